Context: an optimization exercise on an open-source flow, tuned for small area and a short achievable clock period. The choices shown serve that exercise and are no tape-out recipe. At most, simulation tests tie the RTL to the original design; equivalence was not proved. The runs stand in the order in which they began. Some may have run side by side, so a run need not build on the results above it, and the first need not be the original design. Some runs may be left out. An edit can pass the tests and still lose a function that they never use. Only the layout flow was run in runs 2 to 17, 25, 41, 45 and 46; the RTL was not checked for function there. In runs 28 to 48, 50 and 51 the design's own scripts or RTL, not TritonCTS, make the clock network. The clock port is modelled as an ideal driver, which makes a skipped or thinned clock tree look cheaper than it is; a real chip needs a root buffer or a tree. Power is estimated from default activity; no workload was simulated.

==> flow/design.v <==
module fir_filter (
    data_in, data_out, clk, rst
);
    output[17:0] data_out;
    input[7:0] data_in;
    input clk, rst;
    parameter b0 = 8'b01010101;
    parameter b1 = 8'b01001111;
    parameter b2 = 8'b00000000;
    parameter b3 = 8'b01001111;
    parameter b4 = 8'b11111111;
    parameter b5 = 8'b01001111;
    parameter b6 = 8'b00000000;
    parameter b7 = 8'b01001111;
    parameter b8 = 8'b01010101;
    reg[17:0] ff_data[1:8];
    assign data_out = b0*data_in+b1*ff_data[1]+b2*ff_data[2]+b3*ff_data[3]+b4*ff_data[4]+b5*ff_data[5]+b6*ff_data[6]+b7*ff_data[7]+b8*ff_data[8];
    integer k;
    always @ (posedge clk)
        if (rst==1)
        begin
            for (k=1;k<=8;k=k+1)
            begin
                ff_data[k]<=0;
            end
        end
        else
        begin
          	ff_data[1]<=data_in;
            for (k=2;k<=8;k=k+1)
            begin
                ff_data[k]<=ff_data[k-1];
            end
        end
endmodule
==> flow/run.sh <==
#!/bin/bash
# synth_recipe.tcl (not shown) runs the flow's synth.tcl, then flattens the netlist and writes it again
# the make line also repeats each setting of config.mk as NAME=value (left out here)
make -C /OpenROAD-flow-scripts/flow DESIGN_CONFIG=/design/flow/config.mk WORK_HOME=/design/flow/orfs CLKGATE_MAP_FILE= SYNTH_SCRIPT=/design/flow/synth_recipe.tcl finish
==> flow/config.mk <==
export PLATFORM = sky130hd
export DESIGN_NAME = fir_filter
export DESIGN_NICKNAME = fir_filter
export VERILOG_FILES = /design/flow/design.v
export SDC_FILE = /design/flow/constraint.sdc
export NUM_CORES = 4
export LEC_CHECK = 0
export CAP_MARGIN = 20
export CORE_MARGIN = 2
export CORE_UTILIZATION = 40
export SLEW_MARGIN = 20
==> flow/constraint.sdc <==
create_clock -name core_clock -period 11.0 [get_ports {clk}]
set_input_delay 2.2000 -clock core_clock [delete_from_list [all_inputs] [get_ports {clk}]]
set_output_delay 2.2000 -clock core_clock [all_outputs]
set_load 0.01 [all_outputs]
==> results of run 1 <==
==> logic make-up after synthesis <==
family	count (synthesis)
AOI/OAI and AO/OA	43
xor gates and xnor gates	12
and+or+nand+nor	87
buffers and inverters	366
DFF	64
adders and majority gates	422
==> critical path: stages <==
cell and delay [ps]:
clkdlybuf4s50_1 450, buf_4 180, ha_1 270, ha_1 280, ha_1 280, fa_1 490, inv_1 60, fa_1 540
inv_1 60, fa_1 480, fa_1 570, fa_1 430, fa_1 500, ha_2 310, a211o_1 270, a31o_1 250
a31oi_4 180, nand2_1 80, xor2_1 130, clkdlybuf4s50_1 540
==> stage by stage <==
step	setup WS (ps)	hold WS (ps)
finish	261.9	434.9
global route	11.65	454.3
CTS	17.01	436.8
detailed placement	-145.4	421.8
global placement	-108.4	415.8
floorplan	1169	413.8
==> worst paths after layout <==
check | start | end | slack (ps) | depth (start not counted)
max reg2reg | ff_data[4][5] | ff_data[5][5] | 10100 | 2
min | ff_data[2][5] | ff_data[3][5] | 430 | 1
max | data_in[4] | data_out[12] | 260 | 20
min reg2reg | ff_data[2][5] | ff_data[3][5] | 430 | 1
==> routing by layer <==
layer	global-route usage (%)	vias to the layer above	share of wire, %
li1	-	2960	-
met1	24.12	3174	46
met2	28.79	82	50
met3	2.056	14	2.9
met4	3.100	0	1.2
met5	0	-	0
==> Yosys cell counts (all sizes together), types with 2 or more instances <==
master / instances / area share [%]
inv: 359 / 13
o211ai: 3 / 0.21
clkbuf: 6 / 0.21
ha: 171 / 20
a21oi: 12 / 0.60
nand2: 8 / 0.31
xnor2: 7 / 0.57
a21o: 4 / 0.29
a31oi: 4 / 0.29
nor2b: 40 / 2.3
dfxtp: 64 / 12
o21a: 3 / 0.22
a211oi: 2 / 0.19
fa: 251 / 47
o21ai: 6 / 0.28
nor2: 32 / 1.1
a21boi: 2 / 0.14
nand3: 3 / 0.14
xor2: 5 / 0.41
==> area by class of cell <==
class | instances | share of cell area [%]
Clock buffer | 10 | 2.028
Inverter | 359 | 11.44
Sequential cell | 64 | 10.87
Timing Repair Buffer | 39 | 3.122
Clock inverter | 6 | 0.6371
Multi-Input combinational cell | 564 | 68.35
Tap cell | 335 | 3.557
==> what timing repair did <==
action                                  4_1_cts  5_1_grt
gates resized for setup                       3       15
hold buffers                                  0        0
endpoints found under the setup margin        4        6
buffers inserted                              0        1
pin swaps                                     0        3
==> results.txt, run 1 <==
Post-Route WL 21.79 mm; synth warn 2; layout cells sized above 1 4.223%; Max-slew headroom 47.56%; number of flip-flops in the largest register 64; Std-Cell Rows 59; Die Span Y 167.3 um; Final Max Slew Viols 0; outcome finished clean; Vias/cell 4.524; largest net degree at the start of global routing 65; commonest non-fill, non-tap cell in the layout inv_1; first-pass GRT wire length 36.34 mm; RSZ-0062 raised after global routing false; DR pass1 iterations 17; finished layout cell area 11780 sq um; Post-Syn Area 10670 sq um; GRT Total Usage 17.09%; Worst Skew 7.929 ps; Hold Path Class flip-flop to flip-flop; period utilization 97.62%; Worst Setup Path Type input port to output port; WL per Instance 15.82 um; die area 27990 sq um; CTS tree yes; fraction of the mapped netlist area in simple logic gates 4.175%; crit path launch type input port; final setup fails 0; Post-DP Area 11410 sq um; remaining antenna violation count after routing 0; Register Area 1281 sq um; Required @ worst endpoint 8800 ps; xor/xnor share of the synthesized area 0.9852%; DPL Wire Length 19.57 mm; dpl cells 1360; Synth Area per Inst 10.73 sq um; Clock transition at path regs 60 ps; area occupied by multi-input gates 8054 sq um; sequential-to-total area share from yosys stat 12.01%; area added between synthesis and finish 10.46%; H-tree Lvls 3; Worst Path Arrival 8540 ps; Initial DRC Count 250; gp weighted congestion 0.8160; Post-Synthesis Cells 994; top_reg_cell synth dfxtp_1; clk latency of the worst-skew pair 340 ps; Post-Synth Adder-Cell Area 67.16%; initial antenna violation count 0; Antenna Cells 0; starting density of the core 40.82%; Max Root-Sink Buffers 2; EDFF count, synth 0; fin cells 1377; fin crit period 10740 ps; number of I/O port buffers 27; CORE AREA 26130 sq um; largest family of logic cells by synthesized area adder cells; vias in the first global route 6786; Max Cap Violations 0; crit path max fanout 6; Top Registers ff_data x64; Most flops, register ff_data; # fillers 2475; Root Buffer clkbuf_16; Slew @ Worst Pin 786.5 ps; post-layout util 45.09%; cts bufs inserted 9; setup TNS 0 ps; compound-cell area share of the yosys netlist 2.791%; Netlist cell types 39; DRC 0; CP endpoint kind output port; clk sinks 64; Final nets 1469; highest clock rate 0.09313 GHz; via count 6230; multiplexer area fraction after synthesis 0%; final hold vios 0; most frequent cells in the layout inv_1 (359), fa_1 (251), ha_1 (170); Seq cells post-synth 64; grt ovf 0; # IOs 28; Post-synth ARST share 0%; width of the die 167.3 um
Power of run 1 is not shown: the default activity estimate is doubtful for this run.
## Run 2: large edit since run 1, in outline
flow/design.v: 35 -> 282 lines; modules unchanged: 0
  fir_filter: edited, 35 -> 274 lines, shown in part
  fa: new, 4 lines
  ha: new, 4 lines
==> module fir_filter, changes in run 2, first 31 of 304 lines <==
@@ -2,34 +2,273 @@
     data_in, data_out, clk, rst
 );
-    output[17:0] data_out;
-    input[7:0] data_in;
-    input clk, rst;
-    parameter b0 = 8'b01010101;
-    parameter b1 = 8'b01001111;
-    parameter b2 = 8'b00000000;
-    parameter b3 = 8'b01001111;
-    parameter b4 = 8'b11111111;
-    parameter b5 = 8'b01001111;
-    parameter b6 = 8'b00000000;
-    parameter b7 = 8'b01001111;
-    parameter b8 = 8'b01010101;
-    reg[17:0] ff_data[1:8];
-    assign data_out = b0*data_in+b1*ff_data[1]+b2*ff_data[2]+b3*ff_data[3]+b4*ff_data[4]+b5*ff_data[5]+b6*ff_data[6]+b7*ff_data[7]+b8*ff_data[8];
-    integer k;
-    always @ (posedge clk)
-        if (rst==1)
-        begin
-            for (k=1;k<=8;k=k+1)
-            begin
-                ff_data[k]<=0;
-            end
-        end
-        else
-        begin
-          	ff_data[1]<=data_in;
-            for (k=2;k<=8;k=k+1)
-            begin
==> module fa as of run 2 <==
module fa (input a, input b, input c, output s, output co);
    assign s = a ^ b ^ c;
    assign co = (a & b) | (a & c) | (b & c);
endmodule
==> module ha as of run 2 <==
module ha (input a, input b, output s, output co);
    assign s = a ^ b;
    assign co = a & b;
endmodule
--- a/flow/config.mk
+++ b/flow/config.mk
@@ -10,2 +10,3 @@
 export CORE_UTILIZATION = 40
 export SLEW_MARGIN = 20
+export SYNTH_HIERARCHICAL = 1
==> run 2 against run 1 <==
Compared with the run above:
- still clean on timing, DRC and antenna
- synthesized cell count fell by 61%
- final cell count fell by 55%
- maximum frequency barely moved
- wire length fell by 57%
- worst setup slack got worse by 8.6 ps
- critical path depth rose by 6
- die area fell by 51%
- global-route usage fell by 1.9 points
- flip-flop and latch count rose by 10
- clock skew barely moved
- largest cell class unchanged
==> results.txt, run 2 <==
outcome finished clean; period utilization 97.70% (about the same); maximum VDD drop 0.0001858 V; highest clock rate 0.09305 GHz (about the same); r2r worst-path depth 25 (+23); GRT Total Usage 15.17% (-1.9 points); flop-to-flop setup slack 2100 ps (-8000 ps); crit path max fanout 2 (-4); remaining antenna violation count after routing 0 (unchanged); Initial DRC Count 105 (-58%); clk latency of the worst-skew pair 340 ps (about the same); Worst Skew 7.503 ps (-0.4259 ps); PwrDens 288.8 nW/um^2; area added between synthesis and finish 17.86%; CTS tree yes; first-pass GRT wire length 16.04 mm (-56%); Max-slew headroom 53.44% (+5.9 points); postcts setup bufs 0 (unchanged); reg2reg end s[17]; Buf/Inv on CP 2 (-3); Post-Syn Area 5142 sq um (-52%); starting density of the core 40.92% (+0.094 points); Synth Area per Inst 13.36 sq um (+24%); Post-synth ARST share 0% (unchanged); largest net degree at the start of global routing 75 (+15%); CORE AREA 12570 sq um (-52%); Post-Synthesis Cells 385 (-61%); CP max stage cell fa_1; Vias/cell 4.636 (+2.5%); number of flip-flops in the largest register 18 (-72%); Max Cap Violations 0 (unchanged); RSZ-0062 raised after global routing false; final setup fails 0 (unchanged); final hold vios 0 (unchanged); Crit. path cell count 26 (+30%); Root Buffer clkbuf_16; via count 2842 (-54%); synth top area cells fa_1 (45%), dfxtp_1 (29%), nor2b_1 (7.9%), ha_1 (4.4%), xnor2_1 (1.9%); Post-Route M1 WL 4.203 mm (-58%); Pleak 2.497 nW; Slowest Stage Delay on Critical Path 550 ps (-20 ps); Met3 Wirelength 320 um (-49%); Final nets 580 (-61%); grt ovf 0 (unchanged); Post-Route WL 9.323 mm (-57%); die area 13780 sq um (-51%); Die Span Y 117.4 um (-30%); origin of the critical flop-to-flop path x2[1]; worst hold slack 428.9 ps (-6.025 ps); clk sinks 74 (+16%); Clock transition at path regs 60 ps (about the same); commonest non-fill, non-tap cell in the layout fa_1; EDFF count, synth 0 (unchanged); Seq cells post-synth 74 (+16%); WL per Instance 15.21 um (-3.9%); fin crit period 10750 ps (+8.580 ps); DR pass1 iterations 4 (-13); metal2 WL 4.713 mm (-57%); Crit path top cell by count fa_1; pre-CTS WS -752.2 ps (-606.8 ps); DRC 0 (unchanged); width of the die 117.4 um (-30%); # fillers 1151 (-53%); Top Family by Delay on Critical Path adder cells; Synth area leader fa_1; Antenna Cells 0 (unchanged); layout cells sized above 1 12.02% (+7.8 points); DPL Wire Length 7.861 mm (-60%); Std-Cell Rows 41 (-31%); Worst Path Arrival 10950 ps (+2410 ps); vias in the first global route 3266 (-52%); number of I/O port buffers 27 (unchanged); Slew @ Worst Pin 698.5 ps (-88.07 ps); cts bufs inserted 9 (unchanged); Required @ worst endpoint 11200 ps (+2400 ps); sequential-to-total area share from yosys stat 28.81% (+17 points); Netlist cell types 44 (+13%); Top Metal Used met4; Most flops, register s; synth warn 7 (+5); most frequent cell after synthesis fa_1; # IOs 28 (unchanged); CP Capture Point s[17]; Hold Path Class flip-flop to flip-flop; Worst Setup Path Type input port to flip-flop; Final Max Slew Viols 0 (unchanged); post-layout util 48.22% (+3.1 points); Max Root-Sink Buffers 2 (unchanged); crit path from data_in[1]; area share of the largest cell type after synthesis 45.16% (-1.9 points); CP endpoint kind flip-flop; initial antenna violation count 0 (unchanged); most frequent cells in the layout fa_1 (105), dfxtp_1 (74), nor2b_1 (65); gp weighted congestion 0.8554 (+4.8%); CTS Hold Bufs 0 (unchanged); top_reg_cell synth dfxtp_1; Final WS setup 253.3 ps (-8.580 ps); top cells by count, synth fa_1 (116), dfxtp_1 (74), nor2b_1 (65); H-tree Lvls 3 (unchanged); crit path launch type input port
==> run 2: cell types whose count changed in the layout (fill, tap and decap cells not counted), moves of 5 or more <==
cell / change
a21oi_1: -6
clkdlybuf4s50_1: +5
conb_1: +10
dfxtp_1: +10
dlymetal6s2s_1: -6
fa_1: -146
fa_2: +11
ha_1: -153
inv_1: -336
nor2_1: -20
nor2b_1: +25
==> run 2: cell type report <==
class / count / area, sq um / area share (%)
tap: 172 / 215.2 / 3.551
clock inverter: 6 / 90.09 / 1.486
clock buffer: 10 / 229.0 / 3.778
timing repair buffer: 41 / 366.6 / 6.049
sequential: 74 / 1481 / 24.44
inverter: 23 / 86.33 / 1.424
multi-input combinational: 287 / 3592 / 59.27
==> run 2: cells by family after synthesis <==
logic type,count (synthesis),share of synthesized area (%)
fa+ha+maj,134,49.54
simple gates,107,12.36
flops,74,28.81
buf+inv,33,2.579
compound gates,23,4.428
xor+xnor,13,2.214
other cells,1,0.07292
==> run 2: how the worst min path moves through the flow <==
stage / cells past startpoint / end / start
floorplan: 1 / x2[0] / x1[0]
global placement: 1 / x2[5] / x1[5]
detailed placement: 1 / x2[0] / x1[0]
CTS: 1 / x6[5] / x5[5]
global route: 1 / x2[7] / x1[7]
finish: 1 / x6[5] / x5[5]
==> run 2: Yosys stat by module (local to each module, per instance) <==
module	area (sq um)	cells inside	times used
fir_filter	2715	260	1
ha	12.51	1	10
fa	20.02	1	115
==> run 2: repair_timing <==
item	in CTS	in global routing
setup endpoints to repair	2	1
gates resized for setup	8	7
pin swaps	0	1
==> run 2: layer usage <==
layer | global-route usage (%) | up-vias
met2 | 25.29 | 39
met5 | 0 | -
met4 | 3.464 | 0
met1 | 19.66 | 1482
li1 | - | 1313
met3 | 4.475 | 8
==> run 2: power by group <==
group / switching (mW) / internal (mW)
clock network: 0.113 / 0.199
logic: 0.528 / 0.587
registers: 0.0204 / 0.302
total: 0.662 / 1.09
==> run 2: through the flow <==
stage	cells	instance area [sq um]	power, mW	setup TNS, ps
3_5_place_dp	597	5715	1.458	-1331
3_3_place_gp	597	5715	1.430	-1010
6_report	613	6061	1.750	0
4_1_cts	613	6043	1.779	0
5_1_grt	613	6061	1.914	0
2_1_floorplan	394	5176	1.079	0
## Run 3: large edit since run 2, in outline
flow/design.v: 282 -> 267 lines; modules unchanged: 2
  fir_filter: edited, 274 -> 259 lines, not shown
==> run 3 against run 2 <==
Compared with the run above:
- still clean
- synthesized area grew 8.0%
- first-iteration DRC count grew 20%
- synthesized cell count increased by 22%
- design area increased by 4.0%
- critical path depth decreased by 14
- final cell count rose by 12%
==> results.txt, run 3 <==
clk latency of the worst-skew pair 330 ps (about the same); synth top area cells fa_1 (39%), dfxtp_1 (27%), ha_1 (7.7%), nor2b_1 (5.2%), xnor2_1 (2.8%); most frequent cells in the layout fa_1 (109), dfxtp_1 (74), nor2b_1 (46); CTS Hold Bufs 0 (unchanged); Initial DRC Count 126 (+20%); die area 14840 sq um (+7.7%); Post-synth ARST share 0% (unchanged); synth warn 7 (unchanged); Slew @ Worst Pin 681.3 ps (-17.14 ps); flop-to-flop setup slack 4170 ps (+2070 ps); GRT Total Usage 15.79% (+0.62 points); top cells by count, synth fa_1 (109), dfxtp_1 (74), nor2b_1 (46); cts bufs inserted 9 (unchanged); period utilization 79.21% (-18 points); Post-Synthesis Cells 471 (+22%); area added between synthesis and finish 13.54%; setup TNS 0 ps (unchanged); largest net degree at the start of global routing 68 (-9.3%); gp weighted congestion 0.8442 (-1.3%); Worst Setup Path Type input port to output port; Worst Skew 7.558 ps (+0.05515 ps); width of the die 121.8 um (+3.8%); reg2reg end r[17]; final hold vios 0 (unchanged); number of I/O port buffers 27 (unchanged); H-tree Lvls 3 (unchanged); # fillers 1251 (+8.7%); crit path from data_in[5]; remaining antenna violation count after routing 0 (unchanged); layout cells sized above 1 4.536% (-7.5 points); hold depth 1 (unchanged); Root Buffer clkbuf_16; first-pass GRT wire length 17.95 mm (+12%); Clock transition at path regs 60 ps (about the same); clk sinks 74 (unchanged); grt ovf 0 (unchanged); area share of the largest cell type after synthesis 39.30% (-5.9 points); Vias/cell 4.793 (+3.4%); dpl cells 671 (+12%); Die Span Y 121.8 um (+3.8%); fin cells 687 (+12%); final setup fails 0 (unchanged); post-layout util 45.96% (-2.3 points); starting density of the core 40.47% (-0.44 points); postcts setup bufs 0 (unchanged); sequential-to-total area share from yosys stat 26.68% (-2.1 points); DRC 0 (unchanged); Max Root-Sink Buffers 2 (unchanged); number of flip-flops in the largest register 18 (unchanged); Final nets 655 (+13%); commonest non-fill, non-tap cell in the layout fa_1; crit path launch type input port; Std-Cell Rows 43 (+4.9%); Final Max Slew Viols 0 (unchanged); CORE AREA 13720 sq um (+9.2%); Post-Syn Area 5553 sq um (+8.0%); RSZ-0062 raised after global routing false; Post-Route WL 10.40 mm (+11%); EDFF count, synth 0 (unchanged); DPL Wire Length 8.622 mm (+9.7%); Synth Area per Inst 11.79 sq um (-12%); Seq cells post-synth 74 (unchanged); Netlist cell types 45 (+2.3%); DR pass1 iterations 4 (unchanged); r2r worst-path depth 20 (-20%); Hold Path Class flip-flop to flip-flop; Synth area leader fa_1; CP Capture Point data_out[16]; post_cts resized 0 (-8); top_reg_cell synth dfxtp_1; highest clock rate 0.1148 GHz (+23%); crit path max fanout 5 (+3); Antenna Cells 0 (unchanged); # IOs 28 (unchanged); via count 3293 (+16%); vias in the first global route 3667 (+12%); Required @ worst endpoint 8800 ps (-2400 ps); initial antenna violation count 0 (unchanged); Max-slew headroom 54.58% (+1.1 points); most frequent cell after synthesis fa_1; Max Cap Violations 0 (unchanged); outcome finished clean; fin crit period 8713 ps (-2034 ps); origin of the critical flop-to-flop path x2[2]; CTS tree yes; Worst Path Arrival 6510 ps (-4440 ps); CP endpoint kind output port; WL per Instance 15.13 um (-0.51%); Most flops, register r
==> run 3: cell types whose count changed in the layout (fill, tap and decap cells not counted), sizes merged, moves of 5 or more <==
cell | before | now
a21oi | 3 | 12
buf | 15 | 2
conb | 10 | 0
fa | 116 | 109
ha | 18 | 34
inv | 24 | 39
nand3 | 2 | 7
nor2 | 11 | 33
nor2b | 65 | 46
o21ai | 2 | 20
or3 | 0 | 5
xnor2 | 11 | 18
xor2 | 2 | 10
==> run 3: how the worst min path moves through the flow <==
stage               startpoint  endpoint  slack [ps]
floorplan                x5[0]     x6[0]         410
global placement         x5[2]     x6[2]         420
detailed placement       x5[2]     x6[2]         420
CTS                      x5[2]     x6[2]         440
global route             x5[7]     x6[7]         450
finish                   x5[2]     x6[2]         430
==> run 3: logic make-up after synthesis <==
logic type,count (synthesis),synth area share [%]
compound gates,63,7.346
flops,74,26.68
simple gates,115,11.29
buf+inv,48,3.312
fa+ha+maj,143,46.96
xor+xnor,28,4.416
==> run 3: cell type report <==
| cell class | count | area (sq um) | share of cell area (%) |
|---|---|---|---|
| tap | 180 | 225.2 | 3.572 |
| sequential | 74 | 1481 | 23.50 |
| multi-input combinational | 349 | 3887 | 61.66 |
| clock buffer | 11 | 232.7 | 3.691 |
| inverter | 40 | 150.1 | 2.381 |
| clock inverter | 5 | 55.05 | 0.8732 |
| timing repair buffer | 28 | 272.8 | 4.326 |
==> run 3: worst max-delay path, stage by stage <==
cell and delay (ps):
clkdlybuf4s50_1 660, fa_1 490, fa_1 400, fa_1 410, fa_1 390, fa_1 380
ha_1 250, a31oi_1 330, inv_1 90, a41oi_1 210, xnor2_1 150, clkdlybuf4s50_1 550
==> run 3: per-module statistics from Yosys, one instance, submodules excluded <==
| module | cells inside | cell area [sq um] | flip-flops and latches | times used |
|---|---|---|---|---|
| fir_filter | 363 | 3391 | 74 | 1 |
| fa | 1 | 20.02 | 0 | 108 |
==> run 3: metal layers <==
| metal | share of wire [%] | GRT usage, % | wire length, um | up-vias |
|---|---|---|---|---|
| met5 | 0 | 0 | 0 | - |
| met3 | 3.5 | 2.762 | 363 | 13 |
| met4 | 1.6 | 5.029 | 170 | 0 |
| met1 | 46 | 20.77 | 4831 | 1638 |
| met2 | 48 | 26.64 | 5029 | 51 |
| li1 | - | - | - | 1591 |
==> run 3: metrics by stage <==
step | area [sq um] | setup WS, ps | hold slack, ps
floorplan | 5553 | 3439 | 413.8
global placement | 6017 | 2310 | 417.8
detailed placement | 6017 | 2271 | 420.4
CTS | 6305 | 2252 | 435.3
global route | 6305 | 2029 | 446.6
finish | 6305 | 2287 | 432.2
Power of run 3 is not shown: the default activity estimate is doubtful for this run.
==> run 4: changes to the inputs <==
--- a/flow/config.mk
+++ b/flow/config.mk
@@ -8,5 +8,6 @@
 export CAP_MARGIN = 20
 export CORE_MARGIN = 2
-export CORE_UTILIZATION = 40
+export CORE_UTILIZATION = 65
+export CTS_BUF_LIST = sky130_fd_sc_hd__clkbuf_4 sky130_fd_sc_hd__clkbuf_8
 export SLEW_MARGIN = 20
 export SYNTH_HIERARCHICAL = 1
==> run 4 against run 3 <==
Compared with the run above:
- worst setup slack gained 5.9 ps
- count of clock-buffer cells in the layout shrank 1
- die area shrank 37%
- critical path depth is the same
- first-iteration DRC count grew 13%
- critical path type unchanged
- highest routed layer unchanged
- critical endpoint unchanged
- maximum frequency is essentially flat
- synthesized area is the same
==> results.txt, run 4 <==
layout cells sized above 1 4.931% (+0.39 points); Register Area 1481 sq um (unchanged); setup TNS 0 ps (unchanged); Root Buffer clkbuf_8; DPL Wire Length 8.100 mm (-6.1%); Final nets 655 (unchanged); r2r worst-path depth 20 (unchanged); gp weighted congestion 0.8776 (+4.0%); clk latency of the worst-skew pair 360 ps (+30 ps); top cells by count, synth fa_1 (109), dfxtp_1 (74), nor2b_1 (46); CTS tree yes; Seq cells post-synth 74 (unchanged); die area 9298 sq um (-37%); Final Max Slew Viols 0 (unchanged); RSZ-0062 raised after global routing false; cts bufs inserted 9 (unchanged); H-tree Lvls 3 (unchanged); vias in the first global route 3593 (-2.0%); reg2reg end r[17]; commonest non-fill, non-tap cell in the layout fa_1; most frequent cells in the layout fa_1 (109), dfxtp_1 (74), nor2b_1 (46); outcome finished clean; area added between synthesis and finish 11.11%; initial antenna violation count 0 (unchanged); # fillers 576 (-54%); Max Cap Violations 0 (unchanged); Hold Path Class flip-flop to flip-flop; EDFF count, synth 0 (unchanged); Worst Path Arrival 6510 ps (about the same); postcts setup bufs 0 (unchanged); Max Root-Sink Buffers 2 (unchanged); clk sinks 74 (unchanged); Post-Route WL 9.897 mm (-4.8%); Slowest Stage Delay on Critical Path 650 ps (about the same); Vias/cell 5.477 (+14%); Std-Cell Rows 33 (-23%); number of I/O port buffers 27 (unchanged); crit path max fanout 5 (unchanged); Post-Syn Area 5553 sq um (unchanged); largest net degree at the start of global routing 68 (unchanged); Max-slew headroom 55.68% (+1.1 points); CORE AREA 8258 sq um (-40%); highest clock rate 0.1149 GHz (about the same); final setup fails 0 (unchanged); CP max stage cell clkdlybuf4s50_1; synth top area cells fa_1 (39%), dfxtp_1 (27%), ha_1 (7.7%), nor2b_1 (5.2%), xnor2_1 (2.8%); Synth Area per Inst 11.79 sq um (unchanged); width of the die 96.43 um (-21%); Required @ worst endpoint 8800 ps (about the same); post_cts resized 0 (unchanged); top_reg_cell synth dfxtp_1; Worst Skew 11.11 ps (+3.553 ps); chain of cells forming the critical path clkdlybuf4s50_1, fa_1, fa_1, fa_1, fa_1, fa_1, ha_1, a31oi_1, inv_1, a41oi_1, xnor2_1, clkdlybuf4s50_1; Hold Path Origin x5[1]; # IOs 28 (unchanged); Post-synth ARST share 0% (unchanged); final hold vios 0 (unchanged); first-pass GRT wire length 16.67 mm (-7.1%); DRC 0 (unchanged); most frequent cell after synthesis fa_1; Post-Synthesis Cells 471 (unchanged); crit path launch type input port; area share of the largest cell type after synthesis 39.30% (unchanged); CP endpoint kind output port; GRT Total Usage 24.51% (+8.7 points); synth warn 7 (unchanged); starting density of the core 67.24% (+27 points); WL per Instance 16.17 um (+6.9%); Antenna Cells 0 (unchanged); Crit path top cell by count fa_1; Worst Setup Path Type input port to output port; remaining antenna violation count after routing 0 (unchanged); Netlist cell types 45 (unchanged); CTS Hold Bufs 0 (unchanged); Slew @ Worst Pin 664.9 ps (-16.46 ps); via count 3352 (+1.8%); Clock transition at path regs 80 ps (+20 ps); origin of the critical flop-to-flop path x2[2]; DR pass1 iterations 4 (unchanged); Most flops, register r; fin crit period 8707 ps (-5.940 ps); area occupied by multi-input gates 3887 sq um (unchanged); hold depth 1 (unchanged); flop-to-flop setup slack 4180 ps (about the same); post-layout util 74.71% (+29 points); sequential-to-total area share from yosys stat 26.68% (unchanged); grt ovf 0 (unchanged); Worst Hold Path EP x6[1]; Initial DRC Count 142 (+13%); period utilization 79.15% (about the same); Synth area leader fa_1; Die Span Y 96.43 um (-21%); number of flip-flops in the largest register 18 (unchanged)
## run 4: cell counts after synthesis
No cell type changed its count.
## run 4: kinds of logic after synthesis
group	synth area share, %
adders and majority gates	46.96
xor gates and xnor gates	4.416
and+or+nand+nor	11.29
AOI/OAI and AO/OA	7.346
buffers and inverters	3.312
DFF	26.68
## run 4: worst max path at each step
| stage | startpoint | to | depth (start not counted) |
|---|---|---|---|
| 2_1_floorplan | data_in[7] | data_out[17] | 9 |
| 3_3_place_gp | data_in[5] | data_out[17] | 11 |
| 3_5_place_dp | data_in[5] | data_out[16] | 12 |
| 4_1_cts | data_in[5] | data_out[17] | 11 |
| 5_1_grt | data_in[5] | data_out[17] | 11 |
| 6_report | data_in[5] | data_out[16] | 12 |
## run 4: worst max-delay path: cells and delay by family
kind	cells	cell delay (ps)
adders and majority gates	6	2320
buffers and inverters	3	1300
AOI/OAI and AO/OA	2	540
xor gates and xnor gates	1	150
## run 4: metal layers
layer	track usage, %	wire length (um)
met3	4.965	331
met4	9.155	260
met1	30.21	4290
met5	0	0
met2	42.88	5014
## run 4: per-stage QoR
stage	setup slack (ps)	hold WS (ps)	std cells	cell area, sq um
global placement	2349	418.1	596	5923
global route	2069	473.1	612	6170
floorplan	3439	413.8	471	5553
finish	2293	445.3	612	6170
detailed placement	2279	425.6	596	5923
CTS	2279	444.4	612	6170
## run 4: layout make-up
class | instances | area share (%)
clock buffer | 10 | 2.129
clock inverter | 6 | 1.866
inverter | 40 | 2.434
multi-input combinational | 349 | 63.01
sequential | 74 | 24.01
tap | 105 | 2.129
timing repair buffer | 28 | 4.421
## run 4: Yosys stat by module (local to each module, per instance)
module | copies in the design | cells | area, sq um
fa | 108 | 1 | 20.02
fir_filter | 1 | 363 | 3391
Power of run 4 is not shown: the default activity estimate is doubtful for this run.
==> run 5: changes to the inputs <==
--- a/flow/config.mk
+++ b/flow/config.mk
@@ -10,4 +10,5 @@
 export CORE_UTILIZATION = 65
 export CTS_BUF_LIST = sky130_fd_sc_hd__clkbuf_4 sky130_fd_sc_hd__clkbuf_8
+export SETUP_SLACK_MARGIN = 3.5
 export SLEW_MARGIN = 20
 export SYNTH_HIERARCHICAL = 1
==> run 5 against run 4 <==
Compared with the run above:
- die area did not move
- register-to-register slack got worse by 60 ps
- flip-flop and latch count did not move
- largest cell class unchanged
- highest routed layer unchanged
- worst setup slack improved by 1200 ps
- synthesized cell count did not move
- utilization rose by 1.2 points
- via count rose by 0.15%
- final cell count rose by 0.65%
- critical path depth fell by 1
- count of clock-buffer cells in the layout did not move
- still clean
- maximum frequency rose by 16%
==> results.txt, run 5 <==
grt met1 use 30.85% (+0.64 points); Most flops, register r; Most Crowded Layer GR met2; Netlist cell types 45 (unchanged); synth warn 7 (unchanged); fraction of the mapped netlist area in simple logic gates 11.29% (unchanged); Worst Setup Path Type input port to output port; Post-Syn Area 5553 sq um (unchanged); most frequent cells in the layout fa_1 (96), dfxtp_1 (74), nor2b_1 (46); area share of the largest cell type after synthesis 39.30% (unchanged); Std-Cell Rows 33 (unchanged); Final Max Slew Viols 0 (unchanged); vias in the first global route 3636 (+1.2%); CP max stage cell fa_1; largest family of logic cells by synthesized area adder cells; remaining antenna violation count after routing 0 (unchanged); highest clock rate 0.1331 GHz (+16%); multiplexer area fraction after synthesis 0% (unchanged); clk sinks 74 (unchanged); Top Family by Delay on Critical Path adder cells; crit path launch type input port; die area 9298 sq um (unchanged); commonest non-fill, non-tap cell in the layout fa_1; RSZ-0062 raised after global routing true; Worst Skew 10.12 ps (-0.9948 ps); Max Root-Sink Buffers 2 (unchanged); CORE AREA 8258 sq um (unchanged); reg2reg end r[17]; Antenna Cells 0 (unchanged); Final nets 659 (+0.61%); outcome finished clean; Worst Path Arrival 5310 ps (-1200 ps); Synth area leader fa_1; Vias/cell 5.450 (-0.50%); DR pass1 iterations 4 (unchanged); Synth Area per Inst 11.79 sq um (unchanged); grt ovf 0 (unchanged); EDFF count, synth 0 (unchanged); starting density of the core 67.24% (unchanged); sequential-to-total area share from yosys stat 26.68% (unchanged); number of I/O port buffers 27 (unchanged); largest net degree at the start of global routing 68 (unchanged); layout cells sized above 1 12.72% (+7.8 points); # fillers 564 (-2.1%); xor/xnor share of the synthesized area 4.416% (unchanged); period utilization 68.31% (-11 points); Hold Path Origin x5[2]; Worst Hold Path EP x6[2]; CP endpoint kind output port; WL per Instance 16.96 um (+4.9%); fin crit period 7515 ps (-1192 ps); origin of the critical flop-to-flop path x2[2]; Crit path top cell by count fa_1; initial antenna violation count 0 (unchanged); flop-to-flop setup slack 4120 ps (-60 ps); first-pass GRT wire length 17.07 mm (+2.4%); CTS tree yes; crit path max fanout 5 (unchanged); Max Cap Violations 0 (unchanged); width of the die 96.43 um (unchanged); Buf/Inv on CP 2 (-1); Post-Route WL 10.45 mm (+5.5%); chain of cells forming the critical path buf_4, fa_1, fa_1, fa_2, fa_1, ha_1, and3b_2, a21o_1, a41oi_2, xnor2_1, clkdlybuf4s15_2; Slew @ Worst Pin 649.5 ps (-15.38 ps); top cells by count, synth fa_1 (109), dfxtp_1 (74), nor2b_1 (46); H-tree Lvls 3 (unchanged); Slowest Stage Delay on Critical Path 490 ps (-160 ps); met2 Usage GRT 45.54% (+2.7 points); GR Util met3 3.724% (-1.2 points); Post-Synth Adder-Cell Area 46.96% (unchanged); Seq cells post-synth 74 (unchanged); clk latency of the worst-skew pair 360 ps (about the same); via count 3357 (+0.15%); cts bufs inserted 9 (unchanged); Required @ worst endpoint 8800 ps (about the same); Die Span Y 96.43 um (unchanged); setup TNS 0 ps (unchanged); hold depth 1 (unchanged); most frequent cell after synthesis fa_1; Hold Path Class flip-flop to flip-flop; GRT Total Usage 25.20% (+0.69 points); area added between synthesis and finish 12.91%; DPL Wire Length 8.396 mm (+3.7%); top_reg_cell synth dfxtp_1; final hold vios 0 (unchanged); Post-synth ARST share 0% (unchanged); # IOs 28 (unchanged); DRC 0 (unchanged); gp weighted congestion 0.9008 (+2.6%); Clock transition at path regs 80 ps (about the same); final setup fails 0 (unchanged); Max-slew headroom 56.70% (+1.0 points); Post-Synthesis Cells 471 (unchanged); r2r worst-path depth 20 (unchanged); synth top area cells fa_1 (39%), dfxtp_1 (27%), ha_1 (7.7%), nor2b_1 (5.2%), xnor2_1 (2.8%); Initial DRC Count 124 (-13%); number of flip-flops in the largest register 18 (unchanged); compound-cell area share of the yosys netlist 7.346% (unchanged); Root Buffer clkbuf_8
## run 5: cell counts after synthesis
Identical to the previous run, type by type.
## run 5: layout make-up
cell class                      instances  area (sq um)  area share, %
Clock inverter                          6         113.9          1.816
Tap cell                              105         131.4          2.095
Inverter                               40         150.1          2.395
Clock buffer                           10         131.4          2.095
Timing Repair Buffer                   32         272.8          4.350
Sequential cell                        74          1481          23.63
Multi-Input combinational cell        349          3989          63.62
## run 5: logic make-up after synthesis
| group | after synthesis |
|---|---|
| flip-flops | 74 |
| buffers and inverters | 48 |
| adder cells (fa/ha/maj) | 143 |
| AND/OR/NAND/NOR | 115 |
| XOR/XNOR | 28 |
| AO/OA/AOI/OAI | 63 |
## run 5: timing repair
action,CTS,global route
hold endpoints to repair,0,0
resized for setup,81,12
setup buffers,1,3
pin swaps,9,3
setup endpoints to repair,12,10
hold buffers,0,0
## run 5: worst max-delay path by stage
stage               startpoint           end  slack [ps]  cells after the start
floorplan           data_in[7]  data_out[17]        3570                      9
global placement    data_in[5]  data_out[16]        2390                     12
detailed placement  data_in[3]  data_out[16]        2290                     12
CTS                 data_in[5]  data_out[16]        3490                     11
global route        data_in[7]  data_out[14]        3370                     11
finish              data_in[7]  data_out[16]        3490                     11
## run 5: per-layer routing
layer  vias up  wire, um
met5         -         0
met4         0       254
met3        18       261
met2        44      5530
met1      1697      4398
li1       1598         -
## run 5: worst reg2reg max path, cell delays in order (launching register included)
cell and delay (ps):
dfxtp_1 360, fa_1 520, ha_1 320, a21o_1 200, a21oi_1 280, o21ai_0 120, a21oi_1 290, xor2_1 330
fa_1 500, fa_1 450, fa_1 430, fa_1 410, fa_1 400, fa_1 390, fa_1 380, ha_1 350
nand3_2 110, nor3_4 260, a211oi_1 140, or4_1 480, nand3_1 100
## run 5: through the flow
step | cell area (sq um) | hold WS [ps] | worst slack [ps] | instances | utilization (%)
after floorplan | 5553 | 413.8 | 3568 | 471 | -
after global placement | 5923 | 417.6 | 2393 | 596 | 71.73
after detailed placement | 5923 | 429.8 | 2292 | 596 | 71.73
after CTS | 6233 | 452.0 | 3492 | 613 | 75.48
after global routing | 6270 | 467.9 | 3372 | 616 | 75.92
final | 6270 | 447.7 | 3485 | 616 | 75.92
## run 5: Yosys stat by module, one instance, submodules excluded
| module | area, sq um | copies in the design | flip-flops and latches | cells inside |
|---|---|---|---|---|
| fa | 20.02 | 108 | 0 | 1 |
| fir_filter | 3391 | 1 | 74 | 363 |
Power of run 5 is not shown: the default activity estimate is doubtful for this run.
## Run 6: large edit since run 5, in outline
flow/design.v: 267 -> 267 lines; modules unchanged: 2
  fir_filter: edited, 259 -> 259 lines, not shown
--- a/flow/config.mk
+++ b/flow/config.mk
@@ -10,5 +10,5 @@
 export CORE_UTILIZATION = 65
 export CTS_BUF_LIST = sky130_fd_sc_hd__clkbuf_4 sky130_fd_sc_hd__clkbuf_8
-export SETUP_SLACK_MARGIN = 3.5
+export SETUP_SLACK_MARGIN = 4.0
 export SLEW_MARGIN = 20
 export SYNTH_HIERARCHICAL = 1
==> run 6 against run 5 <==
Compared with the run above:
- sequential share of layout area down 1.0 points
- register-to-register slack better by 180 ps
- synthesized area up 2.9%
- non-clock buffer count grew 6
==> results.txt, run 6 <==
outcome finished clean; GRT Total Usage 26.79% (+1.6 points); maximum VDD drop 0.0002344 V; Synth area leader fa_1; area added between synthesis and finish 14.72%; final hold vios 0 (unchanged); Most flops, register s; Max Root-Sink Buffers 2 (unchanged); flop-to-flop setup slack 4300 ps (+180 ps); Worst Skew 7.724 ps (-2.392 ps); cts bufs inserted 9 (unchanged); crit path launch type input port; DPL Wire Length 8.667 mm (+3.2%); highest clock rate 0.1335 GHz (+0.29%); sequential-to-total area share from yosys stat 25.93% (-0.75 points); crit path max fanout 7 (+2); H-tree Lvls 3 (unchanged); Post-Synthesis Cells 494 (+4.9%); setup TNS 0 ps (unchanged); Post-Syn Area 5713 sq um (+2.9%); width of the die 97.75 um (+1.4%); vias in the first global route 4129 (+14%); commonest non-fill, non-tap cell in the layout fa_1; first-pass GRT wire length 20.10 mm (+18%); DR pass1 iterations 5 (+1); Slew @ Worst Pin 750.5 ps (+101.0 ps); gp weighted congestion 0.8292 (-7.9%); Final Max Slew Viols 0 (unchanged); hold depth 1 (unchanged); area share of the largest cell type after synthesis 39.25% (-0.050 points); synth warn 7 (unchanged); CORE AREA 8636 sq um (+4.6%); Antenna Cells 0 (unchanged); via count 3706 (+10%); initial antenna violation count 0 (unchanged); most frequent cell after synthesis fa_1; period utilization 68.12% (-0.20 points); dpl cells 622 (+4.4%); grt ovf 0 (unchanged); Post-synth ARST share 0% (unchanged); Clock transition at path regs 90 ps (about the same); fin crit period 7493 ps (-21.66 ps); # IOs 28 (unchanged); number of I/O port buffers 27 (unchanged); die area 9555 sq um (+2.8%); EDFF count, synth 0 (unchanged); Netlist cell types 44 (-2.2%); clk latency of the worst-skew pair 350 ps (about the same); synth top area cells fa_1 (39%), dfxtp_1 (26%), ha_1 (6.8%), nor2b_1 (5.3%), inv_1 (3.4%); Initial DRC Count 144 (+16%); starting density of the core 66.15% (-1.1 points); origin of the critical flop-to-flop path x2[1]; Worst Path Arrival 5290 ps (-20 ps); clk sinks 74 (unchanged); Post-Route WL 11.24 mm (+7.6%); Hold Path Class flip-flop to flip-flop; layout cells sized above 1 15.74% (+3.0 points); Worst Setup Path Type input port to output port; RSZ-0062 raised after global routing true; CTS tree yes; most frequent cells in the layout fa_1 (104), dfxtp_1 (74), inv_1 (52); Final nets 688 (+4.4%); WL per Instance 17.34 um (+2.3%); Std-Cell Rows 34 (+3.0%); top_reg_cell synth dfxtp_1; Root Buffer clkbuf_8; fin cells 648 (+5.2%); r2r worst-path depth 19 (-5.0%); Required @ worst endpoint 8800 ps (about the same); Max-slew headroom 49.97% (-6.7 points); Synth Area per Inst 11.56 sq um (-1.9%); DRC 0 (unchanged); power consumption 1.784 mW; Seq cells post-synth 74 (unchanged); Worst Hold Path EP x2[5]; PwrDens 272.2 nW/um^2; remaining antenna violation count after routing 0 (unchanged); Pleak 2.819 nW; CP endpoint kind output port; reg2reg end s[16]; Max Cap Violations 0 (unchanged); worst hold slack 441.2 ps (-6.501 ps); CTS Hold Bufs 0 (unchanged); largest net degree at the start of global routing 81 (+19%); final setup fails 0 (unchanged); top cells by count, synth fa_1 (112), dfxtp_1 (74), inv_1 (52); number of flip-flops in the largest register 18 (unchanged); Hold Path Origin x1[5]; Die Span Y 97.75 um (+1.4%); Vias/cell 5.719 (+4.9%)
run 6: metal layers:
metal | track usage (%) | routed length, um | vias up
met5 | 0 | 0 | -
met4 | 5.556 | 131 | 0
met3 | 4.939 | 433 | 13
met2 | 44.14 | 5702 | 69
met1 | 38.10 | 4968 | 1930
li1 | - | - | 1694
run 6: cell families (layout without fill, tap and decap cells):
group / Yosys count / in the layout / share of synthesized area [%]
AO/OA/AOI/OAI: 59 / 59 / 7.162
XOR/XNOR: 26 / 26 / 3.986
adder cells (fa/ha/maj): 143 / 143 / 46.04
buffers and inverters: 60 / 106 / 3.942
flip-flops: 74 / 74 / 25.93
multiplexers: 3 / 3 / 0.5913
AND/OR/NAND/NOR: 129 / 129 / 12.35
run 6: through the flow:
stage | worst slack, ps | cell area [sq um] | util (%)
2_1_floorplan | 3764 | 5788 | -
3_3_place_gp | 2366 | 6166 | 71.40
3_5_place_dp | 2261 | 6166 | 71.40
4_1_cts | 3471 | 6449 | 74.67
5_1_grt | 3385 | 6554 | 75.89
6_report | 3507 | 6554 | 75.89
run 6: how the worst max path moves through the flow:
stage / startpoint / end / slack [ps] / cells past startpoint
6_report: data_in[4] / data_out[15] / 3510 / 12
5_1_grt: data_in[6] / data_out[15] / 3390 / 12
4_1_cts: data_in[6] / data_out[15] / 3470 / 12
3_5_place_dp: data_in[6] / data_out[15] / 2260 / 12
3_3_place_gp: data_in[4] / data_out[15] / 2370 / 12
2_1_floorplan: data_in[6] / data_out[15] / 3760 / 10
run 6: timing repair:
action,4_1_cts,5_1_grt
resized for setup,104,19
setup endpoints to repair,16,14
setup buffers,6,4
pin swaps,15,16
run 6: power breakdown:
group | total (mW) | internal, mW | switching [mW]
registers | 0.317 | 0.299 | 0.0176
clock network | 0.200 | 0.0858 | 0.114
logic | 1.27 | 0.604 | 0.663
total | 1.78 | 0.989 | 0.795
run 6: layout make-up:
| class | instances | area, sq um |
|---|---|---|
| clock inverters | 7 | 58.81 |
| multi-input cells | 360 | 4232 |
| repair buffers | 38 | 327.8 |
| flip-flops and latches | 74 | 1481 |
| inverters | 52 | 195.2 |
| clock buffers | 9 | 123.9 |
| fillers | 608 | 2082 |
| well taps | 108 | 135.1 |
run 6: critical path: stages:
cell	delay, ps
buf_12	120
fa_2	330
fa_1	460
fa_2	350
fa_2	350
fa_2	380
ha_4	310
nand3_4	90
nor3_4	240
a31oi_1	120
xnor2_1	170
buf_2	150
run 6: Yosys stat by module, one instance, submodules excluded:
module | cells inside | times used | flops+latches | area, sq um
fir_filter | 385 | 1 | 74 | 3531
fa | 1 | 109 | 0 | 20.02
==> run 7: changes to the inputs <==
==> flow/design.v (replaced) <==
module fir_filter (
    data_in, data_out, clk, rst
);
    output [17:0] data_out;
    input  [7:0]  data_in;
    input         clk, rst;
    wire [7:0] d = data_in;
    reg  [7:0]  x1, x2, x3, x4, x5, x6, x7;
    reg  [17:0] s;
    wire p1, p2;
    fa u_p1 (.a(x2[0]), .b(x4[0]), .c(x6[0]), .s(p1), .co(p2));
    wire p3, p4;
    fa u_p3 (.a(x2[1]), .b(x4[1]), .c(x6[1]), .s(p3), .co(p4));
    wire p5, p6;
    fa u_p5 (.a(x7[1]), .b(p2), .c(p3), .s(p5), .co(p6));
    wire p7, p8;
    fa u_p7 (.a(x2[2]), .b(x4[2]), .c(x6[2]), .s(p7), .co(p8));
    wire p9, p10;
    fa u_p9 (.a(x7[2]), .b(p4), .c(p7), .s(p9), .co(p10));
    wire p11, p12;
    fa u_p11 (.a(x2[3]), .b(x4[3]), .c(x6[3]), .s(p11), .co(p12));
    wire p13, p14;
    fa u_p13 (.a(x7[3]), .b(p8), .c(p11), .s(p13), .co(p14));
    wire p15, p16;
    fa u_p15 (.a(x2[4]), .b(x4[4]), .c(x6[4]), .s(p15), .co(p16));
    wire p17, p18;
    fa u_p17 (.a(x7[4]), .b(p12), .c(p15), .s(p17), .co(p18));
    wire p19, p20;
    fa u_p19 (.a(x2[5]), .b(x4[5]), .c(x6[5]), .s(p19), .co(p20));
    wire p21, p22;
    fa u_p21 (.a(x7[5]), .b(p16), .c(p19), .s(p21), .co(p22));
    wire p23, p24;
    fa u_p23 (.a(x2[6]), .b(x4[6]), .c(x6[6]), .s(p23), .co(p24));
    wire p25, p26;
    fa u_p25 (.a(x7[6]), .b(p20), .c(p23), .s(p25), .co(p26));
    wire p27, p28;
    fa u_p27 (.a(x2[7]), .b(x4[7]), .c(x6[7]), .s(p27), .co(p28));
    wire p29, p30;
    fa u_p29 (.a(x7[7]), .b(p24), .c(p27), .s(p29), .co(p30));
    wire [10:0] P = {1'b0, 1'b0, p28, p26, p22, p18, p14, p10, p6, p5, x7[0]} + {1'b0, 1'b0, p30, p29, p25, p21, p17, p13, p9, 1'b0, p1};
    wire t1 = ~(~x3[0] ^ ~P[0]);
    wire t2 = ~x3[0] | ~P[0];
    wire t3 = ~(x7[0] ^ ~x3[1]);
    wire t4 = x7[0] | ~x3[1];
    wire t5, t6;
    fa u_t5 (.a(t3), .b(~P[1]), .c(t2), .s(t5), .co(t6));
    wire t7, t8;
    fa u_t7 (.a(x7[1]), .b(x7[0]), .c(~x3[2]), .s(t7), .co(t8));
    wire t9, t10;
    fa u_t9 (.a(t4), .b(t7), .c(~P[2]), .s(t9), .co(t10));
    wire t11, t12;
    fa u_t11 (.a(~d[2]), .b(t9), .c(t6), .s(t11), .co(t12));
    wire t13, t14;
    fa u_t13 (.a(x7[2]), .b(x7[1]), .c(~x3[3]), .s(t13), .co(t14));
    wire t15, t16;
    fa u_t15 (.a(t8), .b(t13), .c(~P[3]), .s(t15), .co(t16));
    wire t17, t18;
    fa u_t17 (.a(~d[3]), .b(t10), .c(t15), .s(t17), .co(t18));
    wire t19, t20;
    fa u_t19 (.a(x7[3]), .b(x7[2]), .c(~x3[4]), .s(t19), .co(t20));
    wire t21, t22;
    fa u_t21 (.a(t14), .b(t19), .c(P[0]), .s(t21), .co(t22));
    wire t23, t24;
    fa u_t23 (.a(~P[4]), .b(d[0]), .c(t21), .s(t23), .co(t24));
    wire t25, t26;
    fa u_t25 (.a(~d[4]), .b(t16), .c(t23), .s(t25), .co(t26));
    wire t27, t28;
    fa u_t27 (.a(x7[4]), .b(x7[3]), .c(~x3[5]), .s(t27), .co(t28));
    wire t29, t30;
    fa u_t29 (.a(t20), .b(t27), .c(P[1]), .s(t29), .co(t30));
    wire t31, t32;
    fa u_t31 (.a(~P[5]), .b(d[1]), .c(t22), .s(t31), .co(t32));
    wire t33, t34;
    fa u_t33 (.a(t29), .b(~d[5]), .c(t24), .s(t33), .co(t34));
    wire t35, t36;
    fa u_t35 (.a(t31), .b(t26), .c(t33), .s(t35), .co(t36));
    wire t37, t38;
    fa u_t37 (.a(x7[5]), .b(x7[4]), .c(~x3[6]), .s(t37), .co(t38));
    wire t39, t40;
    fa u_t39 (.a(t28), .b(t37), .c(P[0]), .s(t39), .co(t40));
    wire t41, t42;
    fa u_t41 (.a(P[2]), .b(~P[6]), .c(d[0]), .s(t41), .co(t42));
    wire t43, t44;
    fa u_t43 (.a(d[2]), .b(t30), .c(t39), .s(t43), .co(t44));
    wire t45, t46;
    fa u_t45 (.a(~d[6]), .b(t32), .c(t41), .s(t45), .co(t46));
    wire t47, t48;
    fa u_t47 (.a(t43), .b(t34), .c(t45), .s(t47), .co(t48));
    wire t49, t50;
    fa u_t49 (.a(x7[6]), .b(x7[5]), .c(~x3[7]), .s(t49), .co(t50));
    wire t51, t52;
    fa u_t51 (.a(t38), .b(t49), .c(P[1]), .s(t51), .co(t52));
    wire t53, t54;
    fa u_t53 (.a(P[3]), .b(~P[7]), .c(d[1]), .s(t53), .co(t54));
    wire t55, t56;
    fa u_t55 (.a(d[3]), .b(t40), .c(t51), .s(t55), .co(t56));
    wire t57, t58;
    fa u_t57 (.a(~d[7]), .b(t42), .c(t44), .s(t57), .co(t58));
    wire t59, t60;
    fa u_t59 (.a(t53), .b(t55), .c(t46), .s(t59), .co(t60));
    wire t61, t62;
    fa u_t61 (.a(t57), .b(t48), .c(t59), .s(t61), .co(t62));
    wire t63, t64;
    fa u_t63 (.a(x3[0]), .b(x7[7]), .c(x7[6]), .s(t63), .co(t64));
    wire t65, t66;
    fa u_t65 (.a(t63), .b(t50), .c(P[2]), .s(t65), .co(t66));
    wire t67, t68;
    fa u_t67 (.a(P[4]), .b(~P[8]), .c(d[2]), .s(t67), .co(t68));
    wire t69, t70;
    fa u_t69 (.a(d[4]), .b(t52), .c(t65), .s(t69), .co(t70));
    wire t71, t72;
    fa u_t71 (.a(t54), .b(t56), .c(t67), .s(t71), .co(t72));
    wire t73, t74;
    fa u_t73 (.a(t69), .b(t58), .c(t71), .s(t73), .co(t74));
    wire t75, t76;
    fa u_t75 (.a(t60), .b(t73), .c(t62), .s(t75), .co(t76));
    wire t77 = ~(x3[1] ^ x7[7]);
    wire t78 = x3[1] | x7[7];
    wire t79, t80;
    fa u_t79 (.a(t77), .b(t64), .c(P[3]), .s(t79), .co(t80));
    wire t81, t82;
    fa u_t81 (.a(P[5]), .b(~P[9]), .c(d[3]), .s(t81), .co(t82));
    wire t83, t84;
    fa u_t83 (.a(d[5]), .b(t66), .c(t79), .s(t83), .co(t84));
    wire t85, t86;
    fa u_t85 (.a(t68), .b(t70), .c(t81), .s(t85), .co(t86));
    wire t87, t88;
    fa u_t87 (.a(t83), .b(t72), .c(t85), .s(t87), .co(t88));
    wire t89, t90;
    fa u_t89 (.a(t74), .b(t87), .c(t76), .s(t89), .co(t90));
    wire t91 = ~(x3[2] ^ t78);
    wire t92 = x3[2] | t78;
    wire t93, t94;
    fa u_t93 (.a(t91), .b(P[4]), .c(P[6]), .s(t93), .co(t94));
    wire t95, t96;
    fa u_t95 (.a(~P[10]), .b(d[4]), .c(d[6]), .s(t95), .co(t96));
    wire t97, t98;
    fa u_t97 (.a(t80), .b(t93), .c(t82), .s(t97), .co(t98));
    wire t99, t100;
    fa u_t99 (.a(t84), .b(t95), .c(t86), .s(t99), .co(t100));
    wire t101, t102;
    fa u_t101 (.a(t97), .b(t88), .c(t99), .s(t101), .co(t102));
    wire t103, t104;
    fa u_t103 (.a(x3[3]), .b(t92), .c(P[5]), .s(t103), .co(t104));
    wire t105, t106;
    fa u_t105 (.a(P[7]), .b(d[5]), .c(d[7]), .s(t105), .co(t106));
    wire t107, t108;
    fa u_t107 (.a(t94), .b(t103), .c(t96), .s(t107), .co(t108));
    wire t109, t110;
    fa u_t109 (.a(t105), .b(t98), .c(t107), .s(t109), .co(t110));
    wire t111, t112;
    fa u_t111 (.a(t100), .b(t109), .c(t102), .s(t111), .co(t112));
    wire t113 = ~(x3[4] ^ P[6]);
    wire t114 = x3[4] | P[6];
    wire t115, t116;
    fa u_t115 (.a(P[8]), .b(t113), .c(d[6]), .s(t115), .co(t116));
    wire t117, t118;
    fa u_t117 (.a(t104), .b(t106), .c(t115), .s(t117), .co(t118));
    wire t119, t120;
    fa u_t119 (.a(t108), .b(t117), .c(t110), .s(t119), .co(t120));
    wire t121 = ~(x3[5] ^ P[7]);
    wire t122 = x3[5] | P[7];
    wire t123, t124;
    fa u_t123 (.a(P[9]), .b(t114), .c(t121), .s(t123), .co(t124));
    wire t125, t126;
    fa u_t125 (.a(d[7]), .b(t123), .c(t116), .s(t125), .co(t126));
    wire t127, t128;
    fa u_t127 (.a(t118), .b(t125), .c(t120), .s(t127), .co(t128));
    wire t129 = ~(x3[6] ^ P[8]);
    wire t130 = x3[6] | P[8];
    wire t131, t132;
    fa u_t131 (.a(P[10]), .b(t122), .c(t129), .s(t131), .co(t132));
    wire t133, t134;
    fa u_t133 (.a(t124), .b(t131), .c(t126), .s(t133), .co(t134));
    wire t135 = ~(x3[7] ^ P[9]);
    wire t136 = x3[7] | P[9];
    wire t137, t138;
    fa u_t137 (.a(t130), .b(t135), .c(t132), .s(t137), .co(t138));
    wire t139 = ~(P[10] ^ t136);
    wire t140 = P[10] | t136;
    wire [17:0] s_next = {1'b1, t139, t137, t133, t127, t119, t111, t101, t89, t75, t61, t36, t35, t18, t17, t11, ~d[1], t1} + {t140, t138, t134, t128, 1'b0, t112, 1'b0, t90, 1'b0, 1'b0, 1'b0, t47, 1'b0, t25, t12, 1'b0, t5, ~d[0]};
    wire o1, o2;
    fa u_o1 (.a(s[2]), .b(d[2]), .c(d[0]), .s(o1), .co(o2));
    wire o3, o4;
    fa u_o3 (.a(s[3]), .b(d[3]), .c(d[1]), .s(o3), .co(o4));
    wire o5, o6;
    fa u_o5 (.a(s[4]), .b(d[4]), .c(d[2]), .s(o5), .co(o6));
    wire o7, o8;
    fa u_o7 (.a(d[0]), .b(o4), .c(o5), .s(o7), .co(o8));
    wire o9, o10;
    fa u_o9 (.a(s[5]), .b(d[5]), .c(d[3]), .s(o9), .co(o10));
    wire o11, o12;
    fa u_o11 (.a(d[1]), .b(o6), .c(o9), .s(o11), .co(o12));
    wire o13, o14;
    fa u_o13 (.a(s[6]), .b(d[6]), .c(d[4]), .s(o13), .co(o14));
    wire o15, o16;
    fa u_o15 (.a(d[2]), .b(d[0]), .c(o10), .s(o15), .co(o16));
    wire o17, o18;
    fa u_o17 (.a(o13), .b(o12), .c(o15), .s(o17), .co(o18));
    wire o19, o20;
    fa u_o19 (.a(s[7]), .b(d[7]), .c(d[5]), .s(o19), .co(o20));
    wire o21, o22;
    fa u_o21 (.a(d[3]), .b(d[1]), .c(o14), .s(o21), .co(o22));
    wire o23, o24;
    fa u_o23 (.a(o19), .b(o16), .c(o21), .s(o23), .co(o24));
    wire o25, o26;
    fa u_o25 (.a(s[8]), .b(d[6]), .c(d[4]), .s(o25), .co(o26));
    wire o27, o28;
    fa u_o27 (.a(d[2]), .b(o20), .c(o25), .s(o27), .co(o28));
    wire o29, o30;
    fa u_o29 (.a(o22), .b(o27), .c(o24), .s(o29), .co(o30));
    wire o31, o32;
    fa u_o31 (.a(s[9]), .b(d[7]), .c(d[5]), .s(o31), .co(o32));
    wire o33, o34;
    fa u_o33 (.a(d[3]), .b(o26), .c(o31), .s(o33), .co(o34));
    wire o35, o36;
    fa u_o35 (.a(o28), .b(o33), .c(o30), .s(o35), .co(o36));
    wire o37, o38;
    fa u_o37 (.a(s[10]), .b(d[6]), .c(d[4]), .s(o37), .co(o38));
    wire o39, o40;
    fa u_o39 (.a(o32), .b(o37), .c(o34), .s(o39), .co(o40));
    wire o41, o42;
    fa u_o41 (.a(s[11]), .b(d[7]), .c(d[5]), .s(o41), .co(o42));
    wire o43, o44;
    fa u_o43 (.a(o38), .b(o41), .c(o40), .s(o43), .co(o44));
    wire o45, o46;
    fa u_o45 (.a(s[12]), .b(d[6]), .c(o42), .s(o45), .co(o46));
    wire o47, o48;
    fa u_o47 (.a(s[13]), .b(d[7]), .c(o46), .s(o47), .co(o48));
    assign data_out = {s[17], s[16], s[15], s[14], o47, o45, o43, o39, o35, o29, o18, o17, o8, o7, o2, o1, s[1], s[0]} + {1'b0, 1'b0, 1'b0, o48, 1'b0, o44, 1'b0, o36, 1'b0, 1'b0, o23, 1'b0, o11, 1'b0, o3, 1'b0, d[1], d[0]};
    always @(posedge clk)
        if (rst) begin
            x1 <= 8'd0; x2 <= 8'd0; x3 <= 8'd0; x4 <= 8'd0;
            x5 <= 8'd0; x6 <= 8'd0; x7 <= 8'd0;
            s <= 18'd0;
        end else begin
            x1 <= d; x2 <= x1; x3 <= x2; x4 <= x3;
            x5 <= x4; x6 <= x5; x7 <= x6;
            s <= s_next;
        end
endmodule
module fa (input a, input b, input c, output s, output co);
    assign s = a ^ b ^ c;
    assign co = (a & b) | (a & c) | (b & c);
endmodule
module ha (input a, input b, output s, output co);
    assign s = a ^ b;
    assign co = a & b;
endmodule
==> run 7 against run 6 <==
Compared with the run above:
- still clean on timing, DRC and antenna
- hold slack got worse by 7.7 ps
- via count fell by 0.40%
- utilization rose by 3.2 points
- synthesized cell count rose by 0.40%
- largest cell class unchanged
- highest routed layer unchanged
==> results.txt, run 7 <==
Max Cap Violations 0 (unchanged); Clock transition at path regs 80 ps (about the same); final hold vios 0 (unchanged); DRC 0 (unchanged); first-pass GRT wire length 18.65 mm (-7.2%); clk sinks 74 (unchanged); commonest non-fill, non-tap cell in the layout fa_1; gp weighted congestion 0.8123 (-2.0%); Std-Cell Rows 33 (-2.9%); Final Max Slew Viols 0 (unchanged); Post-Synthesis Cells 496 (+0.40%); Pleak 2.771 nW (-1.7%); pre-CTS WS 2191 ps (-70.09 ps); Crit path top cell by count fa_2; area added between synthesis and finish 16.42%; die area 9437 sq um (-1.2%); outcome finished clean; Slew @ Worst Pin 722.7 ps (-27.77 ps); highest clock rate 0.1318 GHz (-1.2%); largest net degree at the start of global routing 79 (-2.5%); CTS Hold Bufs 0 (unchanged); CTS tree yes; top cells by count, synth fa_1 (102), dfxtp_1 (74), inv_1 (48); Netlist cell types 54 (+23%); Seq cells post-synth 74 (unchanged); Worst Skew 7.950 ps (+0.2263 ps); WL per Instance 17.09 um (-1.4%); Antenna Cells 0 (unchanged); Required @ worst endpoint 8800 ps (about the same); area share of the largest cell type after synthesis 36.21% (-3.0 points); Max-slew headroom 51.82% (+1.9 points); vias in the first global route 3909 (-5.3%); Die Span Y 97.15 um (-0.62%); Post-Syn Area 5639 sq um (-1.3%); # IOs 28 (unchanged); Final nets 696 (+1.2%); Vias/cell 5.609 (-1.9%); grt ovf 0 (unchanged); period utilization 68.95% (+0.84 points); Synth Area per Inst 11.37 sq um (-1.7%); number of flip-flops in the largest register 18 (unchanged); DR pass1 iterations 4 (-1); fin crit period 7585 ps (+92.11 ps); Hold Path Origin x5[5]; Worst Path Arrival 5390 ps (+100 ps); initial antenna violation count 0 (unchanged); GRT Total Usage 25.27% (-1.5 points); remaining antenna violation count after routing 0 (unchanged); width of the die 97.15 um (-0.62%); Hold Path Class flip-flop to flip-flop; crit path max fanout 4 (-3); origin of the critical flop-to-flop path x2[2]; RSZ-0062 raised after global routing true; layout cells sized above 1 17.72% (+2.0 points); Post-Synth Adder-Cell Area 43.98% (-2.1 points); # fillers 531 (-13%); via count 3691 (-0.40%); largest family of logic cells by synthesized area adder cells; H-tree Lvls 3 (unchanged); Synth area leader fa_1; power consumption 1.821 mW (+2.1%); compound-cell area share of the yosys netlist 7.366% (+0.20 points); crit path launch type input port; cts bufs inserted 9 (unchanged); most frequent cell after synthesis fa_1; multiplexer area fraction after synthesis 0.6434% (+0.052 points); crit path from data_in[6]; number of I/O port buffers 27 (unchanged); xor/xnor share of the synthesized area 5.125% (+1.1 points); top_reg_cell synth dfxtp_1; Final WS setup 3415 ps (-92.11 ps); Post-synth ARST share 0% (unchanged); Most flops, register s; fraction of the mapped netlist area in simple logic gates 12.67% (+0.32 points); CP max stage cell fa_1; EDFF count, synth 0 (unchanged); Slowest Stage Delay on Critical Path 460 ps (about the same); setup TNS 0 ps (unchanged); DPL Wire Length 8.451 mm (-2.5%); Root Buffer clkbuf_8; Max Root-Sink Buffers 2 (unchanged); most frequent cells in the layout fa_1 (93), dfxtp_1 (74), inv_1 (48); Post-Route WL 11.25 mm (about the same); CORE AREA 8299 sq um (-3.9%); synth top area cells fa_1 (36%), dfxtp_1 (26%), ha_1 (7.8%), nor2b_1 (5.0%), xnor2_1 (3.3%); chain of cells forming the critical path buf_12, fa_2, fa_1, fa_2, fa_2, fa_2, ha_4, a31o_1, a31oi_4, nor3_1, a311oi_2, o211ai_1, buf_2; synth warn 7 (unchanged); CP endpoint kind output port; maximum VDD drop 0.0002573 V (+9.8%); PwrDens 277.3 nW/um^2 (+1.9%); sequential-to-total area share from yosys stat 26.27% (+0.34 points); starting density of the core 67.95% (+1.8 points); Initial DRC Count 113 (-22%); clk latency of the worst-skew pair 350 ps (about the same); final setup fails 0 (unchanged); Worst Setup Path Type input port to output port
run 7: cell types whose count changed in the layout (fill, tap and decap cells not counted), sizes merged, moves of 4 or more:
cell	delta
fa	-10
buf	+12
a21o	-5
inv	-8
nor2	+6
a21boi	+4
ha	+4
nand2	+7
xnor2	+4
run 7: worst paths after layout:
check                 end  slack [ps]  depth (start not counted)
max          data_out[17]        3410                         13
min                 x6[5]         430                          1
max reg2reg         s[16]        4270                         20
min reg2reg         x6[5]         430                          1
run 7: cells by family after synthesis:
kind of cell    count (synthesis)
fa+ha+maj                     137
simple gates                  135
flops                          74
buf+inv                        57
compound gates                 55
xor+xnor                       33
mux                             3
other cells                     2
run 7: per-layer routing:
metal / share of wire (%) / global-route usage (%)
met5: 0 / 0
met3: 3.0 / 4.820
met1: 45 / 34.48
met4: 1.3 / 6.609
met2: 51 / 42.09
run 7: report_power, final:
part           total (mW)  switching (mW)  internal (mW)
sequential          0.317          0.0192          0.298
clock               0.183          0.0976         0.0858
combinational        1.32           0.674          0.647
total                1.82           0.790           1.03
run 7: stage by stage:
step | instances | cell area (sq um) | util, % | hold slack [ps]
CTS | 655 | 6457 | 77.81 | 440.1
global route | 658 | 6565 | 79.10 | 456.3
detailed placement | 620 | 6058 | 73.00 | 426.8
global placement | 620 | 6058 | 73.00 | 417.2
finish | 658 | 6565 | 79.10 | 433.5
floorplan | 496 | 5689 | - | 413.8
run 7: what timing repair did:
action                     in CTS  in global routing
hold endpoints to repair        0                  0
pin swaps                      15                  7
buffers inserted               20                  3
gates resized for setup       107                 17
setup endpoints to repair      14                 16
gates cloned                    0                  0
run 7: cell type report:
cell class | count | area [sq um] | area share [%]
well taps | 105 | 131.4 | 2.001
clock inverters | 5 | 31.28 | 0.4765
multi-input cells | 365 | 4153 | 63.26
repair buffers | 51 | 450.4 | 6.861
inverters | 48 | 180.2 | 2.744
flip-flops and latches | 74 | 1481 | 22.57
clock buffers | 10 | 137.6 | 2.096
run 7: critical path: cells and delay by family:
family / cells / cell delay [ps]
adder cells (fa/ha/maj): 6 / 2090
AO/OA/AOI/OAI: 4 / 750
AND/OR/NAND/NOR: 1 / 100
buffers and inverters: 2 / 250
run 7: per-module statistics from Yosys (local to each module, per instance):
| module | cell area (sq um) | times used | flip-flops and latches | cells inside |
|---|---|---|---|---|
| fir_filter | 3637 | 1 | 74 | 396 |
| fa | 20.02 | 100 | 0 | 1 |
## Run 8: large edit since run 7, in outline
flow/design.v: 249 -> 499 lines; modules unchanged: 2
  fir_filter: edited, 241 -> 485 lines, not shown
  nand2v: new, 3 lines
  nor2v: new, 3 lines
==> module nand2v as of run 8 <==
module nand2v (input [7:0] a, input [7:0] b, output [7:0] y);
    assign y = ~(a & b);
endmodule
==> module nor2v as of run 8 <==
module nor2v (input [7:0] a, input [7:0] b, output [7:0] y);
    assign y = ~(a | b);
endmodule
==> run 8 against run 7 <==
Compared with the run above:
- still clean on timing, DRC and antenna
- sequential share of layout area rose by 1.2 points
- clock skew down 2.0 ps
- utilization up 1.0 points
- maximum frequency up 3.9%
- synthesized cell count fell by 9.5%
- combinational power is 6% lower
- critical path type unchanged
- largest power group unchanged
- highest routed layer unchanged
==> results.txt, run 8 <==
setup TNS 0 ps (unchanged); power consumption 1.811 mW (-0.53%); width of the die 93.55 um (-3.7%); fin crit period 7299 ps (-286.3 ps); largest family of logic cells by synthesized area adder cells; largest net degree at the start of global routing 44 (-44%); final setup fails 0 (unchanged); Slew @ Worst Pin 939.9 ps (+217.2 ps); most frequent cells in the layout fa_1 (79), dfxtp_1 (74), ha_1 (52); Slowest Stage Delay on Critical Path 600 ps (+140 ps); combinational share of power 68.3% (-4.2 points); die area 8752 sq um (-7.3%); DRC 0 (unchanged); layout cells sized above 1 21.54% (+3.8 points); Max Root-Sink Buffers 2 (unchanged); Vias/cell 5.288 (-5.7%); Final Max Slew Viols 0 (unchanged); period utilization 66.35% (-2.6 points); Most flops, register s; Synth area leader fa_1; Register Area 1481 sq um (unchanged); grt ovf 0 (unchanged); number of flip-flops in the largest register 18 (unchanged); Pleak 2.895 nW (+4.5%); Max Cap Violations 0 (unchanged); crit path max fanout 3 (-1); Hold Path Class flip-flop to flip-flop; number of I/O port buffers 27 (unchanged); Antenna Cells 0 (unchanged); internal power 1.103 mW (+7.0%); Worst Setup Path Type input port to output port; final hold vios 0 (unchanged); cts bufs inserted 9 (unchanged); area added between synthesis and finish 19.42%; post-layout util 80.14% (+1.0 points); Final WS setup 3701 ps (+286.3 ps); Clock transition at path regs 80 ps (about the same); sequential-to-total area share from yosys stat 28.42% (+2.2 points); # IOs 28 (unchanged); area share of the largest cell type after synthesis 32.65% (-3.6 points); Psw 0.7087 mW (-10%); H-tree Lvls 3 (unchanged); r2r worst-path depth 24 (+20%); Netlist cell types 34 (-37%); Post-DP Area 5579 sq um (-7.9%); compound-cell area share of the yosys netlist 4.393% (-3.0 points); Post-Synth Adder-Cell Area 48.73% (+4.8 points); maximum VDD drop 0.0002648 V (+2.9%); CTS tree yes; outcome finished clean; met2 Usage GRT 42.15% (+0.052 points); DR pass1 iterations 4 (unchanged); clock share of power 14.3% (+4.2 points); grt met1 use 33.42% (-1.1 points); fin cells 594 (-9.7%); highest clock rate 0.1370 GHz (+3.9%); hold depth 1 (unchanged); area occupied by multi-input gates 3806 sq um (-8.3%); dpl cells 560 (-9.7%); Initial DRC Count 91 (-19%); top cells by count, synth fa_1 (85), dfxtp_1 (74), ha_1 (67); Post-synth ARST share 0% (unchanged); Required @ worst endpoint 8800 ps (about the same); vias in the first global route 3397 (-13%); gp weighted congestion 0.8809 (+8.4%); Max-slew headroom 37.27% (-15 points); Synth Area per Inst 11.61 sq um (+2.1%); CP max stage cell fa_1; finished layout cell area 6225 sq um (-5.2%); multiplexer area fraction after synthesis 0% (-0.64 points); Std-Cell Rows 32 (-3.0%); synth warn 7 (unchanged); starting density of the core 67.11% (-0.84 points); CP endpoint kind output port; switching share of power 39.13% (-4.3 points); Post-Syn Area 5212 sq um (-7.6%); clk latency of the worst-skew pair 350 ps (about the same); fraction of the mapped netlist area in simple logic gates 9.554% (-3.1 points); GRT Total Usage 24.86% (-0.41 points); PwrDens 291.0 nW/um^2 (+4.9%); Seq cells post-synth 74 (unchanged); commonest non-fill, non-tap cell in the layout fa_1; Most Crowded Layer GR met2; EDFF count, synth 0 (unchanged); Post-Synthesis Cells 449 (-9.5%); Final nets 649 (-6.8%); top_reg_cell synth dfxtp_1; Worst Skew 5.969 ps (-1.982 ps); GR Util met3 4.190% (-0.63 points); worst hold slack 377.4 ps (-56.06 ps); initial antenna violation count 0 (unchanged); pre-CTS WS 2456 ps (+264.7 ps); RSZ-0062 raised after global routing true; xor/xnor share of the synthesized area 3.361% (-1.8 points); synth top area cells fa_1 (33%), dfxtp_1 (28%), ha_1 (16%), nor2_1 (3.6%), inv_1 (2.7%); via count 3141 (-15%); DPL Wire Length 7.250 mm (-14%); Crit path top cell by count fa_1; Worst Path Arrival 5100 ps (-290 ps); Root Buffer clkbuf_8; crit path launch type input port; first-pass GRT wire length 16.31 mm (-13%); WL per Instance 16.38 um (-4.2%); clk sinks 74 (unchanged); remaining antenna violation count after routing 0 (unchanged); Post-Route WL 9.728 mm (-14%); # fillers 479 (-9.8%); most frequent cell after synthesis fa_1; CORE AREA 7767 sq um (-6.4%); sequential power share 17.5% (about the same); Die Span Y 93.55 um (-3.7%); chain of cells forming the critical path buf_12, buf_6, fa_1, fa_1, ha_4, a21oi_4, o21ai_4, nor3_4, a211oi_4, a211oi_2, nor2b_1, ha_2, xor2_1, buf_2
==> run 8: changes by cell type in the layout (fill, tap and decap cells not counted), sizes merged, moves of 6 or more <==
cell   previous run  this run
a21o              2         8
a31oi             8         1
buf              40        32
fa              102        85
ha               35        67
inv              48        38
nand2            17        36
nor2             38        50
nor2b            45        14
nor3              7         1
xnor2            21        13
==> run 8: timing repair <==
item,4_1_cts,5_1_grt
buffers inserted,10,8
hold buffers,0,0
pin swaps,34,21
setup endpoints to repair,22,16
resized for setup,98,42
==> run 8: power groups by stage <==
stage,clock network (mW),registers [mW],logic (mW)
2_1_floorplan,0,0.318,0.846
3_3_place_gp,0,0.321,1.01
3_5_place_dp,0,0.322,1.04
4_1_cts,0.262,0.316,1.06
5_1_grt,0.274,0.320,1.37
6_report,0.258,0.316,1.24
==> run 8: final timing paths <==
| check | startpoint | end | slack, ps |
|---|---|---|---|
| hold reg to reg | x1n[4] | x2[4] | 380 |
| hold / removal | x1n[4] | x2[4] | 380 |
| setup / recovery | data_in[7] | data_out[17] | 3700 |
| setup reg to reg | x2[2] | s[17] | 4960 |
==> run 8: logic make-up after synthesis <==
| family | Yosys count |
|---|---|
| AO/OA/AOI/OAI | 31 |
| XOR/XNOR | 20 |
| adder cells (fa/ha/maj) | 152 |
| buffers and inverters | 57 |
| flip-flops | 74 |
| other | 2 |
| AND/OR/NAND/NOR | 113 |
==> run 8: per-layer routing <==
metal	up-vias	routed length, um
li1	1483	-
met1	1605	4292
met2	41	5058
met3	12	246
met4	0	129
met5	-	0
==> run 8: modules after synthesis (local to each module, per instance) <==
module	copies in the design	cells	flops+latches	area [sq um]
fir_filter	1	267	74	2788
nand2v	4	8	0	30.03
nor2v	3	8	0	30.03
fa	85	1	0	20.02
ha	41	1	0	12.51
==> run 8: worst max-delay path, delay by kind of cell <==
kind | cells | cell delay, ps
AO/OA/AOI/OAI | 4 | 620
buffers and inverters | 3 | 360
adder cells (fa/ha/maj) | 4 | 1500
XOR/XNOR | 1 | 140
AND/OR/NAND/NOR | 2 | 250
==> run 8: cell type report <==
cell class | count | share of cell area, %
Clock buffer | 10 | 2.111
Clock inverter | 6 | 1.829
Inverter | 37 | 2.231
Multi-Input combinational cell | 319 | 61.15
Sequential cell | 74 | 23.80
Tap cell | 102 | 2.050
Timing Repair Buffer | 46 | 6.834
==> run 9: changes to the inputs <==
--- a/flow/design.v
+++ b/flow/design.v
@@ -388,72 +388,119 @@
     ha u_yc_h14 (.a(s[14]), .b(o48), .s(yc_p14), .co(yc_g14));
     wire yc_G1 = yc_g1 | (yc_p1 & yc_g0);
-    wire yc_G2 = yc_g3 | (yc_p3 & yc_g2);
-    wire yc_P2 = yc_p3 & yc_p2;
-    wire yc_G3 = yc_g5 | (yc_p5 & yc_g4);
-    wire yc_P3 = yc_p5 & yc_p4;
-    wire yc_G4 = yc_g7 | (yc_p7 & yc_g6);
-    wire yc_P4 = yc_p7 & yc_p6;
-    wire yc_G5 = yc_g9 | (yc_p9 & yc_g8);
-    wire yc_P5 = yc_p9 & yc_p8;
-    wire yc_G6 = yc_g11 | (yc_p11 & yc_g10);
-    wire yc_P6 = yc_p11 & yc_p10;
-    wire yc_G7 = yc_g13 | (yc_p13 & yc_g12);
-    wire yc_P7 = yc_p13 & yc_p12;
-    wire yc_G8 = s[15] & yc_g14;
-    wire yc_P8 = s[15] & yc_p14;
-    wire yc_P9 = s[17] & s[16];
-    wire yc_G10 = yc_g2 | (yc_p2 & yc_G1);
-    wire yc_G11 = yc_G2 | (yc_P2 & yc_G1);
-    wire yc_G12 = yc_g6 | (yc_p6 & yc_G3);
-    wire yc_P12 = yc_p6 & yc_P3;
-    wire yc_G13 = yc_G4 | (yc_P4 & yc_G3);
-    wire yc_P13 = yc_P4 & yc_P3;
-    wire yc_G14 = yc_g10 | (yc_p10 & yc_G5);
-    wire yc_P14 = yc_p10 & yc_P5;
-    wire yc_G15 = yc_G6 | (yc_P6 & yc_G5);
-    wire yc_P15 = yc_P6 & yc_P5;
-    wire yc_G16 = yc_g14 | (yc_p14 & yc_G7);
-    wire yc_P16 = yc_p14 & yc_P7;
-    wire yc_G17 = yc_G8 | (yc_P8 & yc_G7);
-    wire yc_P17 = yc_P8 & yc_P7;
-    wire yc_G18 = yc_g4 | (yc_p4 & yc_G11);
-    wire yc_G19 = yc_G3 | (yc_P3 & yc_G11);
-    wire yc_G20 = yc_G12 | (yc_P12 & yc_G11);
-    wire yc_G21 = yc_G13 | (yc_P13 & yc_G11);
-    wire yc_G22 = yc_g12 | (yc_p12 & yc_G15);
-    wire yc_P22 = yc_p12 & yc_P15;
-    wire yc_G23 = yc_G7 | (yc_P7 & yc_G15);
-    wire yc_P23 = yc_P7 & yc_P15;
-    wire yc_G24 = yc_G16 | (yc_P16 & yc_G15);
-    wire yc_P24 = yc_P16 & yc_P15;
-    wire yc_G25 = yc_G17 | (yc_P17 & yc_G15);
-    wire yc_P25 = yc_P17 & yc_P15;
-    wire yc_G26 = yc_g8 | (yc_p8 & yc_G21);
-    wire yc_G27 = yc_G5 | (yc_P5 & yc_G21);
-    wire yc_G28 = yc_G14 | (yc_P14 & yc_G21);
-    wire yc_G29 = yc_G15 | (yc_P15 & yc_G21);
-    wire yc_G30 = yc_G22 | (yc_P22 & yc_G21);
-    wire yc_G31 = yc_G23 | (yc_P23 & yc_G21);
-    wire yc_G32 = yc_G24 | (yc_P24 & yc_G21);
-    wire yc_G33 = yc_G25 | (yc_P25 & yc_G21);
-    wire yc_G34 = s[16] & yc_G33;
-    wire yc_G35 = yc_P9 & yc_G33;
+    wire yc_G2 = yc_g2 | (yc_p2 & yc_g1);
+    wire yc_P2 = yc_p2 & yc_p1;
+    wire yc_G3 = yc_g3 | (yc_p3 & yc_g2);
+    wire yc_P3 = yc_p3 & yc_p2;
+    wire yc_G4 = yc_g4 | (yc_p4 & yc_g3);
+    wire yc_P4 = yc_p4 & yc_p3;
+    wire yc_G5 = yc_g5 | (yc_p5 & yc_g4);
+    wire yc_P5 = yc_p5 & yc_p4;
+    wire yc_G6 = yc_g6 | (yc_p6 & yc_g5);
+    wire yc_P6 = yc_p6 & yc_p5;
+    wire yc_G7 = yc_g7 | (yc_p7 & yc_g6);
+    wire yc_P7 = yc_p7 & yc_p6;
+    wire yc_G8 = yc_g8 | (yc_p8 & yc_g7);
+    wire yc_P8 = yc_p8 & yc_p7;
+    wire yc_G9 = yc_g9 | (yc_p9 & yc_g8);
+    wire yc_P9 = yc_p9 & yc_p8;
+    wire yc_G10 = yc_g10 | (yc_p10 & yc_g9);
+    wire yc_P10 = yc_p10 & yc_p9;
+    wire yc_G11 = yc_g11 | (yc_p11 & yc_g10);
+    wire yc_P11 = yc_p11 & yc_p10;
+    wire yc_G12 = yc_g12 | (yc_p12 & yc_g11);
+    wire yc_P12 = yc_p12 & yc_p11;
+    wire yc_G13 = yc_g13 | (yc_p13 & yc_g12);
+    wire yc_P13 = yc_p13 & yc_p12;
+    wire yc_G14 = yc_g14 | (yc_p14 & yc_g13);
+    wire yc_P14 = yc_p14 & yc_p13;
+    wire yc_G15 = s[15] & yc_g14;
+    wire yc_P15 = s[15] & yc_p14;
+    wire yc_P16 = s[16] & s[15];
+    wire yc_P17 = s[17] & s[16];
+    wire yc_G18 = yc_G2 | (yc_P2 & yc_g0);
+    wire yc_G19 = yc_G3 | (yc_P3 & yc_G1);
+    wire yc_G20 = yc_G4 | (yc_P4 & yc_G2);
+    wire yc_P20 = yc_P4 & yc_P2;
+    wire yc_G21 = yc_G5 | (yc_P5 & yc_G3);
+    wire yc_P21 = yc_P5 & yc_P3;
+    wire yc_G22 = yc_G6 | (yc_P6 & yc_G4);
+    wire yc_P22 = yc_P6 & yc_P4;
+    wire yc_G23 = yc_G7 | (yc_P7 & yc_G5);
+    wire yc_P23 = yc_P7 & yc_P5;
+    wire yc_G24 = yc_G8 | (yc_P8 & yc_G6);
+    wire yc_P24 = yc_P8 & yc_P6;
+    wire yc_G25 = yc_G9 | (yc_P9 & yc_G7);
+    wire yc_P25 = yc_P9 & yc_P7;
+    wire yc_G26 = yc_G10 | (yc_P10 & yc_G8);
+    wire yc_P26 = yc_P10 & yc_P8;
+    wire yc_G27 = yc_G11 | (yc_P11 & yc_G9);
+    wire yc_P27 = yc_P11 & yc_P9;
+    wire yc_G28 = yc_G12 | (yc_P12 & yc_G10);
+    wire yc_P28 = yc_P12 & yc_P10;
+    wire yc_G29 = yc_G13 | (yc_P13 & yc_G11);
+    wire yc_P29 = yc_P13 & yc_P11;
+    wire yc_G30 = yc_G14 | (yc_P14 & yc_G12);
+    wire yc_P30 = yc_P14 & yc_P12;
+    wire yc_G31 = yc_G15 | (yc_P15 & yc_G13);
+    wire yc_P31 = yc_P15 & yc_P13;
+    wire yc_G32 = yc_P16 & yc_G14;
+    wire yc_P32 = yc_P16 & yc_P14;
+    wire yc_G33 = yc_P17 & yc_G15;
+    wire yc_P33 = yc_P17 & yc_P15;
+    wire yc_G34 = yc_G20 | (yc_P20 & yc_g0);
+    wire yc_G35 = yc_G21 | (yc_P21 & yc_G1);
+    wire yc_G36 = yc_G22 | (yc_P22 & yc_G18);
+    wire yc_G37 = yc_G23 | (yc_P23 & yc_G19);
+    wire yc_G38 = yc_G24 | (yc_P24 & yc_G20);
+    wire yc_P38 = yc_P24 & yc_P20;
+    wire yc_G39 = yc_G25 | (yc_P25 & yc_G21);
+    wire yc_P39 = yc_P25 & yc_P21;
+    wire yc_G40 = yc_G26 | (yc_P26 & yc_G22);
+    wire yc_P40 = yc_P26 & yc_P22;
+    wire yc_G41 = yc_G27 | (yc_P27 & yc_G23);
+    wire yc_P41 = yc_P27 & yc_P23;
+    wire yc_G42 = yc_G28 | (yc_P28 & yc_G24);
+    wire yc_P42 = yc_P28 & yc_P24;
+    wire yc_G43 = yc_G29 | (yc_P29 & yc_G25);
+    wire yc_P43 = yc_P29 & yc_P25;
+    wire yc_G44 = yc_G30 | (yc_P30 & yc_G26);
+    wire yc_P44 = yc_P30 & yc_P26;
+    wire yc_G45 = yc_G31 | (yc_P31 & yc_G27);
+    wire yc_P45 = yc_P31 & yc_P27;
+    wire yc_G46 = yc_G32 | (yc_P32 & yc_G28);
+    wire yc_P46 = yc_P32 & yc_P28;
+    wire yc_G47 = yc_G33 | (yc_P33 & yc_G29);
+    wire yc_P47 = yc_P33 & yc_P29;
+    wire yc_G48 = yc_G38 | (yc_P38 & yc_g0);
+    wire yc_G49 = yc_G39 | (yc_P39 & yc_G1);
+    wire yc_G50 = yc_G40 | (yc_P40 & yc_G18);
+    wire yc_G51 = yc_G41 | (yc_P41 & yc_G19);
+    wire yc_G52 = yc_G42 | (yc_P42 & yc_G34);
+    wire yc_G53 = yc_G43 | (yc_P43 & yc_G35);
+    wire yc_G54 = yc_G44 | (yc_P44 & yc_G36);
+    wire yc_G55 = yc_G45 | (yc_P45 & yc_G37);
+    wire yc_G56 = yc_G46 | (yc_P46 & yc_G38);
+    wire yc_P56 = yc_P46 & yc_P38;
+    wire yc_G57 = yc_G47 | (yc_P47 & yc_G39);
+    wire yc_P57 = yc_P47 & yc_P39;
+    wire yc_G58 = yc_G56 | (yc_P56 & yc_g0);
+    wire yc_G59 = yc_G57 | (yc_P57 & yc_G1);
     wire yc_s1 = yc_p1 ^ yc_g0;
     wire yc_s2 = yc_p2 ^ yc_G1;
-    wire yc_s3 = yc_p3 ^ yc_G10;
-    wire yc_s4 = yc_p4 ^ yc_G11;
-    wire yc_s5 = yc_p5 ^ yc_G18;
-    wire yc_s6 = yc_p6 ^ yc_G19;
-    wire yc_s7 = yc_p7 ^ yc_G20;
-    wire yc_s8 = yc_p8 ^ yc_G21;
-    wire yc_s9 = yc_p9 ^ yc_G26;
-    wire yc_s10 = yc_p10 ^ yc_G27;
-    wire yc_s11 = yc_p11 ^ yc_G28;
-    wire yc_s12 = yc_p12 ^ yc_G29;
-    wire yc_s13 = yc_p13 ^ yc_G30;
-    wire yc_s14 = yc_p14 ^ yc_G31;
-    wire yc_s15 = s[15] ^ yc_G32;
-    wire yc_s16 = s[16] ^ yc_G33;
-    wire yc_s17 = s[17] ^ yc_G34;
+    wire yc_s3 = yc_p3 ^ yc_G18;
+    wire yc_s4 = yc_p4 ^ yc_G19;
+    wire yc_s5 = yc_p5 ^ yc_G34;
+    wire yc_s6 = yc_p6 ^ yc_G35;
+    wire yc_s7 = yc_p7 ^ yc_G36;
+    wire yc_s8 = yc_p8 ^ yc_G37;
+    wire yc_s9 = yc_p9 ^ yc_G48;
+    wire yc_s10 = yc_p10 ^ yc_G49;
+    wire yc_s11 = yc_p11 ^ yc_G50;
+    wire yc_s12 = yc_p12 ^ yc_G51;
+    wire yc_s13 = yc_p13 ^ yc_G52;
+    wire yc_s14 = yc_p14 ^ yc_G53;
+    wire yc_s15 = s[15] ^ yc_G54;
+    wire yc_s16 = s[16] ^ yc_G55;
+    wire yc_s17 = s[17] ^ yc_G58;
     wire [17:0] y = {yc_s17, yc_s16, yc_s15, yc_s14, yc_s13, yc_s12, yc_s11, yc_s10, yc_s9, yc_s8, yc_s7, yc_s6, yc_s5, yc_s4, yc_s3, yc_s2, yc_s1, yc_p0};
     assign data_out = y;
==> run 9 against run 8 <==
Compared with the run above:
- still clean
- maximum frequency is 0.57% higher
- count of clock-buffer cells in the layout is 1 lower
- wire length is 4.2% higher
- critical endpoint unchanged
- largest power group unchanged
==> results.txt, run 9 <==
final hold vios 0 (unchanged); hold depth 1 (unchanged); period utilization 65.98% (-0.38 points); Synth area leader fa_1; vias in the first global route 3500 (+3.0%); grt ovf 0 (unchanged); crit path max fanout 4 (+1); CP endpoint kind output port; width of the die 95.18 um (+1.7%); maximum VDD drop 0.0002562 V (-3.2%); Post-synth ARST share 0% (unchanged); most frequent cell after synthesis fa_1; gp weighted congestion 0.8836 (+0.31%); CORE AREA 8134 sq um (+4.7%); largest net degree at the start of global routing 44 (unchanged); area added between synthesis and finish 16.30%; Max Cap Violations 0 (unchanged); number of flip-flops in the largest register 18 (unchanged); die area 9059 sq um (+3.5%); clk latency of the worst-skew pair 350 ps (about the same); first-pass GRT wire length 16.80 mm (+3.0%); CTS tree yes; final setup fails 0 (unchanged); r2r worst-path depth 23 (-4.2%); Post-Route WL 10.14 mm (+4.2%); Worst Path Arrival 5060 ps (-40 ps); cts bufs inserted 9 (unchanged); Worst Skew 12.59 ps (+6.626 ps); area occupied by multi-input gates 3913 sq um (+2.8%); clk sinks 74 (unchanged); Final nets 676 (+4.2%); dpl cells 596 (+6.4%); Most flops, register s; via count 3418 (+8.8%); initial antenna violation count 0 (unchanged); Std-Cell Rows 33 (+3.1%); area share of the largest cell type after synthesis 31.49% (-1.2 points); Worst Setup Path Type input port to output port; setup TNS 0 ps (unchanged); starting density of the core 66.44% (-0.67 points); Max-slew headroom 37.69% (+0.42 points); fin cells 627 (+5.6%); crit path launch type input port; top_reg_cell synth dfxtp_1; Initial DRC Count 98 (+7.7%); WL per Instance 16.16 um (-1.3%); PwrDens 294.1 nW/um^2 (+1.1%); EDFF count, synth 0 (unchanged); DRC 0 (unchanged); remaining antenna violation count after routing 0 (unchanged); Pleak 2.889 nW (-0.21%); synth top area cells fa_1 (31%), dfxtp_1 (27%), ha_1 (15%), nor2_1 (3.1%), inv_1 (2.8%); top cells by count, synth fa_1 (85), dfxtp_1 (74), ha_1 (63); most frequent cells in the layout fa_1 (82), dfxtp_1 (74), ha_1 (48); Final Max Slew Viols 0 (unchanged); Synth Area per Inst 11.19 sq um (-3.6%); H-tree Lvls 3 (unchanged); Hold Path Class flip-flop to flip-flop; fin crit period 7257 ps (-41.26 ps); Die Span Y 95.18 um (+1.7%); Root Buffer clkbuf_8; outcome finished clean; Register Area 1481 sq um (unchanged); GRT Total Usage 25.00% (+0.13 points); Max Root-Sink Buffers 2 (unchanged); number of I/O port buffers 27 (unchanged); DR pass1 iterations 4 (unchanged); DPL Wire Length 7.508 mm (+3.6%); Slew @ Worst Pin 933.7 ps (-6.220 ps); # fillers 537 (+12%); Antenna Cells 0 (unchanged); # IOs 28 (unchanged); Required @ worst endpoint 8800 ps (about the same); commonest non-fill, non-tap cell in the layout fa_1; layout cells sized above 1 18.77% (-2.8 points); Seq cells post-synth 74 (unchanged); Post-Syn Area 5404 sq um (+3.7%); Clock transition at path regs 80 ps (about the same); RSZ-0062 raised after global routing true; sequential-to-total area share from yosys stat 27.41% (-1.0 points); power consumption 1.849 mW (+2.1%); Vias/cell 5.451 (+3.1%); highest clock rate 0.1378 GHz (+0.57%); synth warn 7 (unchanged); Post-Synthesis Cells 483 (+7.6%); Netlist cell types 45 (+32%)
run 9: layer usage:
metal  global-route usage (%)  up-vias  wire, um
met4                    8.575        0       241
li1                         -     1629         -
met3                    4.269       20       362
met5                        0        -         0
met2                    41.43       50      5101
met1                    33.53     1719      4430
run 9: cells by family (layout without fill, tap and decap cells):
logic type                 count (synthesis)  count (layout)  synth area share [%]
other                                      2               3                0.1390
AOI/OAI and AO/OA                         62              62                 7.803
xor gates and xnor gates                  23              23                 3.728
DFF                                       74              74                 27.41
adders and majority gates                148             148                 46.08
and+or+nand+nor                          112             112                 9.285
buffers and inverters                     62             100                 5.557
run 9: where the power goes:
group,total (mW),switching [mW],internal (mW)
registers,0.317,0.0164,0.300
logic,1.28,0.622,0.656
clock network,0.254,0.104,0.151
run 9: what timing repair did:
action,in CTS,in global routing
resized for setup,103,29
pin swaps,25,38
hold buffers,0,0
setup endpoints to repair,22,15
buffers inserted,10,6
run 9: path summary, 6_finish.rpt:
check              from            to  slack, ps
max          data_in[6]  data_out[17]       3740
min              x5n[4]         x6[4]        380
max reg2reg       x2[1]         s[15]       5290
min reg2reg      x5n[4]         x6[4]        380
run 9: Yosys stat by module (local to each module, per instance):
| module | flops+latches | cells inside |
|---|---|---|
| ha | 0 | 1 |
| nand2v | 0 | 8 |
| fir_filter | 74 | 301 |
| fa | 0 | 1 |
| nor2v | 0 | 8 |
run 9: cell type report:
type	instances	share of cell area (%)
multi-input combinational	348	62.25
sequential	74	23.57
timing repair buffer	44	5.873
inverter	41	2.449
tap	105	2.090
clock buffer	9	1.971
clock inverter	6	1.792
run 9: through the flow:
step / instance area (sq um) / utilization, % / hold slack, ps / worst slack (ps)
2_1_floorplan: 5468 / - / 362.7 / 3987
3_3_place_gp: 5731 / 70.45 / 364.0 / 2574
3_5_place_dp: 5731 / 70.45 / 366.5 / 2508
4_1_cts: 6135 / 75.42 / 378.0 / 3723
5_1_grt: 6285 / 77.27 / 392.0 / 3628
6_report: 6285 / 77.27 / 381.7 / 3743
run 9: worst max-delay path, cell delays in order:
cell	delay (ps)
buf_12	120
ha_4	230
fa_1	490
fa_1	450
ha_4	300
o21a_1	130
o211ai_1	120
a221oi_2	290
o211ai_1	140
buf_4	170
a21oi_4	110
xor2_1	140
buf_2	140
==> run 10: changes to the inputs <==
==> flow/design.v: back to that of run 8 <==
--- a/flow/config.mk
+++ b/flow/config.mk
@@ -10,5 +10,5 @@
 export CORE_UTILIZATION = 65
 export CTS_BUF_LIST = sky130_fd_sc_hd__clkbuf_4 sky130_fd_sc_hd__clkbuf_8
-export SETUP_SLACK_MARGIN = 4.0
+export SETUP_SLACK_MARGIN = 3.0
 export SLEW_MARGIN = 20
 export SYNTH_HIERARCHICAL = 1
==> run 10 against run 9 <==
Compared with the run above:
- still clean on timing, DRC and antenna
- synthesized cell count is 7.0% lower
- power is 15% lower
- utilization is 3.6 points lower
- final cell count is 7.7% lower
- design area is 8.9% lower
- combinational power is about 20% lower
- sequential share of layout area is 2.3 points higher
==> results.txt, run 10 <==
Final Max Slew Viols 0 (unchanged); Post-DP Area 5479 sq um (-4.4%); clk sinks 74 (unchanged); Die Span Y 93.55 um (-1.7%); Register Area 1481 sq um (unchanged); H-tree Lvls 3 (unchanged); Max Cap Violations 0 (unchanged); crit path launch type input port; CTS Hold Bufs 0 (unchanged); Worst Path Arrival 5650 ps (+590 ps); largest net degree at the start of global routing 44 (unchanged); CTS tree yes; period utilization 71.33% (+5.4 points); # IOs 28 (unchanged); Slowest Stage Delay on Critical Path 550 ps (+60 ps); Initial DRC Count 71 (-28%); Max-slew headroom 37.76% (+0.068 points); sequential-to-total area share from yosys stat 28.42% (+1.0 points); Netlist cell types 34 (-24%); Hold Path Class flip-flop to flip-flop; number of I/O port buffers 27 (unchanged); Std-Cell Rows 32 (-3.0%); WL per Instance 15.49 um (-4.2%); Buf/Inv on CP 3 (unchanged); worst hold slack 378.8 ps (-2.847 ps); highest clock rate 0.1274 GHz (-7.5%); power consumption 1.564 mW (-15%); synth warn 7 (unchanged); die area 8752 sq um (-3.4%); Clock transition at path regs 80 ps (about the same); outcome finished clean; fin crit period 7847 ps (+589.1 ps); commonest non-fill, non-tap cell in the layout fa_1; CP endpoint kind output port; Post-Synthesis Cells 449 (-7.0%); number of flip-flops in the largest register 18 (unchanged); EDFF count, synth 0 (unchanged); PwrDens 273.2 nW/um^2 (-7.1%); GRT Total Usage 23.55% (-1.4 points); Worst Setup Path Type input port to output port; Post-Syn Area 5212 sq um (-3.5%); finished layout cell area 5724 sq um (-8.9%); chain of cells forming the critical path buf_4, ha_1, fa_1, fa_1, ha_1, nand2_1, nor2_2, o21ai_2, a211oi_4, a211oi_2, buf_4, xnor2_1, clkdlybuf4s50_1; clk latency of the worst-skew pair 350 ps (about the same); Required @ worst endpoint 8800 ps (about the same); gp weighted congestion 0.8585 (-2.8%); top_reg_cell synth dfxtp_1; Most flops, register s; DRC 0 (unchanged); grt ovf 0 (unchanged); starting density of the core 67.11% (+0.67 points); remaining antenna violation count after routing 0 (unchanged); RSZ-0062 raised after global routing false; cts bufs inserted 9 (unchanged); vias in the first global route 3232 (-7.7%); Post-Route WL 8.969 mm (-12%); final setup fails 0 (unchanged); top cells by count, synth fa_1 (85), dfxtp_1 (74), ha_1 (67); initial antenna violation count 0 (unchanged); Max Root-Sink Buffers 2 (unchanged); DPL Wire Length 7.258 mm (-3.3%); area share of the largest cell type after synthesis 32.65% (+1.2 points); # fillers 579 (+7.8%); CORE AREA 7767 sq um (-4.5%); area occupied by multi-input gates 3486 sq um (-11%); Antenna Cells 0 (unchanged); Vias/cell 5.204 (-4.5%); most frequent cell after synthesis fa_1; Synth Area per Inst 11.61 sq um (+3.8%); layout cells sized above 1 9.015% (-9.8 points); Root Buffer clkbuf_8; Synth area leader fa_1; Final nets 634 (-6.2%); Post-synth ARST share 0% (unchanged); first-pass GRT wire length 15.30 mm (-8.9%); area added between synthesis and finish 9.818%; Worst Skew 13.08 ps (+0.4867 ps); Top Family by Delay on Critical Path adder cells; final hold vios 0 (unchanged); post-layout util 73.70% (-3.6 points); crit path max fanout 6 (+2); Pleak 2.738 nW (-5.2%); DR pass1 iterations 4 (unchanged); Seq cells post-synth 74 (unchanged); Slew @ Worst Pin 932.6 ps (-1.020 ps); synth top area cells fa_1 (33%), dfxtp_1 (28%), ha_1 (16%), nor2_1 (3.6%), inv_1 (2.7%); CP max stage cell clkdlybuf4s50_1; most frequent cells in the layout fa_1 (85), dfxtp_1 (74), ha_1 (66); maximum VDD drop 0.0002394 V (-6.5%); width of the die 93.55 um (-1.7%); setup TNS 0 ps (unchanged); via count 3013 (-12%)
-- run 10: repair_timing --
action | CTS | global route
gates resized for setup | 34 | 7
endpoints found under the setup margin | 14 | 3
pin swaps | 3 | 4
setup buffers | 1 | 2
hold endpoints to repair | 0 | 0
-- run 10: final timing paths --
path	from	to	slack, ps	depth (start not counted)
min reg2reg	x5n[5]	x6[5]	380	1
max	data_in[6]	data_out[15]	3150	13
max reg2reg	x2[2]	s[17]	4520	24
min	x5n[5]	x6[5]	380	1
-- run 10: area by class of cell --
cell class	count	share of cell area, %
repair buffers	31	4.896
inverters	37	2.426
flip-flops and latches	74	25.88
well taps	102	2.230
multi-input cells	319	60.90
clock buffers	10	2.404
clock inverters	6	1.268
-- run 10: kinds of logic after synthesis --
logic type	after synthesis	share of synthesized area, %
and+or+nand+nor	113	9.553
adders and majority gates	152	48.73
AOI/OAI and AO/OA	31	4.393
other	2	0.1441
xor gates and xnor gates	20	3.361
buffers and inverters	57	5.401
DFF	74	28.42
-- run 10: layer usage --
| layer | vias to the layer above | global-route usage, % | part of all wire, % | wire (um) |
|---|---|---|---|---|
| li1 | 1452 | - | - | - |
| met3 | 14 | 5.641 | 2.8 | 252 |
| met2 | 35 | 39.51 | 50 | 4527 |
| met5 | - | 0 | 0 | 0 |
| met1 | 1512 | 30.76 | 45 | 4000 |
| met4 | 0 | 6.763 | 2.1 | 189 |
-- run 10: power by group --
part	total, mW	switching, mW	leakage, nW	internal [mW]
clock	0.223	0.109	0.103	0.113
combinational	1.03	0.483	2.03	0.545
sequential	0.313	0.0130	0.607	0.300
-- run 10: modules after synthesis (local to each module, per instance) --
module      copies in the design  flip-flops and latches  cell area [sq um]
fir_filter                     1                      74               2788
nand2v                         4                       0              30.03
nor2v                          3                       0              30.03
fa                            85                       0              20.02
ha                            41                       0              12.51
-- run 10: worst register-to-register path, stage by stage (launching register included) --
cell and delay [ps]:
dfxtp_1 350, fa_1 580, fa_1 430, ha_1 310, a21o_1 160, a21o_1 190, a21o_1 190, a21o_1 200
a21o_1 170, a21o_1 170, ha_1 160, or2_2 340, inv_1 90, fa_1 430, fa_1 390, fa_1 400
fa_1 380, ha_1 320, a41oi_1 200, o21ai_1 100, a221o_1 300, ha_1 180, nor2_1 130, xor2_1 150
nor2_1 50
-- run 10: per-stage QoR --
stage	setup slack, ps	std cells
after floorplan	3468	450
after global placement	2441	560
after detailed placement	2302	560
after CTS	3035	577
after global routing	2985	579
final	3153	579
==> run 11: changes to the inputs <==
--- a/flow/config.mk
+++ b/flow/config.mk
@@ -9,6 +9,8 @@
 export CORE_MARGIN = 2
 export CORE_UTILIZATION = 65
-export CTS_BUF_LIST = sky130_fd_sc_hd__clkbuf_4 sky130_fd_sc_hd__clkbuf_8
-export SETUP_SLACK_MARGIN = 3.0
+export CTS_BUF_LIST = sky130_fd_sc_hd__clkbuf_8
+export CTS_CLUSTER_DIAMETER = 200
+export CTS_CLUSTER_SIZE = 50
+export SETUP_SLACK_MARGIN = 3.5
 export SLEW_MARGIN = 20
 export SYNTH_HIERARCHICAL = 1
==> run 11 against run 10 <==
Compared with the run above:
- critical path depth grew 1
- die area stayed put
- critical endpoint is now data_out[14]
- count of clock-buffer cells in the layout is 1 lower
- register-to-register slack improved by 280 ps
- critical path type unchanged
- still clean on timing, DRC and antenna
==> results.txt, run 11 <==
outcome finished clean; CP Capture Point data_out[14]; sequential-to-total area share from yosys stat 28.42% (unchanged); first-pass GRT wire length 15.33 mm (+0.18%); WL per Instance 15.48 um (about the same); final hold vios 0 (unchanged); period utilization 67.38% (-3.9 points); Root Buffer clkbuf_8; largest net degree at the start of global routing 44 (unchanged); Std-Cell Rows 32 (unchanged); metal2 WL 4.640 mm (+2.5%); DR pass1 iterations 4 (unchanged); setup TNS 0 ps (unchanged); final setup fails 0 (unchanged); synth top area cells fa_1 (33%), dfxtp_1 (28%), ha_1 (16%), nor2_1 (3.6%), inv_1 (2.7%); crit path max fanout 6 (unchanged); commonest non-fill, non-tap cell in the layout fa_1; synth warn 7 (unchanged); CP endpoint kind output port; H-tree Lvls 3 (unchanged); CTS Hold Bufs 0 (unchanged); Slew @ Worst Pin 913.1 ps (-19.52 ps); power consumption 1.631 mW (+4.3%); Post-Syn Area 5212 sq um (unchanged); CTS tree yes; top cells by count, synth fa_1 (85), dfxtp_1 (74), ha_1 (67); Required @ worst endpoint 8800 ps (about the same); Vias/cell 5.212 (+0.15%); DRC 0 (unchanged); vias in the first global route 3286 (+1.7%); Die Span Y 93.55 um (unchanged); width of the die 93.55 um (unchanged); finished layout cell area 5843 sq um (+2.1%); Max Cap Violations 0 (unchanged); gp weighted congestion 0.8779 (+2.3%); top_reg_cell synth dfxtp_1; Antenna Cells 0 (unchanged); Most flops, register s; Netlist cell types 34 (unchanged); maximum VDD drop 0.0002100 V (-12%); Post-DP Area 5492 sq um (+0.23%); Worst Path Arrival 5210 ps (-440 ps); area added between synthesis and finish 12.10%; post-layout util 75.23% (+1.5 points); Worst Setup Path Type input port to output port; Post-synth ARST share 0% (unchanged); Pleak 2.753 nW (+0.53%); reg2reg end s[17]; starting density of the core 67.11% (unchanged); CORE AREA 7767 sq um (unchanged); number of flip-flops in the largest register 18 (unchanged); fin crit period 7412 ps (-434.3 ps); Top Metal Used met4; Hold Path Class flip-flop to flip-flop; area share of the largest cell type after synthesis 32.65% (unchanged); Met3 Wirelength 201 um (-20%); RSZ-0062 raised after global routing true; Post-Synthesis Cells 449 (unchanged); clk sinks 74 (unchanged); number of I/O port buffers 27 (unchanged); via count 3028 (+0.50%); origin of the critical flop-to-flop path x2[2]; flop-to-flop setup slack 4800 ps (+280 ps); clk latency of the worst-skew pair 340 ps (about the same); Clock transition at path regs 70 ps (about the same); highest clock rate 0.1349 GHz (+5.9%); initial antenna violation count 0 (unchanged); Final Max Slew Viols 0 (unchanged); remaining antenna violation count after routing 0 (unchanged); # IOs 28 (unchanged); Seq cells post-synth 74 (unchanged); GRT Total Usage 23.37% (-0.17 points); die area 8752 sq um (unchanged); crit path launch type input port; Final nets 637 (+0.47%); most frequent cell after synthesis fa_1; Max Root-Sink Buffers 2 (unchanged); cts bufs inserted 9 (unchanged); Post-Route WL 8.991 mm (+0.25%); # fillers 535 (-7.6%); most frequent cells in the layout fa_1 (82), dfxtp_1 (74), ha_1 (61); Post-Route M1 WL 4.009 mm (+0.22%); Synth area leader fa_1; grt ovf 0 (unchanged); Initial DRC Count 55 (-23%); Max-slew headroom 39.06% (+1.3 points); crit path from data_in[7]; PwrDens 279.2 nW/um^2 (+2.2%); Worst Skew 11.20 ps (-1.877 ps); layout cells sized above 1 13.99% (+5.0 points); DPL Wire Length 7.138 mm (-1.6%); Synth Area per Inst 11.61 sq um (unchanged); r2r worst-path depth 24 (unchanged); EDFF count, synth 0 (unchanged)
[run 11: worst min path at each step]
stage,to,depth (start not counted),from
finish,x2[4],1,x1n[4]
global route,x2[4],1,x1n[4]
CTS,x2[4],1,x1n[4]
detailed placement,x2[4],1,x1n[4]
global placement,x6[2],1,x5n[2]
floorplan,x2[0],1,x1n[0]
[run 11: repair_timing]
| item | in CTS | in global routing |
|---|---|---|
| setup buffers | 4 | 2 |
| pin swaps | 8 | 20 |
| setup endpoints to repair | 18 | 11 |
| resized for setup | 68 | 22 |
| gates cloned | 0 | 0 |
[run 11: layout make-up]
cell class | count | area [sq um] | share of cell area (%)
tap | 102 | 127.6 | 2.184
inverter | 37 | 138.9 | 2.377
clock buffer | 9 | 123.9 | 2.120
sequential | 74 | 1481 | 25.35
multi-input combinational | 319 | 3611 | 61.80
clock inverter | 6 | 68.82 | 1.178
timing repair buffer | 34 | 291.5 | 4.989
[run 11: logic make-up after synthesis]
logic type | after synthesis | share of synthesized area [%]
flip-flops | 74 | 28.42
buffers and inverters | 57 | 5.401
XOR/XNOR | 20 | 3.361
AO/OA/AOI/OAI | 31 | 4.393
adder cells (fa/ha/maj) | 152 | 48.73
other | 2 | 0.1441
AND/OR/NAND/NOR | 113 | 9.553
[run 11: power breakdown]
part,internal [mW],switching (mW)
registers,0.300,0.0147
logic,0.582,0.531
clock network,0.104,0.100
[run 11: stage by stage]
stage	std cells	hold WS (ps)	worst slack [ps]
6_report	581	375.0	3588
5_1_grt	581	383.8	3456
4_1_cts	579	375.8	3379
3_5_place_dp	560	365.4	2315
3_3_place_gp	560	365.8	2449
2_1_floorplan	450	362.7	3510
[run 11: metal layers]
metal,track usage [%],up-vias
met5,0,-
met4,6.884,0
met3,3.948,9
met2,40.05,33
met1,30.82,1528
li1,-,1458
[run 11: worst max-delay path, stage by stage]
cell and delay, ps:
buf_4 160, ha_4 270, fa_1 410, fa_1 490, ha_4 340, nand2_4 70, o21ai_4 190, nor3_4 70
a211oi_4 280, buf_4 170, buf_6 90, o21ai_2 50, a221oi_2 240, buf_2 170
[run 11: Yosys stat by module, one instance, submodules excluded]
module / cells / area [sq um] / times used
fa: 1 / 20.02 / 85
ha: 1 / 12.51 / 41
fir_filter: 267 / 2788 / 1
nand2v: 8 / 30.03 / 4
nor2v: 8 / 30.03 / 3
==> run 12: changes to the inputs <==
==> flow/flow/run.sh (new file) <==
#!/bin/bash
# Layout flow: the standard ORFS flow (standard.sh, unchanged synthesis),
# with two layout settings changed:
#  - ports are buffered with the smallest buffer (repair_timing upsizes the
#    ones on critical paths) instead of the delay cell buffer_ports picks;
#  - clock tree synthesis without dummy loads.
# Each tool's output is in this folder's orfs/logs; the make output is in
# flow.log.
set -euo pipefail
export BUFFER_PORTS_ARGS="-buffer_cell sky130_fd_sc_hd__buf_1"
export CTS_ARGS="-sink_clustering_enable -repair_clock_nets -dont_use_dummy_load -buf_list {sky130_fd_sc_hd__clkbuf_8}"
bash standard.sh finish > flow.log 2>&1
==> flow/standard.sh (new file) <==
#!/bin/bash
# synth_recipe.tcl (not shown) runs the flow's synth.tcl, then flattens the netlist and writes it again
# the make line also repeats each setting of config.mk as NAME=value (left out here)
make -C /OpenROAD-flow-scripts/flow DESIGN_CONFIG=/design/flow/config.mk WORK_HOME=/design/flow/orfs CLKGATE_MAP_FILE= SYNTH_SCRIPT=/design/flow/synth_recipe.tcl "${@:-finish}"
removed: flow/run.sh
==> run 12 against run 11 <==
Compared with the run above:
- wire length is 3.7% higher
- critical path depth stayed put
- synthesized area unchanged
- die area did not move
- first-iteration DRC count grew 67%
- critical endpoint is now data_out[17]
- largest cell class unchanged
- clock skew grew 14 ps
- combinational power is 9% lower
- still clean
- flip-flop and latch count stayed put
- clock power down 23%
- highest routed layer unchanged
- global-route usage grew 0.63 points
- largest power group unchanged
- power down 9.1%
- design area down 3.4%
==> results.txt, run 12 <==
Max Root-Sink Buffers 2 (unchanged); period utilization 67.35% (about the same); largest net degree at the start of global routing 44 (unchanged); remaining antenna violation count after routing 0 (unchanged); Post-Synthesis Cells 449 (unchanged); finished layout cell area 5645 sq um (-3.4%); PwrDens 262.8 nW/um^2 (-5.9%); DR pass1 iterations 4 (unchanged); DRC 0 (unchanged); Root Buffer clkbuf_8; GR Util met3 3.948% (unchanged); DPL Wire Length 7.571 mm (+6.1%); GRT Total Usage 24.00% (+0.63 points); Most flops, register s; clk sinks 74 (unchanged); first-pass GRT wire length 15.75 mm (+2.7%); worst hold slack 361.9 ps (-13.18 ps); area added between synthesis and finish 8.305%; via count 3042 (+0.46%); final setup fails 0 (unchanged); # IOs 28 (unchanged); synth warn 7 (unchanged); setup TNS 0 ps (unchanged); top cells by count, synth fa_1 (85), dfxtp_1 (74), ha_1 (67); Worst Setup Path Type input port to output port; crit path launch type input port; Max Cap Violations 0 (unchanged); crit path max fanout 6 (unchanged); flop-to-flop setup slack 4800 ps (about the same); grt ovf 0 (unchanged); synth top area cells fa_1 (33%), dfxtp_1 (28%), ha_1 (16%), nor2_1 (3.6%), inv_1 (2.7%); Worst Path Arrival 5210 ps (about the same); fraction of the mapped netlist area in simple logic gates 9.554% (unchanged); gp weighted congestion 0.8181 (-6.8%); CP max stage cell fa_1; width of the die 93.55 um (unchanged); clk latency of the worst-skew pair 350 ps (about the same); Register Area 1481 sq um (unchanged); Post-Route WL 9.320 mm (+3.7%); Vias/cell 5.327 (+2.2%); Netlist cell types 34 (unchanged); Initial DRC Count 92 (+67%); chain of cells forming the critical path buf_4, ha_1, fa_1, fa_1, ha_4, a21oi_4, o21ai_4, nor3_4, a211oi_4, a211oi_2, nor2b_1, ha_2, xor2_1, buf_2; Hold Path Class flip-flop to flip-flop; EDFF count, synth 0 (unchanged); vias in the first global route 3283 (-0.091%); Clock transition at path regs 80 ps (about the same); Post-synth ARST share 0% (unchanged); Crit path top cell by count fa_1; Final nets 633 (-0.63%); Post-Syn Area 5212 sq um (unchanged); Slowest Stage Delay on Critical Path 520 ps (+30 ps); Pleak 2.648 nW (-3.8%); most frequent cell after synthesis fa_1; # fillers 563 (+5.2%); Std-Cell Rows 32 (unchanged); CTS tree yes; area occupied by multi-input gates 3625 sq um (+0.38%); most frequent cells in the layout fa_1 (81), dfxtp_1 (74), ha_1 (59); outcome finished clean; Slew @ Worst Pin 984.0 ps (+70.91 ps); xor/xnor share of the synthesized area 3.361% (unchanged); CP endpoint kind output port; Synth Area per Inst 11.61 sq um (unchanged); Post-DP Area 5316 sq um (-3.2%); H-tree Lvls 3 (unchanged); highest clock rate 0.1350 GHz (about the same); met2 Usage GRT 41.61% (+1.6 points); cts bufs inserted 9 (unchanged); Post-Synth Adder-Cell Area 48.73% (unchanged); Synth area leader fa_1; Required @ worst endpoint 8800 ps (about the same); number of flip-flops in the largest register 18 (unchanged); compound-cell area share of the yosys netlist 4.393% (unchanged); Most Crowded Layer GR met2; starting density of the core 67.11% (unchanged); largest family of logic cells by synthesized area adder cells; maximum VDD drop 0.0002078 V (-1.1%); power consumption 1.483 mW (-9.1%); Antenna Cells 0 (unchanged); CTS Hold Bufs 0 (unchanged); die area 8752 sq um (unchanged); final hold vios 0 (unchanged); number of I/O port buffers 27 (unchanged); Final Max Slew Viols 0 (unchanged); multiplexer area fraction after synthesis 0% (unchanged); Seq cells post-synth 74 (unchanged); fin crit period 7408 ps (-4.270 ps); CORE AREA 7767 sq um (unchanged); Die Span Y 93.55 um (unchanged); Worst Skew 25.24 ps (+14.04 ps); WL per Instance 16.32 um (+5.5%); RSZ-0062 raised after global routing true; top_reg_cell synth dfxtp_1; Max-slew headroom 34.33% (-4.7 points); grt met1 use 32.00% (+1.2 points); layout cells sized above 1 10.87% (-3.1 points); area share of the largest cell type after synthesis 32.65% (unchanged); initial antenna violation count 0 (unchanged); sequential-to-total area share from yosys stat 28.42% (unchanged); commonest non-fill, non-tap cell in the layout fa_1
## run 12: path summary, 6_finish.rpt
path / from / endpoint / depth (start not counted)
max: data_in[6] / data_out[17] / 14
min: x5n[3] / x6[3] / 1
max reg2reg: x2[1] / s[17] / 24
min reg2reg: x5n[3] / x6[3] / 1
## run 12: per-module statistics from Yosys, one instance, submodules excluded
| module | area (sq um) | flops+latches | copies in the design | cells |
|---|---|---|---|---|
| fir_filter | 2788 | 74 | 1 | 267 |
| ha | 12.51 | 0 | 41 | 1 |
| nand2v | 30.03 | 0 | 4 | 8 |
| fa | 20.02 | 0 | 85 | 1 |
| nor2v | 30.03 | 0 | 3 | 8 |
## run 12: stage by stage
stage	util, %	setup slack (ps)	instances
6_report	72.68	3592	571
3_3_place_gp	68.44	2904	559
4_1_cts	71.21	3493	569
5_1_grt	72.68	3476	571
2_1_floorplan	-	3510	450
3_5_place_dp	68.44	2789	559
## run 12: layer usage
metal	share of wire, %	vias up
met5	0	-
met3	2.0	7
met1	44	1555
met4	0.85	0
li1	-	1447
met2	53	33
## run 12: cell families after synthesis
family / after synthesis
xor gates and xnor gates: 20
buffers and inverters: 57
DFF: 74
AOI/OAI and AO/OA: 31
and+or+nand+nor: 113
other: 2
adders and majority gates: 152
## run 12: critical path: cells and delay by family
family / cells / cell delay, ps
and+or+nand+nor: 2 / 200
AOI/OAI and AO/OA: 4 / 660
adders and majority gates: 5 / 1720
buffers and inverters: 2 / 300
xor gates and xnor gates: 1 / 120
## run 12: power breakdown
group	internal (mW)	total, mW	switching [mW]
registers	0.301	0.316	0.0152
clock network	0.0730	0.158	0.0848
logic	0.484	1.01	0.526
total	0.857	1.48	0.626
## run 12: repair_timing
| item | 4_1_cts | 5_1_grt |
|---|---|---|
| setup endpoints to repair | 10 | 6 |
| pin swaps | 6 | 11 |
| cloned | 0 | 0 |
| buffers inserted | 1 | 2 |
| resized for setup | 22 | 16 |
## run 12: layout make-up
cell class	instances	area share [%]
Multi-Input combinational cell	319	64.21
Sequential cell	74	26.24
Timing Repair Buffer	30	2.637
Inverter	37	2.460
Tap cell	102	2.261
Clock buffer	9	2.194
==> run 13: too many edits to list; what changed since run 12 <==
flow/design.v: 499 -> 478 lines; modules unchanged: 4
  fir_filter: edited, 485 -> 464 lines, not shown
--- a/flow/config.mk
+++ b/flow/config.mk
@@ -9,7 +9,4 @@
 export CORE_MARGIN = 2
 export CORE_UTILIZATION = 65
-export CTS_BUF_LIST = sky130_fd_sc_hd__clkbuf_8
-export CTS_CLUSTER_DIAMETER = 200
-export CTS_CLUSTER_SIZE = 50
 export SETUP_SLACK_MARGIN = 3.5
 export SLEW_MARGIN = 20
==> run 13 against run 12 <==
Compared with the run above:
- critical path depth rose by 12
- utilization is 2.0 points higher
- synthesized area decreased by 2.7%
- flip-flop and latch count stayed put
- global-route usage shrank 0.78 points
- combinational power about the same
- register-to-register slack lost 700 ps
- hold slack improved by 6.2 ps
- synthesized cell count decreased by 1.6%
- largest power group unchanged
==> results.txt, run 13 <==
internal power 0.8495 mW (-0.91%); Antenna Cells 0 (unchanged); final hold vios 0 (unchanged); via count 2989 (-1.7%); final setup fails 0 (unchanged); origin of the critical flop-to-flop path x2[3]; clk sinks 74 (unchanged); starting density of the core 66.31% (-0.79 points); Max-slew headroom 33.40% (-0.93 points); width of the die 92.33 um (-1.3%); clock share of power 10.8% (+0.2 points); CP endpoint kind flip-flop; area share of the largest cell type after synthesis 31.58% (-1.1 points); first-pass GRT wire length 15.06 mm (-4.4%); sequential-to-total area share from yosys stat 29.21% (+0.79 points); maximum VDD drop 0.0002013 V (-3.1%); sequential power share 21.6% (+0.3 points); Worst Skew 17.32 ps (-7.918 ps); Most flops, register s; Post-Synthesis Cells 442 (-1.6%); remaining antenna violation count after routing 0 (unchanged); most frequent cell after synthesis fa_1; combinational share of power 67.6% (-0.5 points); PwrDens 256.1 nW/um^2 (-2.5%); crit path from data_in[0]; Slew @ Worst Pin 997.9 ps (+13.93 ps); number of flip-flops in the largest register 18 (unchanged); period utilization 69.18% (+1.8 points); Final Max Slew Viols 0 (unchanged); synth warn 7 (unchanged); Post-synth ARST share 0% (unchanged); layout cells sized above 1 17.89% (+7.0 points); CTS Hold Bufs 0 (unchanged); RSZ-0062 raised after global routing true; setup TNS 0 ps (unchanged); Hold Path Class flip-flop to flip-flop; Clock transition at path regs 80 ps (about the same); synth top area cells fa_1 (32%), dfxtp_1 (29%), ha_1 (16%), nor2_1 (3.6%), inv_1 (3.0%); grt ovf 0 (unchanged); top_reg_cell synth dfxtp_1; Pleak 2.651 nW (+0.11%); Root Buffer clkbuf_8; area added between synthesis and finish 12.61%; Synth area leader fa_1; clk latency of the worst-skew pair 340 ps (about the same); Hold Path Origin x1n[2]; Register Area 1481 sq um (unchanged); post-layout util 74.67% (+2.0 points); Final nets 630 (-0.47%); power consumption 1.462 mW (-1.4%); CTS tree yes; vias in the first global route 3217 (-2.0%); CORE AREA 7647 sq um (-1.5%); worst hold slack 368.1 ps (+6.200 ps); most frequent cells in the layout dfxtp_1 (74), fa_1 (70), ha_1 (51); top cells by count, synth fa_1 (80), dfxtp_1 (74), ha_1 (63); crit path max fanout 2 (-4); Seq cells post-synth 74 (unchanged); Initial DRC Count 60 (-35%); cts bufs inserted 9 (unchanged); number of I/O port buffers 27 (unchanged); Worst Setup Path Type input port to flip-flop; outcome finished clean; Die Span Y 92.33 um (-1.3%); highest clock rate 0.1314 GHz (-2.7%); WL per Instance 15.40 um (-5.6%); DPL Wire Length 6.870 mm (-9.3%); commonest non-fill, non-tap cell in the layout dfxtp_1; Post-Syn Area 5071 sq um (-2.7%); EDFF count, synth 0 (unchanged); initial antenna violation count 0 (unchanged); GRT Total Usage 23.22% (-0.78 points); area occupied by multi-input gates 3542 sq um (-2.3%); Required @ worst endpoint 11190 ps (+2390 ps); Vias/cell 5.180 (-2.8%); DR pass1 iterations 4 (unchanged); largest net degree at the start of global routing 44 (unchanged); Netlist cell types 33 (-2.9%); H-tree Lvls 3 (unchanged); # fillers 552 (-2.0%); Synth Area per Inst 11.47 sq um (-1.2%); Psw 0.6128 mW (-2.1%); switching share of power 41.90% (-0.30 points); Post-Route WL 8.886 mm (-4.7%); DRC 0 (unchanged); # IOs 28 (unchanged); Max Root-Sink Buffers 2 (unchanged); Worst Path Arrival 7800 ps (+2590 ps); die area 8524 sq um (-2.6%); crit path launch type input port; Std-Cell Rows 32 (unchanged); Max Cap Violations 0 (unchanged); gp weighted congestion 0.8764 (+7.1%); fin crit period 7610 ps (+202.1 ps)
==> run 13: worst paths after layout <==
path                              end  slack (ps)  cells after the start
worst min register to register  x2[2]         370                      1
worst min-delay path            x2[2]         370                      1
worst max-delay path            s[17]        3390                     26
worst max register to register  s[17]        4100                     26
==> run 13: timing repair <==
action,CTS,global route
endpoints found under the setup margin,8,9
setup buffers,11,6
pin swaps,33,32
gates resized for setup,26,21
==> run 13: worst max-delay path: stages <==
cell	delay, ps
buf_12	100
fa_2	330
fa_2	360
ha_4	180
ha_4	140
or2_4	240
a21oi_2	110
o21bai_1	90
a21o_1	180
a21o_1	230
ha_4	180
xor2_2	170
inv_2	80
fa_2	340
fa_2	350
fa_2	380
fa_2	400
fa_2	370
fa_2	360
ha_4	220
and4_1	150
a21o_1	180
ha_4	160
nor2_2	90
xor2_1	160
nor2_1	60
==> run 13: cell type report <==
type / instances / area share [%]
Multi-Input combinational cell: 307 / 62.03
Sequential cell: 74 / 25.94
Timing Repair Buffer: 44 / 4.930
Inverter: 41 / 2.695
Tap cell: 102 / 2.235
Clock buffer: 9 / 2.169
==> run 13: power groups by stage <==
stage	Sequential (mW)	Clock (mW)	Combinational (mW)
detailed placement	0.320	0	0.871
floorplan	0.316	0	0.817
global placement	0.320	0	0.848
finish	0.316	0.158	0.988
CTS	0.316	0.163	0.925
global route	0.319	0.172	1.11
==> run 13: kinds of logic after synthesis <==
logic type	Yosys count	share of synthesized area [%]
AOI/OAI and AO/OA	27	4.145
buffers and inverters	61	5.848
other	1	0.07395
adders and majority gates	143	47.13
xor gates and xnor gates	22	3.800
DFF	74	29.21
and+or+nand+nor	114	9.795
==> run 13: per-layer routing <==
layer	vias up	track usage (%)	share of wire (%)
li1	1443	-	-
met1	1503	30.19	43
met2	33	40.09	53
met3	10	3.906	2.3
met4	0	7.090	1.7
met5	-	0	0
==> run 13: Yosys stat by module, one instance, submodules excluded <==
module / times used / area [sq um] / cells / flops+latches
fir_filter: 1 / 2796 / 269 / 74
nand2v: 4 / 30.03 / 8 / 0
nor2v: 3 / 30.03 / 8 / 0
fa: 80 / 20.02 / 1 / 0
ha: 37 / 12.51 / 1 / 0
==> run 13: metrics by stage <==
stage          cells  worst slack [ps]  area [sq um]
2_1_floorplan    442              3282          5159
3_3_place_gp     551              2795          5246
3_5_place_dp     551              2636          5246
4_1_cts          571              3371          5563
5_1_grt          577              3228          5710
6_report         577              3390          5710
==> run 14: changes to the inputs <==
--- a/flow/flow/run.sh
+++ b/flow/flow/run.sh
@@ -9,4 +9,4 @@
 set -euo pipefail
 export BUFFER_PORTS_ARGS="-buffer_cell sky130_fd_sc_hd__buf_1"
-export CTS_ARGS="-sink_clustering_enable -repair_clock_nets -dont_use_dummy_load -buf_list {sky130_fd_sc_hd__clkbuf_8}"
+export CTS_ARGS="-sink_clustering_enable -repair_clock_nets -dont_use_dummy_load -sink_clustering_size 80 -sink_clustering_max_diameter 400 -buf_list {sky130_fd_sc_hd__clkbuf_16}"
 bash standard.sh finish > flow.log 2>&1
==> run 14 against run 13 <==
Compared with the run above:
- die area is the same
- still clean on timing, DRC and antenna
- flip-flop and latch count is the same
- utilization grew 1.2 points
- design area grew 1.6%
- critical endpoint unchanged
- worst setup slack gained 33 ps
- count of clock-buffer cells in the layout is the same
- wire length grew 2.3%
- final cell count shrank 0.17%
==> results.txt, run 14 <==
Worst Skew 11.37 ps (-5.949 ps); Post-Synth Adder-Cell Area 47.13% (unchanged); Post-Syn Area 5071 sq um (unchanged); Synth area leader fa_1; PwrDens 266.0 nW/um^2 (+3.9%); hold depth 1 (unchanged); outcome finished clean; top_reg_cell synth dfxtp_1; Synth Area per Inst 11.47 sq um (unchanged); Max Cap Violations 0 (unchanged); r2r worst-path depth 26 (unchanged); crit path max fanout 2 (unchanged); Slew @ Worst Pin 1013 ps (+15.28 ps); Most flops, register s; Root Buffer clkbuf_16; most frequent cell after synthesis fa_1; Netlist cell types 33 (unchanged); CTS Hold Bufs 0 (unchanged); Clock transition at path regs 60 ps (-20 ps); Max Root-Sink Buffers 2 (unchanged); commonest non-fill, non-tap cell in the layout dfxtp_1; Post-synth ARST share 0% (unchanged); Vias/cell 5.227 (+0.91%); Slowest Stage Delay on Critical Path 400 ps (about the same); multiplexer area fraction after synthesis 0% (unchanged); top cells by count, synth fa_1 (80), dfxtp_1 (74), ha_1 (63); Pleak 2.692 nW (+1.6%); Required @ worst endpoint 11170 ps (-20 ps); setup TNS 0 ps (unchanged); number of flip-flops in the largest register 18 (unchanged); die area 8524 sq um (unchanged); Antenna Cells 0 (unchanged); DPL Wire Length 6.870 mm (unchanged); CTS tree yes; maximum VDD drop 0.0002013 V (about the same); starting density of the core 66.31% (unchanged); remaining antenna violation count after routing 0 (unchanged); Top Family by Delay on Critical Path adder cells; largest net degree at the start of global routing 44 (unchanged); first-pass GRT wire length 15.34 mm (+1.9%); Post-Synthesis Cells 442 (unchanged); RSZ-0062 raised after global routing true; clk latency of the worst-skew pair 330 ps (about the same); synth top area cells fa_1 (32%), dfxtp_1 (29%), ha_1 (16%), nor2_1 (3.6%), inv_1 (3.0%); Crit. path cell count 26 (unchanged); CP max stage cell fa_2; highest clock rate 0.1320 GHz (+0.44%); largest family of logic cells by synthesized area adder cells; crit path launch type input port; cts bufs inserted 9 (unchanged); Hold Path Class flip-flop to flip-flop; compound-cell area share of the yosys netlist 4.145% (unchanged); EDFF count, synth 0 (unchanged); DR pass1 iterations 6 (+2); layout cells sized above 1 17.93% (+0.038 points); DRC 0 (unchanged); synth warn 7 (unchanged); final hold vios 0 (unchanged); Crit path top cell by count fa_2; gp weighted congestion 0.8764 (unchanged); # fillers 529 (-4.2%); worst hold slack 369.3 ps (+1.236 ps); fraction of the mapped netlist area in simple logic gates 9.795% (unchanged); xor/xnor share of the synthesized area 3.800% (unchanged); Seq cells post-synth 74 (unchanged); fin crit period 7577 ps (-33.30 ps); Initial DRC Count 64 (+6.7%); via count 3011 (+0.74%); Worst Setup Path Type input port to flip-flop; number of I/O port buffers 27 (unchanged); Die Span Y 92.33 um (unchanged); final setup fails 0 (unchanged); vias in the first global route 3216 (-0.031%); area share of the largest cell type after synthesis 31.58% (unchanged); Post-Route WL 9.092 mm (+2.3%); width of the die 92.33 um (unchanged); WL per Instance 15.78 um (+2.5%); Final Max Slew Viols 0 (unchanged); Std-Cell Rows 32 (unchanged); Worst Path Arrival 7750 ps (-50 ps); most frequent cells in the layout dfxtp_1 (74), fa_1 (70), ha_1 (51); initial antenna violation count 0 (unchanged); Buf/Inv on CP 2 (unchanged); sequential-to-total area share from yosys stat 29.21% (unchanged); H-tree Lvls 3 (unchanged); # IOs 28 (unchanged); Max-slew headroom 32.38% (-1.0 points); clk sinks 74 (unchanged); Final nets 629 (-0.16%); period utilization 68.88% (-0.30 points); grt ovf 0 (unchanged); GRT Total Usage 23.49% (+0.28 points); area added between synthesis and finish 14.46%; CORE AREA 7647 sq um (unchanged); CP endpoint kind flip-flop
run 14: repair_timing:
| item | 4_1_cts | 5_1_grt |
|---|---|---|
| setup buffers | 11 | 5 |
| endpoints found under the setup margin | 8 | 9 |
| pin swaps | 33 | 32 |
| resized for setup | 26 | 23 |
run 14: per-module statistics from Yosys, one instance, submodules excluded:
module / cells / flops+latches / cell area, sq um / copies in the design
fir_filter: 269 / 74 / 2796 / 1
nand2v: 8 / 0 / 30.03 / 4
nor2v: 8 / 0 / 30.03 / 3
fa: 1 / 0 / 20.02 / 80
ha: 1 / 0 / 12.51 / 37
run 14: logic make-up (layout without fill, tap and decap cells):
| group | Yosys count | count (layout) |
|---|---|---|
| flip-flops | 74 | 74 |
| AND/OR/NAND/NOR | 114 | 114 |
| buffers and inverters | 61 | 93 |
| AO/OA/AOI/OAI | 27 | 27 |
| adder cells (fa/ha/maj) | 143 | 143 |
| other | 1 | 1 |
| XOR/XNOR | 22 | 22 |
run 14: metrics by stage:
step / worst slack, ps / cell area (sq um) / std cells / total power [mW] / utilization [%]
final: 3423 / 5804 / 576 / 1.544 / 75.90
after global routing: 3250 / 5804 / 576 / 1.679 / 75.90
after CTS: 3342 / 5664 / 571 / 1.486 / 74.07
after detailed placement: 2636 / 5246 / 551 / 1.191 / 68.60
after global placement: 2795 / 5246 / 551 / 1.168 / 68.60
after floorplan: 3282 / 5159 / 442 / 1.133 / -
run 14: path summary, 6_finish.rpt:
path / startpoint / endpoint / slack [ps]
worst max register to register: x2[2] / s[17] / 4080
worst min-delay path: x5n[2] / x6[2] / 370
worst min register to register: x5n[2] / x6[2] / 370
worst max-delay path: data_in[0] / s[17] / 3420
run 14: power breakdown:
part	switching [mW]	internal [mW]	total, mW
sequential	0.0158	0.301	0.317
clock	0.0938	0.143	0.237
combinational	0.514	0.476	0.990
run 14: routing by layer:
layer	vias to the layer above	global-route usage, %	part of all wire [%]
li1	1445	-	-
met1	1529	30.27	43
met2	28	41.48	53
met3	9	3.987	1.9
met4	0	5.846	1.6
met5	-	0	0
run 14: cell type report:
cell class / count / area [sq um] / share of cell area (%)
well taps: 102 / 127.6 / 2.199
clock buffers: 9 / 225.2 / 3.880
multi-input cells: 307 / 3542 / 61.03
repair buffers: 43 / 274.0 / 4.721
flip-flops and latches: 74 / 1481 / 25.52
inverters: 41 / 153.9 / 2.651
--- run 15: outline of the changes from run 14 ---
flow/design.v: 478 -> 418 lines; modules unchanged: 4
  fir_filter: edited, 464 -> 404 lines, not shown
--- a/flow/flow/run.sh
+++ b/flow/flow/run.sh
@@ -9,4 +9,4 @@
 set -euo pipefail
 export BUFFER_PORTS_ARGS="-buffer_cell sky130_fd_sc_hd__buf_1"
-export CTS_ARGS="-sink_clustering_enable -repair_clock_nets -dont_use_dummy_load -sink_clustering_size 80 -sink_clustering_max_diameter 400 -buf_list {sky130_fd_sc_hd__clkbuf_16}"
+export CTS_ARGS="-sink_clustering_enable -repair_clock_nets -dont_use_dummy_load -buf_list {sky130_fd_sc_hd__clkbuf_8}"
 bash standard.sh finish > flow.log 2>&1
==> run 15 against run 14 <==
Compared with the run above:
- worst setup slack worse by 410 ps
- utilization is 2.4 points lower
- wire length down 7.1%
- design area shrank 3.6%
- non-clock buffer count grew 1
- die area is 0.44% lower
- still clean
- final cell count down 7.1%
- first-iteration DRC count up 44%
- power fell by 5.3%
- clock power is 32% lower
- hold slack better by 4.2 ps
==> results.txt, run 15 <==
Synth Area per Inst 12.59 sq um (+9.7%); met2 Usage GRT 39.58% (-1.9 points); most frequent cells in the layout fa_1 (84), dfxtp_1 (76), ha_1 (39); final hold vios 0 (unchanged); # IOs 28 (unchanged); DRC 0 (unchanged); Hold Path Origin x1n[2]; r2r worst-path depth 18 (-31%); layout cells sized above 1 18.24% (+0.31 points); fin crit period 7983 ps (+406.6 ps); largest net degree at the start of global routing 54 (+23%); Post-Route WL 8.449 mm (-7.1%); final setup fails 0 (unchanged); area added between synthesis and finish 10.81%; # fillers 546 (+3.2%); starting density of the core 66.35% (about the same); area occupied by multi-input gates 3396 sq um (-4.1%); crit path max fanout 2 (unchanged); H-tree Lvls 3 (unchanged); Synth area leader fa_1; Max-slew headroom 32.67% (+0.29 points); synth warn 7 (unchanged); Post-Syn Area 5047 sq um (-0.47%); Die Span Y 92.12 um (-0.22%); PwrDens 261.4 nW/um^2 (-1.7%); origin of the critical flop-to-flop path x2[1]; Most flops, register s; Worst Path Arrival 8160 ps (+410 ps); hold depth 1 (unchanged); GR Util met3 4.026% (+0.039 points); reg2reg end s[17]; first-pass GRT wire length 14.39 mm (-6.2%); CTS tree yes; Post-synth ARST share 0% (unchanged); initial antenna violation count 0 (unchanged); CP endpoint kind flip-flop; commonest non-fill, non-tap cell in the layout fa_1; setup TNS 0 ps (unchanged); DR pass1 iterations 4 (-2); Worst Skew 19.37 ps (+7.996 ps); flop-to-flop setup slack 3570 ps (-510 ps); gp weighted congestion 0.9033 (+3.1%); maximum VDD drop 0.0002435 V (+21%); Root Buffer clkbuf_8; Antenna Cells 0 (unchanged); Netlist cell types 27 (-18%); fin cells 535 (-7.1%); top cells by count, synth fa_1 (100), dfxtp_1 (76), ha_1 (45); EDFF count, synth 0 (unchanged); width of the die 92.12 um (-0.22%); sequential-to-total area share from yosys stat 30.14% (+0.93 points); grt met1 use 29.87% (-0.40 points); Hold Path Class flip-flop to flip-flop; GRT Total Usage 22.88% (-0.62 points); highest clock rate 0.1253 GHz (-5.1%); via count 2699 (-10%); top_reg_cell synth dfxtp_1; number of I/O port buffers 27 (unchanged); RSZ-0062 raised after global routing true; grt ovf 0 (unchanged); clk sinks 76 (+2.7%); Clock transition at path regs 60 ps (about the same); DPL Wire Length 6.571 mm (-4.3%); vias in the first global route 3036 (-5.6%); Pleak 2.502 nW (-7.1%); die area 8486 sq um (-0.44%); most frequent cell after synthesis fa_1; post-layout util 73.52% (-2.4 points); Seq cells post-synth 76 (+2.7%); Worst Setup Path Type input port to flip-flop; Slew @ Worst Pin 1010 ps (-3.279 ps); number of flip-flops in the largest register 18 (unchanged); Required @ worst endpoint 11180 ps (about the same); WL per Instance 15.79 um (about the same); Std-Cell Rows 32 (unchanged); Initial DRC Count 92 (+44%); Most Crowded Layer GR met2; Register Area 1521 sq um (+2.7%); CORE AREA 7607 sq um (-0.52%); synth top area cells fa_1 (40%), dfxtp_1 (30%), ha_1 (11%), nor2b_1 (3.8%), buf_4 (2.7%); Final Max Slew Viols 0 (unchanged); area share of the largest cell type after synthesis 39.66% (+8.1 points); Vias/cell 5.045 (-3.5%); cts bufs inserted 9 (unchanged); clk latency of the worst-skew pair 350 ps (+20 ps); Max Cap Violations 0 (unchanged); Max Root-Sink Buffers 2 (unchanged); dpl cells 509 (-7.6%); Worst Hold Path EP x2[2]; crit path launch type input port; Final nets 590 (-6.2%); Post-Synthesis Cells 401 (-9.3%); outcome finished clean; remaining antenna violation count after routing 0 (unchanged); period utilization 72.58% (+3.7 points); power consumption 1.462 mW (-5.3%)
## run 15: critical path, stage by stage
cell and delay (ps):
buf_12 100, fa_1 470, fa_2 380, fa_2 340
fa_2 340, fa_2 340, fa_2 560, fa_1 450
fa_2 370, fa_1 500, ha_4 190, fa_2 330
fa_2 350, fa_2 340, fa_2 340, fa_1 420
nor2b_1 130
## run 15: Yosys stat by module, one instance, submodules excluded
module      cells  cell area, sq um  flops+latches  copies in the design
fa              1             20.02              0                   100
nand2v          8             30.03              0                     3
nor2v           8             30.03              0                     3
fir_filter    218              2427             76                     1
ha              1             12.51              0                    35
## run 15: worst max path at each step
stage,slack (ps),start,endpoint,cells after the start
2_1_floorplan,3020,data_in[1],s[16],15
3_3_place_gp,2140,data_in[1],s[17],17
3_5_place_dp,2040,data_in[1],s[17],17
4_1_cts,3020,data_in[1],s[17],17
5_1_grt,2920,data_in[1],s[17],17
6_report,3020,data_in[1],s[17],17
## run 15: cells by family after synthesis
logic type | after synthesis | share of synthesized area [%]
buffers and inverters | 53 | 5.280
and+or+nand+nor | 99 | 9.271
DFF | 76 | 30.14
adders and majority gates | 145 | 50.82
other | 1 | 0.07430
AOI/OAI and AO/OA | 17 | 2.677
xor gates and xnor gates | 10 | 1.735
## run 15: where the power goes
part	total, mW	switching, mW	internal (mW)
combinational	0.974	0.483	0.490
sequential	0.328	0.0176	0.310
clock	0.160	0.0873	0.0731
## run 15: stage by stage
| step | setup WS [ps] | cell area [sq um] | hold slack [ps] |
|---|---|---|---|
| detailed placement | 2037 | 5186 | 366.4 |
| CTS | 3020 | 5459 | 370.5 |
| floorplan | 3018 | 5102 | 362.7 |
| global route | 2922 | 5593 | 373.0 |
| finish | 3017 | 5593 | 373.5 |
| global placement | 2143 | 5186 | 363.0 |
## run 15: area by class of cell
| class | count | area share, % |
|---|---|---|
| clock buffer | 9 | 2.215 |
| inverter | 32 | 2.148 |
| multi-input combinational | 272 | 60.72 |
| sequential | 76 | 27.20 |
| tap | 102 | 2.282 |
| timing repair buffer | 44 | 5.436 |
## run 15: timing repair
item	in CTS	in global routing
pin swaps	26	13
buffers inserted	8	9
setup endpoints to repair	14	11
resized for setup	28	15
hold buffers	0	0
## run 15: metal layers
| layer | share of wire, % | vias to the layer above |
|---|---|---|
| met5 | 0 | - |
| met3 | 2.3 | 10 |
| met1 | 43 | 1377 |
| li1 | - | 1286 |
| met4 | 1.3 | 0 |
| met2 | 54 | 26 |
==> run 16: too many edits to list; what changed since run 15 <==
flow/design.v: 418 -> 410 lines; modules unchanged: 4
  fir_filter: edited, 404 -> 396 lines, not shown
==> run 16 against run 15 <==
Compared with the run above:
- count of clock-buffer cells in the layout is the same
- sequential power is essentially flat
- maximum frequency shrank 9.1%
- design area is 0.40% lower
- worst setup slack worse by 800 ps
- sequential share of layout area grew 0.11 points
- synthesized cell count fell by 3.2%
- non-clock buffer count is 1 higher
- critical path depth rose by 5
- hold slack lost 20 ps
- die area shrank 1.7%
- still clean on timing, DRC and antenna
==> results.txt, run 16 <==
EDFF count, synth 0 (unchanged); Std-Cell Rows 31 (-3.1%); Post-Synthesis Cells 388 (-3.2%); Pleak 2.440 nW (-2.5%); CTS tree yes; Die Span Y 91.32 um (-0.87%); crit path launch type input port; Final Max Slew Viols 0 (unchanged); CTS Hold Bufs 0 (unchanged); PwrDens 271.1 nW/um^2 (+3.7%); fin crit period 8781 ps (+797.3 ps); Post-synth ARST share 0% (unchanged); period utilization 79.83% (+7.2 points); power consumption 1.510 mW (+3.3%); Most flops, register s; Final WS setup 2219 ps (-797.4 ps); Synth Area per Inst 12.77 sq um (+1.5%); area occupied by multi-input gates 3398 sq um (about the same); commonest non-fill, non-tap cell in the layout fa_1; Register Area 1521 sq um (unchanged); Worst Hold Path EP x2[7]; most frequent cells in the layout fa_1 (81), dfxtp_1 (76), ha_1 (35); WL per Instance 15.76 um (-0.20%); number of I/O port buffers 27 (unchanged); area added between synthesis and finish 12.40%; DR pass1 iterations 4 (unchanged); outcome finished clean; Worst Skew 35.58 ps (+16.21 ps); top cells by count, synth fa_1 (99), dfxtp_1 (76), ha_1 (42); Antenna Cells 0 (unchanged); Post-DP Area 5096 sq um (-1.7%); via count 2701 (+0.074%); CORE AREA 7331 sq um (-3.6%); Max Cap Violations 0 (unchanged); Slew @ Worst Pin 984.0 ps (-25.92 ps); area share of the largest cell type after synthesis 39.99% (+0.33 points); Seq cells post-synth 76 (unchanged); final hold vios 0 (unchanged); Vias/cell 5.194 (+3.0%); number of flip-flops in the largest register 18 (unchanged); highest clock rate 0.1139 GHz (-9.1%); initial antenna violation count 0 (unchanged); sequential-to-total area share from yosys stat 30.70% (+0.56 points); Final nets 574 (-2.7%); Crit path top cell by count fa_2; die area 8339 sq um (-1.7%); width of the die 91.32 um (-0.87%); synth top area cells fa_1 (40%), dfxtp_1 (31%), ha_1 (11%), nor2b_1 (3.9%), buf_4 (2.7%); post-layout util 75.99% (+2.5 points); most frequent cell after synthesis fa_1; crit path max fanout 2 (unchanged); reg2reg end s[17]; origin of the critical flop-to-flop path x2[1]; Worst Setup Path Type input port to flip-flop; Initial DRC Count 57 (-38%); # fillers 480 (-12%); grt ovf 0 (unchanged); maximum VDD drop 0.0001474 V (-39%); chain of cells forming the critical path buf_12, fa_1, fa_2, fa_2, fa_2, fa_2, fa_2, fa_2, fa_2, fa_2, ha_4, inv_4, fa_1, fa_2, fa_2, ha_4, fa_2, fa_2, fa_2, fa_2, fa_1, nor2b_1; Post-Syn Area 4956 sq um (-1.8%); Hold Path Class flip-flop to flip-flop; first-pass GRT wire length 14.71 mm (+2.3%); # IOs 28 (unchanged); Post-Route WL 8.196 mm (-3.0%); top_reg_cell synth dfxtp_1; RSZ-0062 raised after global routing true; Root Buffer clkbuf_8; Synth area leader fa_1; setup TNS 0 ps (unchanged); GRT Total Usage 23.50% (+0.62 points); Netlist cell types 27 (unchanged); CP max stage cell fa_1; final setup fails 0 (unchanged); flop-to-flop setup slack 2800 ps (-770 ps); remaining antenna violation count after routing 0 (unchanged); synth warn 7 (unchanged); Top Family by Delay on Critical Path adder cells; CP endpoint kind flip-flop; finished layout cell area 5570 sq um (-0.40%); DRC 0 (unchanged); Worst Path Arrival 8970 ps (+810 ps); Hold Path Origin x1n[7]; gp weighted congestion 0.8218 (-9.0%); layout cells sized above 1 19.71% (+1.5 points); vias in the first global route 3134 (+3.2%); cts bufs inserted 9 (unchanged); hold depth 1 (unchanged); Required @ worst endpoint 11190 ps (about the same); clk sinks 76 (unchanged); pre-CTS WS 1452 ps (-585.2 ps); Max-slew headroom 34.40% (+1.7 points); Max Root-Sink Buffers 2 (unchanged); r2r worst-path depth 23 (+5); clk latency of the worst-skew pair 350 ps (about the same); starting density of the core 67.61% (+1.3 points); Slowest Stage Delay on Critical Path 450 ps (-110 ps); largest net degree at the start of global routing 54 (unchanged); DPL Wire Length 6.245 mm (-5.0%); H-tree Lvls 3 (unchanged); Clock transition at path regs 90 ps (+30 ps); Buf/Inv on CP 2 (+1)
[run 16: cell count changes after synthesis]
cell   previous run  this run
inv_1            32        23
ha_1             45        42
fa_1            100        99
[run 16: metrics by stage]
stage	hold WS, ps	cells
global route	379.2	520
CTS	356.2	513
global placement	364.0	493
floorplan	362.7	388
detailed placement	365.4	493
finish	353.7	520
[run 16: report_power, final]
part | leakage (nW) | internal [mW] | total, mW | switching [mW]
registers | 0.623 | 0.311 | 0.328 | 0.0169
clock network | 0.0647 | 0.0730 | 0.158 | 0.0849
logic | 1.75 | 0.514 | 1.02 | 0.511
[run 16: how the worst max path moves through the flow]
stage / startpoint / to / cells past startpoint
2_1_floorplan: data_in[1] / s[17] / 21
3_3_place_gp: data_in[1] / s[17] / 22
3_5_place_dp: data_in[1] / s[17] / 22
4_1_cts: data_in[1] / s[17] / 22
5_1_grt: data_in[1] / s[17] / 22
6_report: data_in[1] / s[17] / 22
[run 16: cells by family (layout without fill, tap and decap cells)]
group,after synthesis,after routing,share of synthesized area (%)
flops,76,76,30.70
xor+xnor,10,10,1.767
other cells,1,1,0.07567
fa+ha+maj,141,141,50.59
simple gates,99,99,9.442
compound gates,17,17,2.726
buf+inv,44,77,4.696
[run 16: worst register-to-register path, cell delays in order (launching register included)]
cell and delay, ps:
dfxtp_1 340, fa_1 570, fa_1 440, fa_1 490
fa_2 350, fa_2 340, fa_2 340, fa_2 340
fa_2 340, fa_2 340, fa_2 340, fa_2 360
ha_4 180, inv_4 50, fa_1 430, fa_2 360
fa_2 360, ha_4 170, fa_2 330, fa_2 350
fa_2 350, fa_2 340, fa_1 410, nor2b_1 130
[run 16: repair_timing]
item	CTS	global route
gates resized for setup	30	21
buffers inserted	11	7
endpoints found under the setup margin	17	17
pin swaps	24	23
[run 16: Yosys stat by module (local to each module, per instance)]
module / flops+latches / cells / cell area [sq um]
fa: 0 / 1 / 20.02
fir_filter: 76 / 207 / 2369
nor2v: 0 / 8 / 30.03
nand2v: 0 / 8 / 30.03
ha: 0 / 1 / 12.51
[run 16: final cells by class]
class / instances / area share (%)
sequential: 76 / 27.31
inverter: 23 / 1.595
tap: 99 / 2.224
timing repair buffer: 45 / 5.638
clock buffer: 9 / 2.224
multi-input combinational: 268 / 61.01
[run 16: per-layer routing]
metal / track usage [%] / vias to the layer above / wire length, um
li1: - / 1255 / -
met3: 4.564 / 9 / 231
met2: 42.96 / 30 / 4430
met1: 29.25 / 1407 / 3454
met4: 4.545 / 0 / 80
met5: 0 / - / 0
--- run 17: outline of the changes from run 16 ---
flow/design.v: 410 -> 424 lines; modules unchanged: 4
  fir_filter: edited, 396 -> 410 lines, not shown
==> run 17 against run 16 <==
Compared with the run above:
- maximum frequency is 18% higher
- register-to-register slack better by 1400 ps
- highest routed layer unchanged
- wire length grew 3.0%
- critical path type is now input port to output port
- largest power group unchanged
- sequential share of layout area rose by 0.30 points
- largest cell class unchanged
- synthesized cell count is 5.7% higher
- synthesized area up 3.1%
- utilization shrank 4.3 points
==> results.txt, run 17 <==
Post-DP Area 5205 sq um (+2.1%); DPL Wire Length 6.826 mm (+9.3%); clk sinks 76 (unchanged); Initial DRC Count 63 (+11%); top_reg_cell synth dfxtp_1; starting density of the core 66.49% (-1.1 points); # IOs 28 (unchanged); Max-slew headroom 43.12% (+8.7 points); GRT Total Usage 22.47% (-1.0 points); Final nets 593 (+3.3%); Max Cap Violations 0 (unchanged); Seq cells post-synth 76 (unchanged); remaining antenna violation count after routing 0 (unchanged); cts bufs inserted 9 (unchanged); commonest non-fill, non-tap cell in the layout fa_1; initial antenna violation count 0 (unchanged); period utilization 67.50% (-12 points); dpl cells 518 (+5.1%); Std-Cell Rows 32 (+3.2%); Synth area leader fa_1; RSZ-0062 raised after global routing true; clk latency of the worst-skew pair 330 ps (-20 ps); Clock transition at path regs 80 ps (about the same); Worst Path Arrival 5220 ps (-3750 ps); Synth Area per Inst 12.47 sq um (-2.4%); Antenna Cells 0 (unchanged); Slew @ Worst Pin 852.2 ps (-131.8 ps); most frequent cells in the layout fa_1 (94), dfxtp_1 (76), ha_1 (44); Hold Path Class flip-flop to flip-flop; chain of cells forming the critical path buf_8, ha_4, fa_1, fa_1, ha_4, nand4_1, a211oi_2, nor2_2, o31a_1, o21bai_1, ha_2, xor2_1, buf_2; vias in the first global route 3041 (-3.0%); post-layout util 71.66% (-4.3 points); finished layout cell area 5509 sq um (-1.1%); outcome finished clean; Worst Setup Path Type input port to output port; fin crit period 7425 ps (-1356 ps); CP endpoint kind output port; number of I/O port buffers 27 (unchanged); CTS tree yes; most frequent cell after synthesis fa_1; top cells by count, synth fa_1 (99), dfxtp_1 (76), ha_1 (49); sequential-to-total area share from yosys stat 29.77% (-0.93 points); Max Root-Sink Buffers 2 (unchanged); CORE AREA 7687 sq um (+4.9%); Slowest Stage Delay on Critical Path 550 ps (+100 ps); Most flops, register s; gp weighted congestion 0.8509 (+3.5%); Post-Syn Area 5111 sq um (+3.1%); final hold vios 0 (unchanged); Die Span Y 92.68 um (+1.5%); EDFF count, synth 0 (unchanged); grt ovf 0 (unchanged); layout cells sized above 1 11.09% (-8.6 points); via count 2825 (+4.6%); crit path launch type input port; Post-Synthesis Cells 410 (+5.7%); Post-Route WL 8.440 mm (+3.0%); flop-to-flop setup slack 4230 ps (+1430 ps); H-tree Lvls 3 (unchanged); fin cells 535 (+2.9%); CP max stage cell fa_1; Required @ worst endpoint 8800 ps (-2390 ps); area share of the largest cell type after synthesis 38.78% (-1.2 points); largest net degree at the start of global routing 54 (unchanged); setup TNS 0 ps (unchanged); final setup fails 0 (unchanged); Root Buffer clkbuf_8; first-pass GRT wire length 14.59 mm (-0.84%); Worst Skew 27.16 ps (-8.421 ps); WL per Instance 15.78 um (about the same); crit path max fanout 6 (+4); maximum VDD drop 0.0002435 V (+65%); Top Family by Delay on Critical Path adder cells; Netlist cell types 31 (+15%); Vias/cell 5.280 (+1.7%); Buf/Inv on CP 2 (unchanged); Final Max Slew Viols 0 (unchanged); highest clock rate 0.1347 GHz (+18%); Pleak 2.500 nW (+2.5%); width of the die 92.68 um (+1.5%); PwrDens 253.9 nW/um^2 (-6.4%); number of flip-flops in the largest register 18 (unchanged); synth warn 7 (unchanged); Post-synth ARST share 0% (unchanged); die area 8589 sq um (+3.0%); DR pass1 iterations 4 (unchanged); area added between synthesis and finish 7.785%; power consumption 1.399 mW (-7.4%); synth top area cells fa_1 (39%), dfxtp_1 (30%), ha_1 (12%), nor2b_1 (3.5%), buf_4 (2.6%); DRC 0 (unchanged); CTS Hold Bufs 0 (unchanged)
run 17: cell families after synthesis:
group	Yosys count	share of synthesized area, %
fa+ha+maj	148	50.77
compound gates	23	3.182
other cells	1	0.07337
xor+xnor	12	2.056
simple gates	94	8.715
flops	76	29.77
buf+inv	56	5.435
run 17: path summary, 6_finish.rpt:
kind	startpoint	to	cells after the start
setup / recovery	data_in[6]	data_out[17]	13
hold reg to reg	x1n[4]	x2[4]	1
setup reg to reg	x2[1]	s[13]	16
hold / removal	x1n[4]	x2[4]	1
run 17: Yosys stat by module (local to each module, per instance):
module / flops+latches / cells inside / times used
fir_filter: 76 / 225 / 1
nand2v: 0 / 8 / 3
nor2v: 0 / 8 / 3
fa: 0 / 1 / 99
ha: 0 / 1 / 38
run 17: final cells by class:
cell class	count	area [sq um]
clock buffers	9	123.9
well taps	102	127.6
repair buffers	35	214.0
inverters	35	131.4
fillers	572	2178
multi-input cells	278	3391
flip-flops and latches	76	1521
run 17: routing by layer:
| metal | track usage (%) | wire, um | vias to the layer above |
|---|---|---|---|
| li1 | - | - | 1319 |
| met2 | 38.08 | 4468 | 38 |
| met4 | 5.025 | 69 | 0 |
| met5 | 0 | 0 | - |
| met1 | 31.00 | 3685 | 1462 |
| met3 | 3.824 | 217 | 6 |
run 17: repair_timing:
action                     CTS  global route
setup endpoints to repair   13             7
buffers inserted             2             5
pin swaps                    3            11
gates resized for setup     17            13
run 17: power breakdown:
part           switching, mW  internal, mW
Clock                 0.0831        0.0731
Sequential            0.0146         0.309
Combinational          0.480         0.439
run 17: per-stage QoR:
stage	hold WS, ps	worst slack [ps]
after floorplan	362.7	3522
after global placement	364.7	2999
after detailed placement	366.4	2913
after CTS	341.0	3491
after global routing	370.6	3439
final	341.0	3575
## Run 18: large edit since run 17, in outline
flow/design.v: 424 -> 436 lines; modules unchanged: 4
  fir_filter: edited, 410 -> 422 lines, not shown
==> run 18 against run 17 <==
Compared with the run above:
- still clean
- flip-flop and latch count up 1
- critical path depth unchanged
- wire length up 0.81%
- synthesized area up 2.2%
- maximum frequency up 0.85%
- register-to-register slack better by 60 ps
- hold slack better by 18 ps
- sequential power about the same
- largest cell class unchanged
==> results.txt, run 18 <==
Final WS setup 3638 ps (+62.67 ps); CORE AREA 7767 sq um (+1.0%); synth warn 7 (unchanged); # IOs 28 (unchanged); Netlist cell types 31 (unchanged); Hold Path Class flip-flop to flip-flop; Std-Cell Rows 32 (unchanged); Final Max Slew Viols 0 (unchanged); number of I/O port buffers 27 (unchanged); remaining antenna violation count after routing 0 (unchanged); CP endpoint kind output port; Post-Route WL 8.508 mm (+0.81%); fin crit period 7362 ps (-62.67 ps); Max Cap Violations 0 (unchanged); highest clock rate 0.1358 GHz (+0.85%); clk sinks 77 (+1.3%); grt ovf 0 (unchanged); switching share of power 41.54% (+0.23 points); Seq cells post-synth 77 (+1.3%); final setup fails 0 (unchanged); final hold vios 0 (unchanged); Initial DRC Count 74 (+17%); Pleak 2.522 nW (+0.86%); vias in the first global route 3056 (+0.49%); Worst Setup Path Type input port to output port; PwrDens 253.0 nW/um^2 (-0.34%); WL per Instance 15.78 um (about the same); clk latency of the worst-skew pair 340 ps (about the same); DRC 0 (unchanged); Synth area leader fa_1; most frequent cell after synthesis fa_1; Worst Skew 17.73 ps (-9.427 ps); outcome finished clean; DR pass1 iterations 4 (unchanged); via count 2857 (+1.1%); sequential power share 23.3% (about the same); GRT Total Usage 22.27% (-0.20 points); Max-slew headroom 32.19% (-11 points); H-tree Lvls 3 (unchanged); Post-synth ARST share 0% (unchanged); Synth Area per Inst 12.40 sq um (-0.51%); commonest non-fill, non-tap cell in the layout fa_1; CTS tree yes; Antenna Cells 0 (unchanged); RSZ-0062 raised after global routing true; area added between synthesis and finish 6.278%; area share of the largest cell type after synthesis 38.73% (-0.051 points); sequential-to-total area share from yosys stat 29.52% (-0.24 points); top_reg_cell synth dfxtp_1; Required @ worst endpoint 8800 ps (about the same); crit path launch type input port; DPL Wire Length 7.052 mm (+3.3%); Most flops, register s; combinational share of power 65.1% (-0.6 points); starting density of the core 67.22% (+0.73 points); pre-CTS WS 3006 ps (+93.30 ps); top cells by count, synth fa_1 (101), dfxtp_1 (77), ha_1 (51); Psw 0.5832 mW (+0.95%); cts bufs inserted 9 (unchanged); setup TNS 0 ps (unchanged); Die Span Y 93.63 um (+1.0%); most frequent cells in the layout fa_1 (100), dfxtp_1 (77), ha_1 (46); Final nets 601 (+1.3%); Post-Syn Area 5221 sq um (+2.2%); number of flip-flops in the largest register 18 (unchanged); Root Buffer clkbuf_8; # fillers 588 (+2.8%); crit path max fanout 6 (unchanged); width of the die 93.63 um (+1.0%); Clock transition at path regs 80 ps (about the same); internal power 0.8209 mW (about the same); EDFF count, synth 0 (unchanged); Worst Path Arrival 5160 ps (-60 ps); die area 8766 sq um (+2.1%); period utilization 66.93% (-0.57 points); Slew @ Worst Pin 1017 ps (+165.0 ps); initial antenna violation count 0 (unchanged); clock share of power 11.6% (+0.4 points); Post-Synthesis Cells 421 (+2.7%); Vias/cell 5.301 (+0.38%); layout cells sized above 1 8.009% (-3.1 points); gp weighted congestion 0.8983 (+5.6%); Max Root-Sink Buffers 2 (unchanged); maximum VDD drop 0.0001980 V (-19%); largest net degree at the start of global routing 55 (+1.9%); synth top area cells fa_1 (39%), dfxtp_1 (30%), ha_1 (12%), nor2b_1 (3.6%), inv_1 (2.9%); first-pass GRT wire length 14.50 mm (-0.62%)
run 18: cell types whose count changed after synthesis, sizes merged:
cell and change:
fa +2, ha +2, nor2b +1, inv +5, dfxtp +1
run 18: timing repair:
action                                  CTS  global route
endpoints found under the setup margin   11             9
hold endpoints to repair                  0             0
gates resized for setup                  10            21
pin swaps                                 0            11
buffers inserted                          1             0
hold buffers                              0             0
run 18: power by group through the flow:
stage,clock network [mW],logic (mW),registers (mW)
floorplan,0,0.813,0.329
global placement,0,0.841,0.333
detailed placement,0,0.863,0.333
CTS,0.168,0.883,0.327
global route,0.178,1.05,0.330
finish,0.162,0.915,0.327
run 18: final timing paths:
check,start,end,slack [ps],cells after the start
hold reg to reg,x5n[2],x6[2],360,1
setup / recovery,data_in[6],data_out[17],3640,13
hold / removal,x5n[2],x6[2],360,1
setup reg to reg,x2[1],s[9],4290,16
run 18: Yosys stat by module (local to each module, per instance):
module	flip-flops and latches	cells
fir_filter	77	233
nor2v	0	8
fa	0	1
nand2v	0	8
ha	0	1
run 18: logic make-up (layout without fill, tap and decap cells):
kind of cell,after synthesis,count (layout),synth area share (%)
adders and majority gates,152,152,50.95
and+or+nand+nor,95,95,8.651
DFF,77,77,29.52
buffers and inverters,61,77,5.679
AOI/OAI and AO/OA,23,23,3.115
other,1,1,0.07182
xor gates and xnor gates,12,12,2.013
run 18: layout make-up:
type / count / area (sq um) / share of cell area (%)
Multi-Input combinational cell: 283 / 3467 / 62.48
Clock buffer: 9 / 123.9 / 2.232
Inverter: 40 / 150.1 / 2.706
Timing Repair Buffer: 28 / 138.9 / 2.503
Tap cell: 102 / 127.6 / 2.300
Sequential cell: 77 / 1541 / 27.78
run 18: through the flow:
stage,util [%],total power [mW],cells,hold WS (ps),cell area (sq um)
after CTS,70.22,1.378,539,364.0,5454
after global routing,71.44,1.557,539,382.2,5549
after floorplan,-,1.143,421,362.7,5221
after global placement,68.30,1.173,529,363.8,5305
final,71.44,1.404,539,358.6,5549
after detailed placement,68.30,1.196,529,365.7,5305
run 18: routing by layer:
metal	part of all wire (%)	track usage [%]	up-vias
met5	0	0	-
met4	1.5	6.159	0
met3	2.6	4.110	13
met2	53	38.01	35
met1	43	29.57	1476
li1	-	-	1333
run 18: worst max-delay path, cell delays in order:
cell and delay [ps]:
buf_8 120, ha_4 210, fa_1 520, fa_1 450, ha_4 310, nand4_1 110, a211oi_2 260, nor2_4 80
o31a_1 260, o21bai_1 170, ha_2 190, xor2_1 140, buf_2 140
==> run 19: changes to the inputs <==
--- a/flow/config.mk
+++ b/flow/config.mk
@@ -6,4 +6,5 @@
 export NUM_CORES = 4
 export LEC_CHECK = 0
+export ABC_AREA = 1
 export CAP_MARGIN = 20
 export CORE_MARGIN = 2
==> run 19 against run 18 <==
Compared with the run above:
- still clean on timing, DRC and antenna
- design area grew 1.0%
- maximum frequency up 0.71%
- die area rose by 2.8%
- global-route usage rose by 0.79 points
- sequential share of layout area fell by 0.28 points
- largest cell class unchanged
==> results.txt, run 19 <==
outcome finished clean; H-tree Lvls 3 (unchanged); flop-to-flop setup slack 4390 ps (+100 ps); Final Max Slew Viols 0 (unchanged); reg2reg end s[9]; vias in the first global route 3380 (+11%); metal2 WL 4.352 mm (-2.6%); Seq cells post-synth 77 (unchanged); most frequent cell after synthesis fa_1; Psw 0.6143 mW (+5.3%); post-layout util 68.91% (-2.5 points); Worst Setup Path Type input port to output port; clock share of power 11.9% (+0.3 points); DPL Wire Length 7.034 mm (-0.26%); highest clock rate 0.1368 GHz (+0.71%); Antenna Cells 0 (unchanged); width of the die 94.95 um (+1.4%); hold depth 1 (unchanged); Initial DRC Count 60 (-19%); CP max stage cell fa_1; DR pass1 iterations 5 (+1); Post-Syn Area 5376 sq um (+3.0%); CTS Hold Bufs 0 (unchanged); largest net degree at the start of global routing 55 (unchanged); number of flip-flops in the largest register 18 (unchanged); sequential power share 24.0% (+0.7 points); postcts setup bufs 0 (-1); clk sinks 77 (unchanged); area added between synthesis and finish 4.259%; Post-Synthesis Cells 505 (+20%); clk latency of the worst-skew pair 360 ps (+20 ps); Clock transition at path regs 90 ps (about the same); Synth area leader fa_1; CORE AREA 8134 sq um (+4.7%); Std-Cell Rows 33 (+3.1%); grt ovf 0 (unchanged); synth warn 7 (unchanged); final setup fails 0 (unchanged); commonest non-fill, non-tap cell in the layout fa_1; Slew @ Worst Pin 949.2 ps (-67.90 ps); Worst Skew 33.50 ps (+15.77 ps); layout cells sized above 1 5.192% (-2.8 points); first-pass GRT wire length 15.26 mm (+5.3%); top_reg_cell synth dfxtp_1; grt met1 use 29.36% (-0.21 points); Hold Path Origin x5n[2]; CP endpoint kind output port; WL per Instance 13.73 um (-13%); most frequent cells in the layout fa_1 (100), inv_1 (90), dfxtp_1 (77); Root Buffer clkbuf_8; gp weighted congestion 0.8584 (-4.4%); DRC 0 (unchanged); period utilization 66.46% (-0.47 points); GRT Total Usage 23.06% (+0.79 points); Hold Path Class flip-flop to flip-flop; fin crit period 7310 ps (-51.62 ps); synth top area cells fa_1 (38%), dfxtp_1 (29%), ha_1 (12%), inv_1 (6.3%), nand2_1 (5.0%); Most Crowded Layer GR met2; Crit. path cell count 16 (+3); initial antenna violation count 0 (unchanged); Slowest Stage Delay on Critical Path 510 ps (about the same); Worst Hold Path EP x6[2]; CTS tree yes; PwrDens 242.9 nW/um^2 (-4.0%); Max Cap Violations 0 (unchanged); r2r worst-path depth 17 (+1); top cells by count, synth fa_1 (101), inv_1 (90), dfxtp_1 (77); crit path launch type input port; Netlist cell types 17 (-45%); area share of the largest cell type after synthesis 37.61% (-1.1 points); maximum VDD drop 0.0001210 V (-39%); sequential-to-total area share from yosys stat 28.67% (-0.85 points); number of I/O port buffers 27 (unchanged); Final nets 684 (+14%); Synth Area per Inst 10.65 sq um (-14%); Post-Route WL 8.581 mm (+0.86%); via count 3117 (+9.1%); Top Metal Used met4; Vias/cell 4.987 (-5.9%); Most flops, register s; crit path max fanout 6 (unchanged); Met3 Wirelength 280 um (+29%); cts bufs inserted 9 (unchanged); starting density of the core 66.10% (-1.1 points); Max Root-Sink Buffers 2 (unchanged); switching share of power 45.12% (+3.6 points); # IOs 28 (unchanged); chain of cells forming the critical path clkbuf_4, ha_1, fa_1, fa_1, ha_1, nand2_1, nand2_1, nand2_1, nand2_1, inv_1, nand2_2, nand2_1, nand2_1, ha_1, xor2_1, clkbuf_2; GR Util met3 4.948% (+0.84 points); Worst Path Arrival 5110 ps (-50 ps); Post-Route M1 WL 3.870 mm (+4.9%); final hold vios 0 (unchanged); combinational share of power 64.1% (-1.0 points); met2 Usage GRT 40.78% (+2.8 points); Pleak 2.797 nW (+11%); Max-slew headroom 36.72% (+4.5 points); Die Span Y 94.95 um (+1.4%); remaining antenna violation count after routing 0 (unchanged); Post-synth ARST share 0% (unchanged); Top Family by Delay on Critical Path adder cells; origin of the critical flop-to-flop path x2[1]; Buf/Inv on CP 3 (+1); # fillers 656 (+12%); EDFF count, synth 0 (unchanged); die area 9015 sq um (+2.8%); Crit path top cell by count nand2_1; Required @ worst endpoint 8800 ps (about the same); post_cts resized 3 (-7); setup TNS 0 ps (unchanged); internal power 0.7473 mW (-9.0%); RSZ-0062 raised after global routing true
==> run 19: cell count changes in the layout (fill, tap and decap cells not counted), moves of 5 or more <==
cell     delta
inv_1      +50
nand2_1    +43
nor2_1     +36
nor2b_1    -30
nand2_2     +6
nand3_1     +6
ha_1        +5
==> run 19: stage by stage <==
stage / total power, mW / setup WS [ps] / hold WS, ps / instance area, sq um / cells
after floorplan: 1.155 / 3766 / 362.7 / 5376 / 505
after detailed placement: 1.217 / 3068 / 368.2 / 5464 / 616
after global routing: 1.558 / 3495 / 373.8 / 5605 / 625
after global placement: 1.192 / 3159 / 363.8 / 5464 / 616
after CTS: 1.384 / 3565 / 358.1 / 5592 / 625
final: 1.362 / 3690 / 347.7 / 5605 / 625
==> run 19: worst register-to-register path: stages, from the launching register on <==
cell and delay [ps]:
dfxtp_1 340, fa_1 570, fa_1 460, fa_1 490, fa_1 410, fa_1 390, fa_2 600, inv_1 70
fa_1 440, ha_1 220, fa_1 370, fa_1 380, fa_1 380, fa_1 380, fa_1 390, fa_1 430
inv_1 60, nor2_1 30
==> run 19: power groups by stage <==
stage	combinational (mW)	clock, mW	sequential [mW]
6_report	0.873	0.162	0.326
5_1_grt	1.05	0.176	0.330
4_1_cts	0.889	0.168	0.327
3_5_place_dp	0.883	0	0.333
3_3_place_gp	0.860	0	0.333
2_1_floorplan	0.826	0	0.329
==> run 19: area by class of cell <==
class / instances / area (sq um) / area share, %
multi-input combinational: 316 / 3349 / 59.75
sequential: 77 / 1541 / 27.50
inverter: 91 / 341.6 / 6.094
timing repair buffer: 27 / 117.6 / 2.098
tap: 105 / 131.4 / 2.344
clock buffer: 9 / 123.9 / 2.210
==> run 19: worst max path at each step <==
stage	startpoint	endpoint	slack (ps)
after global placement	data_in[1]	s[9]	3160
after floorplan	data_in[1]	s[9]	3770
after CTS	data_in[3]	data_out[17]	3560
after global routing	data_in[7]	data_out[17]	3500
after detailed placement	data_in[1]	s[9]	3070
final	data_in[7]	data_out[17]	3690
==> run 19: cells by family (layout without fill, tap and decap cells) <==
family	after synthesis	after routing	synth area share (%)
buffers and inverters	112	127	9.076
AO/OA/AOI/OAI	9	9	0.9077
adder cells (fa/ha/maj)	152	152	49.48
flip-flops	77	77	28.67
other	1	1	0.06975
AND/OR/NAND/NOR	149	149	10.98
XOR/XNOR	5	5	0.8147
==> run 19: Yosys stat by module, one instance, submodules excluded <==
module	flops+latches	times used	cells
nand2v	0	3	8
ha	0	39	1
nor2v	0	3	8
fa	0	101	1
fir_filter	77	1	317
==> run 20: changes to the inputs <==
--- a/flow/config.mk
+++ b/flow/config.mk
@@ -10,5 +10,5 @@
 export CORE_MARGIN = 2
 export CORE_UTILIZATION = 65
-export SETUP_SLACK_MARGIN = 3.5
+export SETUP_SLACK_MARGIN = 4.0
 export SLEW_MARGIN = 20
 export SYNTH_HIERARCHICAL = 1
==> run 20 against run 19 <==
Compared with the run above:
- via count rose by 2.3%
- first-iteration DRC count rose by 37%
- hold slack improved by 19 ps
- wire length grew 7.0%
- worst setup slack better by 340 ps
- clock skew rose by 6.0 ps
- sequential power about the same
- final cell count grew 2.2%
- design area grew 5.8%
- register-to-register slack improved by 310 ps
- synthesized area is the same
- flip-flop and latch count unchanged
- critical path type unchanged
- largest cell class unchanged
==> results.txt, run 20 <==
clk sinks 77 (unchanged); crit path launch type input port; Hold Path Class flip-flop to flip-flop; top cells by count, synth fa_1 (101), inv_1 (90), dfxtp_1 (77); Crit path top cell by count nand2_2; Max Cap Violations 0 (unchanged); Antenna Cells 0 (unchanged); RSZ-0062 raised after global routing true; crit path from data_in[7]; Clock transition at path regs 90 ps (about the same); number of I/O port buffers 27 (unchanged); Die Span Y 94.95 um (unchanged); dpl cells 616 (unchanged); Post-synth ARST share 0% (unchanged); most frequent cells in the layout inv_1 (87), fa_1 (87), dfxtp_1 (77); CTS Hold Bufs 0 (unchanged); Synth area leader fa_1; CP endpoint kind output port; synth top area cells fa_1 (38%), dfxtp_1 (29%), ha_1 (12%), inv_1 (6.3%), nand2_1 (5.0%); Required @ worst endpoint 8800 ps (about the same); die area 9015 sq um (unchanged); pre-CTS WS 3200 ps (+132.1 ps); width of the die 94.95 um (unchanged); Post-Route WL 9.181 mm (+7.0%); Final Max Slew Viols 0 (unchanged); CP max stage cell fa_1; maximum VDD drop 0.0001823 V (+51%); area share of the largest cell type after synthesis 37.61% (unchanged); DR pass1 iterations 5 (unchanged); period utilization 63.35% (-3.1 points); Hold Path Origin x1n[3]; vias in the first global route 3501 (+3.6%); Max-slew headroom 35.73% (-0.98 points); most frequent cell after synthesis fa_1; sequential-to-total area share from yosys stat 28.67% (unchanged); gp weighted congestion 0.8470 (-1.3%); Vias/cell 4.989 (about the same); area added between synthesis and finish 10.33%; crit path max fanout 4 (-2); Final nets 698 (+2.0%); flop-to-flop setup slack 4700 ps (+310 ps); Most flops, register s; final setup fails 0 (unchanged); largest net degree at the start of global routing 55 (unchanged); starting density of the core 66.10% (unchanged); Max Root-Sink Buffers 2 (unchanged); outcome finished clean; Seq cells post-synth 77 (unchanged); Worst Skew 39.52 ps (+6.016 ps); CTS tree yes; synth warn 7 (unchanged); CORE AREA 8134 sq um (unchanged); GRT Total Usage 24.56% (+1.5 points); Slowest Stage Delay on Critical Path 520 ps (about the same); EDFF count, synth 0 (unchanged); highest clock rate 0.1435 GHz (+4.9%); Slew @ Worst Pin 964.0 ps (+14.75 ps); Synth Area per Inst 10.65 sq um (unchanged); Worst Path Arrival 4770 ps (-340 ps); final hold vios 0 (unchanged); clk latency of the worst-skew pair 350 ps (about the same); chain of cells forming the critical path buf_12, ha_4, fa_1, fa_1, ha_4, nand2_2, inv_2, nand2_2, inv_1, nand2_2, nand2_2, nand2_1, nand2_1, ha_2, xor2_1, buf_2; initial antenna violation count 0 (unchanged); PwrDens 262.5 nW/um^2 (+8.0%); fin crit period 6968 ps (-342.1 ps); cts bufs inserted 9 (unchanged); top_reg_cell synth dfxtp_1; origin of the critical flop-to-flop path x2[1]; DRC 0 (unchanged); setup TNS 0 ps (unchanged); Netlist cell types 17 (unchanged); first-pass GRT wire length 16.20 mm (+6.2%); Final WS setup 4032 ps (+342.1 ps); # IOs 28 (unchanged); Post-Synthesis Cells 505 (unchanged); Root Buffer clkbuf_8; via count 3188 (+2.3%); layout cells sized above 1 15.17% (+10 points); Post-Syn Area 5376 sq um (unchanged); remaining antenna violation count after routing 0 (unchanged); grt ovf 0 (unchanged); Pleak 2.886 nW (+3.2%); H-tree Lvls 3 (unchanged); fin cells 639 (+2.2%); WL per Instance 14.37 um (+4.6%); Initial DRC Count 82 (+37%); number of flip-flops in the largest register 18 (unchanged); Worst Setup Path Type input port to output port; DPL Wire Length 7.208 mm (+2.5%); Std-Cell Rows 33 (unchanged)
## run 20: routing by layer
layer  vias to the layer above  part of all wire [%]  GRT usage, %
met3                        14                   4.1         5.108
met1                      1589                    43         31.17
met5                         -                     0             0
li1                       1531                     -             -
met4                         0                   1.5         7.729
met2                        54                    51         42.49
## run 20: per-module statistics from Yosys (local to each module, per instance)
| module | area (sq um) | flops+latches |
|---|---|---|
| fa | 20.02 | 0 |
| fir_filter | 2686 | 77 |
| ha | 12.51 | 0 |
| nand2v | 30.03 | 0 |
| nor2v | 30.03 | 0 |
## run 20: final timing paths
check | cells past startpoint | to
worst max-delay path | 16 | data_out[17]
worst min-delay path | 1 | x2[3]
worst max register to register | 17 | s[9]
worst min register to register | 1 | x2[3]
## run 20: through the flow
stage / total power, mW / hold WS [ps] / instance area (sq um) / utilization, %
after floorplan: 1.161 / 362.7 / 5391 / -
after global placement: 1.198 / 363.7 / 5479 / 67.36
after detailed placement: 1.225 / 365.4 / 5479 / 67.36
after CTS: 1.480 / 364.8 / 5801 / 71.31
after global routing: 1.758 / 393.4 / 5932 / 72.93
final: 1.557 / 366.8 / 5932 / 72.93
## run 20: cell families (layout without fill, tap and decap cells)
logic type,count (synthesis),count (layout),share of synthesized area [%]
adders and majority gates,152,152,49.48
AOI/OAI and AO/OA,9,9,0.9077
DFF,77,77,28.67
other,1,1,0.06975
buffers and inverters,112,141,9.076
xor gates and xnor gates,5,5,0.8147
and+or+nand+nor,149,149,10.98
## run 20: timing repair
action / CTS / global route
resized for setup: 36 / 26
pin swaps: 19 / 20
setup buffers: 9 / 5
setup endpoints to repair: 17 / 10
## run 20: area by class of cell
class / count / area [sq um]
timing repair buffer: 41 / 276.5
multi-input combinational: 316 / 3517
inverter: 91 / 341.6
sequential: 77 / 1541
clock buffer: 9 / 123.9
tap: 105 / 131.4
fill: 586 / 2202
## run 20: power breakdown
group          switching (mW)  internal (mW)
Sequential             0.0157          0.313
Combinational           0.577          0.489
Clock                  0.0886         0.0730
Total                   0.682          0.875
## run 20: critical path: cells and delay by family
family	cells	cell delay, ps
AND/OR/NAND/NOR	6	350
buffers and inverters	4	370
adder cells (fa/ha/maj)	5	1710
XOR/XNOR	1	120
==> run 21: changes to the inputs <==
--- a/flow/flow/run.sh
+++ b/flow/flow/run.sh
@@ -9,4 +9,4 @@
 set -euo pipefail
 export BUFFER_PORTS_ARGS="-buffer_cell sky130_fd_sc_hd__buf_1"
-export CTS_ARGS="-sink_clustering_enable -repair_clock_nets -dont_use_dummy_load -buf_list {sky130_fd_sc_hd__clkbuf_8}"
+export CTS_ARGS="-repair_clock_nets -dont_use_dummy_load -buf_list {sky130_fd_sc_hd__clkbuf_8}"
 bash standard.sh finish > flow.log 2>&1
--- a/flow/config.mk
+++ b/flow/config.mk
@@ -6,9 +6,8 @@
 export NUM_CORES = 4
 export LEC_CHECK = 0
-export ABC_AREA = 1
 export CAP_MARGIN = 20
 export CORE_MARGIN = 2
 export CORE_UTILIZATION = 65
-export SETUP_SLACK_MARGIN = 4.0
+export SETUP_SLACK_MARGIN = 3.5
 export SLEW_MARGIN = 20
 export SYNTH_HIERARCHICAL = 1
==> run 21 against run 20 <==
Compared with the run above:
- worst setup slack got worse by 390 ps
- largest cell class unchanged
- hold slack got worse by 8.2 ps
- non-clock buffer count fell by 13
- synthesized area fell by 2.9%
- critical path type unchanged
- still clean on timing, DRC and antenna
==> results.txt, run 21 <==
outcome finished clean; Clock transition at path regs 80 ps (about the same); Vias/cell 5.301 (+6.2%); r2r worst-path depth 16 (-1); synth warn 7 (unchanged); gp weighted congestion 0.8983 (+6.1%); grt ovf 0 (unchanged); cts bufs inserted 9 (unchanged); reg2reg end s[9]; vias in the first global route 3056 (-13%); combinational share of power 65.1% (-3.4 points); CTS tree yes; area share of the largest cell type after synthesis 38.73% (+1.1 points); remaining antenna violation count after routing 0 (unchanged); Max Root-Sink Buffers 2 (unchanged); Std-Cell Rows 32 (-3.0%); starting density of the core 67.22% (+1.1 points); DR pass1 iterations 4 (-1); most frequent cells in the layout fa_1 (100), dfxtp_1 (77), ha_1 (46); clk sinks 77 (unchanged); Antenna Cells 0 (unchanged); via count 2857 (-10%); internal power 0.8209 mW (-6.2%); highest clock rate 0.1358 GHz (-5.3%); Post-Synthesis Cells 421 (-17%); Seq cells post-synth 77 (unchanged); sequential power share 23.3% (+2.2 points); Psw 0.5832 mW (-14%); number of flip-flops in the largest register 18 (unchanged); hold depth 1 (unchanged); origin of the critical flop-to-flop path x2[1]; Max-slew headroom 32.19% (-3.5 points); Die Span Y 93.63 um (-1.4%); top_reg_cell synth dfxtp_1; H-tree Lvls 3 (unchanged); WL per Instance 15.78 um (+9.9%); final setup fails 0 (unchanged); width of the die 93.63 um (-1.4%); Register Area 1541 sq um (unchanged); Final Max Slew Viols 0 (unchanged); crit path launch type input port; clock share of power 11.6% (+1.2 points); # fillers 588 (+0.34%); Hold Path Class flip-flop to flip-flop; RSZ-0062 raised after global routing true; DPL Wire Length 7.052 mm (-2.2%); DRC 0 (unchanged); GRT Total Usage 22.27% (-2.3 points); CP max stage cell fa_1; Post-synth ARST share 0% (unchanged); Most flops, register s; layout cells sized above 1 8.009% (-7.2 points); setup TNS 0 ps (unchanged); CORE AREA 7767 sq um (-4.5%); Worst Skew 17.73 ps (-21.79 ps); most frequent cell after synthesis fa_1; Initial DRC Count 74 (-9.8%); final hold vios 0 (unchanged); switching share of power 41.54% (-2.3 points); area occupied by multi-input gates 3467 sq um (-1.4%); synth top area cells fa_1 (39%), dfxtp_1 (30%), ha_1 (12%), nor2b_1 (3.6%), inv_1 (2.9%); Synth Area per Inst 12.40 sq um (+16%); Netlist cell types 31 (+14); area added between synthesis and finish 6.278%; period utilization 66.93% (+3.6 points); top cells by count, synth fa_1 (101), dfxtp_1 (77), ha_1 (51); Final nets 601 (-14%); Worst Hold Path EP x6[2]; Hold Path Origin x5n[2]; Slowest Stage Delay on Critical Path 520 ps (about the same); first-pass GRT wire length 14.50 mm (-11%); Post-Syn Area 5221 sq um (-2.9%); Post-Route WL 8.508 mm (-7.3%); fin crit period 7362 ps (+393.7 ps); PwrDens 253.0 nW/um^2 (-3.6%); Worst Setup Path Type input port to output port; Max Cap Violations 0 (unchanged); CTS Hold Bufs 0 (unchanged); Synth area leader fa_1; EDFF count, synth 0 (unchanged); crit path max fanout 6 (+2); flop-to-flop setup slack 4290 ps (-410 ps); number of I/O port buffers 27 (unchanged); post-layout util 71.44% (-1.5 points); die area 8766 sq um (-2.8%); clk latency of the worst-skew pair 340 ps (about the same); Root Buffer clkbuf_8; # IOs 28 (unchanged); initial antenna violation count 0 (unchanged); Slew @ Worst Pin 1017 ps (+53.15 ps); largest net degree at the start of global routing 55 (unchanged); Pleak 2.522 nW (-13%); maximum VDD drop 0.0001980 V (+8.6%); Required @ worst endpoint 8800 ps (about the same); sequential-to-total area share from yosys stat 29.52% (+0.85 points); commonest non-fill, non-tap cell in the layout fa_1; CP endpoint kind output port; chain of cells forming the critical path buf_8, ha_4, fa_1, fa_1, ha_4, nand4_1, a211oi_2, nor2_4, o31a_1, o21bai_1, ha_2, xor2_1, buf_2; Worst Path Arrival 5160 ps (+390 ps)
run 21: cell count changes in the layout (fill, tap and decap cells not counted), sizes merged, moves of 4 or more:
cell and change:
nor2b +30, xnor2 +4, nand3 -6, nor2 -35, buf -15, nand2 -50
inv -50
run 21: worst max-delay path by stage:
stage                from           end  slack (ps)
6_report       data_in[6]  data_out[17]        3640
5_1_grt        data_in[6]  data_out[17]        3450
4_1_cts        data_in[4]  data_out[17]        3400
3_5_place_dp   data_in[7]  data_out[17]        3010
3_3_place_gp   data_in[6]  data_out[17]        3160
2_1_floorplan  data_in[7]  data_out[17]        3700
run 21: logic make-up (layout without fill, tap and decap cells):
group | Yosys count | in the layout | synth area share [%]
xor gates and xnor gates | 12 | 12 | 2.013
adders and majority gates | 152 | 152 | 50.95
DFF | 77 | 77 | 29.52
other | 1 | 1 | 0.07182
and+or+nand+nor | 95 | 95 | 8.651
AOI/OAI and AO/OA | 23 | 23 | 3.115
buffers and inverters | 61 | 77 | 5.679
run 21: repair_timing:
item	4_1_cts	5_1_grt
pin swaps	0	11
endpoints found under the setup margin	11	9
setup buffers	1	0
resized for setup	10	21
run 21: modules after synthesis, one instance, submodules excluded:
module	area, sq um	cells	flip-flops and latches
ha	12.51	1	0
nor2v	30.03	8	0
nand2v	30.03	8	0
fa	20.02	1	0
fir_filter	2531	233	77
run 21: stage by stage:
stage / instance area, sq um / std cells / power (mW) / worst slack (ps) / hold WS (ps)
finish: 5549 / 539 / 1.404 / 3638 / 358.6
global route: 5549 / 539 / 1.557 / 3448 / 382.2
CTS: 5454 / 539 / 1.378 / 3404 / 364.0
detailed placement: 5305 / 529 / 1.196 / 3006 / 365.7
global placement: 5305 / 529 / 1.173 / 3161 / 363.8
floorplan: 5221 / 421 / 1.143 / 3704 / 362.7
run 21: layout make-up:
cell class	instances	share of cell area (%)
clock buffer	9	2.232
inverter	40	2.706
multi-input combinational	283	62.48
sequential	77	27.78
tap	102	2.300
timing repair buffer	28	2.503
run 21: worst max-delay path: cells and delay by family:
family	cells	cell delay, ps
adders and majority gates	5	1680
AOI/OAI and AO/OA	3	690
buffers and inverters	2	260
and+or+nand+nor	2	190
xor gates and xnor gates	1	140
run 21: power groups by stage:
stage | Combinational, mW | Sequential [mW] | Clock, mW
global route | 1.05 | 0.330 | 0.178
floorplan | 0.813 | 0.329 | 0
detailed placement | 0.863 | 0.333 | 0
global placement | 0.841 | 0.333 | 0
CTS | 0.883 | 0.327 | 0.168
finish | 0.915 | 0.327 | 0.162
run 21: metal layers:
metal	track usage (%)	wire length (um)
met1	29.57	3689
met4	6.159	131
met2	38.01	4470
met5	0	0
met3	4.110	217
==> run 22: changes to the inputs <==
--- a/flow/flow/run.sh
+++ b/flow/flow/run.sh
@@ -9,4 +9,4 @@
 set -euo pipefail
 export BUFFER_PORTS_ARGS="-buffer_cell sky130_fd_sc_hd__buf_1"
-export CTS_ARGS="-repair_clock_nets -dont_use_dummy_load -buf_list {sky130_fd_sc_hd__clkbuf_8}"
+export CTS_ARGS="-sink_clustering_enable -repair_clock_nets -dont_use_dummy_load -sink_clustering_levels 1 -sink_clustering_size 40 -sink_clustering_max_diameter 300 -buf_list {sky130_fd_sc_hd__clkbuf_8}"
 bash standard.sh finish > flow.log 2>&1
==> run 22 against run 21 <==
Compared with the run above:
- still clean
- final cell count stayed put
- synthesized cell count stayed put
- design area stayed put
- critical path depth stayed put
- non-clock buffer count stayed put
- via count stayed put
- die area stayed put
- critical path type unchanged
- largest cell class unchanged
- largest power group unchanged
- highest routed layer unchanged
==> results.txt, run 22 <==
outcome finished clean; CTS tree yes; Post-synth ARST share 0% (unchanged); Worst Setup Path Type input port to output port; fin cells 539 (unchanged); highest clock rate 0.1358 GHz (unchanged); via count 2857 (unchanged); width of the die 93.63 um (unchanged); chain of cells forming the critical path buf_8, ha_4, fa_1, fa_1, ha_4, nand4_1, a211oi_2, nor2_4, o31a_1, o21bai_1, ha_2, xor2_1, buf_2; remaining antenna violation count after routing 0 (unchanged); DR pass1 iterations 4 (unchanged); H-tree Lvls 3 (unchanged); clk sinks 77 (unchanged); CP endpoint kind output port; Root Buffer clkbuf_8; most frequent cells in the layout fa_1 (100), dfxtp_1 (77), ha_1 (46); Synth Area per Inst 12.40 sq um (unchanged); starting density of the core 67.22% (unchanged); Seq cells post-synth 77 (unchanged); Psw 0.5832 mW (unchanged); top cells by count, synth fa_1 (101), dfxtp_1 (77), ha_1 (51); Slew @ Worst Pin 1017 ps (unchanged); largest net degree at the start of global routing 55 (unchanged); most frequent cell after synthesis fa_1; DRC 0 (unchanged); vias in the first global route 3056 (unchanged); worst hold slack 358.6 ps (unchanged); period utilization 66.93% (unchanged); Most flops, register s; Hold Path Origin x5n[2]; Worst Skew 17.73 ps (unchanged); Die Span Y 93.63 um (unchanged); cts bufs inserted 9 (unchanged); Synth area leader fa_1; internal power 0.8209 mW (unchanged); Max Cap Violations 0 (unchanged); initial antenna violation count 0 (unchanged); switching share of power 41.54% (unchanged); Netlist cell types 31 (unchanged); Final nets 601 (unchanged); reg2reg end s[9]; first-pass GRT wire length 14.50 mm (unchanged); Max Root-Sink Buffers 2 (unchanged); grt ovf 0 (unchanged); Antenna Cells 0 (unchanged); die area 8766 sq um (unchanged); RSZ-0062 raised after global routing true; synth warn 7 (unchanged); Required @ worst endpoint 8800 ps (about the same); CTS Hold Bufs 0 (unchanged); maximum VDD drop 0.0001980 V (unchanged); EDFF count, synth 0 (unchanged); hold depth 1 (unchanged); Pleak 2.522 nW (unchanged); sequential power share 23.3% (about the same); Worst Path Arrival 5160 ps (about the same); synth top area cells fa_1 (39%), dfxtp_1 (30%), ha_1 (12%), nor2b_1 (3.6%), inv_1 (2.9%); CORE AREA 7767 sq um (unchanged); crit path launch type input port; Post-Route WL 8.508 mm (unchanged); top_reg_cell synth dfxtp_1; # IOs 28 (unchanged); Hold Path Class flip-flop to flip-flop; Final Max Slew Viols 0 (unchanged); clock share of power 11.6% (about the same); setup TNS 0 ps (unchanged); WL per Instance 15.78 um (unchanged); origin of the critical flop-to-flop path x2[1]; Slowest Stage Delay on Critical Path 520 ps (about the same); combinational share of power 65.1% (about the same); Post-Synthesis Cells 421 (unchanged); sequential-to-total area share from yosys stat 29.52% (unchanged); r2r worst-path depth 16 (unchanged); fin crit period 7362 ps (unchanged); Post-Syn Area 5221 sq um (unchanged); area share of the largest cell type after synthesis 38.73% (unchanged); DPL Wire Length 7.052 mm (unchanged); layout cells sized above 1 8.009% (unchanged); number of flip-flops in the largest register 18 (unchanged); Max-slew headroom 32.19% (unchanged); crit path max fanout 6 (unchanged); flop-to-flop setup slack 4290 ps (about the same); area added between synthesis and finish 6.278% (unchanged); clk latency of the worst-skew pair 340 ps (about the same); GRT Total Usage 22.27% (unchanged); commonest non-fill, non-tap cell in the layout fa_1; power consumption 1.404 mW (unchanged); final hold vios 0 (unchanged); Vias/cell 5.301 (unchanged); number of I/O port buffers 27 (unchanged); Initial DRC Count 74 (unchanged); Std-Cell Rows 32 (unchanged); Clock transition at path regs 80 ps (about the same); CP max stage cell fa_1; final setup fails 0 (unchanged); Worst Hold Path EP x6[2]; dpl cells 529 (unchanged); gp weighted congestion 0.8983 (unchanged); PwrDens 253.0 nW/um^2 (unchanged)
==> run 22: worst max-delay path: cells and delay by family <==
family | cells | cell delay [ps]
compound gates | 3 | 690
buf+inv | 2 | 260
xor+xnor | 1 | 140
fa+ha+maj | 5 | 1680
simple gates | 2 | 190
==> run 22: per-layer routing <==
| layer | share of wire, % | vias up | track usage (%) | routed length, um |
|---|---|---|---|---|
| met1 | 43 | 1476 | 29.57 | 3689 |
| met4 | 1.5 | 0 | 6.159 | 131 |
| met5 | 0 | - | 0 | 0 |
| met3 | 2.6 | 13 | 4.110 | 217 |
| li1 | - | 1333 | - | - |
| met2 | 53 | 35 | 38.01 | 4470 |
==> run 22: Yosys stat by module, one instance, submodules excluded <==
module	flip-flops and latches	copies in the design	cells inside
ha	0	39	1
nor2v	0	3	8
nand2v	0	3	8
fa	0	101	1
fir_filter	77	1	233
==> run 22: timing repair <==
item                       CTS  global route
setup buffers                1             0
pin swaps                    0            11
setup endpoints to repair   11             9
resized for setup           10            21
==> run 22: cells by family after synthesis <==
| group | synth area share (%) |
|---|---|
| adders and majority gates | 50.95 |
| and+or+nand+nor | 8.651 |
| DFF | 29.52 |
| buffers and inverters | 5.679 |
| AOI/OAI and AO/OA | 3.115 |
| xor gates and xnor gates | 2.013 |
| other | 0.07182 |
==> run 22: worst max-delay path by stage <==
stage / start / to / cells after the start
floorplan: data_in[7] / data_out[17] / 12
global placement: data_in[6] / data_out[17] / 13
detailed placement: data_in[7] / data_out[17] / 13
CTS: data_in[4] / data_out[17] / 12
global route: data_in[6] / data_out[17] / 13
finish: data_in[6] / data_out[17] / 13
==> run 22: cell type report <==
cell class / instances / area, sq um
multi-input cells: 283 / 3467
fillers: 588 / 2218
flip-flops and latches: 77 / 1541
inverters: 40 / 150.1
repair buffers: 28 / 138.9
well taps: 102 / 127.6
clock buffers: 9 / 123.9
==> run 22: per-stage QoR <==
| step | util, % | setup slack, ps | instance area, sq um |
|---|---|---|---|
| 4_1_cts | 70.22 | 3404 | 5454 |
| 6_report | 71.44 | 3638 | 5549 |
| 3_5_place_dp | 68.30 | 3006 | 5305 |
| 3_3_place_gp | 68.30 | 3161 | 5305 |
| 5_1_grt | 71.44 | 3448 | 5549 |
| 2_1_floorplan | - | 3704 | 5221 |
==> run 22: power groups by stage <==
stage / registers [mW] / logic, mW / clock network (mW)
global placement: 0.333 / 0.841 / 0
CTS: 0.327 / 0.883 / 0.168
global route: 0.330 / 1.05 / 0.178
detailed placement: 0.333 / 0.863 / 0
finish: 0.327 / 0.915 / 0.162
floorplan: 0.329 / 0.813 / 0
==> run 23: changes to the inputs <==
--- a/flow/flow/run.sh
+++ b/flow/flow/run.sh
@@ -9,4 +9,4 @@
 set -euo pipefail
 export BUFFER_PORTS_ARGS="-buffer_cell sky130_fd_sc_hd__buf_1"
-export CTS_ARGS="-sink_clustering_enable -repair_clock_nets -dont_use_dummy_load -sink_clustering_levels 1 -sink_clustering_size 40 -sink_clustering_max_diameter 300 -buf_list {sky130_fd_sc_hd__clkbuf_8}"
+export CTS_ARGS="-sink_clustering_enable -repair_clock_nets -dont_use_dummy_load -buf_list {sky130_fd_sc_hd__clkbuf_8}"
 bash standard.sh finish > flow.log 2>&1
--- a/flow/config.mk
+++ b/flow/config.mk
@@ -8,5 +8,5 @@
 export CAP_MARGIN = 20
 export CORE_MARGIN = 2
-export CORE_UTILIZATION = 65
+export CORE_UTILIZATION = 50
 export SETUP_SLACK_MARGIN = 3.5
 export SLEW_MARGIN = 20
==> run 23 against run 22 <==
Compared with the run above:
- die area is 29% higher
- critical path depth stayed put
- global-route usage is 4.5 points lower
- design area is 1.6% higher
- wire length is 2.3% higher
- count of clock-buffer cells in the layout stayed put
- sequential power hardly changed
- still clean
- via count is 0.25% lower
==> results.txt, run 23 <==
hold depth 1 (unchanged); area share of the largest cell type after synthesis 38.73% (unchanged); first-pass GRT wire length 14.92 mm (+3.0%); r2r worst-path depth 16 (unchanged); PwrDens 255.8 nW/um^2 (+1.1%); crit path launch type input port; sequential-to-total area share from yosys stat 29.52% (unchanged); Post-Syn Area 5221 sq um (unchanged); CORE AREA 10230 sq um (+32%); Initial DRC Count 71 (-4.1%); CP max stage cell fa_1; number of flip-flops in the largest register 18 (unchanged); gp weighted congestion 0.8290 (-7.7%); Max Root-Sink Buffers 2 (unchanged); top cells by count, synth fa_1 (101), dfxtp_1 (77), ha_1 (51); number of I/O port buffers 27 (unchanged); synth top area cells fa_1 (39%), dfxtp_1 (30%), ha_1 (12%), nor2b_1 (3.6%), inv_1 (2.9%); Worst Skew 21.04 ps (+3.306 ps); final setup fails 0 (unchanged); setup TNS 0 ps (unchanged); post-layout util 55.11% (-16 points); fin crit period 7378 ps (+16.45 ps); Synth area leader fa_1; cts bufs inserted 9 (unchanged); Final nets 606 (+0.83%); starting density of the core 51.03% (-16 points); Pleak 2.541 nW (+0.76%); Seq cells post-synth 77 (unchanged); DPL Wire Length 6.984 mm (-0.97%); Slew @ Worst Pin 959.9 ps (-57.23 ps); clk latency of the worst-skew pair 360 ps (+20 ps); Worst Setup Path Type input port to output port; Synth Area per Inst 12.40 sq um (unchanged); Vias/cell 4.931 (-7.0%); DRC 0 (unchanged); final hold vios 0 (unchanged); area added between synthesis and finish 7.980%; outcome finished clean; Max Cap Violations 0 (unchanged); EDFF count, synth 0 (unchanged); layout cells sized above 1 9.276% (+1.3 points); commonest non-fill, non-tap cell in the layout fa_1; via count 2850 (-0.25%); period utilization 67.08% (+0.15 points); GRT Total Usage 17.81% (-4.5 points); Required @ worst endpoint 8800 ps (about the same); highest clock rate 0.1355 GHz (-0.22%); Root Buffer clkbuf_8; largest net degree at the start of global routing 55 (unchanged); die area 11280 sq um (+29%); Clock transition at path regs 80 ps (about the same); CP endpoint kind output port; Most flops, register s; remaining antenna violation count after routing 0 (unchanged); WL per Instance 15.06 um (-4.6%); initial antenna violation count 0 (unchanged); Hold Path Class flip-flop to flip-flop; width of the die 106.2 um (+13%); Slowest Stage Delay on Critical Path 600 ps (+80 ps); Netlist cell types 31 (unchanged); maximum VDD drop 0.0001936 V (-2.2%); crit path max fanout 6 (unchanged); Antenna Cells 0 (unchanged); # IOs 28 (unchanged); H-tree Lvls 3 (unchanged); chain of cells forming the critical path buf_4, ha_4, fa_1, fa_1, ha_4, a21oi_4, o21ai_4, a221oi_2, o31a_1, o21bai_1, ha_2, xor2_1, buf_2; pre-CTS WS 2984 ps (-21.85 ps); clk sinks 77 (unchanged); most frequent cells in the layout fa_1 (100), dfxtp_1 (77), ha_1 (45); Max-slew headroom 36.01% (+3.8 points); top_reg_cell synth dfxtp_1; vias in the first global route 3083 (+0.88%); synth warn 7 (unchanged); Final Max Slew Viols 0 (unchanged); CTS tree yes; Die Span Y 106.2 um (+13%); CTS Hold Bufs 0 (unchanged); Final WS setup 3622 ps (-16.45 ps); Std-Cell Rows 37 (+16%); RSZ-0062 raised after global routing true; grt ovf 0 (unchanged); Post-Route WL 8.702 mm (+2.3%); Post-Synthesis Cells 421 (unchanged); Post-synth ARST share 0% (unchanged); DR pass1 iterations 4 (unchanged); Worst Path Arrival 5180 ps (+20 ps); most frequent cell after synthesis fa_1
run 23: timing repair:
action	in CTS	in global routing
setup buffers	1	5
pin swaps	1	12
gates resized for setup	13	16
endpoints found under the hold margin	0	0
cloned	0	0
setup endpoints to repair	12	6
run 23: path summary, 6_finish.rpt:
path / slack [ps] / start / end
worst max-delay path: 3620 / data_in[7] / data_out[17]
worst max register to register: 4380 / x2[1] / s[9]
worst min register to register: 370 / x1n[4] / x2[4]
worst min-delay path: 370 / x1n[4] / x2[4]
run 23: modules after synthesis (local to each module, per instance):
module	copies in the design	cell area, sq um	flops+latches
fir_filter	1	2531	77
ha	39	12.51	0
nand2v	3	30.03	0
fa	101	20.02	0
nor2v	3	30.03	0
run 23: kinds of logic after synthesis:
kind of cell | after synthesis | share of synthesized area (%)
AND/OR/NAND/NOR | 95 | 8.651
other | 1 | 0.07182
XOR/XNOR | 12 | 2.013
AO/OA/AOI/OAI | 23 | 3.115
adder cells (fa/ha/maj) | 152 | 50.95
flip-flops | 77 | 29.52
buffers and inverters | 61 | 5.679
run 23: final cells by class:
cell class | instances | area, sq um
multi-input combinational | 283 | 3482
clock buffer | 9 | 123.9
inverter | 40 | 150.1
sequential | 77 | 1541
timing repair buffer | 33 | 170.2
fill | 895 | 4593
tap | 136 | 170.2
run 23: power by group:
group	total (mW)	leakage [nW]	switching (mW)	internal [mW]
logic	0.951	1.84	0.493	0.458
clock network	0.163	0.0647	0.0904	0.0730
registers	0.328	0.632	0.0150	0.313
run 23: routing by layer:
layer  up-vias  track usage (%)  share of wire, %
met3        13            3.985               3.1
met2        30            29.03                51
met1      1466            23.63                44
met4         0            6.203               1.6
li1       1341                -                 -
met5         -                0                 0
run 23: through the flow:
step	cells	hold WS (ps)	cell area, sq um	power, mW
3_5_place_dp	563	365.5	5348	1.189
3_3_place_gp	563	364.3	5348	1.179
2_1_floorplan	421	362.7	5221	1.143
5_1_grt	578	377.9	5638	1.603
6_report	578	369.1	5638	1.442
4_1_cts	573	369.8	5502	1.372
run 23: critical path, delay by kind of cell:
family	cells	cell delay (ps)
compound gates	5	780
xor+xnor	1	150
fa+ha+maj	5	1720
buf+inv	2	310
==> run 24: changes to the inputs <==
--- a/flow/config.mk
+++ b/flow/config.mk
@@ -8,5 +8,5 @@
 export CAP_MARGIN = 20
 export CORE_MARGIN = 2
-export CORE_UTILIZATION = 50
+export CORE_UTILIZATION = 80
 export SETUP_SLACK_MARGIN = 3.5
 export SLEW_MARGIN = 20
==> run 24 against run 23 <==
Compared with the run above:
- worst setup slack lost 200 ps
- utilization grew 34 points
- clock power is essentially flat
- hold slack is essentially flat
- die area shrank 36%
- sequential power grew 1%
- count of clock-buffer cells in the layout is the same
- via count grew 14%
- highest routed layer unchanged
- critical path type unchanged
- maximum frequency shrank 2.7%
- still clean
==> results.txt, run 24 <==
initial antenna violation count 0 (unchanged); H-tree Lvls 3 (unchanged); Worst Skew 21.72 ps (+0.6831 ps); Max Root-Sink Buffers 2 (unchanged); CP max stage cell fa_1; top_reg_cell synth dfxtp_1; Die Span Y 84.79 um (-20%); grt ovf 0 (unchanged); fin cells 525 (-9.2%); Netlist cell types 31 (unchanged); Clock transition at path regs 70 ps (about the same); Worst Path Arrival 5380 ps (+200 ps); synth top area cells fa_1 (39%), dfxtp_1 (30%), ha_1 (12%), nor2b_1 (3.6%), inv_1 (2.9%); layout cells sized above 1 12.05% (+2.8 points); # IOs 28 (unchanged); GRT Total Usage 32.12% (+14 points); top cells by count, synth fa_1 (101), dfxtp_1 (77), ha_1 (51); Synth Area per Inst 12.40 sq um (unchanged); Post-DP Area 5274 sq um (-1.4%); r2r worst-path depth 15 (-1); Post-synth ARST share 0% (unchanged); Antenna Cells 0 (unchanged); Post-Syn Area 5221 sq um (unchanged); crit path max fanout 6 (unchanged); Synth area leader fa_1; Worst Setup Path Type input port to output port; post-layout util 89.30% (+34 points); Required @ worst endpoint 8800 ps (about the same); most frequent cells in the layout fa_1 (98), dfxtp_1 (77), ha_1 (45); CORE AREA 6314 sq um (-38%); maximum VDD drop 0.0003976 V (+110%); final hold vios 0 (unchanged); first-pass GRT wire length 16.78 mm (+12%); crit path from data_in[7]; clk latency of the worst-skew pair 360 ps (about the same); CTS tree yes; Max-slew headroom 32.47% (-3.5 points); area share of the largest cell type after synthesis 38.73% (unchanged); vias in the first global route 3546 (+15%); Slowest Stage Delay on Critical Path 530 ps (-70 ps); starting density of the core 82.70% (+32 points); cts bufs inserted 9 (unchanged); via count 3235 (+14%); highest clock rate 0.1319 GHz (-2.7%); area occupied by multi-input gates 3493 sq um (+0.32%); width of the die 84.79 um (-20%); fin crit period 7582 ps (+203.5 ps); Final Max Slew Viols 0 (unchanged); most frequent cell after synthesis fa_1; WL per Instance 22.76 um (+51%); final setup fails 0 (unchanged); EDFF count, synth 0 (unchanged); Final nets 612 (+0.99%); area added between synthesis and finish 7.980% (unchanged); number of I/O port buffers 27 (unchanged); DR pass1 iterations 5 (+1); Most flops, register s; outcome finished clean; Pleak 2.589 nW (+1.9%); Initial DRC Count 265 (+270%); dpl cells 504 (-10%); gp weighted congestion 0.8944 (+7.9%); largest net degree at the start of global routing 55 (unchanged); CP Capture Point data_out[17]; DRC 0 (unchanged); PwrDens 283.3 nW/um^2 (+11%); origin of the critical flop-to-flop path x2[3]; die area 7189 sq um (-36%); commonest non-fill, non-tap cell in the layout fa_1; Hold Path Class flip-flop to flip-flop; period utilization 68.93% (+1.9 points); Slew @ Worst Pin 1013 ps (+52.99 ps); finished layout cell area 5638 sq um (unchanged); Post-Route WL 11.95 mm (+37%); CP endpoint kind output port; Post-Synthesis Cells 421 (unchanged); Seq cells post-synth 77 (unchanged); number of flip-flops in the largest register 18 (unchanged); RSZ-0062 raised after global routing true; Std-Cell Rows 29 (-22%); remaining antenna violation count after routing 0 (unchanged); chain of cells forming the critical path buf_4, ha_1, fa_1, fa_1, ha_2, a21oi_4, o21ai_2, a221oi_2, o31a_1, o21bai_1, ha_2, xor2_1, buf_2; crit path launch type input port; Register Area 1541 sq um (unchanged); # fillers 275 (-69%); flop-to-flop setup slack 4220 ps (-160 ps); CTS Hold Bufs 0 (unchanged); Root Buffer clkbuf_8; Max Cap Violations 0 (unchanged); DPL Wire Length 7.792 mm (+12%); setup TNS 0 ps (unchanged); clk sinks 77 (unchanged); hold depth 1 (unchanged); reg2reg end s[9]; sequential-to-total area share from yosys stat 29.52% (unchanged); synth warn 7 (unchanged); Vias/cell 6.162 (+25%)
[run 24: critical path, delay by kind of cell]
kind	cells	cell delay, ps
XOR/XNOR	1	140
buffers and inverters	2	290
AO/OA/AOI/OAI	5	880
adder cells (fa/ha/maj)	5	1860
[run 24: timing repair]
item                                    in CTS  in global routing
gates resized for setup                     21                 21
buffers inserted                             3                  9
endpoints found under the setup margin      12                  7
hold endpoints to repair                     0                  0
pin swaps                                    8                 13
[run 24: report_power, final]
part           total (mW)  switching [mW]  internal, mW
clock network       0.162          0.0892        0.0730
logic                1.10           0.608         0.495
registers           0.332          0.0189         0.313
[run 24: final cells by class]
cell class	count	share of cell area, %
clock buffer	9	2.197
inverter	40	2.663
sequential	77	27.34
tap	77	1.709
timing repair buffer	39	4.128
multi-input combinational	283	61.96
[run 24: logic make-up after synthesis]
| family | count (synthesis) | share of synthesized area [%] |
|---|---|---|
| XOR/XNOR | 12 | 2.013 |
| other | 1 | 0.07182 |
| flip-flops | 77 | 29.52 |
| AND/OR/NAND/NOR | 95 | 8.651 |
| buffers and inverters | 61 | 5.679 |
| AO/OA/AOI/OAI | 23 | 3.115 |
| adder cells (fa/ha/maj) | 152 | 50.95 |
[run 24: per-module statistics from Yosys (local to each module, per instance)]
module | cells inside | flops+latches
ha | 1 | 0
nor2v | 8 | 0
nand2v | 8 | 0
fa | 1 | 0
fir_filter | 233 | 77
[run 24: metal layers]
metal	vias up	track usage (%)	share of wire [%]
li1	1351	-	-
met1	1628	35.82	35
met2	179	57.27	52
met3	77	7.276	5.5
met4	0	16.88	7.2
met5	-	0	0
[run 24: how the worst min path moves through the flow]
stage	startpoint	endpoint	slack, ps
floorplan	x1n[0]	x2[0]	360
global placement	x5n[6]	x6[6]	360
detailed placement	x5n[7]	x6[7]	370
CTS	x5n[2]	x6[2]	360
global route	x5n[3]	x6[3]	380
finish	x5n[2]	x6[2]	370
[run 24: per-stage QoR]
stage | total power [mW] | hold WS [ps] | setup WS (ps)
after floorplan | 1.143 | 362.7 | 3704
after global placement | 1.161 | 364.0 | 3187
after detailed placement | 1.222 | 365.7 | 2974
after CTS | 1.442 | 359.3 | 3501
after global routing | 1.709 | 377.2 | 3293
final | 1.597 | 369.2 | 3418
## Run 25: large edit since run 24, in outline
flow/design.v: 436 -> 413 lines; modules unchanged: 4
  fir_filter: edited, 422 -> 399 lines, not shown
--- a/flow/config.mk
+++ b/flow/config.mk
@@ -8,5 +8,5 @@
 export CAP_MARGIN = 20
 export CORE_MARGIN = 2
-export CORE_UTILIZATION = 80
+export CORE_UTILIZATION = 65
 export SETUP_SLACK_MARGIN = 3.5
 export SLEW_MARGIN = 20
==> run 25 against run 24 <==
Compared with the run above:
- global-route usage fell by 8.1 points
- highest routed layer unchanged
- critical path type unchanged
- hold slack got worse by 6.9 ps
- register-to-register slack improved by 330 ps
- critical path depth rose by 1
==> results.txt, run 25 <==
via count 2738 (-15%); clk latency of the worst-skew pair 350 ps (about the same); Final Max Slew Viols 0 (unchanged); Die Span Y 91.89 um (+8.4%); CTS Hold Bufs 0 (unchanged); crit path max fanout 6 (unchanged); DRC 0 (unchanged); most frequent cells in the layout fa_1 (97), dfxtp_1 (77), ha_1 (38); Max Cap Violations 0 (unchanged); number of I/O port buffers 27 (unchanged); area share of the largest cell type after synthesis 39.07% (+0.35 points); GRT Total Usage 24.07% (-8.1 points); CP endpoint kind output port; first-pass GRT wire length 15.08 mm (-10%); final hold vios 0 (unchanged); Worst Skew 26.10 ps (+4.377 ps); CORE AREA 7607 sq um (+20%); top_reg_cell synth dfxtp_1; largest family of logic cells by synthesized area adder cells; WL per Instance 16.34 um (-28%); clock share of power 11.3% (+1.1 points); highest clock rate 0.1358 GHz (+2.9%); Synth area leader fa_1; Crit path top cell by count ha_4; Pleak 2.429 nW (-6.2%); fraction of the mapped netlist area in simple logic gates 9.295% (+0.64 points); fin cells 525 (unchanged); synth top area cells fa_1 (39%), dfxtp_1 (31%), ha_1 (11%), nor2b_1 (3.6%), nor2_1 (2.8%); DPL Wire Length 6.574 mm (-16%); xor/xnor share of the synthesized area 1.919% (-0.094 points); Psw 0.6002 mW (-16%); layout cells sized above 1 10.40% (-1.7 points); power consumption 1.446 mW (-9.5%); crit path launch type input port; outcome finished clean; Slew @ Worst Pin 934.0 ps (-78.92 ps); EDFF count, synth 0 (unchanged); Required @ worst endpoint 8800 ps (about the same); maximum VDD drop 0.0002291 V (-42%); Post-Syn Area 5021 sq um (-3.8%); H-tree Lvls 3 (unchanged); Root Buffer clkbuf_8; area added between synthesis and finish 7.376%; DR pass1 iterations 4 (-1); width of the die 91.89 um (+8.4%); RSZ-0062 raised after global routing true; gp weighted congestion 0.8877 (-0.75%); remaining antenna violation count after routing 0 (unchanged); Seq cells post-synth 77 (unchanged); Std-Cell Rows 32 (+10%); Post-synth ARST share 0% (unchanged); fin crit period 7365 ps (-217.1 ps); Worst Path Arrival 5160 ps (-220 ps); PwrDens 268.2 nW/um^2 (-5.3%); commonest non-fill, non-tap cell in the layout fa_1; setup TNS 0 ps (unchanged); Netlist cell types 26 (-16%); starting density of the core 66.00% (-17 points); final setup fails 0 (unchanged); switching share of power 41.51% (-3.3 points); sequential power share 23.0% (+2.2 points); Post-Synth Adder-Cell Area 49.79% (-1.2 points); die area 8444 sq um (+17%); Post-Synthesis Cells 403 (-4.3%); chain of cells forming the critical path buf_4, ha_4, fa_2, fa_1, ha_4, nand2_4, o21ai_4, nor3_4, a211oi_4, a211oi_2, nor2b_1, ha_2, xor2_1, buf_2; multiplexer area fraction after synthesis 0% (unchanged); Post-Route WL 8.576 mm (-28%); post-layout util 70.87% (-18 points); clk sinks 77 (unchanged); largest net degree at the start of global routing 55 (unchanged); most frequent cell after synthesis fa_1; compound-cell area share of the yosys netlist 2.691% (-0.42 points); Most flops, register s; initial antenna violation count 0 (unchanged); period utilization 66.95% (-2.0 points); Slowest Stage Delay on Critical Path 530 ps (about the same); Hold Path Class flip-flop to flip-flop; Max Root-Sink Buffers 2 (unchanged); top cells by count, synth fa_1 (98), dfxtp_1 (77), ha_1 (43); synth warn 7 (unchanged); Antenna Cells 0 (unchanged); Initial DRC Count 61 (-77%); vias in the first global route 3117 (-12%); internal power 0.8458 mW (-4.0%); Final nets 576 (-5.9%); Worst Setup Path Type input port to output port; number of flip-flops in the largest register 18 (unchanged); Max-slew headroom 37.73% (+5.3 points); CTS tree yes; cts bufs inserted 9 (unchanged); grt ovf 0 (unchanged); combinational share of power 65.8% (-3.3 points); # IOs 28 (unchanged); flop-to-flop setup slack 4550 ps (+330 ps); Clock transition at path regs 80 ps (about the same); Vias/cell 5.215 (-15%); CP max stage cell fa_2; Synth Area per Inst 12.46 sq um (+0.46%); dpl cells 511 (+1.4%); sequential-to-total area share from yosys stat 30.70% (+1.2 points)
==> run 25: cell count changes in the layout (fill, tap and decap cells not counted), moves of 3 or more <==
cell	previous run	this run
inv_1	40	36
nand4_1	3	0
buf_1	14	17
xnor2_1	6	9
buf_4	13	6
ha_1	45	38
xor2_1	5	2
o21bai_1	3	0
nor2_1	28	36
clkbuf_2	3	0
==> run 25: metal layers <==
layer  global-route usage [%]  share of wire (%)
met5                        0                  0
met1                    30.24                 42
met2                    42.89                 54
met3                    5.177                2.7
met4                    5.721                1.6
==> run 25: layout make-up <==
cell class              count  area [sq um]
well taps                 102         127.6
fillers                   562          2216
repair buffers             32         158.9
multi-input cells         269          3304
inverters                  36         135.1
flip-flops and latches     77          1541
clock buffers               9         123.9
==> run 25: power groups by stage <==
stage | combinational, mW | clock (mW) | sequential [mW]
after floorplan | 0.791 | 0 | 0.333
after global placement | 0.813 | 0 | 0.337
after detailed placement | 0.827 | 0 | 0.338
after CTS | 0.884 | 0.169 | 0.331
after global routing | 1.11 | 0.180 | 0.336
final | 0.951 | 0.163 | 0.332
==> run 25: per-stage QoR <==
stage	area [sq um]	worst slack (ps)	hold WS, ps
after floorplan	5021	3822	362.7
after global placement	5105	3179	363.4
after detailed placement	5105	3129	366.0
after CTS	5295	3505	365.3
after global routing	5391	3507	383.8
final	5391	3635	362.3
==> run 25: path summary, 6_finish.rpt <==
kind / startpoint / endpoint / cells after the start
worst max-delay path: data_in[6] / data_out[17] / 14
worst min-delay path: x5n[2] / x6[2] / 1
worst max register to register: x2[1] / s[12] / 16
worst min register to register: x5n[2] / x6[2] / 1
==> run 25: Yosys stat by module (local to each module, per instance) <==
module	times used	cell area, sq um	cells	flip-flops and latches
nor2v	3	30.03	8	0
ha	33	12.51	1	0
fa	98	20.02	1	0
fir_filter	1	2466	224	77
nand2v	3	30.03	8	0
==> run 25: logic make-up (layout without fill, tap and decap cells) <==
group | count (synthesis) | after routing
and+or+nand+nor | 100 | 100
adders and majority gates | 141 | 141
xor gates and xnor gates | 11 | 11
DFF | 77 | 77
buffers and inverters | 57 | 77
AOI/OAI and AO/OA | 17 | 17
==> run 25: worst max-delay path, delay by kind of cell <==
family | cells | cell delay (ps)
buf+inv | 2 | 300
xor+xnor | 1 | 120
fa+ha+maj | 5 | 1690
simple gates | 3 | 270
compound gates | 3 | 570
==> run 25: repair_timing <==
| item | in CTS | in global routing |
|---|---|---|
| cloned | 0 | 0 |
| pin swaps | 5 | 8 |
| setup endpoints to repair | 6 | 5 |
| buffers inserted | 4 | 1 |
| gates resized for setup | 14 | 15 |
==> run 26: changes to the inputs <==
--- a/flow/design.v
+++ b/flow/design.v
@@ -184,5 +184,5 @@
     fa u_Sr3 (.a(t60), .b(t61), .c(Src2), .s(Srs3), .co(Src3));
     wire Srs4, Src4;
-    ha u_Sr4 (.a(t63), .b(t62), .s(Srs4), .co(Src4));
+    fa u_Sr4 (.a(t63), .b(t62), .c(Src3), .s(Srs4), .co(Src4));
     wire Srs5, Src5;
     fa u_Sr5 (.a(t64), .b(t65), .c(Src4), .s(Srs5), .co(Src5));
@@ -214,6 +214,4 @@
     wire Src18 = t90 | Src17;
     wire [17:0] s_next = {Srs18, Srs17, Srs16, Srs15, Srs14, Srs13, Srs12, Srs11, Srs10, Srs9, Srs8, Srs7, Srs6, Srs5, Srs4, Srs3, Srs2, Srs1};
-    reg  sc3;    
-    wire sc3_next = Src3;
     reg  sc9;    
     wire sc9_next = Src9;
@@ -229,45 +227,43 @@
     fa u_o7 (.a(s[9]), .b(sc9), .c(d[7]), .s(o7), .co(o8));
     wire o9, o10;
-    ha u_o9 (.a(s[3]), .b(sc3), .s(o9), .co(o10));
+    ha u_o9 (.a(s[4]), .b(d[4]), .s(o9), .co(o10));
     wire o11, o12;
-    fa u_o11 (.a(s[4]), .b(d[4]), .c(d[2]), .s(o11), .co(o12));
+    fa u_o11 (.a(s[5]), .b(d[5]), .c(d[3]), .s(o11), .co(o12));
     wire o13, o14;
-    fa u_o13 (.a(s[5]), .b(d[5]), .c(d[3]), .s(o13), .co(o14));
+    fa u_o13 (.a(d[4]), .b(d[2]), .c(d[0]), .s(o13), .co(o14));
     wire o15, o16;
-    fa u_o15 (.a(d[4]), .b(d[2]), .c(d[0]), .s(o15), .co(o16));
+    fa u_o15 (.a(d[3]), .b(d[1]), .c(o2), .s(o15), .co(o16));
     wire o17, o18;
-    fa u_o17 (.a(d[3]), .b(d[1]), .c(o2), .s(o17), .co(o18));
+    fa u_o17 (.a(d[4]), .b(d[2]), .c(o5), .s(o17), .co(o18));
     wire o19, o20;
-    fa u_o19 (.a(d[4]), .b(d[2]), .c(o5), .s(o19), .co(o20));
+    fa u_o19 (.a(d[5]), .b(d[3]), .c(o6), .s(o19), .co(o20));
     wire o21, o22;
-    fa u_o21 (.a(d[5]), .b(d[3]), .c(o6), .s(o21), .co(o22));
+    fa u_o21 (.a(s[10]), .b(d[6]), .c(d[4]), .s(o21), .co(o22));
     wire o23, o24;
-    fa u_o23 (.a(s[10]), .b(d[6]), .c(d[4]), .s(o23), .co(o24));
+    ha u_o23 (.a(s[11]), .b(d[7]), .s(o23), .co(o24));
     wire o25, o26;
-    ha u_o25 (.a(s[11]), .b(d[7]), .s(o25), .co(o26));
+    ha u_o25 (.a(s[2]), .b(d[2]), .s(o25), .co(o26));
     wire o27, o28;
-    ha u_o27 (.a(s[2]), .b(d[2]), .s(o27), .co(o28));
+    fa u_o27 (.a(s[3]), .b(d[3]), .c(d[1]), .s(o27), .co(o28));
     wire o29, o30;
-    fa u_o29 (.a(o9), .b(d[3]), .c(d[1]), .s(o29), .co(o30));
+    fa u_o29 (.a(d[2]), .b(d[0]), .c(o9), .s(o29), .co(o30));
     wire o31, o32;
-    fa u_o31 (.a(o10), .b(d[0]), .c(o11), .s(o31), .co(o32));
+    fa u_o31 (.a(d[1]), .b(o10), .c(o11), .s(o31), .co(o32));
     wire o33, o34;
-    fa u_o33 (.a(d[1]), .b(o13), .c(o12), .s(o33), .co(o34));
+    fa u_o33 (.a(o1), .b(o13), .c(o12), .s(o33), .co(o34));
     wire o35, o36;
-    fa u_o35 (.a(o1), .b(o15), .c(o14), .s(o35), .co(o36));
+    fa u_o35 (.a(o3), .b(o14), .c(o15), .s(o35), .co(o36));
     wire o37, o38;
-    fa u_o37 (.a(o3), .b(o16), .c(o17), .s(o37), .co(o38));
+    fa u_o37 (.a(o4), .b(o17), .c(o16), .s(o37), .co(o38));
     wire o39, o40;
-    fa u_o39 (.a(o4), .b(o19), .c(o18), .s(o39), .co(o40));
+    fa u_o39 (.a(o7), .b(o19), .c(o18), .s(o39), .co(o40));
     wire o41, o42;
-    fa u_o41 (.a(o7), .b(o21), .c(o20), .s(o41), .co(o42));
+    fa u_o41 (.a(o8), .b(o21), .c(o20), .s(o41), .co(o42));
     wire o43, o44;
-    fa u_o43 (.a(o8), .b(o23), .c(o22), .s(o43), .co(o44));
+    fa u_o43 (.a(d[5]), .b(o23), .c(o22), .s(o43), .co(o44));
     wire o45, o46;
-    fa u_o45 (.a(d[5]), .b(o25), .c(o24), .s(o45), .co(o46));
+    fa u_o45 (.a(s[12]), .b(d[6]), .c(o24), .s(o45), .co(o46));
     wire o47, o48;
-    fa u_o47 (.a(s[12]), .b(d[6]), .c(o26), .s(o47), .co(o48));
-    wire o49, o50;
-    fa u_o49 (.a(s[13]), .b(sc13), .c(d[7]), .s(o49), .co(o50));
+    fa u_o47 (.a(s[13]), .b(sc13), .c(d[7]), .s(o47), .co(o48));
     wire yc_p0, yc_g0;
     ha u_yc_h0 (.a(s[0]), .b(d[0]), .s(yc_p0), .co(yc_g0));
@@ -275,29 +271,29 @@
     ha u_yc_h1 (.a(s[1]), .b(d[1]), .s(yc_p1), .co(yc_g1));
     wire yc_p2, yc_g2;
-    ha u_yc_h2 (.a(d[0]), .b(o27), .s(yc_p2), .co(yc_g2));
+    ha u_yc_h2 (.a(d[0]), .b(o25), .s(yc_p2), .co(yc_g2));
     wire yc_p3, yc_g3;
-    ha u_yc_h3 (.a(o28), .b(o29), .s(yc_p3), .co(yc_g3));
+    ha u_yc_h3 (.a(o26), .b(o27), .s(yc_p3), .co(yc_g3));
     wire yc_p4, yc_g4;
-    ha u_yc_h4 (.a(o30), .b(o31), .s(yc_p4), .co(yc_g4));
+    ha u_yc_h4 (.a(o28), .b(o29), .s(yc_p4), .co(yc_g4));
     wire yc_p5, yc_g5;
-    ha u_yc_h5 (.a(o33), .b(o32), .s(yc_p5), .co(yc_g5));
+    ha u_yc_h5 (.a(o30), .b(o31), .s(yc_p5), .co(yc_g5));
     wire yc_p6, yc_g6;
-    ha u_yc_h6 (.a(o35), .b(o34), .s(yc_p6), .co(yc_g6));
+    ha u_yc_h6 (.a(o33), .b(o32), .s(yc_p6), .co(yc_g6));
     wire yc_p7, yc_g7;
-    ha u_yc_h7 (.a(o36), .b(o37), .s(yc_p7), .co(yc_g7));
+    ha u_yc_h7 (.a(o34), .b(o35), .s(yc_p7), .co(yc_g7));
     wire yc_p8, yc_g8;
-    ha u_yc_h8 (.a(o39), .b(o38), .s(yc_p8), .co(yc_g8));
+    ha u_yc_h8 (.a(o37), .b(o36), .s(yc_p8), .co(yc_g8));
     wire yc_p9, yc_g9;
-    ha u_yc_h9 (.a(o41), .b(o40), .s(yc_p9), .co(yc_g9));
+    ha u_yc_h9 (.a(o39), .b(o38), .s(yc_p9), .co(yc_g9));
     wire yc_p10, yc_g10;
-    ha u_yc_h10 (.a(o43), .b(o42), .s(yc_p10), .co(yc_g10));
+    ha u_yc_h10 (.a(o41), .b(o40), .s(yc_p10), .co(yc_g10));
     wire yc_p11, yc_g11;
-    ha u_yc_h11 (.a(o45), .b(o44), .s(yc_p11), .co(yc_g11));
+    ha u_yc_h11 (.a(o43), .b(o42), .s(yc_p11), .co(yc_g11));
     wire yc_p12, yc_g12;
-    ha u_yc_h12 (.a(o47), .b(o46), .s(yc_p12), .co(yc_g12));
+    ha u_yc_h12 (.a(o45), .b(o44), .s(yc_p12), .co(yc_g12));
     wire yc_p13, yc_g13;
-    ha u_yc_h13 (.a(o49), .b(o48), .s(yc_p13), .co(yc_g13));
+    ha u_yc_h13 (.a(o47), .b(o46), .s(yc_p13), .co(yc_g13));
     wire yc_p14, yc_g14;
-    ha u_yc_h14 (.a(s[14]), .b(o50), .s(yc_p14), .co(yc_g14));
+    ha u_yc_h14 (.a(s[14]), .b(o48), .s(yc_p14), .co(yc_g14));
     wire yc_G1 = yc_g1 | (yc_p1 & yc_g0);
     wire yc_G2 = yc_g3 | (yc_p3 & yc_g2);
@@ -393,5 +389,4 @@
         x7 <= x7_d;
         s <= rst ? 18'd0 : s_next;
-        sc3 <= rst ? 1'b0 : sc3_next;
         sc9 <= rst ? 1'b0 : sc9_next;
         sc13 <= rst ? 1'b0 : sc13_next;
==> run 26 against run 25 <==
Compared with the run above:
- clock skew about the same
- synthesized area is 0.77% lower
- utilization grew 1.7 points
- power is 3.4% lower
- register-to-register slack worse by 130 ps
- worst setup slack better by 19 ps
- critical path depth unchanged
- hold slack worse by 5.8 ps
- sequential share of layout area about the same
- maximum frequency is 0.25% higher
==> results.txt, run 26 <==
outcome finished clean; Synth Area per Inst 12.46 sq um (about the same); Final nets 573 (-0.52%); Netlist cell types 26 (unchanged); EDFF count, synth 0 (unchanged); CP endpoint kind output port; crit path launch type input port; Worst Path Arrival 5150 ps (about the same); final hold vios 0 (unchanged); crit path max fanout 6 (unchanged); number of flip-flops in the largest register 18 (unchanged); width of the die 91.55 um (-0.37%); Hold Path Origin x1n[5]; Max-slew headroom 51.74% (+14 points); Antenna Cells 0 (unchanged); Final WS setup 3654 ps (+18.61 ps); RSZ-0062 raised after global routing false; highest clock rate 0.1361 GHz (+0.25%); initial antenna violation count 0 (unchanged); hold depth 1 (unchanged); Max Root-Sink Buffers 2 (unchanged); first-pass GRT wire length 14.78 mm (-2.0%); Post-Syn Area 4982 sq um (-0.77%); Pleak 2.404 nW (-0.99%); Synth area leader fa_1; # IOs 28 (unchanged); Seq cells post-synth 76 (-1.3%); Root Buffer clkbuf_8; Worst Skew 26.59 ps (+0.4941 ps); Initial DRC Count 53 (-13%); Post-Route WL 7.988 mm (-6.9%); Hold Path Class flip-flop to flip-flop; Post-synth ARST share 0% (unchanged); via count 2684 (-2.0%); CP Capture Point data_out[17]; final setup fails 0 (unchanged); area share of the largest cell type after synthesis 39.38% (+0.30 points); GRT Total Usage 23.29% (-0.78 points); synth warn 7 (unchanged); commonest non-fill, non-tap cell in the layout fa_1; Vias/cell 5.162 (-1.0%); largest net degree at the start of global routing 54 (-1.8%); fin crit period 7346 ps (-18.61 ps); Final Max Slew Viols 0 (unchanged); top_reg_cell synth dfxtp_1; CTS tree yes; reg2reg end s[8]; Worst Setup Path Type input port to output port; xor/xnor share of the synthesized area 1.934% (+0.015 points); pre-CTS WS 3102 ps (-26.61 ps); Std-Cell Rows 31 (-3.1%); compound-cell area share of the yosys netlist 2.712% (+0.021 points); PwrDens 262.5 nW/um^2 (-2.1%); DR pass1 iterations 4 (unchanged); DRC 0 (unchanged); most frequent cells in the layout fa_1 (97), dfxtp_1 (76), ha_1 (38); H-tree Lvls 3 (unchanged); Max Cap Violations 0 (unchanged); multiplexer area fraction after synthesis 0% (unchanged); top cells by count, synth fa_1 (98), dfxtp_1 (76), ha_1 (42); clk latency of the worst-skew pair 340 ps (about the same); crit path from data_in[6]; sequential-to-total area share from yosys stat 30.54% (-0.16 points); Clock transition at path regs 80 ps (about the same); origin of the critical flop-to-flop path x2[1]; Post-Synthesis Cells 400 (-0.74%); # fillers 506 (-10%); remaining antenna violation count after routing 0 (unchanged); synth top area cells fa_1 (39%), dfxtp_1 (31%), ha_1 (11%), nor2b_1 (3.5%), nor2_1 (2.8%); fraction of the mapped netlist area in simple logic gates 9.242% (-0.053 points); area added between synthesis and finish 6.806%; starting density of the core 67.96% (+2.0 points); number of I/O port buffers 27 (unchanged); Die Span Y 91.55 um (-0.37%); Most flops, register s; layout cells sized above 1 10.21% (-0.19 points); largest family of logic cells by synthesized area adder cells; cts bufs inserted 9 (unchanged); die area 8381 sq um (-0.74%); DPL Wire Length 6.502 mm (-1.1%); maximum VDD drop 0.0001526 V (-33%); gp weighted congestion 0.8601 (-3.1%); clk sinks 76 (-1.3%); most frequent cell after synthesis fa_1; Required @ worst endpoint 8800 ps (about the same); flop-to-flop setup slack 4420 ps (-130 ps); setup TNS 0 ps (unchanged); grt ovf 0 (unchanged); r2r worst-path depth 15 (-1); Slew @ Worst Pin 723.0 ps (-210.9 ps); period utilization 66.78% (-0.17 points); CORE AREA 7331 sq um (-3.6%); WL per Instance 15.36 um (-6.0%); Post-Synth Adder-Cell Area 49.92% (+0.14 points); vias in the first global route 3154 (+1.2%)
run 26: layout make-up:
cell class | instances | area, sq um | share of cell area (%)
clock buffers | 9 | 123.9 | 2.328
inverters | 36 | 135.1 | 2.539
multi-input cells | 267 | 3252 | 61.11
flip-flops and latches | 76 | 1521 | 28.59
well taps | 99 | 123.9 | 2.328
repair buffers | 33 | 165.2 | 3.104
run 26: kinds of logic (layout without fill, tap and decap cells):
logic type | after synthesis | in the layout
simple gates | 99 | 99
xor+xnor | 11 | 11
compound gates | 17 | 17
flops | 76 | 76
buf+inv | 57 | 78
fa+ha+maj | 140 | 140
run 26: metrics by stage:
stage          utilization (%)  cells  cell area [sq um]  hold WS, ps  total power [mW]
2_1_floorplan                -    400               4982        362.7             1.118
3_3_place_gp             69.16    506               5070        363.3             1.148
3_5_place_dp             69.16    506               5070        367.3             1.166
4_1_cts                  71.79    519               5263        360.1             1.378
5_1_grt                  72.59    520               5321        373.1             1.565
6_report                 72.59    520               5321        356.4             1.397
run 26: worst max-delay path: stages:
cell and delay, ps:
buf_6 120, ha_4 220, fa_1 540, fa_1 420, ha_1 320, nand2_2 80
o21ai_4 160, nor3_4 60, a211oi_4 270, a211oi_2 120, nor2b_1 130, ha_2 180
xor2_1 140, buf_2 150
run 26: how the worst min path moves through the flow:
stage | endpoint | slack [ps]
detailed placement | x6[7] | 370
CTS | x2[5] | 360
floorplan | x2[0] | 360
global placement | x2[4] | 360
finish | x2[5] | 360
global route | x2[5] | 370
run 26: modules after synthesis, one instance, submodules excluded:
module,cell area (sq um),flops+latches,times used,cells inside
nor2v,30.03,0,3,8
ha,12.51,0,32,1
fa,20.02,0,98,1
fir_filter,2440,76,1,222
nand2v,30.03,0,3,8
run 26: timing repair:
item	CTS	global route
endpoints found under the setup margin	7	5
gates resized for setup	12	11
gates cloned	0	0
buffers inserted	4	1
hold buffers	0	0
pin swaps	5	10
run 26: metal layers:
metal / track usage (%) / wire [um] / up-vias
met2: 40.26 / 4191 / 41
met5: 0 / 0 / -
li1: - / - / 1256
met4: 7.449 / 146 / 0
met3: 4.647 / 257 / 13
met1: 29.55 / 3392 / 1374
run 26: report_power, final:
| part | internal [mW] | switching (mW) |
|---|---|---|
| registers | 0.311 | 0.0162 |
| logic | 0.439 | 0.474 |
| clock network | 0.0730 | 0.0843 |
==> run 27: changes to the inputs <==
--- a/flow/config.mk
+++ b/flow/config.mk
@@ -9,5 +9,5 @@
 export CORE_MARGIN = 2
 export CORE_UTILIZATION = 65
-export SETUP_SLACK_MARGIN = 3.5
+export SETUP_SLACK_MARGIN = 3.7
 export SLEW_MARGIN = 20
 export SYNTH_HIERARCHICAL = 1
==> run 27 against run 26 <==
Compared with the run above:
- final cell count is 1.2% higher
- utilization up 1.8 points
- clock skew hardly changed
- combinational power up 8.0%
- synthesized cell count did not move
- register-to-register slack better by 100 ps
- power grew 5.3%
- worst setup slack gained 4.6 ps
- largest cell class unchanged
- largest power group unchanged
==> results.txt, run 27 <==
outcome finished clean; width of the die 91.55 um (unchanged); grt ovf 0 (unchanged); Max Root-Sink Buffers 2 (unchanged); largest net degree at the start of global routing 54 (unchanged); Max Cap Violations 0 (unchanged); Hold Path Class flip-flop to flip-flop; CTS Hold Bufs 0 (unchanged); Initial DRC Count 49 (-7.5%); number of flip-flops in the largest register 18 (unchanged); Root Buffer clkbuf_8; RSZ-0062 raised after global routing true; highest clock rate 0.1362 GHz (about the same); CP max stage cell fa_1; Post-synth ARST share 0% (unchanged); number of I/O port buffers 27 (unchanged); DRC 0 (unchanged); synth top area cells fa_1 (39%), dfxtp_1 (31%), ha_1 (11%), nor2b_1 (3.5%), nor2_1 (2.8%); H-tree Lvls 3 (unchanged); Post-Route WL 8.214 mm (+2.8%); gp weighted congestion 0.8601 (unchanged); via count 2727 (+1.6%); crit path launch type input port; Post-DP Area 5070 sq um (unchanged); clk sinks 76 (unchanged); Pleak 2.450 nW (+1.9%); Final Max Slew Viols 0 (unchanged); layout cells sized above 1 14.05% (+3.8 points); Synth Area per Inst 12.46 sq um (unchanged); Seq cells post-synth 76 (unchanged); clk latency of the worst-skew pair 340 ps (about the same); DR pass1 iterations 4 (unchanged); commonest non-fill, non-tap cell in the layout fa_1; Crit path top cell by count ha_4; top_reg_cell synth dfxtp_1; Slowest Stage Delay on Critical Path 510 ps (-30 ps); Post-Syn Area 4982 sq um (unchanged); EDFF count, synth 0 (unchanged); most frequent cell after synthesis fa_1; CP endpoint kind output port; Std-Cell Rows 31 (unchanged); Worst Skew 27.07 ps (+0.4731 ps); area added between synthesis and finish 9.493%; first-pass GRT wire length 14.97 mm (+1.3%); Die Span Y 91.55 um (unchanged); final hold vios 0 (unchanged); Most flops, register s; GRT Total Usage 23.61% (+0.33 points); synth warn 7 (unchanged); Required @ worst endpoint 8800 ps (about the same); die area 8381 sq um (unchanged); Netlist cell types 26 (unchanged); CTS tree yes; area share of the largest cell type after synthesis 39.38% (unchanged); PwrDens 269.6 nW/um^2 (+2.7%); WL per Instance 15.62 um (+1.7%); dpl cells 506 (unchanged); Worst Setup Path Type input port to output port; # IOs 28 (unchanged); top cells by count, synth fa_1 (98), dfxtp_1 (76), ha_1 (42); DPL Wire Length 6.502 mm (unchanged); starting density of the core 67.96% (unchanged); finished layout cell area 5455 sq um (+2.5%); chain of cells forming the critical path buf_12, ha_4, fa_2, fa_1, ha_4, nand2_4, o21ai_4, nor3_4, a211oi_4, a211oi_2, nor2b_1, ha_2, xor2_1, buf_2; maximum VDD drop 0.0001802 V (+18%); Max-slew headroom 51.59% (-0.16 points); cts bufs inserted 9 (unchanged); initial antenna violation count 0 (unchanged); Final nets 579 (+1.0%); sequential-to-total area share from yosys stat 30.54% (unchanged); CORE AREA 7331 sq um (unchanged); vias in the first global route 3187 (+1.0%); period utilization 66.74% (about the same); Post-Synthesis Cells 400 (unchanged); Antenna Cells 0 (unchanged); fin cells 526 (+1.2%); fin crit period 7342 ps (-4.570 ps); setup TNS 0 ps (unchanged); Worst Path Arrival 5140 ps (about the same); final setup fails 0 (unchanged); remaining antenna violation count after routing 0 (unchanged); crit path max fanout 6 (unchanged); most frequent cells in the layout fa_1 (93), dfxtp_1 (76), inv_1 (36); Clock transition at path regs 80 ps (about the same); Synth area leader fa_1; Vias/cell 5.184 (+0.44%); Slew @ Worst Pin 725.4 ps (+2.342 ps)
## run 27: cell types whose count changed in the layout (fill, tap and decap cells not counted), moves of 3 or more
| cell | previous run | this run |
|---|---|---|
| buf_4 | 6 | 12 |
| fa_1 | 97 | 93 |
| fa_2 | 1 | 5 |
| buf_1 | 17 | 14 |
| clkbuf_4 | 0 | 3 |
| ha_1 | 38 | 35 |
| ha_4 | 3 | 6 |
## run 27: final timing paths
kind | slack (ps) | depth (start not counted) | start | end
worst max-delay path | 3660 | 14 | data_in[6] | data_out[17]
worst min-delay path | 360 | 1 | x1n[5] | x2[5]
worst max register to register | 4520 | 15 | x2[1] | s[8]
worst min register to register | 360 | 1 | x1n[5] | x2[5]
## run 27: logic make-up after synthesis
group                      Yosys count  share of synthesized area [%]
AOI/OAI and AO/OA                   17                          2.712
DFF                                 76                          30.54
adders and majority gates          140                          49.92
and+or+nand+nor                     99                          9.242
xor gates and xnor gates            11                          1.934
buffers and inverters               57                          5.650
## run 27: where the power goes
group / switching (mW) / internal (mW)
logic: 0.498 / 0.488
clock network: 0.0841 / 0.0730
registers: 0.0170 / 0.311
## run 27: critical path, delay by kind of cell
kind / cells / cell delay [ps]
compound gates: 3 / 550
simple gates: 3 / 260
buf+inv: 2 / 270
xor+xnor: 1 / 140
fa+ha+maj: 5 / 1690
## run 27: through the flow
| stage | worst slack (ps) | total power [mW] | hold WS, ps | util (%) |
|---|---|---|---|---|
| floorplan | 3822 | 1.118 | 362.7 | - |
| global placement | 3170 | 1.148 | 363.3 | 69.16 |
| detailed placement | 3102 | 1.166 | 367.3 | 69.16 |
| CTS | 3643 | 1.425 | 360.1 | 73.10 |
| global route | 3513 | 1.645 | 373.1 | 74.42 |
| finish | 3658 | 1.471 | 355.5 | 74.42 |
## run 27: layout make-up
class / count / area, sq um
multi-input combinational: 267 / 3314
fill: 484 / 1876
sequential: 76 / 1521
timing repair buffer: 39 / 236.5
inverter: 36 / 135.1
clock buffer: 9 / 123.9
tap: 99 / 123.9
## run 27: metal layers
metal | global-route usage [%] | vias to the layer above | part of all wire (%)
met2 | 41.48 | 46 | 53
met3 | 5.062 | 11 | 3.5
li1 | - | 1268 | -
met5 | 0 | - | 0
met1 | 29.44 | 1402 | 42
met4 | 6.818 | 0 | 1.4
## run 27: timing repair
action                     in CTS  in global routing
buffers inserted                6                  5
setup endpoints to repair      11                 10
pin swaps                      12                 11
resized for setup              29                 15
==> run 28: changes to the inputs <==
==> flow/flow/run.sh (replaced) <==
#!/bin/bash
# Layout flow: the standard ORFS flow (standard.sh, unchanged synthesis),
# with these layout changes:
#  - ports are buffered with the smallest buffer (repair_timing upsizes the
#    ones on critical paths) instead of the delay cell buffer_ports picks;
#  - the clock tree is a root buffer and two leaf buffers (flow/cts_tree.tcl,
#    sourced before the CTS step) instead of TritonCTS's 9-buffer H-tree.
# Each tool's output is in this folder's orfs/logs; the make output is in
# flow.log.
set -euo pipefail
here=$(cd "$(dirname "$0")" && pwd)
export BUFFER_PORTS_ARGS="-buffer_cell sky130_fd_sc_hd__buf_1"
export PRE_CTS_TCL="$here/cts_tree.tcl"
export CTS_NLEAF=4
export CTS_ROOT_CELL=sky130_fd_sc_hd__clkbuf_8
export CTS_LEAF_CELL=sky130_fd_sc_hd__clkbuf_8
bash standard.sh finish > flow.log 2>&1
==> flow/flow/cts_tree.tcl (new file) <==
# Sourced before clock tree synthesis (PRE_CTS_TCL). Replaces TritonCTS with a
# small two-level clock tree: the clock port drives one root buffer, which
# drives NLEAF leaf buffers; the flip-flops are split by position into NLEAF
# equal groups, each driven by the leaf buffer placed at the group's centroid.
# All flip-flops sit at the same depth (root + one leaf), so the tree adds no
# deliberate skew.
proc clock_tree_synthesis { args } {
  set nleaf $::env(CTS_NLEAF)
  set db [ord::get_db]
  set block [ord::get_db_block]
  set clk_net [$block findNet clk]
  set leafm [$db findMaster $::env(CTS_LEAF_CELL)]
  set rootm [$db findMaster $::env(CTS_ROOT_CELL)]
  set sinks {}
  foreach it [$clk_net getITerms] {
    set loc [[$it getInst] getLocation]
    lappend sinks [list $it [lindex $loc 0] [lindex $loc 1]]
  }
  set n [llength $sinks]
  # split by x into nleaf groups of (nearly) equal size
  set sinks [lsort -integer -index 1 $sinks]
  set groups {}
  for {set g 0} {$g < $nleaf} {incr g} {
    set lo [expr {($g * $n) / $nleaf}]
    set hi [expr {(($g + 1) * $n) / $nleaf - 1}]
    lappend groups [lrange $sinks $lo $hi]
  }
  set sx 0; set sy 0
  foreach s $sinks { incr sx [lindex $s 1]; incr sy [lindex $s 2] }
  set root [odb::dbInst_create $block $rootm clkroot]
  $root setLocation [expr {$sx / $n}] [expr {$sy / $n}]
  $root setPlacementStatus PLACED
  set rootnet [odb::dbNet_create $block clknet_root]
  $rootnet setSigType CLOCK
  [$root findITerm A] connect $clk_net
  [$root findITerm X] connect $rootnet
  set g 0
  foreach grp $groups {
    set gx 0; set gy 0
    foreach s $grp { incr gx [lindex $s 1]; incr gy [lindex $s 2] }
    set m [llength $grp]
    set leaf [odb::dbInst_create $block $leafm clkleaf_$g]
    $leaf setLocation [expr {$gx / $m}] [expr {$gy / $m}]
    $leaf setPlacementStatus PLACED
    set net [odb::dbNet_create $block clknet_leaf_$g]
    $net setSigType CLOCK
    [$leaf findITerm A] connect $rootnet
    [$leaf findITerm X] connect $net
    foreach s $grp {
      set it [lindex $s 0]
      $it disconnect
      $it connect $net
    }
    incr g
  }
  $clk_net setSigType CLOCK
  puts "clock tree: root [$rootm getName], $nleaf leaves [$leafm getName], $n sinks"
  set_propagated_clock [all_clocks]
}
--- a/flow/config.mk
+++ b/flow/config.mk
@@ -9,5 +9,5 @@
 export CORE_MARGIN = 2
 export CORE_UTILIZATION = 65
-export SETUP_SLACK_MARGIN = 3.7
+export SETUP_SLACK_MARGIN = 3.5
 export SLEW_MARGIN = 20
 export SYNTH_HIERARCHICAL = 1
==> run 28 against run 27 <==
Compared with the run above:
- still clean on timing, DRC and antenna
- synthesized cell count unchanged
- maximum frequency about the same
- register-to-register slack got worse by 90 ps
- via count decreased by 1.2%
- design area decreased by 3.5%
- die area unchanged
- combinational power decreased by 7.4%
- hold slack improved by 27 ps
- largest power group unchanged
==> results.txt, run 28 <==
Final WS setup 3663 ps (+4.800 ps); CORE AREA 7331 sq um (unchanged); origin of the critical flop-to-flop path x2[1]; Most flops, register s; Antenna Cells 0 (unchanged); Post-Route WL 7.898 mm (-3.8%); post-layout util 71.80% (-2.6 points); maximum VDD drop 0.0001521 V (-16%); area added between synthesis and finish 5.650%; DPL Wire Length 6.502 mm (unchanged); Initial DRC Count 57 (+16%); Crit path top cell by count fa_1; flop-to-flop setup slack 4430 ps (-90 ps); setup TNS 0 ps (unchanged); compound-cell area share of the yosys netlist 2.712% (unchanged); most frequent cells in the layout fa_1 (98), dfxtp_1 (76), ha_1 (38); Max-slew headroom 52.31% (+0.73 points); layout cells sized above 1 9.113% (-4.9 points); CTS Hold Bufs 0 (unchanged); number of flip-flops in the largest register 18 (unchanged); Seq cells post-synth 76 (unchanged); Netlist cell types 26 (unchanged); starting density of the core 67.96% (unchanged); fin crit period 7337 ps (-4.800 ps); Post-Synthesis Cells 400 (unchanged); final hold vios 0 (unchanged); reg2reg end s[8]; commonest non-fill, non-tap cell in the layout fa_1; grt ovf 0 (unchanged); top cells by count, synth fa_1 (98), dfxtp_1 (76), ha_1 (42); Post-Syn Area 4982 sq um (unchanged); GRT Total Usage 22.00% (-1.6 points); Clock transition at path regs 110 ps (+30 ps); DRC 0 (unchanged); area share of the largest cell type after synthesis 39.38% (unchanged); Vias/cell 5.219 (+0.67%); highest clock rate 0.1363 GHz (about the same); Worst Path Arrival 5140 ps (about the same); CP max stage cell fa_1; # fillers 504 (+4.1%); period utilization 66.70% (about the same); Slowest Stage Delay on Critical Path 540 ps (+30 ps); Final Max Slew Viols 0 (unchanged); number of I/O port buffers 27 (unchanged); # IOs 28 (unchanged); Final nets 569 (-1.7%); Worst Hold Path EP x6[7]; top_reg_cell synth dfxtp_1; initial antenna violation count 0 (unchanged); r2r worst-path depth 15 (unchanged); multiplexer area fraction after synthesis 0% (unchanged); width of the die 91.55 um (unchanged); final setup fails 0 (unchanged); Post-Synth Adder-Cell Area 49.92% (unchanged); die area 8381 sq um (unchanged); first-pass GRT wire length 14.64 mm (-2.2%); sequential-to-total area share from yosys stat 30.54% (unchanged); Die Span Y 91.55 um (unchanged); Pleak 2.377 nW (-3.0%); crit path max fanout 6 (unchanged); Max Cap Violations 0 (unchanged); gp weighted congestion 0.8601 (unchanged); via count 2693 (-1.2%); RSZ-0062 raised after global routing false; most frequent cell after synthesis fa_1; hold depth 1 (unchanged); Worst Skew 10.64 ps (-16.43 ps); PwrDens 258.0 nW/um^2 (-4.3%); Std-Cell Rows 31 (unchanged); Worst Setup Path Type input port to output port; synth warn 7 (unchanged); vias in the first global route 3094 (-2.9%); chain of cells forming the critical path buf_6, ha_4, fa_1, fa_1, ha_1, nand2_2, o21ai_4, nor3_4, a211oi_4, a211oi_2, nor2b_1, ha_2, xor2_1, buf_2; largest net degree at the start of global routing 54 (unchanged); synth top area cells fa_1 (39%), dfxtp_1 (31%), ha_1 (11%), nor2b_1 (3.5%), nor2_1 (2.8%); CP endpoint kind output port; remaining antenna violation count after routing 0 (unchanged); pre-CTS WS 3102 ps (unchanged); Synth area leader fa_1; fraction of the mapped netlist area in simple logic gates 9.242% (unchanged); Required @ worst endpoint 8800 ps (about the same); Slew @ Worst Pin 714.5 ps (-10.88 ps); largest family of logic cells by synthesized area adder cells; Post-synth ARST share 0% (unchanged); Synth Area per Inst 12.46 sq um (unchanged); EDFF count, synth 0 (unchanged); clk latency of the worst-skew pair 330 ps (about the same); DR pass1 iterations 4 (unchanged); outcome finished clean; WL per Instance 15.31 um (-2.0%); xor/xnor share of the synthesized area 1.934% (unchanged); crit path launch type input port; Hold Path Origin x5n[7]; Hold Path Class flip-flop to flip-flop
==> run 28: cell counts after synthesis <==
No cell type changed its count.
==> run 28: logic make-up (layout without fill, tap and decap cells) <==
kind of cell    Yosys count  in the layout
compound gates           17             17
xor+xnor                 11             11
fa+ha+maj               140            140
buf+inv                  57             74
flops                    76             76
simple gates             99             99
==> run 28: per-module statistics from Yosys, one instance, submodules excluded <==
module,cells inside,flip-flops and latches
fa,1,0
fir_filter,222,76
ha,1,0
nand2v,8,0
nor2v,8,0
==> run 28: worst max path at each step <==
stage                     startpoint  slack (ps)            to  depth (start not counted)
after global placement    data_in[6]        3170  data_out[17]                         14
after detailed placement  data_in[6]        3100  data_out[17]                         14
after global routing      data_in[6]        3500  data_out[17]                         14
after CTS                 data_in[6]        3510  data_out[17]                         14
final                     data_in[6]        3660  data_out[17]                         14
after floorplan           data_in[6]        3820  data_out[17]                         13
==> run 28: through the flow <==
step	std cells	area (sq um)	total power, mW	hold WS, ps
floorplan	400	4982	1.118	362.7
global placement	506	5070	1.148	363.3
detailed placement	506	5070	1.166	367.3
CTS	515	5207	1.338	384.1
global route	516	5264	1.525	395.4
finish	516	5264	1.358	382.6
==> run 28: routing by layer <==
metal,global-route usage [%],vias up,wire length (um)
met5,0,-,0
met4,1.389,0,59
met3,2.241,7,279
met2,41.05,44,4274
met1,29.15,1394,3285
li1,-,1248,-
==> run 28: what timing repair did <==
item,CTS,global route
gates cloned,0,0
pin swaps,5,10
endpoints found under the setup margin,7,4
gates resized for setup,12,10
setup buffers,4,1
==> run 28: worst max-delay path: cells and delay by family <==
family                   cells  cell delay [ps]
buffers and inverters        2              270
AO/OA/AOI/OAI                3              550
adder cells (fa/ha/maj)      5             1670
AND/OR/NAND/NOR              3              270
XOR/XNOR                     1              140
==> run 28: cell type report <==
class / instances / area, sq um / share of cell area (%)
Buffer: 5 / 68.82 / 1.307
Inverter: 36 / 135.1 / 2.567
Multi-Input combinational cell: 267 / 3249 / 61.73
Sequential cell: 76 / 1521 / 28.90
Tap cell: 99 / 123.9 / 2.353
Timing Repair Buffer: 33 / 165.2 / 3.138
==> run 28: power breakdown <==
part | total, mW | switching (mW) | leakage (nW) | internal [mW]
Clock | 0.119 | 0.0775 | 0.0359 | 0.0417
Combinational | 0.912 | 0.473 | 1.72 | 0.438
Sequential | 0.327 | 0.0162 | 0.623 | 0.311
==> run 29: changes to the inputs <==
--- a/flow/flow/cts_tree.tcl
+++ b/flow/flow/cts_tree.tcl
@@ -1,6 +1,6 @@
 # Sourced before clock tree synthesis (PRE_CTS_TCL). Replaces TritonCTS with a
 # small two-level clock tree: the clock port drives one root buffer, which
-# drives NLEAF leaf buffers; the flip-flops are split by position into NLEAF
-# equal groups, each driven by the leaf buffer placed at the group's centroid.
+# drives NLEAF leaf buffers; the flip-flops are split by position (recursive
+# bisection) into NLEAF equal groups, each driven by the leaf buffer placed at the group's centroid.
 # All flip-flops sit at the same depth (root + one leaf), so the tree adds no
 # deliberate skew.
@@ -18,11 +18,17 @@
   }
   set n [llength $sinks]
-  # split by x into nleaf groups of (nearly) equal size
-  set sinks [lsort -integer -index 1 $sinks]
-  set groups {}
-  for {set g 0} {$g < $nleaf} {incr g} {
-    set lo [expr {($g * $n) / $nleaf}]
-    set hi [expr {(($g + 1) * $n) / $nleaf - 1}]
-    lappend groups [lrange $sinks $lo $hi]
+  # recursive bisection (alternately by x and y) into nleaf groups of
+  # (nearly) equal size; nleaf is a power of two
+  set groups [list $sinks]
+  set axis 1
+  while {[llength $groups] < $nleaf} {
+    set next {}
+    foreach grp $groups {
+      set grp [lsort -integer -index $axis $grp]
+      set h [expr {[llength $grp] / 2}]
+      lappend next [lrange $grp 0 [expr {$h - 1}]] [lrange $grp $h end]
+    }
+    set groups $next
+    set axis [expr {3 - $axis}]
   }
   set sx 0; set sy 0
==> run 29 against run 28 <==
Compared with the run above:
- register-to-register slack got worse by 20 ps
- sequential share of layout area unchanged
- worst setup slack got worse by 0.71 ps
- critical endpoint unchanged
- hold slack got worse by 1.9 ps
- via count decreased by 0.41%
- final cell count unchanged
- die area unchanged
- flip-flop and latch count unchanged
- synthesized area unchanged
- clock power about the same
- global-route usage decreased by 0.072 points
==> results.txt, run 29 <==
Antenna Cells 0 (unchanged); gp weighted congestion 0.8601 (unchanged); outcome finished clean; area added between synthesis and finish 5.650% (unchanged); layout cells sized above 1 9.113% (unchanged); pre-CTS WS 3102 ps (unchanged); synth top area cells fa_1 (39%), dfxtp_1 (31%), ha_1 (11%), nor2b_1 (3.5%), nor2_1 (2.8%); fin cells 516 (unchanged); Post-Route WL 7.907 mm (+0.11%); Final WS setup 3662 ps (-0.7100 ps); Synth area leader fa_1; WL per Instance 15.32 um (+0.11%); # fillers 507 (+0.60%); fin crit period 7338 ps (+0.7100 ps); Std-Cell Rows 31 (unchanged); via count 2682 (-0.41%); sequential-to-total area share from yosys stat 30.54% (unchanged); DR pass1 iterations 4 (unchanged); DPL Wire Length 6.502 mm (unchanged); post-layout util 71.80% (unchanged); crit path from data_in[6]; first-pass GRT wire length 14.59 mm (-0.38%); vias in the first global route 3092 (-0.065%); grt ovf 0 (unchanged); reg2reg end s[8]; Post-DP Area 5070 sq um (unchanged); width of the die 91.55 um (unchanged); Pleak 2.377 nW (unchanged); largest net degree at the start of global routing 54 (unchanged); final setup fails 0 (unchanged); flop-to-flop setup slack 4410 ps (-20 ps); # IOs 28 (unchanged); Hold Path Class flip-flop to flip-flop; Final nets 569 (unchanged); final hold vios 0 (unchanged); number of flip-flops in the largest register 18 (unchanged); die area 8381 sq um (unchanged); Worst Setup Path Type input port to output port; Post-Syn Area 4982 sq um (unchanged); CORE AREA 7331 sq um (unchanged); Initial DRC Count 33 (-42%); Max-slew headroom 51.10% (-1.2 points); remaining antenna violation count after routing 0 (unchanged); r2r worst-path depth 15 (unchanged); CP endpoint kind output port; most frequent cells in the layout fa_1 (98), dfxtp_1 (76), ha_1 (38); period utilization 66.70% (about the same); setup TNS 0 ps (unchanged); Required @ worst endpoint 8800 ps (about the same); top_reg_cell synth dfxtp_1; finished layout cell area 5264 sq um (unchanged); top cells by count, synth fa_1 (98), dfxtp_1 (76), ha_1 (42); starting density of the core 67.96% (unchanged); initial antenna violation count 0 (unchanged); Worst Path Arrival 5140 ps (about the same); RSZ-0062 raised after global routing false; Netlist cell types 26 (unchanged); Post-synth ARST share 0% (unchanged); Final Max Slew Viols 0 (unchanged); Max Cap Violations 0 (unchanged); highest clock rate 0.1363 GHz (about the same); commonest non-fill, non-tap cell in the layout fa_1; Die Span Y 91.55 um (unchanged); Vias/cell 5.198 (-0.41%); crit path launch type input port; most frequent cell after synthesis fa_1; PwrDens 258.0 nW/um^2 (about the same); Post-Synthesis Cells 400 (unchanged); number of I/O port buffers 27 (unchanged); area share of the largest cell type after synthesis 39.38% (unchanged); EDFF count, synth 0 (unchanged); synth warn 7 (unchanged); Most flops, register s; Register Area 1521 sq um (unchanged); Seq cells post-synth 76 (unchanged); Synth Area per Inst 12.46 sq um (unchanged); Worst Skew 11.94 ps (+1.295 ps); maximum VDD drop 0.0001822 V (+20%); origin of the critical flop-to-flop path x2[1]; DRC 0 (unchanged); crit path max fanout 6 (unchanged); dpl cells 506 (unchanged); GRT Total Usage 21.93% (-0.072 points); Clock transition at path regs 110 ps (about the same); CP Capture Point data_out[17]; clk latency of the worst-skew pair 340 ps (about the same); area occupied by multi-input gates 3249 sq um (unchanged); Slew @ Worst Pin 732.7 ps (+18.15 ps)
[run 29: metrics by stage]
step	total power, mW	hold WS (ps)
after floorplan	1.118	362.7
after global routing	1.524	395.1
final	1.358	380.7
after CTS	1.337	383.1
after detailed placement	1.166	367.3
after global placement	1.148	363.3
[run 29: how the worst min path moves through the flow]
stage                start     to  slack, ps  cells past startpoint
detailed placement  x5n[7]  x6[7]        370                      1
floorplan           x1n[0]  x2[0]        360                      1
CTS                 x5n[7]  x6[7]        380                      1
finish              x5n[7]  x6[7]        380                      1
global route        x1n[6]  x2[6]        400                      1
global placement    x1n[4]  x2[4]        360                      1
[run 29: metal layers]
layer | global-route usage [%] | part of all wire (%)
met4 | 2.020 | 1.2
met2 | 40.38 | 53
met5 | 0 | 0
met3 | 2.158 | 2.7
met1 | 29.32 | 43
[run 29: cells by family after synthesis]
logic type	after synthesis	synth area share, %
xor+xnor	11	1.934
fa+ha+maj	140	49.92
flops	76	30.54
simple gates	99	9.242
buf+inv	57	5.650
compound gates	17	2.712
[run 29: what timing repair did]
action | CTS | global route
buffers inserted | 4 | 1
hold buffers | 0 | 0
setup endpoints to repair | 7 | 4
resized for setup | 12 | 10
pin swaps | 5 | 10
[run 29: power by group]
group	switching [mW]	total [mW]	internal (mW)
Sequential	0.0162	0.327	0.311
Clock	0.0770	0.119	0.0417
Combinational	0.474	0.912	0.438
Total	0.567	1.36	0.791
[run 29: area by class of cell]
| type | instances | area share (%) |
|---|---|---|
| buffer | 5 | 1.307 |
| sequential | 76 | 28.90 |
| tap | 99 | 2.353 |
| inverter | 36 | 2.567 |
| multi-input combinational | 267 | 61.73 |
| timing repair buffer | 33 | 3.138 |
[run 29: critical path, stage by stage]
cell and delay (ps):
buf_6 120, ha_4 220, fa_1 540, fa_1 410, ha_1 320, nand2_2 80
o21ai_4 160, nor3_4 60, a211oi_4 270, a211oi_2 120, nor2b_1 130, ha_2 180
xor2_1 150, buf_2 160
[run 29: per-module statistics from Yosys, one instance, submodules excluded]
module,times used,flip-flops and latches,area (sq um)
fa,98,0,20.02
ha,32,0,12.51
fir_filter,1,76,2440
nor2v,3,0,30.03
nand2v,3,0,30.03
==> run 30: changes to the inputs <==
--- a/flow/flow/run.sh
+++ b/flow/flow/run.sh
@@ -4,5 +4,5 @@
 #  - ports are buffered with the smallest buffer (repair_timing upsizes the
 #    ones on critical paths) instead of the delay cell buffer_ports picks;
-#  - the clock tree is a root buffer and two leaf buffers (flow/cts_tree.tcl,
+#  - the clock tree is a root buffer and four leaf buffers (flow/cts_tree.tcl,
 #    sourced before the CTS step) instead of TritonCTS's 9-buffer H-tree.
 # Each tool's output is in this folder's orfs/logs; the make output is in
==> run 30 against run 29 <==
Compared with the run above:
- die area stayed put
- synthesized cell count unchanged
- sequential power is essentially flat
- wire length unchanged
- critical path type unchanged
==> results.txt, run 30 <==
area added between synthesis and finish 5.650% (unchanged); DPL Wire Length 6.502 mm (unchanged); number of flip-flops in the largest register 18 (unchanged); GRT Total Usage 21.93% (unchanged); number of I/O port buffers 27 (unchanged); Initial DRC Count 33 (unchanged); remaining antenna violation count after routing 0 (unchanged); top cells by count, synth fa_1 (98), dfxtp_1 (76), ha_1 (42); crit path max fanout 6 (unchanged); CORE AREA 7331 sq um (unchanged); final hold vios 0 (unchanged); Netlist cell types 26 (unchanged); synth top area cells fa_1 (39%), dfxtp_1 (31%), ha_1 (11%), nor2b_1 (3.5%), nor2_1 (2.8%); Final Max Slew Viols 0 (unchanged); PwrDens 258.0 nW/um^2 (unchanged); Max Cap Violations 0 (unchanged); worst hold slack 380.7 ps (unchanged); Pleak 2.377 nW (unchanged); starting density of the core 67.96% (unchanged); power consumption 1.358 mW (unchanged); RSZ-0062 raised after global routing false; clk latency of the worst-skew pair 340 ps (about the same); via count 2682 (unchanged); initial antenna violation count 0 (unchanged); Die Span Y 91.55 um (unchanged); EDFF count, synth 0 (unchanged); # fillers 507 (unchanged); Hold Path Class flip-flop to flip-flop; grt ovf 0 (unchanged); Synth Area per Inst 12.46 sq um (unchanged); maximum VDD drop 0.0001822 V (unchanged); Final nets 569 (unchanged); width of the die 91.55 um (unchanged); Worst Setup Path Type input port to output port; Post-synth ARST share 0% (unchanged); commonest non-fill, non-tap cell in the layout fa_1; DRC 0 (unchanged); Std-Cell Rows 31 (unchanged); highest clock rate 0.1363 GHz (unchanged); Vias/cell 5.198 (unchanged); layout cells sized above 1 9.113% (unchanged); Post-DP Area 5070 sq um (unchanged); Post-Syn Area 4982 sq um (unchanged); most frequent cell after synthesis fa_1; first-pass GRT wire length 14.59 mm (unchanged); Seq cells post-synth 76 (unchanged); WL per Instance 15.32 um (unchanged); Max-slew headroom 51.10% (unchanged); setup TNS 0 ps (unchanged); area share of the largest cell type after synthesis 39.38% (unchanged); Post-Synthesis Cells 400 (unchanged); Worst Path Arrival 5140 ps (about the same); finished layout cell area 5264 sq um (unchanged); Post-Route WL 7.907 mm (unchanged); # IOs 28 (unchanged); most frequent cells in the layout fa_1 (98), dfxtp_1 (76), ha_1 (38); crit path launch type input port; top_reg_cell synth dfxtp_1; vias in the first global route 3092 (unchanged); final setup fails 0 (unchanged); Clock transition at path regs 110 ps (about the same); synth warn 7 (unchanged); fin crit period 7338 ps (unchanged); sequential-to-total area share from yosys stat 30.54% (unchanged); Most flops, register s; die area 8381 sq um (unchanged); period utilization 66.70% (unchanged); DR pass1 iterations 4 (unchanged); Synth area leader fa_1; outcome finished clean; Required @ worst endpoint 8800 ps (about the same); CP endpoint kind output port; Worst Skew 11.94 ps (unchanged); largest net degree at the start of global routing 54 (unchanged); Antenna Cells 0 (unchanged); gp weighted congestion 0.8601 (unchanged); Slew @ Worst Pin 732.7 ps (unchanged)
run 30: worst max-delay path, cell delays in order:
cell and delay (ps):
buf_6 120, ha_4 220, fa_1 540, fa_1 410, ha_1 320, nand2_2 80, o21ai_4 160, nor3_4 60
a211oi_4 270, a211oi_2 120, nor2b_1 130, ha_2 180, xor2_1 150, buf_2 160
run 30: modules after synthesis (local to each module, per instance):
module / cells / flops+latches
fa: 1 / 0
fir_filter: 222 / 76
ha: 1 / 0
nand2v: 8 / 0
nor2v: 8 / 0
run 30: metrics by stage:
stage	util, %	setup slack, ps	instances
final	71.80	3662	516
after global placement	69.16	3170	506
after detailed placement	69.16	3102	506
after CTS	71.04	3506	515
after global routing	71.80	3498	516
after floorplan	-	3822	400
run 30: final timing paths:
kind	cells after the start	slack [ps]	startpoint	end
setup / recovery	14	3660	data_in[6]	data_out[17]
setup reg to reg	15	4410	x2[1]	s[8]
hold / removal	1	380	x5n[7]	x6[7]
hold reg to reg	1	380	x5n[7]	x6[7]
run 30: metal layers:
| layer | vias to the layer above | GRT usage, % | wire length [um] |
|---|---|---|---|
| met4 | 0 | 2.020 | 93 |
| li1 | 1249 | - | - |
| met5 | - | 0 | 0 |
| met2 | 31 | 40.38 | 4192 |
| met1 | 1394 | 29.32 | 3408 |
| met3 | 8 | 2.158 | 212 |
run 30: where the power goes:
group / switching [mW] / internal (mW)
sequential: 0.0162 / 0.311
combinational: 0.474 / 0.438
clock: 0.0770 / 0.0417
total: 0.567 / 0.791
run 30: cells by family after synthesis:
| family | share of synthesized area (%) |
|---|---|
| flops | 30.54 |
| simple gates | 9.242 |
| xor+xnor | 1.934 |
| compound gates | 2.712 |
| fa+ha+maj | 49.92 |
| buf+inv | 5.650 |
run 30: layout make-up:
type	count	area [sq um]	share of cell area, %
plain buffers	5	68.82	1.307
inverters	36	135.1	2.567
multi-input cells	267	3249	61.73
flip-flops and latches	76	1521	28.90
well taps	99	123.9	2.353
repair buffers	33	165.2	3.138
run 30: what timing repair did:
| item | in CTS | in global routing |
|---|---|---|
| pin swaps | 5 | 10 |
| buffers inserted | 4 | 1 |
| endpoints found under the setup margin | 7 | 4 |
| hold buffers | 0 | 0 |
| gates resized for setup | 12 | 10 |
--- run 31: outline of the changes from run 30 ---
flow/design.v: 408 -> 406 lines; modules unchanged: 4
  fir_filter: edited, 394 -> 392 lines, not shown
==> run 31 against run 30 <==
Compared with the run above:
- worst setup slack got worse by 22 ps
- sequential share of layout area grew 0.75 points
- die area is 1.0% lower
- hold slack improved by 1.0 ps
- final cell count down 3.3%
- first-iteration DRC count increased by 18%
- design area is 2.5% lower
- critical path depth fell by 1
- clock skew down 3.8 ps
- critical endpoint is now data_out[13]
==> results.txt, run 31 <==
clk latency of the worst-skew pair 340 ps (about the same); Most flops, register s; Max-slew headroom 50.72% (-0.38 points); Synth Area per Inst 12.71 sq um (+2.0%); Post-synth ARST share 0% (unchanged); # IOs 28 (unchanged); CORE AREA 7292 sq um (-0.53%); grt ovf 0 (unchanged); CTS Hold Bufs 0 (unchanged); combinational share of power 65.1% (-2.1 points); largest family of logic cells by synthesized area adder cells; WL per Instance 15.58 um (+1.7%); Psw 0.5320 mW (-6.2%); # fillers 571 (+13%); worst hold slack 381.7 ps (+1.003 ps); Worst Skew 8.104 ps (-3.832 ps); pre-CTS WS 3236 ps (+133.8 ps); Hold Path Class flip-flop to flip-flop; internal power 0.7484 mW (-5.4%); number of I/O port buffers 27 (unchanged); number of flip-flops in the largest register 18 (unchanged); sequential power share 25.5% (+1.4 points); top_reg_cell synth dfxtp_1; Seq cells post-synth 76 (unchanged); Antenna Cells 0 (unchanged); width of the die 91.09 um (-0.51%); fin crit period 7360 ps (+22.40 ps); crit path launch type input port; Worst Path Arrival 5160 ps (+20 ps); period utilization 66.91% (+0.20 points); Pleak 2.356 nW (-0.89%); fraction of the mapped netlist area in simple logic gates 8.731% (-0.51 points); Post-Syn Area 4930 sq um (-1.1%); multiplexer area fraction after synthesis 0% (unchanged); EDFF count, synth 0 (unchanged); PwrDens 249.6 nW/um^2 (-3.3%); Std-Cell Rows 31 (unchanged); outcome finished clean; highest clock rate 0.1359 GHz (-0.30%); first-pass GRT wire length 14.36 mm (-1.6%); postcts setup bufs 0 (-4); synth top area cells fa_1 (40%), dfxtp_1 (31%), ha_1 (10%), nor2b_1 (3.3%), buf_4 (2.7%); synth warn 7 (unchanged); area added between synthesis and finish 4.061%; Final Max Slew Viols 0 (unchanged); compound-cell area share of the yosys netlist 2.716% (+0.0035 points); setup TNS 0 ps (unchanged); vias in the first global route 2968 (-4.0%); maximum VDD drop 0.0001694 V (-7.0%); remaining antenna violation count after routing 0 (unchanged); die area 8296 sq um (-1.0%); Max Cap Violations 0 (unchanged); final hold vios 0 (unchanged); initial antenna violation count 0 (unchanged); xor/xnor share of the synthesized area 1.599% (-0.33 points); DRC 0 (unchanged); area share of the largest cell type after synthesis 40.20% (+0.83 points); dpl cells 494 (-2.4%); hold depth 1 (unchanged); sequential-to-total area share from yosys stat 30.86% (+0.33 points); fin cells 499 (-3.3%); Required @ worst endpoint 8800 ps (about the same); Slew @ Worst Pin 738.3 ps (+5.676 ps); Vias/cell 5.206 (+0.17%); Netlist cell types 23 (-12%); GRT Total Usage 21.85% (-0.084 points); DR pass1 iterations 4 (unchanged); via count 2598 (-3.1%); RSZ-0062 raised after global routing false; commonest non-fill, non-tap cell in the layout fa_1; Post-Route WL 7.774 mm (-1.7%); Post-Synthesis Cells 388 (-3.0%); top cells by count, synth fa_1 (99), dfxtp_1 (76), ha_1 (41); switching share of power 41.55% (-0.21 points); DPL Wire Length 6.499 mm (about the same); gp weighted congestion 0.8649 (+0.56%); Die Span Y 91.09 um (-0.51%); Worst Setup Path Type input port to output port; CP endpoint kind output port; r2r worst-path depth 20 (+5); Clock transition at path regs 110 ps (about the same); Final WS setup 3640 ps (-22.40 ps); Initial DRC Count 39 (+18%); clock share of power 9.4% (+0.7 points); post-layout util 70.35% (-1.5 points); Final nets 552 (-3.0%); largest net degree at the start of global routing 54 (unchanged); Synth area leader fa_1; Post-Synth Adder-Cell Area 50.61% (+0.68 points); crit path max fanout 6 (unchanged); final setup fails 0 (unchanged); most frequent cell after synthesis fa_1; most frequent cells in the layout fa_1 (99), dfxtp_1 (76), ha_1 (39); starting density of the core 67.60% (-0.36 points); layout cells sized above 1 6.750% (-2.4 points)
run 31: power groups by stage:
stage | logic [mW] | clock network [mW] | registers [mW]
floorplan | 0.772 | 0 | 0.330
global placement | 0.793 | 0 | 0.334
detailed placement | 0.823 | 0 | 0.334
CTS | 0.845 | 0.125 | 0.328
global route | 0.975 | 0.131 | 0.332
finish | 0.833 | 0.120 | 0.327
run 31: layer usage:
metal	global-route usage [%]	routed length, um	up-vias
li1	-	-	1205
met1	28.92	3260	1359
met2	40.99	4205	26
met3	1.577	194	8
met4	2.399	114	0
met5	0	0	-
run 31: cells by family (layout without fill, tap and decap cells):
| family | count (synthesis) | count (layout) |
|---|---|---|
| xor+xnor | 9 | 9 |
| fa+ha+maj | 140 | 140 |
| compound gates | 16 | 16 |
| simple gates | 93 | 93 |
| buf+inv | 54 | 66 |
| flops | 76 | 76 |
run 31: worst paths after layout:
path         startpoint            to  slack [ps]
max          data_in[6]  data_out[13]        3640
min              x1n[4]         x2[4]         380
max reg2reg       x2[4]         s[12]        4640
min reg2reg      x1n[4]         x2[4]         380
run 31: per-module statistics from Yosys, one instance, submodules excluded:
module | cell area, sq um | flip-flops and latches | cells inside
fa | 20.02 | 0 | 1
nor2v | 30.03 | 0 | 8
nand2v | 30.03 | 0 | 8
ha | 12.51 | 0 | 1
fir_filter | 2417 | 76 | 213
run 31: through the flow:
stage          power, mW  cell area, sq um
6_report           1.280              5130
3_3_place_gp       1.127              5017
2_1_floorplan      1.102              4930
3_5_place_dp       1.158              5017
4_1_cts            1.299              5112
5_1_grt            1.438              5130
run 31: repair_timing:
action,in CTS,in global routing
setup endpoints to repair,8,3
gates cloned,0,0
pin swaps,1,2
gates resized for setup,12,3
endpoints found under the hold margin,0,0
run 31: critical path, stage by stage:
cell,delay [ps]
buf_4,160
ha_1,200
fa_1,500
fa_1,420
ha_1,340
a21oi_1,200
o21ai_1,130
o41ai_4,320
inv_1,80
ha_1,190
nor2_1,130
xnor2_1,130
buf_2,150
run 31: final cells by class:
cell class / instances / area [sq um] / share of cell area [%]
Tap cell: 99 / 123.9 / 2.415
Multi-Input combinational cell: 258 / 3167 / 61.73
Sequential cell: 76 / 1521 / 29.66
Inverter: 33 / 123.9 / 2.415
Buffer: 5 / 68.82 / 1.341
Timing Repair Buffer: 28 / 125.1 / 2.439
==> run 32: changes to the inputs <==
--- a/flow/config.mk
+++ b/flow/config.mk
@@ -9,5 +9,5 @@
 export CORE_MARGIN = 2
 export CORE_UTILIZATION = 65
-export SETUP_SLACK_MARGIN = 3.5
+export SETUP_SLACK_MARGIN = 3.9
 export SLEW_MARGIN = 20
 export SYNTH_HIERARCHICAL = 1
==> run 32 against run 31 <==
Compared with the run above:
- sequential share of layout area down 1.0 points
- flip-flop and latch count unchanged
- critical endpoint is now data_out[15]
- register-to-register slack better by 140 ps
- sequential power about the same
- final cell count up 0.80%
- synthesized area unchanged
- critical path depth unchanged
- largest cell class unchanged
- worst setup slack better by 160 ps
- power up 10%
- die area unchanged
- design area up 3.5%
- global-route usage up 0.95 points
==> results.txt, run 32 <==
DPL Wire Length 6.499 mm (unchanged); GRT Total Usage 22.79% (+0.95 points); gp weighted congestion 0.8649 (unchanged); Met3 Wirelength 242 um (+25%); hold depth 1 (unchanged); Post-Syn Area 4930 sq um (unchanged); # IOs 28 (unchanged); EDFF count, synth 0 (unchanged); Die Span Y 91.09 um (unchanged); Hold Path Origin x1n[0]; pre-CTS WS 3236 ps (unchanged); outcome finished clean; sequential-to-total area share from yosys stat 30.86% (unchanged); vias in the first global route 3054 (+2.9%); CTS Hold Bufs 0 (unchanged); Post-Route M1 WL 3.373 mm (+3.5%); origin of the critical flop-to-flop path x2[4]; Pleak 2.405 nW (+2.1%); crit path max fanout 3 (-3); CP endpoint kind output port; worst hold slack 383.5 ps (+1.713 ps); Worst Skew 10.02 ps (+1.917 ps); CORE AREA 7292 sq um (unchanged); post-layout util 72.84% (+2.5 points); Worst Hold Path EP x2[0]; setup TNS 0 ps (unchanged); Final nets 556 (+0.72%); area share of the largest cell type after synthesis 40.20% (unchanged); largest net degree at the start of global routing 54 (unchanged); number of I/O port buffers 27 (unchanged); top_reg_cell synth dfxtp_1; most frequent cell after synthesis fa_1; reg2reg end s[12]; clk latency of the worst-skew pair 340 ps (about the same); Seq cells post-synth 76 (unchanged); starting density of the core 67.60% (unchanged); fin crit period 7201 ps (-159.4 ps); Required @ worst endpoint 8800 ps (about the same); commonest non-fill, non-tap cell in the layout fa_1; Clock transition at path regs 110 ps (about the same); remaining antenna violation count after routing 0 (unchanged); Hold Path Class flip-flop to flip-flop; most frequent cells in the layout fa_1 (95), dfxtp_1 (76), inv_1 (33), ha_1 (33), nor2_1 (31); grt ovf 0 (unchanged); Worst Path Arrival 5000 ps (-160 ps); Antenna Cells 0 (unchanged); # fillers 552 (-3.3%); flop-to-flop setup slack 4780 ps (+140 ps); period utilization 65.46% (-1.4 points); Top Metal Used met4; Max Cap Violations 0 (unchanged); Vias/cell 5.211 (about the same); first-pass GRT wire length 14.89 mm (+3.7%); maximum VDD drop 0.0002031 V (+20%); area occupied by multi-input gates 3276 sq um (+3.4%); top cells by count, synth fa_1 (99), dfxtp_1 (76), ha_1 (41); number of flip-flops in the largest register 18 (unchanged); layout cells sized above 1 13.12% (+6.4 points); dpl cells 494 (unchanged); Post-DP Area 5017 sq um (unchanged); final setup fails 0 (unchanged); Post-synth ARST share 0% (unchanged); die area 8296 sq um (unchanged); highest clock rate 0.1389 GHz (+2.2%); finished layout cell area 5311 sq um (+3.5%); DRC 0 (unchanged); Max-slew headroom 49.75% (-0.98 points); final hold vios 0 (unchanged); initial antenna violation count 0 (unchanged); via count 2621 (+0.89%); Worst Setup Path Type input port to output port; DR pass1 iterations 4 (unchanged); Std-Cell Rows 31 (unchanged); Register Area 1521 sq um (unchanged); r2r worst-path depth 20 (unchanged); fin cells 503 (+0.80%); Most flops, register s; Netlist cell types 23 (unchanged); Slew @ Worst Pin 753.0 ps (+14.63 ps); metal2 WL 4.499 mm (+7.0%); Synth area leader fa_1; crit path launch type input port; WL per Instance 16.39 um (+5.2%); Synth Area per Inst 12.71 sq um (unchanged); width of the die 91.09 um (unchanged); Initial DRC Count 61 (+56%); synth top area cells fa_1 (40%), dfxtp_1 (31%), ha_1 (10%), nor2b_1 (3.3%), buf_4 (2.7%); Post-Synthesis Cells 388 (unchanged); power consumption 1.414 mW (+10%); RSZ-0062 raised after global routing true; Post-Route WL 8.244 mm (+6.0%); synth warn 7 (unchanged); PwrDens 266.2 nW/um^2 (+6.7%); Final Max Slew Viols 0 (unchanged); Final WS setup 3799 ps (+159.4 ps); area added between synthesis and finish 7.741%
[run 32: cell counts after synthesis]
Identical to the previous run, type by type.
[run 32: per-module statistics from Yosys, one instance, submodules excluded]
module / cells / flip-flops and latches / times used / area [sq um]
fir_filter: 213 / 76 / 1 / 2417
nand2v: 8 / 0 / 3 / 30.03
nor2v: 8 / 0 / 3 / 30.03
fa: 1 / 0 / 99 / 20.02
ha: 1 / 0 / 28 / 12.51
[run 32: worst max-delay path by stage]
stage / startpoint / to / slack, ps
after global placement: data_in[6] / data_out[13] / 3350
final: data_in[6] / data_out[15] / 3800
after floorplan: data_in[6] / data_out[13] / 3950
after CTS: data_in[6] / data_out[13] / 3750
after detailed placement: data_in[6] / data_out[13] / 3240
after global routing: data_in[6] / data_out[15] / 3670
[run 32: timing repair]
item | 4_1_cts | 5_1_grt
setup endpoints to repair | 15 | 11
gates resized for setup | 43 | 8
setup buffers | 2 | 2
pin swaps | 17 | 3
[run 32: where the power goes]
part           internal (mW)  total [mW]  switching (mW)
clock                 0.0417       0.121          0.0796
combinational          0.485       0.964           0.479
sequential             0.311       0.328          0.0177
total                  0.838        1.41           0.576
[run 32: worst max-delay path, stage by stage]
cell	delay [ps]
buf_12	110
ha_4	260
fa_2	430
fa_1	550
ha_4	220
nand4_1	110
a21oi_2	60
o41ai_4	400
o21ai_2	130
ha_4	170
nor2_2	90
xnor2_1	110
buf_2	140
[run 32: layout make-up]
type,count,area share [%]
inverter,33,2.332
buffer,5,1.296
sequential,76,28.65
multi-input combinational,258,61.67
tap,99,2.332
timing repair buffer,32,3.722
[run 32: metal layers]
metal	vias up	global-route usage, %
met4	0	2.525
met2	32	43.21
met3	10	2.075
met5	-	0
li1	1211	-
met1	1368	29.44
[run 32: cell families after synthesis]
family	share of synthesized area, %
compound gates	2.716
fa+ha+maj	50.61
buf+inv	5.482
xor+xnor	1.599
flops	30.86
simple gates	8.731
==> run 33: changes to the inputs <==
--- a/flow/config.mk
+++ b/flow/config.mk
@@ -9,5 +9,5 @@
 export CORE_MARGIN = 2
 export CORE_UTILIZATION = 65
-export SETUP_SLACK_MARGIN = 3.9
+export SETUP_SLACK_MARGIN = 4.1
 export SLEW_MARGIN = 20
 export SYNTH_HIERARCHICAL = 1
==> run 33 against run 32 <==
Compared with the run above:
- still clean on timing, DRC and antenna
- combinational power increased by 8%
- flip-flop and latch count unchanged
- clock skew increased by 7.2 ps
- register-to-register slack improved by 90 ps
- design area increased by 1.8%
- wire length increased by 3.1%
- first-iteration DRC count increased by 28%
- hold slack got worse by 2.2 ps
- critical path type unchanged
- largest cell class unchanged
- largest power group unchanged
- highest routed layer unchanged
==> results.txt, run 33 <==
outcome finished clean; number of I/O port buffers 27 (unchanged); starting density of the core 67.60% (unchanged); origin of the critical flop-to-flop path x2[4]; switching share of power 40.05% (-0.69 points); Antenna Cells 0 (unchanged); gp weighted congestion 0.8384 (-3.1%); Required @ worst endpoint 8800 ps (about the same); WL per Instance 16.77 um (+2.3%); Psw 0.5986 mW (+3.9%); maximum VDD drop 0.0002288 V (+13%); Worst Skew 17.25 ps (+7.229 ps); CTS Hold Bufs 0 (unchanged); most frequent cells in the layout fa_1 (88), dfxtp_1 (76), inv_1 (32); layout cells sized above 1 17.65% (+4.5 points); fin crit period 7217 ps (+16.18 ps); top_reg_cell synth dfxtp_1; area added between synthesis and finish 9.645%; synth top area cells fa_1 (40%), dfxtp_1 (31%), ha_1 (10%), nor2b_1 (3.3%), buf_4 (2.7%); Worst Path Arrival 5020 ps (+20 ps); Initial DRC Count 78 (+28%); Post-Route WL 8.502 mm (+3.1%); flop-to-flop setup slack 4870 ps (+90 ps); first-pass GRT wire length 15.10 mm (+1.4%); reg2reg end s[12]; Synth area leader fa_1; RSZ-0062 raised after global routing true; Hold Path Class flip-flop to flip-flop; crit path launch type input port; top cells by count, synth fa_1 (99), dfxtp_1 (76), ha_1 (41); period utilization 65.61% (+0.15 points); CP endpoint kind output port; Crit. path cell count 14 (+1); Std-Cell Rows 31 (unchanged); commonest non-fill, non-tap cell in the layout fa_1; largest net degree at the start of global routing 54 (unchanged); CORE AREA 7292 sq um (unchanged); width of the die 91.09 um (unchanged); Top Family by Delay on Critical Path adder cells; Most flops, register s; final setup fails 0 (unchanged); crit path max fanout 4 (+1); Post-Syn Area 4930 sq um (unchanged); most frequent cell after synthesis fa_1; Seq cells post-synth 76 (unchanged); DRC 0 (unchanged); Final nets 560 (+0.72%); Pleak 2.423 nW (+0.73%); Post-synth ARST share 0% (unchanged); grt ovf 0 (unchanged); Max Cap Violations 0 (unchanged); Final WS setup 3783 ps (-16.18 ps); highest clock rate 0.1386 GHz (-0.22%); Vias/cell 5.241 (+0.57%); Worst Hold Path EP x2[4]; clock share of power 8.3% (-0.3 points); Slew @ Worst Pin 1048 ps (+295.4 ps); die area 8296 sq um (unchanged); Hold Path Origin x1n[4]; remaining antenna violation count after routing 0 (unchanged); vias in the first global route 3186 (+4.3%); Post-Synthesis Cells 388 (unchanged); Worst Setup Path Type input port to output port; GRT Total Usage 23.27% (+0.48 points); synth warn 7 (unchanged); sequential power share 22.0% (-1.2 points); # IOs 28 (unchanged); Clock transition at path regs 110 ps (about the same); DPL Wire Length 6.713 mm (+3.3%); Final Max Slew Viols 0 (unchanged); pre-CTS WS 3233 ps (-2.720 ps); Die Span Y 91.09 um (unchanged); initial antenna violation count 0 (unchanged); Netlist cell types 23 (unchanged); CP max stage cell fa_2; area share of the largest cell type after synthesis 40.20% (unchanged); Slowest Stage Delay on Critical Path 540 ps (about the same); chain of cells forming the critical path buf_12, ha_4, fa_2, fa_1, ha_4, a21oi_4, o21ai_2, o41ai_4, buf_4, o21ai_2, ha_4, nor2_2, xnor2_1, buf_2; Crit path top cell by count ha_4; r2r worst-path depth 20 (unchanged); number of flip-flops in the largest register 18 (unchanged); hold depth 1 (unchanged); clk latency of the worst-skew pair 340 ps (about the same); setup TNS 0 ps (unchanged); Buf/Inv on CP 3 (+1); PwrDens 276.5 nW/um^2 (+3.9%); via count 2657 (+1.4%); Max-slew headroom 30.11% (-20 points); EDFF count, synth 0 (unchanged); internal power 0.8960 mW (+6.9%); final hold vios 0 (unchanged); combinational share of power 69.7% (+1.5 points); DR pass1 iterations 4 (unchanged); sequential-to-total area share from yosys stat 30.86% (unchanged); Synth Area per Inst 12.71 sq um (unchanged)
## run 33: cell types whose count changed in the layout (fill, tap and decap cells not counted), sizes merged
| cell | delta |
|---|---|
| buf | +4 |
## run 33: through the flow
step | power [mW] | std cells | util (%) | hold slack [ps] | cell area, sq um
floorplan | 1.118 | 388 | - | 362.7 | 4970
CTS | 1.441 | 501 | 72.51 | 382.7 | 5288
global placement | 1.146 | 493 | 69.25 | 364.4 | 5050
detailed placement | 1.181 | 493 | 69.25 | 367.2 | 5050
finish | 1.495 | 507 | 74.12 | 381.2 | 5405
global route | 1.651 | 507 | 74.12 | 392.5 | 5405
## run 33: worst max path at each step
stage / from / end
floorplan: data_in[6] / data_out[13]
global placement: data_in[6] / data_out[13]
detailed placement: data_in[6] / data_out[13]
CTS: data_in[6] / data_out[15]
global route: data_in[6] / data_out[15]
finish: data_in[6] / data_out[15]
## run 33: what timing repair did
| action | 4_1_cts | 5_1_grt |
|---|---|---|
| resized for setup | 39 | 24 |
| gates cloned | 0 | 0 |
| setup buffers | 3 | 6 |
| pin swaps | 9 | 16 |
| endpoints found under the setup margin | 17 | 16 |
## run 33: kinds of logic after synthesis
group	Yosys count	synth area share [%]
simple gates	93	8.731
fa+ha+maj	140	50.61
flops	76	30.86
compound gates	16	2.716
xor+xnor	9	1.599
buf+inv	54	5.482
## run 33: layer usage
| layer | wire, um | GRT usage, % | vias to the layer above |
|---|---|---|---|
| met5 | 0 | 0 | - |
| met4 | 108 | 2.778 | 0 |
| met3 | 176 | 1.577 | 10 |
| met2 | 4676 | 45.37 | 28 |
| met1 | 3540 | 29.17 | 1398 |
| li1 | - | - | 1221 |
## run 33: power groups by stage
stage / Clock, mW / Combinational, mW / Sequential [mW]
floorplan: 0 / 0.788 / 0.331
global placement: 0 / 0.811 / 0.335
finish: 0.124 / 1.04 / 0.329
detailed placement: 0 / 0.845 / 0.335
CTS: 0.126 / 0.986 / 0.329
global route: 0.135 / 1.18 / 0.332
## run 33: layout make-up
| cell class | instances | area [sq um] |
|---|---|---|
| Fill cell | 521 | 1887 |
| Sequential cell | 76 | 1521 |
| Inverter | 33 | 123.9 |
| Buffer | 5 | 68.82 |
| Tap cell | 99 | 123.9 |
| Timing Repair Buffer | 36 | 244.0 |
| Multi-Input combinational cell | 258 | 3323 |
## run 33: Yosys stat by module, one instance, submodules excluded
module	times used	cell area, sq um	flip-flops and latches
fa	99	20.02	0
fir_filter	1	2417	76
ha	28	12.51	0
nand2v	3	30.03	0
nor2v	3	30.03	0
==> run 34: changes to the inputs <==
--- a/flow/config.mk
+++ b/flow/config.mk
@@ -9,5 +9,5 @@
 export CORE_MARGIN = 2
 export CORE_UTILIZATION = 65
-export SETUP_SLACK_MARGIN = 4.1
+export SETUP_SLACK_MARGIN = 3.7
 export SLEW_MARGIN = 20
 export SYNTH_HIERARCHICAL = 1
==> run 34 against run 33 <==
Compared with the run above:
- still clean
- design area fell by 3.5%
- sequential share of layout area rose by 1.0 points
- clock power fell by 3%
- wire length fell by 5.6%
- critical endpoint unchanged
- largest cell class unchanged
- largest power group unchanged
- highest routed layer unchanged
==> results.txt, run 34 <==
chain of cells forming the critical path buf_6, ha_4, fa_2, fa_1, ha_4, nand4_1, a21oi_2, o41ai_4, o21ai_2, ha_1, nor2_1, xnor2_1, buf_2; Worst Skew 9.818 ps (-7.432 ps); Most flops, register s; worst hold slack 381.8 ps (+0.5640 ps); highest clock rate 0.1387 GHz (about the same); gp weighted congestion 0.8649 (+3.2%); DRC 0 (unchanged); die area 8296 sq um (unchanged); Antenna Cells 0 (unchanged); Worst Hold Path EP x2[4]; post-layout util 71.53% (-2.6 points); fin cells 500 (-1.4%); Slowest Stage Delay on Critical Path 550 ps (about the same); power consumption 1.342 mW (-10%); Register Area 1521 sq um (unchanged); Post-Route WL 8.022 mm (-5.6%); Pleak 2.365 nW (-2.4%); number of flip-flops in the largest register 18 (unchanged); final hold vios 0 (unchanged); most frequent cell after synthesis fa_1; Post-synth ARST share 0% (unchanged); Post-Syn Area 4930 sq um (unchanged); final setup fails 0 (unchanged); Die Span Y 91.09 um (unchanged); Worst Setup Path Type input port to output port; largest net degree at the start of global routing 54 (unchanged); Seq cells post-synth 76 (unchanged); EDFF count, synth 0 (unchanged); DR pass1 iterations 4 (unchanged); Netlist cell types 23 (unchanged); commonest non-fill, non-tap cell in the layout fa_1; period utilization 65.54% (about the same); width of the die 91.09 um (unchanged); Slew @ Worst Pin 758.2 ps (-290.2 ps); origin of the critical flop-to-flop path x2[4]; r2r worst-path depth 20 (unchanged); Worst Path Arrival 5010 ps (about the same); Final nets 553 (-1.3%); outcome finished clean; top cells by count, synth fa_1 (99), dfxtp_1 (76), ha_1 (41); PwrDens 257.2 nW/um^2 (-7.0%); CORE AREA 7292 sq um (unchanged); CTS Hold Bufs 0 (unchanged); Hold Path Class flip-flop to flip-flop; Required @ worst endpoint 8800 ps (about the same); hold depth 1 (unchanged); vias in the first global route 3011 (-5.5%); pre-CTS WS 3236 ps (+2.720 ps); synth warn 7 (unchanged); crit path max fanout 6 (+2); Max-slew headroom 49.40% (+19 points); finished layout cell area 5216 sq um (-3.5%); sequential-to-total area share from yosys stat 30.86% (unchanged); Clock transition at path regs 110 ps (about the same); reg2reg end s[12]; setup TNS 0 ps (unchanged); starting density of the core 67.60% (unchanged); Final WS setup 3790 ps (+7.090 ps); first-pass GRT wire length 14.76 mm (-2.3%); flop-to-flop setup slack 4730 ps (-140 ps); layout cells sized above 1 9.975% (-7.7 points); Initial DRC Count 43 (-45%); Vias/cell 5.248 (+0.14%); Crit path top cell by count ha_4; clk latency of the worst-skew pair 340 ps (about the same); Synth Area per Inst 12.71 sq um (unchanged); Max Cap Violations 0 (unchanged); GRT Total Usage 22.54% (-0.74 points); top_reg_cell synth dfxtp_1; via count 2624 (-1.2%); Hold Path Origin x1n[4]; maximum VDD drop 0.0001711 V (-25%); dpl cells 494 (+0.20%); # fillers 563 (+8.1%); RSZ-0062 raised after global routing true; CP max stage cell fa_1; most frequent cells in the layout fa_1 (97), dfxtp_1 (76), ha_1 (34); Post-DP Area 5017 sq um (-0.64%); WL per Instance 16.04 um (-4.3%); remaining antenna violation count after routing 0 (unchanged); CP endpoint kind output port; number of I/O port buffers 27 (unchanged); Post-Synthesis Cells 388 (unchanged); initial antenna violation count 0 (unchanged); crit path launch type input port; Synth area leader fa_1; area added between synthesis and finish 5.812%; Final Max Slew Viols 0 (unchanged); # IOs 28 (unchanged); area occupied by multi-input gates 3236 sq um (-2.6%); fin crit period 7210 ps (-7.090 ps); Std-Cell Rows 31 (unchanged); grt ovf 0 (unchanged); synth top area cells fa_1 (40%), dfxtp_1 (31%), ha_1 (10%), nor2b_1 (3.3%), buf_4 (2.7%); DPL Wire Length 6.499 mm (-3.2%); area share of the largest cell type after synthesis 40.20% (unchanged)
run 34: kinds of logic after synthesis:
kind of cell	count (synthesis)	synth area share (%)
compound gates	16	2.716
xor+xnor	9	1.599
fa+ha+maj	140	50.61
buf+inv	54	5.482
flops	76	30.86
simple gates	93	8.731
run 34: report_power, final:
| part | switching, mW | leakage (nW) | internal [mW] |
|---|---|---|---|
| Sequential | 0.0172 | 0.623 | 0.311 |
| Clock | 0.0784 | 0.0359 | 0.0417 |
| Combinational | 0.461 | 1.71 | 0.433 |
run 34: metal layers:
metal  global-route usage [%]  wire length (um)  share of wire, %  vias to the layer above
met2                    42.41              4355                54                       32
met1                    29.38              3334                42                     1376
met4                    2.652               115               1.4                        0
met5                        0                 0                 0                        -
li1                         -                 -                 -                     1208
met3                    1.992               216               2.7                        8
run 34: layout make-up:
class | count | share of cell area (%)
buffer | 5 | 1.319
timing repair buffer | 29 | 2.734
tap | 99 | 2.375
sequential | 76 | 29.17
multi-input combinational | 258 | 62.03
inverter | 33 | 2.375
run 34: worst max-delay path by stage:
stage	start	to	slack, ps	depth (start not counted)
after floorplan	data_in[6]	data_out[13]	3950	12
after detailed placement	data_in[6]	data_out[13]	3240	13
after global placement	data_in[6]	data_out[13]	3350	13
final	data_in[6]	data_out[15]	3790	13
after global routing	data_in[6]	data_out[15]	3640	13
after CTS	data_in[6]	data_out[15]	3700	13
run 34: Yosys stat by module, one instance, submodules excluded:
module | cell area [sq um] | copies in the design | cells | flops+latches
fa | 20.02 | 99 | 1 | 0
fir_filter | 2417 | 1 | 213 | 76
ha | 12.51 | 28 | 1 | 0
nand2v | 30.03 | 3 | 8 | 0
nor2v | 30.03 | 3 | 8 | 0
run 34: what timing repair did:
item,CTS,global route
gates resized for setup,27,4
endpoints found under the setup margin,11,6
pin swaps,13,2
buffers inserted,1,0
cloned,0,0
hold endpoints to repair,0,0
run 34: worst max-delay path, delay by kind of cell:
kind / cells / cell delay [ps]
XOR/XNOR: 1 / 120
buffers and inverters: 2 / 270
AO/OA/AOI/OAI: 3 / 530
adder cells (fa/ha/maj): 5 / 1660
AND/OR/NAND/NOR: 2 / 220
==> run 35: changes to the inputs <==
--- a/flow/config.mk
+++ b/flow/config.mk
@@ -8,5 +8,5 @@
 export CAP_MARGIN = 20
 export CORE_MARGIN = 2
-export CORE_UTILIZATION = 65
+export CORE_UTILIZATION = 72
 export SETUP_SLACK_MARGIN = 3.7
 export SLEW_MARGIN = 20
==> run 35 against run 34 <==
Compared with the run above:
- die area fell by 9.3%
- worst setup slack got worse by 9.9 ps
- sequential power about the same
- maximum frequency decreased by 0.14%
- critical path type unchanged
- critical endpoint unchanged
==> results.txt, run 35 <==
outcome finished clean; Final nets 556 (+0.54%); CP endpoint kind output port; WL per Instance 16.57 um (+3.3%); Most flops, register s; Seq cells post-synth 76 (unchanged); die area 7525 sq um (-9.3%); final setup fails 0 (unchanged); Register Area 1521 sq um (unchanged); grt ovf 0 (unchanged); synth top area cells fa_1 (40%), dfxtp_1 (31%), ha_1 (10%), nor2b_1 (3.3%), buf_4 (2.7%); # fillers 436 (-23%); PwrDens 252.3 nW/um^2 (-1.9%); # IOs 28 (unchanged); Worst Path Arrival 5020 ps (about the same); Netlist cell types 23 (unchanged); highest clock rate 0.1385 GHz (-0.14%); Hold Path Class flip-flop to flip-flop; Max-slew headroom 31.24% (-18 points); RSZ-0062 raised after global routing true; commonest non-fill, non-tap cell in the layout fa_1; Required @ worst endpoint 8800 ps (about the same); vias in the first global route 2903 (-3.6%); fin crit period 7220 ps (+9.930 ps); crit path launch type input port; clk latency of the worst-skew pair 330 ps (about the same); Pleak 2.386 nW (+0.90%); Final Max Slew Viols 0 (unchanged); area added between synthesis and finish 5.634%; Post-DP Area 4986 sq um (-0.62%); Antenna Cells 0 (unchanged); synth warn 7 (unchanged); number of flip-flops in the largest register 18 (unchanged); area share of the largest cell type after synthesis 40.20% (unchanged); power consumption 1.314 mW (-2.1%); period utilization 65.63% (+0.090 points); Post-Route WL 8.018 mm (about the same); Worst Setup Path Type input port to output port; Vias/cell 5.376 (+2.4%); CTS Hold Bufs 0 (unchanged); Synth Area per Inst 12.71 sq um (unchanged); layout cells sized above 1 9.901% (-0.074 points); DR pass1 iterations 4 (unchanged); finished layout cell area 5207 sq um (-0.17%); r2r worst-path depth 20 (unchanged); width of the die 86.75 um (-4.8%); Initial DRC Count 59 (+37%); hold depth 1 (unchanged); DPL Wire Length 6.327 mm (-2.6%); Post-Syn Area 4930 sq um (unchanged); maximum VDD drop 0.0002236 V (+31%); DRC 0 (unchanged); Synth area leader fa_1; setup TNS 0 ps (unchanged); initial antenna violation count 0 (unchanged); remaining antenna violation count after routing 0 (unchanged); Slew @ Worst Pin 1031 ps (+273.2 ps); CORE AREA 6719 sq um (-7.9%); fin cells 484 (-3.2%); number of I/O port buffers 27 (unchanged); starting density of the core 73.37% (+5.8 points); Post-synth ARST share 0% (unchanged); most frequent cell after synthesis fa_1; Std-Cell Rows 30 (-3.2%); EDFF count, synth 0 (unchanged); dpl cells 474 (-4.0%); most frequent cells in the layout fa_1 (99), dfxtp_1 (76), ha_1 (35); Worst Skew 10.45 ps (+0.6293 ps); top_reg_cell synth dfxtp_1; largest net degree at the start of global routing 54 (unchanged); Max Cap Violations 0 (unchanged); gp weighted congestion 0.8379 (-3.1%); final hold vios 0 (unchanged); crit path max fanout 5 (-1); top cells by count, synth fa_1 (99), dfxtp_1 (76), ha_1 (41); sequential-to-total area share from yosys stat 30.86% (unchanged); Post-Synthesis Cells 388 (unchanged); Die Span Y 86.75 um (-4.8%); first-pass GRT wire length 13.93 mm (-5.6%); GRT Total Usage 24.47% (+1.9 points); area occupied by multi-input gates 3219 sq um (-0.50%); via count 2602 (-0.84%); Clock transition at path regs 100 ps (about the same)
[run 35: repair_timing]
item,CTS,global route
endpoints found under the setup margin,11,6
resized for setup,18,11
cloned,0,0
setup buffers,0,5
pin swaps,6,9
[run 35: where the power goes]
part / leakage, nW / internal, mW / switching (mW)
sequential: 0.623 / 0.311 / 0.0172
combinational: 1.73 / 0.419 / 0.447
clock: 0.0359 / 0.0417 / 0.0774
[run 35: logic make-up (layout without fill, tap and decap cells)]
group | after synthesis | count (layout) | synth area share (%)
AOI/OAI and AO/OA | 16 | 16 | 2.716
adders and majority gates | 140 | 140 | 50.61
and+or+nand+nor | 93 | 93 | 8.731
xor gates and xnor gates | 9 | 9 | 1.599
DFF | 76 | 76 | 30.86
buffers and inverters | 54 | 70 | 5.482
[run 35: Yosys stat by module, one instance, submodules excluded]
module      cells inside  copies in the design
fa                     1                    99
fir_filter           213                     1
ha                     1                    28
nand2v                 8                     3
nor2v                  8                     3
[run 35: path summary, 6_finish.rpt]
kind / from / end / slack, ps
max: data_in[6] / data_out[15] / 3780
min reg2reg: x5n[1] / x6[1] / 380
min: x5n[1] / x6[1] / 380
max reg2reg: x2[4] / s[12] / 4640
[run 35: worst max-delay path, cell delays in order]
cell and delay [ps]:
buf_12 110, ha_4 210, fa_1 560, fa_1 460
ha_4 270, nand4_1 90, a21oi_2 70, o41ai_4 410
o21ai_2 80, ha_1 200, nor2_2 90, xnor2_1 120
buf_2 160
[run 35: cell type report]
class,instances,area share (%)
Sequential cell,76,29.22
Multi-Input combinational cell,258,61.82
Inverter,33,2.379
Tap cell,80,1.922
Buffer,5,1.321
Timing Repair Buffer,32,3.340
[run 35: per-stage QoR]
stage	hold slack (ps)	worst slack (ps)	utilization [%]
after CTS	378.7	3703	76.29
after global routing	389.2	3647	77.50
after global placement	363.7	3240	74.21
final	379.6	3780	77.50
after detailed placement	365.7	3199	74.21
after floorplan	362.7	3948	-
[run 35: per-layer routing]
layer	share of wire, %	vias up	global-route usage, %
met5	0	-	0
met4	1.3	0	2.983
met3	2.6	9	1.429
met2	53	33	44.55
met1	43	1346	33.96
li1	-	1214	-
==> run 36: changes to the inputs <==
--- a/flow/config.mk
+++ b/flow/config.mk
@@ -8,5 +8,5 @@
 export CAP_MARGIN = 20
 export CORE_MARGIN = 2
-export CORE_UTILIZATION = 72
+export CORE_UTILIZATION = 62
 export SETUP_SLACK_MARGIN = 3.7
 export SLEW_MARGIN = 20
==> run 36 against run 35 <==
Compared with the run above:
- still clean on timing, DRC and antenna
- final cell count up 3.7%
- sequential share of layout area down 0.077 points
- synthesized area unchanged
- largest cell class unchanged
==> results.txt, run 36 <==
outcome finished clean; number of I/O port buffers 27 (unchanged); top_reg_cell synth dfxtp_1; number of flip-flops in the largest register 18 (unchanged); Synth Area per Inst 12.71 sq um (unchanged); sequential-to-total area share from yosys stat 30.86% (unchanged); Hold Path Origin x5n[4]; Vias/cell 5.104 (-5.1%); vias in the first global route 2978 (+2.6%); DRC 0 (unchanged); CP endpoint kind output port; nonclk inv count 33 (unchanged); most frequent cell after synthesis fa_1; highest clock rate 0.1395 GHz (+0.73%); DR pass1 iterations 4 (unchanged); EDFF count, synth 0 (unchanged); Max-slew headroom 32.07% (+0.83 points); chain of cells forming the critical path buf_6, ha_4, fa_2, fa_2, ha_4, nand4_1, a21oi_2, o41ai_4, o21ai_2, ha_1, nor2_2, xnor2_1, buf_2; # fillers 601 (+38%); largest net degree at the start of global routing 54 (unchanged); # IOs 28 (unchanged); final setup fails 0 (unchanged); crit path max fanout 6 (+1); commonest non-fill, non-tap cell in the layout fa_1; area occupied by multi-input gates 3241 sq um (+0.66%); maximum VDD drop 0.0001971 V (-12%); Final nets 552 (-0.72%); Std-Cell Rows 32 (+6.7%); Worst Skew 9.562 ps (-0.8856 ps); die area 8681 sq um (+15%); setup TNS 0 ps (unchanged); Worst Path Arrival 4970 ps (-50 ps); most frequent cells in the layout fa_1 (97), dfxtp_1 (76), ha_1 (34); Initial DRC Count 54 (-8.5%); area share of the largest cell type after synthesis 40.20% (unchanged); Seq cells post-synth 76 (unchanged); Buf/Inv on CP 2 (unchanged); Slowest Stage Delay on Critical Path 560 ps (about the same); fin cells 502 (+3.7%); Die Span Y 93.17 um (+7.4%); Antenna Cells 0 (unchanged); Worst Setup Path Type input port to output port; Well Taps 102 (+28%); synth top area cells fa_1 (40%), dfxtp_1 (31%), ha_1 (10%), nor2b_1 (3.3%), buf_4 (2.7%); width of the die 93.17 um (+7.4%); via count 2562 (-1.5%); dpl cells 496 (+4.6%); RSZ-0062 raised after global routing true; power consumption 1.326 mW (+0.91%); PwrDens 253.9 nW/um^2 (+0.65%); Top class by area multi-input gates; r2r worst-path depth 20 (unchanged); comb_multi_in 258 (unchanged); fraction of area in multi-input gates 62.07% (+0.24 points); first-pass GRT wire length 13.93 mm (unchanged); DPL Wire Length 6.352 mm (+0.38%); top cells by count, synth fa_1 (99), dfxtp_1 (76), ha_1 (41); Post-Syn Area 4930 sq um (unchanged); Hold Path Class flip-flop to flip-flop; hold depth 1 (unchanged); synth warn 7 (unchanged); Worst Hold Path EP x6[4]; Synth area leader fa_1; remaining antenna violation count after routing 0 (unchanged); Top Family by Delay on Critical Path adder cells; period utilization 65.16% (-0.47 points); Post-Route WL 7.874 mm (-1.8%); layout cells sized above 1 9.750% (-0.15 points); fin crit period 7168 ps (-52.05 ps); Required @ worst endpoint 8800 ps (about the same); crit path launch type input port; area added between synthesis and finish 5.914%; Netlist cell types 23 (unchanged); flop-to-flop setup slack 4690 ps (+50 ps); final hold vios 0 (unchanged); grt ovf 0 (unchanged); clk latency of the worst-skew pair 340 ps (about the same); Most flops, register s; Clock transition at path regs 110 ps (about the same); post-layout util 67.57% (-9.9 points); Seq/total area 29.14% (-0.077 points); Final Max Slew Viols 0 (unchanged); reg2reg end s[12]; CP max stage cell fa_2; Post-synth ARST share 0% (unchanged); Post-Synthesis Cells 388 (unchanged); Pleak 2.359 nW (-1.1%); GRT Total Usage 20.81% (-3.7 points); Slew @ Worst Pin 1019 ps (-12.42 ps); CORE AREA 7727 sq um (+15%); WL per Instance 15.69 um (-5.3%); initial antenna violation count 0 (unchanged); FFs & Latches 76 (unchanged); starting density of the core 63.80% (-9.6 points); gp weighted congestion 0.8797 (+5.0%); origin of the critical flop-to-flop path x2[4]; Max Cap Violations 0 (unchanged); Register Area 1521 sq um (unchanged)
==> run 36: changes by cell type in the layout (fill, tap and decap cells not counted) <==
cell / change
buf_2: -2
fa_2: +2
a21oi_1: -1
clkbuf_4: +2
ha_1: -1
clkbuf_2: -1
a21oi_2: +1
buf_6: +1
buf_4: -4
fa_1: -2
buf_1: +1
ha_4: +1
buf_12: -1
==> run 36: how the worst max path moves through the flow <==
stage                     startpoint            to  slack (ps)  cells after the start
after floorplan           data_in[6]  data_out[13]        3950                     12
after CTS                 data_in[5]  data_out[13]        3700                     12
final                     data_in[6]  data_out[15]        3830                     13
after global placement    data_in[6]  data_out[13]        3250                     13
after detailed placement  data_in[6]  data_out[15]        3190                     13
after global routing      data_in[6]  data_out[15]        3670                     13
==> run 36: where the power goes <==
part           switching, mW  internal [mW]  total, mW
combinational          0.447          0.429      0.876
sequential            0.0168          0.311      0.328
clock                 0.0799         0.0417      0.122
total                  0.544          0.782       1.33
==> run 36: what timing repair did <==
| action | in CTS | in global routing |
|---|---|---|
| cloned | 0 | 0 |
| endpoints found under the hold margin | 0 | 0 |
| pin swaps | 9 | 5 |
| buffers inserted | 0 | 1 |
| resized for setup | 24 | 8 |
| endpoints found under the setup margin | 10 | 8 |
| hold buffers | 0 | 0 |
==> run 36: kinds of logic (layout without fill, tap and decap cells) <==
group / Yosys count / in the layout / synth area share [%]
adders and majority gates: 140 / 140 / 50.61
and+or+nand+nor: 93 / 93 / 8.731
buffers and inverters: 54 / 66 / 5.482
DFF: 76 / 76 / 30.86
xor gates and xnor gates: 9 / 9 / 1.599
AOI/OAI and AO/OA: 16 / 16 / 2.716
==> run 36: layer usage <==
layer / global-route usage [%] / vias up / part of all wire (%)
li1: - / 1207 / -
met2: 37.86 / 31 / 50
met4: 4.657 / 0 / 2.7
met3: 1.370 / 12 / 2.7
met1: 27.68 / 1312 / 44
met5: 0 / - / 0
==> run 36: per-module statistics from Yosys, one instance, submodules excluded <==
| module | area (sq um) | times used | flip-flops and latches | cells |
|---|---|---|---|---|
| fir_filter | 2417 | 1 | 76 | 213 |
| nand2v | 30.03 | 3 | 0 | 8 |
| nor2v | 30.03 | 3 | 0 | 8 |
| fa | 20.02 | 99 | 0 | 1 |
| ha | 12.51 | 28 | 0 | 1 |
==> run 36: stage by stage <==
step / cell area (sq um) / hold WS [ps] / setup slack, ps
2_1_floorplan: 4930 / 362.7 / 3948
3_3_place_gp: 5014 / 364.3 / 3247
3_5_place_dp: 5014 / 366.7 / 3189
4_1_cts: 5172 / 373.5 / 3702
5_1_grt: 5221 / 382.8 / 3675
6_report: 5221 / 378.7 / 3832
==> run 37: changes to the inputs <==
--- a/flow/config.mk
+++ b/flow/config.mk
@@ -8,5 +8,5 @@
 export CAP_MARGIN = 20
 export CORE_MARGIN = 2
-export CORE_UTILIZATION = 62
+export CORE_UTILIZATION = 52
 export SETUP_SLACK_MARGIN = 3.7
 export SLEW_MARGIN = 20
==> run 37 against run 36 <==
Compared with the run above:
- synthesized cell count unchanged
- via count grew 1.1%
- register-to-register slack improved by 80 ps
- wire length up 4.1%
- first-iteration DRC count shrank 5.6%
- sequential power is essentially flat
- sequential share of layout area is 0.20 points lower
- clock skew decreased by 1.8 ps
- critical endpoint unchanged
- highest routed layer unchanged
==> results.txt, run 37 <==
final hold vios 0 (unchanged); outcome finished clean; crit path max fanout 6 (unchanged); Netlist cell types 23 (unchanged); starting density of the core 53.35% (-10 points); grt ovf 0 (unchanged); synth warn 7 (unchanged); post-layout util 56.90% (-11 points); fin crit period 7177 ps (+9.300 ps); GRT Total Usage 18.51% (-2.3 points); Final Max Slew Viols 0 (unchanged); top_reg_cell synth dfxtp_1; Worst Setup Path Type input port to output port; maximum VDD drop 0.0001653 V (-16%); vias in the first global route 3023 (+1.5%); number of I/O port buffers 27 (unchanged); gp weighted congestion 0.8251 (-6.2%); hold depth 1 (unchanged); crit path launch type input port; commonest non-fill, non-tap cell in the layout fa_1; most frequent cells in the layout fa_1 (97), dfxtp_1 (76), ha_1 (34); r2r worst-path depth 20 (unchanged); DRC 0 (unchanged); die area 10270 sq um (+18%); CTS Hold Bufs 0 (unchanged); DPL Wire Length 6.613 mm (+4.1%); Max Cap Violations 0 (unchanged); DR pass1 iterations 4 (unchanged); final setup fails 0 (unchanged); area added between synthesis and finish 6.650%; Post-Syn Area 4930 sq um (unchanged); remaining antenna violation count after routing 0 (unchanged); sequential-to-total area share from yosys stat 30.86% (unchanged); Post-Synthesis Cells 388 (unchanged); dpl cells 524 (+5.6%); number of flip-flops in the largest register 18 (unchanged); synth top area cells fa_1 (40%), dfxtp_1 (31%), ha_1 (10%), nor2b_1 (3.3%), buf_4 (2.7%); Synth Area per Inst 12.71 sq um (unchanged); Hold Path Class flip-flop to flip-flop; Std-Cell Rows 35 (+9.4%); PwrDens 252.2 nW/um^2 (-0.69%); # IOs 28 (unchanged); width of the die 101.4 um (+8.8%); Worst Hold Path EP x6[6]; Worst Skew 7.731 ps (-1.831 ps); initial antenna violation count 0 (unchanged); via count 2589 (+1.1%); Vias/cell 4.885 (-4.3%); origin of the critical flop-to-flop path x2[4]; Final nets 553 (+0.18%); layout cells sized above 1 10.22% (+0.47 points); Required @ worst endpoint 8800 ps (about the same); fin cells 530 (+5.6%); clk latency of the worst-skew pair 340 ps (about the same); Antenna Cells 0 (unchanged); CORE AREA 9240 sq um (+20%); most frequent cell after synthesis fa_1; Post-Route WL 8.198 mm (+4.1%); area share of the largest cell type after synthesis 40.20% (unchanged); Max-slew headroom 43.01% (+11 points); Seq cells post-synth 76 (unchanged); reg2reg end s[12]; top cells by count, synth fa_1 (99), dfxtp_1 (76), ha_1 (41); WL per Instance 15.47 um (-1.4%); Die Span Y 101.4 um (+8.8%); largest net degree at the start of global routing 54 (unchanged); Pleak 2.366 nW (+0.29%); CP endpoint kind output port; first-pass GRT wire length 14.74 mm (+5.8%); Synth area leader fa_1; highest clock rate 0.1393 GHz (-0.13%); # fillers 813 (+35%); Slew @ Worst Pin 853.9 ps (-165.1 ps); setup TNS 0 ps (unchanged); Clock transition at path regs 110 ps (about the same); flop-to-flop setup slack 4770 ps (+80 ps); Most flops, register s; EDFF count, synth 0 (unchanged); Initial DRC Count 51 (-5.6%); Post-synth ARST share 0% (unchanged); Hold Path Origin x5n[6]; period utilization 65.24% (+0.085 points); RSZ-0062 raised after global routing true; Worst Path Arrival 4980 ps (about the same)
==> run 37: how the worst max path moves through the flow <==
stage                           from      endpoint  slack [ps]  cells after the start
after detailed placement  data_in[6]  data_out[13]        3200                     13
after floorplan           data_in[6]  data_out[13]        3950                     12
after global placement    data_in[6]  data_out[15]        3280                     13
after CTS                 data_in[6]  data_out[15]        3710                     13
final                     data_in[6]  data_out[15]        3820                     13
after global routing      data_in[6]  data_out[15]        3700                     13
==> run 37: layout make-up <==
type | instances | area, sq um | area share [%]
Timing Repair Buffer | 29 | 151.4 | 2.880
Inverter | 33 | 123.9 | 2.356
Sequential cell | 76 | 1521 | 28.94
Tap cell | 129 | 161.4 | 3.070
Multi-Input combinational cell | 258 | 3231 | 61.45
Buffer | 5 | 68.82 | 1.309
==> run 37: stage by stage <==
stage / hold slack (ps) / setup WS (ps) / cell area (sq um) / power [mW]
after floorplan: 362.7 / 3948 / 4930 / 1.102
after CTS: 381.8 / 3707 / 5245 / 1.349
after detailed placement: 365.9 / 3199 / 5055 / 1.157
after global placement: 364.6 / 3279 / 5055 / 1.137
final: 381.1 / 3823 / 5258 / 1.326
after global routing: 386.1 / 3699 / 5258 / 1.507
==> run 37: cells by family after synthesis <==
family,synth area share (%)
adder cells (fa/ha/maj),50.61
buffers and inverters,5.482
XOR/XNOR,1.599
AO/OA/AOI/OAI,2.716
flip-flops,30.86
AND/OR/NAND/NOR,8.731
==> run 37: worst max-delay path: stages <==
cell	delay [ps]
buf_8	130
ha_4	270
fa_2	430
fa_1	530
ha_4	220
nand4_1	110
a21oi_2	70
o41ai_4	390
o21ai_2	110
ha_2	180
nor2_2	80
xnor2_1	120
buf_2	140
==> run 37: repair_timing <==
| action | CTS | global route |
|---|---|---|
| gates resized for setup | 30 | 5 |
| buffers inserted | 1 | 0 |
| setup endpoints to repair | 10 | 7 |
| pin swaps | 14 | 2 |
| endpoints found under the hold margin | 0 | 0 |
==> run 37: where the power goes <==
part / switching, mW / internal (mW) / total, mW
registers: 0.0182 / 0.311 / 0.329
logic: 0.452 / 0.425 / 0.877
clock network: 0.0782 / 0.0417 / 0.120
==> run 37: modules after synthesis (local to each module, per instance) <==
module      cells inside  flip-flops and latches  times used
nor2v                  8                       0           3
fa                     1                       0          99
nand2v                 8                       0           3
ha                     1                       0          28
fir_filter           213                      76           1
==> run 37: layer usage <==
| layer | GRT usage (%) | vias up | wire length (um) |
|---|---|---|---|
| met2 | 33.67 | 22 | 4245 |
| met5 | 0 | - | 0 |
| li1 | - | 1207 | - |
| met4 | 1.871 | 0 | 104 |
| met3 | 1.104 | 11 | 175 |
| met1 | 25.57 | 1349 | 3673 |
==> run 38: changes to the inputs <==
--- a/flow/config.mk
+++ b/flow/config.mk
@@ -8,5 +8,6 @@
 export CAP_MARGIN = 20
 export CORE_MARGIN = 2
-export CORE_UTILIZATION = 52
+export CORE_UTILIZATION = 58
+export PLACE_DENSITY = 0.75
 export SETUP_SLACK_MARGIN = 3.7
 export SLEW_MARGIN = 20
==> run 38 against run 37 <==
Compared with the run above:
- global-route usage up 0.22 points
- sequential power about the same
- sequential share of layout area about the same
- clock power about the same
- synthesized cell count unchanged
- worst setup slack worse by 37 ps
- die area down 10%
- wire length down 5.2%
==> results.txt, run 38 <==
Top Metal Used met4; remaining antenna violation count after routing 0 (unchanged); Post-Synthesis Cells 388 (unchanged); PwrDens 256.0 nW/um^2 (+1.5%); # fillers 640 (-21%); commonest non-fill, non-tap cell in the layout fa_1; outcome finished clean; Slew @ Worst Pin 706.1 ps (-147.7 ps); Max Cap Violations 0 (unchanged); origin of the critical flop-to-flop path x2[4]; Final Max Slew Viols 0 (unchanged); top_reg_cell synth dfxtp_1; Met3 Wirelength 172 um (-1.7%); synth top area cells fa_1 (40%), dfxtp_1 (31%), ha_1 (10%), nor2b_1 (3.3%), buf_4 (2.7%); Post-Route M1 WL 3.601 mm (-2.0%); final hold vios 0 (unchanged); period utilization 65.58% (+0.34 points); Post-Syn Area 4930 sq um (unchanged); Final WS setup 3786 ps (-37.22 ps); area added between synthesis and finish 6.802%; Die Span Y 96.19 um (-5.1%); setup TNS 0 ps (unchanged); sequential-to-total area share from yosys stat 30.86% (unchanged); layout cells sized above 1 11.14% (+0.91 points); Netlist cell types 23 (unchanged); CORE AREA 8217 sq um (-11%); Final nets 556 (+0.54%); clk latency of the worst-skew pair 340 ps (about the same); metal2 WL 3.907 mm (-8.0%); Max-slew headroom 52.87% (+9.9 points); Clock transition at path regs 110 ps (about the same); crit path from data_in[6]; highest clock rate 0.1386 GHz (-0.52%); largest net degree at the start of global routing 54 (unchanged); Initial DRC Count 41 (-20%); Post-synth ARST share 0% (unchanged); fin crit period 7214 ps (+37.22 ps); Pleak 2.383 nW (+0.71%); width of the die 96.19 um (-5.1%); gp weighted congestion 0.8429 (+2.2%); RSZ-0062 raised after global routing true; most frequent cells in the layout fa_1 (96), dfxtp_1 (76), ha_1 (34); maximum VDD drop 0.00009821 V (-41%); Worst Skew 18.33 ps (+10.60 ps); EDFF count, synth 0 (unchanged); synth warn 7 (unchanged); Worst Path Arrival 5010 ps (+30 ps); WL per Instance 15.26 um (-1.3%); vias in the first global route 2754 (-8.9%); Seq cells post-synth 76 (unchanged); Vias/cell 5.037 (+3.1%); grt ovf 0 (unchanged); GRT Total Usage 18.73% (+0.22 points); Synth Area per Inst 12.71 sq um (unchanged); worst hold slack 380.5 ps (-0.5570 ps); top cells by count, synth fa_1 (99), dfxtp_1 (76), ha_1 (41); final setup fails 0 (unchanged); Post-Route WL 7.769 mm (-5.2%); Antenna Cells 0 (unchanged); most frequent cell after synthesis fa_1; post-layout util 64.08% (+7.2 points); crit path max fanout 3 (-3); pre-CTS WS 3204 ps (+4.930 ps); via count 2564 (-0.97%); Synth area leader fa_1; Hold Path Class flip-flop to flip-flop; first-pass GRT wire length 13.25 mm (-10%); Worst Setup Path Type input port to output port; Hold Path Origin x5n[2]; Most flops, register s; die area 9253 sq um (-10%); CTS Hold Bufs 0 (unchanged); CP endpoint kind output port; DPL Wire Length 6.328 mm (-4.3%); Required @ worst endpoint 8800 ps (about the same); number of flip-flops in the largest register 18 (unchanged); initial antenna violation count 0 (unchanged); DR pass1 iterations 4 (unchanged); starting density of the core 60.00% (+6.6 points); area share of the largest cell type after synthesis 40.20% (unchanged); # IOs 28 (unchanged); Std-Cell Rows 33 (-5.7%); number of I/O port buffers 27 (unchanged); crit path launch type input port; DRC 0 (unchanged)
run 38: timing repair:
action | CTS | global route
buffers inserted | 3 | 1
endpoints found under the setup margin | 10 | 8
gates resized for setup | 30 | 9
pin swaps | 16 | 9
run 38: path summary, 6_finish.rpt:
| kind | end | slack, ps | cells after the start |
|---|---|---|---|
| max | data_out[15] | 3790 | 13 |
| min | x6[2] | 380 | 1 |
| max reg2reg | s[12] | 4760 | 20 |
| min reg2reg | x6[2] | 380 | 1 |
run 38: metrics by stage:
stage               power, mW  area (sq um)  instances
finish                  1.348          5265        509
global route            1.516          5265        509
CTS                     1.354          5238        508
detailed placement      1.149          5025        500
global placement        1.121          5025        500
floorplan               1.102          4930        388
run 38: logic make-up after synthesis:
group | synth area share, %
compound gates | 2.716
simple gates | 8.731
fa+ha+maj | 50.61
flops | 30.86
xor+xnor | 1.599
buf+inv | 5.482
run 38: metal layers:
metal  vias up  global-route usage, %
li1       1216                      -
met1      1314                  26.60
met2        28                  33.28
met3         6                  1.096
met4         0                  1.786
met5         -                      0
run 38: layout make-up:
| type | count | area (sq um) | area share [%] |
|---|---|---|---|
| plain buffers | 5 | 68.82 | 1.307 |
| inverters | 33 | 123.9 | 2.353 |
| well taps | 105 | 131.4 | 2.495 |
| repair buffers | 32 | 178.9 | 3.398 |
| flip-flops and latches | 76 | 1521 | 28.90 |
| multi-input cells | 258 | 3241 | 61.55 |
run 38: critical path, cell delays in order:
cell and delay, ps:
buf_12 110, ha_4 260, fa_2 440, fa_2 590, ha_4 220, nand2_1 80
o21ai_2 70, o41ai_4 430, o21ai_2 80, ha_2 190, nor2_2 90, xnor2_1 110
buf_2 140
run 38: where the power goes:
group          leakage, nW  internal, mW  switching [mW]  total (mW)
combinational         1.72         0.443           0.458       0.901
clock               0.0359        0.0417          0.0774       0.119
sequential           0.623         0.311          0.0172       0.328
run 38: per-module statistics from Yosys, one instance, submodules excluded:
module | copies in the design | cells | flops+latches | area [sq um]
fir_filter | 1 | 213 | 76 | 2417
nand2v | 3 | 8 | 0 | 30.03
nor2v | 3 | 8 | 0 | 30.03
fa | 99 | 1 | 0 | 20.02
ha | 28 | 1 | 0 | 12.51
==> run 39: changes to the inputs <==
--- a/flow/config.mk
+++ b/flow/config.mk
@@ -9,5 +9,5 @@
 export CORE_MARGIN = 2
 export CORE_UTILIZATION = 58
-export PLACE_DENSITY = 0.75
+export PLACE_DENSITY = 0.45
 export SETUP_SLACK_MARGIN = 3.7
 export SLEW_MARGIN = 20
==> run 39 against run 38 <==
Compared with the run above:
- flip-flop and latch count unchanged
- combinational power down 4.1%
- first-iteration DRC count down 17%
- worst setup slack better by 25 ps
- die area unchanged
- clock skew down 3.6 ps
- power down 2.6%
- highest routed layer unchanged
==> results.txt, run 39 <==
outcome finished clean; commonest non-fill, non-tap cell in the layout fa_1; worst hold slack 365.2 ps (-15.31 ps); synth warn 7 (unchanged); Top Family by Delay on Critical Path adder cells; Post-Synthesis Cells 388 (unchanged); Post-synth ARST share 0% (unchanged); DRC 0 (unchanged); setup TNS 0 ps (unchanged); post-layout util 63.33% (-0.75 points); clk latency of the worst-skew pair 340 ps (about the same); vias in the first global route 2890 (+4.9%); die area 9253 sq um (unchanged); Post-Syn Area 4930 sq um (unchanged); period utilization 65.35% (-0.23 points); remaining antenna violation count after routing 0 (unchanged); width of the die 96.19 um (unchanged); top cells by count, synth fa_1 (99), dfxtp_1 (76), ha_1 (41); Worst Skew 14.77 ps (-3.559 ps); highest clock rate 0.1391 GHz (+0.35%); gp weighted congestion 0.8345 (-1.0%); PwrDens 252.4 nW/um^2 (-1.4%); fin crit period 7189 ps (-25.49 ps); Clock transition at path regs 120 ps (about the same); chain of cells forming the critical path buf_6, ha_4, fa_2, fa_1, ha_4, nand4_1, a21oi_2, o41ai_4, inv_1, ha_2, nor2_2, xnor2_1, buf_2; Slew @ Worst Pin 918.7 ps (+212.6 ps); number of flip-flops in the largest register 18 (unchanged); DPL Wire Length 6.456 mm (+2.0%); via count 2575 (+0.43%); Vias/cell 5.109 (+1.4%); Synth area leader fa_1; Synth Area per Inst 12.71 sq um (unchanged); EDFF count, synth 0 (unchanged); Post-Route WL 7.963 mm (+2.5%); WL per Instance 15.80 um (+3.5%); final hold vios 0 (unchanged); Max-slew headroom 38.75% (-14 points); final setup fails 0 (unchanged); most frequent cell after synthesis fa_1; most frequent cells in the layout fa_1 (97), dfxtp_1 (76), ha_1 (34); crit path max fanout 6 (+3); Initial DRC Count 34 (-17%); Final nets 551 (-0.90%); fin cells 504 (-0.98%); Seq cells post-synth 76 (unchanged); top_reg_cell synth dfxtp_1; first-pass GRT wire length 13.72 mm (+3.5%); Antenna Cells 0 (unchanged); Most flops, register s; Die Span Y 96.19 um (unchanged); power consumption 1.314 mW (-2.6%); layout cells sized above 1 9.774% (-1.4 points); Required @ worst endpoint 8800 ps (about the same); maximum VDD drop 0.0001336 V (+36%); sequential-to-total area share from yosys stat 30.86% (unchanged); CP endpoint kind output port; Netlist cell types 23 (unchanged); Max Cap Violations 0 (unchanged); CORE AREA 8217 sq um (unchanged); RSZ-0062 raised after global routing true; DR pass1 iterations 4 (unchanged); number of I/O port buffers 27 (unchanged); grt ovf 0 (unchanged); largest net degree at the start of global routing 54 (unchanged); Hold Path Class flip-flop to flip-flop; Std-Cell Rows 33 (unchanged); synth top area cells fa_1 (40%), dfxtp_1 (31%), ha_1 (10%), nor2b_1 (3.3%), buf_4 (2.7%); Crit path top cell by count ha_4; GRT Total Usage 19.78% (+1.1 points); starting density of the core 60.00% (unchanged); Buf/Inv on CP 3 (+1); area share of the largest cell type after synthesis 40.20% (unchanged); # IOs 28 (unchanged); dpl cells 499 (-0.20%); Worst Setup Path Type input port to output port; CP max stage cell fa_1; Pleak 2.354 nW (-1.2%); # fillers 663 (+3.6%); initial antenna violation count 0 (unchanged); Slowest Stage Delay on Critical Path 560 ps (-30 ps); postcts setup bufs 0 (-3); Final Max Slew Viols 0 (unchanged); Worst Path Arrival 4990 ps (-20 ps); crit path launch type input port; area added between synthesis and finish 5.558%; CTS Hold Bufs 0 (unchanged)
run 39: changes by cell type in the layout (fill, tap and decap cells not counted), sizes merged:
cell / delta
clkbuf: -2
buf: -3
run 39: area by class of cell:
class / count / area [sq um] / area share (%)
plain buffers: 5 / 68.82 / 1.322
inverters: 33 / 123.9 / 2.380
multi-input cells: 258 / 3231 / 62.08
flip-flops and latches: 76 / 1521 / 29.24
well taps: 105 / 131.4 / 2.525
repair buffers: 27 / 127.6 / 2.453
run 39: kinds of logic after synthesis:
| group | after synthesis | synth area share, % |
|---|---|---|
| DFF | 76 | 30.86 |
| buffers and inverters | 54 | 5.482 |
| AOI/OAI and AO/OA | 16 | 2.716 |
| and+or+nand+nor | 93 | 8.731 |
| xor gates and xnor gates | 9 | 1.599 |
| adders and majority gates | 140 | 50.61 |
run 39: final timing paths:
check | startpoint | end | slack, ps | cells after the start
max | data_in[6] | data_out[13] | 3810 | 13
min | x5n[7] | x6[7] | 370 | 1
max reg2reg | x2[4] | s[12] | 4760 | 20
min reg2reg | x5n[7] | x6[7] | 370 | 1
run 39: modules after synthesis, one instance, submodules excluded:
module / cell area [sq um] / cells inside / copies in the design / flip-flops and latches
fa: 20.02 / 1 / 99 / 0
fir_filter: 2417 / 213 / 1 / 76
ha: 12.51 / 1 / 28 / 0
nand2v: 30.03 / 8 / 3 / 0
nor2v: 30.03 / 8 / 3 / 0
run 39: power breakdown:
| group | switching, mW | total, mW | leakage (nW) | internal [mW] |
|---|---|---|---|---|
| registers | 0.0173 | 0.328 | 0.623 | 0.311 |
| clock network | 0.0794 | 0.121 | 0.0359 | 0.0418 |
| logic | 0.445 | 0.864 | 1.69 | 0.419 |
| total | 0.542 | 1.31 | 2.35 | 0.772 |
run 39: what timing repair did:
item                                    4_1_cts  5_1_grt
pin swaps                                     8        6
endpoints found under the setup margin       12        8
resized for setup                            22        9
run 39: through the flow:
step                worst slack (ps)  instance area (sq um)
global placement                3209                   5017
detailed placement              3167                   5017
finish                          3811                   5204
global route                    3658                   5204
CTS                             3706                   5172
floorplan                       3948                   4930
run 39: metal layers:
| layer | track usage [%] | wire (um) | vias up | share of wire (%) |
|---|---|---|---|---|
| li1 | - | - | 1202 | - |
| met1 | 25.86 | 3477 | 1338 | 44 |
| met2 | 37.33 | 4184 | 25 | 53 |
| met3 | 1.096 | 182 | 10 | 2.3 |
| met4 | 2.381 | 119 | 0 | 1.5 |
| met5 | 0 | 0 | - | 0 |
==> run 40: changes to the inputs <==
--- a/flow/config.mk
+++ b/flow/config.mk
@@ -9,5 +9,4 @@
 export CORE_MARGIN = 2
 export CORE_UTILIZATION = 58
-export PLACE_DENSITY = 0.45
 export SETUP_SLACK_MARGIN = 3.7
 export SLEW_MARGIN = 20
==> run 40 against run 39 <==
Compared with the run above:
- design area is the same
- critical endpoint unchanged
- maximum frequency is the same
- register-to-register slack is essentially flat
- power is the same
- synthesized area is the same
- still clean on timing, DRC and antenna
- die area is the same
==> results.txt, run 40 <==
most frequent cell after synthesis fa_1; Worst Path Arrival 4990 ps (about the same); CORE AREA 8217 sq um (unchanged); Final WS setup 3811 ps (unchanged); post-layout util 63.33% (unchanged); number of I/O port buffers 27 (unchanged); CP max stage cell fa_1; Worst Setup Path Type input port to output port; DRC 0 (unchanged); Clock transition at path regs 120 ps (about the same); initial antenna violation count 0 (unchanged); Post-Route WL 7.963 mm (unchanged); area added between synthesis and finish 5.558% (unchanged); Std-Cell Rows 33 (unchanged); outcome finished clean; number of flip-flops in the largest register 18 (unchanged); postcts setup bufs 0 (unchanged); CTS Hold Bufs 0 (unchanged); synth warn 7 (unchanged); Antenna Cells 0 (unchanged); chain of cells forming the critical path buf_6, ha_4, fa_2, fa_1, ha_4, nand4_1, a21oi_2, o41ai_4, inv_1, ha_2, nor2_2, xnor2_1, buf_2; Max Cap Violations 0 (unchanged); Pleak 2.354 nW (unchanged); first-pass GRT wire length 13.72 mm (unchanged); largest net degree at the start of global routing 54 (unchanged); area share of the largest cell type after synthesis 40.20% (unchanged); switching share of power 41.25% (unchanged); gp weighted congestion 0.8345 (unchanged); Max-slew headroom 38.75% (unchanged); Vias/cell 5.109 (unchanged); maximum VDD drop 0.0001336 V (unchanged); most frequent cells in the layout fa_1 (97), dfxtp_1 (76), ha_1 (34); internal power 0.7718 mW (unchanged); width of the die 96.19 um (unchanged); final hold vios 0 (unchanged); vias in the first global route 2890 (unchanged); Post-Syn Area 4930 sq um (unchanged); top_reg_cell synth dfxtp_1; grt ovf 0 (unchanged); top cells by count, synth fa_1 (99), dfxtp_1 (76), ha_1 (41); starting density of the core 60.00% (unchanged); Psw 0.5418 mW (unchanged); highest clock rate 0.1391 GHz (unchanged); commonest non-fill, non-tap cell in the layout fa_1; remaining antenna violation count after routing 0 (unchanged); clk latency of the worst-skew pair 340 ps (about the same); DR pass1 iterations 4 (unchanged); combinational share of power 65.8% (about the same); WL per Instance 15.80 um (unchanged); Slew @ Worst Pin 918.7 ps (unchanged); fin crit period 7189 ps (unchanged); # IOs 28 (unchanged); Worst Skew 14.77 ps (unchanged); layout cells sized above 1 9.774% (unchanged); Initial DRC Count 34 (unchanged); final setup fails 0 (unchanged); Final nets 551 (unchanged); crit path max fanout 6 (unchanged); Synth Area per Inst 12.71 sq um (unchanged); Hold Path Class flip-flop to flip-flop; GRT Total Usage 19.78% (unchanged); Die Span Y 96.19 um (unchanged); Crit path top cell by count ha_4; clock share of power 9.2% (about the same); crit path launch type input port; DPL Wire Length 6.456 mm (unchanged); EDFF count, synth 0 (unchanged); Slowest Stage Delay on Critical Path 560 ps (about the same); die area 9253 sq um (unchanged); PwrDens 252.4 nW/um^2 (unchanged); via count 2575 (unchanged); Seq cells post-synth 76 (unchanged); period utilization 65.35% (unchanged); power consumption 1.314 mW (unchanged); Synth area leader fa_1; fin cells 504 (unchanged); flop-to-flop setup slack 4760 ps (about the same); RSZ-0062 raised after global routing true; sequential-to-total area share from yosys stat 30.86% (unchanged); CP endpoint kind output port; Post-Synthesis Cells 388 (unchanged); sequential power share 25.0% (about the same); pre-CTS WS 3167 ps (unchanged); dpl cells 499 (unchanged); Final Max Slew Viols 0 (unchanged); Required @ worst endpoint 8800 ps (about the same); synth top area cells fa_1 (40%), dfxtp_1 (31%), ha_1 (10%), nor2b_1 (3.3%), buf_4 (2.7%); Post-synth ARST share 0% (unchanged); setup TNS 0 ps (unchanged); Most flops, register s; Netlist cell types 23 (unchanged)
run 40: path summary, 6_finish.rpt:
kind	to	startpoint	cells after the start
worst min-delay path	x6[7]	x5n[7]	1
worst max-delay path	data_out[13]	data_in[6]	13
worst min register to register	x6[7]	x5n[7]	1
worst max register to register	s[12]	x2[4]	20
run 40: cell families (layout without fill, tap and decap cells):
kind of cell / count (synthesis) / count (layout) / synth area share [%]
fa+ha+maj: 140 / 140 / 50.61
buf+inv: 54 / 65 / 5.482
flops: 76 / 76 / 30.86
compound gates: 16 / 16 / 2.716
xor+xnor: 9 / 9 / 1.599
simple gates: 93 / 93 / 8.731
run 40: layout make-up:
type	count	area (sq um)
multi-input cells	258	3231
fillers	663	3013
flip-flops and latches	76	1521
well taps	105	131.4
repair buffers	27	127.6
inverters	33	123.9
plain buffers	5	68.82
run 40: worst max-delay path, delay by kind of cell:
family                   cells  cell delay [ps]
XOR/XNOR                     1              110
buffers and inverters        3              360
AO/OA/AOI/OAI                2              460
AND/OR/NAND/NOR              2              190
adder cells (fa/ha/maj)      5             1660
run 40: repair_timing:
| action | CTS | global route |
|---|---|---|
| pin swaps | 8 | 6 |
| setup endpoints to repair | 12 | 8 |
| resized for setup | 22 | 9 |
| hold endpoints to repair | 0 | 0 |
run 40: modules after synthesis (local to each module, per instance):
module	cells inside	cell area (sq um)	times used
nand2v	8	30.03	3
fa	1	20.02	99
nor2v	8	30.03	3
ha	1	12.51	28
fir_filter	213	2417	1
run 40: power groups by stage:
stage	Combinational (mW)	Clock, mW	Sequential, mW
floorplan	0.772	0	0.330
global placement	0.796	0	0.334
detailed placement	0.811	0	0.335
CTS	0.869	0.126	0.329
global route	1.02	0.137	0.333
finish	0.864	0.121	0.328
run 40: stage by stage:
stage / hold slack, ps / cell area (sq um)
final: 365.2 / 5204
after global routing: 385.2 / 5204
after detailed placement: 366.3 / 5017
after CTS: 362.8 / 5172
after floorplan: 362.7 / 4930
after global placement: 363.5 / 5017
run 40: metal layers:
layer | GRT usage [%] | wire (um) | vias up
met5 | 0 | 0 | -
met4 | 2.381 | 119 | 0
met3 | 1.096 | 182 | 10
met2 | 37.33 | 4184 | 25
met1 | 25.86 | 3477 | 1338
li1 | - | - | 1202
--- run 41: outline of the changes from run 40 ---
flow/design.v: 406 -> 412 lines; modules unchanged: 4
  fir_filter: edited, 392 -> 398 lines, not shown
--- a/flow/config.mk
+++ b/flow/config.mk
@@ -6,8 +6,9 @@
 export NUM_CORES = 4
 export LEC_CHECK = 0
+export ABC_AREA = 1
 export CAP_MARGIN = 20
 export CORE_MARGIN = 2
 export CORE_UTILIZATION = 58
-export SETUP_SLACK_MARGIN = 3.7
+export SETUP_SLACK_MARGIN = 3.9
 export SLEW_MARGIN = 20
 export SYNTH_HIERARCHICAL = 1
==> run 41 against run 40 <==
Compared with the run above:
- still clean on timing, DRC and antenna
- hold slack improved by 16 ps
- final cell count rose by 12%
- first-iteration DRC count rose by 29%
- sequential share of layout area fell by 0.89 points
- register-to-register slack improved by 290 ps
- maximum frequency rose by 2.7%
- critical path type unchanged
- critical endpoint is now data_out[15]
- largest cell class unchanged
==> results.txt, run 41 <==
remaining antenna violation count after routing 0 (unchanged); CP Capture Point data_out[15]; top cells by count, synth fa_1 (98), dfxtp_1 (77), inv_1 (73); Worst Setup Path Type input port to output port; GR Util met3 1.439% (+0.34 points); switching share of power 42.79% (+1.5 points); sequential-to-total area share from yosys stat 30.46% (-0.40 points); period utilization 63.64% (-1.7 points); Psw 0.5819 mW (+7.4%); Hold Path Class flip-flop to flip-flop; largest net degree at the start of global routing 55 (+1.9%); Max-slew headroom 35.64% (-3.1 points); WL per Instance 15.29 um (-3.2%); width of the die 97.40 um (+1.3%); most frequent cell after synthesis fa_1; crit path max fanout 6 (unchanged); Synth Area per Inst 11.42 sq um (-10%); reg2reg end s[12]; fin crit period 7000 ps (-188.5 ps); Max Cap Violations 0 (unchanged); fin cells 566 (+12%); flop-to-flop setup slack 5050 ps (+290 ps); top_reg_cell synth dfxtp_1; crit path launch type input port; Slew @ Worst Pin 965.3 ps (+46.64 ps); PwrDens 250.1 nW/um^2 (-0.93%); setup TNS 0 ps (unchanged); Clock transition at path regs 110 ps (about the same); layout cells sized above 1 10.92% (+1.1 points); CP endpoint kind output port; Antenna Cells 0 (unchanged); power consumption 1.360 mW (+3.5%); Worst Path Arrival 4800 ps (-190 ps); met2 Usage GRT 38.41% (+1.1 points); sequential power share 24.4% (-0.6 points); Netlist cell types 20 (-13%); outcome finished clean; Post-synth ARST share 0% (unchanged); most frequent cells in the layout fa_1 (97), dfxtp_1 (77), inv_1 (72); Seq cells post-synth 77 (+1.3%); DPL Wire Length 6.939 mm (+7.5%); grt met1 use 26.67% (+0.81 points); gp weighted congestion 0.8073 (-3.3%); Std-Cell Rows 34 (+3.0%); commonest non-fill, non-tap cell in the layout fa_1; r2r worst-path depth 16 (-20%); Final WS setup 4000 ps (+188.5 ps); vias in the first global route 3276 (+13%); DR pass1 iterations 4 (unchanged); via count 2815 (+9.3%); clk latency of the worst-skew pair 340 ps (about the same); highest clock rate 0.1429 GHz (+2.7%); CORE AREA 8593 sq um (+4.6%); Final nets 612 (+11%); EDFF count, synth 0 (unchanged); crit path from data_in[2]; die area 9487 sq um (+2.5%); Initial DRC Count 44 (+29%); GRT Total Usage 20.53% (+0.75 points); final hold vios 0 (unchanged); origin of the critical flop-to-flop path x2[4]; maximum VDD drop 0.0002028 V (+52%); Die Span Y 97.40 um (+1.3%); Synth area leader fa_1; Most Crowded Layer GR met2; first-pass GRT wire length 15.58 mm (+14%); # IOs 28 (unchanged); starting density of the core 58.88% (-1.1 points); internal power 0.7781 mW (+0.81%); Post-Route WL 8.654 mm (+8.7%); dpl cells 557 (+12%); RSZ-0062 raised after global routing true; DRC 0 (unchanged); Post-Synthesis Cells 443 (+14%); Required @ worst endpoint 8800 ps (about the same); number of flip-flops in the largest register 18 (unchanged); synth top area cells fa_1 (39%), dfxtp_1 (30%), ha_1 (11%), inv_1 (5.4%), nor2_1 (4.7%); Vias/cell 4.973 (-2.7%); clock share of power 9.2% (about the same); Worst Skew 10.31 ps (-4.459 ps); post-layout util 63.28% (about the same); Most flops, register s; number of I/O port buffers 27 (unchanged); initial antenna violation count 0 (unchanged); combinational share of power 66.4% (+0.6 points); pre-CTS WS 3410 ps (+243.5 ps); synth warn 7 (unchanged); area added between synthesis and finish 7.468%; area share of the largest cell type after synthesis 38.77% (-1.4 points); Pleak 2.557 nW (+8.6%); final setup fails 0 (unchanged); Post-Syn Area 5060 sq um (+2.6%); Final Max Slew Viols 0 (unchanged); grt ovf 0 (unchanged)
## run 41: cell types whose count changed after synthesis, sizes merged, moves of 2 or more
cell,change
a21o,-2
ha,+3
inv,+40
nand2,+19
nand4,-2
nor2,+30
nor2b,-26
o21ai,-5
or2,-2
## run 41: power groups by stage
stage | Sequential, mW | Clock (mW) | Combinational, mW
2_1_floorplan | 0.334 | 0 | 0.775
4_1_cts | 0.332 | 0.129 | 0.899
3_5_place_dp | 0.338 | 0 | 0.815
5_1_grt | 0.336 | 0.138 | 1.06
6_report | 0.332 | 0.125 | 0.903
3_3_place_gp | 0.337 | 0 | 0.795
## run 41: per-stage QoR
stage	area, sq um	hold slack, ps
6_report	5438	381.1
5_1_grt	5438	398.7
4_1_cts	5368	381.8
3_5_place_dp	5151	365.7
3_3_place_gp	5151	364.4
2_1_floorplan	5060	362.7
## run 41: what timing repair did
action | 4_1_cts | 5_1_grt
endpoints found under the setup margin | 11 | 8
gates resized for setup | 32 | 21
buffers inserted | 3 | 1
pin swaps | 16 | 21
endpoints found under the hold margin | 0 | 0
hold buffers | 0 | 0
## run 41: cell type report
type,count,area (sq um)
flip-flops and latches,77,1541
well taps,108,135.1
inverters,74,277.8
plain buffers,5,68.82
repair buffers,31,201.4
multi-input cells,271,3213
fillers,741,3156
## run 41: worst min path at each step
stage                       end  slack (ps)  cells past startpoint    from
final                     x6[7]         380                      1  x5n[7]
after global routing      x2[3]         400                      1  x1n[3]
after CTS                 x6[5]         380                      1  x5n[5]
after detailed placement  x6[0]         370                      1  x5n[0]
after global placement    x6[5]         360                      1  x5n[5]
after floorplan           x2[0]         360                      1  x1n[0]
## run 41: Yosys stat by module (local to each module, per instance)
| module | cells inside | flops+latches |
|---|---|---|
| ha | 1 | 0 |
| fir_filter | 268 | 77 |
| nor2v | 8 | 0 |
| fa | 1 | 0 |
| nand2v | 8 | 0 |
## run 41: critical path, cell delays in order
cell and delay (ps):
buf_6 130, fa_1 520, fa_1 600, ha_4 220
nand2_4 80, inv_2 40, a21oi_4 160, nand2_2 80
nand2_2 60, nand2_2 60, nand2_1 60, nand2_1 50
ha_2 170, nor2_2 110, xnor2_1 110, buf_2 140
## run 41: metal layers
metal  routed length [um]  vias up  share of wire (%)
li1                     -     1323                  -
met1                 3752     1451                 43
met2                 4534       30                 52
met3                  190       11                2.2
met4                  176        0                2.0
met5                    0        -                  0
## run 41: cells by family after synthesis
logic type / after synthesis / share of synthesized area [%]
xor+xnor: 9 / 1.558
flops: 77 / 30.46
compound gates: 9 / 1.162
buf+inv: 95 / 8.383
simple gates: 111 / 8.779
fa+ha+maj: 142 / 49.65
==> run 42: changes to the inputs <==
==> flow/design.v: back to that of run 31 <==
--- a/flow/config.mk
+++ b/flow/config.mk
@@ -10,5 +10,5 @@
 export CORE_MARGIN = 2
 export CORE_UTILIZATION = 58
-export SETUP_SLACK_MARGIN = 3.9
+export SETUP_SLACK_MARGIN = 3.8
 export SLEW_MARGIN = 20
 export SYNTH_HIERARCHICAL = 1
==> run 42 against run 41 <==
Compared with the run above:
- still clean on timing, DRC and antenna
- global-route usage down 0.98 points
- die area is 1.4% lower
- worst setup slack worse by 99 ps
- clock skew rose by 2.0 ps
- highest routed layer unchanged
==> results.txt, run 42 <==
outcome finished clean; Pleak 2.504 nW (-2.1%); final setup fails 0 (unchanged); CORE AREA 8258 sq um (-3.9%); clk latency of the worst-skew pair 340 ps (about the same); CP endpoint kind output port; Top Family by Delay on Critical Path adder cells; pre-CTS WS 3312 ps (-98.51 ps); top cells by count, synth fa_1 (99), dfxtp_1 (76), inv_1 (64); Initial DRC Count 40 (-9.1%); Max Cap Violations 0 (unchanged); Post-Route WL 8.146 mm (-5.9%); area added between synthesis and finish 6.723%; Netlist cell types 21 (+5.0%); Clock transition at path regs 110 ps (about the same); Slew @ Worst Pin 777.4 ps (-187.9 ps); vias in the first global route 3168 (-3.3%); Most Crowded Layer GR met2; layout cells sized above 1 11.38% (+0.47 points); Synth Area per Inst 11.60 sq um (+1.5%); crit path max fanout 6 (unchanged); initial antenna violation count 0 (unchanged); Required @ worst endpoint 8800 ps (about the same); Most flops, register s; crit path launch type input port; synth top area cells fa_1 (40%), dfxtp_1 (31%), ha_1 (10%), inv_1 (4.8%), nor2_1 (4.7%); fin cells 553 (-2.3%); Final WS setup 3901 ps (-98.59 ps); CTS Hold Bufs 0 (unchanged); Std-Cell Rows 33 (-2.9%); met2 Usage GRT 36.38% (-2.0 points); Buf/Inv on CP 3 (unchanged); RSZ-0062 raised after global routing true; grt met1 use 25.90% (-0.77 points); most frequent cell after synthesis fa_1; number of I/O port buffers 27 (unchanged); Seq cells post-synth 76 (-1.3%); Worst Skew 12.32 ps (+2.009 ps); chain of cells forming the critical path buf_12, ha_4, fa_1, fa_1, ha_4, nand2_2, inv_2, a21oi_4, nand2_2, nand2_2, nand2_4, nand2_2, nand2_2, ha_2, nor2_2, xnor2_1, buf_2; commonest non-fill, non-tap cell in the layout fa_1; width of the die 96.73 um (-0.69%); Hold Path Class flip-flop to flip-flop; PwrDens 254.0 nW/um^2 (+1.5%); dpl cells 542 (-2.7%); sequential-to-total area share from yosys stat 30.51% (+0.042 points); Worst Setup Path Type input port to output port; Final Max Slew Viols 0 (unchanged); DRC 0 (unchanged); number of flip-flops in the largest register 18 (unchanged); Worst Path Arrival 4900 ps (+100 ps); most frequent cells in the layout fa_1 (98), dfxtp_1 (76), inv_1 (63); highest clock rate 0.1409 GHz (-1.4%); synth warn 7 (unchanged); worst hold slack 381.7 ps (+0.6030 ps); Slowest Stage Delay on Critical Path 600 ps (about the same); Post-synth ARST share 0% (unchanged); gp weighted congestion 0.8145 (+0.89%); Synth area leader fa_1; GRT Total Usage 19.55% (-0.98 points); grt ovf 0 (unchanged); area share of the largest cell type after synthesis 39.74% (+0.97 points); DR pass1 iterations 4 (unchanged); Post-Syn Area 4987 sq um (-1.4%); CP max stage cell fa_1; Antenna Cells 0 (unchanged); via count 2743 (-2.6%); Post-Synthesis Cells 430 (-2.9%); starting density of the core 60.39% (+1.5 points); die area 9357 sq um (-1.4%); final hold vios 0 (unchanged); first-pass GRT wire length 14.84 mm (-4.8%); largest net degree at the start of global routing 54 (-1.8%); period utilization 64.53% (+0.90 points); WL per Instance 14.73 um (-3.7%); Die Span Y 96.73 um (-0.69%); EDFF count, synth 0 (unchanged); setup TNS 0 ps (unchanged); remaining antenna violation count after routing 0 (unchanged); fin crit period 7099 ps (+98.59 ps); maximum VDD drop 0.0001874 V (-7.6%); Final nets 600 (-2.0%); top_reg_cell synth dfxtp_1; # fillers 699 (-5.7%); Max-slew headroom 48.12% (+12 points); DPL Wire Length 6.550 mm (-5.6%); Crit path top cell by count nand2_2; GR Util met3 1.301% (-0.14 points); Vias/cell 4.960 (-0.27%); # IOs 28 (unchanged)
-- run 42: worst paths after layout --
path                                  from            to  slack, ps  depth (start not counted)
worst max-delay path            data_in[6]  data_out[15]       3900                         17
worst min-delay path                x1n[3]         x2[3]        380                          1
worst max register to register       x2[4]         s[12]       4810                         21
worst min register to register      x1n[3]         x2[3]        380                          1
-- run 42: modules after synthesis, one instance, submodules excluded --
| module | copies in the design | area (sq um) |
|---|---|---|
| ha | 28 | 12.51 |
| nand2v | 3 | 30.03 |
| fir_filter | 1 | 2475 |
| nor2v | 3 | 30.03 |
| fa | 99 | 20.02 |
-- run 42: power by group --
group | internal (mW) | switching, mW | total [mW]
Clock | 0.0417 | 0.0796 | 0.121
Combinational | 0.415 | 0.486 | 0.901
Sequential | 0.311 | 0.0186 | 0.329
-- run 42: kinds of logic (layout without fill, tap and decap cells) --
family | Yosys count | count (layout) | share of synthesized area [%]
adder cells (fa/ha/maj) | 140 | 140 | 50.03
AND/OR/NAND/NOR | 110 | 110 | 8.831
buffers and inverters | 86 | 104 | 7.877
flip-flops | 76 | 76 | 30.51
AO/OA/AOI/OAI | 9 | 9 | 1.179
XOR/XNOR | 9 | 9 | 1.581
-- run 42: final cells by class --
cell class | instances | area, sq um | area share, %
sequential | 76 | 1521 | 28.58
multi-input combinational | 268 | 3164 | 59.45
tap | 105 | 131.4 | 2.468
timing repair buffer | 34 | 192.7 | 3.620
inverter | 65 | 244.0 | 4.584
buffer | 5 | 68.82 | 1.293
-- run 42: routing by layer --
metal / share of wire (%) / wire length (um) / vias up
li1: - / - / 1294
met1: 43 / 3504 / 1409
met2: 52 / 4244 / 29
met3: 3.0 / 244 / 11
met4: 1.9 / 153 / 0
met5: 0 / 0 / -
-- run 42: through the flow --
stage | instance area (sq um) | total power [mW] | utilization [%]
floorplan | 4987 | 1.118 | -
global placement | 5080 | 1.149 | 61.52
detailed placement | 5080 | 1.170 | 61.52
global route | 5323 | 1.545 | 64.45
CTS | 5187 | 1.321 | 62.82
finish | 5323 | 1.352 | 64.45
-- run 42: repair_timing --
item	CTS	global route
gates cloned	0	0
gates resized for setup	13	27
setup buffers	1	5
pin swaps	1	17
setup endpoints to repair	11	7
==> run 43: changes to the inputs <==
--- a/flow/config.mk
+++ b/flow/config.mk
@@ -6,9 +6,8 @@
 export NUM_CORES = 4
 export LEC_CHECK = 0
-export ABC_AREA = 1
 export CAP_MARGIN = 20
 export CORE_MARGIN = 2
 export CORE_UTILIZATION = 58
-export SETUP_SLACK_MARGIN = 3.8
+export SETUP_SLACK_MARGIN = 3.6
 export SLEW_MARGIN = 20
 export SYNTH_HIERARCHICAL = 1
==> run 43 against run 42 <==
Compared with the run above:
- clock power hardly changed
- synthesized cell count is 9.8% lower
- maximum frequency is 1.9% lower
- critical endpoint is now data_out[13]
- largest power group unchanged
==> results.txt, run 43 <==
Top Family by Delay on Critical Path adder cells; # fillers 659 (-5.7%); Register Area 1521 sq um (unchanged); Vias/cell 5.101 (+2.8%); setup TNS 0 ps (unchanged); Final Max Slew Viols 0 (unchanged); final setup fails 0 (unchanged); Final nets 551 (-8.2%); GR Util met3 1.096% (-0.20 points); finished layout cell area 5205 sq um (-2.2%); starting density of the core 60.00% (-0.40 points); # IOs 28 (unchanged); CORE AREA 8217 sq um (-0.50%); Most flops, register s; xor/xnor share of the synthesized area 1.599% (+0.018 points); GRT Total Usage 19.70% (+0.15 points); WL per Instance 15.81 um (+7.4%); remaining antenna violation count after routing 0 (unchanged); area added between synthesis and finish 5.584%; compound-cell area share of the yosys netlist 2.716% (+1.5 points); Post-DP Area 5017 sq um (-1.2%); Buf/Inv on CP 3 (unchanged); Post-synth ARST share 0% (unchanged); PwrDens 252.2 nW/um^2 (-0.68%); gp weighted congestion 0.8345 (+2.5%); Worst Path Arrival 5030 ps (+130 ps); width of the die 96.19 um (-0.56%); CP endpoint kind output port; multiplexer area fraction after synthesis 0% (unchanged); Antenna Cells 0 (unchanged); RSZ-0062 raised after global routing false; fin cells 504 (-8.9%); final hold vios 0 (unchanged); maximum VDD drop 0.0001335 V (-29%); highest clock rate 0.1382 GHz (-1.9%); Seq cells post-synth 76 (unchanged); Hold Path Origin x5n[7]; grt ovf 0 (unchanged); number of I/O port buffers 27 (unchanged); pre-CTS WS 3167 ps (-145.0 ps); largest net degree at the start of global routing 54 (unchanged); crit path launch type input port; Clock transition at path regs 120 ps (about the same); Hold Path Class flip-flop to flip-flop; Netlist cell types 23 (+9.5%); synth warn 7 (unchanged); crit path from data_in[6]; Required @ worst endpoint 8800 ps (about the same); Max-slew headroom 38.79% (-9.3 points); Synth area leader fa_1; Initial DRC Count 42 (+5.0%); period utilization 65.76% (+1.2 points); synth top area cells fa_1 (40%), dfxtp_1 (31%), ha_1 (10%), nor2b_1 (3.3%), buf_4 (2.7%); sequential-to-total area share from yosys stat 30.86% (+0.36 points); crit path max fanout 6 (unchanged); grt met1 use 25.65% (-0.25 points); met2 Usage GRT 37.27% (+0.89 points); CP max stage cell fa_1; area occupied by multi-input gates 3233 sq um (+2.2%); Worst Skew 14.09 ps (+1.773 ps); outcome finished clean; fin crit period 7234 ps (+134.9 ps); layout cells sized above 1 8.772% (-2.6 points); initial antenna violation count 0 (unchanged); dpl cells 499 (-7.9%); vias in the first global route 2885 (-8.9%); Slew @ Worst Pin 918.2 ps (+140.8 ps); Std-Cell Rows 33 (unchanged); most frequent cells in the layout fa_1 (98), dfxtp_1 (76), ha_1 (35); number of flip-flops in the largest register 18 (unchanged); EDFF count, synth 0 (unchanged); Max Cap Violations 0 (unchanged); CTS Hold Bufs 0 (unchanged); Final WS setup 3766 ps (-134.9 ps); postcts setup bufs 0 (-1); top cells by count, synth fa_1 (99), dfxtp_1 (76), ha_1 (41); Post-Synth Adder-Cell Area 50.61% (+0.58 points); Post-Route WL 7.970 mm (-2.2%); post-layout util 63.35% (-1.1 points); Synth Area per Inst 12.71 sq um (+9.5%); DRC 0 (unchanged); die area 9253 sq um (-1.1%); Post-Synthesis Cells 388 (-9.8%); Slowest Stage Delay on Critical Path 580 ps (-20 ps); DR pass1 iterations 4 (unchanged); area share of the largest cell type after synthesis 40.20% (+0.46 points); first-pass GRT wire length 13.66 mm (-7.9%); fraction of the mapped netlist area in simple logic gates 8.731% (-0.10 points); Most Crowded Layer GR met2; commonest non-fill, non-tap cell in the layout fa_1; clk latency of the worst-skew pair 330 ps (about the same); Pleak 2.355 nW (-6.0%); chain of cells forming the critical path buf_6, ha_4, fa_1, fa_1, ha_4, a21oi_2, o21ai_2, o41ai_4, inv_1, ha_1, nor2_1, xnor2_1, buf_2; top_reg_cell synth dfxtp_1; most frequent cell after synthesis fa_1; via count 2571 (-6.3%); origin of the critical flop-to-flop path x2[4]; largest family of logic cells by synthesized area adder cells; Die Span Y 96.19 um (-0.56%); Post-Syn Area 4930 sq um (-1.2%); power consumption 1.313 mW (-2.9%); worst hold slack 366.0 ps (-15.76 ps); DPL Wire Length 6.456 mm (-1.4%); Worst Setup Path Type input port to output port
## run 43: cell count changes after synthesis, moves of 3 or more
cell	before	now
nor2_1	62	34
inv_1	64	33
a21o_1	0	3
nor2b_1	0	26
o21ai_0	0	3
nand2_1	39	27
nand2_2	6	0
## run 43: cells by family after synthesis
kind of cell             count (synthesis)
buffers and inverters                   54
flip-flops                              76
XOR/XNOR                                 9
AND/OR/NAND/NOR                         93
AO/OA/AOI/OAI                           16
adder cells (fa/ha/maj)                140
## run 43: timing repair
item                                    CTS  global route
resized for setup                        18            10
pin swaps                                 3             5
endpoints found under the setup margin    9             3
## run 43: modules after synthesis (local to each module, per instance)
module      area (sq um)  copies in the design  cells
fa                 20.02                    99      1
nand2v             30.03                     3      8
fir_filter          2417                     1    213
ha                 12.51                    28      1
nor2v              30.03                     3      8
## run 43: worst paths after layout
check                                     to  slack (ps)  depth (start not counted)
worst max-delay path            data_out[13]        3770                         13
worst min-delay path                   x6[7]         370                          1
worst min register to register         x6[7]         370                          1
worst max register to register         s[12]        4670                         20
## run 43: where the power goes
group	internal, mW	leakage, nW	switching, mW
Combinational	0.418	1.70	0.445
Clock	0.0418	0.0359	0.0796
Sequential	0.311	0.623	0.0178
## run 43: cell type report
cell class	count	share of cell area [%]
Tap cell	105	2.524
Sequential cell	76	29.23
Multi-Input combinational cell	258	62.12
Inverter	33	2.380
Buffer	5	1.322
Timing Repair Buffer	27	2.428
## run 43: worst register-to-register path, stage by stage, from the launching register on
cell and delay (ps):
dfxtp_1 350, fa_1 550, fa_1 450, fa_1 460
inv_1 60, ha_1 130, inv_1 50, fa_1 370
fa_1 380, fa_1 480, inv_1 110, fa_1 430
fa_1 400, fa_1 430, inv_1 70, ha_1 140
inv_1 50, fa_1 370, fa_1 380, fa_1 420
nor2b_1 130
## run 43: routing by layer
layer | vias up | part of all wire [%]
li1 | 1202 | -
met1 | 1332 | 44
met2 | 27 | 52
met3 | 10 | 2.1
met4 | 0 | 1.5
met5 | - | 0
==> run 44: changes to the inputs <==
--- a/flow/config.mk
+++ b/flow/config.mk
@@ -9,5 +9,5 @@
 export CORE_MARGIN = 2
 export CORE_UTILIZATION = 58
-export SETUP_SLACK_MARGIN = 3.6
+export SETUP_SLACK_MARGIN = 3.8
 export SLEW_MARGIN = 20
 export SYNTH_HIERARCHICAL = 1
==> run 44 against run 43 <==
Compared with the run above:
- still clean
- critical path depth unchanged
- register-to-register slack gained 100 ps
- sequential power about the same
- clock skew about the same
- clock power about the same
- wire length increased by 0.26%
- design area grew 2.1%
- utilization grew 1.3 points
- combinational power is 5.0% higher
- maximum frequency increased by 0.77%
- hold slack unchanged
- synthesized area stayed put
- critical path type unchanged
- critical endpoint is now data_out[17]
- largest power group unchanged
==> results.txt, run 44 <==
DPL Wire Length 6.456 mm (unchanged); crit path launch type input port; most frequent cell after synthesis fa_1; Psw 0.5511 mW (+1.6%); fin crit period 7178 ps (-55.47 ps); Slew @ Worst Pin 931.6 ps (+13.37 ps); CP max stage cell fa_1; pre-CTS WS 3167 ps (unchanged); power consumption 1.356 mW (+3.3%); highest clock rate 0.1393 GHz (+0.77%); GRT Total Usage 19.86% (+0.17 points); Worst Setup Path Type input port to output port; flop-to-flop setup slack 4770 ps (+100 ps); area share of the largest cell type after synthesis 40.20% (unchanged); most frequent cells in the layout fa_1 (96), dfxtp_1 (76), inv_1 (33); grt met1 use 26.32% (+0.67 points); Most flops, register s; maximum VDD drop 0.0001571 V (+18%); CORE AREA 8217 sq um (unchanged); Final Max Slew Viols 0 (unchanged); switching share of power 40.64% (-0.69 points); Slowest Stage Delay on Critical Path 560 ps (-20 ps); Post-Route WL 7.991 mm (+0.26%); Std-Cell Rows 33 (unchanged); area added between synthesis and finish 7.817%; DRC 0 (unchanged); largest net degree at the start of global routing 54 (unchanged); Worst Path Arrival 4980 ps (-50 ps); PwrDens 255.1 nW/um^2 (+1.1%); commonest non-fill, non-tap cell in the layout fa_1; reg2reg end s[12]; Final WS setup 3822 ps (+55.47 ps); Post-synth ARST share 0% (unchanged); Seq cells post-synth 76 (unchanged); GR Util met3 1.096% (unchanged); clock share of power 8.9% (-0.3 points); sequential-to-total area share from yosys stat 30.86% (unchanged); number of flip-flops in the largest register 18 (unchanged); width of the die 96.19 um (unchanged); Max Cap Violations 0 (unchanged); chain of cells forming the critical path buf_12, ha_4, fa_2, fa_1, ha_4, nand4_1, a21oi_2, o41ai_4, buf_4, o21ai_4, ha_4, xor2_1, buf_2; Post-Synthesis Cells 388 (unchanged); met2 Usage GRT 37.09% (-0.17 points); crit path max fanout 3 (-3); CP endpoint kind output port; Synth Area per Inst 12.71 sq um (unchanged); grt ovf 0 (unchanged); Hold Path Class flip-flop to flip-flop; Initial DRC Count 32 (-24%); internal power 0.8048 mW (+4.5%); outcome finished clean; Required @ worst endpoint 8800 ps (about the same); combinational share of power 66.8% (+1.1 points); Max-slew headroom 37.89% (-0.89 points); synth top area cells fa_1 (40%), dfxtp_1 (31%), ha_1 (10%), nor2b_1 (3.3%), buf_4 (2.7%); Die Span Y 96.19 um (unchanged); final setup fails 0 (unchanged); remaining antenna violation count after routing 0 (unchanged); Most Crowded Layer GR met2; layout cells sized above 1 12.62% (+3.9 points); top_reg_cell synth dfxtp_1; r2r worst-path depth 20 (unchanged); Worst Skew 14.20 ps (+0.1064 ps); first-pass GRT wire length 13.79 mm (+0.91%); DR pass1 iterations 4 (unchanged); synth warn 7 (unchanged); Post-Syn Area 4930 sq um (unchanged); origin of the critical flop-to-flop path x2[4]; Synth area leader fa_1; Clock transition at path regs 120 ps (about the same); Antenna Cells 0 (unchanged); initial antenna violation count 0 (unchanged); period utilization 65.26% (-0.50 points); via count 2598 (+1.1%); Worst Hold Path EP x6[7]; hold depth 1 (unchanged); gp weighted congestion 0.8345 (unchanged); clk latency of the worst-skew pair 330 ps (about the same); CTS Hold Bufs 0 (unchanged); setup TNS 0 ps (unchanged); Vias/cell 5.104 (about the same); WL per Instance 15.70 um (-0.72%); EDFF count, synth 0 (unchanged); vias in the first global route 2906 (+0.73%); Netlist cell types 23 (unchanged); Crit path top cell by count ha_4; # IOs 28 (unchanged); post-layout util 64.69% (+1.3 points); Final nets 556 (+0.91%); die area 9253 sq um (unchanged); sequential power share 24.3% (-0.7 points); final hold vios 0 (unchanged); starting density of the core 60.00% (unchanged); RSZ-0062 raised after global routing true; Hold Path Origin x5n[7]; number of I/O port buffers 27 (unchanged); top cells by count, synth fa_1 (99), dfxtp_1 (76), ha_1 (41); crit path from data_in[6]; Pleak 2.391 nW (+1.5%)
-- run 44: cell families (layout without fill, tap and decap cells) --
| family | after synthesis | in the layout | synth area share (%) |
|---|---|---|---|
| simple gates | 93 | 93 | 8.731 |
| fa+ha+maj | 140 | 140 | 50.61 |
| flops | 76 | 76 | 30.86 |
| xor+xnor | 9 | 9 | 1.599 |
| buf+inv | 54 | 70 | 5.482 |
| compound gates | 16 | 16 | 2.716 |
-- run 44: layout make-up --
class	instances	area, sq um
inverters	33	123.9
flip-flops and latches	76	1521
multi-input cells	258	3278
repair buffers	32	191.4
well taps	105	131.4
plain buffers	5	68.82
fillers	653	2902
-- run 44: modules after synthesis, one instance, submodules excluded --
module      cells inside  copies in the design
fir_filter           213                     1
nand2v                 8                     3
nor2v                  8                     3
fa                     1                    99
ha                     1                    28
-- run 44: power groups by stage --
| stage | sequential [mW] | clock (mW) | combinational (mW) |
|---|---|---|---|
| floorplan | 0.330 | 0 | 0.772 |
| global placement | 0.334 | 0 | 0.796 |
| detailed placement | 0.335 | 0 | 0.811 |
| CTS | 0.330 | 0.126 | 0.884 |
| global route | 0.334 | 0.137 | 1.07 |
| finish | 0.329 | 0.121 | 0.906 |
-- run 44: worst max-delay path by stage --
stage               cells after the start  slack [ps]      endpoint
floorplan                              12        3950  data_out[13]
detailed placement                     13        3170  data_out[13]
finish                                 13        3820  data_out[17]
global placement                       13        3210  data_out[15]
CTS                                    13        3710  data_out[15]
global route                           13        3690  data_out[15]
-- run 44: worst max-delay path, delay by kind of cell --
| family | cells | cell delay, ps |
|---|---|---|
| adder cells (fa/ha/maj) | 5 | 1620 |
| AO/OA/AOI/OAI | 3 | 500 |
| buffers and inverters | 3 | 430 |
| XOR/XNOR | 1 | 130 |
| AND/OR/NAND/NOR | 1 | 80 |
-- run 44: routing by layer --
| layer | part of all wire (%) | vias to the layer above |
|---|---|---|
| li1 | - | 1214 |
| met1 | 44 | 1350 |
| met2 | 52 | 25 |
| met3 | 2.4 | 9 |
| met4 | 1.5 | 0 |
| met5 | 0 | - |
-- run 44: timing repair --
action / in CTS / in global routing
endpoints found under the setup margin: 12 / 10
buffers inserted: 2 / 3
pin swaps: 15 / 10
gates resized for setup: 32 / 17
endpoints found under the hold margin: 0 / 0
-- run 44: through the flow --
step / hold slack [ps] / cell area (sq um) / std cells
global placement: 363.5 / 5017 / 499
finish: 366.0 / 5315 / 509
detailed placement: 366.3 / 5017 / 499
floorplan: 362.7 / 4930 / 388
global route: 385.2 / 5315 / 509
CTS: 362.8 / 5221 / 506
==> run 45: changes to the inputs <==
--- a/flow/design.v
+++ b/flow/design.v
@@ -60,6 +60,6 @@
     wire p45, p46;
     fa u_p45 (.a(p38), .b(p43), .c(d[7]), .s(p45), .co(p46));
-    wire p47, p48;
-    fa u_p47 (.a(p42), .b(p44), .c(p46), .s(p47), .co(p48));
+    wire p47 = ~(p42 ^ p44);
+    wire p48 = p42 | p44;
     wire Prs3, Prc3;
     ha u_Pr3 (.a(p15), .b(p10), .s(Prs3), .co(Prc3));
@@ -73,41 +73,42 @@
     fa u_Pr7 (.a(p34), .b(p39), .c(Prc6), .s(Prs7), .co(Prc7));
     wire Prs8, Prc8;
-    fa u_Pr8 (.a(p40), .b(p45), .c(Prc7), .s(Prs8), .co(Prc8));
-    wire Prs9 = ~p47;
+    ha u_Pr8 (.a(p40), .b(p45), .s(Prs8), .co(Prc8));
+    wire Prs9, Prc9;
+    fa u_Pr9 (.a(p47), .b(p46), .c(Prc8), .s(Prs9), .co(Prc9));
     wire Prs10, Prc10;
-    ha u_Pr10 (.a(p48), .b(p47), .s(Prs10), .co(Prc10));
+    ha u_Pr10 (.a(p48), .b(Prc9), .s(Prs10), .co(Prc10));
     wire [10:0] P = {Prc10, Prs10, Prs9, Prs8, Prs7, Prs6, Prs5, Prs4, Prs3, p9, p3};
     wire P_c4 = Prc4;    
-    wire P_c8 = Prc8;    
-    wire t1, t2;
-    fa u_t1 (.a(~x3n[0]), .b(x7[7]), .c(x7[6]), .s(t1), .co(t2));
+    wire P_c7 = Prc7;    
+    wire t1 = ~(x7[6] ^ x7[5]);
+    wire t2 = x7[6] | x7[5];
     wire t3, t4;
-    fa u_t3 (.a(x7[3]), .b(x7[2]), .c(x3n[4]), .s(t3), .co(t4));
+    fa u_t3 (.a(~x3n[0]), .b(x7[7]), .c(x7[6]), .s(t3), .co(t4));
     wire t5, t6;
-    fa u_t5 (.a(x7[4]), .b(x7[3]), .c(x3n[5]), .s(t5), .co(t6));
+    fa u_t5 (.a(x7[3]), .b(x7[2]), .c(x3n[4]), .s(t5), .co(t6));
     wire t7, t8;
-    fa u_t7 (.a(x7[5]), .b(x7[4]), .c(x3n[6]), .s(t7), .co(t8));
+    fa u_t7 (.a(x7[4]), .b(x7[3]), .c(x3n[5]), .s(t7), .co(t8));
     wire t9, t10;
-    ha u_t9 (.a(P[0]), .b(P[2]), .s(t9), .co(t10));
+    fa u_t9 (.a(x7[5]), .b(x7[4]), .c(x3n[6]), .s(t9), .co(t10));
     wire t11, t12;
-    fa u_t11 (.a(x7[6]), .b(x7[5]), .c(x3n[7]), .s(t11), .co(t12));
+    ha u_t11 (.a(P[0]), .b(P[2]), .s(t11), .co(t12));
     wire t13, t14;
-    fa u_t13 (.a(P[1]), .b(P[3]), .c(~P[7]), .s(t13), .co(t14));
+    fa u_t13 (.a(x3n[7]), .b(t1), .c(P[1]), .s(t13), .co(t14));
     wire t15, t16;
-    fa u_t15 (.a(t1), .b(P[2]), .c(P[4]), .s(t15), .co(t16));
+    fa u_t15 (.a(P[3]), .b(~P[7]), .c(~P_c7), .s(t15), .co(t16));
     wire t17, t18;
-    fa u_t17 (.a(P_c4), .b(~P[8]), .c(~P_c8), .s(t17), .co(t18));
+    fa u_t17 (.a(t2), .b(t3), .c(P[2]), .s(t17), .co(t18));
     wire t19, t20;
-    fa u_t19 (.a(~x3n[1]), .b(x7[7]), .c(t2), .s(t19), .co(t20));
+    fa u_t19 (.a(P[4]), .b(P_c4), .c(~P[8]), .s(t19), .co(t20));
     wire t21, t22;
-    fa u_t21 (.a(P[3]), .b(P[5]), .c(~P[9]), .s(t21), .co(t22));
+    fa u_t21 (.a(~x3n[1]), .b(x7[7]), .c(t4), .s(t21), .co(t22));
     wire t23, t24;
-    fa u_t23 (.a(~x3n[2]), .b(P[4]), .c(P[6]), .s(t23), .co(t24));
+    fa u_t23 (.a(P[3]), .b(P[5]), .c(~P[9]), .s(t23), .co(t24));
     wire t25, t26;
-    ha u_t25 (.a(P_c4), .b(~P[10]), .s(t25), .co(t26));
+    fa u_t25 (.a(~x3n[2]), .b(P[4]), .c(P[6]), .s(t25), .co(t26));
     wire t27, t28;
-    ha u_t27 (.a(~x3n[3]), .b(P[5]), .s(t27), .co(t28));
+    ha u_t27 (.a(P_c4), .b(~P[10]), .s(t27), .co(t28));
     wire t29, t30;
-    ha u_t29 (.a(~x3n[4]), .b(P[6]), .s(t29), .co(t30));
+    fa u_t29 (.a(~x3n[3]), .b(P[5]), .c(P[7]), .s(t29), .co(t30));
     wire t31 = ~(x7[0]);
     wire t32, t33;
@@ -116,25 +117,25 @@
     fa u_t34 (.a(x7[2]), .b(x7[1]), .c(x3n[3]), .s(t34), .co(t35));
     wire t36, t37;
-    fa u_t36 (.a(t3), .b(P[0]), .c(~P[4]), .s(t36), .co(t37));
+    fa u_t36 (.a(t5), .b(P[0]), .c(~P[4]), .s(t36), .co(t37));
     wire t38, t39;
-    fa u_t38 (.a(t5), .b(t4), .c(P[1]), .s(t38), .co(t39));
+    fa u_t38 (.a(t7), .b(t6), .c(P[1]), .s(t38), .co(t39));
     wire t40, t41;
-    fa u_t40 (.a(t7), .b(t6), .c(~P[6]), .s(t40), .co(t41));
+    fa u_t40 (.a(t9), .b(t8), .c(~P[6]), .s(t40), .co(t41));
     wire t42, t43;
-    fa u_t42 (.a(t11), .b(t8), .c(t10), .s(t42), .co(t43));
+    fa u_t42 (.a(t10), .b(t12), .c(t13), .s(t42), .co(t43));
     wire t44, t45;
-    fa u_t44 (.a(t12), .b(t15), .c(t17), .s(t44), .co(t45));
+    fa u_t44 (.a(t17), .b(t14), .c(t19), .s(t44), .co(t45));
     wire t46, t47;
-    fa u_t46 (.a(t19), .b(t16), .c(t21), .s(t46), .co(t47));
+    fa u_t46 (.a(t21), .b(t18), .c(t23), .s(t46), .co(t47));
     wire t48, t49;
-    fa u_t48 (.a(t20), .b(t25), .c(t23), .s(t48), .co(t49));
+    fa u_t48 (.a(t22), .b(t27), .c(t25), .s(t48), .co(t49));
     wire t50, t51;
-    fa u_t50 (.a(P[7]), .b(t27), .c(t26), .s(t50), .co(t51));
+    fa u_t50 (.a(P_c7), .b(t28), .c(t29), .s(t50), .co(t51));
     wire t52, t53;
-    fa u_t52 (.a(P[8]), .b(P_c8), .c(t29), .s(t52), .co(t53));
+    fa u_t52 (.a(~x3n[4]), .b(P[6]), .c(P[8]), .s(t52), .co(t53));
     wire t54, t55;
     fa u_t54 (.a(~x3n[5]), .b(P[7]), .c(P[9]), .s(t54), .co(t55));
     wire t56, t57;
-    fa u_t56 (.a(~x3n[6]), .b(P[8]), .c(P[10]), .s(t56), .co(t57));
+    ha u_t56 (.a(~x3n[6]), .b(P[8]), .s(t56), .co(t57));
     wire t58 = ~(~x3n[7]);
     wire t59, t60;
@@ -149,21 +150,21 @@
     fa u_t67 (.a(~P[5]), .b(t38), .c(t37), .s(t67), .co(t68));
     wire t69, t70;
-    fa u_t69 (.a(t9), .b(t39), .c(t40), .s(t69), .co(t70));
+    fa u_t69 (.a(t11), .b(t39), .c(t40), .s(t69), .co(t70));
     wire t71, t72;
-    fa u_t71 (.a(t13), .b(t41), .c(t42), .s(t71), .co(t72));
+    fa u_t71 (.a(t15), .b(t41), .c(t42), .s(t71), .co(t72));
     wire t73, t74;
-    fa u_t73 (.a(t14), .b(t43), .c(t44), .s(t73), .co(t74));
+    fa u_t73 (.a(t16), .b(t43), .c(t44), .s(t73), .co(t74));
     wire t75, t76;
-    fa u_t75 (.a(t18), .b(t46), .c(t45), .s(t75), .co(t76));
+    fa u_t75 (.a(t20), .b(t46), .c(t45), .s(t75), .co(t76));
     wire t77, t78;
-    fa u_t77 (.a(t22), .b(t48), .c(t47), .s(t77), .co(t78));
+    fa u_t77 (.a(t24), .b(t48), .c(t47), .s(t77), .co(t78));
     wire t79, t80;
-    fa u_t79 (.a(t24), .b(t50), .c(t49), .s(t79), .co(t80));
+    fa u_t79 (.a(t26), .b(t50), .c(t49), .s(t79), .co(t80));
     wire t81, t82;
-    fa u_t81 (.a(t28), .b(t52), .c(t51), .s(t81), .co(t82));
+    fa u_t81 (.a(t30), .b(t52), .c(t51), .s(t81), .co(t82));
     wire t83, t84;
-    fa u_t83 (.a(t30), .b(t54), .c(t53), .s(t83), .co(t84));
+    fa u_t83 (.a(P_c7), .b(t54), .c(t53), .s(t83), .co(t84));
     wire t85, t86;
-    fa u_t85 (.a(P_c8), .b(t56), .c(t55), .s(t85), .co(t86));
+    fa u_t85 (.a(P[10]), .b(t56), .c(t55), .s(t85), .co(t86));
     wire t87, t88;
     fa u_t87 (.a(t58), .b(P[9]), .c(t57), .s(t87), .co(t88));
--- a/flow/config.mk
+++ b/flow/config.mk
@@ -9,5 +9,5 @@
 export CORE_MARGIN = 2
 export CORE_UTILIZATION = 58
-export SETUP_SLACK_MARGIN = 3.8
+export SETUP_SLACK_MARGIN = 3.7
 export SLEW_MARGIN = 20
 export SYNTH_HIERARCHICAL = 1
==> run 45 against run 44 <==
Compared with the run above:
- critical path type unchanged
- flip-flop and latch count unchanged
- power fell by 0.73%
- largest cell class unchanged
- register-to-register slack improved by 200 ps
- sequential share of layout area decreased by 0.087 points
- synthesized area rose by 0.71%
- still clean on timing, DRC and antenna
- die area grew 0.69%
- hold slack better by 9.7 ps
- utilization shrank 0.13 points
- global-route usage rose by 0.29 points
- worst setup slack improved by 24 ps
==> results.txt, run 45 <==
die area 9316 sq um (+0.69%); CP max stage cell fa_1; number of flip-flops in the largest register 18 (unchanged); Post-DP Area 5052 sq um (+0.70%); gp weighted congestion 0.8101 (-2.9%); PwrDens 252.5 nW/um^2 (-1.0%); remaining antenna violation count after routing 0 (unchanged); DRC 0 (unchanged); width of the die 96.52 um (+0.34%); RSZ-0062 raised after global routing false; crit path max fanout 3 (unchanged); Seq cells post-synth 76 (unchanged); grt ovf 0 (unchanged); area added between synthesis and finish 7.384%; dpl cells 508 (+1.8%); Final nets 564 (+1.4%); worst hold slack 375.7 ps (+9.714 ps); Initial DRC Count 47 (+47%); most frequent cell after synthesis fa_1; post-layout util 64.56% (-0.13 points); most frequent cells in the layout fa_1 (97), dfxtp_1 (76), inv_1 (41); Hold Path Class flip-flop to flip-flop; final setup fails 0 (unchanged); top cells by count, synth fa_1 (98), dfxtp_1 (76), ha_1 (43); final hold vios 0 (unchanged); Clock transition at path regs 110 ps (about the same); finished layout cell area 5331 sq um (+0.31%); # IOs 28 (unchanged); CP endpoint kind output port; CORE AREA 8258 sq um (+0.50%); pre-CTS WS 3286 ps (+119.3 ps); top_reg_cell synth dfxtp_1; DPL Wire Length 6.555 mm (+1.5%); Synth area leader fa_1; Post-Synthesis Cells 397 (+2.3%); chain of cells forming the critical path buf_12, ha_4, fa_2, fa_1, ha_4, nand4_1, a21oi_2, o41ai_4, o21ai_2, ha_2, nor2_2, xnor2_1, buf_2; Synth Area per Inst 12.51 sq um (-1.6%); fin cells 516 (+1.4%); power consumption 1.346 mW (-0.73%); starting density of the core 60.12% (+0.12 points); vias in the first global route 2983 (+2.6%); number of I/O port buffers 27 (unchanged); Slew @ Worst Pin 840.0 ps (-91.57 ps); period utilization 65.04% (-0.21 points); WL per Instance 15.88 um (+1.2%); setup TNS 0 ps (unchanged); clk latency of the worst-skew pair 340 ps (about the same); Vias/cell 5.085 (-0.37%); crit path launch type input port; Pleak 2.412 nW (+0.85%); fin crit period 7154 ps (-23.64 ps); Worst Skew 12.64 ps (-1.556 ps); sequential-to-total area share from yosys stat 30.65% (-0.22 points); outcome finished clean; commonest non-fill, non-tap cell in the layout fa_1; Slowest Stage Delay on Critical Path 530 ps (-30 ps); Post-Route WL 8.195 mm (+2.6%); Final WS setup 3846 ps (+23.64 ps); EDFF count, synth 0 (unchanged); Std-Cell Rows 33 (unchanged); Required @ worst endpoint 8800 ps (about the same); via count 2624 (+1.0%); Post-Syn Area 4965 sq um (+0.71%); area share of the largest cell type after synthesis 39.52% (-0.69 points); GRT Total Usage 20.16% (+0.29 points); Crit path top cell by count ha_4; Max-slew headroom 43.94% (+6.0 points); synth top area cells fa_1 (40%), dfxtp_1 (31%), ha_1 (11%), nor2b_1 (3.3%), inv_1 (3.1%); Worst Setup Path Type input port to output port; initial antenna violation count 0 (unchanged); Max Cap Violations 0 (unchanged); Worst Path Arrival 4950 ps (-30 ps); Most flops, register s; largest net degree at the start of global routing 54 (unchanged); Antenna Cells 0 (unchanged); highest clock rate 0.1398 GHz (+0.33%); Post-synth ARST share 0% (unchanged); Die Span Y 96.52 um (+0.34%); DR pass1 iterations 4 (unchanged); maximum VDD drop 0.0001713 V (+9.1%); Netlist cell types 23 (unchanged); first-pass GRT wire length 14.12 mm (+2.4%); synth warn 7 (unchanged); layout cells sized above 1 10.22% (-2.4 points); Final Max Slew Viols 0 (unchanged)
==> run 45: timing repair <==
action,CTS,global route
gates resized for setup,30,9
setup buffers,2,0
setup endpoints to repair,9,6
pin swaps,15,5
hold buffers,0,0
==> run 45: area by class of cell <==
cell class              count  area [sq um]
multi-input cells         259          3273
repair buffers             30         182.7
fillers                   680          2927
flip-flops and latches     76          1521
well taps                 105         131.4
inverters                  41         153.9
plain buffers               5         68.82
==> run 45: cells by family (layout without fill, tap and decap cells) <==
group	after synthesis	in the layout	synth area share, %
xor gates and xnor gates	9	9	1.588
DFF	76	76	30.65
AOI/OAI and AO/OA	16	16	2.697
buffers and inverters	62	76	6.048
adders and majority gates	141	141	50.35
and+or+nand+nor	93	93	8.669
==> run 45: critical path: cells and delay by family <==
kind / cells / cell delay, ps
AO/OA/AOI/OAI: 3 / 580
buffers and inverters: 2 / 260
XOR/XNOR: 1 / 120
adder cells (fa/ha/maj): 5 / 1610
AND/OR/NAND/NOR: 2 / 180
==> run 45: power by group <==
group	internal, mW	switching (mW)
registers	0.311	0.0176
clock network	0.0418	0.0799
logic	0.437	0.459
==> run 45: path summary, 6_finish.rpt <==
kind                       end  slack (ps)        from  depth (start not counted)
setup / recovery  data_out[15]        3850  data_in[6]                         13
hold / removal           x6[0]         380      x5n[0]                          1
setup reg to reg         s[12]        4970       x2[4]                         15
hold reg to reg          x6[0]         380      x5n[0]                          1
==> run 45: metal layers <==
layer	vias up	global-route usage, %	wire, um
met2	39	37.56	4219
met5	-	0	0
met1	1340	27.00	3564
li1	1236	-	-
met4	0	2.465	125
met3	9	1.086	285
==> run 45: modules after synthesis, one instance, submodules excluded <==
module | area [sq um] | flops+latches
fa | 20.02 | 0
fir_filter | 2472 | 76
ha | 12.51 | 0
nand2v | 30.03 | 0
nor2v | 30.03 | 0
==> run 46: too many edits to list; what changed since run 45 <==
flow/design.v: 407 -> 411 lines; modules unchanged: 4
  fir_filter: edited, 393 -> 397 lines, not shown
==> run 46 against run 45 <==
Compared with the run above:
- global-route usage down 0.34 points
- worst setup slack worse by 22 ps
- sequential power grew 1%
- final cell count down 1.2%
- via count shrank 0.46%
- register-to-register slack worse by 250 ps
- clock skew down 0.52 ps
- flip-flop and latch count is 1 higher
- synthesized cell count fell by 1.5%
- synthesized area hardly changed
- first-iteration DRC count decreased by 26%
- highest routed layer unchanged
==> results.txt, run 46 <==
outcome finished clean; Die Span Y 96.56 um (about the same); clk latency of the worst-skew pair 340 ps (about the same); grt ovf 0 (unchanged); highest clock rate 0.1393 GHz (-0.31%); top cells by count, synth fa_1 (99), dfxtp_1 (77), ha_1 (42); Max Cap Violations 0 (unchanged); first-pass GRT wire length 13.94 mm (-1.3%); PwrDens 252.0 nW/um^2 (-0.20%); Seq cells post-synth 77 (+1.3%); gp weighted congestion 0.8568 (+5.8%); area added between synthesis and finish 6.875%; EDFF count, synth 0 (unchanged); Post-Syn Area 4969 sq um (about the same); top_reg_cell synth dfxtp_1; area occupied by multi-input gates 3279 sq um (+0.19%); Final WS setup 3823 ps (-22.23 ps); Pleak 2.394 nW (-0.72%); RSZ-0062 raised after global routing false; Slowest Stage Delay on Critical Path 570 ps (+40 ps); crit path max fanout 3 (unchanged); Clock transition at path regs 120 ps (about the same); CP max stage cell fa_2; Register Area 1541 sq um (+1.3%); Post-Synthesis Cells 391 (-1.5%); Worst Path Arrival 4980 ps (+30 ps); Post-Route WL 8.035 mm (-2.0%); WL per Instance 15.75 um (-0.80%); most frequent cells in the layout fa_1 (97), dfxtp_1 (77), inv_1 (33), ha_1 (33), nor2_1 (32); width of the die 96.56 um (about the same); CP endpoint kind output port; DPL Wire Length 6.401 mm (-2.3%); most frequent cell after synthesis fa_1; Worst Setup Path Type input port to output port; DR pass1 iterations 4 (unchanged); CTS Hold Bufs 0 (unchanged); initial antenna violation count 0 (unchanged); layout cells sized above 1 10.62% (+0.40 points); Final nets 558 (-1.1%); Most flops, register s; area share of the largest cell type after synthesis 39.89% (+0.37 points); largest net degree at the start of global routing 55 (+1.9%); synth warn 7 (unchanged); Worst Skew 12.12 ps (-0.5245 ps); synth top area cells fa_1 (40%), dfxtp_1 (31%), ha_1 (11%), nor2b_1 (3.4%), buf_4 (2.7%); final hold vios 0 (unchanged); Slew @ Worst Pin 815.8 ps (-24.20 ps); pre-CTS WS 3135 ps (-150.8 ps); # IOs 28 (unchanged); maximum VDD drop 0.0001883 V (+9.9%); die area 9323 sq um (about the same); crit path launch type input port; fin crit period 7177 ps (+22.23 ps); Synth area leader fa_1; commonest non-fill, non-tap cell in the layout fa_1; remaining antenna violation count after routing 0 (unchanged); Std-Cell Rows 33 (unchanged); sequential-to-total area share from yosys stat 31.02% (+0.38 points); setup TNS 0 ps (unchanged); vias in the first global route 2965 (-0.60%); number of flip-flops in the largest register 18 (unchanged); Required @ worst endpoint 8800 ps (about the same); CORE AREA 8258 sq um (unchanged); via count 2612 (-0.46%); GRT Total Usage 19.82% (-0.34 points); Antenna Cells 0 (unchanged); Max-slew headroom 45.55% (+1.6 points); starting density of the core 60.17% (about the same); # fillers 672 (-1.2%); chain of cells forming the critical path buf_12, ha_4, fa_2, fa_2, ha_4, nand4_1, a21oi_2, o41ai_4, inv_1, ha_2, nor2_2, xnor2_1, buf_2; Vias/cell 5.122 (+0.71%); Final Max Slew Viols 0 (unchanged); flop-to-flop setup slack 4720 ps (-250 ps); Netlist cell types 23 (unchanged); Post-synth ARST share 0% (unchanged); post-layout util 64.30% (-0.26 points); Initial DRC Count 35 (-26%); Synth Area per Inst 12.71 sq um (+1.6%); DRC 0 (unchanged); number of I/O port buffers 27 (unchanged); period utilization 65.24% (+0.20 points); Hold Path Class flip-flop to flip-flop; final setup fails 0 (unchanged)
-- run 46: cell count changes after synthesis --
cell	previous run	this run
inv_1	41	33
ha_1	43	42
nor2b_1	26	27
dfxtp_1	76	77
fa_1	98	99
-- run 46: final cells by class --
| class | count | area share (%) |
|---|---|---|
| inverters | 33 | 2.333 |
| repair buffers | 30 | 3.110 |
| well taps | 105 | 2.474 |
| flip-flops and latches | 77 | 29.03 |
| multi-input cells | 260 | 61.76 |
| plain buffers | 5 | 1.296 |
-- run 46: final timing paths --
path	startpoint	to	cells after the start
min	x5n[0]	x6[0]	1
min reg2reg	x5n[0]	x6[0]	1
max	data_in[6]	data_out[13]	13
max reg2reg	x2[4]	s[12]	20
-- run 46: layer usage --
metal  share of wire, %  GRT usage [%]
met1                 45          26.87
met2                 51          36.63
met3                2.7          1.319
met4                1.1          1.878
met5                  0              0
-- run 46: repair_timing --
action / in CTS / in global routing
resized for setup: 33 / 6
endpoints found under the setup margin: 12 / 7
pin swaps: 17 / 9
setup buffers: 2 / 0
hold endpoints to repair: 0 / 0
-- run 46: logic make-up after synthesis --
| logic type | Yosys count | share of synthesized area [%] |
|---|---|---|
| adder cells (fa/ha/maj) | 141 | 50.47 |
| AND/OR/NAND/NOR | 94 | 8.789 |
| flip-flops | 77 | 31.02 |
| buffers and inverters | 54 | 5.439 |
| AO/OA/AOI/OAI | 16 | 2.695 |
| XOR/XNOR | 9 | 1.587 |
-- run 46: where the power goes --
| group | internal (mW) | total (mW) | leakage [nW] | switching (mW) |
|---|---|---|---|---|
| sequential | 0.314 | 0.332 | 0.632 | 0.0174 |
| combinational | 0.433 | 0.885 | 1.73 | 0.452 |
| clock | 0.0418 | 0.121 | 0.0359 | 0.0796 |
-- run 46: critical path, delay by kind of cell --
family / cells / cell delay, ps
buffers and inverters: 3 / 340
xor gates and xnor gates: 1 / 110
adders and majority gates: 5 / 1650
and+or+nand+nor: 2 / 180
AOI/OAI and AO/OA: 2 / 480
-- run 46: per-stage QoR --
stage          hold slack [ps]  total power [mW]  cells  instance area (sq um)
2_1_floorplan            362.7             1.109    391                   4969
3_3_place_gp             363.7             1.142    503                   5064
3_5_place_dp             365.7             1.152    503                   5064
4_1_cts                  365.5             1.343    510                   5273
5_1_grt                  383.4             1.514    510                   5310
6_report                 370.3             1.338    510                   5310
-- run 46: per-module statistics from Yosys, one instance, submodules excluded --
module      times used  cells  area [sq um]  flops+latches
fir_filter           1    215          2444             77
nand2v               3      8         30.03              0
nor2v                3      8         30.03              0
fa                  99      1         20.02              0
ha                  29      1         12.51              0
==> run 47: changes to the inputs <==
==> flow/design.v: back to that of run 31 <==
--- a/flow/config.mk
+++ b/flow/config.mk
@@ -9,4 +9,5 @@
 export CORE_MARGIN = 2
 export CORE_UTILIZATION = 58
+export GPL_ROUTABILITY_DRIVEN = 0
 export SETUP_SLACK_MARGIN = 3.7
 export SLEW_MARGIN = 20
==> run 47 against run 46 <==
Compared with the run above:
- global-route usage hardly changed
- still clean
- register-to-register slack better by 40 ps
- highest routed layer unchanged
- utilization is 0.97 points lower
- combinational power decreased by 2.4%
- critical endpoint unchanged
==> results.txt, run 47 <==
outcome finished clean; Hold Path Class flip-flop to flip-flop; final hold vios 0 (unchanged); Netlist cell types 23 (unchanged); Worst Setup Path Type input port to output port; flop-to-flop setup slack 4760 ps (+40 ps); Seq cells post-synth 76 (-1.3%); reg2reg end s[12]; Max-slew headroom 38.75% (-6.8 points); CTS Hold Bufs 0 (unchanged); r2r worst-path depth 20 (unchanged); Pleak 2.354 nW (-1.7%); Final Max Slew Viols 0 (unchanged); area added between synthesis and finish 5.558%; xor/xnor share of the synthesized area 1.599% (+0.012 points); Max Cap Violations 0 (unchanged); # IOs 28 (unchanged); origin of the critical flop-to-flop path x2[4]; Synth Area per Inst 12.71 sq um (about the same); DR pass1 iterations 4 (unchanged); CP endpoint kind output port; Post-Route WL 7.963 mm (-0.90%); sequential-to-total area share from yosys stat 30.86% (-0.16 points); Vias/cell 5.109 (-0.24%); CP max stage cell fa_1; Worst Path Arrival 4990 ps (about the same); crit path max fanout 6 (+3); fraction of the mapped netlist area in simple logic gates 8.731% (-0.058 points); final setup fails 0 (unchanged); Slowest Stage Delay on Critical Path 560 ps (about the same); Initial DRC Count 34 (-2.9%); largest net degree at the start of global routing 54 (-1.8%); Crit path top cell by count ha_4; CP Capture Point data_out[13]; starting density of the core 60.00% (-0.17 points); Clock transition at path regs 120 ps (about the same); via count 2575 (-1.4%); CORE AREA 8217 sq um (-0.50%); initial antenna violation count 0 (unchanged); pre-CTS WS 3167 ps (+31.52 ps); number of I/O port buffers 27 (unchanged); period utilization 65.35% (+0.11 points); Std-Cell Rows 33 (unchanged); DPL Wire Length 6.456 mm (+0.87%); WL per Instance 15.80 um (+0.28%); Most flops, register s; die area 9253 sq um (-0.75%); EDFF count, synth 0 (unchanged); Post-Synthesis Cells 388 (-0.77%); Post-DP Area 5017 sq um (-0.91%); fin cells 504 (-1.2%); Synth area leader fa_1; crit path launch type input port; top_reg_cell synth dfxtp_1; remaining antenna violation count after routing 0 (unchanged); synth top area cells fa_1 (40%), dfxtp_1 (31%), ha_1 (10%), nor2b_1 (3.3%), buf_4 (2.7%); first-pass GRT wire length 13.72 mm (-1.6%); vias in the first global route 2890 (-2.5%); number of flip-flops in the largest register 18 (unchanged); DRC 0 (unchanged); setup TNS 0 ps (unchanged); maximum VDD drop 0.0001336 V (-29%); finished layout cell area 5204 sq um (-2.0%); post-layout util 63.33% (-0.97 points); clk latency of the worst-skew pair 340 ps (about the same); multiplexer area fraction after synthesis 0% (unchanged); area share of the largest cell type after synthesis 40.20% (+0.31 points); # fillers 663 (-1.3%); Final nets 551 (-1.3%); Post-Syn Area 4930 sq um (-0.78%); dpl cells 499 (-0.80%); Worst Skew 14.77 ps (+2.651 ps); chain of cells forming the critical path buf_6, ha_4, fa_2, fa_1, ha_4, nand4_1, a21oi_2, o41ai_4, inv_1, ha_2, nor2_2, xnor2_1, buf_2; Post-Synth Adder-Cell Area 50.61% (+0.14 points); fin crit period 7189 ps (+11.90 ps); width of the die 96.19 um (-0.38%); Die Span Y 96.19 um (-0.38%); top cells by count, synth fa_1 (99), dfxtp_1 (76), ha_1 (41); Antenna Cells 0 (unchanged); Required @ worst endpoint 8800 ps (about the same); layout cells sized above 1 9.774% (-0.84 points); crit path from data_in[6]; most frequent cell after synthesis fa_1; RSZ-0062 raised after global routing true; Slew @ Worst Pin 918.7 ps (+102.9 ps); Crit. path cell count 13 (unchanged); largest family of logic cells by synthesized area adder cells; Post-synth ARST share 0% (unchanged); Buf/Inv on CP 3 (unchanged); GRT Total Usage 19.78% (-0.035 points); highest clock rate 0.1391 GHz (-0.17%); grt ovf 0 (unchanged); Final WS setup 3811 ps (-11.90 ps); synth warn 7 (unchanged); PwrDens 252.4 nW/um^2 (+0.19%); most frequent cells in the layout fa_1 (97), dfxtp_1 (76), ha_1 (34); commonest non-fill, non-tap cell in the layout fa_1; compound-cell area share of the yosys netlist 2.716% (+0.021 points); Top Family by Delay on Critical Path adder cells
[run 47: worst reg2reg max path, cell delays in order (launching register included)]
cell and delay, ps:
dfxtp_1 350, fa_1 550, fa_1 450, fa_1 460
inv_1 60, ha_1 130, inv_1 50, fa_1 370
fa_1 390, fa_2 410, inv_1 90, fa_1 430
fa_1 400, fa_1 430, inv_1 70, ha_1 140
inv_1 50, fa_1 370, fa_1 380, fa_1 420
nor2b_1 130
[run 47: cell families (layout without fill, tap and decap cells)]
group / after synthesis / count (layout)
xor gates and xnor gates: 9 / 9
buffers and inverters: 54 / 65
AOI/OAI and AO/OA: 16 / 16
adders and majority gates: 140 / 140
and+or+nand+nor: 93 / 93
DFF: 76 / 76
[run 47: area by class of cell]
cell class	instances	area (sq um)	area share [%]
tap	105	131.4	2.525
inverter	33	123.9	2.380
sequential	76	1521	29.24
buffer	5	68.82	1.322
multi-input combinational	258	3231	62.08
timing repair buffer	27	127.6	2.453
[run 47: report_power, final]
| part | switching [mW] | internal [mW] |
|---|---|---|
| clock | 0.0794 | 0.0418 |
| sequential | 0.0173 | 0.311 |
| combinational | 0.445 | 0.419 |
| total | 0.542 | 0.772 |
[run 47: how the worst min path moves through the flow]
stage | slack [ps] | from | depth (start not counted) | to
2_1_floorplan | 360 | x1n[0] | 1 | x2[0]
3_3_place_gp | 360 | x1n[1] | 1 | x2[1]
3_5_place_dp | 370 | x5n[0] | 1 | x6[0]
4_1_cts | 360 | x5n[7] | 1 | x6[7]
5_1_grt | 390 | x5n[7] | 1 | x6[7]
6_report | 370 | x5n[7] | 1 | x6[7]
[run 47: what timing repair did]
item | 4_1_cts | 5_1_grt
endpoints found under the setup margin | 12 | 8
buffers inserted | 0 | 0
resized for setup | 22 | 9
pin swaps | 8 | 6
[run 47: routing by layer]
metal / global-route usage (%) / share of wire, % / up-vias
met1: 25.86 / 44 / 1338
met5: 0 / 0 / -
met3: 1.096 / 2.3 / 10
met4: 2.381 / 1.5 / 0
li1: - / - / 1202
met2: 37.33 / 53 / 25
[run 47: per-module statistics from Yosys (local to each module, per instance)]
module	copies in the design	area, sq um	flops+latches	cells inside
nor2v	3	30.03	0	8
fir_filter	1	2417	76	213
ha	28	12.51	0	1
nand2v	3	30.03	0	8
fa	99	20.02	0	1
[run 47: metrics by stage]
step / hold WS, ps / power, mW
2_1_floorplan: 362.7 / 1.102
3_5_place_dp: 366.3 / 1.146
4_1_cts: 362.8 / 1.324
3_3_place_gp: 363.5 / 1.131
6_report: 365.2 / 1.314
5_1_grt: 385.2 / 1.492
==> run 48: changes to the inputs <==
--- a/flow/config.mk
+++ b/flow/config.mk
@@ -9,5 +9,5 @@
 export CORE_MARGIN = 2
 export CORE_UTILIZATION = 58
-export GPL_ROUTABILITY_DRIVEN = 0
+export GPL_TIMING_DRIVEN = 0
 export SETUP_SLACK_MARGIN = 3.7
 export SLEW_MARGIN = 20
==> run 48 against run 47 <==
Compared with the run above:
- global-route usage rose by 1.3 points
- sequential power barely moved
- flip-flop and latch count unchanged
- largest cell class unchanged
==> results.txt, run 48 <==
outcome finished clean; Pleak 2.479 nW (+5.3%); post-layout util 66.51% (+3.2 points); DRC 0 (unchanged); width of the die 96.19 um (unchanged); synth warn 7 (unchanged); Post-Syn Area 4930 sq um (unchanged); number of flip-flops in the largest register 18 (unchanged); synth top area cells fa_1 (40%), dfxtp_1 (31%), ha_1 (10%), nor2b_1 (3.3%), buf_4 (2.7%); Hold Path Class flip-flop to flip-flop; number of I/O port buffers 27 (unchanged); Most flops, register s; sequential-to-total area share from yosys stat 30.86% (unchanged); final setup fails 0 (unchanged); most frequent cell after synthesis fa_1; Post-synth ARST share 0% (unchanged); RSZ-0062 raised after global routing true; CP max stage cell fa_1; Worst Skew 11.70 ps (-3.065 ps); Vias/cell 5.087 (-0.43%); top cells by count, synth fa_1 (99), dfxtp_1 (76), ha_1 (41); Buf/Inv on CP 4 (+1); fin crit period 7329 ps (+140.1 ps); # IOs 28 (unchanged); Clock transition at path regs 120 ps (about the same); # fillers 656 (-1.1%); Die Span Y 96.19 um (unchanged); Seq cells post-synth 76 (unchanged); Max-slew headroom 50.54% (+12 points); commonest non-fill, non-tap cell in the layout fa_1; period utilization 66.62% (+1.3 points); largest net degree at the start of global routing 27 (-50%); Post-Route WL 8.364 mm (+5.0%); area added between synthesis and finish 10.86%; Post-Synthesis Cells 388 (unchanged); Final Max Slew Viols 0 (unchanged); Worst Path Arrival 5130 ps (+140 ps); setup TNS 0 ps (unchanged); most frequent cells in the layout fa_1 (98), dfxtp_1 (76), inv_1 (33); Slew @ Worst Pin 741.0 ps (-177.7 ps); gp weighted congestion 0.8042; top_reg_cell synth dfxtp_1; starting density of the core 60.00% (unchanged); power consumption 1.547 mW (+18%); initial antenna violation count 0 (unchanged); Worst Setup Path Type input port to output port; WL per Instance 15.84 um (+0.26%); clk latency of the worst-skew pair 340 ps (about the same); Netlist cell types 23 (unchanged); Slowest Stage Delay on Critical Path 540 ps (-20 ps); highest clock rate 0.1365 GHz (-1.9%); CORE AREA 8217 sq um (unchanged); area occupied by multi-input gates 3281 sq um (+1.5%); via count 2686 (+4.3%); area share of the largest cell type after synthesis 40.20% (unchanged); final hold vios 0 (unchanged); pre-CTS WS 3080 ps (-87.21 ps); grt ovf 0 (unchanged); layout cells sized above 1 15.13% (+5.4 points); Synth area leader fa_1; DPL Wire Length 6.600 mm (+2.2%); PwrDens 283.1 nW/um^2 (+12%); chain of cells forming the critical path buf_12, ha_4, fa_2, fa_1, ha_4, nand4_1, a21oi_2, o41ai_4, buf_4, o21ai_4, ha_4, xor2_1, buf_4, buf_6; vias in the first global route 2955 (+2.2%); Antenna Cells 0 (unchanged); GRT Total Usage 21.07% (+1.3 points); first-pass GRT wire length 14.60 mm (+6.4%); Final nets 575 (+4.4%); Top Family by Delay on Critical Path adder cells; crit path launch type input port; remaining antenna violation count after routing 0 (unchanged); Required @ worst endpoint 8800 ps (about the same); maximum VDD drop 0.0003023 V (+130%); DR pass1 iterations 4 (unchanged); Initial DRC Count 36 (+5.9%); CP endpoint kind output port; Register Area 1521 sq um (unchanged); Synth Area per Inst 12.71 sq um (unchanged); Std-Cell Rows 33 (unchanged); Crit path top cell by count ha_4; Max Cap Violations 0 (unchanged); Final WS setup 3671 ps (-140.1 ps); die area 9253 sq um (unchanged); crit path max fanout 3 (-3); EDFF count, synth 0 (unchanged)
[run 48: cell types whose count changed in the layout (fill, tap and decap cells not counted), moves of 2 or more]
cell / before / now
buf_1: 15 / 13
buf_2: 8 / 5
buf_4: 0 / 22
buf_6: 1 / 5
clkbuf_1: 0 / 3
ha_1: 34 / 31
ha_4: 5 / 8
[run 48: power breakdown]
| part | internal (mW) | leakage, nW | switching [mW] |
|---|---|---|---|
| Clock | 0.0417 | 0.0359 | 0.0793 |
| Combinational | 0.603 | 1.82 | 0.493 |
| Sequential | 0.311 | 0.623 | 0.0188 |
[run 48: stage by stage]
stage                     instance area (sq um)  hold slack [ps]  std cells
final                                      5465            368.0        528
after global routing                       5465            380.6        528
after CTS                                  5383            370.8        527
after detailed placement                   5162            366.0        520
after global placement                     5162            364.0        520
after floorplan                            4930            362.7        388
[run 48: cell families (layout without fill, tap and decap cells)]
| kind of cell | count (synthesis) | count (layout) | share of synthesized area [%] |
|---|---|---|---|
| DFF | 76 | 76 | 30.86 |
| AOI/OAI and AO/OA | 16 | 16 | 2.716 |
| buffers and inverters | 54 | 89 | 5.482 |
| xor gates and xnor gates | 9 | 9 | 1.599 |
| adders and majority gates | 140 | 140 | 50.61 |
| and+or+nand+nor | 93 | 93 | 8.731 |
[run 48: final cells by class]
type | instances | share of cell area, %
Tap cell | 105 | 2.404
Inverter | 33 | 2.266
Buffer | 26 | 4.006
Sequential cell | 76 | 27.84
Multi-Input combinational cell | 258 | 60.03
Timing Repair Buffer | 30 | 3.457
[run 48: metal layers]
layer,track usage [%],part of all wire (%)
met5,0,0
met4,2.143,1.3
met3,1.253,2.2
met2,39.06,53
met1,28.26,43
[run 48: worst paths after layout]
path              cells past startpoint  startpoint  slack [ps]      endpoint
setup / recovery                     14  data_in[6]        3670  data_out[17]
hold / removal                        1      x1n[5]         370         x2[5]
setup reg to reg                     20       x2[4]        4730         s[12]
hold reg to reg                       1      x1n[5]         370         x2[5]
[run 48: Yosys stat by module (local to each module, per instance)]
module	cells inside	cell area (sq um)	copies in the design	flip-flops and latches
nor2v	8	30.03	3	0
fa	1	20.02	99	0
ha	1	12.51	28	0
nand2v	8	30.03	3	0
fir_filter	213	2417	1	76
[run 48: timing repair]
| action | in CTS | in global routing |
|---|---|---|
| endpoints found under the hold margin | 0 | 0 |
| endpoints found under the setup margin | 11 | 8 |
| gates cloned | 0 | 0 |
| gates resized for setup | 36 | 12 |
| hold buffers | 0 | 0 |
| setup buffers | 2 | 1 |
| pin swaps | 16 | 2 |
==> run 49: changes to the inputs <==
==> flow/flow/run.sh (replaced) <==
#!/bin/bash
# Layout flow: the standard ORFS flow (standard.sh, unchanged synthesis),
# with two layout settings changed:
#  - ports are buffered with the smallest buffer (repair_timing upsizes the
#    ones on critical paths) instead of the delay cell buffer_ports picks;
#  - clock tree synthesis without dummy loads.
# Each tool's output is in this folder's orfs/logs; the make output is in
# flow.log.
set -euo pipefail
export BUFFER_PORTS_ARGS="-buffer_cell sky130_fd_sc_hd__buf_1"
export CTS_ARGS="-sink_clustering_enable -repair_clock_nets -dont_use_dummy_load -buf_list {sky130_fd_sc_hd__clkbuf_8}"
bash standard.sh finish > flow.log 2>&1
--- a/flow/config.mk
+++ b/flow/config.mk
@@ -9,5 +9,4 @@
 export CORE_MARGIN = 2
 export CORE_UTILIZATION = 58
-export GPL_TIMING_DRIVEN = 0
 export SETUP_SLACK_MARGIN = 3.7
 export SLEW_MARGIN = 20
removed: flow/flow/cts_tree.tcl
==> run 49 against run 48 <==
Compared with the run above:
- still clean
- die area stayed put
- maximum frequency grew 1.8%
- power is 13% lower
- flip-flop and latch count did not move
- critical path depth down 1
- first-iteration DRC count grew 36%
- utilization down 2.6 points
- design area decreased by 4.0%
- highest routed layer unchanged
==> results.txt, run 49 <==
outcome finished clean; Slew @ Worst Pin 920.7 ps (+179.7 ps); final setup fails 0 (unchanged); CORE AREA 8217 sq um (unchanged); most frequent cell after synthesis fa_1; via count 2591 (-3.5%); fraction of the mapped netlist area in simple logic gates 8.731% (unchanged); xor/xnor share of the synthesized area 1.599% (unchanged); Synth Area per Inst 12.71 sq um (unchanged); top cells by count, synth fa_1 (99), dfxtp_1 (76), ha_1 (41); Post-Syn Area 4930 sq um (unchanged); width of the die 96.19 um (unchanged); number of flip-flops in the largest register 18 (unchanged); gp weighted congestion 0.8345 (+3.8%); final hold vios 0 (unchanged); DRC 0 (unchanged); period utilization 65.44% (-1.2 points); Initial DRC Count 49 (+36%); initial antenna violation count 0 (unchanged); Max-slew headroom 38.62% (-12 points); postcts setup bufs 0 (-2); Post-Synthesis Cells 388 (unchanged); finished layout cell area 5248 sq um (-4.0%); PwrDens 256.8 nW/um^2 (-9.3%); first-pass GRT wire length 13.84 mm (-5.2%); GRT Total Usage 21.10% (+0.038 points); Seq cells post-synth 76 (unchanged); synth top area cells fa_1 (40%), dfxtp_1 (31%), ha_1 (10%), nor2b_1 (3.3%), buf_4 (2.7%); synth warn 7 (unchanged); Required @ worst endpoint 8800 ps (about the same); DPL Wire Length 6.456 mm (-2.2%); # IOs 28 (unchanged); maximum VDD drop 0.0001333 V (-56%); setup TNS 0 ps (unchanged); largest family of logic cells by synthesized area adder cells; clk latency of the worst-skew pair 350 ps (about the same); CP Capture Point data_out[13]; Worst Setup Path Type input port to output port; Worst Skew 22.73 ps (+11.03 ps); Post-Route WL 8.000 mm (-4.4%); r2r worst-path depth 20 (unchanged); origin of the critical flop-to-flop path x2[4]; top_reg_cell synth dfxtp_1; flop-to-flop setup slack 4750 ps (+20 ps); Std-Cell Rows 33 (unchanged); largest net degree at the start of global routing 54 (+100%); Max Root-Sink Buffers 2; Root Buffer clkbuf_8; highest clock rate 0.1389 GHz (+1.8%); Worst Path Arrival 5000 ps (-130 ps); WL per Instance 15.75 um (-0.59%); compound-cell area share of the yosys netlist 2.716% (unchanged); crit path launch type input port; Netlist cell types 23 (unchanged); remaining antenna violation count after routing 0 (unchanged); vias in the first global route 2934 (-0.71%); fin crit period 7199 ps (-129.8 ps); DR pass1 iterations 4 (unchanged); Clock transition at path regs 70 ps (-50 ps); CTS tree yes; crit path from data_in[6]; die area 9253 sq um (unchanged); CTS Hold Bufs 0 (unchanged); Synth area leader fa_1; most frequent cells in the layout fa_1 (97), dfxtp_1 (76), ha_1 (36); Post-DP Area 5017 sq um (-2.8%); commonest non-fill, non-tap cell in the layout fa_1; number of I/O port buffers 27 (unchanged); Max Cap Violations 0 (unchanged); H-tree Lvls 3; Die Span Y 96.19 um (unchanged); Vias/cell 5.100 (+0.26%); Final Max Slew Viols 0 (unchanged); crit path max fanout 6 (+3); Most flops, register s; Post-synth ARST share 0% (unchanged); area share of the largest cell type after synthesis 40.20% (unchanged); Post-Synth Adder-Cell Area 50.61% (unchanged); Pleak 2.382 nW (-3.9%); multiplexer area fraction after synthesis 0% (unchanged); Hold Path Class flip-flop to flip-flop; RSZ-0062 raised after global routing true; area added between synthesis and finish 6.447%; layout cells sized above 1 9.429% (-5.7 points); starting density of the core 60.00% (unchanged); EDFF count, synth 0 (unchanged); CP endpoint kind output port; reg2reg end s[12]; cts bufs inserted 9; Antenna Cells 0 (unchanged); sequential-to-total area share from yosys stat 30.86% (unchanged); grt ovf 0 (unchanged); clk sinks 76; Final nets 555 (-3.5%)
[run 49: final cells by class]
cell class                 instances  area (sq um)
clock buffer                       9         123.9
fill                             651          2969
inverter                          33         123.9
multi-input combinational        258          3221
sequential                        76          1521
tap                              105         131.4
timing repair buffer              27         126.4
[run 49: cell families after synthesis]
family,after synthesis
adder cells (fa/ha/maj),140
AND/OR/NAND/NOR,93
flip-flops,76
buffers and inverters,54
AO/OA/AOI/OAI,16
XOR/XNOR,9
[run 49: routing by layer]
layer	share of wire [%]	global-route usage (%)	vias up
met5	0	0	-
met4	1.5	5.952	0
met3	2.4	4.229	10
met2	54	38.60	35
met1	43	25.12	1334
li1	-	-	1212
[run 49: modules after synthesis, one instance, submodules excluded]
module      cells  area [sq um]
fir_filter    213          2417
fa              1         20.02
ha              1         12.51
nand2v          8         30.03
nor2v           8         30.03
[run 49: repair_timing]
action                     in CTS  in global routing
resized for setup              22                  4
pin swaps                       8                  3
setup endpoints to repair      12                  8
[run 49: worst min path at each step]
stage                     startpoint  endpoint  slack (ps)  cells after the start
after floorplan               x1n[0]     x2[0]         360                      1
after global placement        x1n[1]     x2[1]         360                      1
after detailed placement      x5n[0]     x6[0]         370                      1
after CTS                     x1n[1]     x2[1]         360                      1
after global routing          x1n[1]     x2[1]         370                      1
final                         x1n[1]     x2[1]         370                      1
[run 49: critical path, stage by stage]
cell     delay (ps)
buf_6           130
ha_4            270
fa_2            430
fa_1            540
ha_4            210
nand4_1         100
a21oi_2          60
o41ai_4         410
inv_1            80
ha_1            190
nor2_1          110
xnor2_1         120
buf_2           140
[run 49: where the power goes]
group,internal [mW],switching [mW]
Sequential,0.311,0.0173
Combinational,0.415,0.444
Clock,0.0730,0.0865
[run 49: through the flow]
step	hold slack [ps]	power, mW	utilization, %	setup slack (ps)	instances
after global routing	374.2	1.524	63.86	3621	508
after floorplan	362.7	1.102	-	3948	388
after global placement	363.5	1.131	61.06	3209	499
after CTS	364.5	1.365	63.62	3706	508
after detailed placement	366.3	1.146	61.06	3167	499
final	366.7	1.347	63.86	3801	508
==> run 50: changes to the inputs <==
==> flow/flow/run.sh (replaced) <==
#!/bin/bash
# Layout flow: the standard ORFS flow (standard.sh, unchanged synthesis),
# with these layout changes:
#  - ports are buffered with the smallest buffer (repair_timing upsizes the
#    ones on critical paths) instead of the delay cell buffer_ports picks;
#  - the clock tree is a root buffer and four leaf buffers (flow/cts_tree.tcl,
#    sourced before the CTS step) instead of TritonCTS's 9-buffer H-tree.
# Each tool's output is in this folder's orfs/logs; the make output is in
# flow.log.
set -euo pipefail
here=$(cd "$(dirname "$0")" && pwd)
export BUFFER_PORTS_ARGS="-buffer_cell sky130_fd_sc_hd__buf_1"
export PRE_CTS_TCL="$here/cts_tree.tcl"
export CTS_NLEAF=4
export CTS_ROOT_CELL=sky130_fd_sc_hd__clkbuf_8
export CTS_LEAF_CELL=sky130_fd_sc_hd__clkbuf_8
bash standard.sh finish > flow.log 2>&1
==> flow/flow/cts_tree.tcl (new file) <==
# Sourced before clock tree synthesis (PRE_CTS_TCL). Replaces TritonCTS with a
# small two-level clock tree: the clock port drives one root buffer, which
# drives NLEAF leaf buffers; the flip-flops are split by position (recursive
# bisection) into NLEAF equal groups, each driven by the leaf buffer placed at the group's centroid.
# All flip-flops sit at the same depth (root + one leaf), so the tree adds no
# deliberate skew.
proc clock_tree_synthesis { args } {
  set nleaf $::env(CTS_NLEAF)
  set db [ord::get_db]
  set block [ord::get_db_block]
  set clk_net [$block findNet clk]
  set leafm [$db findMaster $::env(CTS_LEAF_CELL)]
  set rootm [$db findMaster $::env(CTS_ROOT_CELL)]
  set sinks {}
  foreach it [$clk_net getITerms] {
    set loc [[$it getInst] getLocation]
    lappend sinks [list $it [lindex $loc 0] [lindex $loc 1]]
  }
  set n [llength $sinks]
  # recursive bisection (alternately by x and y) into nleaf groups of
  # (nearly) equal size; nleaf is a power of two
  set groups [list $sinks]
  set axis 1
  while {[llength $groups] < $nleaf} {
    set next {}
    foreach grp $groups {
      set grp [lsort -integer -index $axis $grp]
      set h [expr {[llength $grp] / 2}]
      lappend next [lrange $grp 0 [expr {$h - 1}]] [lrange $grp $h end]
    }
    set groups $next
    set axis [expr {3 - $axis}]
  }
  set sx 0; set sy 0
  foreach s $sinks { incr sx [lindex $s 1]; incr sy [lindex $s 2] }
  set root [odb::dbInst_create $block $rootm clkroot]
  $root setLocation [expr {$sx / $n}] [expr {$sy / $n}]
  $root setPlacementStatus PLACED
  set rootnet [odb::dbNet_create $block clknet_root]
  $rootnet setSigType CLOCK
  [$root findITerm A] connect $clk_net
  [$root findITerm X] connect $rootnet
  set g 0
  foreach grp $groups {
    set gx 0; set gy 0
    foreach s $grp { incr gx [lindex $s 1]; incr gy [lindex $s 2] }
    set m [llength $grp]
    set leaf [odb::dbInst_create $block $leafm clkleaf_$g]
    $leaf setLocation [expr {$gx / $m}] [expr {$gy / $m}]
    $leaf setPlacementStatus PLACED
    set net [odb::dbNet_create $block clknet_leaf_$g]
    $net setSigType CLOCK
    [$leaf findITerm A] connect $rootnet
    [$leaf findITerm X] connect $net
    foreach s $grp {
      set it [lindex $s 0]
      $it disconnect
      $it connect $net
    }
    incr g
  }
  $clk_net setSigType CLOCK
  puts "clock tree: root [$rootm getName], $nleaf leaves [$leafm getName], $n sinks"
  set_propagated_clock [all_clocks]
}
--- a/flow/config.mk
+++ b/flow/config.mk
@@ -12,2 +12,3 @@
 export SLEW_MARGIN = 20
 export SYNTH_HIERARCHICAL = 1
+export TNS_END_PERCENT = 20
==> run 50 against run 49 <==
Compared with the run above:
- still clean
- sequential share of layout area is 0.28 points higher
- critical path depth stayed put
- power is 2.7% lower
- design area is 0.95% lower
- hold slack worse by 1.3 ps
- die area stayed put
- clock skew is 8.1 ps lower
- utilization is 0.61 points lower
- via count is 0.85% lower
- first-iteration DRC count is 18% lower
- wire length is 0.58% lower
==> results.txt, run 50 <==
switching share of power 41.31% (+0.65 points); DPL Wire Length 6.456 mm (unchanged); period utilization 65.55% (+0.11 points); worst hold slack 365.4 ps (-1.300 ps); clock share of power 9.3% (-2.5 points); DRC 0 (unchanged); width of the die 96.19 um (unchanged); GRT Total Usage 19.78% (-1.3 points); Post-Syn Area 4930 sq um (unchanged); area occupied by multi-input gates 3226 sq um (+0.16%); Final nets 551 (-0.72%); Netlist cell types 23 (unchanged); Seq cells post-synth 76 (unchanged); Clock transition at path regs 120 ps (+50 ps); multiplexer area fraction after synthesis 0% (unchanged); sequential-to-total area share from yosys stat 30.86% (unchanged); Most flops, register s; Post-synth ARST share 0% (unchanged); WL per Instance 15.78 um (+0.21%); Final Max Slew Viols 0 (unchanged); Post-Synth Adder-Cell Area 50.61% (unchanged); CTS Hold Bufs 0 (unchanged); commonest non-fill, non-tap cell in the layout fa_1; number of I/O port buffers 27 (unchanged); crit path max fanout 6 (unchanged); Psw 0.5416 mW (-1.1%); Post-Synthesis Cells 388 (unchanged); CP endpoint kind output port; # fillers 660 (+1.4%); Worst Setup Path Type input port to output port; Required @ worst endpoint 8800 ps (about the same); crit path launch type input port; Std-Cell Rows 33 (unchanged); Initial DRC Count 40 (-18%); via count 2569 (-0.85%); highest clock rate 0.1387 GHz (-0.16%); remaining antenna violation count after routing 0 (unchanged); clk latency of the worst-skew pair 340 ps (about the same); fin crit period 7211 ps (+11.86 ps); largest net degree at the start of global routing 54 (unchanged); Pleak 2.352 nW (-1.3%); top cells by count, synth fa_1 (99), dfxtp_1 (76), ha_1 (41); fraction of the mapped netlist area in simple logic gates 8.731% (unchanged); initial antenna violation count 0 (unchanged); number of flip-flops in the largest register 18 (unchanged); top_reg_cell synth dfxtp_1; sequential power share 25.0% (+0.6 points); largest family of logic cells by synthesized area adder cells; most frequent cells in the layout fa_1 (97), dfxtp_1 (76), ha_1 (35); final setup fails 0 (unchanged); area share of the largest cell type after synthesis 40.20% (unchanged); first-pass GRT wire length 13.72 mm (-0.90%); die area 9253 sq um (unchanged); Hold Path Class flip-flop to flip-flop; area added between synthesis and finish 5.431%; starting density of the core 60.00% (unchanged); layout cells sized above 1 9.023% (-0.41 points); Die Span Y 96.19 um (unchanged); grt ovf 0 (unchanged); Synth Area per Inst 12.71 sq um (unchanged); combinational share of power 65.7% (+1.9 points); most frequent cell after synthesis fa_1; internal power 0.7695 mW (-3.8%); synth top area cells fa_1 (40%), dfxtp_1 (31%), ha_1 (10%), nor2b_1 (3.3%), buf_4 (2.7%); Max Cap Violations 0 (unchanged); Register Area 1521 sq um (unchanged); vias in the first global route 2890 (-1.5%); Synth area leader fa_1; Vias/cell 5.097 (about the same); gp weighted congestion 0.8345 (unchanged); synth warn 7 (unchanged); outcome finished clean; PwrDens 252.3 nW/um^2 (-1.8%); maximum VDD drop 0.0001334 V (about the same); # IOs 28 (unchanged); Slew @ Worst Pin 916.6 ps (-4.113 ps); EDFF count, synth 0 (unchanged); Post-Route WL 7.954 mm (-0.58%); Worst Skew 14.65 ps (-8.089 ps); RSZ-0062 raised after global routing true; final hold vios 0 (unchanged); Max-slew headroom 38.89% (+0.27 points); setup TNS 0 ps (unchanged); Worst Path Arrival 5010 ps (about the same); xor/xnor share of the synthesized area 1.599% (unchanged); CORE AREA 8217 sq um (unchanged); DR pass1 iterations 4 (unchanged); compound-cell area share of the yosys netlist 2.716% (unchanged); Antenna Cells 0 (unchanged)
[run 50: cell counts after synthesis]
No cell type changed its count.
[run 50: what timing repair did]
| item | in CTS | in global routing |
|---|---|---|
| endpoints found under the setup margin | 12 | 8 |
| buffers inserted | 0 | 0 |
| resized for setup | 22 | 6 |
| pin swaps | 8 | 4 |
[run 50: Yosys stat by module (local to each module, per instance)]
module	copies in the design	flops+latches	cells inside
fir_filter	1	76	213
nand2v	3	0	8
nor2v	3	0	8
fa	99	0	1
ha	28	0	1
[run 50: worst max-delay path, cell delays in order]
cell and delay [ps]:
buf_6 130, ha_4 270, fa_2 430, fa_1 560
ha_4 210, nand4_1 100, a21oi_2 60, o41ai_4 400
inv_1 80, ha_1 180, nor2_1 110, xnor2_1 120
buf_2 140
[run 50: worst paths after layout]
path,endpoint,cells after the start,slack [ps],startpoint
worst max-delay path,data_out[13],13,3790,data_in[6]
worst min-delay path,x6[7],1,370,x5n[7]
worst max register to register,s[12],20,4750,x2[4]
worst min register to register,x6[7],1,370,x5n[7]
[run 50: area by class of cell]
cell class,count,share of cell area (%)
Inverter,33,2.383
Tap cell,105,2.528
Timing Repair Buffer,27,2.431
Sequential cell,76,29.27
Multi-Input combinational cell,258,62.06
Buffer,5,1.324
[run 50: metrics by stage]
stage	instance area [sq um]	power (mW)	worst slack, ps	utilization (%)	cells
4_1_cts	5172	1.324	3706	62.95	504
3_5_place_dp	5017	1.146	3167	61.06	499
5_1_grt	5197	1.487	3642	63.26	504
6_report	5197	1.311	3789	63.26	504
3_3_place_gp	5017	1.131	3209	61.06	499
2_1_floorplan	4930	1.102	3948	-	388
[run 50: cells by family after synthesis]
group,after synthesis
fa+ha+maj,140
xor+xnor,9
flops,76
compound gates,16
simple gates,93
buf+inv,54
[run 50: layer usage]
metal  GRT usage, %  up-vias  wire, um  part of all wire, %
met3          1.096       10       168                  2.1
li1               -     1203         -                    -
met2          37.33       27      4160                   52
met1          25.86     1329      3506                   44
met4          2.381        0       119                  1.5
met5              0        -         0                    0
[run 50: power by group through the flow]
stage | sequential [mW] | clock (mW) | combinational, mW
2_1_floorplan | 0.330 | 0 | 0.772
3_5_place_dp | 0.335 | 0 | 0.811
6_report | 0.328 | 0.121 | 0.862
4_1_cts | 0.329 | 0.126 | 0.869
5_1_grt | 0.333 | 0.137 | 1.02
3_3_place_gp | 0.334 | 0 | 0.796
==> run 51: changes to the inputs <==
--- a/flow/config.mk
+++ b/flow/config.mk
@@ -12,3 +12,3 @@
 export SLEW_MARGIN = 20
 export SYNTH_HIERARCHICAL = 1
-export TNS_END_PERCENT = 20
+export TNS_END_PERCENT = 0
==> run 51 against run 50 <==
Compared with the run above:
- combinational power about the same
- highest routed layer unchanged
- utilization unchanged
- critical endpoint unchanged
- wire length stayed put
- sequential power about the same
==> results.txt, run 51 <==
outcome finished clean; area occupied by multi-input gates 3226 sq um (unchanged); DPL Wire Length 6.456 mm (unchanged); sequential-to-total area share from yosys stat 30.86% (unchanged); highest clock rate 0.1387 GHz (unchanged); Post-Route WL 7.954 mm (unchanged); Required @ worst endpoint 8800 ps (about the same); number of I/O port buffers 27 (unchanged); Buf/Inv on CP 3 (unchanged); Final Max Slew Viols 0 (unchanged); xor/xnor share of the synthesized area 1.599% (unchanged); multiplexer area fraction after synthesis 0% (unchanged); Slew @ Worst Pin 916.6 ps (unchanged); clk latency of the worst-skew pair 340 ps (about the same); fraction of the mapped netlist area in simple logic gates 8.731% (unchanged); CP endpoint kind output port; r2r worst-path depth 20 (unchanged); hold depth 1 (unchanged); # fillers 660 (unchanged); Vias/cell 5.097 (unchanged); Final nets 551 (unchanged); largest net degree at the start of global routing 54 (unchanged); Max Cap Violations 0 (unchanged); Antenna Cells 0 (unchanged); Most flops, register s; DR pass1 iterations 4 (unchanged); crit path launch type input port; width of the die 96.19 um (unchanged); layout cells sized above 1 9.023% (unchanged); Hold Path Class flip-flop to flip-flop; reg2reg end s[12]; Crit path top cell by count ha_4; CTS Hold Bufs 0 (unchanged); # IOs 28 (unchanged); number of flip-flops in the largest register 18 (unchanged); area share of the largest cell type after synthesis 40.20% (unchanged); grt ovf 0 (unchanged); most frequent cell after synthesis fa_1; flop-to-flop setup slack 4750 ps (about the same); initial antenna violation count 0 (unchanged); starting density of the core 60.00% (unchanged); RSZ-0062 raised after global routing true; Clock transition at path regs 120 ps (about the same); Std-Cell Rows 33 (unchanged); Initial DRC Count 40 (unchanged); GR Util met3 1.096% (unchanged); period utilization 65.55% (unchanged); via count 2569 (unchanged); Post-Syn Area 4930 sq um (unchanged); crit path max fanout 6 (unchanged); first-pass GRT wire length 13.72 mm (unchanged); commonest non-fill, non-tap cell in the layout fa_1; Synth area leader fa_1; Hold Path Origin x5n[7]; final hold vios 0 (unchanged); pre-CTS WS 3167 ps (unchanged); power consumption 1.311 mW (unchanged); top cells by count, synth fa_1 (99), dfxtp_1 (76), ha_1 (41); CORE AREA 8217 sq um (unchanged); remaining antenna violation count after routing 0 (unchanged); setup TNS 0 ps (unchanged); largest family of logic cells by synthesized area adder cells; Worst Path Arrival 5010 ps (about the same); die area 9253 sq um (unchanged); grt met1 use 25.86% (unchanged); Die Span Y 96.19 um (unchanged); synth top area cells fa_1 (40%), dfxtp_1 (31%), ha_1 (10%), nor2b_1 (3.3%), buf_4 (2.7%); chain of cells forming the critical path buf_6, ha_4, fa_2, fa_1, ha_4, nand4_1, a21oi_2, o41ai_4, inv_1, ha_1, nor2_1, xnor2_1, buf_2; Worst Setup Path Type input port to output port; gp weighted congestion 0.8345 (unchanged); GRT Total Usage 19.78% (unchanged); most frequent cells in the layout fa_1 (97), dfxtp_1 (76), ha_1 (35); Post-Synth Adder-Cell Area 50.61% (unchanged); area added between synthesis and finish 5.431% (unchanged); top_reg_cell synth dfxtp_1; Max-slew headroom 38.89% (unchanged); PwrDens 252.3 nW/um^2 (unchanged); maximum VDD drop 0.0001334 V (unchanged); Netlist cell types 23 (unchanged); Register Area 1521 sq um (unchanged); fin crit period 7211 ps (unchanged); Post-Synthesis Cells 388 (unchanged); vias in the first global route 2890 (unchanged); Synth Area per Inst 12.71 sq um (unchanged); Final WS setup 3789 ps (unchanged); worst hold slack 365.4 ps (unchanged); Post-synth ARST share 0% (unchanged); CP max stage cell fa_1; final setup fails 0 (unchanged); Seq cells post-synth 76 (unchanged); Top Family by Delay on Critical Path adder cells; EDFF count, synth 0 (unchanged); met2 Usage GRT 37.33% (unchanged); Most Crowded Layer GR met2; Worst Hold Path EP x6[7]; origin of the critical flop-to-flop path x2[4]; Pleak 2.352 nW (unchanged); WL per Instance 15.78 um (unchanged); Slowest Stage Delay on Critical Path 560 ps (about the same); Worst Skew 14.65 ps (unchanged); synth warn 7 (unchanged); compound-cell area share of the yosys netlist 2.716% (unchanged); postcts setup bufs 0 (unchanged); DRC 0 (unchanged)
## run 51: repair_timing
action / in CTS / in global routing
cloned: 0 / 0
pin swaps: 8 / 4
setup endpoints to repair: 12 / 8
resized for setup: 22 / 6
## run 51: kinds of logic (layout without fill, tap and decap cells)
| kind of cell | count (synthesis) | count (layout) |
|---|---|---|
| adders and majority gates | 140 | 140 |
| and+or+nand+nor | 93 | 93 |
| DFF | 76 | 76 |
| buffers and inverters | 54 | 65 |
| AOI/OAI and AO/OA | 16 | 16 |
| xor gates and xnor gates | 9 | 9 |
## run 51: worst register-to-register path, delay by kind of cell, from the launching register on
family / cells / cell delay [ps]
adder cells (fa/ha/maj): 14 / 5330
flip-flops: 1 / 350
AND/OR/NAND/NOR: 1 / 130
buffers and inverters: 5 / 320
## run 51: cell type report
cell class / count / share of cell area [%]
Tap cell: 105 / 2.528
Buffer: 5 / 1.324
Inverter: 33 / 2.383
Sequential cell: 76 / 29.27
Timing Repair Buffer: 27 / 2.431
Multi-Input combinational cell: 258 / 62.06
## run 51: worst max path at each step
stage,startpoint,to,slack (ps),depth (start not counted)
2_1_floorplan,data_in[6],data_out[13],3950,12
3_3_place_gp,data_in[6],data_out[15],3210,13
3_5_place_dp,data_in[6],data_out[13],3170,13
4_1_cts,data_in[6],data_out[13],3710,13
5_1_grt,data_in[6],data_out[15],3640,13
6_report,data_in[6],data_out[13],3790,13
## run 51: per-stage QoR
step / cells / util, % / cell area [sq um]
after global placement: 499 / 61.06 / 5017
final: 504 / 63.26 / 5197
after CTS: 504 / 62.95 / 5172
after global routing: 504 / 63.26 / 5197
after floorplan: 388 / - / 4930
after detailed placement: 499 / 61.06 / 5017
## run 51: power by group
| group | internal (mW) | switching [mW] |
|---|---|---|
| clock | 0.0418 | 0.0796 |
| sequential | 0.311 | 0.0173 |
| combinational | 0.417 | 0.445 |
## run 51: per-layer routing
layer,vias to the layer above,share of wire (%)
met5,-,0
met1,1329,44
li1,1203,-
met2,27,52
met4,0,1.5
met3,10,2.1
## run 51: modules after synthesis (local to each module, per instance)
| module | cells inside | flops+latches |
|---|---|---|
| fir_filter | 213 | 76 |
| nand2v | 8 | 0 |
| nor2v | 8 | 0 |
| fa | 1 | 0 |
| ha | 1 | 0 |

## separate check: timing with driven ports
The flow's constraints put no driver on any port. The routed layouts listed below were extracted and timed again, unchanged, in two steps. Step 1 sets driving cells, clkbuf_16 on the clock port and buf_2 on the other inputs (assumed; they add their load-dependent delay and slew). Step 2, shift: input delay + t, output delay - t, t = (earliest + latest rising clock arrival at the registers) / 2. This alone moves slack from input paths to output paths. Slacks: ideal ports / drivers / drivers and shift; pairs: ideal ports / drivers.
run	shift t [ns]	slack for setup (ns)	worst slew at a driven data input, ns	cell pins on the clock port's net
run 1	0.379	0.262 / 0.224 / 0.224	0.04	1
run 2	0.370	0.253 / 0.266 / -0.104	0.04	1
run 3	0.359	2.287 / 2.260 / 2.260	0.03	1
run 4	0.382	2.293 / 2.261 / 2.261	0.04	1
run 5	0.382	3.485 / 3.462 / 3.462	0.04	1
run 6	0.377	3.507 / 3.457 / 3.457	0.06	1
run 7	0.382	3.415 / 3.368 / 3.368	0.06	1
run 8	0.378	3.701 / 3.652 / 3.495	0.07	1
run 9	0.378	3.743 / 3.696 / 3.696	0.06	1
run 10	0.376	3.153 / 3.133 / 2.987	0.03	1
run 11	0.371	3.588 / 3.556 / 3.350	0.05	1
run 12	0.367	3.592 / 3.570 / 3.275	0.04	1
run 13	0.369	3.390 / 3.377 / 3.007	0.06	1
run 14	0.356	3.423 / 3.410 / 3.053	0.06	1
run 15	0.371	3.017 / 2.997 / 2.626	0.07	1
run 16	0.367	2.219 / 2.198 / 1.831	0.07	1
run 17	0.345	3.575 / 3.537 / 3.286	0.05	1
run 18	0.367	3.638 / 3.598 / 3.292	0.05	1
run 19	0.372	3.690 / 3.662 / 3.414	0.03	1
run 20	0.360	4.032 / 3.982 / 3.721	0.06	1
run 21	0.367	3.638 / 3.598 / 3.292	0.05	1
run 22	0.367	3.638 / 3.598 / 3.292	0.05	1
run 23	0.383	3.622 / 3.593 / 3.316	0.04	1
run 24	0.389	3.418 / 3.388 / 3.136	0.08	1
run 25	0.365	3.635 / 3.607 / 3.472	0.03	1
run 26	0.358	3.654 / 3.622 / 3.385	0.04	1
run 27	0.359	3.658 / 3.613 / 3.515	0.06	1
run 28	0.352	3.663 / 3.632 / 3.389	0.04	1
run 29	0.360	3.662 / 3.632 / 3.376	0.04	1
run 30	0.360	3.662 / 3.632 / 3.376	0.04	1
run 31	0.364	3.640 / 3.617 / 3.573	0.03	1
run 32	0.365	3.799 / 3.753 / 3.753	0.06	1
run 33	0.363	3.783 / 3.735 / 3.735	0.06	1
run 34	0.364	3.790 / 3.758 / 3.659	0.04	1
run 35	0.357	3.780 / 3.730 / 3.572	0.06	1
run 36	0.368	3.832 / 3.801 / 3.635	0.04	1
run 37	0.361	3.823 / 3.786 / 3.719	0.05	1
run 38	0.361	3.786 / 3.740 / 3.649	0.06	1
run 39	0.358	3.811 / 3.781 / 3.671	0.04	1
run 40	0.358	3.811 / 3.781 / 3.671	0.04	1
run 41	0.369	4.000 / 3.955 / 3.948	0.06	1
run 42	0.367	3.901 / 3.852 / 3.779	0.06	1
run 43	0.358	3.766 / 3.736 / 3.587	0.04	1
run 44	0.358	3.822 / 3.771 / 3.737	0.06	1
run 45	0.359	3.846 / 3.798 / 3.798	0.06	1
run 46	0.362	3.823 / 3.773 / 3.652	0.06	1
run 47	0.358	3.811 / 3.781 / 3.671	0.04	1
run 48	0.362	3.671 / 3.621 / 3.617	0.06	1
run 49	0.363	3.801 / 3.771 / 3.650	0.04	1
run 50	0.360	3.789 / 3.759 / 3.671	0.04	1
run 51	0.360	3.789 / 3.759 / 3.671	0.04	1
With both steps, setup timing fails in run 2, where it was met with ideal ports. The setup slack of run 15, which loses most, moves by -0.020 ns with the drivers and by -0.391 ns with both steps.
